Source: an optimization exercise on an open RTL-to-GDS flow (aim: small area). Production flows keep margins and buffers that such runs may drop. Where RTL was checked, it was by simulation tests only, not by an equivalence proof against the original. Runs are listed by start time; runs that overlapped did not see each other's results, and the first one shown may already differ from the original design. Not every run is shown, and edits may drop behaviour that the tests do not exercise. Function not checked in runs 2 to 6, 22, 23 and 44: the RTL went through the layout flow alone. Power is estimated from default activity; no workload was simulated.

===== constraint.sdc =====
create_clock -name core_clock -period 8.0 [get_ports {clk}]
set_input_delay 1.6000 -clock core_clock [delete_from_list [all_inputs] [get_ports {clk}]]
set_output_delay 1.6000 -clock core_clock [all_outputs]
set_load 0.01 [all_outputs]

===== design.v =====
`timescale 1ns/1ns
module TX(input clk, input rst, input in, input run, input [3:0]rate, input tx_request, output [51:0]out, output valid, output ready, output reg [1:0]cr, output reg [1:0]mod);
reg [3:0]rate_reg;
wire run1, run2, run3, run4;
wire x_scrambled;
wire [1:0]x_encoded, x_matched;
wire [17:0]x0_interleaved, x1_interleaved;
wire [3:0]new_rate_reg;
assign new_rate_reg = (tx_request == 1'b1) ? rate : rate_reg;
scrambler tx_scrambler(.x(in), .initialState(7'd127), .run(run), .clk(clk), .reset(rst), .x_scrambled(x_scrambled), .valid(run1), .rdy(ready));
encoder tx_encoder(.clk(clk), .rst(rst), .x(x_scrambled), .run(run1), .x_encoded(x_encoded), .valid(run2));
cr_matcher tx_cr_matcher(.rst(rst), .clk(clk), .cr(cr), .x(x_encoded), .run(run2), .valid(run3), .x_matched(x_matched));
interleaver tx_interleaver(.clk(clk), .rst(rst), .run(run3), .x(x_matched), .mod(mod), .valid(run4), .x0_interleaved(x0_interleaved), .x1_interleaved(x1_interleaved));
mapper_pi tx_mapper_pi(.clk(clk), .rst(rst), .mod(mod), .x0(x0_interleaved), .x1(x1_interleaved), .run(run4), .valid_tx(valid), .x_out_tx(out));
always @ (*) begin
	if(rate_reg == 4'b1101) begin  
		cr = 2'b00 ;
		mod = 2'b00 ;
	end
	else if(rate_reg == 4'b1111) begin  
		cr = 2'b10 ;
		mod = 2'b00 ;
	end
	else if(rate_reg == 4'b0101) begin  
		cr = 2'b00 ;
		mod = 2'b01 ;
	end
	else if(rate_reg == 4'b0111) begin  
		cr = 2'b10 ;
		mod = 2'b01 ;
	end
	else if(rate_reg == 4'b1001) begin  
		cr = 2'b00 ;
		mod = 2'b10 ;
	end
	else if(rate_reg == 4'b1011) begin  
		cr = 2'b10 ;
		mod = 2'b10 ;
	end
	else if(rate_reg == 4'b0001) begin  
		cr = 2'b01 ;
		mod = 2'b11 ;
	end
	else begin  
		cr = 2'b10 ;
		mod = 2'b11 ;
	end
end
always @ (posedge clk, negedge rst) begin
	if(~rst) begin
		rate_reg <= 4'd0;
	end
	else begin
		rate_reg <= new_rate_reg;
	end
end
endmodule
`timescale 1ns/1ns
module scrambler(input x, input [6:0] initialState, input run, 
		input clk, input reset, output reg x_scrambled
		, output reg valid, output rdy);
	parameter seed_init = 1'b0, ready = 1'b1;
	wire valid_run, internal_xor;
	reg [6:0] scramblerInitBits;
	reg State;
	assign rdy = State;  
	assign valid_run = run & rdy;  
	assign internal_xor = scramblerInitBits[6] ^ scramblerInitBits[3];
	always @(posedge clk, negedge reset) begin
		if(~reset) begin
			State <= 1'b0;  
			scramblerInitBits[6:0] <= 7'd0;
			x_scrambled <= 1'b0;
			valid <= 1'b0;
		end
		else begin
			valid <= valid_run;  
			if(State == seed_init) begin
				State <= ready;
				scramblerInitBits[6:0] <= initialState[6:0];
				x_scrambled <= x_scrambled;
			end
			else begin   
				State <= State;
				if(valid_run) begin
					scramblerInitBits[6:1] <= scramblerInitBits[5:0]; 
					scramblerInitBits[0] <= internal_xor;
					x_scrambled <= x ^ internal_xor;
				end
				else begin  
					scramblerInitBits[6:0] <= scramblerInitBits[6:0];
					x_scrambled <= x_scrambled;
				end
			end
		end
	end
endmodule
`timescale 1ns/1ns
module encoder(input clk, input rst, input x, input run, output [1:0]x_encoded, output valid);
reg [5:0]state;
assign valid = run;
assign x_encoded[1] = x ^ state[4] ^ state[3] ^ state[1] ^ state[0];
assign x_encoded[0] = x ^ state[5] ^ state[4] ^ state[3] ^ state[0];
always @ (posedge clk, negedge rst) begin
	if(~rst) begin
		state <= 6'd0;
	end
	else begin
		if(valid) begin
			state[4:0] <= state[5:1];
			state[5] <= x;
			end
		else begin  
			state[5:0] <= state[5:0]; 
		end
	end
end
endmodule
`timescale 1ns/1ns
module cr_matcher(input rst, input clk, input [1:0]cr, input [1:0]x, input run, output valid, output [1:0]x_matched);
parameter s0 = 2'b00, s1 = 2'b01, s2 = 2'b10, s3 = 2'b11;
reg [1:0]s;
reg r1, r2;
wire [1:0]c1;
wire c2;
wire [1:0]new_s;
assign c1 = (cr == 2'b00) ? 2'b00 : (s == s0) ? 2'b00 : (s == s1) ? 2'b00 : (s == s2) ? 2'b01 : 2'b10;
assign c2 = (cr != 2'b01) ? 1'b0 : ((s == s0) || (s == s1)) ? 1'b0 : 1'b1;
assign valid = ((cr == 2'b00) || (s != s1)) ? run : 1'b0;
assign x_matched[1] = (c1 == 2'b00) ? x[1] : (c1 == 2'b01) ? r1 : r2;
assign x_matched[0] = (c2 == 1'b0) ? x[0] : x[1];
assign new_s = (s == s3) ? s0 : (s == s0) ? s1 : (s == s1) ? s2 : ((s == s2) && ((cr == 2'b00)||(cr == 2'b01))) ? s3 : s0;
always @ (posedge clk, negedge rst) begin
	if(~rst) begin
		s <= 2'b00;
		r1 <= 1'b0;
		r2 <= 1'b0;
	end
	else begin
		if(run) begin
			s <= new_s;
			r1 <= x[1];
			r2 <= x[0];
		end
		else begin
			s <= s;
			r1 <= r1;
			r2 <= r2;
		end
	end
end
endmodule
`timescale 1ns/1ns
module interleaver(input clk, input rst, input run, input [1:0]x, input [1:0]mod, output valid, output [17:0]x0_interleaved, output [17:0]x1_interleaved);
parameter s0 = 4'd0,s1 = 4'd1,s2 = 4'd2,s3 = 4'd3,s4 = 4'd4,s5 = 4'd5,s6 = 4'd6,s7 = 4'd7,s8 = 4'd8;
reg [135:0]evens, odds;
reg [3:0]s;
wire [17:0]inter1_evens, inter1_odds, pre_x_even, pre_x_odd;
wire gozero, count_run;
reg [1:0]inter_mod_even, inter_mod_odd;
reg [3:0]new_s;
assign inter1_evens[17:0] = {evens[0], evens[8], evens[16], evens[24], evens[32], evens[40], evens[48], evens[56], evens[64], evens[72], evens[80], evens[88], evens[96], evens[104], evens[112], evens[120], evens[128], x[1]};
assign inter1_odds[17:0] = {odds[0], odds[8], odds[16], odds[24], odds[32], odds[40], odds[48], odds[56], odds[64], odds[72], odds[80], odds[88], odds[96], odds[104], odds[112], odds[120], odds[128], x[0]};
assign count_run = (s == s0) ? run : 1'b0;
assign valid = (s != s0) ? run : 1'b0;
always @ (*) begin
	if(s == s0) begin
		new_s = ((run == 1'b1) && (gozero == 1'b1)) ? s1 : s;
	end
	else if(s == s1) begin
		new_s = (run == 1'b1) ? s2 : s;
	end
	else if(s == s2) begin
		new_s = (run == 1'b1) ? s3 : s;
	end
	else if(s == s3) begin
		new_s = (run == 1'b1) ? s4 : s;
	end
	else if(s == s4) begin
		new_s = (run == 1'b1) ? s5 : s;
	end
	else if(s == s5) begin
		new_s = (run == 1'b1) ? s6 : s;
	end
	else if(s == s6) begin
		new_s = (run == 1'b1) ? s7 : s;
	end
	else if(s == s7) begin
		new_s = (run == 1'b1) ? s8 : s;
	end
	else begin
		new_s = (run == 1'b1) ? s0 : s;
	end
end
always @ (*) begin
	if((mod == 2'd0) || (mod == 2'd1)) begin
		inter_mod_even = 2'd0;
		inter_mod_odd = 2'd0;
	end
	else if(mod == 2'd2) begin
		inter_mod_even = 2'd0;
		inter_mod_odd = 2'd1;
	end
	else begin
		if((s == s0) || (s == s1)) begin
			inter_mod_even = 2'd0;
			inter_mod_odd = 2'd2;
		end
		else if(s == s2) begin
			inter_mod_even = 2'd3;
			inter_mod_odd = 2'd0;
		end
		else if(s == s3) begin
			inter_mod_even = 2'd2;
			inter_mod_odd = 2'd3;
		end
		else if(s == s4) begin
			inter_mod_even = 2'd0;
			inter_mod_odd = 2'd2;
		end
		else if(s == s5) begin
			inter_mod_even = 2'd3;
			inter_mod_odd = 2'd0;
		end
		else if(s == s6) begin
			inter_mod_even = 2'd2;
			inter_mod_odd = 2'd3;
		end
		else if(s == s7) begin
			inter_mod_even = 2'd0;
			inter_mod_odd = 2'd2;
		end
		else begin
			inter_mod_even = 2'd3;
			inter_mod_odd = 2'd0;
		end
	end
end
interleave2_even inter2_even(.inter_mod(inter_mod_even), .in(inter1_evens), .out(pre_x_even));
interleave2_odd inter2_odd(.inter_mod(inter_mod_odd), .in(inter1_odds), .out(pre_x_odd));
counter8 counter(.clk(clk), .rst(rst), .run(count_run), .mod(mod), .gozero(gozero));
regulator regulator_even(.x(pre_x_even), .mod(mod), .x_regulated(x0_interleaved));
regulator regulator_odd(.x(pre_x_odd), .mod(mod), .x_regulated(x1_interleaved));
always @ (posedge clk, negedge rst) begin
	if(~rst) begin
		s <= 4'd0;
		evens <= 136'd0;
		odds <= 136'd0;
	end
	else begin
		s <= new_s;
		if(run == 1'b1) begin
			evens <= {x[1], evens[135:1]};
			odds <= {x[0], odds[135:1]};
		end
		else begin
			evens <= evens;
			odds <= odds;
		end
	end
end
endmodule
`timescale 1ns/1ns
module interleave2_even(input [1:0]inter_mod, input [17:0]in, output reg [17:0]out);
always @ (*) begin
	if(inter_mod == 2'd3) begin  
		out[5:0] = {in[3], in[5], in[4], in[0], in[2], in[1]};
		out[11:6] = {in[9], in[11], in[10], in[6], in[8], in[7]};
		out[17:12] = {in[15], in[17], in[16], in[12], in[14], in[13]};
	end
	else if(inter_mod == 2'd2) begin  
		out[5:0] = {in[4], in[3], in[5], in[1], in[0], in[2]};
		out[11:6] = {in[10], in[9], in[11], in[7], in[6], in[8]};
		out[17:12] = {in[16], in[15], in[17], in[13], in[12], in[14]};
	end
	else begin  
		out[5:0] = {in[5], in[4], in[3], in[2], in[1], in[0]};
		out[11:6] = {in[11], in[10], in[9], in[8], in[7], in[6]};
		out[17:12] = {in[17], in[16], in[15], in[14], in[13], in[12]};
	end
end
endmodule
`timescale 1ns/1ns
module interleave2_odd(input [1:0]inter_mod, input [17:0]in, output reg [17:0]out);
always @ (*) begin
	if(inter_mod == 2'd3) begin  
		out[5:0] = {in[3], in[5], in[4], in[0], in[2], in[1]};
		out[11:6] = {in[9], in[11], in[10], in[6], in[8], in[7]};
		out[17:12] = {in[15], in[17], in[16], in[12], in[14], in[13]};
	end
	else if(inter_mod == 2'd2) begin  
		out[5:0] = {in[4], in[3], in[5], in[1], in[0], in[2]};
		out[11:6] = {in[10], in[9], in[11], in[7], in[6], in[8]};
		out[17:12] = {in[16], in[15], in[17], in[13], in[12], in[14]};
	end
	else if(inter_mod == 2'd1) begin  
		out[5:0] = {in[4], in[5], in[2], in[3], in[0], in[1]};
		out[11:6] = {in[10], in[11], in[8], in[9], in[6], in[7]};
		out[17:12] = {in[17], in[16], in[15], in[14], in[13], in[12]};  
	end
	else begin  
		out[5:0] = {in[5], in[4], in[3], in[2], in[1], in[0]};
		out[11:6] = {in[11], in[10], in[9], in[8], in[7], in[6]};
		out[17:12] = {in[17], in[16], in[15], in[14], in[13], in[12]};
	end
end
endmodule
`timescale 1ns/1ns
module counter8(input clk, input rst, input run, input [1:0]mod, output gozero);
reg [7:0]count;
wire [7:0]count_end;
assign count_end = (mod == 2'd0) ? 8'd15 : (mod == 2'd1) ? 8'd39 : (mod == 2'd2) ? 8'd87 : 8'd135;
assign gozero = (count == count_end)? 1'b1 : 1'b0;
always @(posedge clk, negedge rst) begin
	if(~rst) begin
		count <= 8'd0;
	end
	else if((run == 1'b1) && (gozero == 1'b1)) begin
		count <= 8'd0;
	end
	else if((run == 1'b1) && (gozero == 1'b0)) begin
		count <= count + 1'b1;
	end
	else begin
		count <= count;
	end
end
endmodule
`timescale 1ns/1ns
module regulator(input [17:0]x, input [1:0]mod, output [17:0]x_regulated);
assign x_regulated = (mod == 2'd0) ? {x[17:3],x[0],x[1],x[2]} : (mod == 2'd1) ? {x[17:6],x[0],x[1],x[2],x[3],x[4],x[5]} : (mod == 2'd2)? {x[17:12],x[0],x[1],x[2],x[3],x[4],x[5],x[6],x[7],x[8],x[9],x[10],x[11]} : {x[0],x[1],x[2],x[3],x[4],x[5],x[6],x[7],x[8],x[9],x[10],x[11],x[12],x[13],x[14],x[15],x[16],x[17]};
endmodule
`timescale 1ns/1ns
module mapper_pi(input clk, input rst, input [1:0]mod, input [17:0]x0, input [17:0]x1, input run, output reg valid_tx, output[51:0]x_out_tx);  
reg [47:0]out_flop;
reg [2:0]s;
wire [47:0]x_out;
wire scram_run, pilot_type;
wire [1:0]useless;
reg [5:0]subc0, subc1, subc2, subc3, subc4, subc5;
assign scram_run = (s == 3'd0) ? run : 1'b0;
assign x_out_tx[51:48] = (s == 3'd0)?{pilot_type, 3'b001}:(s == 3'd1)? 4'd0:(s == 3'd2)?{pilot_type, 3'b001}:(s == 3'd3)? 4'd0:(s == 3'd4)?{pilot_type, 3'b001}:(s == 3'd5)? 4'd0:(s == 3'd6)?{(~pilot_type), 3'b001} : 4'd0;
assign x_out_tx[47:0] = out_flop;
always @ (*) begin
	if(mod == 2'd0) begin  
		subc0 = {5'd0, x0[0]};
		subc1 = {5'd0, x0[1]};
		subc2 = {5'd0, x0[2]};
		subc3 = {5'd0, x1[0]};
		subc4 = {5'd0, x1[1]};
		subc5 = {5'd0, x1[2]};
	end
	else if(mod == 2'd1) begin  
		subc0 = {4'd0, x0[1:0]};
		subc1 = {4'd0, x0[3:2]};
		subc2 = {4'd0, x0[5:4]};
		subc3 = {4'd0, x1[1:0]};
		subc4 = {4'd0, x1[3:2]};
		subc5 = {4'd0, x1[5:4]};
	end
	else if(mod == 2'd2) begin  
		subc0 = {2'd0, x0[3:0]};
		subc1 = {2'd0, x0[7:4]};
		subc2 = {2'd0, x0[11:8]};
		subc3 = {2'd0, x1[3:0]};
		subc4 = {2'd0, x1[7:4]};
		subc5 = {2'd0, x1[11:8]};
	end
	else begin  
		subc0 = x0[5:0];
		subc1 = x0[11:6];
		subc2 = x0[17:12];
		subc3 = x1[5:0];
		subc4 = x1[11:6];
		subc5 = x1[17:12];
	end
end
mapper map0(.x(subc0), .mod(mod), .x_mapped(x_out[7:0]));
mapper map1(.x(subc1), .mod(mod), .x_mapped(x_out[15:8]));
mapper map2(.x(subc2), .mod(mod), .x_mapped(x_out[23:16]));
mapper map3(.x(subc3), .mod(mod), .x_mapped(x_out[31:24]));
mapper map4(.x(subc4), .mod(mod), .x_mapped(x_out[39:32]));
mapper map5(.x(subc5), .mod(mod), .x_mapped(x_out[47:40]));
scrambler scram_pilot(.x(1'b0), .initialState(7'd127), .run(scram_run), .clk(clk), .reset(rst), .x_scrambled(pilot_type), .valid(useless[1]), .rdy(useless[0]));
always @ (posedge clk, negedge rst) begin
	if(~rst) begin
		s <= 3'd0;
		out_flop <= 48'd0;
		valid_tx <= 1'b0;
	end
	else begin
		valid_tx <= run;
		if(run) begin
			s <= s + 1'b1;
			out_flop <= x_out;
		end
		else begin
			s <= s;
			out_flop <= out_flop;
		end
	end
end
endmodule
`timescale 1ns/1ns
module mapper(input [5:0]x, input [1:0]mod, output reg [7:0]x_mapped);
always @ (*) begin
	if(mod == 2'd0) begin  
		x_mapped = (x[0] == 1'b1) ? 8'h10 : 8'h90;
	end
	else if(mod == 2'd1) begin  
		x_mapped[7:4] = (x[0] == 1'b1) ? 4'h1 : 4'h9;
		x_mapped[3:0] = (x[1] == 1'b1) ? 4'h1 : 4'h9;
	end
	else if(mod == 2'd2) begin  
		x_mapped[7:4] = (x[1:0] == 2'd0) ? 4'hb:(x[1:0] == 2'd1) ? 4'h3:(x[1:0] == 2'd2) ? 4'h9: 4'h1;
		x_mapped[3:0] = (x[3:2] == 2'd0) ? 4'hb:(x[3:2] == 2'd1) ? 4'h3:(x[3:2] == 2'd2) ? 4'h9: 4'h1;
	end
	else begin  
		x_mapped[7:4] = (x[2:0] == 3'd0) ? 4'hf:(x[2:0] == 3'd1) ? 4'h7:(x[2:0] == 3'd2) ? 4'h9:(x[2:0] == 3'd3) ? 4'h1:(x[2:0] == 3'd4) ? 4'hd:(x[2:0] == 3'd5) ? 4'h5:(x[2:0] == 3'd6) ? 4'hb:4'h3;
		x_mapped[3:0] = (x[5:3] == 3'd0) ? 4'hf:(x[5:3] == 3'd1) ? 4'h7:(x[5:3] == 3'd2) ? 4'h9:(x[5:3] == 3'd3) ? 4'h1:(x[5:3] == 3'd4) ? 4'hd:(x[5:3] == 3'd5) ? 4'h5:(x[5:3] == 3'd6) ? 4'hb:4'h3;
	end
end
endmodule

===== run.sh =====
#!/bin/bash
# synth_recipe.tcl (not shown) runs the flow's synth.tcl, then flattens the netlist and writes it again
# the make line also repeats each setting of config.mk as NAME=value (left out here)
make -C /OpenROAD-flow-scripts/flow DESIGN_CONFIG=/design/flow/config.mk WORK_HOME=/design/flow/orfs CLKGATE_MAP_FILE= SYNTH_SCRIPT=/design/flow/synth_recipe.tcl finish

===== config.mk =====
export PLATFORM = sky130hd
export DESIGN_NAME = TX
export DESIGN_NICKNAME = TX
export VERILOG_FILES = /design/flow/design.v
export SDC_FILE = /design/flow/constraint.sdc
export NUM_CORES = 8
export LEC_CHECK = 0
export CAP_MARGIN = 20
export CORE_MARGIN = 2
export CORE_UTILIZATION = 40
export SLEW_MARGIN = 20

==> results.yml, run 1 <==
synth:
  seq_area_frac_synth_pct: 56.4
  avgSynthCellArea_um2: 12.7
  ys_ff_latch: 358
  netlist_area_um2: 15900
  yosysWarnings: 10
  ys_types: 93
  synth-async-reset-ratio_pct: 100
  synth_ff_type: "dfrtp_1"
  syn_inst: 1252
  synth_edf_count: 0
clock_network:
  cts_resized: 0
  clk-insertion-delay-late_ns: 0.53
  cts-buffers-inserted: 37
  cts_setup_buffers: 0
  holdBufCountCts: 0
  cts.clk_slew.worst_paths_ns: 0.07
  root_buffer: "clkbuf_16"
  cts.sinks: 358
  cts_tree: "built"
  clockBufferDepth: 3
  htree_num_levels: 2
critical_path:
  r2r-start: "rate_reg[2]"
  critPathLaunchType: "flop"
  critPathBufInv: 2
  critical_path_required_ns: 6.40
  slowest_delay_ns: 0.88
  r2r_end: "tx_mapper_pi.out_flop[21]"
  cp_cell_sequence: "inv_1 -> nand2_1 -> nor2_1 -> clkdlybuf4s50_1"
  end_kind: "primary output"
  rrSetupSlack_ns: 4.29
  arrival_ns: 2.65
  path_max_fanout: 22
  rr_worst_depth: 9
  cp_top_family: "flip-flops"
  crit_slowest_cell: "dfrtp_1"
  critPathKind: "flop to primary output"
finish:
  num_antenna_cells: 0
  nNetsFinal: 1293
  multi_input_comb_area_um2: 6390
  final_area_um2: 18100
  seqCellArea_um2: 8960
  fillers: 3588
  reg.largest.list: "tx_interleaver.evens x136, tx_interleaver.odds x136, tx_mapper_pi.out_flop x38"
  layout-drive-gt1-share_pct: 27.0
  syn_to_final_growth_pct: 13.7
die:
  fp.dieW_um: 203
  fp-row-count: 73
  die-area_um2: 41300
  start_util_pct: 40.3
  die-height_um: 203
  io_pins: 67
  core_region_area_um2: 39500
sta:
  fin_crit_sh_pct: 53.2
  min_period_ns: 4.25
  slew_violations: 0
  hold_viol_final: 0
  worst_pin_slew_ns: 1.05
  rsz0062_at_grt: "false"
  final.setup.tns_ns: 0
  skew_ns: 0.0203
  fmax_mhz: 235
  holdWs_ns: 0.477
  max-slew-margin-rel_pct: 30.0
  finalSetupViolations: 0
  setup_slack_ns: 3.75
routing:
  drtIter0Drc: 793
  vias: 9901
  final_antenna_net_count: 0
  routedWlPerCell_um: 17.6
  via_per_inst: 5.41
  routed_wl_mm: 32.3
  drtPass1Iterations: 5
  drc_errors: 0
power_and_ir_drop:
  p_leak_nw: 8.63
  power_density_nw_per_um2: 281
  ir_drop_mv: 0.135
placed_design:
  port_buffers: 64
  dp_worst_setup_slack_ns: 4.34
  dpl_cell_area_um2: 16800
  gp_congestion: 0.900
  dpl.hpwl_mm: 21.0
global_route:
  grt_pass1_wl_mm: 53.7
  grt_pass1_vias: 9767
  grt_use_total_pct: 16.0
  gr-total-overflow: 0
  grt_antenna_before_repair: 0
  grt_max_degree: 190
worst_hold_path:
  hold_path.class: "flop to flop"
  worstHoldEndpoint: "tx_mapper_pi.out_flop[31]"
  hp-start: "tx_mapper_pi.out_flop[31]"
  min_path_cells: 1
outcome:
  outcome: "no timing/DRC/antenna violations"
job:
  cap_violations: 0
-- synth_stat cells, drive strengths merged (6+ instances only) --
cell type  instances  share of area [%]
dfrtp            358                 56
mux2             278                 20
nand2             96                2.3
o21ai             61                2.0
buf               60                2.4
nor2              59                1.5
a21oi             30               0.99
clkbuf            27               0.64
nand3             21               0.72
o22ai             21               0.83
mux2i             17                1.1
inv               16               0.38
nor3              16               0.60
o31ai             16               0.84
xnor2             14               0.82
a31oi             10               0.39
nand2b            10               0.39
nand4              8               0.32
o211ai             8               0.38
o221ai             8               0.48
ha                 7               0.55
a21o               6               0.28
a221oi             6               0.48
a22o               6               0.33
and3               6               0.24
nor4               6               0.43
-- worst max path at each step --
stage                            startpoint       to  slack [ns]  cells after the start
final                           rate_reg[2]    cr[0]        3.75                      4
after floorplan           tx_mapper_pi.s[0]  out[51]        5.17                      4
after detailed placement        rate_reg[2]    cr[0]        4.34                      4
after global placement          rate_reg[0]   mod[1]        4.37                      3
after CTS                       rate_reg[2]    cr[0]        3.75                      4
after global routing            rate_reg[2]    cr[0]        3.67                      4
-- worst reg2reg max path, cell delays in order, from the launching register on --
cell	delay, ns
dfrtp_1	0.68
o21ai_4	0.67
nand3_2	0.65
o22ai_1	0.37
a21o_1	0.20
nor2_1	0.09
a211oi_1	0.39
ha_1	0.29
o21ai_0	0.16
o31ai_1	0.08
-- through the flow --
stage               instances  util, %  total power (W)
floorplan                1253        -          0.00291
global placement         1763     42.6          0.00334
detailed placement       1763     42.6          0.00335
CTS                      1829     45.8          0.00513
global route             1829     45.8          0.00534
finish                   1829     45.8          0.00507
-- layer usage --
| metal | part of all wire, % | wire length (um) | vias up | track usage [%] |
|---|---|---|---|---|
| met5 | 0 | 0 | - | 0 |
| met1 | 47 | 15300 | 4998 | 23.2 |
| met3 | 6.2 | 1990 | 65 | 3.36 |
| met2 | 43 | 14000 | 280 | 23.6 |
| li1 | - | - | 4558 | - |
| met4 | 3.1 | 994 | 0 | 6.18 |
-- power breakdown --
group / switching, W / internal, W / total, W
combinational: 0.000621 / 0.000540 / 0.00116
sequential: 0.000165 / 0.00199 / 0.00215
clock: 0.000692 / 0.00107 / 0.00176
-- cell families (layout without fill, tap and decap cells) --
kind of cell               Yosys count  count (layout)  share of synthesized area, %
adders and majority gates            8               8                         0.614
other                                2               3                        0.0473
xor gates and xnor gates            20              20                          1.28
muxes                              295             295                          20.8
DFF                                358             358                          56.4
buffers and inverters              104             155                          3.43
and+or+nand+nor                    244             244                          7.52
AOI/OAI and AO/OA                  221             221                          9.93
-- final cells by class --
| cell class | count | share of cell area (%) |
|---|---|---|
| Timing Repair Buffer | 72 | 4.05 |
| Sequential cell | 358 | 49.6 |
| Clock inverter | 11 | 0.790 |
| Inverter | 17 | 0.353 |
| Clock buffer | 55 | 6.18 |
| Tap cell | 525 | 3.64 |
| Multi-Input combinational cell | 791 | 35.4 |
-- cell usage in the layout (no fill, tap or decap), types with 13 or more instances in the layout --
master             n
clkbuf_16         39
xnor2_1           13
nand2_1           95
nor3_1            13
mux2_1            26
mux2_2           252
clkdlybuf4s50_1   63
nand3_1           19
o21ai_1           20
o21ai_0           39
o22ai_1           21
inv_1             13
dfrtp_1          358
mux2i_1           17
o31ai_1           15
a21oi_1           28
nor2_1            57
==> run 2, diff against run 1 <==
==> design.v (replaced) <==
`timescale 1ns/1ns
module TX(input clk, input rst, input in, input run, input [3:0]rate, input tx_request, output [51:0]out, output valid, output ready, output [1:0]cr, output [1:0]mod);
reg m1, m0, c1;
assign mod = {m1, m0};
assign cr = {c1, ~c1 & m1 & m0};
always @(posedge clk, negedge rst) begin
	if(~rst) begin
		m1 <= 1'b1; m0 <= 1'b1; c1 <= 1'b1;
	end
	else if(tx_request) begin
		m1 <= ~(rate[2] & rate[0]);
		m0 <= ~(rate[3] & rate[0]);
		c1 <= rate[1] | ~rate[0];
	end
end
reg st;               
reg [6:0] sc;         
reg [6:0] d;          
reg v1;
wire vr = run & st;
wire fb = sc[6] ^ sc[3];
assign ready = st;
always @(posedge clk, negedge rst) begin
	if(~rst) begin
		st <= 1'b0;
		sc <= 7'h7f;
		d <= 7'd0;
		v1 <= 1'b0;
	end
	else begin
		st <= 1'b1;
		v1 <= vr;
		if(vr) begin
			sc <= {sc[5:0], fb};
			d <= {d[5:0], in ^ fb};
		end
	end
end
wire ea = d[0] ^ d[2] ^ d[3] ^ d[5] ^ d[6];
wire eb = d[0] ^ d[1] ^ d[2] ^ d[3] ^ d[6];
reg [1:0] ps;
reg r1, r2;
wire cr_half = ~c1 & ~cr[0];
wire v3 = v1 & (cr_half | ps != 2'd1);
wire xa = (cr_half | ps[1] == 1'b0) ? ea : (ps == 2'd2) ? r1 : r2;
wire xb = (cr[0] & ps[1]) ? ea : eb;
always @(posedge clk, negedge rst) begin
	if(~rst) begin
		ps <= 2'd0;
	end
	else if(v1) begin
		ps <= (ps == 2'd3) ? 2'd0 : (ps == 2'd2) ? ((~c1) ? 2'd3 : 2'd0) : ps + 2'd1;
	end
end
always @(posedge clk) begin
	if(v1) begin
		r1 <= ea;
		r2 <= eb;
	end
end
reg [136:0] ev, od;
always @(posedge clk) begin
	if(v3) begin
		ev <= {xa, ev[136:90], (mod == 2'd2) ? xa : ev[89], ev[88:42], (mod == 2'd1) ? xa : ev[41], ev[40:18], (mod == 2'd0) ? xa : ev[17], ev[16:1]};
		od <= {xb, od[136:90], (mod == 2'd2) ? xb : od[89], od[88:42], (mod == 2'd1) ? xb : od[41], od[40:18], (mod == 2'd0) ? xb : od[17], od[16:1]};
	end
end
reg [4:0] g;
reg [2:0] w;
reg vt;
wire [4:0] glast = (mod == 2'd0) ? 5'd2 : (mod == 2'd1) ? 5'd5 : (mod == 2'd2) ? 5'd11 : 5'd17;
wire oph = (g == glast);
always @(posedge clk, negedge rst) begin
	if(~rst) begin
		g <= 5'd0;
		w <= 3'd0;
		vt <= 1'b0;
	end
	else begin
		vt <= v3 & oph;
		if(v3) begin
			w <= w + 3'd1;
			if(w == 3'd7) g <= oph ? 5'd0 : g + 5'd1;
		end
	end
end
assign valid = vt;
reg [6:0] pl;
always @(posedge clk, negedge rst) begin
	if(~rst) pl <= 7'h7f;
	else if(v3 & oph & (w == 3'd0)) pl <= {pl[5:0], pl[6] ^ pl[3]};
end
wire [17:0] E, F;
genvar k;
generate for(k = 0; k < 18; k = k + 1) begin : taps
	assign E[k] = ev[8*k];
	assign F[k] = od[8*k];
end endgenerate
wire [2:0] j = w - 3'd1;
wire [1:0] j3 = (j == 3'd0 || j == 3'd3 || j == 3'd6) ? 2'd0 : (j == 3'd1 || j == 3'd4 || j == 3'd7) ? 2'd1 : 2'd2;
reg [17:0] x0, x1;
integer b;
always @(*) begin
	x0 = E;
	x1 = F;
	if(mod == 2'd3) begin
		for(b = 0; b < 6; b = b + 1) begin
			case(j3)
				2'd0: begin x0[3*b+2 -: 3] = E[3*b+2 -: 3]; x1[3*b+2 -: 3] = {F[3*b], F[3*b+2], F[3*b+1]}; end
				2'd1: begin x0[3*b+2 -: 3] = {E[3*b+1], E[3*b], E[3*b+2]}; x1[3*b+2 -: 3] = F[3*b+2 -: 3]; end
				default: begin x0[3*b+2 -: 3] = {E[3*b], E[3*b+2], E[3*b+1]}; x1[3*b+2 -: 3] = {F[3*b+1], F[3*b], F[3*b+2]}; end
			endcase
		end
	end
	else if(mod == 2'd2) begin
		for(b = 0; b < 6; b = b + 1)
			x1[2*b+1 -: 2] = {F[2*b], F[2*b+1]};
	end
end
function [7:0] map(input [5:0] x, input [1:0] m);
	case(m)
		2'd0: map = {~x[0], 3'b001, 4'b0000};
		2'd1: map = {~x[0], 3'b001, ~x[1], 3'b001};
		2'd2: map = {~x[0], 1'b0, ~x[1], 1'b1, ~x[2], 1'b0, ~x[3], 1'b1};
		default: map = {~x[0], ~x[1], ~(x[1] ^ x[2]), 1'b1, ~x[3], ~x[4], ~(x[4] ^ x[5]), 1'b1};
	endcase
endfunction
wire [5:0] s0 = (mod == 2'd0) ? {5'd0, x0[0]} : (mod == 2'd1) ? {4'd0, x0[1:0]} : (mod == 2'd2) ? {2'd0, x0[3:0]} : x0[5:0];
wire [5:0] s1 = (mod == 2'd0) ? {5'd0, x0[1]} : (mod == 2'd1) ? {4'd0, x0[3:2]} : (mod == 2'd2) ? {2'd0, x0[7:4]} : x0[11:6];
wire [5:0] s2 = (mod == 2'd0) ? {5'd0, x0[2]} : (mod == 2'd1) ? {4'd0, x0[5:4]} : (mod == 2'd2) ? {2'd0, x0[11:8]} : x0[17:12];
wire [5:0] s3 = (mod == 2'd0) ? {5'd0, x1[0]} : (mod == 2'd1) ? {4'd0, x1[1:0]} : (mod == 2'd2) ? {2'd0, x1[3:0]} : x1[5:0];
wire [5:0] s4 = (mod == 2'd0) ? {5'd0, x1[1]} : (mod == 2'd1) ? {4'd0, x1[3:2]} : (mod == 2'd2) ? {2'd0, x1[7:4]} : x1[11:6];
wire [5:0] s5 = (mod == 2'd0) ? {5'd0, x1[2]} : (mod == 2'd1) ? {4'd0, x1[5:4]} : (mod == 2'd2) ? {2'd0, x1[11:8]} : x1[17:12];
assign out[47:0] = {map(s5, mod), map(s4, mod), map(s3, mod), map(s2, mod), map(s1, mod), map(s0, mod)};
wire pt = pl[0] ^ (w[2] & w[1]);
assign out[51:48] = {~w[0] & pt, 2'b00, ~w[0]};
endmodule
==> run 2 against run 1 <==
  * Still clean on timing, DRC and antenna
  * Clock-buffer cell count decreased by 23
  * Global-route usage is 2.2 points lower
  * Via count decreased by 38%
  * Area after synthesis is 26% lower
  * Die area decreased by 25%
  * Clock power decreased by about 20%
  * Sequential share of layout area grew 18 points
  * Sequential power shrank 2%
  * Hold slack lost 0.065 ns
  * Maximum frequency is 30% lower
  * Critical endpoint is now out[29]
  * Largest power group unchanged
  * Highest routed layer unchanged
==> results.yml, run 2 <==
global_route:
  grt_pass1_vias: 5664
  grt_antenna_before_repair: 0
  grt_max_degree: 118
  gr-total-overflow: 0
  grt_use_total_pct: 13.8
  grt_pass1_wl_mm: 33.2
critical_path:
  path_max_fanout: 54
  end_kind: "primary output"
  critPathBufInv: 3
  crit_top_cell: "o22ai_1"
  critical_path_required_ns: 6.40
  critPathKind: "flop to primary output"
  critPathLaunchType: "flop"
  cp_cell_sequence: "inv_1 -> ha_1 -> xnor2_2 -> mux2i_4 -> buf_4 -> o22ai_1 -> or3_1 -> xnor2_1 -> o22ai_1 -> clkdlybuf4s50_1"
  crit_slowest_cell: "xnor2_2"
  slowest_delay_ns: 0.84
  arrival_ns: 4.49
  cp_top_family: "buffers and inverters"
placed_design:
  placed_cells: 1126
  gp_congestion: 0.804
  dpl.hpwl_mm: 13.1
  port_buffers: 58
  dpl_cell_area_um2: 12700
finish:
  multi_input_comb_area_um2: 2300
  stdcell_count: 1182
  seqCellArea_um2: 9240
  layout-drive-gt1-share_pct: 14.0
  reg.largest.list: "ev x137, od x137"
  fillers: 2476
  mostFrequentLayoutCells: "276 x edfxtp_1, 60 x nand2_1, 58 x clkdlybuf4s50_1"
  final_common_cell: "edfxtp_1"
  syn_to_final_growth_pct: 16.0
  num_antenna_cells: 0
  nNetsFinal: 792
  final_area_um2: 13700
power_and_ir_drop:
  ir_drop_mv: 0.216
  pwr-share-clk_pct: 26.7
  p_seq_share_pct: 40.2
  totalPowerFinal_w: 0.00526
  p_sw_share_pct: 32.3
  p_leak_nw: 4.73
  power.internal_w: 0.00356
  p_comb_share_pct: 33.1
  switching_power_w: 0.00170
  power_density_nw_per_um2: 383
synth:
  yosysWarnings: 1
  seq_area_frac_synth_pct: 78.0
  synth_edf_count: 276
  synth_ff_type: "edfxtp_1"
  yosysMostFrequentCell: "edfxtp_1"
  syn_inst: 712
  synth_top_area_cell: "edfxtp_1"
  synth_top_cells_by_count: "276 x edfxtp_1, 60 x nand2_1, 39 x nor2_1, 38 x o21ai_0, 22 x inv_1"
  ys_ff_latch: 313
  synth_top_area_share_pct: 70.0
  netlist_area_um2: 11800
  synth-async-reset-ratio_pct: 11.8
  ys_types: 64
  avgSynthCellArea_um2: 16.6
  synth_area_leaders: "edfxtp_1 70%, dfrtp_1 4.2%, dfstp_2 3.8%, nand2_1 1.9%, mux2_2 1.8%"
sta:
  rsz0062_at_grt: "false"
  finalSetupViolations: 0
  skew_ns: 0.0101
  worst_pin_slew_ns: 1.06
  max-slew-margin-rel_pct: 29.0
  fmax_mhz: 164
  fin_crit_sh_pct: 76.1
  min_period_ns: 6.09
  holdWs_ns: 0.412
  final.setup.tns_ns: 0
  slew_violations: 0
  hold_viol_final: 0
die:
  die-height_um: 176
  start_util_pct: 40.9
  core_region_area_um2: 28900
  fp.dieW_um: 176
  io_pins: 67
  fp-row-count: 62
  die-area_um2: 31000
routing:
  via_per_inst: 5.16
  final_antenna_net_count: 0
  routed_wl_mm: 21.8
  routedWlPerCell_um: 18.5
  drtPass1Iterations: 5
  drtIter0Drc: 661
  vias: 6095
  drc_errors: 0
clock_network:
  clk-insertion-delay-late_ns: 0.54
  cts_resized: 0
  root_buffer: "clkbuf_16"
  cts.clk_slew.worst_paths_ns: 0.06
  clockBufferDepth: 3
  cts-buffers-inserted: 31
  cts_tree: "built"
  cts_setup_buffers: 0
  holdBufCountCts: 0
  cts.sinks: 313
  htree_num_levels: 1
outcome:
  outcome: "no timing/DRC/antenna violations"
worst_hold_path:
  hold_path.class: "flop to flop"
job:
  cap_violations: 0
## run 2: cell count changes after synthesis, moves of 11 or more
| cell | delta |
|---|---|
| dfrtp_1 | -338 |
| edfxtp_1 | +276 |
| mux2_2 | -233 |
| nand2_1 | -36 |
| mux2_1 | -26 |
| buf_2 | -23 |
| o21ai_1 | -19 |
| nor2_1 | -18 |
| dfstp_2 | +17 |
| clkbuf_1 | -15 |
| o31ai_1 | -14 |
| nand3_1 | -11 |
## run 2: layout make-up
| cell class | instances | share of cell area (%) |
|---|---|---|
| clock buffer | 32 | 5.68 |
| clock inverter | 24 | 1.57 |
| inverter | 23 | 0.684 |
| multi-input combinational | 344 | 16.8 |
| sequential | 313 | 67.3 |
| tap | 384 | 3.50 |
| timing repair buffer | 62 | 4.48 |
## run 2: worst paths after layout
kind,start,end,slack (ns),depth (start not counted)
max,w[0],out[29],1.91,10
min,ev[2],ev[1],0.41,0
max reg2reg,m0,ev[48],4.31,5
min reg2reg,ev[2],ev[1],0.41,0
max in group asynchronous,rst,pl[0],6.17,2
min in group asynchronous,rst,d[0],1.48,2
## run 2: per-layer routing
| layer | up-vias | share of wire (%) | GRT usage, % |
|---|---|---|---|
| li1 | 2805 | - | - |
| met1 | 3058 | 48 | 22.1 |
| met2 | 197 | 43 | 19.3 |
| met3 | 35 | 6.4 | 2.86 |
| met4 | 0 | 2.1 | 3.27 |
| met5 | - | 0 | 0 |
## run 2: cells by family after synthesis
| group | count (synthesis) | share of synthesized area, % |
|---|---|---|
| XOR/XNOR | 23 | 1.77 |
| other | 2 | 0.0635 |
| multiplexers | 36 | 4.07 |
| AO/OA/AOI/OAI | 136 | 7.44 |
| flip-flops | 313 | 78.0 |
| adder cells (fa/ha/maj) | 8 | 0.846 |
| buffers and inverters | 62 | 2.72 |
| AND/OR/NAND/NOR | 132 | 5.04 |
## run 2: metrics by stage
step                setup WS (ns)  util [%]
detailed placement           2.56      44.0
global route                 1.69      47.4
finish                       1.91      47.4
global placement             2.66      44.0
floorplan                   0.755         -
CTS                          1.94      47.4
## run 2: worst reg2reg max path, cell delays in order, from the launching register on
cell and delay (ns):
dfstp_2 0.85, and2_1 0.56, nor2_1 0.13, o21ai_1 0.68, inv_8 0.46, buf_4 0.58
## run 2: power by group through the flow
stage                     clock network (W)  logic, W  registers, W
after floorplan                           0   0.00115       0.00213
after global placement                    0   0.00170       0.00214
after detailed placement                  0   0.00173       0.00214
after CTS                           0.00144   0.00174       0.00211
after global routing                0.00151   0.00189       0.00213
final                               0.00140   0.00174       0.00211
==> run 3, diff against run 2 <==
--- a/config.mk
+++ b/config.mk
@@ -8,4 +8,6 @@
 export CAP_MARGIN = 20
 export CORE_MARGIN = 2
-export CORE_UTILIZATION = 40
+export CORE_UTILIZATION = 70
+export CTS_BUF_LIST = sky130_fd_sc_hd__clkbuf_8
+export PLACE_DENSITY = 0.8
 export SLEW_MARGIN = 20
==> run 3 against run 2 <==
  * Via count grew 4.8%
  * Clock power shrank 19%
  * Sequential share of layout area grew 2.0 points
  * Largest cell class unchanged
  * Largest power group unchanged
  * Critical endpoint is now out[17]
  * Critical path depth shrank 1
==> results.yml, run 3 <==
outcome:
  outcome: "no timing/DRC/antenna violations"
global_route:
  grt_use_total_pct: 24.3
  grt_pass1_wl_mm: 32.7
  grt_pass1_vias: 6151
  grt_antenna_before_repair: 0
  gr-total-overflow: 0
  grt_max_degree: 110
routing:
  drtPass1Iterations: 11
  routedWlPerCell_um: 20.6
  highest_layer: "met4"
  drc_errors: 0
  met1_length_mm: 8.86
  wl_met3_mm: 2.17
  wl_met2_mm: 9.47
  routed_wl_mm: 21.4
  drtIter0Drc: 700
  via_per_inst: 6.14
  final_antenna_net_count: 0
  vias: 6386
placed_design:
  gp_congestion: 0.859
  dp_worst_setup_slack_ns: 2.54
  placed_cells: 963
  dpl.hpwl_mm: 12.7
  port_buffers: 58
finish:
  num_antenna_cells: 0
  multi_input_comb_area_um2: 2300
  layout-drive-gt1-share_pct: 14.3
  syn_to_final_growth_pct: 12.7
  mostFrequentLayoutCells: "276 x edfxtp_1, 60 x nand2_1, 58 x clkdlybuf4s50_1"
  seqCellArea_um2: 9240
  final_core_util_pct: 80.7
  stdcell_count: 1040
  reg.largest.list: "ev x137, od x137"
  fillers: 818
  final_common_cell: "edfxtp_1"
  nNetsFinal: 808
clock_network:
  cts.clk_slew.worst_paths_ns: 0.06
  cts_setup_buffers: 0
  root_buffer: "clkbuf_8"
  holdBufCountCts: 0
  clockBufferDepth: 3
  clk-insertion-delay-late_ns: 0.55
  cts.sinks: 313
  cts_tree: "built"
  cts-buffers-inserted: 46
  htree_num_levels: 2
  cts_resized: 0
sta:
  fmax_mhz: 164
  worst_pin_slew_ns: 1.06
  rsz0062_at_grt: "false"
  setup_slack_ns: 1.89
  slew_violations: 0
  skew_ns: 0.0174
  final.setup.tns_ns: 0
  min_period_ns: 6.11
  hold_viol_final: 0
  finalSetupViolations: 0
  max-slew-margin-rel_pct: 29.3
  fin_crit_sh_pct: 76.4
synth:
  avgSynthCellArea_um2: 16.6
  synth-async-reset-ratio_pct: 11.8
  synth_ff_type: "edfxtp_1"
  syn_inst: 712
  synth_top_area_share_pct: 70.0
  synth_top_area_cell: "edfxtp_1"
  ys_ff_latch: 313
  synth_edf_count: 276
  yosysMostFrequentCell: "edfxtp_1"
  synth_area_leaders: "edfxtp_1 70%, dfrtp_1 4.2%, dfstp_2 3.8%, nand2_1 1.9%, mux2_2 1.8%"
  seq_area_frac_synth_pct: 78.0
  netlist_area_um2: 11800
  synth_top_cells_by_count: "276 x edfxtp_1, 60 x nand2_1, 39 x nor2_1, 38 x o21ai_0, 22 x inv_1"
  yosysWarnings: 1
  ys_types: 64
worst_hold_path:
  min_path_cells: 0
  hp-start: "ev[84]"
  hold_path.class: "flop to flop"
  worstHoldEndpoint: "ev[83]"
critical_path:
  critPathLaunchType: "flop"
  r2r_end: "od[126]"
  cp_top_family: "XOR/XNOR gates"
  r2r-start: "m0"
  rr_worst_depth: 6
  path_max_fanout: 17
  critPathKind: "flop to primary output"
  crit_slowest_cell: "xnor2_2"
  slowest_delay_ns: 0.84
  cp_cell_sequence: "inv_1 -> ha_1 -> xnor2_2 -> mux2i_4 -> mux2i_1 -> xor2_1 -> a21oi_1 -> a211oi_1 -> clkdlybuf4s50_1"
  rrSetupSlack_ns: 3.51
  critPathBufInv: 2
  arrival_ns: 4.51
  critical_path_required_ns: 6.40
  end_kind: "primary output"
die:
  die-area_um2: 18000
  start_util_pct: 71.6
  io_pins: 67
  core_region_area_um2: 16500
  fp.dieW_um: 134
  fp-row-count: 47
  die-height_um: 134
power_and_ir_drop:
  pwr-share-clk_pct: 22.8
  p_comb_share_pct: 35.0
  p_sw_share_pct: 33.4
  ir_drop_mv: 0.261
  power.internal_w: 0.00334
  p_leak_nw: 4.74
  p_seq_share_pct: 42.2
  switching_power_w: 0.00167
  power_density_nw_per_um2: 376
job:
  cap_violations: 0
run 3: cell types whose count changed in the layout (fill, tap and decap cells not counted), sizes merged:
cell,previous run,this run
buf,4,5
inv,24,43
clkinv,16,7
clkbuf,32,48
bufinv,3,1
clkinvlp,4,1
run 3: worst max path at each step:
| stage | startpoint | end | slack [ns] | cells past startpoint |
|---|---|---|---|---|
| final | w[0] | out[17] | 1.89 | 9 |
| after global routing | w[0] | out[17] | 1.71 | 9 |
| after CTS | w[0] | out[17] | 1.88 | 9 |
| after detailed placement | w[0] | out[17] | 2.54 | 9 |
| after global placement | w[0] | out[17] | 2.80 | 9 |
| after floorplan | m0 | g[0] | 0.75 | 8 |
run 3: per-stage QoR:
stage / power (W) / cell area [um2] / hold slack (ns)
final: 0.00501 / 13300 / 0.411
after global routing: 0.00524 / 13300 / 0.414
after CTS: 0.00501 / 13300 / 0.413
after detailed placement: 0.00385 / 12500 / 0.405
after global placement: 0.00377 / 12500 / 0.400
after floorplan: 0.00328 / 11900 / 0.400
run 3: power by group through the flow:
stage / clock [W] / sequential (W) / combinational (W)
finish: 0.00114 / 0.00212 / 0.00175
global route: 0.00124 / 0.00213 / 0.00186
CTS: 0.00117 / 0.00212 / 0.00172
detailed placement: 0 / 0.00214 / 0.00171
global placement: 0 / 0.00213 / 0.00164
floorplan: 0 / 0.00213 / 0.00115
run 3: layout make-up:
type	count	share of cell area (%)
Clock buffer	48	4.95
Clock inverter	29	1.12
Inverter	23	0.704
Multi-Input combinational cell	344	17.3
Sequential cell	313	69.3
Tap cell	220	2.06
Timing Repair Buffer	63	4.64
run 3: kinds of logic (layout without fill, tap and decap cells):
family	count (synthesis)	after routing	share of synthesized area, %
flip-flops	313	313	78.0
AO/OA/AOI/OAI	136	136	7.44
AND/OR/NAND/NOR	132	132	5.04
buffers and inverters	62	163	2.72
multiplexers	36	36	4.07
XOR/XNOR	23	23	1.77
adder cells (fa/ha/maj)	8	8	0.846
other	2	9	0.0635
run 3: routing by layer:
layer	vias up	track usage [%]
met5	-	0
met1	3058	35.3
met2	402	35.3
met4	0	11.3
li1	2836	-
met3	90	6.39
==> run 4, diff against run 3 <==
--- a/config.mk
+++ b/config.mk
@@ -8,6 +8,5 @@
 export CAP_MARGIN = 20
 export CORE_MARGIN = 2
-export CORE_UTILIZATION = 70
-export CTS_BUF_LIST = sky130_fd_sc_hd__clkbuf_8
-export PLACE_DENSITY = 0.8
+export CORE_UTILIZATION = 40
+export CTS_BUF_LIST = sky130_fd_sc_hd__clkbuf_4
 export SLEW_MARGIN = 20
==> run 4 against run 3 <==
  * Final area up 3.0%
  * Still clean
  * Flip-flop and latch count unchanged
  * First-iteration DRC count up 1.3%
  * Clock power up 19%
  * Power up 3.9%
  * Critical path type unchanged
  * Register-to-register slack better by 0.80 ns
  * Clock-buffer cell count up 67
  * Sequential share of layout area down 2.0 points
  * Routed wire length up 4.8%
  * Largest power group unchanged
  * Largest cell class unchanged
==> results.yml, run 4 <==
routing:
  drtIter0Drc: 709
  drtPass1Iterations: 5
  drc_errors: 0
  final_antenna_net_count: 0
  routedWlPerCell_um: 17.8
  via_per_inst: 5.10
  vias: 6406
  routed_wl_mm: 22.4
die:
  core_region_area_um2: 28900
  die-height_um: 176
  fp-row-count: 62
  start_util_pct: 40.9
  fp.dieW_um: 176
  die-area_um2: 31000
  io_pins: 67
placed_design:
  dpl_cell_area_um2: 12700
  dpl.hpwl_mm: 13.1
  port_buffers: 58
  placed_cells: 1126
  gp_congestion: 0.804
sta:
  max-slew-margin-rel_pct: 29.1
  slew_violations: 0
  min_period_ns: 6.15
  rsz0062_at_grt: "false"
  final.setup.tns_ns: 0
  finalSetupViolations: 0
  fin_crit_sh_pct: 76.9
  fmax_mhz: 163
  worst_pin_slew_ns: 1.06
  hold_viol_final: 0
  skew_ns: 0.0349
synth:
  avgSynthCellArea_um2: 16.6
  synth_edf_count: 276
  yosysMostFrequentCell: "edfxtp_1"
  synth_ff_type: "edfxtp_1"
  ys_types: 64
  syn_inst: 712
  synth_top_area_cell: "edfxtp_1"
  synth_top_area_share_pct: 70.0
  synth_area_leaders: "edfxtp_1 70%, dfrtp_1 4.2%, dfstp_2 3.8%, nand2_1 1.9%, mux2_2 1.8%"
  synth_top_cells_by_count: "276 x edfxtp_1, 60 x nand2_1, 39 x nor2_1, 38 x o21ai_0, 22 x inv_1"
  ys_ff_latch: 313
  seq_area_frac_synth_pct: 78.0
  netlist_area_um2: 11800
  yosysWarnings: 1
  synth-async-reset-ratio_pct: 11.8
finish:
  reg.largest.list: "ev x137, od x137"
  nNetsFinal: 838
  layout-drive-gt1-share_pct: 21.1
  mostFrequentLayoutCells: "276 x edfxtp_1, 115 x clkbuf_4, 60 x nand2_1"
  multi_input_comb_area_um2: 2300
  syn_to_final_growth_pct: 16.0
  final_area_um2: 13700
  seqCellArea_um2: 9240
  stdcell_count: 1257
  fillers: 2520
  final_common_cell: "edfxtp_1"
  num_antenna_cells: 0
clock_network:
  cts_setup_buffers: 0
  clockBufferDepth: 3
  holdBufCountCts: 0
  cts-buffers-inserted: 77
  clk-insertion-delay-late_ns: 0.66
  cts_resized: 0
  cts.sinks: 313
  cts_tree: "built"
  root_buffer: "clkbuf_4"
  htree_num_levels: 3
  cts.clk_slew.worst_paths_ns: 0.08
critical_path:
  crit_top_cell: "o22ai_1"
  path_max_fanout: 54
  arrival_ns: 4.55
  crit_slowest_cell: "xnor2_2"
  critPathLaunchType: "flop"
  critPathKind: "flop to primary output"
  cp_cell_sequence: "inv_1 -> ha_1 -> xnor2_2 -> mux2i_4 -> buf_4 -> o22ai_1 -> or3_1 -> xnor2_1 -> o22ai_1 -> clkdlybuf4s50_1"
  rr_worst_depth: 5
  critical_path_required_ns: 6.40
  end_kind: "primary output"
  slowest_delay_ns: 0.84
worst_hold_path:
  min_path_cells: 0
  hold_path.class: "flop to flop"
global_route:
  gr-total-overflow: 0
  grt_max_degree: 118
  grt_pass1_wl_mm: 34.3
  grt_use_total_pct: 14.5
  grt_antenna_before_repair: 0
  grt_pass1_vias: 6149
job:
  cap_violations: 0
power_and_ir_drop:
  p_leak_nw: 4.85
  ir_drop_mv: 0.230
  totalPowerFinal_w: 0.00521
  power_density_nw_per_um2: 379
outcome:
  outcome: "no timing/DRC/antenna violations"
==> run 4: changes by cell type in the layout (fill, tap and decap cells not counted), sizes merged <==
cell / change
bufinv: +2
buf: -1
clkbuf: +67
clkinv: +5
inv: -19
clkinvlp: -1
==> run 4: final timing paths <==
kind,start,endpoint,slack [ns]
min in group asynchronous,rst,d[6],1.36
setup / recovery,w[0],out[29],1.85
setup reg to reg,m1,ev[11],4.31
max in group asynchronous,rst,pl[2],6.26
hold reg to reg,ev[91],ev[90],0.39
hold / removal,ev[91],ev[90],0.39
==> run 4: worst max-delay path, delay by kind of cell, from the launching register on <==
kind / cells / cell delay (ns)
adders and majority gates: 1 / 0.25
buffers and inverters: 3 / 1.20
muxes: 1 / 0.35
AOI/OAI and AO/OA: 2 / 0.31
DFF: 1 / 0.46
and+or+nand+nor: 1 / 0.35
xor gates and xnor gates: 2 / 0.98
==> run 4: layout make-up <==
class / instances / share of cell area (%)
Timing Repair Buffer: 62 / 4.47
Clock inverter: 16 / 1.03
Sequential cell: 313 / 67.3
Multi-Input combinational cell: 344 / 16.8
Inverter: 23 / 0.683
Clock buffer: 115 / 6.29
Tap cell: 384 / 3.50
==> run 4: cell families (layout without fill, tap and decap cells) <==
logic type	Yosys count	count (layout)	synth area share, %
mux	36	36	4.07
buf+inv	62	216	2.72
flops	313	313	78.0
xor+xnor	23	23	1.77
compound gates	136	136	7.44
simple gates	132	132	5.04
fa+ha+maj	8	8	0.846
other cells	2	9	0.0635
==> run 4: through the flow <==
stage	util, %	setup slack (ns)	hold slack, ns
detailed placement	44.0	2.56	0.405
finish	47.5	1.85	0.388
floorplan	-	0.755	0.400
CTS	47.4	1.80	0.391
global route	47.5	1.55	0.374
global placement	44.0	2.66	0.401
==> run 4: routing by layer <==
metal | global-route usage [%] | routed length [um]
met5 | 0 | 0
met4 | 5.89 | 497
met3 | 4.26 | 1580
met2 | 19.6 | 9660
met1 | 21.9 | 10700
==> run 4: power breakdown <==
group / internal (W) / switching [W]
Sequential: 0.00200 / 0.000110
Clock: 0.000751 / 0.000604
Combinational: 0.000750 / 0.000994
==> run 5, diff against run 4 <==
--- a/config.mk
+++ b/config.mk
@@ -8,5 +8,8 @@
 export CAP_MARGIN = 20
 export CORE_MARGIN = 2
-export CORE_UTILIZATION = 40
-export CTS_BUF_LIST = sky130_fd_sc_hd__clkbuf_4
+export CORE_UTILIZATION = 70
+export CTS_BUF_LIST = sky130_fd_sc_hd__clkbuf_8
+export CTS_CLUSTER_DIAMETER = 60
+export CTS_CLUSTER_SIZE = 20
+export PLACE_DENSITY = 0.8
 export SLEW_MARGIN = 20
==> run 5 against run 4 <==
  * Power down 12%
  * Maximum frequency about the same
  * Critical endpoint is now out[17]
  * Synthesized cell count unchanged
  * Sequential share of layout area up 4.4 points
  * Sequential power about the same
  * Largest power group unchanged
==> results.yml, run 5 <==
die:
  start_util_pct: 71.6
  die-height_um: 134
  core_region_area_um2: 16500
  die-area_um2: 18000
  fp-row-count: 47
  io_pins: 67
  fp.dieW_um: 134
clock_network:
  clk-insertion-delay-late_ns: 0.54
  holdBufCountCts: 0
  cts.sinks: 313
  htree_num_levels: 1
  clockBufferDepth: 3
  cts_resized: 0
  cts-buffers-inserted: 20
  cts_tree: "built"
  cts.clk_slew.worst_paths_ns: 0.12
  root_buffer: "clkbuf_8"
  cts_setup_buffers: 0
synth:
  yosysWarnings: 1
  ys_ff_latch: 313
  synth_area_leaders: "edfxtp_1 70%, dfrtp_1 4.2%, dfstp_2 3.8%, nand2_1 1.9%, mux2_2 1.8%"
  synth_edf_count: 276
  netlist_area_um2: 11800
  synth_top_cells_by_count: "276 x edfxtp_1, 60 x nand2_1, 39 x nor2_1, 38 x o21ai_0, 22 x inv_1"
  seq_area_frac_synth_pct: 78.0
  synth_ff_type: "edfxtp_1"
  synth-async-reset-ratio_pct: 11.8
  syn_inst: 712
  ys_types: 64
  synth_top_area_cell: "edfxtp_1"
  synth_top_area_share_pct: 70.0
  avgSynthCellArea_um2: 16.6
  yosysMostFrequentCell: "edfxtp_1"
critical_path:
  slowest_delay_ns: 0.83
  critPathKind: "flop to primary output"
  critical_path_required_ns: 6.40
  critPathLaunchType: "flop"
  end_kind: "primary output"
  cp_cell_sequence: "inv_1 -> ha_1 -> xnor2_2 -> mux2i_4 -> mux2i_1 -> xor2_1 -> a21oi_1 -> a211oi_1 -> clkdlybuf4s50_1"
  path_max_fanout: 17
  arrival_ns: 4.55
  crit_slowest_cell: "xnor2_2"
finish:
  nNetsFinal: 782
  syn_to_final_growth_pct: 8.94
  final_common_cell: "edfxtp_1"
  mostFrequentLayoutCells: "276 x edfxtp_1, 60 x nand2_1, 58 x clkdlybuf4s50_1"
  reg.largest.list: "ev x137, od x137"
  stdcell_count: 999
  layout-drive-gt1-share_pct: 11.3
  num_antenna_cells: 0
  fillers: 891
global_route:
  grt_use_total_pct: 23.2
  grt-busiest-layer: "met2"
  grt_max_degree: 110
  grt_antenna_before_repair: 0
  grt_pass1_wl_mm: 31.6
  gr-total-overflow: 0
  grt_pass1_vias: 5937
  use_met1_pct: 34.5
  use_met2_pct: 35.4
  met3_usage_pct: 4.46
power_and_ir_drop:
  ir_drop_mv: 0.256
  power_density_nw_per_um2: 356
  power.internal_w: 0.00300
  p_sw_share_pct: 34.5
  switching_power_w: 0.00158
  p_leak_nw: 4.49
  pwr-share-clk_pct: 15.7
  p_seq_share_pct: 46.0
  p_comb_share_pct: 38.2
sta:
  min_period_ns: 6.15
  fin_crit_sh_pct: 76.8
  worst_pin_slew_ns: 1.04
  rsz0062_at_grt: "false"
  fmax_mhz: 163
  finalSetupViolations: 0
  hold_viol_final: 0
  max-slew-margin-rel_pct: 30.1
  final.setup.tns_ns: 0
  slew_violations: 0
  skew_ns: 0.0174
outcome:
  outcome: "no timing/DRC/antenna violations"
routing:
  drtPass1Iterations: 6
  drtIter0Drc: 762
  final_antenna_net_count: 0
  routed_wl_mm: 20.8
  drc_errors: 0
  routedWlPerCell_um: 20.8
  via_per_inst: 6.22
  vias: 6212
placed_design:
  gp_congestion: 0.859
  port_buffers: 58
  dpl.hpwl_mm: 12.7
  placed_cells: 963
worst_hold_path:
  hold_path.class: "flop to flop"
job:
  cap_violations: 0
==> run 5: cell counts after synthesis <==
Identical to the previous run, type by type.
==> run 5: final timing paths <==
kind,start,to,slack [ns],cells past startpoint
setup / recovery,w[0],out[17],1.85,9
hold / removal,od[14],od[13],0.42,0
setup reg to reg,m0,od[133],3.52,6
hold reg to reg,od[14],od[13],0.42,0
max in group asynchronous,rst,pl[0],6.18,2
min in group asynchronous,rst,st,1.47,2
==> run 5: cell type report <==
type | count | area [um2] | share of cell area [%]
Clock buffer | 21 | 289 | 2.24
Sequential cell | 313 | 9240 | 71.6
Tap cell | 220 | 275 | 2.14
Inverter | 23 | 93.8 | 0.728
Multi-Input combinational cell | 344 | 2300 | 17.9
Clock inverter | 15 | 76.3 | 0.592
Timing Repair Buffer | 63 | 618 | 4.80
==> run 5: metal layers <==
metal  wire [um]  vias up
met5           0        -
met4         699        0
met3        2050       77
met2        9380      382
met1        8700     2989
li1            -     2764
==> run 5: worst max-delay path, delay by kind of cell (launching register included) <==
| family | cells | cell delay, ns |
|---|---|---|
| compound gates | 2 | 0.53 |
| flops | 1 | 0.49 |
| mux | 2 | 0.97 |
| fa+ha+maj | 1 | 0.25 |
| xor+xnor | 2 | 1.01 |
| buf+inv | 2 | 0.77 |
==> run 5: cells by family (layout without fill, tap and decap cells) <==
family | Yosys count | in the layout | synth area share [%]
muxes | 36 | 36 | 4.07
and+or+nand+nor | 132 | 132 | 5.04
other | 2 | 9 | 0.0635
DFF | 313 | 313 | 78.0
adders and majority gates | 8 | 8 | 0.846
AOI/OAI and AO/OA | 136 | 136 | 7.44
buffers and inverters | 62 | 122 | 2.72
xor gates and xnor gates | 23 | 23 | 1.77
==> run 5: power groups by stage <==
stage | clock network, W | registers [W] | logic (W)
4_1_cts | 0.000744 | 0.00211 | 0.00172
2_1_floorplan | 0 | 0.00213 | 0.00115
3_5_place_dp | 0 | 0.00214 | 0.00171
3_3_place_gp | 0 | 0.00213 | 0.00164
6_report | 0.000722 | 0.00211 | 0.00175
5_1_grt | 0.000795 | 0.00213 | 0.00187
==> run 5: metrics by stage <==
stage / hold slack, ns / utilization [%] / setup WS (ns) / instance area [um2] / total power (W)
5_1_grt: 0.415 / 78.0 / 1.71 / 12900 / 0.00479
3_5_place_dp: 0.405 / 75.8 / 2.54 / 12500 / 0.00385
6_report: 0.420 / 78.0 / 1.85 / 12900 / 0.00459
2_1_floorplan: 0.400 / - / 0.755 / 11900 / 0.00328
3_3_place_gp: 0.400 / 75.8 / 2.80 / 12500 / 0.00377
4_1_cts: 0.415 / 78.0 / 1.90 / 12900 / 0.00458
==> run 6, diff against run 5 <==
--- a/config.mk
+++ b/config.mk
@@ -9,7 +9,7 @@
 export CORE_MARGIN = 2
 export CORE_UTILIZATION = 70
-export CTS_BUF_LIST = sky130_fd_sc_hd__clkbuf_8
-export CTS_CLUSTER_DIAMETER = 60
-export CTS_CLUSTER_SIZE = 20
+export CTS_BUF_LIST = sky130_fd_sc_hd__clkbuf_16
+export CTS_CLUSTER_DIAMETER = 80
+export CTS_CLUSTER_SIZE = 30
 export PLACE_DENSITY = 0.8
 export SLEW_MARGIN = 20
==> run 6 against run 5 <==
  * Still clean on timing, DRC and antenna
  * Area after synthesis unchanged
  * Non-clock buffer count is the same
  * Clock power grew 11%
  * Routed wire length is 4.0% higher
  * First-iteration DRC count down 0.39%
  * Cell count shrank 1.7%
  * Clock skew is 0.0018 ns lower
  * Die area unchanged
  * Combinational power barely moved
  * Maximum frequency rose by 1.1%
  * Register-to-register slack about the same
  * Critical path type unchanged
  * Critical endpoint unchanged
  * Largest power group unchanged
  * Highest routed layer unchanged
==> results.yml, run 6 <==
placed_design:
  placed_cells: 963
  port_buffers: 58
  dpl.hpwl_mm: 12.7
  dpl_cell_area_um2: 12500
  gp_congestion: 0.859
clock_network:
  cts_tree: "built"
  cts.sinks: 313
  holdBufCountCts: 0
  clockBufferDepth: 3
  root_buffer: "clkbuf_16"
  cts_setup_buffers: 0
  cts_resized: 0
  htree_num_levels: 1
  cts-buffers-inserted: 14
  cts.clk_slew.worst_paths_ns: 0.10
  clk-insertion-delay-late_ns: 0.50
synth:
  synth_top_area_cell: "edfxtp_1"
  synth_edf_count: 276
  ys_ff_latch: 313
  ys_types: 64
  seq_area_frac_synth_pct: 78.0
  yosysWarnings: 1
  yosysMostFrequentCell: "edfxtp_1"
  synth_ff_type: "edfxtp_1"
  syn_inst: 712
  netlist_area_um2: 11800
  synth_top_cells_by_count: "276 x edfxtp_1, 60 x nand2_1, 39 x nor2_1, 38 x o21ai_0, 22 x inv_1"
  synth_area_leaders: "edfxtp_1 70%, dfrtp_1 4.2%, dfstp_2 3.8%, nand2_1 1.9%, mux2_2 1.8%"
  synth_top_area_share_pct: 70.0
  synth-async-reset-ratio_pct: 11.8
  avgSynthCellArea_um2: 16.6
sta:
  fin_crit_sh_pct: 76.0
  min_period_ns: 6.08
  max-slew-margin-rel_pct: 31.7
  final.setup.tns_ns: 0
  fmax_mhz: 164
  rsz0062_at_grt: "false"
  worst_pin_slew_ns: 1.02
  skew_ns: 0.0156
  finalSetupViolations: 0
  hold_viol_final: 0
  slew_violations: 0
routing:
  routed_wl_mm: 21.7
  final_antenna_net_count: 0
  via_per_inst: 6.41
  vias: 6290
  drtIter0Drc: 759
  drc_errors: 0
  routedWlPerCell_um: 22.0
  drtPass1Iterations: 6
global_route:
  gr-total-overflow: 0
  grt_use_total_pct: 24.2
  grt_pass1_wl_mm: 32.6
  grt_pass1_vias: 5947
  grt_max_degree: 110
  grt_antenna_before_repair: 0
critical_path:
  crit_slowest_cell: "xnor2_2"
  critical_path_required_ns: 6.40
  cp_top_family: "XOR/XNOR gates"
  slowest_delay_ns: 0.80
  critPathBufInv: 2
  critPathLaunchType: "flop"
  arrival_ns: 4.48
  cp_cell_sequence: "inv_1 -> ha_1 -> xnor2_2 -> mux2i_4 -> mux2i_1 -> xor2_1 -> a21oi_1 -> a211oi_1 -> clkdlybuf4s50_1"
  critPathKind: "flop to primary output"
  end_kind: "primary output"
  path_max_fanout: 17
die:
  die-area_um2: 18000
  core_region_area_um2: 16500
  fp.dieW_um: 134
  io_pins: 67
  fp-row-count: 47
  start_util_pct: 71.6
  die-height_um: 134
finish:
  num_antenna_cells: 0
  mostFrequentLayoutCells: "276 x edfxtp_1, 60 x nand2_1, 58 x clkdlybuf4s50_1"
  reg.largest.list: "ev x137, od x137"
  stdcell_count: 982
  layout-drive-gt1-share_pct: 10.6
  syn_to_final_growth_pct: 9.26
  nNetsFinal: 776
  final_area_um2: 12900
  final_common_cell: "edfxtp_1"
power_and_ir_drop:
  ir_drop_mv: 0.260
  p_leak_nw: 4.46
  power_density_nw_per_um2: 363
outcome:
  outcome: "no timing/DRC/antenna violations"
job:
  cap_violations: 0
worst_hold_path:
  hold_path.class: "flop to flop"
-- run 6: cell counts after synthesis --
Identical to the previous run, type by type.
-- run 6: cell families after synthesis --
logic type	Yosys count	synth area share, %
AND/OR/NAND/NOR	132	5.04
AO/OA/AOI/OAI	136	7.44
flip-flops	313	78.0
buffers and inverters	62	2.72
other	2	0.0635
multiplexers	36	4.07
XOR/XNOR	23	1.77
adder cells (fa/ha/maj)	8	0.846
-- run 6: routing by layer --
layer | vias to the layer above | GRT usage, % | wire length [um]
met3 | 63 | 4.54 | 2220
met1 | 3042 | 34.8 | 8500
met4 | 0 | 8.30 | 670
met5 | - | 0 | 0
li1 | 2745 | - | -
met2 | 440 | 38.3 | 10300
-- run 6: worst paths after layout --
kind | startpoint | to | slack (ns) | depth (start not counted)
min | ev[39] | ev[38] | 0.42 | 0
max reg2reg | m0 | od[130] | 3.51 | 6
max in group asynchronous | rst | pl[0] | 6.14 | 2
max | w[0] | out[17] | 1.92 | 9
min reg2reg | ev[39] | ev[38] | 0.42 | 0
min in group asynchronous | rst | d[3] | 1.51 | 2
-- run 6: layout make-up --
| class | count | area (um2) |
|---|---|---|
| Clock inverter | 4 | 28.8 |
| Timing Repair Buffer | 63 | 618 |
| Multi-Input combinational cell | 344 | 2300 |
| Fill cell | 859 | 3600 |
| Clock buffer | 15 | 375 |
| Inverter | 23 | 93.8 |
| Sequential cell | 313 | 9240 |
| Tap cell | 220 | 275 |
-- run 6: where the power goes --
group | leakage, nW | internal (W) | switching, W
combinational | 1.26 | 0.000752 | 0.00103
clock | 0.207 | 0.000346 | 0.000458
sequential | 2.99 | 0.00200 | 0.000116
-- run 6: metrics by stage --
stage	total power, W	worst slack (ns)	util [%]	hold slack [ns]
finish	0.00470	1.92	78.2	0.419
global route	0.00488	1.76	78.2	0.427
CTS	0.00467	1.94	78.2	0.420
detailed placement	0.00385	2.54	75.8	0.405
global placement	0.00377	2.80	75.8	0.400
floorplan	0.00328	0.755	-	0.400
==> run 7, diff against run 6 <==
==> design.v (replaced) <==
`timescale 1ns/1ns
module TX(input clk, input rst, input in, input run, input [3:0]rate, input tx_request, output [51:0]out, output valid, output ready, output [1:0]cr, output [1:0]mod);
reg m1, m0, c1;
assign mod = {m1, m0};
assign cr = {c1, ~c1 & m1 & m0};
wire m3 = m1 & m0;
wire m2 = m1 & ~m0;
wire nz = m1 | m0;
wire cr_half = ~c1 & ~cr[0];
always @(posedge clk, negedge rst) begin
	if(~rst) begin
		m1 <= 1'b1; m0 <= 1'b1; c1 <= 1'b1;
	end
	else if(tx_request) begin
		m1 <= ~(rate[2] & rate[0]);
		m0 <= ~(rate[3] & rate[0]);
		c1 <= rate[1] | ~rate[0];
	end
end
reg st;               
reg [6:0] sc;         
reg [6:0] d;          
reg [1:0] q;          
reg v1;               
reg en, enb;          
wire vr = run & st;
wire fb = sc[6] ^ sc[3];
wire en_n = vr & (cr_half | q != 2'd1);
assign ready = st;
always @(posedge clk, negedge rst) begin
	if(~rst) begin
		st <= 1'b0;
		sc <= 7'h7f;
		d <= 7'd0;
		q <= 2'd0;
		v1 <= 1'b0;
		en <= 1'b0;
		enb <= 1'b1;
	end
	else begin
		st <= 1'b1;
		v1 <= vr;
		en <= en_n;
		enb <= ~en_n;
		if(vr) begin
			sc <= {sc[5:0], fb};
			d <= {d[5:0], in ^ fb};
			q <= (q == 2'd3 || (q == 2'd2 && c1)) ? 2'd0 : q + 2'd1;
		end
	end
end
wire ea = d[0] ^ d[2] ^ d[3] ^ d[5] ^ d[6];
wire eb = d[0] ^ d[1] ^ d[2] ^ d[3] ^ d[6];
reg r1, r2;
wire qa = q[0] ^ q[1];
wire xa = (cr_half | qa) ? ea : (q[0] | c1) ? r1 : r2;
wire xb = (cr[0] & ~qa) ? ea : eb;
always @(posedge clk) begin
	if(v1) begin
		r1 <= ea;
		r2 <= eb;
	end
end
reg [136:0] ev, od;
wire [136:0] evn, odn;
genvar p;
generate for(p = 0; p < 137; p = p + 1) begin : chain
	if(p == 136) begin
		assign evn[p] = xa;
		assign odn[p] = xb;
	end
	else if(p == 0) begin
		assign evn[p] = m1 ? ev[1] : m0 ? ev[17] : ev[41];
		assign odn[p] = m1 ? od[1] : m0 ? od[17] : od[41];
	end
	else if(p == 48) begin
		assign evn[p] = m1 ? ev[49] : m0 ? ev[65] : ev[89];
		assign odn[p] = m1 ? od[49] : m0 ? od[65] : od[89];
	end
	else if(p == 96) begin
		assign evn[p] = m1 ? ev[97] : m0 ? ev[113] : xa;
		assign odn[p] = m1 ? od[97] : m0 ? od[113] : xb;
	end
	else if(p == 24 || p == 72) begin
		assign evn[p] = m1 ? ev[p+1] : ev[p+17];
		assign odn[p] = m1 ? od[p+1] : od[p+17];
	end
	else if(p == 120) begin
		assign evn[p] = m1 ? ev[p+1] : xa;
		assign odn[p] = m1 ? od[p+1] : xb;
	end
	else if(p == 128) begin
		assign evn[p] = m0 ? ev[p+1] : xa;
		assign odn[p] = m0 ? od[p+1] : xb;
	end
	else if(p == 8 || p == 32 || p == 56 || p == 80 || p == 104) begin
		assign evn[p] = m0 ? ev[p+1] : ev[p+9];
		assign odn[p] = m0 ? od[p+1] : od[p+9];
	end
	else begin
		assign evn[p] = ev[p+1];
		assign odn[p] = od[p+1];
	end
end endgenerate
always @(posedge clk) begin
	ev <= ({137{en}} & evn) | ({137{enb}} & ev);
	od <= ({137{en}} & odn) | ({137{enb}} & od);
end
reg [4:0] g;
reg [2:0] w;
reg vt;
wire [4:0] glast = (mod == 2'd0) ? 5'd2 : (mod == 2'd1) ? 5'd5 : (mod == 2'd2) ? 5'd11 : 5'd17;
wire oph = (g == glast);
always @(posedge clk, negedge rst) begin
	if(~rst) begin
		g <= 5'd0;
		w <= 3'd0;
		vt <= 1'b0;
	end
	else begin
		vt <= en & oph;
		if(en) begin
			w <= w + 3'd1;
			if(w == 3'd7) g <= oph ? 5'd0 : g + 5'd1;
		end
	end
end
assign valid = vt;
reg [6:0] pl;
always @(posedge clk, negedge rst) begin
	if(~rst) pl <= 7'h7f;
	else if(en & oph & (w == 3'd0)) pl <= {pl[5:0], pl[6] ^ pl[3]};
end
wire J0 = (w == 3'd1) | (w == 3'd4) | (w == 3'd7);
wire J1 = (w == 3'd2) | (w == 3'd5) | (w == 3'd0);
wire J2 = (w == 3'd3) | (w == 3'd6);
wire [2:0] se0 = {m3 & J1, m3 & J2, ~m3 | J0};
wire [2:0] se2 = {m3 & J1, m3 & J2, m3 & J0};
wire [2:0] so0 = {m3 & J2, m3 ? J0 : m2, m3 ? J1 : ~m2};
wire [2:0] so1 = {m3 ? J2 : m2, m3 & J0, m3 & J1};
wire [2:0] so2 = {m3 & J2, m3 & J0, m3 & J1};
function [7:0] sub(input [5:0] t, input [2:0] s0, input [2:0] s1, input [2:0] s2, input m3, input m1, input nz);
	reg n0, n1, n2, n3, n4, n5;
	begin
		n0 = ~(s0[0] & t[0] | s0[1] & t[1] | s0[2] & t[2]);
		n1 = ~(s1[0] & t[1] | s1[1] & t[2] | s1[2] & t[0]);
		n2 = ~(s2[0] & t[2] | s2[1] & t[0] | s2[2] & t[1]);
		n3 = ~(s0[0] & t[3] | s0[1] & t[4] | s0[2] & t[5]);
		n4 = ~(s1[0] & t[4] | s1[1] & t[5] | s1[2] & t[3]);
		n5 = ~(s2[0] & t[5] | s2[1] & t[3] | s2[2] & t[4]);
		sub = {n0, m3 & n1, m1 & ~(n1 ^ n2), 1'b1, nz & n3, m3 & n4, m1 & ~(n4 ^ n5), nz};
	end
endfunction
genvar k;
generate for(k = 0; k < 3; k = k + 1) begin : subc
	wire [5:0] te = {ev[48*k+40], ev[48*k+32], ev[48*k+24], ev[48*k+16], ev[48*k+8], ev[48*k]};
	wire [5:0] to = {od[48*k+40], od[48*k+32], od[48*k+24], od[48*k+16], od[48*k+8], od[48*k]};
	assign out[8*k+7 -: 8] = sub(te, se0, se0, se2, m3, m1, nz);
	assign out[8*k+31 -: 8] = sub(to, so0, so1, so2, m3, m1, nz);
end endgenerate
wire pt = pl[0] ^ (w[2] & w[1]);
assign out[51:48] = {~w[0] & pt, 2'b00, ~w[0]};
endmodule
--- a/config.mk
+++ b/config.mk
@@ -9,7 +9,7 @@
 export CORE_MARGIN = 2
 export CORE_UTILIZATION = 70
-export CTS_BUF_LIST = sky130_fd_sc_hd__clkbuf_16
-export CTS_CLUSTER_DIAMETER = 80
-export CTS_CLUSTER_SIZE = 30
+export CTS_BUF_LIST = sky130_fd_sc_hd__clkbuf_8
+export CTS_CLUSTER_DIAMETER = 50
+export CTS_CLUSTER_SIZE = 16
 export PLACE_DENSITY = 0.8
 export SLEW_MARGIN = 20
==> run 7 against run 6 <==
  * Hold slack improved by 0.058 ns
  * Critical path depth down 2
  * Power is 20% lower
  * Combinational power is 52% lower
  * Sequential share of layout area shrank 18 points
  * Flip-flop and latch count increased by 2
  * Clock power grew 7.8%
  * Via count rose by 22%
  * Critical path type unchanged
  * Cell count up 21%
  * Sequential power shrank 4%
  * First-iteration DRC count up 16%
  * Register-to-register slack better by 1.3 ns
==> results.yml, run 7 <==
synth:
  synth_edf_count: 2
  synth_top_family_by_area: "compound AO/OA/AOI/OAI gates"
  muxShareOfSynthArea_pct: 3.97
  synthSimpleGateAreaFrac_pct: 4.60
  netlist_area_um2: 11400
  yosysMostFrequentCell: "dfxtp_1"
  ys_types: 49
  ys_ff_latch: 315
  synth_top_area_share_pct: 48.1
  synth_ff_type: "dfxtp_1"
  synth_compound_gate_area_share_pct: 26.6
  avgSynthCellArea_um2: 11.9
  synth-async-reset-ratio_pct: 12.4
  synth_area_leaders: "dfxtp_1 48%, a22o_1 21%, dfrtp_1 4.6%, dfstp_2 4.1%, mux2_2 3.2%"
  yosysWarnings: 1
  seq_area_frac_synth_pct: 57.4
  synth_top_cells_by_count: "274 x dfxtp_1, 270 x a22o_1, 60 x clkbuf_1, 32 x mux2_2, 28 x nand2_1"
  synthAdderAreaFrac_pct: 1.10
  synth-xor-area-share_pct: 1.89
  syn_inst: 960
  synth_top_area_cell: "dfxtp_1"
die:
  fp.dieW_um: 132
  die-height_um: 132
  fp-row-count: 46
  start_util_pct: 71.8
  die-area_um2: 17300
  io_pins: 67
  core_region_area_um2: 15900
clock_network:
  holdBufCountCts: 0
  cts_setup_buffers: 0
  cts_tree: "built"
  htree_num_levels: 1
  clk-insertion-delay-late_ns: 0.55
  cts.sinks: 315
  cts_resized: 0
  cts-buffers-inserted: 25
  clockBufferDepth: 3
  cts.clk_slew.worst_paths_ns: 0.10
  root_buffer: "clkbuf_8"
sta:
  fin_crit_sh_pct: 76.9
  max-slew-margin-rel_pct: 30.5
  hold_viol_final: 0
  fmax_mhz: 163
  slew_violations: 0
  worst_pin_slew_ns: 1.03
  rsz0062_at_grt: "false"
  final.setup.tns_ns: 0
  finalSetupViolations: 0
  min_period_ns: 6.15
  skew_ns: 0.0206
routing:
  routed_wl_mm: 22.1
  drc_errors: 0
  vias: 7685
  drtIter0Drc: 881
  via_per_inst: 6.49
  routedWlPerCell_um: 18.7
  final_antenna_net_count: 0
  drtPass1Iterations: 8
job:
  cap_violations: 0
global_route:
  grt_antenna_before_repair: 0
  grt_use_total_pct: 25.3
  gr-total-overflow: 0
  grt_pass1_vias: 7385
  grt_max_degree: 118
  grt_pass1_wl_mm: 37.2
finish:
  nNetsFinal: 979
  layout-drive-gt1-share_pct: 9.92
  reg.largest.list: "ev x137, od x137"
  syn_to_final_growth_pct: 8.35
  final_area_um2: 12400
  final_common_cell: "dfxtp_1"
  mostFrequentLayoutCells: "274 x dfxtp_1, 270 x a22o_1, 57 x clkdlybuf4s50_1"
  num_antenna_cells: 0
outcome:
  outcome: "no timing/DRC/antenna violations"
power_and_ir_drop:
  pwr-share-clk_pct: 23.2
  p_sw_share_pct: 31.6
  switching_power_w: 0.00118
  power.internal_w: 0.00256
  power_density_nw_per_um2: 303
  p_seq_share_pct: 54.2
  ir_drop_mv: 0.187
  p_comb_share_pct: 22.7
  p_leak_nw: 4.92
critical_path:
  critPathLaunchType: "flop"
  critPathBufInv: 2
  arrival_ns: 4.55
  cp_cell_sequence: "nand2_1 -> a21oi_1 -> buf_4 -> a21o_1 -> a221o_1 -> a21oi_1 -> clkdlybuf4s50_1"
  crit_top_cell: "a21oi_1"
  slowest_delay_ns: 1.22
  critPathKind: "flop to primary output"
  r2r-start: "m1"
  cp_top_family: "flip-flops"
  end_kind: "primary output"
  critical_path.startpoint: "m1"
  path_max_fanout: 51
  crit_slowest_cell: "dfstp_2"
  critical_path_required_ns: 6.40
placed_design:
  dpl.hpwl_mm: 13.5
  port_buffers: 58
  dpl_cell_area_um2: 11900
  gp_congestion: 0.808
worst_hold_path:
  hold_path.class: "flop to flop"
  hp-start: "ev[57]"
run 7: changes by cell type after synthesis, moves of 13 or more:
| cell | previous run | this run |
|---|---|---|
| dfxtp_1 | 0 | 274 |
| edfxtp_1 | 276 | 2 |
| a22o_1 | 2 | 270 |
| clkbuf_1 | 12 | 60 |
| nand2_1 | 60 | 28 |
| a222oi_1 | 0 | 24 |
| nor2_1 | 39 | 19 |
| o22ai_1 | 18 | 0 |
| o21ai_0 | 38 | 21 |
| a31oi_1 | 18 | 3 |
| mux2_2 | 19 | 32 |
run 7: power groups by stage:
stage | Sequential, W | Combinational (W) | Clock [W]
finish | 0.00203 | 0.000849 | 0.000867
global route | 0.00206 | 0.000924 | 0.000940
CTS | 0.00202 | 0.000844 | 0.000884
detailed placement | 0.00205 | 0.000840 | 0
global placement | 0.00204 | 0.000809 | 0
floorplan | 0.00195 | 0.000657 | 0
run 7: worst paths after layout:
kind / endpoint / slack (ns) / cells after the start
max: out[35] / 1.85 / 7
min: ev[57] / 0.48 / 1
max reg2reg: ev[96] / 4.78 / 5
min reg2reg: ev[57] / 0.48 / 1
max in group asynchronous: en / 6.31 / 1
min in group asynchronous: d[6] / 1.12 / 1
run 7: layout make-up:
cell class | instances | area, um2
fillers | 1037 | 3530
multi-input cells | 542 | 4390
well taps | 216 | 270
flip-flops and latches | 315 | 6550
inverters | 12 | 45.0
clock buffers | 26 | 358
clock inverters | 9 | 109
repair buffers | 64 | 628
run 7: kinds of logic after synthesis:
| family | Yosys count |
|---|---|
| simple gates | 101 |
| xor+xnor | 23 |
| buf+inv | 110 |
| flops | 315 |
| other cells | 2 |
| fa+ha+maj | 10 |
| mux | 40 |
| compound gates | 359 |
run 7: stage by stage:
stage	instances	total power (W)	worst slack [ns]	hold WS, ns	util (%)
3_3_place_gp	1149	0.00285	2.26	0.446	74.8
2_1_floorplan	967	0.00261	4.39	0.433	-
5_1_grt	1184	0.00392	1.57	0.492	77.8
4_1_cts	1184	0.00375	1.49	0.472	77.7
6_report	1184	0.00374	1.85	0.477	77.8
3_5_place_dp	1149	0.00289	2.07	0.451	74.8
run 7: layer usage:
| metal | share of wire (%) | wire length (um) | track usage (%) | vias to the layer above |
|---|---|---|---|---|
| met5 | 0 | 0 | 0 | - |
| met4 | 2.6 | 573 | 8.15 | 0 |
| met3 | 4.9 | 1090 | 3.20 | 43 |
| met2 | 47 | 10300 | 40.6 | 236 |
| met1 | 46 | 10100 | 36.0 | 3783 |
| li1 | - | - | - | 3623 |
==> run 8, diff against run 7 <==
--- a/config.mk
+++ b/config.mk
@@ -9,7 +9,7 @@
 export CORE_MARGIN = 2
 export CORE_UTILIZATION = 70
-export CTS_BUF_LIST = sky130_fd_sc_hd__clkbuf_8
-export CTS_CLUSTER_DIAMETER = 50
-export CTS_CLUSTER_SIZE = 16
+export CTS_BUF_LIST = sky130_fd_sc_hd__clkbuf_16
+export CTS_CLUSTER_DIAMETER = 80
+export CTS_CLUSTER_SIZE = 30
 export PLACE_DENSITY = 0.8
 export SLEW_MARGIN = 20
==> run 8 against run 7 <==
  * Maximum frequency grew 0.40%
  * Clock power decreased by 4.8%
  * Worst setup slack improved by 0.025 ns
  * Non-clock buffer count did not move
  * Final area down 0.35%
  * Routed wire length increased by 0.79%
  * Power fell by 0.85%
  * Cell count fell by 1.3%
  * Die area unchanged
  * Combinational power increased by 0.7%
  * Critical path depth shrank 1
==> results.yml, run 8 <==
routing:
  drc_errors: 0
  routed_wl_mm: 22.3
  via_per_inst: 6.54
  drtPass1Iterations: 6
  final_antenna_net_count: 0
  vias: 7641
  drtIter0Drc: 823
  routedWlPerCell_um: 19.0
synth:
  netlist_area_um2: 11400
  synth-async-reset-ratio_pct: 12.4
  synth_top_area_share_pct: 48.1
  yosysWarnings: 1
  synth_area_leaders: "dfxtp_1 48%, a22o_1 21%, dfrtp_1 4.6%, dfstp_2 4.1%, mux2_2 3.2%"
  synth_edf_count: 2
  synth_top_area_cell: "dfxtp_1"
  yosysMostFrequentCell: "dfxtp_1"
  synth_ff_type: "dfxtp_1"
  synth_top_cells_by_count: "274 x dfxtp_1, 270 x a22o_1, 60 x clkbuf_1, 32 x mux2_2, 28 x nand2_1"
  avgSynthCellArea_um2: 11.9
  seq_area_frac_synth_pct: 57.4
  ys_types: 49
  ys_ff_latch: 315
  syn_inst: 960
sta:
  final.setup.tns_ns: 0
  finalSetupViolations: 0
  worst_pin_slew_ns: 1.04
  setup_slack_ns: 1.87
  hold_viol_final: 0
  max-slew-margin-rel_pct: 30.8
  skew_ns: 0.0116
  slew_violations: 0
  fin_crit_sh_pct: 76.6
  fmax_mhz: 163
  rsz0062_at_grt: "false"
  min_period_ns: 6.13
power_and_ir_drop:
  power.internal_w: 0.00255
  pwr-share-clk_pct: 22.2
  switching_power_w: 0.00116
  ir_drop_mv: 0.213
  p_seq_share_pct: 54.7
  p_sw_share_pct: 31.2
  p_comb_share_pct: 23.0
  p_leak_nw: 4.88
  power_density_nw_per_um2: 301
clock_network:
  cts_resized: 0
  cts.sinks: 315
  cts.clk_slew.worst_paths_ns: 0.10
  root_buffer: "clkbuf_16"
  cts_tree: "built"
  clockBufferDepth: 3
  clk-insertion-delay-late_ns: 0.49
  htree_num_levels: 1
  cts_setup_buffers: 0
  cts-buffers-inserted: 14
  holdBufCountCts: 0
die:
  fp.dieW_um: 132
  die-height_um: 132
  core_region_area_um2: 15900
  die-area_um2: 17300
  fp-row-count: 46
  io_pins: 67
  start_util_pct: 71.8
finish:
  layout-drive-gt1-share_pct: 8.71
  num_antenna_cells: 0
  final_common_cell: "dfxtp_1"
  mostFrequentLayoutCells: "274 x dfxtp_1, 270 x a22o_1, 57 x clkdlybuf4s50_1"
  final_core_util_pct: 77.5
  nNetsFinal: 968
  syn_to_final_growth_pct: 7.97
  reg.largest.list: "ev x137, od x137"
global_route:
  grt_pass1_wl_mm: 37.5
  grt_use_total_pct: 25.6
  gr-total-overflow: 0
  grt_pass1_vias: 7409
  grt_max_degree: 118
  grt_antenna_before_repair: 0
placed_design:
  gp_congestion: 0.808
  dpl.hpwl_mm: 13.5
  port_buffers: 58
  dp_worst_setup_slack_ns: 2.07
worst_hold_path:
  min_path_cells: 1
  hold_path.class: "flop to flop"
critical_path:
  critPathLaunchType: "flop"
  rr_worst_depth: 5
  path_max_fanout: 51
  critical_path_required_ns: 6.40
  end_kind: "primary output"
  arrival_ns: 4.53
  critPathKind: "flop to primary output"
outcome:
  outcome: "no timing/DRC/antenna violations"
job:
  cap_violations: 0
-- run 8: cell type report --
cell class / instances / area [um2]
clock buffer: 16 / 400
clock inverter: 4 / 22.5
fill: 1026 / 3570
inverter: 12 / 45.0
multi-input combinational: 542 / 4390
sequential: 315 / 6550
tap: 216 / 270
timing repair buffer: 64 / 628
-- run 8: stage by stage --
step | std cells | instance area (um2) | hold WS [ns] | total power [W]
after floorplan | 967 | 11400 | 0.433 | 0.00261
after global placement | 1149 | 11900 | 0.446 | 0.00285
after detailed placement | 1149 | 11900 | 0.451 | 0.00289
after CTS | 1169 | 12300 | 0.479 | 0.00372
after global routing | 1169 | 12300 | 0.495 | 0.00389
final | 1169 | 12300 | 0.476 | 0.00371
-- run 8: worst paths after layout --
kind	slack, ns	from	endpoint
max	1.87	m1	out[9]
min	0.48	ev[57]	ev[57]
max reg2reg	4.78	m1	ev[96]
min reg2reg	0.48	ev[57]	ev[57]
max in group asynchronous	6.25	rst	en
min in group asynchronous	1.17	rst	st
-- run 8: layer usage --
metal	up-vias	wire length, um	global-route usage (%)
met3	41	953	2.74
met5	-	0	0
met1	3788	10100	36.2
met4	0	532	8.57
met2	209	10700	41.4
li1	3603	-	-
-- run 8: critical path, stage by stage, from the launching register on --
cell             delay [ns]
dfstp_2                1.23
nand2_1                0.77
nor2_4                 0.80
a222oi_1               0.32
xnor2_1                0.20
and2_1                 0.14
clkdlybuf4s50_1        0.53
-- run 8: cells by family after synthesis --
| family | Yosys count | synth area share, % |
|---|---|---|
| buffers and inverters | 110 | 4.42 |
| flip-flops | 315 | 57.4 |
| other | 2 | 0.0659 |
| AND/OR/NAND/NOR | 101 | 4.60 |
| multiplexers | 40 | 3.97 |
| adder cells (fa/ha/maj) | 10 | 1.10 |
| XOR/XNOR | 23 | 1.89 |
| AO/OA/AOI/OAI | 359 | 26.6 |
-- run 8: power groups by stage --
stage	combinational (W)	clock, W	sequential (W)
global placement	0.000809	0	0.00204
global route	0.000929	0.000899	0.00206
floorplan	0.000657	0	0.00195
detailed placement	0.000840	0	0.00205
CTS	0.000849	0.000848	0.00202
finish	0.000855	0.000825	0.00203
==> run 9, diff against run 8 <==
==> flow/run.sh (new file) <==
#!/bin/bash
# Standard ORFS layout with smaller port buffers and a leaner clock tree.
set -euo pipefail
export BUFFER_PORTS_ARGS="-buffer_cell sky130_fd_sc_hd__buf_1"
export CTS_ARGS="-sink_clustering_enable -repair_clock_nets -dont_use_dummy_load -buf_list sky130_fd_sc_hd__clkbuf_16 -sink_clustering_size 30 -sink_clustering_max_diameter 80"
bash standard.sh > standard.log 2>&1
==> standard.sh (new file) <==
#!/bin/bash
# synth_recipe.tcl (not shown) runs the flow's synth.tcl, then flattens the netlist and writes it again
# the make line also repeats each setting of config.mk as NAME=value (left out here)
make -C /OpenROAD-flow-scripts/flow DESIGN_CONFIG=/design/flow/config.mk WORK_HOME=/design/flow/orfs CLKGATE_MAP_FILE= SYNTH_SCRIPT=/design/flow/synth_recipe.tcl "${@:-finish}"
removed: run.sh
==> run 9 against run 8 <==
  * Area after synthesis unchanged
  * Clock skew increased by 0.012 ns
  * Maximum frequency increased by 27%
  * Utilization decreased by 2.6 points
  * Hold slack improved by 0.0018 ns
  * Critical path depth increased by 3
  * Flip-flop and latch count unchanged
  * Critical path type unchanged
  * Highest routed layer unchanged
==> results.yml, run 9 <==
finish:
  layout-drive-gt1-share_pct: 8.54
  reg.largest.list: "ev x137, od x137"
  final_core_util_pct: 74.9
  syn_to_final_growth_pct: 4.33
  final_common_cell: "dfxtp_1"
  stdcell_count: 1165
  mostFrequentLayoutCells: "274 x dfxtp_1, 270 x a22o_1, 57 x buf_1"
  num_antenna_cells: 0
  nNetsFinal: 970
synth:
  synth_edf_count: 2
  synth_area_leaders: "dfxtp_1 48%, a22o_1 21%, dfrtp_1 4.6%, dfstp_2 4.1%, mux2_2 3.2%"
  ys_ff_latch: 315
  synth_top_area_cell: "dfxtp_1"
  yosysMostFrequentCell: "dfxtp_1"
  synth_top_cells_by_count: "274 x dfxtp_1, 270 x a22o_1, 60 x clkbuf_1, 32 x mux2_2, 28 x nand2_1"
  yosysWarnings: 1
  netlist_area_um2: 11400
  ys_types: 49
  synth_ff_type: "dfxtp_1"
  seq_area_frac_synth_pct: 57.4
  syn_inst: 960
  avgSynthCellArea_um2: 11.9
  synth_top_area_share_pct: 48.1
  synth-async-reset-ratio_pct: 12.4
clock_network:
  root_buffer: "clkbuf_16"
  clockBufferDepth: 3
  htree_num_levels: 1
  cts.clk_slew.worst_paths_ns: 0.11
  cts_tree: "built"
  cts-buffers-inserted: 14
  clk-insertion-delay-late_ns: 0.49
  holdBufCountCts: 0
  cts_setup_buffers: 0
  cts_resized: 0
  cts.sinks: 315
critical_path:
  critical_path_required_ns: 6.40
  end_kind: "primary output"
  arrival_ns: 3.21
  cp_top_family: "compound AO/OA/AOI/OAI gates"
  slowest_delay_ns: 0.46
  cp_cell_sequence: "ha_1 -> ha_1 -> inv_1 -> a21oi_1 -> buf_4 -> a21o_1 -> a221o_1 -> a21oi_1 -> buf_1"
  critPathKind: "flop to primary output"
  crit_slowest_cell: "dfrtp_1"
  path_max_fanout: 9
  critPathLaunchType: "flop"
  critPathBufInv: 3
die:
  fp.dieW_um: 132
  die-area_um2: 17300
  fp-row-count: 46
  die-height_um: 132
  core_region_area_um2: 15900
  io_pins: 67
  start_util_pct: 71.8
worst_hold_path:
  hold_path.class: "flop to flop"
routing:
  met1_length_mm: 10.0
  wl_met2_mm: 10.2
  routedWlPerCell_um: 18.7
  drtIter0Drc: 645
  vias: 7635
  via_per_inst: 6.55
  wl_met3_um: 976
  final_antenna_net_count: 0
  routed_wl_mm: 21.8
  drc_errors: 0
  drtPass1Iterations: 7
  highest_layer: "met4"
placed_design:
  gp_congestion: 0.815
  placed_cells: 1151
  port_buffers: 58
  dpl.hpwl_mm: 13.5
global_route:
  grt_max_degree: 120
  grt_pass1_wl_mm: 35.8
  grt_antenna_before_repair: 0
  grt_pass1_vias: 7132
  grt_use_total_pct: 24.4
  gr-total-overflow: 0
power_and_ir_drop:
  pwr-share-clk_pct: 21.3
  ir_drop_mv: 0.188
  switching_power_w: 0.00113
  p_seq_share_pct: 56.5
  p_leak_nw: 4.68
  power.internal_w: 0.00244
  p_sw_share_pct: 31.6
  power_density_nw_per_um2: 300
  p_comb_share_pct: 22.2
sta:
  finalSetupViolations: 0
  max-slew-margin-rel_pct: 34.9
  skew_ns: 0.0231
  slew_violations: 0
  hold_viol_final: 0
  final.setup.tns_ns: 0
  min_period_ns: 4.81
  worst_pin_slew_ns: 0.969
  fmax_mhz: 208
  rsz0062_at_grt: "false"
  fin_crit_sh_pct: 60.1
outcome:
  outcome: "no timing/DRC/antenna violations"
job:
  cap_violations: 0
==> run 9: layer usage <==
metal  track usage [%]  up-vias
met5                 0        -
met4              7.13        0
met3              2.97       42
met2              39.0      221
met1              35.0     3774
li1                  -     3598
==> run 9: worst register-to-register path: cells and delay by family (launching register included) <==
kind            cells  cell delay (ns)
flops               1             1.12
buf+inv             2             1.65
compound gates      1             0.30
==> run 9: area by class of cell <==
| cell class | count | area, um2 |
|---|---|---|
| clock buffer | 14 | 350 |
| fill | 1079 | 3990 |
| inverter | 12 | 45.0 |
| multi-input combinational | 542 | 4390 |
| sequential | 315 | 6550 |
| tap | 216 | 270 |
| timing repair buffer | 66 | 287 |
==> run 9: path summary, 6_finish.rpt <==
check,start,end,slack (ns),cells after the start
worst min-delay path,ev[9],ev[9],0.48,1
worst min register to register,ev[9],ev[9],0.48,1
worst max-delay path,w[0],out[35],3.19,9
min in group asynchronous,rst,st,1.22,1
max in group asynchronous,rst,en,6.08,1
worst max register to register,enb,od[92],4.88,3
==> run 9: cell families (layout without fill, tap and decap cells) <==
group / count (synthesis) / in the layout / synth area share [%]
DFF: 315 / 315 / 57.4
adders and majority gates: 10 / 10 / 1.10
muxes: 40 / 40 / 3.97
other: 2 / 9 / 0.0659
xor gates and xnor gates: 23 / 23 / 1.89
buffers and inverters: 110 / 92 / 4.42
AOI/OAI and AO/OA: 359 / 359 / 26.6
and+or+nand+nor: 101 / 101 / 4.60
==> run 9: power groups by stage <==
stage	Sequential (W)	Clock [W]	Combinational, W
3_3_place_gp	0.00203	0	0.000748
4_1_cts	0.00201	0.000774	0.000787
2_1_floorplan	0.00195	0	0.000657
5_1_grt	0.00204	0.000826	0.000868
3_5_place_dp	0.00204	0	0.000780
6_report	0.00202	0.000759	0.000793
==> run 9: stage by stage <==
step	hold slack, ns	area, um2	worst slack (ns)	total power, W
floorplan	0.433	11400	4.39	0.00261
global placement	0.445	11500	3.66	0.00278
detailed placement	0.452	11500	3.52	0.00282
CTS	0.479	11900	2.97	0.00357
global route	0.492	11900	3.06	0.00374
finish	0.478	11900	3.19	0.00357
==> run 10, diff against run 9 <==
==> flow/run.sh (replaced) <==
#!/bin/bash
# Standard ORFS layout with smaller port buffers and a leaner clock tree.
set -euo pipefail
export BUFFER_PORTS_ARGS="-buffer_cell sky130_fd_sc_hd__buf_1"
export CTS_ARGS="-sink_clustering_enable -repair_clock_nets -dont_use_dummy_load -buf_list {sky130_fd_sc_hd__clkbuf_8 sky130_fd_sc_hd__clkbuf_16} -sink_clustering_size 30 -sink_clustering_max_diameter 80"
bash standard.sh > standard.log 2>&1
--- a/config.mk
+++ b/config.mk
@@ -9,7 +9,4 @@
 export CORE_MARGIN = 2
 export CORE_UTILIZATION = 70
-export CTS_BUF_LIST = sky130_fd_sc_hd__clkbuf_16
-export CTS_CLUSTER_DIAMETER = 80
-export CTS_CLUSTER_SIZE = 30
 export PLACE_DENSITY = 0.8
 export SLEW_MARGIN = 20
==> run 10 against run 9 <==
  * Sequential power barely moved
  * Synthesized cell count did not move
  * Clock skew is the same
  * First-iteration DRC count did not move
  * Clock-buffer cell count unchanged
  * Critical path type unchanged
  * Critical endpoint unchanged
  * Highest routed layer unchanged
==> results.yml, run 10 <==
sta:
  hold_viol_final: 0
  setup_slack_ns: 3.19
  slew_violations: 0
  rsz0062_at_grt: "false"
  fmax_mhz: 208
  worst_pin_slew_ns: 0.969
  skew_ns: 0.0231
  finalSetupViolations: 0
  min_period_ns: 4.81
  fin_crit_sh_pct: 60.1
  max-slew-margin-rel_pct: 34.9
  final.setup.tns_ns: 0
  holdWs_ns: 0.478
synth:
  synth_top_area_share_pct: 48.1
  synth_edf_count: 2
  netlist_area_um2: 11400
  synth-async-reset-ratio_pct: 12.4
  synth_area_leaders: "dfxtp_1 48%, a22o_1 21%, dfrtp_1 4.6%, dfstp_2 4.1%, mux2_2 3.2%"
  synth_ff_type: "dfxtp_1"
  yosysWarnings: 1
  ys_ff_latch: 315
  synth_top_area_cell: "dfxtp_1"
  avgSynthCellArea_um2: 11.9
  yosysMostFrequentCell: "dfxtp_1"
  seq_area_frac_synth_pct: 57.4
  synth_top_cells_by_count: "274 x dfxtp_1, 270 x a22o_1, 60 x clkbuf_1, 32 x mux2_2, 28 x nand2_1"
  ys_types: 49
  syn_inst: 960
critical_path:
  r2r-start: "enb"
  arrival_ns: 3.21
  r2r_end: "od[92]"
  path_max_fanout: 9
  critical_path_required_ns: 6.40
  end_kind: "primary output"
  rr_worst_depth: 3
  critPathLaunchType: "flop"
  critPathKind: "flop to primary output"
  rrSetupSlack_ns: 4.88
clock_network:
  htree_num_levels: 1
  cts_resized: 0
  clk-insertion-delay-late_ns: 0.49
  cts.clk_slew.worst_paths_ns: 0.11
  cts_tree: "built"
  root_buffer: "clkbuf_16"
  holdBufCountCts: 0
  cts-buffers-inserted: 14
  cts_setup_buffers: 0
  cts.sinks: 315
  clockBufferDepth: 3
routing:
  drtPass1Iterations: 7
  drc_errors: 0
  routed_wl_mm: 21.8
  vias: 7635
  via_per_inst: 6.55
  routedWlPerCell_um: 18.7
  final_antenna_net_count: 0
  drtIter0Drc: 645
power_and_ir_drop:
  p_comb_share_pct: 22.2
  power_density_nw_per_um2: 300
  ir_drop_mv: 0.188
  p_leak_nw: 4.68
  p_seq_share_pct: 56.5
  pwr-share-clk_pct: 21.3
  p_sw_share_pct: 31.6
  power.internal_w: 0.00244
  switching_power_w: 0.00113
outcome:
  outcome: "no timing/DRC/antenna violations"
global_route:
  grt_antenna_before_repair: 0
  gr-total-overflow: 0
  grt_pass1_vias: 7132
  grt_max_degree: 120
  grt_pass1_wl_mm: 35.8
  grt_use_total_pct: 24.4
worst_hold_path:
  hp-start: "ev[9]"
  worstHoldEndpoint: "ev[9]"
  hold_path.class: "flop to flop"
  min_path_cells: 1
die:
  fp.dieW_um: 132
  die-area_um2: 17300
  start_util_pct: 71.8
  fp-row-count: 46
  io_pins: 67
  die-height_um: 132
  core_region_area_um2: 15900
finish:
  num_antenna_cells: 0
  reg.largest.list: "ev x137, od x137"
  layout-drive-gt1-share_pct: 8.54
  mostFrequentLayoutCells: "274 x dfxtp_1, 270 x a22o_1, 57 x buf_1"
  nNetsFinal: 970
  stdcell_count: 1165
  final_common_cell: "dfxtp_1"
  syn_to_final_growth_pct: 4.33
placed_design:
  placed_cells: 1151
  port_buffers: 58
  dp_worst_setup_slack_ns: 3.52
  gp_congestion: 0.815
  dpl.hpwl_mm: 13.5
job:
  cap_violations: 0
run 10: cell counts in the layout (fill, tap and decap cells not counted):
Identical to the previous run, type by type.
run 10: cells by family (layout without fill, tap and decap cells):
family,after synthesis,count (layout),share of synthesized area [%]
AO/OA/AOI/OAI,359,359,26.6
flip-flops,315,315,57.4
buffers and inverters,110,92,4.42
AND/OR/NAND/NOR,101,101,4.60
multiplexers,40,40,3.97
XOR/XNOR,23,23,1.89
adder cells (fa/ha/maj),10,10,1.10
other,2,9,0.0659
run 10: critical path, cell delays in order (launching register included):
cell,delay (ns)
dfrtp_1,0.46
ha_1,0.25
ha_1,0.22
inv_1,0.29
a21oi_1,0.23
buf_4,0.26
a21o_1,0.26
a221o_1,0.33
a21oi_1,0.25
buf_1,0.19
run 10: per-layer routing:
| layer | part of all wire [%] | vias to the layer above | track usage, % |
|---|---|---|---|
| met2 | 47 | 221 | 39.0 |
| li1 | - | 3598 | - |
| met1 | 46 | 3774 | 35.0 |
| met3 | 4.5 | 42 | 2.97 |
| met5 | 0 | - | 0 |
| met4 | 2.5 | 0 | 7.13 |
run 10: power by group through the flow:
stage | clock network, W | logic (W) | registers [W]
3_3_place_gp | 0 | 0.000748 | 0.00203
6_report | 0.000759 | 0.000793 | 0.00202
2_1_floorplan | 0 | 0.000657 | 0.00195
3_5_place_dp | 0 | 0.000780 | 0.00204
5_1_grt | 0.000826 | 0.000868 | 0.00204
4_1_cts | 0.000774 | 0.000787 | 0.00201
run 10: how the worst max path moves through the flow:
stage                     startpoint       to  slack, ns  depth (start not counted)
after floorplan                 w[0]  out[25]       4.39                          8
after global placement            m0  out[41]       3.66                          6
after detailed placement          m0   out[1]       3.52                          6
after CTS                         m0  out[17]       2.97                          6
after global routing            w[0]  out[35]       3.06                          9
final                           w[0]  out[35]       3.19                          9
run 10: area by class of cell:
cell class	count	area, um2
well taps	216	270
flip-flops and latches	315	6550
multi-input cells	542	4390
clock buffers	14	350
fillers	1079	3990
inverters	12	45.0
repair buffers	66	287
run 10: per-stage QoR:
stage               instance area, um2  total power (W)  util [%]
detailed placement               11500          0.00282      72.6
global route                     11900          0.00374      74.9
global placement                 11500          0.00278      72.6
finish                           11900          0.00357      74.9
CTS                              11900          0.00357      74.8
floorplan                        11400          0.00261         -
==> run 11, diff against run 10 <==
==> flow/run.sh (replaced) <==
#!/bin/bash
# Standard ORFS layout with smaller port buffers and a leaner clock tree.
set -euo pipefail
export BUFFER_PORTS_ARGS="-buffer_cell sky130_fd_sc_hd__buf_1"
export CTS_ARGS="-sink_clustering_enable -repair_clock_nets -dont_use_dummy_load -buf_list sky130_fd_sc_hd__clkbuf_16 -sink_clustering_size 35 -sink_clustering_max_diameter 70"
bash standard.sh > standard.log 2>&1
==> run 11 against run 10 <==
  * Via count fell by 0.58%
  * Die area did not move
  * Clock power rose by 3.6%
  * Final area rose by 0.21%
  * Power rose by 0.85%
  * Routed wire length rose by 0.76%
  * Worst setup slack got worse by 0.025 ns
  * Sequential power barely moved
  * Synthesized cell count did not move
  * Still clean
  * First-iteration DRC count rose by 13%
==> results.yml, run 11 <==
synth:
  yosysWarnings: 1
  synth-xor-area-share_pct: 1.89
  synthAdderAreaFrac_pct: 1.10
  synthSimpleGateAreaFrac_pct: 4.60
  synth_top_area_cell: "dfxtp_1"
  ys_ff_latch: 315
  synth_top_cells_by_count: "274 x dfxtp_1, 270 x a22o_1, 60 x clkbuf_1, 32 x mux2_2, 28 x nand2_1"
  avgSynthCellArea_um2: 11.9
  synth_top_family_by_area: "compound AO/OA/AOI/OAI gates"
  muxShareOfSynthArea_pct: 3.97
  synth_edf_count: 2
  synth_area_leaders: "dfxtp_1 48%, a22o_1 21%, dfrtp_1 4.6%, dfstp_2 4.1%, mux2_2 3.2%"
  synth_top_area_share_pct: 48.1
  synth_compound_gate_area_share_pct: 26.6
  syn_inst: 960
  seq_area_frac_synth_pct: 57.4
  ys_types: 49
  synth_ff_type: "dfxtp_1"
  netlist_area_um2: 11400
  yosysMostFrequentCell: "dfxtp_1"
  synth-async-reset-ratio_pct: 12.4
routing:
  routed_wl_mm: 22.0
  via_per_inst: 6.51
  vias: 7591
  drtIter0Drc: 726
  final_antenna_net_count: 0
  drtPass1Iterations: 10
  routedWlPerCell_um: 18.8
  drc_errors: 0
job:
  cap_violations: 0
clock_network:
  cts_resized: 0
  root_buffer: "clkbuf_16"
  cts_tree: "built"
  cts-buffers-inserted: 15
  clk-insertion-delay-late_ns: 0.50
  holdBufCountCts: 0
  htree_num_levels: 1
  clockBufferDepth: 3
  cts.sinks: 315
  cts.clk_slew.worst_paths_ns: 0.12
  cts_setup_buffers: 0
finish:
  syn_to_final_growth_pct: 4.55
  nNetsFinal: 971
  final_core_util_pct: 75.0
  final_area_um2: 11900
  reg.largest.list: "ev x137, od x137"
  final_common_cell: "dfxtp_1"
  layout-drive-gt1-share_pct: 8.63
  stdcell_count: 1166
  num_antenna_cells: 0
  mostFrequentLayoutCells: "274 x dfxtp_1, 270 x a22o_1, 57 x buf_1"
die:
  die-area_um2: 17300
  io_pins: 67
  core_region_area_um2: 15900
  fp.dieW_um: 132
  die-height_um: 132
  fp-row-count: 46
  start_util_pct: 71.8
power_and_ir_drop:
  power_density_nw_per_um2: 302
  ir_drop_mv: 0.186
  p_leak_nw: 4.69
sta:
  hold_viol_final: 0
  fmax_mhz: 207
  max-slew-margin-rel_pct: 33.3
  min_period_ns: 4.83
  finalSetupViolations: 0
  worst_pin_slew_ns: 0.992
  skew_ns: 0.0442
  slew_violations: 0
  rsz0062_at_grt: "false"
  fin_crit_sh_pct: 60.4
  final.setup.tns_ns: 0
outcome:
  outcome: "no timing/DRC/antenna violations"
global_route:
  grt_pass1_wl_mm: 36.0
  grt_antenna_before_repair: 0
  grt_pass1_vias: 7128
  grt_use_total_pct: 24.6
  grt_max_degree: 120
  gr-total-overflow: 0
critical_path:
  cp_cell_sequence: "buf_4 -> inv_1 -> o31ai_1 -> a222oi_1 -> buf_1"
  cp_top_family: "compound AO/OA/AOI/OAI gates"
  critPathKind: "flop to primary output"
  critPathLaunchType: "flop"
  crit_slowest_cell: "o31ai_1"
  critPathBufInv: 3
  path_max_fanout: 34
  arrival_ns: 3.23
  end_kind: "primary output"
  slowest_delay_ns: 0.90
  critical_path_required_ns: 6.40
placed_design:
  port_buffers: 58
  gp_congestion: 0.815
  dpl.hpwl_mm: 13.5
  placed_cells: 1151
  dpl_cell_area_um2: 11500
worst_hold_path:
  hold_path.class: "flop to flop"
[run 11: cell counts after synthesis]
Identical to the previous run, type by type.
[run 11: cell type report]
| class | count | area [um2] |
|---|---|---|
| Timing Repair Buffer | 66 | 287 |
| Multi-Input combinational cell | 542 | 4390 |
| Clock buffer | 15 | 375 |
| Inverter | 12 | 45.0 |
| Fill cell | 1075 | 3960 |
| Sequential cell | 315 | 6550 |
| Tap cell | 216 | 270 |
[run 11: cell families (layout without fill, tap and decap cells)]
family,Yosys count,count (layout)
AOI/OAI and AO/OA,359,359
DFF,315,315
buffers and inverters,110,93
and+or+nand+nor,101,101
muxes,40,40
xor gates and xnor gates,23,23
adders and majority gates,10,10
other,2,9
[run 11: stage by stage]
| step | worst slack, ns | hold WS, ns | total power [W] |
|---|---|---|---|
| after global placement | 3.66 | 0.445 | 0.00278 |
| after CTS | 2.95 | 0.457 | 0.00360 |
| after detailed placement | 3.52 | 0.452 | 0.00282 |
| after global routing | 3.06 | 0.469 | 0.00377 |
| after floorplan | 4.39 | 0.433 | 0.00261 |
| final | 3.17 | 0.450 | 0.00360 |
[run 11: final timing paths]
path / start / end / slack [ns] / cells past startpoint
worst max-delay path: m0 / out[47] / 3.17 / 5
worst min-delay path: ev[46] / ev[45] / 0.45 / 1
worst max register to register: enb / od[92] / 4.88 / 3
worst min register to register: ev[46] / ev[45] / 0.45 / 1
max in group asynchronous: rst / en / 6.08 / 1
min in group asynchronous: rst / st / 1.21 / 1
[run 11: layer usage]
| metal | track usage (%) | wire [um] | share of wire [%] |
|---|---|---|---|
| met4 | 6.88 | 505 | 2.3 |
| met5 | 0 | 0 | 0 |
| met2 | 39.2 | 10300 | 47 |
| met1 | 35.4 | 10100 | 46 |
| met3 | 3.16 | 1090 | 5.0 |
[run 11: report_power, final]
part           switching [W]  internal, W  total, W
Clock               0.000447     0.000339  0.000786
Combinational       0.000472     0.000323  0.000795
Sequential          0.000217      0.00180   0.00202
==> run 12, diff against run 11 <==
==> flow/run.sh (replaced) <==
#!/bin/bash
# Standard ORFS layout with smaller port buffers and a leaner clock tree.
set -euo pipefail
export BUFFER_PORTS_ARGS="-buffer_cell sky130_fd_sc_hd__buf_1"
export CTS_ARGS="-sink_clustering_enable -repair_clock_nets -dont_use_dummy_load -buf_list sky130_fd_sc_hd__clkbuf_8 -sink_clustering_size 20 -sink_clustering_max_diameter 60"
bash standard.sh > standard.log 2>&1
==> run 12 against run 11 <==
  * Still clean on timing, DRC and antenna
  * Combinational power shrank 0.6%
  * Register-to-register slack worse by 0.04 ns
  * Synthesized cell count unchanged
  * Clock-buffer cell count increased by 5
  * Utilization decreased by 0.63 points
  * Clock power down 15%
  * Critical path depth is 4 higher
  * Highest routed layer unchanged
==> results.yml, run 12 <==
outcome:
  outcome: "no timing/DRC/antenna violations"
sta:
  rsz0062_at_grt: "false"
  finalSetupViolations: 0
  max-slew-margin-rel_pct: 36.8
  min_period_ns: 4.88
  hold_viol_final: 0
  slew_violations: 0
  final.setup.tns_ns: 0
  fin_crit_sh_pct: 60.9
  fmax_mhz: 205
  worst_pin_slew_ns: 0.940
  skew_ns: 0.0522
die:
  die-height_um: 132
  fp.dieW_um: 132
  die-area_um2: 17300
  core_region_area_um2: 15900
  io_pins: 67
  start_util_pct: 71.8
  fp-row-count: 46
clock_network:
  holdBufCountCts: 0
  cts_resized: 0
  htree_num_levels: 1
  cts_tree: "built"
  cts.clk_slew.worst_paths_ns: 0.11
  clk-insertion-delay-late_ns: 0.54
  clockBufferDepth: 3
  cts-buffers-inserted: 20
  cts.sinks: 315
  cts_setup_buffers: 0
  root_buffer: "clkbuf_8"
synth:
  synth_top_cells_by_count: "274 x dfxtp_1, 270 x a22o_1, 60 x clkbuf_1, 32 x mux2_2, 28 x nand2_1"
  ys_types: 49
  ys_ff_latch: 315
  synth_area_leaders: "dfxtp_1 48%, a22o_1 21%, dfrtp_1 4.6%, dfstp_2 4.1%, mux2_2 3.2%"
  netlist_area_um2: 11400
  synth_edf_count: 2
  synth_top_area_cell: "dfxtp_1"
  seq_area_frac_synth_pct: 57.4
  synth_top_area_share_pct: 48.1
  synth_ff_type: "dfxtp_1"
  synth-async-reset-ratio_pct: 12.4
  syn_inst: 960
  yosysMostFrequentCell: "dfxtp_1"
  avgSynthCellArea_um2: 11.9
  yosysWarnings: 1
routing:
  drc_errors: 0
  vias: 7592
  drtPass1Iterations: 8
  drtIter0Drc: 637
  final_antenna_net_count: 0
  routed_wl_mm: 21.8
  routedWlPerCell_um: 18.7
  via_per_inst: 6.48
critical_path:
  critical_path_required_ns: 6.40
  crit_slowest_cell: "dfrtp_1"
  arrival_ns: 3.28
  critPathKind: "flop to primary output"
  cp_cell_sequence: "ha_1 -> ha_1 -> inv_1 -> a21oi_1 -> buf_4 -> a21o_1 -> a221o_1 -> a21oi_1 -> buf_1"
  slowest_delay_ns: 0.47
  critPathLaunchType: "flop"
  path_max_fanout: 9
  end_kind: "primary output"
  rrSetupSlack_ns: 4.84
finish:
  syn_to_final_growth_pct: 3.68
  mostFrequentLayoutCells: "274 x dfxtp_1, 270 x a22o_1, 57 x buf_1"
  nNetsFinal: 976
  fillers: 1104
  final_area_um2: 11800
  layout-drive-gt1-share_pct: 9.11
  num_antenna_cells: 0
  reg.largest.list: "ev x137, od x137"
  final_common_cell: "dfxtp_1"
global_route:
  gr-total-overflow: 0
  grt_pass1_wl_mm: 35.9
  grt_antenna_before_repair: 0
  grt_use_total_pct: 24.5
  grt_pass1_vias: 7195
  grt_max_degree: 120
placed_design:
  port_buffers: 58
  dpl.hpwl_mm: 13.5
  dpl_cell_area_um2: 11500
  gp_congestion: 0.815
power_and_ir_drop:
  power_density_nw_per_um2: 294
  p_leak_nw: 4.65
  switching_power_w: 0.00113
  power.internal_w: 0.00235
  p_seq_share_pct: 58.0
  p_comb_share_pct: 22.7
  p_sw_share_pct: 32.4
  ir_drop_mv: 0.186
  pwr-share-clk_pct: 19.2
job:
  cap_violations: 0
worst_hold_path:
  hold_path.class: "flop to flop"
## run 12: per-stage QoR
stage               util, %  hold WS (ns)  std cells  setup WS [ns]  total power [W]
floorplan                 -         0.433        967           4.39          0.00261
global placement       72.6         0.445       1151           3.66          0.00278
detailed placement     72.6         0.452       1151           3.52          0.00282
CTS                    74.3         0.433       1171           2.94          0.00348
global route           74.4         0.453       1171           3.00          0.00365
finish                 74.4         0.430       1171           3.12          0.00348
## run 12: final cells by class
type                    count  area, um2  share of cell area, %
flip-flops and latches    315       6550                   55.4
multi-input cells         542       4390                   37.2
repair buffers             66        287                   2.42
inverters                  12       45.0                  0.381
clock buffers              20        275                   2.33
well taps                 216        270                   2.29
## run 12: final timing paths
path,start,endpoint,depth (start not counted)
max,w[0],out[35],9
min,ev[124],ev[123],1
max reg2reg,enb,od[80],3
min reg2reg,ev[124],ev[123],1
max in group asynchronous,rst,en,1
min in group asynchronous,rst,st,1
## run 12: power groups by stage
stage	registers (W)	clock network, W	logic, W
after floorplan	0.00195	0	0.000657
after global placement	0.00203	0	0.000748
after detailed placement	0.00204	0	0.000780
after CTS	0.00201	0.000684	0.000784
after global routing	0.00204	0.000739	0.000864
final	0.00202	0.000669	0.000790
## run 12: routing by layer
layer	track usage, %	part of all wire [%]
met2	38.7	46
met4	8.39	2.6
met1	34.6	46
met3	3.90	5.2
met5	0	0
## run 12: cell families after synthesis
logic type | synth area share (%)
flops | 57.4
fa+ha+maj | 1.10
simple gates | 4.60
compound gates | 26.6
xor+xnor | 1.89
other cells | 0.0659
buf+inv | 4.42
mux | 3.97
## run 12: critical path, delay by kind of cell (launching register included)
| kind | cells | cell delay [ns] |
|---|---|---|
| compound gates | 4 | 1.07 |
| fa+ha+maj | 2 | 0.47 |
| buf+inv | 3 | 0.74 |
| flops | 1 | 0.47 |
==> run 13, diff against run 12 <==
==> flow/run.sh (replaced) <==
#!/bin/bash
# Standard ORFS layout with smaller port buffers and a leaner clock tree.
set -euo pipefail
export BUFFER_PORTS_ARGS="-buffer_cell sky130_fd_sc_hd__buf_1"
export CTS_ARGS="-sink_clustering_enable -repair_clock_nets -dont_use_dummy_load -buf_list sky130_fd_sc_hd__clkbuf_4 -sink_clustering_size 12 -sink_clustering_max_diameter 40"
bash standard.sh > standard.log 2>&1
==> run 13 against run 12 <==
  * Still clean
  * Synthesized cell count unchanged
  * Register-to-register slack about the same
  * Flip-flop and latch count did not move
  * Cell count grew 1.3%
  * Non-clock buffer count unchanged
  * Worst setup slack got worse by 0.085 ns
  * Clock-buffer cell count rose by 14
  * Routed wire length is 0.53% higher
  * Final area is 0.15% lower
  * Power shrank 0.48%
  * Largest power group unchanged
==> results.yml, run 13 <==
die:
  start_util_pct: 71.8
  fp-row-count: 46
  die-area_um2: 17300
  die-height_um: 132
  io_pins: 67
  core_region_area_um2: 15900
  fp.dieW_um: 132
critical_path:
  critPathKind: "flop to primary output"
  end_kind: "primary output"
  critPathLaunchType: "flop"
  path_max_fanout: 9
  arrival_ns: 3.36
  critical_path_required_ns: 6.40
synth:
  syn_inst: 960
  synth_top_area_share_pct: 48.1
  synth_top_area_cell: "dfxtp_1"
  yosysMostFrequentCell: "dfxtp_1"
  synth_edf_count: 2
  ys_ff_latch: 315
  seq_area_frac_synth_pct: 57.4
  yosysWarnings: 1
  avgSynthCellArea_um2: 11.9
  synth-async-reset-ratio_pct: 12.4
  synth_area_leaders: "dfxtp_1 48%, a22o_1 21%, dfrtp_1 4.6%, dfstp_2 4.1%, mux2_2 3.2%"
  ys_types: 49
  synth_ff_type: "dfxtp_1"
  synth_top_cells_by_count: "274 x dfxtp_1, 270 x a22o_1, 60 x clkbuf_1, 32 x mux2_2, 28 x nand2_1"
  netlist_area_um2: 11400
placed_design:
  port_buffers: 58
  dpl.hpwl_mm: 13.5
  dpl_cell_area_um2: 11500
  gp_congestion: 0.815
outcome:
  outcome: "no timing/DRC/antenna violations"
finish:
  multi_input_comb_area_um2: 4390
  mostFrequentLayoutCells: "274 x dfxtp_1, 270 x a22o_1, 57 x buf_1"
  reg.largest.list: "ev x137, od x137"
  fillers: 1107
  nNetsFinal: 990
  final_area_um2: 11800
  layout-drive-gt1-share_pct: 10.4
  final_common_cell: "dfxtp_1"
  seqCellArea_um2: 6550
  syn_to_final_growth_pct: 3.52
  final_core_util_pct: 74.3
routing:
  drtPass1Iterations: 7
  routed_wl_mm: 22.0
  final_antenna_net_count: 0
  via_per_inst: 6.51
  drtIter0Drc: 672
  routedWlPerCell_um: 18.5
  vias: 7715
  drc_errors: 0
global_route:
  grt_use_total_pct: 24.9
  grt_antenna_before_repair: 1
  grt_pass1_vias: 7287
  grt_max_degree: 120
  gr-total-overflow: 0
  grt_pass1_wl_mm: 36.1
clock_network:
  cts.clk_slew.worst_paths_ns: 0.11
  cts-buffers-inserted: 34
  clk-insertion-delay-late_ns: 0.62
  htree_num_levels: 2
  holdBufCountCts: 0
  clockBufferDepth: 3
  cts_setup_buffers: 0
  cts_tree: "built"
  root_buffer: "clkbuf_4"
  cts.sinks: 315
  cts_resized: 0
sta:
  finalSetupViolations: 0
  min_period_ns: 4.96
  slew_violations: 0
  skew_ns: 0.0353
  final.setup.tns_ns: 0
  fmax_mhz: 202
  rsz0062_at_grt: "false"
  hold_viol_final: 0
  max-slew-margin-rel_pct: 36.3
  fin_crit_sh_pct: 62.0
  worst_pin_slew_ns: 0.947
job:
  cap_violations: 0
power_and_ir_drop:
  p_leak_nw: 4.67
  totalPowerFinal_w: 0.00346
  power_density_nw_per_um2: 293
  ir_drop_mv: 0.189
worst_hold_path:
  hold_path.class: "flop to flop"
run 13: worst paths after layout:
path / start / endpoint / slack (ns) / cells past startpoint
worst min register to register: od[59] / od[58] / 0.46 / 1
worst min-delay path: od[59] / od[58] / 0.46 / 1
worst max-delay path: w[0] / out[35] / 3.04 / 9
min in group asynchronous: rst / vt / 1.09 / 1
max in group asynchronous: rst / en / 6.25 / 1
worst max register to register: enb / od[32] / 4.85 / 3
run 13: metal layers:
metal  part of all wire [%]  wire length (um)  vias to the layer above  global-route usage, %
met5                      0                 0                        -                      0
met4                    2.7               593                        0                   9.96
met3                    6.0              1310                       61                   4.21
met2                     46             10200                      262                   39.0
met1                     45              9880                     3758                   34.8
li1                       -                 -                     3634                      -
run 13: layout make-up:
cell class              instances  area share [%]
multi-input cells             542            37.2
diodes                          1          0.0212
flip-flops and latches        315            55.5
clock buffers                  34            2.16
inverters                      12           0.382
repair buffers                 66            2.43
well taps                     216            2.29
run 13: worst max-delay path, stage by stage (launching register included):
cell,delay [ns]
dfrtp_1,0.47
ha_1,0.25
ha_1,0.22
inv_1,0.29
a21oi_1,0.23
buf_4,0.26
a21o_1,0.26
a221o_1,0.33
a21oi_1,0.23
buf_1,0.19
run 13: stage by stage:
| stage | setup WS (ns) | cells | hold WS (ns) |
|---|---|---|---|
| global placement | 3.66 | 1151 | 0.445 |
| detailed placement | 3.52 | 1151 | 0.452 |
| CTS | 2.83 | 1185 | 0.458 |
| global route | 2.89 | 1186 | 0.488 |
| finish | 3.04 | 1186 | 0.460 |
| floorplan | 4.39 | 967 | 0.433 |
run 13: power breakdown:
| part | internal, W | switching [W] | leakage [nW] |
|---|---|---|---|
| logic | 0.000322 | 0.000467 | 1.83 |
| clock network | 0.000198 | 0.000457 | 0.156 |
| registers | 0.00180 | 0.000215 | 2.68 |
| total | 0.00232 | 0.00114 | 4.67 |
run 13: logic make-up (layout without fill, tap and decap cells):
family	after synthesis	in the layout	share of synthesized area (%)
xor+xnor	23	23	1.89
fa+ha+maj	10	10	1.10
other cells	2	10	0.0659
simple gates	101	101	4.60
buf+inv	110	112	4.42
mux	40	40	3.97
compound gates	359	359	26.6
flops	315	315	57.4
==> run 14, diff against run 13 <==
--- a/design.v
+++ b/design.v
@@ -19,11 +19,10 @@
 end
 reg st;               
-reg [6:0] sc;         
+reg [6:0] scn;        
 reg [6:0] d;          
 reg [1:0] q;          
-reg v1;               
 reg en, enb;          
 wire vr = run & st;
-wire fb = sc[6] ^ sc[3];
+wire fb = scn[6] ^ scn[3];
 wire en_n = vr & (cr_half | q != 2'd1);
 assign ready = st;
@@ -31,18 +30,14 @@
 	if(~rst) begin
 		st <= 1'b0;
-		sc <= 7'h7f;
+		scn <= 7'h00;
 		d <= 7'd0;
 		q <= 2'd0;
-		v1 <= 1'b0;
 		en <= 1'b0;
-		enb <= 1'b1;
 	end
 	else begin
 		st <= 1'b1;
-		v1 <= vr;
 		en <= en_n;
-		enb <= ~en_n;
 		if(vr) begin
-			sc <= {sc[5:0], fb};
+			scn <= {scn[5:0], ~fb};
 			d <= {d[5:0], in ^ fb};
 			q <= (q == 2'd3 || (q == 2'd2 && c1)) ? 2'd0 : q + 2'd1;
@@ -50,4 +45,5 @@
 	end
 end
+always @(posedge clk) enb <= ~en_n;
 wire ea = d[0] ^ d[2] ^ d[3] ^ d[5] ^ d[6];
 wire eb = d[0] ^ d[1] ^ d[2] ^ d[3] ^ d[6];
@@ -57,8 +53,6 @@
 wire xb = (cr[0] & ~qa) ? ea : eb;
 always @(posedge clk) begin
-	if(v1) begin
-		r1 <= ea;
-		r2 <= eb;
-	end
+	r1 <= ea;
+	r2 <= eb;
 end
 reg [136:0] ev, od;
@@ -110,6 +104,5 @@
 reg [2:0] w;
 reg vt;
-wire [4:0] glast = (mod == 2'd0) ? 5'd2 : (mod == 2'd1) ? 5'd5 : (mod == 2'd2) ? 5'd11 : 5'd17;
-wire oph = (g == glast);
+wire oph = m1 ? (m0 ? g[4] & g[0] : g[3] & g[1] & g[0]) : (m0 ? g[2] & g[0] : g[1]);
 always @(posedge clk, negedge rst) begin
 	if(~rst) begin
@@ -127,8 +120,8 @@
 end
 assign valid = vt;
-reg [6:0] pl;
+reg [6:0] pln;        
 always @(posedge clk, negedge rst) begin
-	if(~rst) pl <= 7'h7f;
-	else if(en & oph & (w == 3'd0)) pl <= {pl[5:0], pl[6] ^ pl[3]};
+	if(~rst) pln <= 7'h00;
+	else if(en & oph & (w == 3'd0)) pln <= {pln[5:0], ~(pln[6] ^ pln[3])};
 end
 wire J0 = (w == 3'd1) | (w == 3'd4) | (w == 3'd7);
@@ -159,5 +152,5 @@
 	assign out[8*k+31 -: 8] = sub(to, so0, so1, so2, m3, m1, nz);
 end endgenerate
-wire pt = pl[0] ^ (w[2] & w[1]);
+wire pt = ~pln[0] ^ (w[2] & w[1]);
 assign out[51:48] = {~w[0] & pt, 2'b00, ~w[0]};
 endmodule
==> flow/run.sh (replaced) <==
#!/bin/bash
# Standard ORFS layout with smaller port buffers and a leaner clock tree.
set -euo pipefail
export BUFFER_PORTS_ARGS="-buffer_cell sky130_fd_sc_hd__buf_1"
export CTS_ARGS="-sink_clustering_enable -repair_clock_nets -dont_use_dummy_load -buf_list sky130_fd_sc_hd__clkbuf_8 -sink_clustering_size 20 -sink_clustering_max_diameter 60"
bash standard.sh > standard.log 2>&1
--- a/config.mk
+++ b/config.mk
@@ -8,5 +8,5 @@
 export CAP_MARGIN = 20
 export CORE_MARGIN = 2
-export CORE_UTILIZATION = 70
-export PLACE_DENSITY = 0.8
+export CORE_UTILIZATION = 80
+export PLACE_DENSITY = 0.9
 export SLEW_MARGIN = 20
==> run 14 against run 13 <==
  * Still clean on timing, DRC and antenna
  * Power increased by 2.7%
  * Area after synthesis decreased by 0.94%
  * Critical path depth is 3 lower
  * Synthesized cell count shrank 0.94%
  * Final area shrank 1.5%
  * Critical endpoint is now out[37]
  * Highest routed layer unchanged
==> results.yml, run 14 <==
sta:
  hold_viol_final: 0
  finalSetupViolations: 0
  min_period_ns: 5.45
  max-slew-margin-rel_pct: 23.6
  fmax_mhz: 184
  worst_pin_slew_ns: 1.15
  fin_crit_sh_pct: 68.1
  skew_ns: 0.0359
  final.setup.tns_ns: 0
  rsz0062_at_grt: "false"
  holdWs_ns: 0.472
  slew_violations: 0
power_and_ir_drop:
  power_density_nw_per_um2: 306
  p_leak_nw: 4.59
  ir_drop_mv: 0.294
global_route:
  grt_antenna_before_repair: 0
  grt_pass1_vias: 7360
  grt_use_total_pct: 29.5
  grt_max_degree: 283
  grt_pass1_wl_mm: 36.2
  gr-total-overflow: 0
critical_path:
  arrival_ns: 3.85
  path_max_fanout: 33
  critPathKind: "flop to primary output"
  critPathLaunchType: "flop"
  critical_path_required_ns: 6.40
  end_kind: "primary output"
synth:
  avgSynthCellArea_um2: 11.9
  seq_area_frac_synth_pct: 57.3
  synth_area_leaders: "dfxtp_1 49%, a22o_1 21%, dfrtp_1 7.5%, mux2_2 3.7%, clkbuf_1 2.1%"
  synth_ff_type: "dfxtp_1"
  yosysWarnings: 1
  synth_top_area_share_pct: 49.1
  syn_inst: 951
  netlist_area_um2: 11300
  yosysMostFrequentCell: "dfxtp_1"
  synth_edf_count: 0
  ys_ff_latch: 314
  synth_top_area_cell: "dfxtp_1"
  ys_types: 49
  synth-async-reset-ratio_pct: 11.8
  synth_top_cells_by_count: "277 x dfxtp_1, 271 x a22o_1, 64 x clkbuf_1, 37 x mux2_2, 34 x dfrtp_1"
clock_network:
  holdBufCountCts: 0
  cts.sinks: 314
  htree_num_levels: 1
  clk-insertion-delay-late_ns: 0.54
  cts_setup_buffers: 0
  root_buffer: "clkbuf_8"
  cts-buffers-inserted: 19
  cts_resized: 0
  cts_tree: "built"
  clockBufferDepth: 3
  cts.clk_slew.worst_paths_ns: 0.11
die:
  start_util_pct: 81.7
  core_region_area_um2: 13800
  io_pins: 67
  die-height_um: 123
  fp.dieW_um: 123
  fp-row-count: 43
  die-area_um2: 15100
placed_design:
  port_buffers: 58
  gp_congestion: 0.868
  placed_cells: 1103
  dpl.hpwl_mm: 13.6
  dpl_cell_area_um2: 11400
routing:
  routedWlPerCell_um: 19.8
  via_per_inst: 6.86
  drtPass1Iterations: 5
  drc_errors: 0
  routed_wl_mm: 22.3
  vias: 7692
  drtIter0Drc: 815
  final_antenna_net_count: 0
finish:
  syn_to_final_growth_pct: 2.97
  reg.largest.list: "ev x137, od x137"
  num_antenna_cells: 0
  nNetsFinal: 963
  final_common_cell: "dfxtp_1"
  layout-drive-gt1-share_pct: 8.07
  mostFrequentLayoutCells: "276 x dfxtp_1, 271 x a22o_1, 57 x buf_1"
  final_area_um2: 11600
  stdcell_count: 1122
  fillers: 759
worst_hold_path:
  hold_path.class: "flop to flop"
outcome:
  outcome: "no timing/DRC/antenna violations"
job:
  cap_violations: 0
## run 14: cell types whose count changed after synthesis, moves of 4 or more
cell / change
clkbuf_1: +4
xnor2_1: +11
inv_1: -4
a222oi_1: -9
a221o_1: +6
mux2_2: +5
nor2_1: +13
dfstp_2: -15
nor2b_1: -9
nand2_1: -6
xor2_1: -9
and2_1: -11
nor3b_1: +6
dfrtp_1: +13
## run 14: final cells by class
cell class | instances | area, um2 | area share [%]
multi-input cells | 536 | 4350 | 37.4
inverters | 10 | 37.5 | 0.323
well taps | 180 | 225 | 1.94
repair buffers | 63 | 273 | 2.35
flip-flops and latches | 314 | 6480 | 55.7
clock buffers | 19 | 262 | 2.25
## run 14: through the flow
step                      worst slack, ns  power [W]  utilization [%]
after global routing                 2.39    0.00373             84.1
final                                2.55    0.00356             84.1
after floorplan                      4.43    0.00268                -
after global placement               3.37    0.00284             82.2
after CTS                            2.68    0.00355             84.1
after detailed placement             3.24    0.00291             82.2
## run 14: where the power goes
part           total (W)  internal (W)  switching (W)
Combinational   0.000861      0.000354       0.000507
Clock           0.000660      0.000216       0.000444
Sequential       0.00203       0.00181       0.000221
Total            0.00356       0.00238        0.00117
## run 14: cells by family (layout without fill, tap and decap cells)
group / Yosys count / in the layout / synth area share, %
AO/OA/AOI/OAI: 362 / 362 / 27.0
XOR/XNOR: 24 / 24 / 1.86
adder cells (fa/ha/maj): 10 / 10 / 1.11
buffers and inverters: 108 / 92 / 4.43
flip-flops: 314 / 314 / 57.3
multiplexers: 44 / 44 / 4.53
other: 2 / 9 / 0.0665
AND/OR/NAND/NOR: 87 / 87 / 3.66
## run 14: final timing paths
kind / startpoint / end / slack [ns] / cells past startpoint
max in group asynchronous: rst / en / 6.15 / 1
max reg2reg: m1 / pln[3] / 5.40 / 5
min: ev[125] / ev[124] / 0.47 / 1
min in group asynchronous: rst / g[0] / 1.17 / 1
min reg2reg: ev[125] / ev[124] / 0.47 / 1
max: m1 / out[37] / 2.55 / 6
## run 14: worst max-delay path, stage by stage (launching register included)
cell      delay (ns)
dfstp_2         1.00
nand2_1         0.74
a21oi_2         0.82
a222oi_1        0.24
xnor2_1         0.18
nor2_1          0.16
buf_1           0.17
## run 14: routing by layer
metal / vias to the layer above / global-route usage [%] / share of wire (%)
li1: 3567 / - / -
met1: 3795 / 41.0 / 45
met2: 280 / 46.8 / 47
met3: 50 / 4.46 / 5.4
met4: 0 / 11.3 / 2.8
met5: - / 0 / 0
==> run 15, diff against run 14 <==
--- a/config.mk
+++ b/config.mk
@@ -8,5 +8,5 @@
 export CAP_MARGIN = 20
 export CORE_MARGIN = 2
-export CORE_UTILIZATION = 80
-export PLACE_DENSITY = 0.9
+export CORE_UTILIZATION = 70
+export PLACE_DENSITY = 0.8
 export SLEW_MARGIN = 20
==> run 15 against run 14 <==
  * Still clean on timing, DRC and antenna
  * Maximum frequency increased by 4.6%
  * Critical path depth increased by 1
  * Power decreased by 0.49%
  * Cell count increased by 3.5%
  * First-iteration DRC count decreased by 12%
  * Non-clock buffer count increased by 3
  * Synthesized cell count unchanged
  * Flip-flop and latch count unchanged
  * Routed wire length decreased by 2.3%
  * Critical path type unchanged
  * Critical endpoint unchanged
  * Largest cell class unchanged
  * Largest power group unchanged
==> results.yml, run 15 <==
routing:
  via_per_inst: 6.54
  routed_wl_mm: 21.7
  drtIter0Drc: 720
  drc_errors: 0
  vias: 7592
  drtPass1Iterations: 7
  routedWlPerCell_um: 18.7
  final_antenna_net_count: 0
critical_path:
  crit_end: "out[37]"
  r2r-start: "en"
  critPathLaunchType: "flop"
  rr_worst_depth: 4
  rrSetupSlack_ns: 5.29
  path_max_fanout: 33
  arrival_ns: 3.61
  critical_path.startpoint: "m1"
  r2r_end: "od[128]"
  end_kind: "primary output"
  critPathKind: "flop to primary output"
  critical_path_required_ns: 6.40
synth:
  synth_top_cells_by_count: "277 x dfxtp_1, 271 x a22o_1, 64 x clkbuf_1, 37 x mux2_2, 34 x dfrtp_1"
  avgSynthCellArea_um2: 11.9
  synthSimpleGateAreaFrac_pct: 3.66
  yosysMostFrequentCell: "dfxtp_1"
  yosysWarnings: 1
  synth_top_area_share_pct: 49.1
  synthAdderAreaFrac_pct: 1.11
  synth-xor-area-share_pct: 1.86
  ys_types: 49
  synth-async-reset-ratio_pct: 11.8
  synth_top_area_cell: "dfxtp_1"
  netlist_area_um2: 11300
  synth_edf_count: 0
  syn_inst: 951
  synth_compound_gate_area_share_pct: 27.0
  synth_area_leaders: "dfxtp_1 49%, a22o_1 21%, dfrtp_1 7.5%, mux2_2 3.7%, clkbuf_1 2.1%"
  synth_top_family_by_area: "compound AO/OA/AOI/OAI gates"
  muxShareOfSynthArea_pct: 4.53
  ys_ff_latch: 314
  seq_area_frac_synth_pct: 57.3
  synth_ff_type: "dfxtp_1"
finish:
  mostFrequentLayoutCells: "276 x dfxtp_1, 271 x a22o_1, 57 x buf_1"
  layout-drive-gt1-share_pct: 8.36
  final_area_um2: 11700
  syn_to_final_growth_pct: 3.46
  fillers: 1115
  final_common_cell: "dfxtp_1"
  num_antenna_cells: 0
  nNetsFinal: 966
  reg.largest.list: "ev x137, od x137"
die:
  fp-row-count: 46
  die-height_um: 131
  die-area_um2: 17200
  start_util_pct: 71.4
  io_pins: 67
  fp.dieW_um: 131
  core_region_area_um2: 15800
power_and_ir_drop:
  ir_drop_mv: 0.215
  p_leak_nw: 4.61
  power_density_nw_per_um2: 303
  totalPowerFinal_w: 0.00354
sta:
  rsz0062_at_grt: "false"
  hold_viol_final: 0
  min_period_ns: 5.21
  skew_ns: 0.0198
  final.setup.tns_ns: 0
  worst_pin_slew_ns: 0.976
  slew_violations: 0
  fin_crit_sh_pct: 65.1
  max-slew-margin-rel_pct: 34.8
  setup_slack_ns: 2.79
  finalSetupViolations: 0
  fmax_mhz: 192
clock_network:
  cts_tree: "built"
  cts-buffers-inserted: 19
  cts_setup_buffers: 0
  root_buffer: "clkbuf_8"
  cts_resized: 0
  cts.sinks: 314
  clk-insertion-delay-late_ns: 0.53
  holdBufCountCts: 0
  htree_num_levels: 1
  cts.clk_slew.worst_paths_ns: 0.10
  clockBufferDepth: 3
job:
  cap_violations: 0
placed_design:
  gp_congestion: 0.795
  port_buffers: 58
  dpl.hpwl_mm: 13.7
  dpl_cell_area_um2: 11400
  dp_worst_setup_slack_ns: 3.43
global_route:
  grt_antenna_before_repair: 0
  grt_pass1_vias: 7056
  grt_use_total_pct: 25.0
  gr-total-overflow: 0
  grt_max_degree: 120
  grt_pass1_wl_mm: 35.1
worst_hold_path:
  hold_path.class: "flop to flop"
outcome:
  outcome: "no timing/DRC/antenna violations"
==> run 15: worst min path at each step <==
stage,from,to,slack (ns),depth (start not counted)
6_report,od[52],od[52],0.48,1
3_3_place_gp,ev[25],ev[25],0.45,1
4_1_cts,od[97],od[97],0.48,1
2_1_floorplan,ev[105],ev[105],0.43,1
3_5_place_dp,od[21],od[21],0.45,1
5_1_grt,od[114],od[114],0.50,1
==> run 15: stage by stage <==
stage          cells  util (%)  hold slack, ns
2_1_floorplan    958         -           0.433
3_3_place_gp    1142      72.2           0.448
3_5_place_dp    1142      72.2           0.454
4_1_cts         1161      73.8           0.482
5_1_grt         1161      73.8           0.497
6_report        1161      73.8           0.480
==> run 15: cell type report <==
cell class,count,area [um2],share of cell area [%]
clock buffers,19,262,2.24
flip-flops and latches,314,6480,55.5
multi-input cells,536,4350,37.2
repair buffers,66,283,2.42
inverters,10,37.5,0.321
well taps,216,270,2.31
==> run 15: power by group <==
part           switching (W)  internal (W)  total, W
clock network       0.000436      0.000216  0.000652
registers           0.000228       0.00181   0.00204
logic               0.000492      0.000354  0.000846
==> run 15: logic make-up after synthesis <==
kind of cell | after synthesis
compound gates | 362
flops | 314
buf+inv | 108
simple gates | 87
mux | 44
xor+xnor | 24
fa+ha+maj | 10
other cells | 2
==> run 15: critical path, stage by stage (launching register included) <==
cell and delay [ns]:
dfstp_2 0.53, buf_4 0.34, nand2_1 0.66, a21oi_2 0.82, a222oi_1 0.24, xnor2_1 0.18, nor2_1 0.14, buf_1 0.18
==> run 15: routing by layer <==
metal	up-vias	share of wire, %	GRT usage, %
met5	-	0	0
met4	0	2.4	7.26
met2	225	46	39.6
met1	3751	46	35.8
met3	43	5.1	3.91
li1	3573	-	-
==> run 16, diff against run 15 <==
--- a/flow/run.sh
+++ b/flow/run.sh
@@ -4,3 +4,4 @@
 export BUFFER_PORTS_ARGS="-buffer_cell sky130_fd_sc_hd__buf_1"
 export CTS_ARGS="-sink_clustering_enable -repair_clock_nets -dont_use_dummy_load -buf_list sky130_fd_sc_hd__clkbuf_8 -sink_clustering_size 20 -sink_clustering_max_diameter 60"
+
 bash standard.sh > standard.log 2>&1
--- a/config.mk
+++ b/config.mk
@@ -6,7 +6,7 @@
 export NUM_CORES = 8
 export LEC_CHECK = 0
-export CAP_MARGIN = 20
+export CAP_MARGIN = 0
 export CORE_MARGIN = 2
 export CORE_UTILIZATION = 70
 export PLACE_DENSITY = 0.8
-export SLEW_MARGIN = 20
+export SLEW_MARGIN = 0
==> run 16 against run 15 <==
  * Still clean
  * Clock-buffer cell count unchanged
  * Maximum frequency rose by 0.80%
  * Worst setup slack improved by 0.042 ns
  * Hold slack about the same
  * Routed wire length rose by 0.27%
  * Global-route usage did not move
  * First-iteration DRC count grew 0.56%
  * Critical path depth stayed put
  * Critical endpoint unchanged
==> results.yml, run 16 <==
global_route:
  grt_max_degree: 120
  grt_antenna_before_repair: 0
  use_met2_pct: 39.6
  met3_usage_pct: 3.91
  grt_use_total_pct: 25.0
  grt-busiest-layer: "met2"
  grt_pass1_vias: 7056
  use_met1_pct: 35.8
  grt_pass1_wl_mm: 35.1
  gr-total-overflow: 0
die:
  start_util_pct: 71.4
  fp.dieW_um: 131
  core_region_area_um2: 15800
  die-height_um: 131
  io_pins: 67
  fp-row-count: 46
  die-area_um2: 17200
critical_path:
  end_kind: "primary output"
  r2r_end: "od[56]"
  r2r-start: "enb"
  arrival_ns: 3.56
  path_max_fanout: 33
  rrSetupSlack_ns: 5.03
  critPathKind: "flop to primary output"
  rr_worst_depth: 3
  critical_path_required_ns: 6.40
  critPathLaunchType: "flop"
synth:
  synth_edf_count: 0
  synth_area_leaders: "dfxtp_1 49%, a22o_1 21%, dfrtp_1 7.5%, mux2_2 3.7%, clkbuf_1 2.1%"
  synth_top_cells_by_count: "277 x dfxtp_1, 271 x a22o_1, 64 x clkbuf_1, 37 x mux2_2, 34 x dfrtp_1"
  yosysMostFrequentCell: "dfxtp_1"
  synth_top_area_share_pct: 49.1
  ys_types: 49
  synth_ff_type: "dfxtp_1"
  seq_area_frac_synth_pct: 57.3
  synth_top_area_cell: "dfxtp_1"
  ys_ff_latch: 314
  netlist_area_um2: 11300
  avgSynthCellArea_um2: 11.9
  synth-async-reset-ratio_pct: 11.8
  yosysWarnings: 1
  syn_inst: 951
routing:
  via_per_inst: 6.50
  vias: 7545
  drtIter0Drc: 724
  routedWlPerCell_um: 18.8
  routed_wl_mm: 21.8
  final_antenna_net_count: 0
  drtPass1Iterations: 5
  drc_errors: 0
sta:
  fin_crit_sh_pct: 64.6
  setup_slack_ns: 2.84
  skew_ns: 0.0192
  worst_pin_slew_ns: 1.13
  final.setup.tns_ns: 0
  fmax_mhz: 194
  finalSetupViolations: 0
  rsz0062_at_grt: "false"
  min_period_ns: 5.16
  hold_viol_final: 0
  max-slew-margin-rel_pct: 24.9
  slew_violations: 0
clock_network:
  cts_resized: 0
  cts.sinks: 314
  root_buffer: "clkbuf_8"
  cts_setup_buffers: 0
  cts-buffers-inserted: 19
  clockBufferDepth: 3
  holdBufCountCts: 0
  htree_num_levels: 1
  clk-insertion-delay-late_ns: 0.53
  cts.clk_slew.worst_paths_ns: 0.10
  cts_tree: "built"
finish:
  nNetsFinal: 966
  mostFrequentLayoutCells: "276 x dfxtp_1, 271 x a22o_1, 57 x buf_1"
  layout-drive-gt1-share_pct: 8.36
  fillers: 1113
  num_antenna_cells: 0
  reg.largest.list: "ev x137, od x137"
  final_common_cell: "dfxtp_1"
  final_area_um2: 11700
  syn_to_final_growth_pct: 3.42
worst_hold_path:
  min_path_cells: 1
  worstHoldEndpoint: "od[52]"
  hold_path.class: "flop to flop"
  hp-start: "od[52]"
placed_design:
  gp_congestion: 0.795
  dpl_cell_area_um2: 11400
  port_buffers: 58
  dp_worst_setup_slack_ns: 3.43
  dpl.hpwl_mm: 13.7
power_and_ir_drop:
  power_density_nw_per_um2: 303
  ir_drop_mv: 0.215
  totalPowerFinal_w: 0.00354
  p_leak_nw: 4.60
job:
  cap_violations: 0
outcome:
  outcome: "no timing/DRC/antenna violations"
-- run 16: cell counts after synthesis --
No cell type changed its count.
-- run 16: worst max path at each step --
stage	startpoint	to	slack, ns	cells past startpoint
floorplan	w[0]	out[13]	4.43	8
global placement	m1	out[37]	3.56	7
detailed placement	m1	out[37]	3.43	7
CTS	m1	out[37]	2.85	7
global route	m1	out[37]	2.62	7
finish	m1	out[37]	2.84	7
-- run 16: cells by family after synthesis --
logic type | Yosys count | synth area share [%]
muxes | 44 | 4.53
other | 2 | 0.0665
AOI/OAI and AO/OA | 362 | 27.0
and+or+nand+nor | 87 | 3.66
adders and majority gates | 10 | 1.11
xor gates and xnor gates | 24 | 1.86
DFF | 314 | 57.3
buffers and inverters | 108 | 4.43
-- run 16: metrics by stage --
stage	hold WS [ns]	utilization, %	instances
6_report	0.480	73.8	1161
5_1_grt	0.497	73.8	1161
4_1_cts	0.482	73.8	1161
3_5_place_dp	0.454	72.2	1142
3_3_place_gp	0.448	72.2	1142
2_1_floorplan	0.433	-	958
-- run 16: power breakdown --
group	switching [W]	internal (W)	leakage, nW	total (W)
combinational	0.000495	0.000353	1.76	0.000848
sequential	0.000228	0.00181	2.70	0.00204
clock	0.000436	0.000216	0.137	0.000652
total	0.00116	0.00238	4.60	0.00354
-- run 16: per-layer routing --
layer	routed length (um)	part of all wire, %
met1	10000	46
met2	10200	47
met3	1100	5.0
met4	507	2.3
met5	0	0
-- run 16: final cells by class --
| class | count | area (um2) | share of cell area [%] |
|---|---|---|---|
| Tap cell | 216 | 270 | 2.31 |
| Inverter | 10 | 37.5 | 0.321 |
| Timing Repair Buffer | 66 | 279 | 2.39 |
| Multi-Input combinational cell | 536 | 4350 | 37.2 |
| Clock buffer | 19 | 262 | 2.24 |
| Sequential cell | 314 | 6480 | 55.5 |
-- run 16: worst max-delay path: stages (launching register included) --
cell and delay [ns]:
dfstp_2 0.53, buf_4 0.33, nand2_1 0.64, a21oi_2 0.81, a222oi_1 0.24, xnor2_1 0.18
nor2_1 0.14, buf_1 0.18
==> run 17, diff against run 16 <==
--- a/flow/run.sh
+++ b/flow/run.sh
@@ -4,4 +4,4 @@
 export BUFFER_PORTS_ARGS="-buffer_cell sky130_fd_sc_hd__buf_1"
 export CTS_ARGS="-sink_clustering_enable -repair_clock_nets -dont_use_dummy_load -buf_list sky130_fd_sc_hd__clkbuf_8 -sink_clustering_size 20 -sink_clustering_max_diameter 60"
-
+export RECOVER_POWER=100
 bash standard.sh > standard.log 2>&1
--- a/config.mk
+++ b/config.mk
@@ -6,7 +6,7 @@
 export NUM_CORES = 8
 export LEC_CHECK = 0
-export CAP_MARGIN = 0
+export CAP_MARGIN = 20
 export CORE_MARGIN = 2
 export CORE_UTILIZATION = 70
 export PLACE_DENSITY = 0.8
-export SLEW_MARGIN = 0
+export SLEW_MARGIN = 20
==> run 17 against run 16 <==
  * Now fails the layout checks on max-capacitance violations, max-slew violations
  * First-iteration DRC count decreased by 3.0%
  * Sequential share of layout area about the same
  * Cell count did not move
  * Power is essentially flat
  * Global-route usage is the same
  * Largest power group unchanged
  * Highest routed layer unchanged
==> results.yml, run 17 <==
sta:
  finalSetupViolations: 0
  fin_crit_sh_pct: 72.9
  max-slew-margin-rel_pct: -104
  skew_ns: 0.0209
  rsz0062_at_grt: "false"
  min_period_ns: 5.84
  setup_slack_ns: 2.16
  hold_viol_final: 0
  fmax_mhz: 171
  worst_pin_slew_ns: 3.06
  final.setup.tns_ns: 0
  slew_violations: 377
die:
  fp.dieW_um: 131
  die-height_um: 131
  fp-row-count: 46
  io_pins: 67
  core_region_area_um2: 15800
  start_util_pct: 71.4
  die-area_um2: 17200
power_and_ir_drop:
  power.internal_w: 0.00238
  p_comb_share_pct: 24.0
  power_density_nw_per_um2: 304
  p_seq_share_pct: 57.5
  ir_drop_mv: 0.216
  p_sw_share_pct: 32.8
  pwr-share-clk_pct: 18.4
  switching_power_w: 0.00116
  p_leak_nw: 4.59
finish:
  fillers: 1122
  final_common_cell: "dfxtp_1"
  nNetsFinal: 966
  layout-drive-gt1-share_pct: 7.41
  stdcell_count: 1161
  syn_to_final_growth_pct: 3.26
  final_core_util_pct: 73.7
  mostFrequentLayoutCells: "277 x dfxtp_1, 271 x a22o_1, 56 x buf_1"
  num_antenna_cells: 0
  seqCellArea_um2: 6470
  multi_input_comb_area_um2: 4350
  reg.largest.list: "ev x137, od x137"
placed_design:
  gp_congestion: 0.795
  placed_cells: 1142
  dpl.hpwl_mm: 13.7
  port_buffers: 58
  dp_worst_setup_slack_ns: 3.43
synth:
  yosysMostFrequentCell: "dfxtp_1"
  netlist_area_um2: 11300
  synth_top_area_cell: "dfxtp_1"
  seq_area_frac_synth_pct: 57.3
  synth-async-reset-ratio_pct: 11.8
  synth_edf_count: 0
  syn_inst: 951
  ys_types: 49
  synth_ff_type: "dfxtp_1"
  yosysWarnings: 1
  ys_ff_latch: 314
  synth_top_area_share_pct: 49.1
  synth_area_leaders: "dfxtp_1 49%, a22o_1 21%, dfrtp_1 7.5%, mux2_2 3.7%, clkbuf_1 2.1%"
  avgSynthCellArea_um2: 11.9
  synth_top_cells_by_count: "277 x dfxtp_1, 271 x a22o_1, 64 x clkbuf_1, 37 x mux2_2, 34 x dfrtp_1"
critical_path:
  end_kind: "primary output"
  crit_slowest_cell: "clkbuf_1"
  arrival_ns: 4.24
  cp_cell_sequence: "clkbuf_1 -> and2_0 -> nand3_1 -> a221o_1 -> xnor2_1 -> nor2_1 -> buf_1"
  r2r-start: "enb"
  critical_path.startpoint: "m0"
  slowest_delay_ns: 1.44
  path_max_fanout: 34
  critPathKind: "flop to primary output"
  critical_path_required_ns: 6.40
  critPathLaunchType: "flop"
global_route:
  gr-total-overflow: 0
  grt_pass1_wl_mm: 35.1
  grt_use_total_pct: 25.0
  grt_max_degree: 120
  grt_pass1_vias: 7056
  grt_antenna_before_repair: 0
clock_network:
  cts.clk_slew.worst_paths_ns: 0.11
  cts_setup_buffers: 0
  root_buffer: "clkbuf_8"
  cts.sinks: 314
  clockBufferDepth: 3
  cts_resized: 0
  holdBufCountCts: 0
  clk-insertion-delay-late_ns: 0.53
  htree_num_levels: 1
  cts_tree: "built"
  cts-buffers-inserted: 19
worst_hold_path:
  hold_path.class: "flop to flop"
  hp-start: "od[52]"
routing:
  drtPass1Iterations: 5
  drc_errors: 0
  via_per_inst: 6.48
  drtIter0Drc: 702
  final_antenna_net_count: 0
  vias: 7525
  routedWlPerCell_um: 18.8
  routed_wl_mm: 21.8
outcome:
  failed_checks: "max-capacitance violations, max-slew violations"
  outcome: "finished with violations"
job:
  cap_violations: 6
[run 17: layout make-up]
type                            instances  share of cell area [%]
Sequential cell                       314                    55.5
Timing Repair Buffer                   66                    2.32
Clock buffer                           19                    2.24
Inverter                               10                   0.322
Multi-Input combinational cell        536                    37.3
Tap cell                              216                    2.32
[run 17: per-layer routing]
layer	global-route usage (%)	up-vias	wire, um
met2	39.6	226	10100
li1	-	3569	-
met4	7.26	0	457
met5	0	-	0
met3	3.91	43	1070
met1	35.8	3687	10200
[run 17: critical path, delay by kind of cell (launching register included)]
kind	cells	cell delay [ns]
AOI/OAI and AO/OA	1	0.48
buffers and inverters	2	1.60
DFF	1	0.59
and+or+nand+nor	3	0.91
xor gates and xnor gates	1	0.14
[run 17: worst paths after layout]
path / depth (start not counted) / slack (ns) / to
worst max-delay path: 7 / 2.16 / out[1]
worst min-delay path: 1 / 0.48 / od[52]
worst max register to register: 3 / 2.44 / ev[56]
worst min register to register: 1 / 0.48 / od[52]
max in group asynchronous: 1 / 5.30 / w[2]
min in group asynchronous: 1 / 1.60 / d[5]
[run 17: cells by family after synthesis]
| family | synth area share (%) |
|---|---|
| AND/OR/NAND/NOR | 3.66 |
| multiplexers | 4.53 |
| AO/OA/AOI/OAI | 27.0 |
| adder cells (fa/ha/maj) | 1.11 |
| flip-flops | 57.3 |
| XOR/XNOR | 1.86 |
| buffers and inverters | 4.43 |
| other | 0.0665 |
[run 17: power by group through the flow]
stage / Combinational (W) / Clock, W / Sequential [W]
floorplan: 0.000714 / 0 / 0.00197
global placement: 0.000802 / 0 / 0.00205
detailed placement: 0.000838 / 0 / 0.00207
CTS: 0.000844 / 0.000667 / 0.00204
global route: 0.000927 / 0.000729 / 0.00207
finish: 0.000851 / 0.000653 / 0.00204
[run 17: stage by stage]
| stage | cell area (um2) | hold WS, ns | power [W] |
|---|---|---|---|
| 6_report | 11700 | 0.482 | 0.00354 |
| 5_1_grt | 11700 | 0.497 | 0.00373 |
| 4_1_cts | 11700 | 0.482 | 0.00355 |
| 3_5_place_dp | 11400 | 0.454 | 0.00291 |
| 3_3_place_gp | 11400 | 0.448 | 0.00285 |
| 2_1_floorplan | 11300 | 0.433 | 0.00268 |
==> run 18, diff against run 17 <==
==> flow/run.sh (replaced) <==
#!/bin/bash
# ORFS layout as in standard.sh, with three changes:
#  - synthesis maps logic with an area-recovering ABC script (flow/abc_area.script)
#    instead of ORFS's speed script; registers are mapped exactly as before
#  - port buffers use buf_1
#  - the clock tree uses clkbuf_8 with clusters of 20 sinks and no dummy loads
set -euo pipefail
W=$(pwd)
F=$W/flow
# synthesis script: ORFS synth.tcl with the ABC script replaced
python3 - "$FLOW_HOME/scripts/synth.tcl" "$W/synth_area.tcl" "$F/abc_area.script" <<'PY'
import sys
src, dst, script = sys.argv[1:]
s = open(src).read()
a = "  log_cmd abc {*}$abc_args\n"
assert s.count(a) == 1
s = s.replace(a, "  set abc_args [lreplace $abc_args 1 1 %s]\n%s" % (script, a))
open(dst, "w").write(s)
PY
sed "s#source \$::env(SCRIPTS_DIR)/synth.tcl#source $W/synth_area.tcl#" synth_recipe.tcl > synth_top.tcl
grep -q "synth_area.tcl" synth_top.tcl
sed "s#SYNTH_SCRIPT=[^ ]*#SYNTH_SCRIPT=$W/synth_top.tcl#" standard.sh > flow_run.sh
grep -q "synth_top.tcl" flow_run.sh
export BUFFER_PORTS_ARGS="-buffer_cell sky130_fd_sc_hd__buf_1"
export CTS_ARGS="-sink_clustering_enable -repair_clock_nets -dont_use_dummy_load -buf_list sky130_fd_sc_hd__clkbuf_8 -sink_clustering_size 20 -sink_clustering_max_diameter 60"
bash flow_run.sh > flow_run.log 2>&1
==> flow/abc_area.script (new file) <==
&get -n
&st
&syn2
&dch
&nf -R 1000
&put
==> run 18 against run 17 <==
  * The run now finishes clean
  * Worst setup slack gained 0.71 ns
  * Global-route usage is 2.3 points higher
  * Die area shrank 4.6%
  * Hold slack lost 0.0054 ns
  * Non-clock buffer count increased by 3
  * Flip-flop and latch count stayed put
  * Area after synthesis down 4.7%
  * First-iteration DRC count increased by 0.43%
  * Clock-buffer cell count is the same
  * Routed wire length grew 2.5%
  * Final area decreased by 1.4%
  * Synthesized cell count down 5.7%
  * Critical path type unchanged
  * Critical endpoint is now out[5]
==> results.yml, run 18 <==
clock_network:
  root_buffer: "clkbuf_8"
  cts_setup_buffers: 0
  holdBufCountCts: 0
  cts_tree: "built"
  cts-buffers-inserted: 19
  cts.sinks: 314
  clk-insertion-delay-late_ns: 0.55
  htree_num_levels: 1
  cts.clk_slew.worst_paths_ns: 0.10
  cts_resized: 0
  clockBufferDepth: 3
finish:
  final_area_um2: 11500
  mostFrequentLayoutCells: "276 x dfxtp_1, 260 x a22o_1, 58 x nand2_1"
  layout-drive-gt1-share_pct: 4.10
  final_common_cell: "dfxtp_1"
  nNetsFinal: 996
  syn_to_final_growth_pct: 6.84
  stdcell_count: 1163
  reg.largest.list: "ev x137, od x137"
  num_antenna_cells: 0
synth:
  synth_top_area_cell: "dfxtp_1"
  netlist_area_um2: 10800
  ys_types: 33
  synth_ff_type: "dfxtp_1"
  synth_top_area_share_pct: 51.5
  synth-async-reset-ratio_pct: 11.8
  synth_top_cells_by_count: "277 x dfxtp_1, 260 x a22o_1, 58 x nand2_1, 57 x o21ai_0, 38 x nor2_1"
  seq_area_frac_synth_pct: 60.2
  ys_ff_latch: 314
  synth_area_leaders: "dfxtp_1 52%, a22o_1 21%, dfrtp_1 7.9%, mux2_1 2.7%, o21ai_0 2.7%"
  avgSynthCellArea_um2: 12.0
  yosysMostFrequentCell: "dfxtp_1"
  yosysWarnings: 1
  synth_edf_count: 0
  syn_inst: 897
critical_path:
  crit_top_cell: "nand2_1"
  rrSetupSlack_ns: 5.01
  critical_path.startpoint: "m1"
  rr_worst_depth: 8
  path_max_fanout: 38
  crit_slowest_cell: "dfstp_2"
  critPathLaunchType: "flop"
  r2r_end: "ev[96]"
  slowest_delay_ns: 0.55
  cp_cell_sequence: "buf_4 -> clkinv_1 -> nor2_1 -> nand2_1 -> a22oi_1 -> nand2_1 -> o21ai_0 -> a21oi_1 -> buf_1"
  crit_end: "out[5]"
  critical_path_required_ns: 6.40
  end_kind: "primary output"
  critPathKind: "flop to primary output"
  r2r-start: "m1"
  arrival_ns: 3.53
global_route:
  grt_pass1_wl_mm: 36.6
  grt_max_degree: 126
  grt_use_total_pct: 27.2
  grt_antenna_before_repair: 0
  gr-total-overflow: 0
  grt_pass1_vias: 7193
routing:
  via_per_inst: 6.62
  drtPass1Iterations: 7
  final_antenna_net_count: 0
  drtIter0Drc: 705
  vias: 7697
  routed_wl_mm: 22.3
  routedWlPerCell_um: 19.2
  drc_errors: 0
sta:
  fmax_mhz: 195
  slew_violations: 0
  skew_ns: 0.0496
  finalSetupViolations: 0
  setup_slack_ns: 2.87
  min_period_ns: 5.13
  max-slew-margin-rel_pct: 31.5
  final.setup.tns_ns: 0
  worst_pin_slew_ns: 1.02
  rsz0062_at_grt: "false"
  hold_viol_final: 0
  fin_crit_sh_pct: 64.1
power_and_ir_drop:
  ir_drop_mv: 0.262
  totalPowerFinal_w: 0.00440
  power_density_nw_per_um2: 383
  p_leak_nw: 4.68
placed_design:
  placed_cells: 1143
  dpl.hpwl_mm: 13.4
  dpl_cell_area_um2: 11200
  dp_worst_setup_slack_ns: 3.44
  port_buffers: 58
  gp_congestion: 0.794
die:
  core_region_area_um2: 15100
  io_pins: 67
  fp.dieW_um: 128
  die-height_um: 128
  fp-row-count: 45
  start_util_pct: 71.3
  die-area_um2: 16400
worst_hold_path:
  min_path_cells: 1
  hold_path.class: "flop to flop"
outcome:
  outcome: "no timing/DRC/antenna violations"
job:
  cap_violations: 0
## run 18: changes by cell type after synthesis, sizes merged, moves of 8 or more
cell,before,now
buf,34,17
mux2,37,26
a22oi,1,13
a221o,18,6
xnor2,21,5
a22o,271,260
o21ai,20,57
inv,9,0
clkbuf,64,0
clkinv,1,9
nand2,22,58
nand3,11,1
## run 18: area by class of cell
| cell class | count | area (um2) |
|---|---|---|
| Sequential cell | 314 | 6480 |
| Multi-Input combinational cell | 564 | 4160 |
| Timing Repair Buffer | 69 | 318 |
| Tap cell | 188 | 235 |
| Fill cell | 1025 | 3590 |
| Clock buffer | 19 | 262 |
| Inverter | 9 | 33.8 |
## run 18: where the power goes
part | total, W | internal, W | switching [W]
Clock | 0.000656 | 0.000216 | 0.000439
Combinational | 0.00123 | 0.000565 | 0.000661
Sequential | 0.00252 | 0.00210 | 0.000424
Total | 0.00440 | 0.00288 | 0.00152
## run 18: routing by layer
metal,wire (um),global-route usage [%]
met1,9990,38.3
met3,1020,3.51
met5,0,0
met4,559,8.53
met2,10800,44.5
## run 18: through the flow
step / util (%) / hold WS (ns)
CTS: 76.0 / 0.478
finish: 76.2 / 0.477
global placement: 74.2 / 0.446
detailed placement: 74.3 / 0.451
floorplan: - / 0.434
global route: 76.2 / 0.499
## run 18: worst min-delay path by stage
| stage | from | endpoint | slack (ns) |
|---|---|---|---|
| detailed placement | od[129] | od[129] | 0.45 |
| global route | od[129] | od[129] | 0.50 |
| floorplan | ev[121] | ev[121] | 0.43 |
| CTS | od[132] | od[131] | 0.48 |
| finish | od[121] | od[121] | 0.48 |
| global placement | od[129] | od[129] | 0.45 |
## run 18: worst max-delay path, delay by kind of cell (launching register included)
family / cells / cell delay [ns]
buffers and inverters: 3 / 1.02
and+or+nand+nor: 3 / 0.91
DFF: 1 / 0.55
AOI/OAI and AO/OA: 3 / 0.53
## run 18: kinds of logic (layout without fill, tap and decap cells)
group	count (synthesis)	after routing	share of synthesized area, %
compound gates	391	391	28.8
xor+xnor	12	12	0.977
fa+ha+maj	10	10	1.16
buf+inv	26	97	1.50
flops	314	314	60.2
mux	28	28	2.91
other cells	2	9	0.0698
simple gates	114	114	4.36
==> run 19, diff against run 18 <==
--- a/flow/run.sh
+++ b/flow/run.sh
@@ -23,4 +23,4 @@
 grep -q "synth_top.tcl" flow_run.sh
 export BUFFER_PORTS_ARGS="-buffer_cell sky130_fd_sc_hd__buf_1"
-export CTS_ARGS="-sink_clustering_enable -repair_clock_nets -dont_use_dummy_load -buf_list sky130_fd_sc_hd__clkbuf_8 -sink_clustering_size 20 -sink_clustering_max_diameter 60"
+export CTS_ARGS="-sink_clustering_enable -repair_clock_nets -dont_use_dummy_load -buf_list sky130_fd_sc_hd__clkbuf_8 -sink_clustering_size 20 -sink_clustering_max_diameter 40"
 bash flow_run.sh > flow_run.log 2>&1
==> flow/abc_area.script (replaced) <==
&get -n
&st
&syn2
&dch
&nf -R 1000 -p -F 16 -C 32 -E 100
&put
==> run 19 against run 18 <==
  * Via count hardly changed
  * Clock-buffer cell count is 18 higher
  * Still clean
  * Critical endpoint unchanged
  * Critical path type unchanged
  * Synthesized cell count is 2.7% lower
  * First-iteration DRC count is 20% higher
  * Highest routed layer unchanged
  * Non-clock buffer count is 2 lower
==> results.yml, run 19 <==
routing:
  via_per_inst: 6.67
  vias: 7700
  routed_wl_mm: 22.1
  drtPass1Iterations: 6
  routedWlPerCell_um: 19.1
  final_antenna_net_count: 0
  drc_errors: 0
  drtIter0Drc: 848
synth:
  synth_top_cells_by_count: "277 x dfxtp_1, 257 x a22o_1, 49 x o21ai_0, 40 x nor2_1, 37 x nand2_1"
  synth_ff_type: "dfxtp_1"
  synth-async-reset-ratio_pct: 11.8
  ys_ff_latch: 314
  yosysMostFrequentCell: "dfxtp_1"
  synth_edf_count: 0
  ys_types: 29
  avgSynthCellArea_um2: 12.3
  seq_area_frac_synth_pct: 60.4
  yosysWarnings: 1
  syn_inst: 873
  netlist_area_um2: 10700
  synth_top_area_share_pct: 51.7
  synth_top_area_cell: "dfxtp_1"
  synth_area_leaders: "dfxtp_1 52%, a22o_1 21%, dfrtp_1 7.9%, a222oi_1 2.8%, mux2_1 2.4%"
clock_network:
  cts.sinks: 314
  cts.clk_slew.worst_paths_ns: 0.08
  cts-buffers-inserted: 37
  root_buffer: "clkbuf_8"
  clockBufferDepth: 3
  clk-insertion-delay-late_ns: 0.53
  cts_setup_buffers: 0
  htree_num_levels: 2
  holdBufCountCts: 0
  cts_resized: 0
  cts_tree: "built"
critical_path:
  critPathKind: "flop to primary output"
  arrival_ns: 3.96
  end_kind: "primary output"
  path_max_fanout: 32
  critical_path_required_ns: 6.40
  critPathLaunchType: "flop"
die:
  start_util_pct: 71.1
  die-height_um: 128
  die-area_um2: 16300
  fp-row-count: 45
  fp.dieW_um: 128
  io_pins: 67
  core_region_area_um2: 15100
placed_design:
  port_buffers: 58
  dp_worst_setup_slack_ns: 3.14
  dpl.hpwl_mm: 12.8
  gp_congestion: 0.801
  placed_cells: 1118
power_and_ir_drop:
  ir_drop_mv: 0.245
  power_density_nw_per_um2: 399
  p_leak_nw: 4.74
  totalPowerFinal_w: 0.00466
finish:
  final_common_cell: "dfxtp_1"
  mostFrequentLayoutCells: "276 x dfxtp_1, 257 x a22o_1, 57 x buf_1"
  layout-drive-gt1-share_pct: 5.58
  reg.largest.list: "ev x137, od x137"
  nNetsFinal: 988
  stdcell_count: 1155
  syn_to_final_growth_pct: 8.85
  fillers: 993
  num_antenna_cells: 0
global_route:
  grt_pass1_vias: 7338
  grt_pass1_wl_mm: 36.6
  grt_max_degree: 120
  grt_use_total_pct: 27.2
  grt_antenna_before_repair: 0
  gr-total-overflow: 0
sta:
  fin_crit_sh_pct: 69.5
  fmax_mhz: 180
  rsz0062_at_grt: "false"
  hold_viol_final: 0
  holdWs_ns: 0.463
  final.setup.tns_ns: 0
  setup_slack_ns: 2.44
  max-slew-margin-rel_pct: 26.9
  worst_pin_slew_ns: 1.08
  finalSetupViolations: 0
  slew_violations: 0
  skew_ns: 0.0238
  min_period_ns: 5.56
worst_hold_path:
  hold_path.class: "flop to flop"
job:
  cap_violations: 0
outcome:
  outcome: "no timing/DRC/antenna violations"
## run 19: final cells by class
class                      instances  area (um2)  share of cell area [%]
clock buffer                      37         509                    4.36
inverter                          10        37.5                   0.322
multi-input combinational        539        4120                    35.3
sequential                       314        6480                    55.5
tap                              188         235                    2.02
timing repair buffer              67         290                    2.49
## run 19: cell families after synthesis
logic type / count (synthesis) / share of synthesized area, %
adder cells (fa/ha/maj): 10 / 1.17
other: 2 / 0.0700
buffers and inverters: 27 / 1.54
flip-flops: 314 / 60.4
AND/OR/NAND/NOR: 99 / 3.93
multiplexers: 25 / 2.60
XOR/XNOR: 25 / 2.04
AO/OA/AOI/OAI: 371 / 28.3
## run 19: stage by stage
step | instance area, um2 | util, %
floorplan | 10700 | -
global placement | 11200 | 73.9
detailed placement | 11200 | 73.9
CTS | 11700 | 77.3
global route | 11700 | 77.3
finish | 11700 | 77.3
## run 19: path summary, 6_finish.rpt
path	slack (ns)	cells after the start	end	start
setup / recovery	2.44	8	out[5]	m1
hold / removal	0.46	1	ev[126]	ev[127]
setup reg to reg	4.89	8	ev[96]	m1
hold reg to reg	0.46	1	ev[126]	ev[127]
max in group asynchronous	6.15	1	en	rst
min in group asynchronous	1.19	1	g[0]	rst
## run 19: layer usage
metal | vias to the layer above | part of all wire, % | track usage, %
li1 | 3599 | - | -
met1 | 3771 | 44 | 38.4
met2 | 273 | 47 | 42.1
met3 | 57 | 6.0 | 4.55
met4 | 0 | 2.6 | 11.1
met5 | - | 0 | 0
## run 19: power breakdown
part / internal (W) / switching, W
clock network: 0.000412 / 0.000495
registers: 0.00210 / 0.000434
logic: 0.000571 / 0.000646
total: 0.00309 / 0.00157
## run 19: critical path, stage by stage (launching register included)
cell and delay (ns):
dfstp_2 1.01, clkinv_1 0.46, buf_4 0.36, nor2_1 0.19, nand2_1 0.40, a222oi_1 0.61, xor2_1 0.12, nor2_1 0.10
buf_1 0.16
==> run 20, diff against run 19 <==
--- a/flow/run.sh
+++ b/flow/run.sh
@@ -23,4 +23,4 @@
 grep -q "synth_top.tcl" flow_run.sh
 export BUFFER_PORTS_ARGS="-buffer_cell sky130_fd_sc_hd__buf_1"
-export CTS_ARGS="-sink_clustering_enable -repair_clock_nets -dont_use_dummy_load -buf_list sky130_fd_sc_hd__clkbuf_8 -sink_clustering_size 20 -sink_clustering_max_diameter 40"
+export CTS_ARGS="-sink_clustering_enable -repair_clock_nets -dont_use_dummy_load -buf_list sky130_fd_sc_hd__clkbuf_8 -sink_clustering_size 18 -sink_clustering_max_diameter 60"
 bash flow_run.sh > flow_run.log 2>&1
==> run 20 against run 19 <==
  * Still clean
  * Clock power down 24%
  * Global-route usage decreased by 0.85 points
  * Maximum frequency grew 0.13%
  * Routed wire length down 2.8%
  * Clock skew is 0.018 ns higher
  * Area after synthesis did not move
  * Hold slack worse by 0.013 ns
  * Clock-buffer cell count shrank 16
  * Die area is the same
  * Synthesized cell count is the same
  * Power down 5.0%
  * Sequential share of layout area rose by 1.1 points
  * Critical path type unchanged
  * Critical endpoint unchanged
==> results.yml, run 20 <==
global_route:
  grt_antenna_before_repair: 0
  grt_pass1_vias: 7123
  gr-total-overflow: 0
  grt_max_degree: 120
  grt_use_total_pct: 26.3
  grt_pass1_wl_mm: 35.6
synth:
  yosysWarnings: 1
  synth_ff_type: "dfxtp_1"
  synth_area_leaders: "dfxtp_1 52%, a22o_1 21%, dfrtp_1 7.9%, a222oi_1 2.8%, mux2_1 2.4%"
  avgSynthCellArea_um2: 12.3
  syn_inst: 873
  synth_top_area_share_pct: 51.7
  synth_top_area_cell: "dfxtp_1"
  yosysMostFrequentCell: "dfxtp_1"
  ys_ff_latch: 314
  synth_top_cells_by_count: "277 x dfxtp_1, 257 x a22o_1, 49 x o21ai_0, 40 x nor2_1, 37 x nand2_1"
  synth-async-reset-ratio_pct: 11.8
  netlist_area_um2: 10700
  seq_area_frac_synth_pct: 60.4
  ys_types: 29
  synth_edf_count: 0
sta:
  max-slew-margin-rel_pct: 28.0
  fmax_mhz: 180
  min_period_ns: 5.55
  fin_crit_sh_pct: 69.4
  finalSetupViolations: 0
  skew_ns: 0.0417
  rsz0062_at_grt: "false"
  final.setup.tns_ns: 0
  slew_violations: 0
  hold_viol_final: 0
  worst_pin_slew_ns: 1.07
critical_path:
  end_kind: "primary output"
  r2r-start: "m1"
  arrival_ns: 3.95
  critical_path_required_ns: 6.40
  rr_worst_depth: 8
  crit_top_cell: "nor2_1"
  critPathLaunchType: "flop"
  crit_slowest_cell: "dfstp_2"
  critPathBufInv: 3
  slowest_delay_ns: 1.01
  cp_top_family: "flip-flops"
  critical_path.startpoint: "m1"
  path_max_fanout: 32
  r2r_end: "ev[96]"
  cp_cell_sequence: "clkinv_1 -> buf_4 -> nor2_1 -> nand2_1 -> a222oi_1 -> xor2_1 -> nor2_1 -> buf_1"
  rrSetupSlack_ns: 4.88
  critPathKind: "flop to primary output"
routing:
  routedWlPerCell_um: 18.8
  drtPass1Iterations: 6
  final_antenna_net_count: 0
  via_per_inst: 6.62
  drtIter0Drc: 785
  routed_wl_mm: 21.5
  drc_errors: 0
  vias: 7542
power_and_ir_drop:
  totalPowerFinal_w: 0.00443
  power_density_nw_per_um2: 387
  ir_drop_mv: 0.252
  p_leak_nw: 4.63
die:
  core_region_area_um2: 15100
  fp-row-count: 45
  io_pins: 67
  start_util_pct: 71.1
  die-height_um: 128
  fp.dieW_um: 128
  die-area_um2: 16300
placed_design:
  placed_cells: 1118
  gp_congestion: 0.801
  dpl.hpwl_mm: 12.8
  port_buffers: 58
worst_hold_path:
  hp-start: "st"
  hold_path.class: "flop to flop"
  worstHoldEndpoint: "enb"
  min_path_cells: 1
finish:
  final_common_cell: "dfxtp_1"
  reg.largest.list: "ev x137, od x137"
  mostFrequentLayoutCells: "276 x dfxtp_1, 257 x a22o_1, 57 x buf_1"
  layout-drive-gt1-share_pct: 4.00
  nNetsFinal: 972
  final_core_util_pct: 75.9
  num_antenna_cells: 0
  stdcell_count: 1139
  fillers: 1029
  syn_to_final_growth_pct: 6.79
clock_network:
  cts.sinks: 314
  cts_setup_buffers: 0
  cts.clk_slew.worst_paths_ns: 0.11
  clk-insertion-delay-late_ns: 0.55
  cts_resized: 0
  cts_tree: "built"
  root_buffer: "clkbuf_8"
  htree_num_levels: 1
  holdBufCountCts: 0
  clockBufferDepth: 3
  cts-buffers-inserted: 21
outcome:
  outcome: "no timing/DRC/antenna violations"
job:
  cap_violations: 0
==> run 20: cell count changes in the layout (fill, tap and decap cells not counted) <==
cell      delta
clkbuf_8    -16
==> run 20: worst max path at each step <==
stage / to / slack [ns] / cells after the start
2_1_floorplan: pln[1] / 2.52 / 3
3_3_place_gp: out[17] / 3.25 / 8
3_5_place_dp: out[5] / 3.14 / 8
4_1_cts: out[5] / 2.47 / 8
5_1_grt: out[9] / 2.19 / 8
6_report: out[5] / 2.45 / 8
==> run 20: layout make-up <==
type | instances | area (um2) | share of cell area (%)
inverters | 10 | 37.5 | 0.328
clock buffers | 21 | 289 | 2.52
multi-input cells | 539 | 4120 | 35.9
repair buffers | 67 | 290 | 2.54
well taps | 188 | 235 | 2.05
flip-flops and latches | 314 | 6480 | 56.6
==> run 20: cells by family (layout without fill, tap and decap cells) <==
family	after synthesis	in the layout	share of synthesized area, %
buf+inv	27	98	1.54
simple gates	99	99	3.93
other cells	2	9	0.0700
fa+ha+maj	10	10	1.17
compound gates	371	371	28.3
flops	314	314	60.4
xor+xnor	25	25	2.04
mux	25	25	2.60
==> run 20: through the flow <==
stage,instance area [um2],worst slack [ns],hold slack [ns]
after floorplan,10700,2.52,0.434
final,11400,2.45,0.450
after global placement,11200,3.25,0.446
after detailed placement,11200,3.14,0.451
after CTS,11400,2.47,0.466
after global routing,11400,2.19,0.484
==> run 20: layer usage <==
layer	global-route usage, %	wire, um	vias up
met2	41.3	10100	233
met1	37.7	9590	3705
met3	4.17	1320	44
li1	-	-	3560
met4	8.99	473	0
met5	0	0	-
==> run 20: power breakdown <==
group / leakage [nW] / switching, W / internal [W] / total, W
Combinational: 1.75 / 0.000643 / 0.000571 / 0.00121
Clock: 0.151 / 0.000449 / 0.000238 / 0.000686
Sequential: 2.73 / 0.000428 / 0.00210 / 0.00253
Total: 4.63 / 0.00152 / 0.00291 / 0.00443
==> run 21, diff against run 20 <==
--- a/flow/run.sh
+++ b/flow/run.sh
@@ -23,4 +23,4 @@
 grep -q "synth_top.tcl" flow_run.sh
 export BUFFER_PORTS_ARGS="-buffer_cell sky130_fd_sc_hd__buf_1"
-export CTS_ARGS="-sink_clustering_enable -repair_clock_nets -dont_use_dummy_load -buf_list sky130_fd_sc_hd__clkbuf_8 -sink_clustering_size 18 -sink_clustering_max_diameter 60"
+export CTS_ARGS="-sink_clustering_enable -repair_clock_nets -dont_use_dummy_load -buf_list {sky130_fd_sc_hd__clkbuf_4 sky130_fd_sc_hd__clkbuf_8} -sink_clustering_size 18 -sink_clustering_max_diameter 60"
 bash flow_run.sh > flow_run.log 2>&1
==> run 21 against run 20 <==
  * Final area stayed put
  * Global-route usage stayed put
  * Utilization unchanged
  * First-iteration DRC count stayed put
  * Maximum frequency unchanged
  * Combinational power about the same
  * Critical path type unchanged
  * Largest power group unchanged
==> results.yml, run 21 <==
outcome:
  outcome: "no timing/DRC/antenna violations"
sta:
  slew_violations: 0
  worst_pin_slew_ns: 1.07
  max-slew-margin-rel_pct: 28.0
  rsz0062_at_grt: "false"
  finalSetupViolations: 0
  hold_viol_final: 0
  min_period_ns: 5.55
  final.setup.tns_ns: 0
  skew_ns: 0.0417
  fmax_mhz: 180
  fin_crit_sh_pct: 69.4
clock_network:
  cts-buffers-inserted: 21
  cts.sinks: 314
  holdBufCountCts: 0
  cts_setup_buffers: 0
  clk-insertion-delay-late_ns: 0.55
  clockBufferDepth: 3
  root_buffer: "clkbuf_8"
  cts.clk_slew.worst_paths_ns: 0.11
  cts_resized: 0
  cts_tree: "built"
  htree_num_levels: 1
power_and_ir_drop:
  switching_power_w: 0.00152
  power_density_nw_per_um2: 387
  p_leak_nw: 4.63
  p_comb_share_pct: 27.4
  power.internal_w: 0.00291
  p_seq_share_pct: 57.1
  pwr-share-clk_pct: 15.5
  p_sw_share_pct: 34.3
  ir_drop_mv: 0.252
die:
  fp-row-count: 45
  fp.dieW_um: 128
  die-height_um: 128
  core_region_area_um2: 15100
  start_util_pct: 71.1
  io_pins: 67
  die-area_um2: 16300
worst_hold_path:
  min_path_cells: 1
  worstHoldEndpoint: "enb"
  hold_path.class: "flop to flop"
  hp-start: "st"
finish:
  nNetsFinal: 972
  reg.largest.list: "ev x137, od x137"
  mostFrequentLayoutCells: "276 x dfxtp_1, 257 x a22o_1, 57 x buf_1"
  num_antenna_cells: 0
  stdcell_count: 1139
  final_common_cell: "dfxtp_1"
  fillers: 1029
  syn_to_final_growth_pct: 6.79
  layout-drive-gt1-share_pct: 4.00
synth:
  yosysWarnings: 1
  syn_inst: 873
  yosysMostFrequentCell: "dfxtp_1"
  synth_ff_type: "dfxtp_1"
  netlist_area_um2: 10700
  synth_top_cells_by_count: "277 x dfxtp_1, 257 x a22o_1, 49 x o21ai_0, 40 x nor2_1, 37 x nand2_1"
  synth_area_leaders: "dfxtp_1 52%, a22o_1 21%, dfrtp_1 7.9%, a222oi_1 2.8%, mux2_1 2.4%"
  synth_top_area_share_pct: 51.7
  seq_area_frac_synth_pct: 60.4
  synth_edf_count: 0
  ys_types: 29
  synth-async-reset-ratio_pct: 11.8
  avgSynthCellArea_um2: 12.3
  synth_top_area_cell: "dfxtp_1"
  ys_ff_latch: 314
routing:
  drtIter0Drc: 785
  final_antenna_net_count: 0
  routed_wl_mm: 21.5
  drc_errors: 0
  vias: 7542
  via_per_inst: 6.62
  drtPass1Iterations: 6
  routedWlPerCell_um: 18.8
critical_path:
  rr_worst_depth: 8
  critPathLaunchType: "flop"
  arrival_ns: 3.95
  cp_cell_sequence: "clkinv_1 -> buf_4 -> nor2_1 -> nand2_1 -> a222oi_1 -> xor2_1 -> nor2_1 -> buf_1"
  crit_slowest_cell: "dfstp_2"
  crit_top_cell: "nor2_1"
  slowest_delay_ns: 1.01
  cp_top_family: "flip-flops"
  critical_path.startpoint: "m1"
  critPathBufInv: 3
  critical_path_required_ns: 6.40
  r2r_end: "ev[96]"
  r2r-start: "m1"
  critPathKind: "flop to primary output"
  rrSetupSlack_ns: 4.88
  path_max_fanout: 32
  end_kind: "primary output"
global_route:
  grt_pass1_vias: 7123
  gr-total-overflow: 0
  grt_antenna_before_repair: 0
  grt_pass1_wl_mm: 35.6
  grt_max_degree: 120
  grt_use_total_pct: 26.3
placed_design:
  placed_cells: 1118
  port_buffers: 58
  gp_congestion: 0.801
  dpl.hpwl_mm: 12.8
job:
  cap_violations: 0
-- run 21: final cells by class --
cell class              instances  area [um2]  share of cell area [%]
flip-flops and latches        314        6480                    56.6
multi-input cells             539        4120                    35.9
repair buffers                 67         290                    2.54
clock buffers                  21         289                    2.52
well taps                     188         235                    2.05
inverters                      10        37.5                   0.328
-- run 21: cell families (layout without fill, tap and decap cells) --
| family | Yosys count | count (layout) | share of synthesized area, % |
|---|---|---|---|
| AND/OR/NAND/NOR | 99 | 99 | 3.93 |
| flip-flops | 314 | 314 | 60.4 |
| adder cells (fa/ha/maj) | 10 | 10 | 1.17 |
| AO/OA/AOI/OAI | 371 | 371 | 28.3 |
| multiplexers | 25 | 25 | 2.60 |
| buffers and inverters | 27 | 98 | 1.54 |
| other | 2 | 9 | 0.0700 |
| XOR/XNOR | 25 | 25 | 2.04 |
-- run 21: worst max path at each step --
stage / end / slack (ns) / depth (start not counted)
finish: out[5] / 2.45 / 8
global route: out[9] / 2.19 / 8
CTS: out[5] / 2.47 / 8
detailed placement: out[5] / 3.14 / 8
global placement: out[17] / 3.25 / 8
floorplan: pln[1] / 2.52 / 3
-- run 21: metal layers --
metal | global-route usage, % | vias to the layer above | wire length (um)
met5 | 0 | - | 0
met4 | 8.99 | 0 | 473
met3 | 4.17 | 44 | 1320
met2 | 41.3 | 233 | 10100
met1 | 37.7 | 3705 | 9590
li1 | - | 3560 | -
-- run 21: metrics by stage --
stage	utilization (%)	power (W)	setup slack [ns]	hold WS [ns]	cell area [um2]
3_3_place_gp	73.9	0.00367	3.25	0.446	11200
2_1_floorplan	-	0.00333	2.52	0.434	10700
3_5_place_dp	73.9	0.00375	3.14	0.451	11200
5_1_grt	75.9	0.00470	2.19	0.484	11400
6_report	75.9	0.00443	2.45	0.450	11400
4_1_cts	75.9	0.00443	2.47	0.466	11400
-- run 21: power by group through the flow --
| stage | clock, W | sequential, W | combinational [W] |
|---|---|---|---|
| final | 0.000686 | 0.00253 | 0.00121 |
| after global routing | 0.000757 | 0.00260 | 0.00134 |
| after CTS | 0.000703 | 0.00252 | 0.00121 |
| after detailed placement | 0 | 0.00255 | 0.00120 |
| after global placement | 0 | 0.00251 | 0.00115 |
| after floorplan | 0 | 0.00248 | 0.000852 |
==> run 22, diff against run 21 <==
--- a/design.v
+++ b/design.v
@@ -56,45 +56,21 @@
 	r2 <= eb;
 end
+wire mq0 = ~m1 & ~m0;    
+wire mq1 = ~m1 & m0;     
 reg [136:0] ev, od;
-wire [136:0] evn, odn;
-genvar p;
-generate for(p = 0; p < 137; p = p + 1) begin : chain
-	if(p == 136) begin
-		assign evn[p] = xa;
-		assign odn[p] = xb;
+reg [136:0] evn, odn;
+integer p;
+always @(*) begin
+	evn = {xa, ev[136:1]};
+	odn = {xb, od[136:1]};
+	if(m2) begin evn[128] = xa; odn[128] = xb; end
+	if(mq1) begin evn[120] = xa; odn[120] = xb; end
+	if(mq0) begin evn[112] = xa; odn[112] = xb; end
+	for(p = 0; p < 2; p = p + 1) begin
+		if(m2) begin evn[48*p+32] = ev[48*p+49]; odn[48*p+32] = od[48*p+49]; end
+		if(mq1) begin evn[48*p+24] = ev[48*p+57]; odn[48*p+24] = od[48*p+57]; end
+		if(mq0) begin evn[48*p+16] = ev[48*p+57]; odn[48*p+16] = od[48*p+57]; end
 	end
-	else if(p == 0) begin
-		assign evn[p] = m1 ? ev[1] : m0 ? ev[17] : ev[41];
-		assign odn[p] = m1 ? od[1] : m0 ? od[17] : od[41];
-	end
-	else if(p == 48) begin
-		assign evn[p] = m1 ? ev[49] : m0 ? ev[65] : ev[89];
-		assign odn[p] = m1 ? od[49] : m0 ? od[65] : od[89];
-	end
-	else if(p == 96) begin
-		assign evn[p] = m1 ? ev[97] : m0 ? ev[113] : xa;
-		assign odn[p] = m1 ? od[97] : m0 ? od[113] : xb;
-	end
-	else if(p == 24 || p == 72) begin
-		assign evn[p] = m1 ? ev[p+1] : ev[p+17];
-		assign odn[p] = m1 ? od[p+1] : od[p+17];
-	end
-	else if(p == 120) begin
-		assign evn[p] = m1 ? ev[p+1] : xa;
-		assign odn[p] = m1 ? od[p+1] : xb;
-	end
-	else if(p == 128) begin
-		assign evn[p] = m0 ? ev[p+1] : xa;
-		assign odn[p] = m0 ? od[p+1] : xb;
-	end
-	else if(p == 8 || p == 32 || p == 56 || p == 80 || p == 104) begin
-		assign evn[p] = m0 ? ev[p+1] : ev[p+9];
-		assign odn[p] = m0 ? od[p+1] : od[p+9];
-	end
-	else begin
-		assign evn[p] = ev[p+1];
-		assign odn[p] = od[p+1];
-	end
-end endgenerate
+end
 always @(posedge clk) begin
 	ev <= ({137{en}} & evn) | ({137{enb}} & ev);
@@ -128,10 +104,15 @@
 wire J1 = (w == 3'd2) | (w == 3'd5) | (w == 3'd0);
 wire J2 = (w == 3'd3) | (w == 3'd6);
-wire [2:0] se0 = {m3 & J1, m3 & J2, ~m3 | J0};
-wire [2:0] se2 = {m3 & J1, m3 & J2, m3 & J0};
-wire [2:0] so0 = {m3 & J2, m3 ? J0 : m2, m3 ? J1 : ~m2};
-wire [2:0] so1 = {m3 ? J2 : m2, m3 & J0, m3 & J1};
-wire [2:0] so2 = {m3 & J2, m3 & J0, m3 & J1};
-function [7:0] sub(input [5:0] t, input [2:0] s0, input [2:0] s1, input [2:0] s2, input m3, input m1, input nz);
+wire A0 = m3 & J0, A1 = m3 & J2, A2 = m3 & J1;
+wire B0 = m3 & J1, B1 = m3 & J0, B2 = m3 & J2;
+wire [2:0] le0 = {A2 | ~m1, A1 | m2, A0};
+wire [2:0] le3 = {A2, A1, A0 | ~m3};
+wire [2:0] le2 = {A2, A1, A0};
+wire [2:0] lo0 = {B2 | ~m3, B1, B0};
+wire [2:0] lo1 = {B2, B1, B0 | m2};
+wire [2:0] lo2 = {B2, B1, B0};
+wire [2:0] lo3 = {B2, B1 | m2, B0 | ~m1};
+wire [2:0] lo4 = {B2 | m2, B1, B0};
+function [7:0] sub(input [5:0] t, input [2:0] s0, input [2:0] s1, input [2:0] s2, input [2:0] s3, input [2:0] s4, input [2:0] s5, input m3, input m1, input nz);
 	reg n0, n1, n2, n3, n4, n5;
 	begin
@@ -139,7 +120,7 @@
 		n1 = ~(s1[0] & t[1] | s1[1] & t[2] | s1[2] & t[0]);
 		n2 = ~(s2[0] & t[2] | s2[1] & t[0] | s2[2] & t[1]);
-		n3 = ~(s0[0] & t[3] | s0[1] & t[4] | s0[2] & t[5]);
-		n4 = ~(s1[0] & t[4] | s1[1] & t[5] | s1[2] & t[3]);
-		n5 = ~(s2[0] & t[5] | s2[1] & t[3] | s2[2] & t[4]);
+		n3 = ~(s3[0] & t[3] | s3[1] & t[4] | s3[2] & t[5]);
+		n4 = ~(s4[0] & t[4] | s4[1] & t[5] | s4[2] & t[3]);
+		n5 = ~(s5[0] & t[5] | s5[1] & t[3] | s5[2] & t[4]);
 		sub = {n0, m3 & n1, m1 & ~(n1 ^ n2), 1'b1, nz & n3, m3 & n4, m1 & ~(n4 ^ n5), nz};
 	end
@@ -149,6 +130,6 @@
 	wire [5:0] te = {ev[48*k+40], ev[48*k+32], ev[48*k+24], ev[48*k+16], ev[48*k+8], ev[48*k]};
 	wire [5:0] to = {od[48*k+40], od[48*k+32], od[48*k+24], od[48*k+16], od[48*k+8], od[48*k]};
-	assign out[8*k+7 -: 8] = sub(te, se0, se0, se2, m3, m1, nz);
-	assign out[8*k+31 -: 8] = sub(to, so0, so1, so2, m3, m1, nz);
+	assign out[8*k+7 -: 8] = sub(te, le0, le0, le2, le3, le3, le2, m3, m1, nz);
+	assign out[8*k+31 -: 8] = sub(to, lo0, lo1, lo2, lo3, lo4, lo2, m3, m1, nz);
 end endgenerate
 wire pt = ~pln[0] ^ (w[2] & w[1]);
--- a/flow/run.sh
+++ b/flow/run.sh
@@ -23,4 +23,4 @@
 grep -q "synth_top.tcl" flow_run.sh
 export BUFFER_PORTS_ARGS="-buffer_cell sky130_fd_sc_hd__buf_1"
-export CTS_ARGS="-sink_clustering_enable -repair_clock_nets -dont_use_dummy_load -buf_list {sky130_fd_sc_hd__clkbuf_4 sky130_fd_sc_hd__clkbuf_8} -sink_clustering_size 18 -sink_clustering_max_diameter 60"
+export CTS_ARGS="-sink_clustering_enable -repair_clock_nets -dont_use_dummy_load -buf_list sky130_fd_sc_hd__clkbuf_8 -sink_clustering_size 18 -sink_clustering_max_diameter 60"
 bash flow_run.sh > flow_run.log 2>&1
==> run 22 against run 21 <==
  * Largest power group unchanged
  * Via count decreased by 0.50%
  * Area after synthesis decreased by 0.23%
  * Critical path type unchanged
  * Non-clock buffer count decreased by 1
  * Maximum frequency increased by 6.0%
  * Die area decreased by 0.23%
  * Critical path depth decreased by 1
  * Cell count decreased by 0.70%
  * Largest cell class unchanged
  * Clock-buffer cell count unchanged
  * Register-to-register slack improved by 0.32 ns
  * Worst setup slack improved by 0.31 ns
  * Utilization decreased by 0.083 points
==> results.yml, run 22 <==
critical_path:
  arrival_ns: 3.64
  critPathLaunchType: "flop"
  rrSetupSlack_ns: 5.20
  end_kind: "primary output"
  slowest_delay_ns: 0.99
  cp.depth: 7
  r2r-start: "m0"
  crit_end: "out[17]"
  critical_path_required_ns: 6.40
  r2r_end: "pln[1]"
  crit_slowest_cell: "dfstp_2"
  cp_cell_sequence: "nand2_1 -> nor2_1 -> buf_4 -> a222oi_1 -> xnor2_1 -> and2_0 -> buf_1"
  cp_top_family: "simple AND/OR/NAND/NOR gates"
  critical_path.startpoint: "m1"
  path_max_fanout: 38
  critPathKind: "flop to primary output"
  critPathBufInv: 2
  rr_worst_depth: 6
synth:
  ys_types: 31
  synth_top_area_share_pct: 51.8
  avgSynthCellArea_um2: 12.4
  synth_area_leaders: "dfxtp_1 52%, a22o_1 21%, dfrtp_1 8.0%, a222oi_1 2.8%, o21ai_0 2.2%"
  synth_top_cells_by_count: "277 x dfxtp_1, 257 x a22o_1, 47 x o21ai_0, 40 x nand2_1, 34 x dfrtp_1"
  synth-async-reset-ratio_pct: 11.8
  ys_ff_latch: 314
  yosysWarnings: 1
  synth_edf_count: 0
  seq_area_frac_synth_pct: 60.5
  yosysMostFrequentCell: "dfxtp_1"
  synth_top_area_cell: "dfxtp_1"
  synth_ff_type: "dfxtp_1"
  syn_inst: 866
  netlist_area_um2: 10700
global_route:
  gr-total-overflow: 0
  grt_max_degree: 125
  grt_pass1_wl_mm: 34.7
  grt_antenna_before_repair: 0
  grt_use_total_pct: 25.9
  grt_pass1_vias: 6996
sta:
  final.setup.tns_ns: 0
  fmax_mhz: 191
  max-slew-margin-rel_pct: 29.8
  fin_crit_sh_pct: 65.5
  hold_viol_final: 0
  skew_ns: 0.0360
  min_period_ns: 5.24
  slew_violations: 0
  finalSetupViolations: 0
  holdWs_ns: 0.455
  rsz0062_at_grt: "false"
  worst_pin_slew_ns: 1.05
finish:
  layout-drive-gt1-share_pct: 3.82
  nNetsFinal: 965
  syn_to_final_growth_pct: 6.92
  final_common_cell: "dfxtp_1"
  fillers: 1040
  seqCellArea_um2: 6480
  multi_input_comb_area_um2: 4100
  reg.largest.list: "ev x137, od x137"
  num_antenna_cells: 0
  mostFrequentLayoutCells: "276 x dfxtp_1, 257 x a22o_1, 57 x buf_1"
placed_design:
  port_buffers: 58
  gp_congestion: 0.782
  dpl.hpwl_mm: 13.2
clock_network:
  cts-buffers-inserted: 21
  clockBufferDepth: 3
  htree_num_levels: 1
  cts_tree: "built"
  cts_setup_buffers: 0
  cts.sinks: 314
  clk-insertion-delay-late_ns: 0.53
  cts_resized: 0
  cts.clk_slew.worst_paths_ns: 0.10
  holdBufCountCts: 0
  root_buffer: "clkbuf_8"
routing:
  final_antenna_net_count: 0
  drtPass1Iterations: 8
  routedWlPerCell_um: 19.0
  drc_errors: 0
  routed_wl_mm: 21.5
  drtIter0Drc: 857
  via_per_inst: 6.63
  vias: 7504
power_and_ir_drop:
  power_density_nw_per_um2: 361
  ir_drop_mv: 0.223
  p_leak_nw: 4.55
worst_hold_path:
  hold_path.class: "flop to flop"
die:
  core_region_area_um2: 15100
  die-height_um: 128
  fp-row-count: 45
  die-area_um2: 16300
  start_util_pct: 70.9
  io_pins: 67
  fp.dieW_um: 128
job:
  cap_violations: 0
outcome:
  outcome: "no timing/DRC/antenna violations"
## run 22: cell count changes in the layout (fill, tap and decap cells not counted), moves of 6 or more
cell / before / now
xor2_1: 20 / 6
a21oi_1: 16 / 7
nor2_1: 39 / 31
and2_0: 2 / 14
a21o_1: 6 / 0
xnor2_1: 5 / 18
## run 22: through the flow
| step | setup WS, ns | util, % | power (W) | area (um2) | instances |
|---|---|---|---|---|---|
| floorplan | 2.49 | - | 0.00308 | 10700 | 873 |
| global placement | 3.47 | 73.6 | 0.00337 | 11100 | 1109 |
| detailed placement | 3.35 | 73.6 | 0.00346 | 11100 | 1109 |
| CTS | 2.74 | 75.6 | 0.00413 | 11400 | 1130 |
| global route | 2.58 | 75.8 | 0.00436 | 11400 | 1131 |
| finish | 2.76 | 75.8 | 0.00413 | 11400 | 1131 |
## run 22: how the worst min path moves through the flow
stage	from	endpoint	slack, ns	depth (start not counted)
after floorplan	ev[113]	ev[113]	0.43	1
after global placement	ev[113]	ev[113]	0.45	1
after detailed placement	od[121]	od[121]	0.45	1
after CTS	d[4]	d[5]	0.46	1
after global routing	d[4]	d[5]	0.47	1
final	d[4]	d[5]	0.46	1
## run 22: worst reg2reg max path: stages, from the launching register on
cell      delay (ns)
dfstp_2         0.91
nor2b_1         0.61
a32oi_1         0.19
nand2_1         0.14
and2_0          0.16
nand3b_1        0.27
mux2_1          0.41
## run 22: final cells by class
type	instances	share of cell area (%)
multi-input combinational	534	35.8
sequential	314	56.7
tap	188	2.06
inverter	8	0.263
clock buffer	21	2.53
timing repair buffer	66	2.65
## run 22: power by group
group          switching, W  leakage [nW]  internal [W]
clock network      0.000441         0.151      0.000238
logic              0.000605          1.68      0.000499
registers          0.000351          2.72       0.00200
total               0.00140          4.55       0.00273
## run 22: metal layers
layer / vias to the layer above / GRT usage [%] / wire length, um
met5: - / 0 / 0
met4: 0 / 7.43 / 427
met3: 39 / 4.06 / 1080
met2: 221 / 42.9 / 10400
met1: 3720 / 35.5 / 9650
li1: 3524 / - / -
## run 22: cells by family (layout without fill, tap and decap cells)
| logic type | count (synthesis) | in the layout | share of synthesized area (%) |
|---|---|---|---|
| AO/OA/AOI/OAI | 356 | 356 | 27.5 |
| XOR/XNOR | 24 | 24 | 1.97 |
| multiplexers | 22 | 22 | 2.29 |
| buffers and inverters | 25 | 95 | 1.47 |
| other | 2 | 9 | 0.0702 |
| adder cells (fa/ha/maj) | 11 | 11 | 1.29 |
| flip-flops | 314 | 314 | 60.5 |
| AND/OR/NAND/NOR | 112 | 112 | 4.84 |
==> run 23, diff against run 22 <==
--- a/flow/run.sh
+++ b/flow/run.sh
@@ -23,4 +23,4 @@
 grep -q "synth_top.tcl" flow_run.sh
 export BUFFER_PORTS_ARGS="-buffer_cell sky130_fd_sc_hd__buf_1"
-export CTS_ARGS="-sink_clustering_enable -repair_clock_nets -dont_use_dummy_load -buf_list sky130_fd_sc_hd__clkbuf_8 -sink_clustering_size 18 -sink_clustering_max_diameter 60"
+export CTS_ARGS="-sink_clustering_enable -repair_clock_nets -dont_use_dummy_load -buf_list sky130_fd_sc_hd__clkbuf_8 -sink_clustering_buffer sky130_fd_sc_hd__clkbuf_4 -sink_clustering_size 10 -sink_clustering_max_diameter 50"
 bash flow_run.sh > flow_run.log 2>&1
==> run 23 against run 22 <==
  * Still clean
  * Synthesized cell count unchanged
  * Sequential share of layout area down 0.099 points
  * Combinational power about the same
  * Global-route usage up 0.80 points
  * First-iteration DRC count down 14%
  * Clock-buffer cell count up 16
  * Power up 0.83%
  * Flip-flop and latch count unchanged
  * Highest routed layer unchanged
==> results.yml, run 23 <==
clock_network:
  htree_num_levels: 2
  cts-buffers-inserted: 37
  cts_tree: "built"
  root_buffer: "clkbuf_8"
  cts_resized: 0
  cts.clk_slew.worst_paths_ns: 0.11
  cts.sinks: 314
  clk-insertion-delay-late_ns: 0.54
  clockBufferDepth: 3
  cts_setup_buffers: 0
  holdBufCountCts: 0
power_and_ir_drop:
  totalPowerFinal_w: 0.00417
  p_leak_nw: 4.59
  power_density_nw_per_um2: 364
  ir_drop_mv: 0.238
sta:
  rsz0062_at_grt: "false"
  skew_ns: 0.0345
  worst_pin_slew_ns: 1.08
  hold_viol_final: 0
  max-slew-margin-rel_pct: 28.1
  fin_crit_sh_pct: 65.6
  finalSetupViolations: 0
  slew_violations: 0
  fmax_mhz: 191
  min_period_ns: 5.25
  final.setup.tns_ns: 0
synth:
  yosysWarnings: 1
  synth_edf_count: 0
  ys_ff_latch: 314
  synth_top_area_cell: "dfxtp_1"
  synth_top_family_by_area: "compound AO/OA/AOI/OAI gates"
  avgSynthCellArea_um2: 12.4
  seq_area_frac_synth_pct: 60.5
  netlist_area_um2: 10700
  syn_inst: 866
  ys_types: 31
  synth_area_leaders: "dfxtp_1 52%, a22o_1 21%, dfrtp_1 8.0%, a222oi_1 2.8%, o21ai_0 2.2%"
  synthSimpleGateAreaFrac_pct: 4.84
  synth_top_cells_by_count: "277 x dfxtp_1, 257 x a22o_1, 47 x o21ai_0, 40 x nand2_1, 34 x dfrtp_1"
  synth_compound_gate_area_share_pct: 27.5
  synthAdderAreaFrac_pct: 1.29
  synth-async-reset-ratio_pct: 11.8
  muxShareOfSynthArea_pct: 2.29
  yosysMostFrequentCell: "dfxtp_1"
  synth-xor-area-share_pct: 1.97
  synth_ff_type: "dfxtp_1"
  synth_top_area_share_pct: 51.8
die:
  fp.dieW_um: 128
  start_util_pct: 70.9
  core_region_area_um2: 15100
  io_pins: 67
  fp-row-count: 45
  die-area_um2: 16300
  die-height_um: 128
critical_path:
  critPathLaunchType: "flop"
  rr_worst_depth: 6
  path_max_fanout: 38
  r2r-start: "m0"
  r2r_end: "pln[1]"
  critical_path_required_ns: 6.40
  end_kind: "primary output"
  arrival_ns: 3.65
  critPathKind: "flop to primary output"
  rrSetupSlack_ns: 5.23
global_route:
  gr-total-overflow: 0
  grt_use_total_pct: 26.7
  grt_antenna_before_repair: 0
  grt_max_degree: 125
  grt_pass1_vias: 7209
  grt_pass1_wl_mm: 35.3
finish:
  final_core_util_pct: 75.9
  nNetsFinal: 981
  num_antenna_cells: 0
  layout-drive-gt1-share_pct: 5.42
  reg.largest.list: "ev x137, od x137"
  final_area_um2: 11500
  syn_to_final_growth_pct: 7.11
  mostFrequentLayoutCells: "276 x dfxtp_1, 257 x a22o_1, 57 x buf_1"
  final_common_cell: "dfxtp_1"
routing:
  drc_errors: 0
  vias: 7558
  routed_wl_mm: 22.0
  drtIter0Drc: 736
  highest_layer: "met4"
  met1_length_mm: 9.93
  final_antenna_net_count: 0
  wl_met2_mm: 10.3
  via_per_inst: 6.59
  wl_met3_mm: 1.15
  routedWlPerCell_um: 19.1
  drtPass1Iterations: 8
job:
  cap_violations: 0
worst_hold_path:
  min_path_cells: 1
  worstHoldEndpoint: "od[121]"
  hp-start: "od[122]"
  hold_path.class: "flop to flop"
placed_design:
  dpl_cell_area_um2: 11100
  port_buffers: 58
  gp_congestion: 0.782
  dpl.hpwl_mm: 13.2
outcome:
  outcome: "no timing/DRC/antenna violations"
## run 23: changes by cell type in the layout (fill, tap and decap cells not counted), sizes merged
| cell | before | now |
|---|---|---|
| clkbuf | 22 | 38 |
## run 23: final cells by class
type	instances	area, um2
Fill cell	1040	3630
Sequential cell	314	6480
Tap cell	188	235
Clock buffer	37	309
Inverter	8	30.0
Multi-Input combinational cell	534	4100
Timing Repair Buffer	66	303
## run 23: cells by family (layout without fill, tap and decap cells)
family | count (synthesis) | after routing
compound gates | 356 | 356
flops | 314 | 314
simple gates | 112 | 112
buf+inv | 25 | 111
xor+xnor | 24 | 24
mux | 22 | 22
fa+ha+maj | 11 | 11
other cells | 2 | 9
## run 23: worst max path at each step
stage | startpoint | endpoint | slack, ns
after floorplan | en | pln[1] | 2.49
after global placement | m1 | out[17] | 3.47
after detailed placement | m1 | out[17] | 3.35
after CTS | m1 | out[17] | 2.76
after global routing | m1 | out[17] | 2.57
final | m1 | out[17] | 2.75
## run 23: per-layer routing
| layer | track usage, % | up-vias |
|---|---|---|
| li1 | - | 3563 |
| met1 | 35.8 | 3718 |
| met2 | 43.2 | 231 |
| met3 | 4.69 | 46 |
| met4 | 11.0 | 0 |
| met5 | 0 | - |
## run 23: critical path, stage by stage, from the launching register on
cell and delay [ns]:
dfstp_2 1.00, nand2_1 0.29, nor2_1 0.74, buf_4 0.36
a222oi_1 0.17, xnor2_1 0.20, and2_0 0.18, buf_1 0.16
## run 23: where the power goes
group | total, W | internal [W] | switching, W | leakage [nW]
registers | 0.00235 | 0.00200 | 0.000351 | 2.72
logic | 0.00110 | 0.000499 | 0.000606 | 1.68
clock network | 0.000712 | 0.000244 | 0.000468 | 0.183
total | 0.00417 | 0.00274 | 0.00143 | 4.59
## run 23: per-stage QoR
step	hold WS (ns)	setup slack, ns	std cells
after floorplan	0.434	2.49	873
after global placement	0.448	3.47	1109
after detailed placement	0.451	3.35	1109
after CTS	0.471	2.76	1146
after global routing	0.469	2.57	1147
final	0.477	2.75	1147
==> run 24, diff against run 23 <==
--- a/design.v
+++ b/design.v
@@ -74,6 +74,6 @@
 end
 always @(posedge clk) begin
-	ev <= ({137{en}} & evn) | ({137{enb}} & ev);
-	od <= ({137{en}} & odn) | ({137{enb}} & od);
+	ev <= {({136{en}} & evn[136:1]) | ({136{enb}} & ev[136:1]), ev[1]};
+	od <= {({136{en}} & odn[136:1]) | ({136{enb}} & od[136:1]), od[1]};
 end
 reg [4:0] g;
--- a/flow/run.sh
+++ b/flow/run.sh
@@ -23,4 +23,4 @@
 grep -q "synth_top.tcl" flow_run.sh
 export BUFFER_PORTS_ARGS="-buffer_cell sky130_fd_sc_hd__buf_1"
-export CTS_ARGS="-sink_clustering_enable -repair_clock_nets -dont_use_dummy_load -buf_list sky130_fd_sc_hd__clkbuf_8 -sink_clustering_buffer sky130_fd_sc_hd__clkbuf_4 -sink_clustering_size 10 -sink_clustering_max_diameter 50"
+export CTS_ARGS="-sink_clustering_enable -repair_clock_nets -dont_use_dummy_load -buf_list sky130_fd_sc_hd__clkbuf_8 -sink_clustering_size 18 -sink_clustering_max_diameter 60"
 bash flow_run.sh > flow_run.log 2>&1
==> run 24 against run 23 <==
  * Cell count fell by 1.7%
  * Area after synthesis fell by 0.16%
  * Register-to-register slack got worse by 0.19 ns
  * Die area fell by 0.16%
  * Global-route usage fell by 0.30 points
  * Clock skew rose by 0.022 ns
  * Critical endpoint is now out[9]
  * Largest power group unchanged
==> results.yml, run 24 <==
outcome:
  outcome: "no timing/DRC/antenna violations"
sta:
  slew_violations: 0
  finalSetupViolations: 0
  hold_viol_final: 0
  min_period_ns: 5.26
  fin_crit_sh_pct: 65.7
  max-slew-margin-rel_pct: 25.7
  rsz0062_at_grt: "false"
  skew_ns: 0.0565
  worst_pin_slew_ns: 1.12
  final.setup.tns_ns: 0
  fmax_mhz: 190
synth:
  synth_area_leaders: "dfxtp_1 52%, a22o_1 21%, dfrtp_1 8.0%, a222oi_1 2.8%, o21ai_0 2.2%"
  synth_top_area_share_pct: 51.9
  ys_types: 31
  synth_edf_count: 0
  netlist_area_um2: 10700
  yosysWarnings: 1
  synth-async-reset-ratio_pct: 11.8
  yosysMostFrequentCell: "dfxtp_1"
  synth_top_cells_by_count: "277 x dfxtp_1, 255 x a22o_1, 47 x o21ai_0, 40 x nand2_1, 34 x dfrtp_1"
  avgSynthCellArea_um2: 12.4
  seq_area_frac_synth_pct: 60.6
  synth_top_area_cell: "dfxtp_1"
  syn_inst: 864
  synth_ff_type: "dfxtp_1"
  ys_ff_latch: 314
finish:
  nNetsFinal: 961
  final_area_um2: 11400
  num_antenna_cells: 0
  layout-drive-gt1-share_pct: 3.62
  mostFrequentLayoutCells: "276 x dfxtp_1, 255 x a22o_1, 57 x buf_1"
  final_common_cell: "dfxtp_1"
  reg.largest.list: "ev x137, od x137"
  syn_to_final_growth_pct: 6.57
  fillers: 1038
critical_path:
  arrival_ns: 3.66
  path_max_fanout: 38
  end_kind: "primary output"
  crit_slowest_cell: "dfstp_2"
  critPathLaunchType: "flop"
  critPathKind: "flop to primary output"
  cp_cell_sequence: "nand2_1 -> nor2_1 -> buf_4 -> a222oi_1 -> xnor2_1 -> and2_0 -> buf_1"
  critical_path_required_ns: 6.40
  slowest_delay_ns: 0.97
placed_design:
  dpl.hpwl_mm: 13.2
  gp_congestion: 0.816
  port_buffers: 58
  dpl_cell_area_um2: 11100
routing:
  via_per_inst: 6.57
  drc_errors: 0
  vias: 7410
  routedWlPerCell_um: 19.4
  wl_met2_mm: 10.0
  final_antenna_net_count: 0
  met1_length_mm: 10.0
  drtIter0Drc: 767
  wl_met3_mm: 1.25
  routed_wl_mm: 21.8
  drtPass1Iterations: 8
  highest_layer: "met4"
die:
  io_pins: 67
  start_util_pct: 71.0
  fp.dieW_um: 128
  die-area_um2: 16300
  die-height_um: 128
  core_region_area_um2: 15000
  fp-row-count: 45
job:
  cap_violations: 0
clock_network:
  root_buffer: "clkbuf_8"
  clockBufferDepth: 3
  cts_tree: "built"
  htree_num_levels: 1
  clk-insertion-delay-late_ns: 0.54
  cts.sinks: 314
  cts_setup_buffers: 0
  cts.clk_slew.worst_paths_ns: 0.11
  cts_resized: 0
  cts-buffers-inserted: 21
  holdBufCountCts: 0
power_and_ir_drop:
  power_density_nw_per_um2: 364
  p_leak_nw: 4.53
  ir_drop_mv: 0.277
global_route:
  grt_pass1_vias: 6979
  grt_pass1_wl_mm: 35.3
  gr-total-overflow: 0
  grt_max_degree: 109
  grt_use_total_pct: 26.4
  grt_antenna_before_repair: 0
worst_hold_path:
  hold_path.class: "flop to flop"
-- run 24: changes by cell type after synthesis --
cell / delta
a22o_1: -2
-- run 24: area by class of cell --
type / count / area (um2) / area share (%)
Clock buffer: 21 / 289 / 2.54
Timing Repair Buffer: 64 / 264 / 2.32
Tap cell: 188 / 235 / 2.07
Multi-Input combinational cell: 532 / 4080 / 35.9
Inverter: 8 / 30.0 / 0.264
Sequential cell: 314 / 6480 / 57.0
-- run 24: kinds of logic (layout without fill, tap and decap cells) --
group           after synthesis  count (layout)  synth area share, %
other cells                   2               9               0.0703
fa+ha+maj                    11              11                 1.29
mux                          22              22                 2.30
flops                       314             314                 60.6
buf+inv                      25              93                 1.48
compound gates              354             354                 27.4
simple gates                112             112                 4.85
xor+xnor                     24              24                 1.97
-- run 24: path summary, 6_finish.rpt --
check	startpoint	end	slack, ns	cells after the start
max reg2reg	m0	pln[1]	5.04	6
max in group asynchronous	rst	en	6.18	1
max	m1	out[9]	2.74	7
min reg2reg	od[1]	od[0]	0.36	0
min	od[1]	od[0]	0.36	0
min in group asynchronous	rst	pln[4]	1.17	1
-- run 24: through the flow --
step / std cells / setup slack (ns) / power, W / hold WS, ns / util, %
after global placement: 1106 / 3.56 / 0.00338 / 0.343 / 73.7
after floorplan: 871 / 2.53 / 0.00308 / 0.332 / -
final: 1127 / 2.74 / 0.00414 / 0.357 / 75.7
after global routing: 1127 / 2.56 / 0.00438 / 0.368 / 75.7
after CTS: 1127 / 2.78 / 0.00414 / 0.364 / 75.7
after detailed placement: 1106 / 3.39 / 0.00346 / 0.346 / 73.7
-- run 24: critical path: cells and delay by family, from the launching register on --
family | cells | cell delay, ns
xor gates and xnor gates | 1 | 0.21
buffers and inverters | 2 | 0.55
DFF | 1 | 0.97
AOI/OAI and AO/OA | 1 | 0.17
and+or+nand+nor | 3 | 1.23
-- run 24: layer usage --
layer / up-vias / track usage, %
met5: - / 0
met4: 0 / 8.73
met3: 46 / 4.02
met2: 239 / 41.6
met1: 3626 / 37.6
li1: 3499 / -
-- run 24: where the power goes --
| group | leakage (nW) | internal [W] | switching (W) |
|---|---|---|---|
| logic | 1.66 | 0.000490 | 0.000594 |
| registers | 2.72 | 0.00200 | 0.000372 |
| clock network | 0.151 | 0.000238 | 0.000448 |
==> run 25, diff against run 24 <==
--- a/config.mk
+++ b/config.mk
@@ -8,5 +8,5 @@
 export CAP_MARGIN = 20
 export CORE_MARGIN = 2
-export CORE_UTILIZATION = 70
-export PLACE_DENSITY = 0.8
+export CORE_UTILIZATION = 60
+export PLACE_DENSITY = 0.7
 export SLEW_MARGIN = 20
==> run 25 against run 24 <==
  * Cell count grew 3.3%
  * Combinational power hardly changed
  * Hold slack better by 0.0025 ns
  * Non-clock buffer count unchanged
  * Synthesized cell count unchanged
  * Clock skew down 0.030 ns
  * Critical path depth is 1 lower
  * Worst setup slack worse by 0.0052 ns
  * Utilization decreased by 9.7 points
  * Flip-flop and latch count did not move
  * Final area increased by 0.60%
  * Clock-buffer cell count unchanged
==> results.yml, run 25 <==
outcome:
  outcome: "no timing/DRC/antenna violations"
global_route:
  grt_max_degree: 125
  grt_antenna_before_repair: 0
  grt_pass1_vias: 6869
  gr-total-overflow: 0
  grt_pass1_wl_mm: 35.4
  grt_use_total_pct: 23.3
power_and_ir_drop:
  p_comb_share_pct: 26.4
  power.internal_w: 0.00273
  p_sw_share_pct: 34.0
  p_seq_share_pct: 57.1
  switching_power_w: 0.00140
  p_leak_nw: 4.54
  pwr-share-clk_pct: 16.5
  power_density_nw_per_um2: 361
  ir_drop_mv: 0.231
critical_path:
  rr_worst_depth: 5
  cp_cell_sequence: "nand2_1 -> nor2_2 -> a222oi_1 -> xnor2_1 -> and2_0 -> buf_1"
  r2r-start: "en"
  rrSetupSlack_ns: 4.78
  arrival_ns: 3.66
  path_max_fanout: 38
  end_kind: "primary output"
  critPathKind: "flop to primary output"
  critPathBufInv: 1
  critPathLaunchType: "flop"
  cp.depth: 6
  slowest_delay_ns: 1.00
  crit_slowest_cell: "nor2_2"
  critical_path.startpoint: "m1"
  r2r_end: "od[80]"
  cp_top_family: "simple AND/OR/NAND/NOR gates"
  critical_path_required_ns: 6.40
synth:
  synth_top_cells_by_count: "277 x dfxtp_1, 255 x a22o_1, 47 x o21ai_0, 40 x nand2_1, 34 x dfrtp_1"
  syn_inst: 864
  netlist_area_um2: 10700
  seq_area_frac_synth_pct: 60.6
  synth_ff_type: "dfxtp_1"
  synth_edf_count: 0
  synth-async-reset-ratio_pct: 11.8
  avgSynthCellArea_um2: 12.4
  ys_types: 31
  yosysMostFrequentCell: "dfxtp_1"
  synth_top_area_share_pct: 51.9
  synth_top_area_cell: "dfxtp_1"
  synth_area_leaders: "dfxtp_1 52%, a22o_1 21%, dfrtp_1 8.0%, a222oi_1 2.8%, o21ai_0 2.2%"
  yosysWarnings: 1
  ys_ff_latch: 314
routing:
  drtIter0Drc: 690
  drc_errors: 0
  routedWlPerCell_um: 19.0
  drtPass1Iterations: 6
  via_per_inst: 6.33
  final_antenna_net_count: 0
  routed_wl_mm: 22.1
  vias: 7364
die:
  core_region_area_um2: 17400
  die-height_um: 137
  start_util_pct: 61.5
  io_pins: 67
  fp.dieW_um: 137
  fp-row-count: 48
  die-area_um2: 18900
finish:
  final_area_um2: 11400
  nNetsFinal: 961
  layout-drive-gt1-share_pct: 3.73
  reg.largest.list: "ev x137, od x137"
  seqCellArea_um2: 6480
  mostFrequentLayoutCells: "276 x dfxtp_1, 255 x a22o_1, 57 x buf_1"
  final_core_util_pct: 66.0
  final_common_cell: "dfxtp_1"
  fillers: 1331
  multi_input_comb_area_um2: 4080
  syn_to_final_growth_pct: 7.22
  num_antenna_cells: 0
placed_design:
  dpl_cell_area_um2: 11100
  gp_congestion: 0.755
  port_buffers: 58
  dpl.hpwl_mm: 13.6
  dp_worst_setup_slack_ns: 3.39
sta:
  rsz0062_at_grt: "false"
  worst_pin_slew_ns: 1.21
  hold_viol_final: 0
  finalSetupViolations: 0
  min_period_ns: 5.26
  slew_violations: 0
  skew_ns: 0.0265
  fin_crit_sh_pct: 65.8
  fmax_mhz: 190
  final.setup.tns_ns: 0
  setup_slack_ns: 2.74
  max-slew-margin-rel_pct: 19.4
  holdWs_ns: 0.360
worst_hold_path:
  worstHoldEndpoint: "ev[0]"
  min_path_cells: 0
  hold_path.class: "flop to flop"
  hp-start: "ev[1]"
job:
  cap_violations: 0
clock_network:
  cts_resized: 0
  htree_num_levels: 1
  cts.clk_slew.worst_paths_ns: 0.11
  cts_setup_buffers: 0
  holdBufCountCts: 0
  cts_tree: "built"
  root_buffer: "clkbuf_8"
  cts.sinks: 314
  clk-insertion-delay-late_ns: 0.54
  cts-buffers-inserted: 21
  clockBufferDepth: 3
==> run 25: changes by cell type in the layout (fill, tap and decap cells not counted) <==
cell / previous run / this run
buf_16: 0 / 1
buf_4: 6 / 5
nor2_1: 31 / 30
nor2_2: 0 / 1
==> run 25: metal layers <==
metal / track usage, % / part of all wire [%]
met5: 0 / 0
met2: 36.9 / 47
met3: 3.27 / 4.8
met4: 6.87 / 2.2
met1: 33.2 / 46
==> run 25: worst register-to-register path, delay by kind of cell, from the launching register on <==
kind,cells,cell delay [ns]
AO/OA/AOI/OAI,2,0.65
buffers and inverters,3,1.77
flip-flops,1,0.72
==> run 25: how the worst max path moves through the flow <==
stage	slack, ns	to
2_1_floorplan	2.53	pln[1]
4_1_cts	2.76	out[45]
3_5_place_dp	3.39	out[45]
5_1_grt	2.57	out[9]
6_report	2.74	out[9]
3_3_place_gp	3.48	out[45]
==> run 25: final cells by class <==
class                      count  area share (%)
clock buffer                  21            2.52
inverter                       8           0.262
multi-input combinational    532            35.7
sequential                   314            56.6
tap                          225            2.46
timing repair buffer          64            2.48
==> run 25: logic make-up after synthesis <==
logic type                 after synthesis  synth area share, %
buffers and inverters                   25                 1.48
DFF                                    314                 60.6
xor gates and xnor gates                24                 1.97
AOI/OAI and AO/OA                      354                 27.4
and+or+nand+nor                        112                 4.85
adders and majority gates               11                 1.29
muxes                                   22                 2.30
other                                    2               0.0703
==> run 25: power by group through the flow <==
| stage | Clock, W | Combinational, W | Sequential, W |
|---|---|---|---|
| floorplan | 0 | 0.000750 | 0.00233 |
| global placement | 0 | 0.00102 | 0.00237 |
| detailed placement | 0 | 0.00106 | 0.00240 |
| CTS | 0.000705 | 0.00107 | 0.00237 |
| global route | 0.000764 | 0.00121 | 0.00241 |
| finish | 0.000682 | 0.00109 | 0.00236 |
==> run 25: per-stage QoR <==
stage               power, W  instances
CTS                  0.00414       1163
floorplan            0.00308        871
finish               0.00413       1164
detailed placement   0.00346       1142
global placement     0.00339       1142
global route         0.00439       1164
==> run 26, diff against run 25 <==
--- a/config.mk
+++ b/config.mk
@@ -8,5 +8,5 @@
 export CAP_MARGIN = 20
 export CORE_MARGIN = 2
-export CORE_UTILIZATION = 60
-export PLACE_DENSITY = 0.7
+export CORE_UTILIZATION = 76
+export PLACE_DENSITY = 0.86
 export SLEW_MARGIN = 20
==> run 26 against run 25 <==
  * Still clean
  * Sequential share of layout area up 0.15 points
  * Clock skew down 0.0030 ns
  * Maximum frequency up 3.1%
  * Global-route usage up 5.8 points
  * First-iteration DRC count up 30%
  * Non-clock buffer count up 2
  * Hold slack better by 0.0014 ns
  * Flip-flop and latch count unchanged
  * Register-to-register slack better by 0.59 ns
  * Power up 0.75%
  * Critical path depth up 2
  * Synthesized cell count unchanged
  * Largest power group unchanged
==> results.yml, run 26 <==
outcome:
  outcome: "no timing/DRC/antenna violations"
clock_network:
  cts.sinks: 314
  cts.clk_slew.worst_paths_ns: 0.11
  clk-insertion-delay-late_ns: 0.54
  cts_resized: 0
  cts_setup_buffers: 0
  holdBufCountCts: 0
  cts-buffers-inserted: 21
  root_buffer: "clkbuf_8"
  cts_tree: "built"
  clockBufferDepth: 3
  htree_num_levels: 1
synth:
  synth_top_area_cell: "dfxtp_1"
  netlist_area_um2: 10700
  synth_top_area_share_pct: 51.9
  syn_inst: 864
  synth_area_leaders: "dfxtp_1 52%, a22o_1 21%, dfrtp_1 8.0%, a222oi_1 2.8%, o21ai_0 2.2%"
  synth_top_cells_by_count: "277 x dfxtp_1, 255 x a22o_1, 47 x o21ai_0, 40 x nand2_1, 34 x dfrtp_1"
  yosysWarnings: 1
  avgSynthCellArea_um2: 12.4
  yosysMostFrequentCell: "dfxtp_1"
  synth_ff_type: "dfxtp_1"
  ys_types: 31
  ys_ff_latch: 314
  synth-async-reset-ratio_pct: 11.8
  seq_area_frac_synth_pct: 60.6
  synth_edf_count: 0
global_route:
  grt_max_degree: 282
  grt_pass1_wl_mm: 34.9
  grt_antenna_before_repair: 0
  gr-total-overflow: 0
  grt_pass1_vias: 6862
  grt_use_total_pct: 29.0
routing:
  via_per_inst: 6.76
  vias: 7582
  drtPass1Iterations: 9
  drc_errors: 0
  routedWlPerCell_um: 19.9
  final_antenna_net_count: 0
  drtIter0Drc: 898
  routed_wl_mm: 22.3
finish:
  nNetsFinal: 963
  syn_to_final_growth_pct: 6.92
  num_antenna_cells: 0
  layout-drive-gt1-share_pct: 3.83
  final_area_um2: 11400
  final_common_cell: "dfxtp_1"
  mostFrequentLayoutCells: "276 x dfxtp_1, 255 x a22o_1, 57 x buf_1"
  reg.largest.list: "ev x137, od x137"
sta:
  skew_ns: 0.0235
  slew_violations: 0
  final.setup.tns_ns: 0
  max-slew-margin-rel_pct: 25.8
  rsz0062_at_grt: "false"
  min_period_ns: 5.11
  fin_crit_sh_pct: 63.8
  finalSetupViolations: 0
  hold_viol_final: 0
  fmax_mhz: 196
  worst_pin_slew_ns: 1.11
critical_path:
  critPathLaunchType: "flop"
  crit_slowest_cell: "a211oi_1"
  arrival_ns: 3.51
  critPathKind: "flop to primary output"
  critical_path_required_ns: 6.40
  critPathBufInv: 1
  path_max_fanout: 6
  end_kind: "primary output"
  crit_top_cell: "ha_1"
  cp_cell_sequence: "ha_1 -> ha_1 -> a211oi_1 -> nand2_1 -> a222oi_1 -> xnor2_1 -> and2_0 -> buf_1"
  slowest_delay_ns: 0.55
  cp_top_family: "compound AO/OA/AOI/OAI gates"
worst_hold_path:
  hold_path.class: "flop to flop"
placed_design:
  dpl.hpwl_mm: 13.2
  dpl_cell_area_um2: 11100
  port_buffers: 58
  gp_congestion: 0.804
power_and_ir_drop:
  power_density_nw_per_um2: 365
  ir_drop_mv: 0.257
  p_leak_nw: 4.55
die:
  die-height_um: 123
  fp.dieW_um: 123
  io_pins: 67
  start_util_pct: 77.2
  die-area_um2: 15000
  core_region_area_um2: 13800
  fp-row-count: 43
job:
  cap_violations: 0
==> run 26: path summary, 6_finish.rpt <==
kind / startpoint / endpoint / slack, ns / cells after the start
max: w[0] / out[9] / 2.89 / 8
min: ev[1] / ev[0] / 0.36 / 0
max reg2reg: m1 / pln[6] / 5.37 / 7
min reg2reg: ev[1] / ev[0] / 0.36 / 0
max in group asynchronous: rst / en / 6.15 / 1
min in group asynchronous: rst / d[0] / 1.16 / 1
==> run 26: power by group <==
part | internal (W) | switching, W | leakage [nW]
Sequential | 0.00200 | 0.000345 | 2.72
Clock | 0.000238 | 0.000452 | 0.151
Combinational | 0.000500 | 0.000630 | 1.68
==> run 26: layout make-up <==
type                            count  area, um2
Tap cell                          180        225
Clock buffer                       21        289
Fill cell                         816       2410
Timing Repair Buffer               66        312
Multi-Input combinational cell    532       4080
Inverter                            8       30.0
Sequential cell                   314       6480
==> run 26: logic make-up after synthesis <==
family / after synthesis / synth area share, %
xor+xnor: 24 / 1.97
fa+ha+maj: 11 / 1.29
mux: 22 / 2.30
other cells: 2 / 0.0703
flops: 314 / 60.6
buf+inv: 25 / 1.48
compound gates: 354 / 27.4
simple gates: 112 / 4.85
==> run 26: metal layers <==
layer	vias up	global-route usage, %	part of all wire [%]
met2	301	44.5	46
met3	59	5.16	6.5
met4	0	10.9	3.4
met1	3719	41.4	44
met5	-	0	0
li1	3503	-	-
==> run 26: worst reg2reg max path, cell delays in order, from the launching register on <==
cell and delay, ns:
dfstp_2 0.99, nor2_1 0.15, buf_4 0.25, a32oi_1 0.17, nand2_1 0.12, and2_0 0.19, nand3b_1 0.29, mux2_1 0.36
==> run 26: stage by stage <==
stage / power [W] / util, % / std cells / setup slack [ns] / hold slack [ns]
after global routing: 0.00437 / 82.6 / 1121 / 2.68 / 0.374
after CTS: 0.00415 / 82.3 / 1120 / 2.80 / 0.364
after global placement: 0.00337 / 80.3 / 1099 / 3.52 / 0.344
final: 0.00416 / 82.6 / 1121 / 2.89 / 0.361
after detailed placement: 0.00346 / 80.3 / 1099 / 3.39 / 0.349
after floorplan: 0.00308 / - / 871 / 2.53 / 0.332
==> run 27, diff against run 26 <==
--- a/flow/run.sh
+++ b/flow/run.sh
@@ -22,4 +22,5 @@
 sed "s#SYNTH_SCRIPT=[^ ]*#SYNTH_SCRIPT=$W/synth_top.tcl#" standard.sh > flow_run.sh
 grep -q "synth_top.tcl" flow_run.sh
+export SKIP_REPAIR_TIE_FANOUT=1
 export BUFFER_PORTS_ARGS="-buffer_cell sky130_fd_sc_hd__buf_1"
 export CTS_ARGS="-sink_clustering_enable -repair_clock_nets -dont_use_dummy_load -buf_list sky130_fd_sc_hd__clkbuf_8 -sink_clustering_size 18 -sink_clustering_max_diameter 60"
--- a/config.mk
+++ b/config.mk
@@ -8,5 +8,5 @@
 export CAP_MARGIN = 20
 export CORE_MARGIN = 2
-export CORE_UTILIZATION = 76
-export PLACE_DENSITY = 0.86
+export CORE_UTILIZATION = 70
+export PLACE_DENSITY = 0.8
 export SLEW_MARGIN = 20
==> run 27 against run 26 <==
  * Area after synthesis unchanged
  * Global-route usage decreased by 2.3 points
  * Clock-buffer cell count unchanged
  * Combinational power about the same
  * Largest cell class unchanged
  * Flip-flop and latch count unchanged
  * Critical endpoint unchanged
==> results.yml, run 27 <==
clock_network:
  root_buffer: "clkbuf_8"
  cts.clk_slew.worst_paths_ns: 0.10
  htree_num_levels: 1
  cts_tree: "built"
  clockBufferDepth: 3
  cts_setup_buffers: 0
  cts.sinks: 314
  holdBufCountCts: 0
  cts-buffers-inserted: 21
  clk-insertion-delay-late_ns: 0.54
  cts_resized: 0
die:
  fp.dieW_um: 128
  io_pins: 67
  core_region_area_um2: 15000
  die-area_um2: 16300
  start_util_pct: 71.0
  fp-row-count: 45
  die-height_um: 128
routing:
  routedWlPerCell_um: 19.7
  via_per_inst: 6.63
  drtIter0Drc: 793
  drtPass1Iterations: 8
  drc_errors: 0
  vias: 7427
  final_antenna_net_count: 0
  routed_wl_mm: 22.1
power_and_ir_drop:
  ir_drop_mv: 0.256
  p_leak_nw: 4.51
  power_density_nw_per_um2: 364
  totalPowerFinal_w: 0.00414
synth:
  synth_ff_type: "dfxtp_1"
  yosysMostFrequentCell: "dfxtp_1"
  ys_types: 31
  synth_edf_count: 0
  muxShareOfSynthArea_pct: 2.30
  synth_top_area_share_pct: 51.9
  synthSimpleGateAreaFrac_pct: 4.85
  synthAdderAreaFrac_pct: 1.29
  synth_area_leaders: "dfxtp_1 52%, a22o_1 21%, dfrtp_1 8.0%, a222oi_1 2.8%, o21ai_0 2.2%"
  yosysWarnings: 1
  ys_ff_latch: 314
  synth-async-reset-ratio_pct: 11.8
  synth_top_area_cell: "dfxtp_1"
  seq_area_frac_synth_pct: 60.6
  netlist_area_um2: 10700
  synth-xor-area-share_pct: 1.97
  synth_top_family_by_area: "compound AO/OA/AOI/OAI gates"
  syn_inst: 864
  avgSynthCellArea_um2: 12.4
  synth_top_cells_by_count: "277 x dfxtp_1, 255 x a22o_1, 47 x o21ai_0, 40 x nand2_1, 34 x dfrtp_1"
  synth_compound_gate_area_share_pct: 27.4
critical_path:
  crit_slowest_cell: "dfstp_2"
  critPathKind: "flop to primary output"
  path_max_fanout: 38
  slowest_delay_ns: 0.99
  cp_cell_sequence: "nand2_1 -> nor2_1 -> buf_4 -> a222oi_1 -> xnor2_1 -> and2_0 -> buf_1"
  arrival_ns: 3.63
  end_kind: "primary output"
  critical_path_required_ns: 6.40
  critPathLaunchType: "flop"
placed_design:
  port_buffers: 58
  dpl_cell_area_um2: 11100
  dpl.hpwl_mm: 13.5
  placed_cells: 1100
  gp_congestion: 0.800
sta:
  hold_viol_final: 0
  skew_ns: 0.0290
  min_period_ns: 5.23
  rsz0062_at_grt: "false"
  slew_violations: 0
  final.setup.tns_ns: 0
  fmax_mhz: 191
  holdWs_ns: 0.360
  max-slew-margin-rel_pct: 28.7
  worst_pin_slew_ns: 1.07
  finalSetupViolations: 0
  fin_crit_sh_pct: 65.4
job:
  cap_violations: 0
global_route:
  grt_pass1_vias: 7100
  gr-total-overflow: 0
  grt_use_total_pct: 26.7
  grt_antenna_before_repair: 0
  grt_max_degree: 122
  grt_pass1_wl_mm: 35.8
finish:
  reg.largest.list: "ev x137, od x137"
  layout-drive-gt1-share_pct: 3.75
  nNetsFinal: 955
  stdcell_count: 1121
  mostFrequentLayoutCells: "276 x dfxtp_1, 255 x a22o_1, 57 x buf_1"
  fillers: 1011
  final_common_cell: "dfxtp_1"
  num_antenna_cells: 0
  final_area_um2: 11400
  syn_to_final_growth_pct: 6.43
outcome:
  outcome: "no timing/DRC/antenna violations"
worst_hold_path:
  hold_path.class: "flop to flop"
==> run 27: report_power, final <==
| part | leakage (nW) | switching [W] | internal [W] |
|---|---|---|---|
| combinational | 1.64 | 0.000610 | 0.000494 |
| sequential | 2.72 | 0.000359 | 0.00200 |
| clock | 0.151 | 0.000437 | 0.000238 |
| total | 4.51 | 0.00141 | 0.00273 |
==> run 27: critical path, delay by kind of cell (launching register included) <==
kind,cells,cell delay [ns]
compound gates,1,0.17
xor+xnor,1,0.19
buf+inv,2,0.55
flops,1,0.99
simple gates,3,1.20
==> run 27: cell type report <==
| type | instances | area [um2] | share of cell area (%) |
|---|---|---|---|
| clock buffers | 21 | 289 | 2.54 |
| well taps | 188 | 235 | 2.07 |
| repair buffers | 65 | 275 | 2.42 |
| flip-flops and latches | 314 | 6480 | 57.0 |
| multi-input cells | 525 | 4050 | 35.7 |
| inverters | 8 | 30.0 | 0.264 |
==> run 27: worst paths after layout <==
kind / startpoint / end / slack (ns) / cells past startpoint
setup reg to reg: m0 / pln[3] / 5.12 / 6
hold / removal: ev[1] / ev[0] / 0.36 / 0
max in group asynchronous: rst / en / 6.14 / 1
min in group asynchronous: rst / g[4] / 1.19 / 1
hold reg to reg: ev[1] / ev[0] / 0.36 / 0
setup / recovery: m1 / out[9] / 2.77 / 7
==> run 27: stage by stage <==
step                util [%]  worst slack (ns)
floorplan                  -              2.53
global placement        73.6              3.48
detailed placement      73.6              3.36
CTS                     75.5              2.76
finish                  75.6              2.77
global route            75.6              2.58
==> run 27: logic make-up (layout without fill, tap and decap cells) <==
logic type | after synthesis | count (layout)
buffers and inverters | 25 | 94
multiplexers | 22 | 22
AO/OA/AOI/OAI | 354 | 354
other | 2 | 2
flip-flops | 314 | 314
AND/OR/NAND/NOR | 112 | 112
adder cells (fa/ha/maj) | 11 | 11
XOR/XNOR | 24 | 24
==> run 27: layer usage <==
| metal | track usage, % | vias up | part of all wire (%) |
|---|---|---|---|
| li1 | - | 3506 | - |
| met1 | 39.0 | 3653 | 46 |
| met2 | 41.1 | 218 | 46 |
| met3 | 3.73 | 50 | 5.0 |
| met4 | 9.63 | 0 | 3.0 |
| met5 | 0 | - | 0 |
==> run 28, diff against run 27 <==
--- a/flow/run.sh
+++ b/flow/run.sh
@@ -24,4 +24,4 @@
 export SKIP_REPAIR_TIE_FANOUT=1
 export BUFFER_PORTS_ARGS="-buffer_cell sky130_fd_sc_hd__buf_1"
-export CTS_ARGS="-sink_clustering_enable -repair_clock_nets -dont_use_dummy_load -buf_list sky130_fd_sc_hd__clkbuf_8 -sink_clustering_size 18 -sink_clustering_max_diameter 60"
+export CTS_ARGS="-sink_clustering_enable -repair_clock_nets -dont_use_dummy_load -buf_list sky130_fd_sc_hd__clkbuf_8 -sink_clustering_size 18 -sink_clustering_max_diameter 60 -root_buf sky130_fd_sc_hd__clkbuf_16"
 bash flow_run.sh > flow_run.log 2>&1
==> run 28 against run 27 <==
  * Combinational power about the same
  * Area after synthesis unchanged
  * Sequential power about the same
==> results.yml, run 28 <==
outcome:
  outcome: "no timing/DRC/antenna violations"
synth:
  synth_top_area_share_pct: 51.9
  yosysMostFrequentCell: "dfxtp_1"
  synth_top_area_cell: "dfxtp_1"
  syn_inst: 864
  avgSynthCellArea_um2: 12.4
  synth_top_cells_by_count: "277 x dfxtp_1, 255 x a22o_1, 47 x o21ai_0, 40 x nand2_1, 34 x dfrtp_1"
  ys_ff_latch: 314
  synth-async-reset-ratio_pct: 11.8
  yosysWarnings: 1
  synth_edf_count: 0
  synth_area_leaders: "dfxtp_1 52%, a22o_1 21%, dfrtp_1 8.0%, a222oi_1 2.8%, o21ai_0 2.2%"
  ys_types: 31
  seq_area_frac_synth_pct: 60.6
  netlist_area_um2: 10700
  synth_ff_type: "dfxtp_1"
clock_network:
  cts_resized: 0
  cts.sinks: 314
  root_buffer: "clkbuf_16"
  cts.clk_slew.worst_paths_ns: 0.10
  cts_setup_buffers: 0
  cts-buffers-inserted: 21
  htree_num_levels: 1
  cts_tree: "built"
  holdBufCountCts: 0
  clk-insertion-delay-late_ns: 0.49
  clockBufferDepth: 3
sta:
  hold_viol_final: 0
  max-slew-margin-rel_pct: 28.4
  fin_crit_sh_pct: 65.0
  final.setup.tns_ns: 0
  rsz0062_at_grt: "false"
  slew_violations: 0
  holdWs_ns: 0.362
  skew_ns: 0.0242
  finalSetupViolations: 0
  worst_pin_slew_ns: 1.07
  fmax_mhz: 192
  min_period_ns: 5.20
global_route:
  grt_pass1_vias: 7094
  grt_use_total_pct: 26.8
  gr-total-overflow: 0
  grt_antenna_before_repair: 0
  grt_max_degree: 122
  grt_pass1_wl_mm: 35.9
critical_path:
  crit_slowest_cell: "dfstp_2"
  critPathKind: "flop to primary output"
  arrival_ns: 3.60
  slowest_delay_ns: 0.99
  cp_cell_sequence: "nand2_1 -> nor2_1 -> buf_4 -> a222oi_1 -> xnor2_1 -> and2_0 -> buf_1"
  critical_path_required_ns: 6.40
  path_max_fanout: 38
  critPathLaunchType: "flop"
  end_kind: "primary output"
power_and_ir_drop:
  switching_power_w: 0.00141
  p_seq_share_pct: 56.5
  p_sw_share_pct: 33.7
  p_leak_nw: 4.53
  power.internal_w: 0.00277
  ir_drop_mv: 0.263
  pwr-share-clk_pct: 17.1
  totalPowerFinal_w: 0.00417
  power_density_nw_per_um2: 366
  p_comb_share_pct: 26.4
routing:
  drtIter0Drc: 820
  routedWlPerCell_um: 19.6
  drtPass1Iterations: 6
  via_per_inst: 6.60
  final_antenna_net_count: 0
  vias: 7399
  drc_errors: 0
  routed_wl_mm: 22.0
worst_hold_path:
  hold_path.class: "flop to flop"
die:
  io_pins: 67
  die-area_um2: 16300
  fp-row-count: 45
  core_region_area_um2: 15000
  start_util_pct: 71.0
  fp.dieW_um: 128
  die-height_um: 128
placed_design:
  gp_congestion: 0.800
  dpl.hpwl_mm: 13.5
  port_buffers: 58
finish:
  num_antenna_cells: 0
  layout-drive-gt1-share_pct: 3.75
  syn_to_final_growth_pct: 6.75
  nNetsFinal: 955
  mostFrequentLayoutCells: "276 x dfxtp_1, 255 x a22o_1, 57 x buf_1"
  final_common_cell: "dfxtp_1"
  reg.largest.list: "ev x137, od x137"
job:
  cap_violations: 0
[run 28: critical path, delay by kind of cell (launching register included)]
family,cells,cell delay [ns]
AND/OR/NAND/NOR,3,1.21
buffers and inverters,2,0.55
AO/OA/AOI/OAI,1,0.17
XOR/XNOR,1,0.19
flip-flops,1,0.99
[run 28: area by class of cell]
cell class / count / area [um2]
Sequential cell: 314 / 6480
Multi-Input combinational cell: 525 / 4050
Timing Repair Buffer: 65 / 275
Inverter: 8 / 30.0
Tap cell: 188 / 235
Clock buffer: 21 / 323
Fill cell: 1013 / 3630
[run 28: final timing paths]
check	from	endpoint	slack [ns]	depth (start not counted)
setup / recovery	m1	out[9]	2.80	7
hold / removal	od[1]	od[0]	0.36	0
setup reg to reg	m0	pln[3]	5.13	6
hold reg to reg	od[1]	od[0]	0.36	0
max in group asynchronous	rst	en	6.11	1
min in group asynchronous	rst	q[0]	1.23	1
[run 28: metrics by stage]
| step | util (%) | area, um2 | worst slack [ns] | cells |
|---|---|---|---|---|
| after floorplan | - | 10700 | 2.53 | 864 |
| after global placement | 73.6 | 11100 | 3.48 | 1100 |
| after detailed placement | 73.6 | 11100 | 3.36 | 1100 |
| after CTS | 75.8 | 11400 | 2.81 | 1121 |
| after global routing | 75.8 | 11400 | 2.64 | 1121 |
| final | 75.8 | 11400 | 2.80 | 1121 |
[run 28: layer usage]
metal | global-route usage (%) | wire (um) | vias to the layer above | part of all wire [%]
li1 | - | - | 3513 | -
met1 | 39.2 | 9940 | 3644 | 45
met2 | 41.4 | 10200 | 196 | 47
met3 | 3.60 | 1210 | 46 | 5.5
met4 | 9.18 | 586 | 0 | 2.7
met5 | 0 | 0 | - | 0
[run 28: kinds of logic after synthesis]
group | count (synthesis) | share of synthesized area [%]
and+or+nand+nor | 112 | 4.85
xor gates and xnor gates | 24 | 1.97
adders and majority gates | 11 | 1.29
buffers and inverters | 25 | 1.48
DFF | 314 | 60.6
muxes | 22 | 2.30
other | 2 | 0.0703
AOI/OAI and AO/OA | 354 | 27.4
[run 28: power groups by stage]
stage	Clock, W	Sequential [W]	Combinational, W
final	0.000714	0.00235	0.00110
after global routing	0.000791	0.00241	0.00121
after CTS	0.000734	0.00235	0.00110
after detailed placement	0	0.00238	0.00109
after global placement	0	0.00234	0.00104
after floorplan	0	0.00233	0.000750
==> run 29, diff against run 28 <==
--- a/flow/run.sh
+++ b/flow/run.sh
@@ -24,4 +24,4 @@
 export SKIP_REPAIR_TIE_FANOUT=1
 export BUFFER_PORTS_ARGS="-buffer_cell sky130_fd_sc_hd__buf_1"
-export CTS_ARGS="-sink_clustering_enable -repair_clock_nets -dont_use_dummy_load -buf_list sky130_fd_sc_hd__clkbuf_8 -sink_clustering_size 18 -sink_clustering_max_diameter 60 -root_buf sky130_fd_sc_hd__clkbuf_16"
+export CTS_ARGS="-sink_clustering_enable -repair_clock_nets -dont_use_dummy_load -buf_list sky130_fd_sc_hd__clkbuf_8 -sink_clustering_size 21 -sink_clustering_max_diameter 60"
 bash flow_run.sh > flow_run.log 2>&1
==> run 29 against run 28 <==
  * Clock-buffer cell count fell by 2
  * Sequential power barely moved
  * Die area did not move
  * Still clean
  * Flip-flop and latch count did not move
  * Cell count fell by 0.18%
  * Critical path depth did not move
  * Non-clock buffer count did not move
  * Power fell by 1.4%
  * Global-route usage barely moved
  * Clock power fell by 8.8%
  * Utilization fell by 0.41 points
==> results.yml, run 29 <==
sta:
  final.setup.tns_ns: 0
  worst_pin_slew_ns: 1.07
  fmax_mhz: 192
  rsz0062_at_grt: "false"
  max-slew-margin-rel_pct: 28.6
  skew_ns: 0.0655
  fin_crit_sh_pct: 65.1
  finalSetupViolations: 0
  setup_slack_ns: 2.79
  hold_viol_final: 0
  slew_violations: 0
  min_period_ns: 5.21
synth:
  ys_ff_latch: 314
  synth_area_leaders: "dfxtp_1 52%, a22o_1 21%, dfrtp_1 8.0%, a222oi_1 2.8%, o21ai_0 2.2%"
  synth_top_area_share_pct: 51.9
  avgSynthCellArea_um2: 12.4
  yosysWarnings: 1
  synth_top_cells_by_count: "277 x dfxtp_1, 255 x a22o_1, 47 x o21ai_0, 40 x nand2_1, 34 x dfrtp_1"
  seq_area_frac_synth_pct: 60.6
  netlist_area_um2: 10700
  synth_ff_type: "dfxtp_1"
  synth-async-reset-ratio_pct: 11.8
  synth_top_area_cell: "dfxtp_1"
  yosysMostFrequentCell: "dfxtp_1"
  synth_edf_count: 0
  ys_types: 31
  syn_inst: 864
global_route:
  grt_antenna_before_repair: 0
  grt_pass1_wl_mm: 35.9
  gr-total-overflow: 0
  grt_pass1_vias: 7096
  grt_use_total_pct: 26.8
  grt_max_degree: 122
routing:
  highest_layer: "met4"
  routed_wl_mm: 22.0
  wl_met3_mm: 1.20
  drtPass1Iterations: 8
  via_per_inst: 6.66
  drc_errors: 0
  final_antenna_net_count: 0
  routedWlPerCell_um: 19.6
  wl_met2_mm: 10.1
  vias: 7447
  met1_length_mm: 10.0
  drtIter0Drc: 738
finish:
  nNetsFinal: 953
  num_antenna_cells: 0
  syn_to_final_growth_pct: 6.17
  fillers: 1020
  mostFrequentLayoutCells: "276 x dfxtp_1, 255 x a22o_1, 57 x buf_1"
  final_area_um2: 11300
  stdcell_count: 1119
  layout-drive-gt1-share_pct: 3.54
  final_common_cell: "dfxtp_1"
  reg.largest.list: "ev x137, od x137"
critical_path:
  slowest_delay_ns: 0.99
  critical_path_required_ns: 6.40
  end_kind: "primary output"
  critPathKind: "flop to primary output"
  arrival_ns: 3.61
  critPathLaunchType: "flop"
  path_max_fanout: 38
  cp_cell_sequence: "nand2_1 -> nor2_1 -> buf_4 -> a222oi_1 -> xnor2_1 -> and2_0 -> buf_1"
  crit_slowest_cell: "dfstp_2"
placed_design:
  gp_congestion: 0.800
  dp_worst_setup_slack_ns: 3.36
  dpl_cell_area_um2: 11100
  dpl.hpwl_mm: 13.5
  placed_cells: 1100
  port_buffers: 58
clock_network:
  cts-buffers-inserted: 19
  cts_setup_buffers: 0
  holdBufCountCts: 0
  cts.clk_slew.worst_paths_ns: 0.12
  clk-insertion-delay-late_ns: 0.55
  htree_num_levels: 1
  cts_resized: 0
  root_buffer: "clkbuf_8"
  clockBufferDepth: 3
  cts.sinks: 314
  cts_tree: "built"
die:
  die-area_um2: 16300
  core_region_area_um2: 15000
  start_util_pct: 71.0
  io_pins: 67
  fp.dieW_um: 128
  fp-row-count: 45
  die-height_um: 128
power_and_ir_drop:
  ir_drop_mv: 0.257
  p_leak_nw: 4.50
  power_density_nw_per_um2: 362
outcome:
  outcome: "no timing/DRC/antenna violations"
worst_hold_path:
  hold_path.class: "flop to flop"
job:
  cap_violations: 0
-- run 29: per-layer routing --
metal,global-route usage [%],vias up
met5,0,-
met4,9.11,0
met3,4.02,48
met2,41.3,236
met1,39.2,3655
li1,-,3508
-- run 29: final timing paths --
check / cells past startpoint / to / slack, ns / startpoint
worst max register to register: 6 / pln[6] / 5.11 / m0
min in group asynchronous: 1 / g[4] / 1.16 / rst
worst min register to register: 0 / ev[0] / 0.36 / ev[1]
max in group asynchronous: 1 / en / 6.14 / rst
worst max-delay path: 7 / out[9] / 2.79 / m1
worst min-delay path: 0 / ev[0] / 0.36 / ev[1]
-- run 29: kinds of logic after synthesis --
family,count (synthesis),share of synthesized area [%]
buffers and inverters,25,1.48
other,2,0.0703
AO/OA/AOI/OAI,354,27.4
flip-flops,314,60.6
multiplexers,22,2.30
AND/OR/NAND/NOR,112,4.85
adder cells (fa/ha/maj),11,1.29
XOR/XNOR,24,1.97
-- run 29: power breakdown --
part	switching [W]	internal [W]
Sequential	0.000357	0.00200
Combinational	0.000609	0.000494
Clock	0.000435	0.000216
Total	0.00140	0.00271
-- run 29: final cells by class --
cell class              count  area, um2  area share (%)
repair buffers             65        275            2.43
flip-flops and latches    314       6480            57.2
well taps                 188        235            2.07
multi-input cells         525       4050            35.8
inverters                   8       30.0           0.265
clock buffers              19        262            2.31
-- run 29: worst max-delay path, delay by kind of cell, from the launching register on --
family                 cells  cell delay [ns]
AO/OA/AOI/OAI              1             0.17
XOR/XNOR                   1             0.19
buffers and inverters      2             0.55
flip-flops                 1             0.99
AND/OR/NAND/NOR            3             1.20
-- run 29: metrics by stage --
step	hold slack [ns]	total power [W]	utilization (%)
after global placement	0.341	0.00338	73.6
after floorplan	0.332	0.00308	-
after CTS	0.365	0.00411	75.4
after global routing	0.372	0.00435	75.4
final	0.363	0.00411	75.4
after detailed placement	0.347	0.00346	73.6
==> run 30, diff against run 29 <==
--- a/design.v
+++ b/design.v
@@ -80,4 +80,5 @@
 reg [2:0] w;
 reg vt;
+wire w7 = (w == 3'd7);
 wire oph = m1 ? (m0 ? g[4] & g[0] : g[3] & g[1] & g[0]) : (m0 ? g[2] & g[0] : g[1]);
 always @(posedge clk, negedge rst) begin
@@ -89,15 +90,14 @@
 	else begin
 		vt <= en & oph;
-		if(en) begin
-			w <= w + 3'd1;
-			if(w == 3'd7) g <= oph ? 5'd0 : g + 5'd1;
-		end
+		w <= ({3{en}} & (w + 3'd1)) | ({3{enb}} & w);
+		g <= ({5{en & w7}} & (oph ? 5'd0 : g + 5'd1)) | ({5{enb | ~w7}} & g);
 	end
 end
 assign valid = vt;
-reg [6:0] pln;        
+reg [6:0] pln;
+wire pw = oph & (w == 3'd0);        
 always @(posedge clk, negedge rst) begin
 	if(~rst) pln <= 7'h00;
-	else if(en & oph & (w == 3'd0)) pln <= {pln[5:0], ~(pln[6] ^ pln[3])};
+	else pln <= ({7{en & pw}} & {pln[5:0], ~(pln[6] ^ pln[3])}) | ({7{enb | ~pw}} & pln);
 end
 wire J0 = (w == 3'd1) | (w == 3'd4) | (w == 3'd7);
--- a/flow/run.sh
+++ b/flow/run.sh
@@ -24,4 +24,4 @@
 export SKIP_REPAIR_TIE_FANOUT=1
 export BUFFER_PORTS_ARGS="-buffer_cell sky130_fd_sc_hd__buf_1"
-export CTS_ARGS="-sink_clustering_enable -repair_clock_nets -dont_use_dummy_load -buf_list sky130_fd_sc_hd__clkbuf_8 -sink_clustering_size 21 -sink_clustering_max_diameter 60"
+export CTS_ARGS="-sink_clustering_enable -repair_clock_nets -dont_use_dummy_load -buf_list sky130_fd_sc_hd__clkbuf_8 -sink_clustering_size 18 -sink_clustering_max_diameter 60"
 bash flow_run.sh > flow_run.log 2>&1
==> run 30 against run 29 <==
  * Still clean on timing, DRC and antenna
  * Via count fell by 1.1%
  * Combinational power is essentially flat
  * Sequential power fell by 2%
  * Sequential share of layout area is 0.14 points lower
  * Hold slack gained 0.0026 ns
  * Clock power grew 4.3%
  * Cell count stayed put
  * Maximum frequency shrank 0.92%
  * Utilization increased by 0.19 points
  * Critical path depth unchanged
  * Final area up 0.25%
  * Global-route usage fell by 0.92 points
  * Largest power group unchanged
==> results.yml, run 30 <==
synth:
  yosysWarnings: 1
  syn_inst: 862
  ys_types: 30
  synth_top_area_share_pct: 52.0
  synth-async-reset-ratio_pct: 11.8
  synth_top_cells_by_count: "277 x dfxtp_1, 263 x a22o_1, 51 x o21ai_0, 38 x nand2_1, 34 x dfrtp_1"
  synth_ff_type: "dfxtp_1"
  synth_top_area_cell: "dfxtp_1"
  netlist_area_um2: 10700
  avgSynthCellArea_um2: 12.4
  synth_edf_count: 0
  yosysMostFrequentCell: "dfxtp_1"
  seq_area_frac_synth_pct: 60.7
  ys_ff_latch: 314
  synth_area_leaders: "dfxtp_1 52%, a22o_1 22%, dfrtp_1 8.0%, a222oi_1 2.8%, o21ai_0 2.4%"
sta:
  finalSetupViolations: 0
  fmax_mhz: 190
  fin_crit_sh_pct: 65.7
  final.setup.tns_ns: 0
  hold_viol_final: 0
  rsz0062_at_grt: "false"
  worst_pin_slew_ns: 1.11
  slew_violations: 0
  min_period_ns: 5.26
  max-slew-margin-rel_pct: 26.0
  skew_ns: 0.0459
finish:
  syn_to_final_growth_pct: 6.64
  layout-drive-gt1-share_pct: 3.76
  num_antenna_cells: 0
  stdcell_count: 1119
  final_area_um2: 11400
  final_common_cell: "dfxtp_1"
  nNetsFinal: 952
  mostFrequentLayoutCells: "276 x dfxtp_1, 263 x a22o_1, 57 x buf_1"
  reg.largest.list: "ev x137, od x137"
routing:
  drtPass1Iterations: 6
  via_per_inst: 6.58
  drtIter0Drc: 783
  final_antenna_net_count: 0
  drc_errors: 0
  routed_wl_mm: 21.3
  routedWlPerCell_um: 19.0
  vias: 7367
clock_network:
  root_buffer: "clkbuf_8"
  cts.clk_slew.worst_paths_ns: 0.10
  cts-buffers-inserted: 21
  clk-insertion-delay-late_ns: 0.54
  cts.sinks: 314
  cts_setup_buffers: 0
  cts_resized: 0
  clockBufferDepth: 3
  cts_tree: "built"
  holdBufCountCts: 0
  htree_num_levels: 1
critical_path:
  critPathLaunchType: "flop"
  end_kind: "primary output"
  critPathKind: "flop to primary output"
  critical_path_required_ns: 6.40
  arrival_ns: 3.66
  path_max_fanout: 37
job:
  cap_violations: 0
global_route:
  grt_use_total_pct: 25.9
  grt_pass1_wl_mm: 34.7
  grt_antenna_before_repair: 0
  grt_pass1_vias: 6873
  grt_max_degree: 278
  gr-total-overflow: 0
power_and_ir_drop:
  pwr-share-clk_pct: 16.5
  p_seq_share_pct: 56.3
  p_sw_share_pct: 33.7
  p_leak_nw: 4.46
  p_comb_share_pct: 27.3
  ir_drop_mv: 0.300
  power.internal_w: 0.00273
  switching_power_w: 0.00139
  power_density_nw_per_um2: 363
die:
  fp-row-count: 45
  core_region_area_um2: 15000
  fp.dieW_um: 127
  die-area_um2: 16200
  start_util_pct: 70.9
  io_pins: 67
  die-height_um: 127
outcome:
  outcome: "no timing/DRC/antenna violations"
worst_hold_path:
  hold_path.class: "flop to flop"
placed_design:
  placed_cells: 1098
  dpl_cell_area_um2: 11100
  dpl.hpwl_mm: 12.6
  port_buffers: 58
  gp_congestion: 0.787
run 30: changes by cell type after synthesis, sizes merged, moves of 3 or more:
| cell | delta |
|---|---|
| o21ai | +4 |
| mux2 | -6 |
| nor2 | -3 |
| a22o | +8 |
run 30: cell families after synthesis:
logic type | Yosys count | share of synthesized area (%)
fa+ha+maj | 10 | 1.17
flops | 314 | 60.7
buf+inv | 26 | 1.51
xor+xnor | 24 | 1.97
compound gates | 365 | 28.3
simple gates | 105 | 4.59
mux | 16 | 1.67
other cells | 2 | 0.0705
run 30: critical path, stage by stage, from the launching register on:
cell      delay (ns)
dfstp_2         0.93
nand2_1         0.32
nor2_1          0.85
buf_4           0.35
a222oi_1        0.12
xnor2_1         0.19
and2_0          0.20
buf_1           0.17
run 30: metal layers:
| metal | GRT usage (%) | vias up | wire, um |
|---|---|---|---|
| met3 | 3.39 | 38 | 1040 |
| met2 | 40.6 | 203 | 9810 |
| met4 | 6.79 | 0 | 477 |
| met1 | 38.4 | 3624 | 9940 |
| li1 | - | 3502 | - |
| met5 | 0 | - | 0 |
run 30: final cells by class:
type / count / area (um2)
flip-flops and latches: 314 / 6480
fillers: 1026 / 3670
clock buffers: 21 / 289
inverters: 9 / 33.8
well taps: 188 / 235
multi-input cells: 522 / 4030
repair buffers: 65 / 297
run 30: stage by stage:
stage / utilization (%) / hold slack (ns) / setup slack, ns / power, W
final: 75.6 / 0.366 / 2.74 / 0.00412
after floorplan: - / 0.332 / 2.50 / 0.00307
after global routing: 75.6 / 0.366 / 2.56 / 0.00436
after detailed placement: 73.7 / 0.350 / 3.31 / 0.00345
after CTS: 75.6 / 0.362 / 2.71 / 0.00413
after global placement: 73.7 / 0.342 / 3.45 / 0.00337
run 30: power groups by stage:
stage | Sequential (W) | Clock, W | Combinational [W]
2_1_floorplan | 0.00232 | 0 | 0.000742
3_3_place_gp | 0.00231 | 0 | 0.00106
3_5_place_dp | 0.00234 | 0 | 0.00111
4_1_cts | 0.00231 | 0.000697 | 0.00112
5_1_grt | 0.00237 | 0.000759 | 0.00123
6_report | 0.00232 | 0.000679 | 0.00113
run 30: worst paths after layout:
check,from,to,cells past startpoint,slack (ns)
max in group asynchronous,rst,en,1,6.19
worst max register to register,m0,pln[0],7,4.92
worst min register to register,od[1],od[0],0,0.37
worst min-delay path,od[1],od[0],0,0.37
min in group asynchronous,rst,d[6],1,1.17
worst max-delay path,m1,out[41],7,2.74
==> run 31, diff against run 30 <==
--- a/config.mk
+++ b/config.mk
@@ -9,4 +9,6 @@
 export CORE_MARGIN = 2
 export CORE_UTILIZATION = 70
+export GPL_ROUTABILITY_DRIVEN = 0
+export GPL_TIMING_DRIVEN = 0
 export PLACE_DENSITY = 0.8
 export SLEW_MARGIN = 20
==> run 31 against run 30 <==
  * Sequential share of layout area down 1.4 points
  * Power rose by 1.2%
  * First-iteration DRC count down 1.4%
  * Critical path depth unchanged
  * Routed wire length grew 2.5%
  * Synthesized cell count is the same
  * Final area rose by 2.5%
==> results.yml, run 31 <==
finish:
  syn_to_final_growth_pct: 9.30
  layout-drive-gt1-share_pct: 6.30
  final_common_cell: "dfxtp_1"
  reg.largest.list: "ev x137, od x137"
  num_antenna_cells: 0
  nNetsFinal: 973
  mostFrequentLayoutCells: "276 x dfxtp_1, 263 x a22o_1, 57 x buf_1"
power_and_ir_drop:
  ir_drop_mv: 0.236
  power.internal_w: 0.00277
  p_sw_share_pct: 33.7
  p_leak_nw: 4.60
  power_density_nw_per_um2: 358
  pwr-share-clk_pct: 16.4
  p_comb_share_pct: 27.3
  switching_power_w: 0.00140
  p_seq_share_pct: 56.2
global_route:
  grt_max_degree: 82
  grt_use_total_pct: 26.4
  use_met2_pct: 40.6
  gr-total-overflow: 0
  grt-busiest-layer: "met2"
  use_met1_pct: 38.5
  grt_pass1_vias: 7047
  met3_usage_pct: 3.98
  grt_antenna_before_repair: 0
  grt_pass1_wl_mm: 35.2
routing:
  via_per_inst: 6.58
  routed_wl_mm: 21.8
  drtPass1Iterations: 9
  final_antenna_net_count: 0
  routedWlPerCell_um: 19.1
  vias: 7506
  drtIter0Drc: 772
  drc_errors: 0
clock_network:
  cts.clk_slew.worst_paths_ns: 0.10
  holdBufCountCts: 0
  cts_setup_buffers: 0
  cts_tree: "built"
  root_buffer: "clkbuf_8"
  cts_resized: 0
  htree_num_levels: 1
  cts-buffers-inserted: 21
  cts.sinks: 314
  clk-insertion-delay-late_ns: 0.53
  clockBufferDepth: 3
synth:
  syn_inst: 862
  synth_top_cells_by_count: "277 x dfxtp_1, 263 x a22o_1, 51 x o21ai_0, 38 x nand2_1, 34 x dfrtp_1"
  synth_edf_count: 0
  ys_ff_latch: 314
  yosysMostFrequentCell: "dfxtp_1"
  synth_top_area_share_pct: 52.0
  synthAdderAreaFrac_pct: 1.17
  avgSynthCellArea_um2: 12.4
  seq_area_frac_synth_pct: 60.7
  muxShareOfSynthArea_pct: 1.67
  synth_area_leaders: "dfxtp_1 52%, a22o_1 22%, dfrtp_1 8.0%, a222oi_1 2.8%, o21ai_0 2.4%"
  netlist_area_um2: 10700
  ys_types: 30
  synth_compound_gate_area_share_pct: 28.3
  synth-async-reset-ratio_pct: 11.8
  synth-xor-area-share_pct: 1.97
  synth_ff_type: "dfxtp_1"
  synth_top_area_cell: "dfxtp_1"
  yosysWarnings: 1
  synthSimpleGateAreaFrac_pct: 4.59
  synth_top_family_by_area: "compound AO/OA/AOI/OAI gates"
critical_path:
  rr_worst_depth: 7
  rrSetupSlack_ns: 4.81
  cp_cell_sequence: "nand2_1 -> nor2_2 -> buf_8 -> a222oi_1 -> xnor2_1 -> and2_0 -> buf_1"
  slowest_delay_ns: 1.00
  cp_top_family: "simple AND/OR/NAND/NOR gates"
  r2r_end: "pln[0]"
  crit_slowest_cell: "dfstp_2"
  critical_path_required_ns: 6.40
  critPathBufInv: 2
  critPathLaunchType: "flop"
  r2r-start: "m0"
  end_kind: "primary output"
  critPathKind: "flop to primary output"
  arrival_ns: 3.48
  cp.depth: 7
  path_max_fanout: 37
die:
  die-area_um2: 16200
  core_region_area_um2: 15000
  io_pins: 67
  fp.dieW_um: 127
  die-height_um: 127
  start_util_pct: 70.9
  fp-row-count: 45
sta:
  fin_crit_sh_pct: 63.6
  slew_violations: 0
  finalSetupViolations: 0
  max-slew-margin-rel_pct: 41.6
  skew_ns: 0.0224
  worst_pin_slew_ns: 0.867
  rsz0062_at_grt: "false"
  fmax_mhz: 197
  setup_slack_ns: 2.92
  final.setup.tns_ns: 0
  hold_viol_final: 0
  min_period_ns: 5.09
job:
  cap_violations: 0
worst_hold_path:
  worstHoldEndpoint: "od[0]"
  min_path_cells: 0
  hold_path.class: "flop to flop"
  hp-start: "od[1]"
placed_design:
  dp_worst_setup_slack_ns: 3.53
  dpl.hpwl_mm: 13.6
  port_buffers: 58
outcome:
  outcome: "no timing/DRC/antenna violations"
==> run 31: cell counts after synthesis <==
Identical to the previous run, type by type.
==> run 31: worst max-delay path by stage <==
| stage | startpoint | endpoint | slack [ns] |
|---|---|---|---|
| 3_5_place_dp | m1 | out[41] | 3.53 |
| 3_3_place_gp | enb | pln[0] | 0.82 |
| 2_1_floorplan | enb | pln[0] | 2.50 |
| 4_1_cts | m1 | out[41] | 2.95 |
| 6_report | m1 | out[33] | 2.92 |
| 5_1_grt | m1 | out[45] | 2.70 |
==> run 31: power by group through the flow <==
stage | clock [W] | combinational, W | sequential [W]
after detailed placement | 0 | 0.00113 | 0.00237
final | 0.000686 | 0.00114 | 0.00235
after floorplan | 0 | 0.000742 | 0.00232
after CTS | 0.000702 | 0.00114 | 0.00234
after global placement | 0 | 0.000950 | 0.00242
after global routing | 0.000755 | 0.00125 | 0.00240
==> run 31: area by class of cell <==
| class | instances | area [um2] |
|---|---|---|
| tap | 188 | 235 |
| buffer | 17 | 128 |
| clock buffer | 21 | 289 |
| inverter | 9 | 33.8 |
| sequential | 314 | 6480 |
| multi-input combinational | 522 | 4040 |
| timing repair buffer | 69 | 445 |
| fill | 961 | 3380 |
==> run 31: stage by stage <==
step	utilization, %	power [W]	hold slack, ns	cells	area, um2
finish	77.5	0.00417	0.363	1140	11600
global route	77.5	0.00441	0.370	1140	11600
CTS	77.5	0.00418	0.366	1140	11600
detailed placement	75.6	0.00350	0.350	1119	11400
global placement	73.9	0.00337	0.340	1108	11100
floorplan	-	0.00307	0.332	862	10700
==> run 31: logic make-up (layout without fill, tap and decap cells) <==
family                   count (synthesis)  in the layout
XOR/XNOR                                24             24
adder cells (fa/ha/maj)                 10             10
other                                    2              2
buffers and inverters                   26            116
AND/OR/NAND/NOR                        105            105
multiplexers                            16             16
flip-flops                             314            314
AO/OA/AOI/OAI                          365            365
==> run 31: per-layer routing <==
metal / share of wire (%) / routed length [um]
met3: 6.0 / 1300
met4: 2.5 / 538
met2: 45 / 9830
met1: 46 / 10100
met5: 0 / 0
==> run 32, diff against run 31 <==
--- a/config.mk
+++ b/config.mk
@@ -9,5 +9,4 @@
 export CORE_MARGIN = 2
 export CORE_UTILIZATION = 70
-export GPL_ROUTABILITY_DRIVEN = 0
 export GPL_TIMING_DRIVEN = 0
 export PLACE_DENSITY = 0.8
==> run 32 against run 31 <==
  * First-iteration DRC count unchanged
  * Worst setup slack unchanged
  * Largest power group unchanged
  * Die area unchanged
  * Sequential power about the same
  * Cell count unchanged
  * Routed wire length unchanged
  * Maximum frequency unchanged
  * Synthesized cell count unchanged
  * Clock skew unchanged
  * Hold slack unchanged
==> results.yml, run 32 <==
sta:
  slew_violations: 0
  skew_ns: 0.0224
  min_period_ns: 5.09
  hold_viol_final: 0
  fmax_mhz: 197
  final.setup.tns_ns: 0
  fin_crit_sh_pct: 63.6
  finalSetupViolations: 0
  worst_pin_slew_ns: 0.867
  max-slew-margin-rel_pct: 41.6
  rsz0062_at_grt: "false"
global_route:
  grt_pass1_wl_mm: 35.2
  use_met1_pct: 38.5
  gr-total-overflow: 0
  grt_use_total_pct: 26.4
  grt_antenna_before_repair: 0
  use_met2_pct: 40.6
  met3_usage_pct: 3.98
  grt-busiest-layer: "met2"
  grt_max_degree: 82
  grt_pass1_vias: 7047
critical_path:
  slowest_delay_ns: 1.00
  arrival_ns: 3.48
  critPathKind: "flop to primary output"
  cp_top_family: "simple AND/OR/NAND/NOR gates"
  cp_cell_sequence: "nand2_1 -> nor2_2 -> buf_8 -> a222oi_1 -> xnor2_1 -> and2_0 -> buf_1"
  path_max_fanout: 37
  critPathBufInv: 2
  end_kind: "primary output"
  crit_slowest_cell: "dfstp_2"
  critPathLaunchType: "flop"
  critical_path_required_ns: 6.40
placed_design:
  dpl_cell_area_um2: 11400
  gp_congestion: 0.776
  dpl.hpwl_mm: 13.6
  port_buffers: 58
synth:
  seq_area_frac_synth_pct: 60.7
  ys_types: 30
  synth_top_cells_by_count: "277 x dfxtp_1, 263 x a22o_1, 51 x o21ai_0, 38 x nand2_1, 34 x dfrtp_1"
  synth_top_family_by_area: "compound AO/OA/AOI/OAI gates"
  yosysWarnings: 1
  syn_inst: 862
  synth-xor-area-share_pct: 1.97
  synth_area_leaders: "dfxtp_1 52%, a22o_1 22%, dfrtp_1 8.0%, a222oi_1 2.8%, o21ai_0 2.4%"
  avgSynthCellArea_um2: 12.4
  ys_ff_latch: 314
  synthAdderAreaFrac_pct: 1.17
  synth_top_area_cell: "dfxtp_1"
  synth_ff_type: "dfxtp_1"
  synth-async-reset-ratio_pct: 11.8
  synth_edf_count: 0
  synth_compound_gate_area_share_pct: 28.3
  synthSimpleGateAreaFrac_pct: 4.59
  yosysMostFrequentCell: "dfxtp_1"
  synth_top_area_share_pct: 52.0
  muxShareOfSynthArea_pct: 1.67
  netlist_area_um2: 10700
routing:
  via_per_inst: 6.58
  drtIter0Drc: 772
  vias: 7506
  final_antenna_net_count: 0
  routed_wl_mm: 21.8
  drtPass1Iterations: 9
  routedWlPerCell_um: 19.1
  drc_errors: 0
worst_hold_path:
  hold_path.class: "flop to flop"
clock_network:
  cts.clk_slew.worst_paths_ns: 0.10
  cts_resized: 0
  htree_num_levels: 1
  clk-insertion-delay-late_ns: 0.53
  holdBufCountCts: 0
  root_buffer: "clkbuf_8"
  cts-buffers-inserted: 21
  cts_tree: "built"
  cts_setup_buffers: 0
  clockBufferDepth: 3
  cts.sinks: 314
finish:
  nNetsFinal: 973
  num_antenna_cells: 0
  final_area_um2: 11600
  final_core_util_pct: 77.5
  reg.largest.list: "ev x137, od x137"
  mostFrequentLayoutCells: "276 x dfxtp_1, 263 x a22o_1, 57 x buf_1"
  final_common_cell: "dfxtp_1"
  layout-drive-gt1-share_pct: 6.30
  syn_to_final_growth_pct: 9.30
  fillers: 961
die:
  start_util_pct: 70.9
  die-area_um2: 16200
  fp-row-count: 45
  io_pins: 67
  fp.dieW_um: 127
  core_region_area_um2: 15000
  die-height_um: 127
job:
  cap_violations: 0
power_and_ir_drop:
  p_leak_nw: 4.60
  totalPowerFinal_w: 0.00417
  ir_drop_mv: 0.236
  power_density_nw_per_um2: 358
outcome:
  outcome: "no timing/DRC/antenna violations"
==> run 32: cell counts in the layout (fill, tap and decap cells not counted) <==
No cell type changed its count.
==> run 32: power breakdown <==
part	total, W	internal (W)	switching, W
Sequential	0.00235	0.00200	0.000351
Clock	0.000686	0.000238	0.000448
Combinational	0.00114	0.000534	0.000606
==> run 32: cells by family (layout without fill, tap and decap cells) <==
logic type / after synthesis / count (layout)
AOI/OAI and AO/OA: 365 / 365
xor gates and xnor gates: 24 / 24
adders and majority gates: 10 / 10
buffers and inverters: 26 / 116
DFF: 314 / 314
muxes: 16 / 16
other: 2 / 2
and+or+nand+nor: 105 / 105
==> run 32: routing by layer <==
layer,routed length [um],part of all wire [%],vias to the layer above
li1,-,-,3547
met1,10100,46,3634
met2,9830,45,276
met3,1300,6.0,49
met4,538,2.5,0
met5,0,0,-
==> run 32: stage by stage <==
step	hold slack (ns)	std cells	setup WS, ns
finish	0.363	1140	2.92
global placement	0.340	1108	0.824
CTS	0.366	1140	2.95
floorplan	0.332	862	2.50
global route	0.370	1140	2.70
detailed placement	0.350	1119	3.53
==> run 32: final timing paths <==
| kind | slack, ns | from | depth (start not counted) | to |
|---|---|---|---|---|
| max | 2.92 | m1 | 7 | out[33] |
| min reg2reg | 0.36 | od[1] | 0 | od[0] |
| max reg2reg | 4.81 | m0 | 7 | pln[0] |
| min in group asynchronous | 0.88 | rst | 1 | st |
| min | 0.36 | od[1] | 0 | od[0] |
| max in group asynchronous | 6.73 | rst | 2 | g[1] |
==> run 32: final cells by class <==
type | instances | area, um2 | share of cell area [%]
sequential | 314 | 6480 | 55.6
timing repair buffer | 69 | 445 | 3.82
tap | 188 | 235 | 2.02
clock buffer | 21 | 289 | 2.48
inverter | 9 | 33.8 | 0.290
buffer | 17 | 128 | 1.10
multi-input combinational | 522 | 4040 | 34.6
==> run 33, diff against run 32 <==
--- a/design.v
+++ b/design.v
@@ -80,5 +80,4 @@
 reg [2:0] w;
 reg vt;
-wire w7 = (w == 3'd7);
 wire oph = m1 ? (m0 ? g[4] & g[0] : g[3] & g[1] & g[0]) : (m0 ? g[2] & g[0] : g[1]);
 always @(posedge clk, negedge rst) begin
@@ -90,14 +89,15 @@
 	else begin
 		vt <= en & oph;
-		w <= ({3{en}} & (w + 3'd1)) | ({3{enb}} & w);
-		g <= ({5{en & w7}} & (oph ? 5'd0 : g + 5'd1)) | ({5{enb | ~w7}} & g);
+		if(en) begin
+			w <= w + 3'd1;
+			if(w == 3'd7) g <= oph ? 5'd0 : g + 5'd1;
+		end
 	end
 end
 assign valid = vt;
-reg [6:0] pln;
-wire pw = oph & (w == 3'd0);        
+reg [6:0] pln;        
 always @(posedge clk, negedge rst) begin
 	if(~rst) pln <= 7'h00;
-	else pln <= ({7{en & pw}} & {pln[5:0], ~(pln[6] ^ pln[3])}) | ({7{enb | ~pw}} & pln);
+	else if(en & oph & (w == 3'd0)) pln <= {pln[5:0], ~(pln[6] ^ pln[3])};
 end
 wire J0 = (w == 3'd1) | (w == 3'd4) | (w == 3'd7);
--- a/config.mk
+++ b/config.mk
@@ -9,5 +9,4 @@
 export CORE_MARGIN = 2
 export CORE_UTILIZATION = 70
-export GPL_TIMING_DRIVEN = 0
-export PLACE_DENSITY = 0.8
+export PLACE_DENSITY = 0.92
 export SLEW_MARGIN = 20
==> run 33 against run 32 <==
  * Still clean
  * Non-clock buffer count shrank 23
  * Area after synthesis grew 0.19%
  * Clock power shrank 0.7%
  * Largest power group unchanged
==> results.yml, run 33 <==
synth:
  synth_top_area_share_pct: 51.9
  synth_top_area_cell: "dfxtp_1"
  syn_inst: 864
  synth_ff_type: "dfxtp_1"
  synth_area_leaders: "dfxtp_1 52%, a22o_1 21%, dfrtp_1 8.0%, a222oi_1 2.8%, o21ai_0 2.2%"
  synth_top_cells_by_count: "277 x dfxtp_1, 255 x a22o_1, 47 x o21ai_0, 40 x nand2_1, 34 x dfrtp_1"
  netlist_area_um2: 10700
  avgSynthCellArea_um2: 12.4
  synth_edf_count: 0
  yosysMostFrequentCell: "dfxtp_1"
  ys_ff_latch: 314
  seq_area_frac_synth_pct: 60.6
  synth-async-reset-ratio_pct: 11.8
  yosysWarnings: 1
  ys_types: 31
sta:
  rsz0062_at_grt: "false"
  skew_ns: 0.0328
  slew_violations: 0
  min_period_ns: 5.08
  finalSetupViolations: 0
  hold_viol_final: 0
  max-slew-margin-rel_pct: 29.2
  fmax_mhz: 197
  fin_crit_sh_pct: 63.4
  worst_pin_slew_ns: 1.06
  final.setup.tns_ns: 0
  holdWs_ns: 0.362
power_and_ir_drop:
  p_comb_share_pct: 26.5
  p_seq_share_pct: 57.0
  p_sw_share_pct: 34.1
  pwr-share-clk_pct: 16.5
  switching_power_w: 0.00141
  power.internal_w: 0.00273
  ir_drop_mv: 0.275
  p_leak_nw: 4.51
  power_density_nw_per_um2: 364
  totalPowerFinal_w: 0.00414
die:
  die-area_um2: 16300
  start_util_pct: 71.0
  fp-row-count: 45
  io_pins: 67
  fp.dieW_um: 128
  die-height_um: 128
  core_region_area_um2: 15000
routing:
  final_antenna_net_count: 0
  drc_errors: 0
  via_per_inst: 6.69
  routedWlPerCell_um: 19.3
  drtIter0Drc: 796
  drtPass1Iterations: 8
  routed_wl_mm: 21.6
  vias: 7486
finish:
  num_antenna_cells: 0
  final_common_cell: "dfxtp_1"
  final_core_util_pct: 75.6
  syn_to_final_growth_pct: 6.41
  nNetsFinal: 953
  mostFrequentLayoutCells: "276 x dfxtp_1, 255 x a22o_1, 57 x buf_1"
  layout-drive-gt1-share_pct: 3.65
  stdcell_count: 1119
  fillers: 979
  reg.largest.list: "ev x137, od x137"
job:
  cap_violations: 0
clock_network:
  cts_tree: "built"
  htree_num_levels: 1
  cts_resized: 0
  holdBufCountCts: 0
  clk-insertion-delay-late_ns: 0.54
  cts.sinks: 314
  cts.clk_slew.worst_paths_ns: 0.11
  cts-buffers-inserted: 21
  clockBufferDepth: 3
  cts_setup_buffers: 0
  root_buffer: "clkbuf_8"
critical_path:
  end_kind: "primary output"
  critPathKind: "flop to primary output"
  arrival_ns: 3.48
  rrSetupSlack_ns: 5.06
  path_max_fanout: 24
  critical_path_required_ns: 6.40
  critPathLaunchType: "flop"
placed_design:
  dpl.hpwl_mm: 12.6
  placed_cells: 1098
  gp_congestion: 0.776
  port_buffers: 58
global_route:
  gr-total-overflow: 0
  grt_pass1_wl_mm: 35.3
  grt_max_degree: 234
  grt_antenna_before_repair: 0
  grt_pass1_vias: 7062
  grt_use_total_pct: 26.2
outcome:
  outcome: "no timing/DRC/antenna violations"
worst_hold_path:
  hold_path.class: "flop to flop"
==> run 33: cell types whose count changed after synthesis, moves of 2 or more <==
cell / delta
and3_1: +2
nand3_1: -2
o21ai_0: -4
mux2_1: +6
nor2_1: +3
a22o_1: -8
nand2_1: +2
nor3_1: +2
==> run 33: final timing paths <==
kind / from / end / cells past startpoint
setup / recovery: w[0] / out[25] / 9
hold / removal: od[1] / od[0] / 0
setup reg to reg: m0 / pln[1] / 6
hold reg to reg: od[1] / od[0] / 0
max in group asynchronous: rst / en / 1
min in group asynchronous: rst / g[0] / 1
==> run 33: cell type report <==
type | count | area [um2] | area share (%)
sequential | 314 | 6480 | 57.0
multi-input combinational | 525 | 4060 | 35.7
clock buffer | 21 | 289 | 2.54
timing repair buffer | 63 | 269 | 2.37
tap | 188 | 235 | 2.07
inverter | 8 | 30.0 | 0.264
==> run 33: through the flow <==
| step | worst slack (ns) | cell area, um2 |
|---|---|---|
| 3_5_place_dp | 3.32 | 11100 |
| 5_1_grt | 2.70 | 11400 |
| 6_report | 2.92 | 11400 |
| 3_3_place_gp | 3.47 | 11100 |
| 4_1_cts | 2.70 | 11400 |
| 2_1_floorplan | 2.53 | 10700 |
==> run 33: cells by family after synthesis <==
| group | share of synthesized area, % |
|---|---|
| DFF | 60.6 |
| buffers and inverters | 1.48 |
| xor gates and xnor gates | 1.97 |
| AOI/OAI and AO/OA | 27.4 |
| muxes | 2.30 |
| adders and majority gates | 1.29 |
| other | 0.0703 |
| and+or+nand+nor | 4.85 |
==> run 33: power groups by stage <==
stage / Sequential, W / Combinational [W] / Clock, W
2_1_floorplan: 0.00233 / 0.000750 / 0
3_3_place_gp: 0.00235 / 0.00104 / 0
3_5_place_dp: 0.00237 / 0.00108 / 0
4_1_cts: 0.00234 / 0.00109 / 0.000694
5_1_grt: 0.00241 / 0.00121 / 0.000757
6_report: 0.00236 / 0.00110 / 0.000681
==> run 33: routing by layer <==
metal	vias to the layer above	global-route usage, %	wire length (um)
met5	-	0	0
met4	0	7.56	522
met3	38	5.03	1520
met2	273	41.3	9970
met1	3684	37.4	9580
li1	3491	-	-
==> run 33: worst max-delay path, cell delays in order (launching register included) <==
cell and delay, ns:
dfrtp_1 0.47, clkinv_1 0.18, ha_1 0.26, nor3_1 0.21
a21oi_1 0.10, and3_1 0.57, a222oi_1 0.62, xnor2_1 0.18
and2_0 0.19, buf_1 0.16
==> run 34, diff against run 33 <==
--- a/config.mk
+++ b/config.mk
@@ -9,4 +9,4 @@
 export CORE_MARGIN = 2
 export CORE_UTILIZATION = 70
-export PLACE_DENSITY = 0.92
+export PLACE_DENSITY = 0.65
 export SLEW_MARGIN = 20
==> run 34 against run 33 <==
  * Die area stayed put
  * Power hardly changed
  * Clock-buffer cell count stayed put
  * Sequential share of layout area is 0.050 points higher
  * Register-to-register slack better by 0.15 ns
  * Critical path type unchanged
  * Clock power hardly changed
  * Critical path depth is 3 lower
  * Cell count stayed put
==> results.yml, run 34 <==
sta:
  final.setup.tns_ns: 0
  max-slew-margin-rel_pct: 20.3
  slew_violations: 0
  worst_pin_slew_ns: 1.19
  fmax_mhz: 189
  hold_viol_final: 0
  finalSetupViolations: 0
  fin_crit_sh_pct: 66.0
  min_period_ns: 5.28
  rsz0062_at_grt: "false"
  skew_ns: 0.0452
global_route:
  grt_pass1_wl_mm: 35.2
  gr-total-overflow: 0
  grt_antenna_before_repair: 0
  grt_pass1_vias: 6978
  grt_max_degree: 121
  grt_use_total_pct: 26.2
critical_path:
  end_kind: "primary output"
  critPathKind: "flop to primary output"
  critPathLaunchType: "flop"
  arrival_ns: 3.68
  critical_path_required_ns: 6.40
  path_max_fanout: 38
placed_design:
  port_buffers: 58
  dpl.hpwl_mm: 13.3
  placed_cells: 1098
  gp_congestion: 0.800
clock_network:
  root_buffer: "clkbuf_8"
  htree_num_levels: 1
  cts-buffers-inserted: 21
  clockBufferDepth: 3
  clk-insertion-delay-late_ns: 0.54
  holdBufCountCts: 0
  cts_setup_buffers: 0
  cts.sinks: 314
  cts_tree: "built"
  cts.clk_slew.worst_paths_ns: 0.11
  cts_resized: 0
routing:
  via_per_inst: 6.55
  routed_wl_mm: 21.7
  met1_length_mm: 9.95
  wl_met3_mm: 1.13
  drtIter0Drc: 685
  final_antenna_net_count: 0
  vias: 7325
  drc_errors: 0
  highest_layer: "met4"
  routedWlPerCell_um: 19.4
  wl_met2_mm: 9.85
  drtPass1Iterations: 7
synth:
  synth_area_leaders: "dfxtp_1 52%, a22o_1 21%, dfrtp_1 8.0%, a222oi_1 2.8%, o21ai_0 2.2%"
  synth-async-reset-ratio_pct: 11.8
  netlist_area_um2: 10700
  ys_ff_latch: 314
  syn_inst: 864
  synth_top_area_cell: "dfxtp_1"
  yosysMostFrequentCell: "dfxtp_1"
  seq_area_frac_synth_pct: 60.6
  synth_top_cells_by_count: "277 x dfxtp_1, 255 x a22o_1, 47 x o21ai_0, 40 x nand2_1, 34 x dfrtp_1"
  synth_ff_type: "dfxtp_1"
  avgSynthCellArea_um2: 12.4
  ys_types: 31
  synth_edf_count: 0
  yosysWarnings: 1
  synth_top_area_share_pct: 51.9
finish:
  final_core_util_pct: 75.5
  mostFrequentLayoutCells: "276 x dfxtp_1, 255 x a22o_1, 57 x buf_1"
  nNetsFinal: 953
  stdcell_count: 1119
  final_common_cell: "dfxtp_1"
  num_antenna_cells: 0
  layout-drive-gt1-share_pct: 3.65
  syn_to_final_growth_pct: 6.32
  reg.largest.list: "ev x137, od x137"
die:
  die-area_um2: 16300
  die-height_um: 128
  io_pins: 67
  core_region_area_um2: 15000
  start_util_pct: 71.0
  fp-row-count: 45
  fp.dieW_um: 128
power_and_ir_drop:
  ir_drop_mv: 0.278
  totalPowerFinal_w: 0.00414
  p_leak_nw: 4.50
  power_density_nw_per_um2: 365
worst_hold_path:
  hold_path.class: "flop to flop"
job:
  cap_violations: 0
outcome:
  outcome: "no timing/DRC/antenna violations"
[run 34: cell counts after synthesis]
Identical to the previous run, type by type.
[run 34: routing by layer]
layer / GRT usage [%] / vias to the layer above
met1: 37.1 / 3579
li1: - / 3498
met5: 0 / -
met4: 9.24 / 0
met3: 5.11 / 49
met2: 40.7 / 199
[run 34: final timing paths]
path / depth (start not counted) / end / from / slack (ns)
hold reg to reg: 0 / ev[0] / ev[1] / 0.36
max in group asynchronous: 1 / en / rst / 6.14
min in group asynchronous: 1 / g[1] / rst / 1.16
hold / removal: 0 / ev[0] / ev[1] / 0.36
setup / recovery: 6 / out[37] / m1 / 2.72
setup reg to reg: 6 / pln[4] / m0 / 5.21
[run 34: cell type report]
class                   count  area, um2
flip-flops and latches    314       6480
multi-input cells         525       4060
fillers                  1036       3680
clock buffers              21        289
repair buffers             63        260
well taps                 188        235
inverters                   8       30.0
[run 34: worst max-delay path, stage by stage (launching register included)]
cell and delay, ns:
dfstp_2 0.97, nand2_1 0.30, nor2_2 0.99, a222oi_1 0.30
xnor2_1 0.24, and2_0 0.18, buf_1 0.17
[run 34: where the power goes]
group | total (W) | leakage, nW | switching, W | internal [W]
sequential | 0.00236 | 2.72 | 0.000362 | 0.00200
combinational | 0.00110 | 1.63 | 0.000608 | 0.000490
clock | 0.000681 | 0.151 | 0.000443 | 0.000238
[run 34: cell families after synthesis]
| group | after synthesis | synth area share, % |
|---|---|---|
| buffers and inverters | 25 | 1.48 |
| other | 2 | 0.0703 |
| flip-flops | 314 | 60.6 |
| AND/OR/NAND/NOR | 112 | 4.85 |
| XOR/XNOR | 24 | 1.97 |
| multiplexers | 22 | 2.30 |
| AO/OA/AOI/OAI | 354 | 27.4 |
| adder cells (fa/ha/maj) | 11 | 1.29 |
[run 34: metrics by stage]
step                cell area, um2  setup slack [ns]  hold slack, ns
floorplan                    10700              2.53           0.332
global placement             11100              3.51           0.344
detailed placement           11100              3.38           0.352
CTS                          11300              2.75           0.359
global route                 11400              2.51           0.365
finish                       11400              2.72           0.362
==> run 35, diff against run 34 <==
--- a/design.v
+++ b/design.v
@@ -80,5 +80,7 @@
 reg [2:0] w;
 reg vt;
-wire oph = m1 ? (m0 ? g[4] & g[0] : g[3] & g[1] & g[0]) : (m0 ? g[2] & g[0] : g[1]);
+wire w7 = (w == 3'd7);
+wire oph = m1 ? (m0 ? g[4] & ~g[3] & ~g[1] : g[4] & g[1] & g[0]) : (m0 ? g[4] : g[1]);
+wire [4:0] gn = {g[3:0], ~(g[4] ^ g[1])};
 always @(posedge clk, negedge rst) begin
 	if(~rst) begin
@@ -89,15 +91,14 @@
 	else begin
 		vt <= en & oph;
-		if(en) begin
-			w <= w + 3'd1;
-			if(w == 3'd7) g <= oph ? 5'd0 : g + 5'd1;
-		end
+		w <= ({3{en}} & (w + 3'd1)) | ({3{enb}} & w);
+		g <= ({5{en & w7}} & (oph ? 5'd0 : gn)) | ({5{enb | ~w7}} & g);
 	end
 end
 assign valid = vt;
-reg [6:0] pln;        
+reg [6:0] pln;
+wire pw = oph & (w == 3'd0);        
 always @(posedge clk, negedge rst) begin
 	if(~rst) pln <= 7'h00;
-	else if(en & oph & (w == 3'd0)) pln <= {pln[5:0], ~(pln[6] ^ pln[3])};
+	else pln <= ({7{en & pw}} & {pln[5:0], ~(pln[6] ^ pln[3])}) | ({7{enb | ~pw}} & pln);
 end
 wire J0 = (w == 3'd1) | (w == 3'd4) | (w == 3'd7);
--- a/flow/run.sh
+++ b/flow/run.sh
@@ -1,8 +1,10 @@
 #!/bin/bash
-# ORFS layout as in standard.sh, with three changes:
+# ORFS layout as in standard.sh, with these changes:
 #  - synthesis maps logic with an area-recovering ABC script (flow/abc_area.script)
 #    instead of ORFS's speed script; registers are mapped exactly as before
 #  - port buffers use buf_1
-#  - the clock tree uses clkbuf_8 with clusters of 20 sinks and no dummy loads
+#  - the clock tree uses clkbuf_8 with clusters of up to 18 sinks and no dummy loads
+#  - the constant outputs share the tie cells (no tie fanout repair)
+# make's output goes to flow_run.log; ORFS keeps each step's log under orfs/logs.
 set -euo pipefail
 W=$(pwd)
--- a/config.mk
+++ b/config.mk
@@ -9,4 +9,4 @@
 export CORE_MARGIN = 2
 export CORE_UTILIZATION = 70
-export PLACE_DENSITY = 0.65
+export PLACE_DENSITY = 0.8
 export SLEW_MARGIN = 20
==> run 35 against run 34 <==
  * Routed wire length fell by 1.9%
  * Final area barely moved
  * Cell count fell by 0.80%
  * Utilization barely moved
  * Sequential power barely moved
  * Largest cell class unchanged
  * Power fell by 0.43%
  * Highest routed layer unchanged
  * Critical path type unchanged
  * Critical path depth rose by 1
  * Sequential share of layout area barely moved
  * Still clean on timing, DRC and antenna
  * Clock skew fell by 0.0042 ns
  * Flip-flop and latch count did not move
  * Critical endpoint is now out[33]
  * First-iteration DRC count rose by 3.1%
==> results.yml, run 35 <==
sta:
  skew_ns: 0.0410
  worst_pin_slew_ns: 0.958
  final.setup.tns_ns: 0
  slew_violations: 0
  min_period_ns: 5.25
  holdWs_ns: 0.358
  hold_viol_final: 0
  setup_slack_ns: 2.75
  fin_crit_sh_pct: 65.6
  max-slew-margin-rel_pct: 36.1
  fmax_mhz: 190
  finalSetupViolations: 0
  rsz0062_at_grt: "false"
finish:
  num_antenna_cells: 0
  layout-drive-gt1-share_pct: 4.23
  final_core_util_pct: 75.5
  fillers: 1027
  mostFrequentLayoutCells: "276 x dfxtp_1, 267 x a22o_1, 57 x buf_1"
  syn_to_final_growth_pct: 6.83
  reg.largest.list: "ev x137, od x137"
  nNetsFinal: 943
  final_common_cell: "dfxtp_1"
critical_path:
  critical_path_required_ns: 6.40
  end_kind: "primary output"
  cp_top_family: "simple AND/OR/NAND/NOR gates"
  path_max_fanout: 37
  critPathKind: "flop to primary output"
  critPathLaunchType: "flop"
  critPathBufInv: 2
  crit_slowest_cell: "dfstp_2"
  cp_cell_sequence: "nand2_1 -> nor2_1 -> buf_4 -> a222oi_1 -> xnor2_1 -> and2_0 -> buf_1"
  rrSetupSlack_ns: 5.47
  slowest_delay_ns: 0.95
  arrival_ns: 3.65
clock_network:
  root_buffer: "clkbuf_8"
  clk-insertion-delay-late_ns: 0.54
  cts_setup_buffers: 0
  cts_resized: 0
  cts.clk_slew.worst_paths_ns: 0.10
  htree_num_levels: 1
  clockBufferDepth: 3
  holdBufCountCts: 0
  cts-buffers-inserted: 21
  cts.sinks: 314
  cts_tree: "built"
synth:
  synth-async-reset-ratio_pct: 11.8
  syn_inst: 850
  yosysMostFrequentCell: "dfxtp_1"
  synth_top_area_cell: "dfxtp_1"
  yosysWarnings: 1
  seq_area_frac_synth_pct: 60.9
  synth_top_cells_by_count: "277 x dfxtp_1, 267 x a22o_1, 46 x o21ai_0, 34 x dfrtp_1, 32 x nand2_1"
  synth_area_leaders: "dfxtp_1 52%, a22o_1 22%, dfrtp_1 8.0%, a222oi_1 2.8%, o21ai_0 2.2%"
  netlist_area_um2: 10600
  synth_edf_count: 0
  synth_ff_type: "dfxtp_1"
  synth_top_area_share_pct: 52.2
  ys_ff_latch: 314
  ys_types: 31
  avgSynthCellArea_um2: 12.5
power_and_ir_drop:
  totalPowerFinal_w: 0.00412
  p_leak_nw: 4.48
  power_density_nw_per_um2: 363
  ir_drop_mv: 0.230
global_route:
  grt_pass1_vias: 6883
  grt_use_total_pct: 25.7
  grt_antenna_before_repair: 0
  grt_pass1_wl_mm: 34.5
  grt_max_degree: 119
  gr-total-overflow: 0
routing:
  routedWlPerCell_um: 19.2
  via_per_inst: 6.58
  drtIter0Drc: 706
  routed_wl_mm: 21.3
  drtPass1Iterations: 6
  vias: 7307
  drc_errors: 0
  final_antenna_net_count: 0
die:
  die-area_um2: 16200
  io_pins: 67
  core_region_area_um2: 15000
  fp.dieW_um: 127
  start_util_pct: 70.7
  fp-row-count: 45
  die-height_um: 127
placed_design:
  dp_worst_setup_slack_ns: 3.31
  gp_congestion: 0.803
  port_buffers: 58
  dpl.hpwl_mm: 12.8
worst_hold_path:
  hold_path.class: "flop to flop"
outcome:
  outcome: "no timing/DRC/antenna violations"
job:
  cap_violations: 0
run 35: worst register-to-register path, delay by kind of cell, from the launching register on:
kind	cells	cell delay, ns
compound gates	1	0.21
buf+inv	1	0.92
simple gates	1	0.43
flops	1	0.92
run 35: power breakdown:
group | leakage, nW | internal, W | switching (W)
logic | 1.60 | 0.000499 | 0.000599
clock network | 0.151 | 0.000238 | 0.000444
registers | 2.72 | 0.00200 | 0.000344
run 35: stage by stage:
stage	cells	instance area, um2
finish	1110	11300
global route	1110	11300
CTS	1109	11300
detailed placement	1088	11000
global placement	1088	11000
floorplan	850	10600
run 35: cell families after synthesis:
kind of cell,after synthesis,share of synthesized area [%]
simple gates,96,4.25
xor+xnor,21,1.73
mux,17,1.78
buf+inv,25,1.48
fa+ha+maj,10,1.18
flops,314,60.9
other cells,2,0.0707
compound gates,365,28.6
run 35: path summary, 6_finish.rpt:
check / from / to / cells past startpoint
min reg2reg: ev[1] / ev[0] / 0
max: m1 / out[33] / 7
max in group asynchronous: rst / en / 1
min: ev[1] / ev[0] / 0
max reg2reg: enb / pln[0] / 3
min in group asynchronous: rst / pln[3] / 1
run 35: area by class of cell:
class | instances | area [um2] | area share (%)
clock buffer | 21 | 289 | 2.55
multi-input combinational | 511 | 4010 | 35.3
timing repair buffer | 68 | 307 | 2.70
inverter | 8 | 30.0 | 0.265
sequential | 314 | 6480 | 57.1
tap | 188 | 235 | 2.07
run 35: layer usage:
layer	track usage (%)	share of wire, %	vias up
li1	-	-	3477
met1	38.2	47	3588
met2	38.5	44	194
met3	4.56	5.7	48
met4	8.47	2.8	0
met5	0	0	-
==> run 36, diff against run 35 <==
--- a/design.v
+++ b/design.v
@@ -59,21 +59,30 @@
 wire mq1 = ~m1 & m0;     
 reg [136:0] ev, od;
-reg [136:0] evn, odn;
+wire g2 = en & m2, g2n = en & ~m2;
+wire g1 = en & mq1, g1n = en & ~mq1;
+wire g0 = en & mq0, g0n = en & ~mq0;
+reg [136:0] evs, ods;    
 integer p;
 always @(*) begin
-	evn = {xa, ev[136:1]};
-	odn = {xb, od[136:1]};
-	if(m2) begin evn[128] = xa; odn[128] = xb; end
-	if(mq1) begin evn[120] = xa; odn[120] = xb; end
-	if(mq0) begin evn[112] = xa; odn[112] = xb; end
+	evs = {137{en}} & {xa, ev[136:1]};
+	ods = {137{en}} & {xb, od[136:1]};
+	evs[128] = g2 & xa | g2n & ev[129];
+	ods[128] = g2 & xb | g2n & od[129];
+	evs[120] = g1 & xa | g1n & ev[121];
+	ods[120] = g1 & xb | g1n & od[121];
+	evs[112] = g0 & xa | g0n & ev[113];
+	ods[112] = g0 & xb | g0n & od[113];
 	for(p = 0; p < 2; p = p + 1) begin
-		if(m2) begin evn[48*p+32] = ev[48*p+49]; odn[48*p+32] = od[48*p+49]; end
-		if(mq1) begin evn[48*p+24] = ev[48*p+57]; odn[48*p+24] = od[48*p+57]; end
-		if(mq0) begin evn[48*p+16] = ev[48*p+57]; odn[48*p+16] = od[48*p+57]; end
+		evs[48*p+32] = g2 & ev[48*p+49] | g2n & ev[48*p+33];
+		ods[48*p+32] = g2 & od[48*p+49] | g2n & od[48*p+33];
+		evs[48*p+24] = g1 & ev[48*p+57] | g1n & ev[48*p+25];
+		ods[48*p+24] = g1 & od[48*p+57] | g1n & od[48*p+25];
+		evs[48*p+16] = g0 & ev[48*p+57] | g0n & ev[48*p+17];
+		ods[48*p+16] = g0 & od[48*p+57] | g0n & od[48*p+17];
 	end
 end
 always @(posedge clk) begin
-	ev <= {({136{en}} & evn[136:1]) | ({136{enb}} & ev[136:1]), ev[1]};
-	od <= {({136{en}} & odn[136:1]) | ({136{enb}} & od[136:1]), od[1]};
+	ev <= {evs[136:1] | ({136{enb}} & ev[136:1]), ev[1]};
+	od <= {ods[136:1] | ({136{enb}} & od[136:1]), od[1]};
 end
 reg [4:0] g;
==> run 36 against run 35 <==
  * Global-route usage increased by 0.92 points
  * Area after synthesis down 0.52%
  * Critical path depth did not move
  * Non-clock buffer count down 1
  * Largest power group unchanged
  * Routed wire length increased by 2.7%
  * First-iteration DRC count up 24%
  * Utilization increased by 1.4 points
  * Die area down 0.50%
  * Power shrank 4.7%
==> results.yml, run 36 <==
finish:
  seqCellArea_um2: 6480
  final_common_cell: "dfxtp_1"
  num_antenna_cells: 0
  multi_input_comb_area_um2: 3920
  mostFrequentLayoutCells: "276 x dfxtp_1, 267 x a22o_1, 57 x buf_1"
  fillers: 982
  reg.largest.list: "ev x137, od x137"
  layout-drive-gt1-share_pct: 4.07
  nNetsFinal: 931
  syn_to_final_growth_pct: 6.56
  stdcell_count: 1094
critical_path:
  critPathKind: "flop to primary output"
  path_max_fanout: 24
  critPathLaunchType: "flop"
  critical_path_required_ns: 6.40
  arrival_ns: 3.54
  end_kind: "primary output"
synth:
  synth_area_leaders: "dfxtp_1 52%, a22o_1 22%, dfrtp_1 8.1%, a222oi_1 3.4%, mux2_1 1.6%"
  synth_top_area_share_pct: 52.5
  yosysWarnings: 1
  yosysMostFrequentCell: "dfxtp_1"
  synth-async-reset-ratio_pct: 11.8
  netlist_area_um2: 10600
  synth_ff_type: "dfxtp_1"
  seq_area_frac_synth_pct: 61.3
  ys_ff_latch: 314
  synth_edf_count: 0
  syn_inst: 839
  synth_top_cells_by_count: "277 x dfxtp_1, 267 x a22o_1, 37 x nor2_1, 36 x a222oi_1, 34 x dfrtp_1"
  synth_top_area_cell: "dfxtp_1"
  ys_types: 31
  avgSynthCellArea_um2: 12.6
global_route:
  grt_pass1_vias: 6973
  grt_max_degree: 109
  gr-total-overflow: 0
  grt_pass1_wl_mm: 35.3
  grt_use_total_pct: 26.6
  grt_antenna_before_repair: 0
sta:
  hold_viol_final: 0
  skew_ns: 0.0411
  rsz0062_at_grt: "false"
  holdWs_ns: 0.365
  fmax_mhz: 194
  final.setup.tns_ns: 0
  fin_crit_sh_pct: 64.3
  finalSetupViolations: 0
  setup_slack_ns: 2.86
  slew_violations: 0
  max-slew-margin-rel_pct: 25.9
  min_period_ns: 5.14
  worst_pin_slew_ns: 1.11
clock_network:
  root_buffer: "clkbuf_8"
  holdBufCountCts: 0
  clockBufferDepth: 3
  cts-buffers-inserted: 21
  cts.clk_slew.worst_paths_ns: 0.11
  clk-insertion-delay-late_ns: 0.54
  cts_setup_buffers: 0
  cts_resized: 0
  htree_num_levels: 1
  cts_tree: "built"
  cts.sinks: 314
placed_design:
  dp_worst_setup_slack_ns: 3.50
  gp_congestion: 0.808
  dpl.hpwl_mm: 13.2
  port_buffers: 58
  placed_cells: 1073
routing:
  drc_errors: 0
  final_antenna_net_count: 0
  drtIter0Drc: 877
  routed_wl_mm: 21.8
  drtPass1Iterations: 11
  vias: 7307
  via_per_inst: 6.68
  routedWlPerCell_um: 20.0
power_and_ir_drop:
  power_density_nw_per_um2: 349
  totalPowerFinal_w: 0.00393
  p_leak_nw: 4.43
  p_sw_share_pct: 33.4
  p_comb_share_pct: 25.0
  ir_drop_mv: 0.294
  p_seq_share_pct: 57.6
  switching_power_w: 0.00131
  pwr-share-clk_pct: 17.4
  power.internal_w: 0.00261
die:
  fp.dieW_um: 127
  die-area_um2: 16100
  fp-row-count: 44
  io_pins: 67
  die-height_um: 127
  core_region_area_um2: 14600
  start_util_pct: 72.2
outcome:
  outcome: "no timing/DRC/antenna violations"
job:
  cap_violations: 0
worst_hold_path:
  hold_path.class: "flop to flop"
-- run 36: cell type report --
| cell class | count | area share (%) |
|---|---|---|
| Clock buffer | 21 | 2.57 |
| Sequential cell | 314 | 57.6 |
| Tap cell | 184 | 2.04 |
| Timing Repair Buffer | 67 | 2.54 |
| Multi-Input combinational cell | 493 | 34.8 |
| Inverter | 15 | 0.500 |
-- run 36: final timing paths --
kind                        from       to  depth (start not counted)  slack (ns)
min in group asynchronous    rst   scn[3]                          1        1.17
max                           m0  out[45]                          7        2.86
min reg2reg                ev[1]    ev[0]                          0        0.36
min                        ev[1]    ev[0]                          0        0.36
max in group asynchronous    rst       en                          1        6.16
max reg2reg                   en   ev[24]                          5        4.51
-- run 36: critical path: stages, from the launching register on --
cell and delay (ns):
dfstp_2 0.88, nand2_1 0.26, nor2_1 0.78, buf_4 0.35
a222oi_1 0.14, xor2_1 0.22, nor2_1 0.19, buf_1 0.17
-- run 36: power groups by stage --
stage,registers (W),clock network (W),logic [W]
3_5_place_dp,0.00229,0,0.000967
4_1_cts,0.00226,0.000701,0.000975
5_1_grt,0.00231,0.000756,0.00108
3_3_place_gp,0.00226,0,0.000928
6_report,0.00226,0.000682,0.000982
2_1_floorplan,0.00225,0,0.000663
-- run 36: per-layer routing --
layer / track usage, % / share of wire [%] / vias to the layer above
li1: - / - / 3447
met1: 37.8 / 45 / 3559
met2: 43.1 / 47 / 259
met3: 4.22 / 5.7 / 42
met4: 7.11 / 1.9 / 0
met5: 0 / 0 / -
-- run 36: metrics by stage --
step / util (%) / cell area [um2]
after floorplan: - / 10600
after global placement: 74.9 / 11000
after detailed placement: 74.9 / 11000
after CTS: 76.9 / 11300
after global routing: 76.9 / 11300
final: 76.9 / 11300
-- run 36: cell families (layout without fill, tap and decap cells) --
kind of cell / after synthesis / count (layout) / share of synthesized area (%)
AOI/OAI and AO/OA: 360 / 360 / 28.7
xor gates and xnor gates: 21 / 21 / 1.74
adders and majority gates: 10 / 10 / 1.18
buffers and inverters: 32 / 103 / 1.74
DFF: 314 / 314 / 61.3
muxes: 17 / 17 / 1.79
other: 2 / 2 / 0.0711
and+or+nand+nor: 83 / 83 / 3.48
==> run 37, diff against run 36 <==
--- a/flow/run.sh
+++ b/flow/run.sh
@@ -6,4 +6,5 @@
 #  - the clock tree uses clkbuf_8 with clusters of up to 18 sinks and no dummy loads
 #  - the constant outputs share the tie cells (no tie fanout repair)
+#  - no adder extraction before ABC (ADDER_MAP_FILE empty), so ABC maps all logic
 # make's output goes to flow_run.log; ORFS keeps each step's log under orfs/logs.
 set -euo pipefail
@@ -22,6 +23,6 @@
 sed "s#source \$::env(SCRIPTS_DIR)/synth.tcl#source $W/synth_area.tcl#" synth_recipe.tcl > synth_top.tcl
 grep -q "synth_area.tcl" synth_top.tcl
-sed "s#SYNTH_SCRIPT=[^ ]*#SYNTH_SCRIPT=$W/synth_top.tcl#" standard.sh > flow_run.sh
-grep -q "synth_top.tcl" flow_run.sh
+sed -e "s#SYNTH_SCRIPT=[^ ]*#SYNTH_SCRIPT=$W/synth_top.tcl ADDER_MAP_FILE=#" standard.sh > flow_run.sh
+grep -q "synth_top.tcl ADDER_MAP_FILE=" flow_run.sh
 export SKIP_REPAIR_TIE_FANOUT=1
 export BUFFER_PORTS_ARGS="-buffer_cell sky130_fd_sc_hd__buf_1"
==> run 37 against run 36 <==
  * Critical path depth unchanged
  * Utilization fell by 0.30 points
  * Flip-flop and latch count did not move
  * Combinational power down 7.5%
  * Critical path type unchanged
==> results.yml, run 37 <==
routing:
  routedWlPerCell_um: 20.0
  drc_errors: 0
  drtIter0Drc: 1024
  routed_wl_mm: 21.9
  vias: 7486
  drtPass1Iterations: 9
  via_per_inst: 6.83
  final_antenna_net_count: 0
die:
  start_util_pct: 71.7
  die-height_um: 126
  fp-row-count: 44
  die-area_um2: 15900
  io_pins: 67
  core_region_area_um2: 14600
  fp.dieW_um: 126
finish:
  nNetsFinal: 923
  seqCellArea_um2: 6480
  final_common_cell: "dfxtp_1"
  multi_input_comb_area_um2: 3820
  final_core_util_pct: 76.6
  mostFrequentLayoutCells: "276 x dfxtp_1, 266 x a22o_1, 57 x buf_1"
  syn_to_final_growth_pct: 6.78
  fillers: 983
  layout-drive-gt1-share_pct: 3.95
  reg.largest.list: "ev x137, od x137"
  num_antenna_cells: 0
sta:
  slew_violations: 0
  skew_ns: 0.0356
  fin_crit_sh_pct: 69.3
  rsz0062_at_grt: "false"
  hold_viol_final: 0
  min_period_ns: 5.54
  worst_pin_slew_ns: 1.07
  final.setup.tns_ns: 0
  finalSetupViolations: 0
  setup_slack_ns: 2.46
  holdWs_ns: 0.366
  max-slew-margin-rel_pct: 27.9
  fmax_mhz: 180
synth:
  syn_inst: 842
  synth_edf_count: 0
  yosysWarnings: 1
  synth_ff_type: "dfxtp_1"
  synth_top_area_cell: "dfxtp_1"
  seq_area_frac_synth_pct: 61.9
  netlist_area_um2: 10500
  synth-async-reset-ratio_pct: 11.8
  avgSynthCellArea_um2: 12.4
  ys_types: 32
  synth_area_leaders: "dfxtp_1 53%, a22o_1 22%, dfrtp_1 8.1%, a222oi_1 3.2%, o21ai_0 1.5%"
  synth_top_cells_by_count: "277 x dfxtp_1, 266 x a22o_1, 39 x nor2_1, 34 x dfrtp_1, 33 x a222oi_1"
  synth_top_area_share_pct: 53.0
  yosysMostFrequentCell: "dfxtp_1"
  ys_ff_latch: 314
global_route:
  grt_pass1_wl_mm: 35.7
  gr-total-overflow: 0
  grt_use_total_pct: 27.0
  grt_antenna_before_repair: 0
  grt_pass1_vias: 6967
  grt_max_degree: 119
placed_design:
  dp_worst_setup_slack_ns: 3.13
  gp_congestion: 0.830
  port_buffers: 58
  dpl.hpwl_mm: 13.3
clock_network:
  clk-insertion-delay-late_ns: 0.54
  clockBufferDepth: 3
  root_buffer: "clkbuf_8"
  cts_tree: "built"
  cts.clk_slew.worst_paths_ns: 0.10
  cts_resized: 0
  htree_num_levels: 1
  cts.sinks: 314
  cts-buffers-inserted: 21
  cts_setup_buffers: 0
  holdBufCountCts: 0
power_and_ir_drop:
  totalPowerFinal_w: 0.00383
  ir_drop_mv: 0.268
  p_leak_nw: 4.36
  power_density_nw_per_um2: 343
critical_path:
  end_kind: "primary output"
  arrival_ns: 3.94
  critPathKind: "flop to primary output"
  critPathLaunchType: "flop"
  critical_path_required_ns: 6.40
  path_max_fanout: 25
outcome:
  outcome: "no timing/DRC/antenna violations"
worst_hold_path:
  hold_path.class: "flop to flop"
job:
  cap_violations: 0
[run 37: final cells by class]
class                           count  share of cell area (%)
Sequential cell                   314                    58.0
Timing Repair Buffer               66                    2.71
Tap cell                          184                    2.06
Multi-Input combinational cell    498                    34.2
Clock buffer                       21                    2.59
Inverter                           13                   0.437
[run 37: kinds of logic (layout without fill, tap and decap cells)]
kind of cell    Yosys count  count (layout)  synth area share, %
compound gates          368             368                 29.3
xor+xnor                 20              20                 1.67
buf+inv                  30             100                 1.69
flops                   314             314                 61.9
mux                      15              15                 1.60
other cells               2               2               0.0718
simple gates             93              93                 3.79
[run 37: final timing paths]
check / startpoint / endpoint / slack [ns] / cells past startpoint
hold / removal: od[1] / od[0] / 0.37 / 0
setup reg to reg: m1 / od[24] / 5.14 / 4
min in group asynchronous: rst / pln[6] / 1.16 / 1
setup / recovery: m1 / out[33] / 2.46 / 7
max in group asynchronous: rst / en / 6.19 / 1
hold reg to reg: od[1] / od[0] / 0.37 / 0
[run 37: through the flow]
stage          area (um2)  instances
6_report            11200       1096
5_1_grt             11200       1096
4_1_cts             11100       1095
3_5_place_dp        10900       1074
3_3_place_gp        10900       1074
2_1_floorplan       10500        842
[run 37: critical path, cell delays in order (launching register included)]
cell	delay (ns)
dfstp_2	0.88
clkinv_1	0.62
nor2_1	0.85
buf_4	0.36
a222oi_1	0.15
xor2_1	0.21
nor2_1	0.16
buf_1	0.18
[run 37: per-layer routing]
layer | vias to the layer above | share of wire (%) | track usage, %
li1 | 3449 | - | -
met1 | 3719 | 45 | 40.2
met2 | 260 | 46 | 41.2
met3 | 58 | 6.8 | 3.87
met4 | 0 | 2.6 | 8.73
met5 | - | 0 | 0
[run 37: power by group]
group | leakage (nW) | internal (W) | total [W] | switching, W
logic | 1.50 | 0.000398 | 0.000908 | 0.000509
registers | 2.72 | 0.00194 | 0.00224 | 0.000299
clock network | 0.151 | 0.000238 | 0.000687 | 0.000449
==> run 38, diff against run 37 <==
--- a/flow/run.sh
+++ b/flow/run.sh
@@ -27,4 +27,4 @@
 export SKIP_REPAIR_TIE_FANOUT=1
 export BUFFER_PORTS_ARGS="-buffer_cell sky130_fd_sc_hd__buf_1"
-export CTS_ARGS="-sink_clustering_enable -repair_clock_nets -dont_use_dummy_load -buf_list sky130_fd_sc_hd__clkbuf_8 -sink_clustering_size 18 -sink_clustering_max_diameter 60"
+export CTS_ARGS="-sink_clustering_enable -repair_clock_nets -dont_use_dummy_load -buf_list sky130_fd_sc_hd__clkbuf_8 -sink_clustering_size 19 -sink_clustering_max_diameter 60"
 bash flow_run.sh > flow_run.log 2>&1
==> run 38 against run 37 <==
  * Final area fell by 0.12%
  * Clock-buffer cell count shrank 1
  * Critical path depth is the same
  * Cell count is essentially flat
  * Sequential share of layout area grew 0.071 points
  * Die area did not move
  * Maximum frequency up 0.44%
  * Non-clock buffer count stayed put
  * Area after synthesis stayed put
  * Largest power group unchanged
==> results.yml, run 38 <==
outcome:
  outcome: "no timing/DRC/antenna violations"
die:
  core_region_area_um2: 14600
  fp-row-count: 44
  io_pins: 67
  fp.dieW_um: 126
  start_util_pct: 71.7
  die-height_um: 126
  die-area_um2: 15900
clock_network:
  cts_setup_buffers: 0
  root_buffer: "clkbuf_8"
  cts-buffers-inserted: 20
  holdBufCountCts: 0
  cts_tree: "built"
  clockBufferDepth: 3
  cts_resized: 0
  htree_num_levels: 1
  clk-insertion-delay-late_ns: 0.54
  cts.clk_slew.worst_paths_ns: 0.11
  cts.sinks: 314
finish:
  reg.largest.list: "ev x137, od x137"
  final_common_cell: "dfxtp_1"
  layout-drive-gt1-share_pct: 3.84
  nNetsFinal: 922
  num_antenna_cells: 0
  syn_to_final_growth_pct: 6.65
  mostFrequentLayoutCells: "276 x dfxtp_1, 266 x a22o_1, 57 x buf_1"
sta:
  max-slew-margin-rel_pct: 28.7
  rsz0062_at_grt: "false"
  setup_slack_ns: 2.48
  min_period_ns: 5.52
  skew_ns: 0.0441
  finalSetupViolations: 0
  fin_crit_sh_pct: 69.0
  fmax_mhz: 181
  final.setup.tns_ns: 0
  slew_violations: 0
  hold_viol_final: 0
  worst_pin_slew_ns: 1.06
synth:
  syn_inst: 842
  netlist_area_um2: 10500
  yosysMostFrequentCell: "dfxtp_1"
  synth_edf_count: 0
  ys_types: 32
  synth_top_area_cell: "dfxtp_1"
  seq_area_frac_synth_pct: 61.9
  yosysWarnings: 1
  synth_top_cells_by_count: "277 x dfxtp_1, 266 x a22o_1, 39 x nor2_1, 34 x dfrtp_1, 33 x a222oi_1"
  synth_top_area_share_pct: 53.0
  avgSynthCellArea_um2: 12.4
  synth_area_leaders: "dfxtp_1 53%, a22o_1 22%, dfrtp_1 8.1%, a222oi_1 3.2%, o21ai_0 1.5%"
  synth-async-reset-ratio_pct: 11.8
  synth_ff_type: "dfxtp_1"
  ys_ff_latch: 314
routing:
  routed_wl_mm: 22.1
  drtIter0Drc: 1032
  final_antenna_net_count: 0
  routedWlPerCell_um: 20.2
  drtPass1Iterations: 10
  via_per_inst: 6.81
  drc_errors: 0
  vias: 7460
global_route:
  grt-busiest-layer: "met2"
  met3_usage_pct: 3.78
  grt_pass1_vias: 6949
  use_met2_pct: 41.5
  grt_pass1_wl_mm: 35.7
  grt_antenna_before_repair: 0
  use_met1_pct: 40.0
  gr-total-overflow: 0
  grt_use_total_pct: 27.1
  grt_max_degree: 119
power_and_ir_drop:
  ir_drop_mv: 0.268
  totalPowerFinal_w: 0.00382
  p_leak_nw: 4.36
  power_density_nw_per_um2: 342
critical_path:
  arrival_ns: 3.92
  critical_path_required_ns: 6.40
  critPathLaunchType: "flop"
  path_max_fanout: 25
  end_kind: "primary output"
  critPathKind: "flop to primary output"
worst_hold_path:
  hold_path.class: "flop to flop"
job:
  cap_violations: 0
placed_design:
  dp_worst_setup_slack_ns: 3.13
  gp_congestion: 0.830
  port_buffers: 58
  dpl.hpwl_mm: 13.3
-- run 38: cell counts after synthesis --
Identical to the previous run, type by type.
-- run 38: final timing paths --
path / startpoint / end / slack [ns] / depth (start not counted)
hold reg to reg: od[1] / od[0] / 0.35 / 0
min in group asynchronous: rst / pln[6] / 1.17 / 1
setup / recovery: m1 / out[33] / 2.48 / 7
setup reg to reg: m1 / od[24] / 5.17 / 4
max in group asynchronous: rst / en / 6.19 / 1
hold / removal: od[1] / od[0] / 0.35 / 0
-- run 38: layout make-up --
class,instances,area [um2]
clock buffer,20,275
inverter,13,48.8
sequential,314,6480
multi-input combinational,498,3820
tap,184,230
timing repair buffer,66,303
fill,973,3430
-- run 38: kinds of logic after synthesis --
family,Yosys count,share of synthesized area [%]
xor gates and xnor gates,20,1.67
other,2,0.0718
and+or+nand+nor,93,3.79
DFF,314,61.9
buffers and inverters,30,1.69
muxes,15,1.60
AOI/OAI and AO/OA,368,29.3
-- run 38: metal layers --
metal / part of all wire (%) / vias up
met3: 6.4 / 60
met4: 3.0 / 0
met5: 0 / -
met1: 45 / 3693
li1: - / 3446
met2: 45 / 261
-- run 38: critical path, stage by stage (launching register included) --
cell and delay (ns):
dfstp_2 0.87, clkinv_1 0.61, nor2_1 0.83, buf_4 0.35, a222oi_1 0.14, xor2_1 0.22, nor2_1 0.18, buf_1 0.18
-- run 38: through the flow --
step	hold slack, ns	utilization (%)	area (um2)	cells
6_report	0.354	76.5	11200	1095
5_1_grt	0.365	76.5	11200	1095
4_1_cts	0.367	76.3	11100	1094
3_5_place_dp	0.355	74.4	10900	1074
3_3_place_gp	0.343	74.4	10900	1074
2_1_floorplan	0.332	-	10500	842
-- run 38: report_power, final --
group | leakage (nW) | switching, W | total [W] | internal, W
Combinational | 1.50 | 0.000508 | 0.000906 | 0.000398
Sequential | 2.72 | 0.000304 | 0.00224 | 0.00194
Clock | 0.144 | 0.000442 | 0.000669 | 0.000227
Total | 4.36 | 0.00125 | 0.00382 | 0.00256
==> run 39, diff against run 38 <==
--- a/flow/run.sh
+++ b/flow/run.sh
@@ -27,4 +27,4 @@
 export SKIP_REPAIR_TIE_FANOUT=1
 export BUFFER_PORTS_ARGS="-buffer_cell sky130_fd_sc_hd__buf_1"
-export CTS_ARGS="-sink_clustering_enable -repair_clock_nets -dont_use_dummy_load -buf_list sky130_fd_sc_hd__clkbuf_8 -sink_clustering_size 19 -sink_clustering_max_diameter 60"
+export CTS_ARGS="-sink_clustering_enable -repair_clock_nets -dont_use_dummy_load -buf_list sky130_fd_sc_hd__clkbuf_8 -sink_clustering_size 20 -sink_clustering_max_diameter 45"
 bash flow_run.sh > flow_run.log 2>&1
==> run 39 against run 38 <==
  * Sequential share of layout area is 0.71 points lower
  * Clock skew is 0.0091 ns lower
  * Utilization is 0.94 points higher
  * Sequential power hardly changed
  * Via count is 0.38% higher
  * Clock power is about 20% higher
  * Hold slack better by 0.015 ns
  * Critical path type unchanged
  * Largest power group unchanged
  * Highest routed layer unchanged
==> results.yml, run 39 <==
outcome:
  outcome: "no timing/DRC/antenna violations"
power_and_ir_drop:
  ir_drop_mv: 0.247
  p_comb_share_pct: 23.0
  pwr-share-clk_pct: 20.3
  switching_power_w: 0.00128
  p_leak_nw: 4.43
  power_density_nw_per_um2: 350
  p_seq_share_pct: 56.7
  power.internal_w: 0.00267
  p_sw_share_pct: 32.4
clock_network:
  clockBufferDepth: 3
  root_buffer: "clkbuf_8"
  cts.clk_slew.worst_paths_ns: 0.09
  cts.sinks: 314
  cts_setup_buffers: 0
  cts_tree: "built"
  clk-insertion-delay-late_ns: 0.57
  htree_num_levels: 1
  holdBufCountCts: 0
  cts_resized: 0
  cts-buffers-inserted: 30
die:
  core_region_area_um2: 14600
  fp-row-count: 44
  fp.dieW_um: 126
  die-height_um: 126
  die-area_um2: 15900
  start_util_pct: 71.7
  io_pins: 67
finish:
  multi_input_comb_area_um2: 3820
  fillers: 956
  layout-drive-gt1-share_pct: 4.89
  seqCellArea_um2: 6480
  nNetsFinal: 932
  reg.largest.list: "ev x137, od x137"
  num_antenna_cells: 0
  final_area_um2: 11300
  syn_to_final_growth_pct: 7.96
  mostFrequentLayoutCells: "276 x dfxtp_1, 266 x a22o_1, 57 x buf_1"
  final_common_cell: "dfxtp_1"
  stdcell_count: 1105
sta:
  min_period_ns: 5.57
  hold_viol_final: 0
  fmax_mhz: 180
  worst_pin_slew_ns: 1.07
  fin_crit_sh_pct: 69.6
  final.setup.tns_ns: 0
  skew_ns: 0.0350
  holdWs_ns: 0.369
  setup_slack_ns: 2.43
  rsz0062_at_grt: "false"
  max-slew-margin-rel_pct: 27.8
  slew_violations: 0
  finalSetupViolations: 0
critical_path:
  rrSetupSlack_ns: 5.13
  critPathKind: "flop to primary output"
  critical_path_required_ns: 6.40
  critical_path.startpoint: "m1"
  arrival_ns: 3.97
  r2r_end: "od[72]"
  critPathLaunchType: "flop"
  end_kind: "primary output"
  path_max_fanout: 25
  rr_worst_depth: 4
  r2r-start: "m1"
routing:
  drtPass1Iterations: 8
  final_antenna_net_count: 0
  via_per_inst: 6.78
  vias: 7488
  drc_errors: 0
  routed_wl_mm: 22.3
  drtIter0Drc: 1016
  routedWlPerCell_um: 20.2
global_route:
  grt_pass1_wl_mm: 36.2
  grt_antenna_before_repair: 0
  gr-total-overflow: 0
  grt_max_degree: 119
  grt_pass1_vias: 7003
  grt_use_total_pct: 27.5
placed_design:
  dpl_cell_area_um2: 10900
  dpl.hpwl_mm: 13.3
  gp_congestion: 0.830
  port_buffers: 58
  dp_worst_setup_slack_ns: 3.13
  placed_cells: 1074
job:
  cap_violations: 0
synth:
  yosysWarnings: 1
  synth_area_leaders: "dfxtp_1 53%, a22o_1 22%, dfrtp_1 8.1%, a222oi_1 3.2%, o21ai_0 1.5%"
  synth_top_area_cell: "dfxtp_1"
  ys_types: 32
  syn_inst: 842
  avgSynthCellArea_um2: 12.4
  synth_edf_count: 0
  ys_ff_latch: 314
  seq_area_frac_synth_pct: 61.9
  synth_top_cells_by_count: "277 x dfxtp_1, 266 x a22o_1, 39 x nor2_1, 34 x dfrtp_1, 33 x a222oi_1"
  synth_top_area_share_pct: 53.0
  synth_ff_type: "dfxtp_1"
  yosysMostFrequentCell: "dfxtp_1"
  netlist_area_um2: 10500
  synth-async-reset-ratio_pct: 11.8
worst_hold_path:
  min_path_cells: 0
  hp-start: "ev[1]"
  hold_path.class: "flop to flop"
  worstHoldEndpoint: "ev[0]"
run 39: changes by cell type in the layout (fill, tap and decap cells not counted), sizes merged:
cell    delta
clkbuf    +10
run 39: worst max-delay path by stage:
stage	slack, ns	cells after the start	endpoint
3_5_place_dp	3.13	7	out[33]
4_1_cts	2.53	7	out[33]
6_report	2.43	7	out[33]
2_1_floorplan	2.51	2	ev[120]
5_1_grt	2.28	7	out[33]
3_3_place_gp	3.24	7	out[33]
run 39: cell families after synthesis:
group | count (synthesis) | share of synthesized area, %
DFF | 314 | 61.9
buffers and inverters | 30 | 1.69
muxes | 15 | 1.60
xor gates and xnor gates | 20 | 1.67
other | 2 | 0.0718
and+or+nand+nor | 93 | 3.79
AOI/OAI and AO/OA | 368 | 29.3
run 39: per-layer routing:
layer | global-route usage [%] | wire [um] | vias to the layer above
li1 | - | - | 3470
met1 | 40.8 | 9910 | 3653
met2 | 42.0 | 10200 | 299
met3 | 3.91 | 1560 | 66
met4 | 8.92 | 659 | 0
met5 | 0 | 0 | -
run 39: power groups by stage:
stage | combinational, W | sequential [W] | clock (W)
2_1_floorplan | 0.000614 | 0.00222 | 0
4_1_cts | 0.000885 | 0.00224 | 0.000815
6_report | 0.000909 | 0.00224 | 0.000803
5_1_grt | 0.000996 | 0.00228 | 0.000872
3_3_place_gp | 0.000842 | 0.00224 | 0
3_5_place_dp | 0.000874 | 0.00227 | 0
run 39: area by class of cell:
cell class | count | area share (%)
sequential | 314 | 57.4
multi-input combinational | 498 | 33.8
clock buffer | 30 | 3.65
timing repair buffer | 66 | 2.68
tap | 184 | 2.04
inverter | 13 | 0.432
run 39: through the flow:
| stage | util [%] | power, W |
|---|---|---|
| floorplan | - | 0.00283 |
| global placement | 74.4 | 0.00308 |
| detailed placement | 74.4 | 0.00315 |
| CTS | 77.2 | 0.00394 |
| global route | 77.5 | 0.00415 |
| finish | 77.5 | 0.00395 |
run 39: critical path, stage by stage, from the launching register on:
cell and delay [ns]:
dfstp_2 0.87, clkinv_1 0.61, nor2_1 0.82, buf_4 0.35, a222oi_1 0.16, xor2_1 0.22
nor2_1 0.18, buf_1 0.18
==> run 40, diff against run 39 <==
--- a/flow/run.sh
+++ b/flow/run.sh
@@ -27,4 +27,4 @@
 export SKIP_REPAIR_TIE_FANOUT=1
 export BUFFER_PORTS_ARGS="-buffer_cell sky130_fd_sc_hd__buf_1"
-export CTS_ARGS="-sink_clustering_enable -repair_clock_nets -dont_use_dummy_load -buf_list sky130_fd_sc_hd__clkbuf_8 -sink_clustering_size 20 -sink_clustering_max_diameter 45"
+export CTS_ARGS="-sink_clustering_enable -repair_clock_nets -dont_use_dummy_load -buf_list sky130_fd_sc_hd__clkbuf_8 -sink_clustering_size 19 -sink_clustering_max_diameter 70"
 bash flow_run.sh > flow_run.log 2>&1
==> run 40 against run 39 <==
  * Still clean
  * Area after synthesis unchanged
  * Synthesized cell count unchanged
  * Global-route usage shrank 0.42 points
  * Cell count down 0.90%
  * Hold slack lost 0.015 ns
  * Power is 3.4% lower
  * Routed wire length is 0.85% lower
  * Sequential share of layout area rose by 0.71 points
  * Via count is 0.37% lower
  * Maximum frequency grew 0.89%
  * Critical path depth stayed put
  * First-iteration DRC count grew 1.6%
  * Critical endpoint unchanged
  * Largest cell class unchanged
==> results.yml, run 40 <==
sta:
  max-slew-margin-rel_pct: 28.7
  final.setup.tns_ns: 0
  min_period_ns: 5.52
  rsz0062_at_grt: "false"
  fin_crit_sh_pct: 69.0
  hold_viol_final: 0
  skew_ns: 0.0441
  slew_violations: 0
  finalSetupViolations: 0
  worst_pin_slew_ns: 1.06
  fmax_mhz: 181
clock_network:
  cts-buffers-inserted: 20
  htree_num_levels: 1
  holdBufCountCts: 0
  cts.clk_slew.worst_paths_ns: 0.11
  clockBufferDepth: 3
  cts_resized: 0
  root_buffer: "clkbuf_8"
  clk-insertion-delay-late_ns: 0.54
  cts.sinks: 314
  cts_setup_buffers: 0
  cts_tree: "built"
synth:
  seq_area_frac_synth_pct: 61.9
  yosysMostFrequentCell: "dfxtp_1"
  syn_inst: 842
  netlist_area_um2: 10500
  avgSynthCellArea_um2: 12.4
  ys_ff_latch: 314
  synth_edf_count: 0
  yosysWarnings: 1
  synth_top_cells_by_count: "277 x dfxtp_1, 266 x a22o_1, 39 x nor2_1, 34 x dfrtp_1, 33 x a222oi_1"
  synth_top_area_share_pct: 53.0
  synth_ff_type: "dfxtp_1"
  synth_area_leaders: "dfxtp_1 53%, a22o_1 22%, dfrtp_1 8.1%, a222oi_1 3.2%, o21ai_0 1.5%"
  ys_types: 32
  synth-async-reset-ratio_pct: 11.8
  synth_top_area_cell: "dfxtp_1"
critical_path:
  path_max_fanout: 25
  critical_path_required_ns: 6.40
  cp_cell_sequence: "clkinv_1 -> nor2_1 -> buf_4 -> a222oi_1 -> xor2_1 -> nor2_1 -> buf_1"
  rr_worst_depth: 4
  arrival_ns: 3.92
  crit_top_cell: "nor2_1"
  slowest_delay_ns: 0.87
  critPathKind: "flop to primary output"
  crit_slowest_cell: "dfstp_2"
  end_kind: "primary output"
  critPathLaunchType: "flop"
outcome:
  outcome: "no timing/DRC/antenna violations"
global_route:
  grt_pass1_wl_mm: 35.7
  grt_antenna_before_repair: 0
  grt_pass1_vias: 6949
  grt_max_degree: 119
  gr-total-overflow: 0
  grt_use_total_pct: 27.1
power_and_ir_drop:
  p_comb_share_pct: 23.8
  power_density_nw_per_um2: 342
  p_leak_nw: 4.36
  p_seq_share_pct: 58.7
  power.internal_w: 0.00256
  p_sw_share_pct: 32.9
  switching_power_w: 0.00125
  pwr-share-clk_pct: 17.5
  totalPowerFinal_w: 0.00382
  ir_drop_mv: 0.268
job:
  cap_violations: 0
routing:
  drtPass1Iterations: 10
  routed_wl_mm: 22.1
  via_per_inst: 6.81
  drc_errors: 0
  routedWlPerCell_um: 20.2
  drtIter0Drc: 1032
  final_antenna_net_count: 0
  vias: 7460
die:
  start_util_pct: 71.7
  io_pins: 67
  die-height_um: 126
  core_region_area_um2: 14600
  fp-row-count: 44
  die-area_um2: 15900
  fp.dieW_um: 126
finish:
  syn_to_final_growth_pct: 6.65
  nNetsFinal: 922
  fillers: 973
  mostFrequentLayoutCells: "276 x dfxtp_1, 266 x a22o_1, 57 x buf_1"
  layout-drive-gt1-share_pct: 3.84
  num_antenna_cells: 0
  final_common_cell: "dfxtp_1"
  multi_input_comb_area_um2: 3820
  reg.largest.list: "ev x137, od x137"
  seqCellArea_um2: 6480
worst_hold_path:
  hold_path.class: "flop to flop"
  min_path_cells: 0
placed_design:
  port_buffers: 58
  gp_congestion: 0.830
  dpl.hpwl_mm: 13.3
==> run 40: cell counts after synthesis <==
No cell type changed its count.
==> run 40: power groups by stage <==
stage | combinational (W) | sequential (W) | clock (W)
3_5_place_dp | 0.000874 | 0.00227 | 0
3_3_place_gp | 0.000842 | 0.00224 | 0
4_1_cts | 0.000885 | 0.00224 | 0.000684
6_report | 0.000906 | 0.00224 | 0.000669
5_1_grt | 0.000993 | 0.00228 | 0.000735
2_1_floorplan | 0.000614 | 0.00222 | 0
==> run 40: final timing paths <==
kind	startpoint	slack, ns	endpoint
min in group asynchronous	rst	1.17	pln[6]
max reg2reg	m1	5.17	od[24]
max in group asynchronous	rst	6.19	en
max	m1	2.48	out[33]
min	od[1]	0.35	od[0]
min reg2reg	od[1]	0.35	od[0]
==> run 40: area by class of cell <==
| type | instances | share of cell area [%] |
|---|---|---|
| Clock buffer | 20 | 2.47 |
| Inverter | 13 | 0.437 |
| Multi-Input combinational cell | 498 | 34.2 |
| Sequential cell | 314 | 58.1 |
| Tap cell | 184 | 2.06 |
| Timing Repair Buffer | 66 | 2.71 |
==> run 40: cells by family (layout without fill, tap and decap cells) <==
group           after synthesis  count (layout)  synth area share (%)
buf+inv                      30              99                  1.69
flops                       314             314                  61.9
other cells                   2               2                0.0718
simple gates                 93              93                  3.79
mux                          15              15                  1.60
compound gates              368             368                  29.3
xor+xnor                     20              20                  1.67
==> run 40: routing by layer <==
metal,up-vias,global-route usage [%],share of wire [%]
met3,60,3.78,6.4
met5,-,0,0
li1,3446,-,-
met2,261,41.5,45
met1,3693,40.0,45
met4,0,9.05,3.0
==> run 40: metrics by stage <==
| step | instances | hold slack [ns] | instance area [um2] | worst slack, ns | utilization, % |
|---|---|---|---|---|---|
| after floorplan | 842 | 0.332 | 10500 | 2.51 | - |
| after global placement | 1074 | 0.343 | 10900 | 3.24 | 74.4 |
| after detailed placement | 1074 | 0.355 | 10900 | 3.13 | 74.4 |
| after CTS | 1094 | 0.367 | 11100 | 2.55 | 76.3 |
| after global routing | 1095 | 0.365 | 11200 | 2.31 | 76.5 |
| final | 1095 | 0.354 | 11200 | 2.48 | 76.5 |
==> run 40: critical path, delay by kind of cell, from the launching register on <==
kind	cells	cell delay, ns
DFF	1	0.87
and+or+nand+nor	2	1.01
AOI/OAI and AO/OA	1	0.14
xor gates and xnor gates	1	0.22
buffers and inverters	3	1.14
==> run 41, diff against run 40 <==
--- a/flow/run.sh
+++ b/flow/run.sh
@@ -27,4 +27,4 @@
 export SKIP_REPAIR_TIE_FANOUT=1
 export BUFFER_PORTS_ARGS="-buffer_cell sky130_fd_sc_hd__buf_1"
-export CTS_ARGS="-sink_clustering_enable -repair_clock_nets -dont_use_dummy_load -buf_list sky130_fd_sc_hd__clkbuf_8 -sink_clustering_size 19 -sink_clustering_max_diameter 70"
+export CTS_ARGS="-sink_clustering_enable -repair_clock_nets -dont_use_dummy_load -buf_list sky130_fd_sc_hd__clkbuf_4 -sink_clustering_buffer sky130_fd_sc_hd__clkbuf_8 -sink_clustering_size 19 -sink_clustering_max_diameter 60"
 bash flow_run.sh > flow_run.log 2>&1
==> run 41 against run 40 <==
  * Register-to-register slack hardly changed
  * Global-route usage hardly changed
  * Via count hardly changed
  * Routed wire length is 0.69% lower
  * Largest cell class unchanged
==> results.yml, run 41 <==
outcome:
  outcome: "no timing/DRC/antenna violations"
power_and_ir_drop:
  p_comb_share_pct: 23.9
  ir_drop_mv: 0.251
  p_leak_nw: 4.35
  totalPowerFinal_w: 0.00380
  p_seq_share_pct: 58.9
  switching_power_w: 0.00125
  power_density_nw_per_um2: 341
  pwr-share-clk_pct: 17.2
  power.internal_w: 0.00254
  p_sw_share_pct: 33.0
global_route:
  grt_antenna_before_repair: 0
  gr-total-overflow: 0
  grt_use_total_pct: 27.0
  grt_max_degree: 119
  grt_pass1_vias: 6965
  grt_pass1_wl_mm: 35.7
finish:
  seqCellArea_um2: 6480
  mostFrequentLayoutCells: "276 x dfxtp_1, 266 x a22o_1, 57 x buf_1"
  final_common_cell: "dfxtp_1"
  syn_to_final_growth_pct: 6.47
  nNetsFinal: 922
  reg.largest.list: "ev x137, od x137"
  final_core_util_pct: 76.4
  num_antenna_cells: 0
  layout-drive-gt1-share_pct: 3.84
  stdcell_count: 1095
  multi_input_comb_area_um2: 3820
  final_area_um2: 11100
  fillers: 980
critical_path:
  critical_path_required_ns: 6.40
  rr_worst_depth: 4
  path_max_fanout: 25
  rrSetupSlack_ns: 5.17
  slowest_delay_ns: 0.87
  r2r_end: "od[24]"
  critPathKind: "flop to primary output"
  crit_slowest_cell: "dfstp_2"
  r2r-start: "m1"
  crit_top_cell: "nor2_1"
  cp_cell_sequence: "clkinv_1 -> nor2_1 -> buf_4 -> a222oi_1 -> xor2_1 -> nor2_1 -> buf_1"
  end_kind: "primary output"
  critical_path.startpoint: "m1"
  critPathLaunchType: "flop"
  crit_end: "out[33]"
  arrival_ns: 4.08
placed_design:
  port_buffers: 58
  gp_congestion: 0.830
  dpl.hpwl_mm: 13.3
  placed_cells: 1074
  dpl_cell_area_um2: 10900
clock_network:
  cts.clk_slew.worst_paths_ns: 0.12
  clk-insertion-delay-late_ns: 0.67
  cts_resized: 0
  clockBufferDepth: 3
  holdBufCountCts: 0
  cts-buffers-inserted: 20
  cts_tree: "built"
  htree_num_levels: 1
  cts_setup_buffers: 0
  cts.sinks: 314
  root_buffer: "clkbuf_4"
sta:
  hold_viol_final: 0
  skew_ns: 0.0596
  max-slew-margin-rel_pct: 28.5
  min_period_ns: 5.68
  slew_violations: 0
  fmax_mhz: 176
  fin_crit_sh_pct: 71.0
  worst_pin_slew_ns: 1.06
  rsz0062_at_grt: "false"
  final.setup.tns_ns: 0
  finalSetupViolations: 0
routing:
  drc_errors: 0
  routedWlPerCell_um: 20.0
  via_per_inst: 6.81
  final_antenna_net_count: 0
  routed_wl_mm: 21.9
  drtPass1Iterations: 10
  drtIter0Drc: 1077
  vias: 7458
die:
  fp-row-count: 44
  die-height_um: 126
  io_pins: 67
  start_util_pct: 71.7
  die-area_um2: 15900
  core_region_area_um2: 14600
  fp.dieW_um: 126
synth:
  muxShareOfSynthArea_pct: 1.60
  ys_types: 32
  synth_top_area_share_pct: 53.0
  seq_area_frac_synth_pct: 61.9
  synth_top_family_by_area: "compound AO/OA/AOI/OAI gates"
  synth_compound_gate_area_share_pct: 29.3
  synth_ff_type: "dfxtp_1"
  synth-async-reset-ratio_pct: 11.8
  synthSimpleGateAreaFrac_pct: 3.79
  syn_inst: 842
  yosysWarnings: 1
  synth_edf_count: 0
  netlist_area_um2: 10500
  synth_top_cells_by_count: "277 x dfxtp_1, 266 x a22o_1, 39 x nor2_1, 34 x dfrtp_1, 33 x a222oi_1"
  avgSynthCellArea_um2: 12.4
  synth-xor-area-share_pct: 1.67
  synth_area_leaders: "dfxtp_1 53%, a22o_1 22%, dfrtp_1 8.1%, a222oi_1 3.2%, o21ai_0 1.5%"
  yosysMostFrequentCell: "dfxtp_1"
  synth_top_area_cell: "dfxtp_1"
  ys_ff_latch: 314
  synthAdderAreaFrac_pct: 0
job:
  cap_violations: 0
worst_hold_path:
  hold_path.class: "flop to flop"
  min_path_cells: 0
==> run 41: cell count changes in the layout (fill, tap and decap cells not counted) <==
cell,before,now
clkbuf_4,0,3
clkbuf_8,20,17
==> run 41: cell families after synthesis <==
kind of cell,after synthesis
flip-flops,314
multiplexers,15
XOR/XNOR,20
AND/OR/NAND/NOR,93
other,2
buffers and inverters,30
AO/OA/AOI/OAI,368
==> run 41: power by group through the flow <==
stage	clock network [W]	registers, W	logic, W
2_1_floorplan	0	0.00222	0.000614
3_3_place_gp	0	0.00224	0.000842
3_5_place_dp	0	0.00227	0.000874
4_1_cts	0.000663	0.00224	0.000885
5_1_grt	0.000715	0.00228	0.000993
6_report	0.000653	0.00224	0.000906
==> run 41: final cells by class <==
class                   instances  share of cell area [%]
clock buffers                  20                    2.30
multi-input cells             498                    34.3
well taps                     184                    2.07
inverters                      13                   0.438
flip-flops and latches        314                    58.2
repair buffers                 66                    2.72
==> run 41: worst min path at each step <==
stage | startpoint | to
floorplan | ev[1] | ev[0]
global placement | od[1] | od[0]
detailed placement | od[1] | od[0]
CTS | od[1] | od[0]
global route | od[1] | od[0]
finish | od[1] | od[0]
==> run 41: routing by layer <==
layer / vias up / track usage, % / share of wire, %
met2: 289 / 41.7 / 46
met1: 3659 / 39.8 / 45
met5: - / 0 / 0
li1: 3447 / - / -
met4: 0 / 9.05 / 3.2
met3: 63 / 3.78 / 6.6
==> run 41: worst max-delay path: cells and delay by family (launching register included) <==
kind,cells,cell delay (ns)
buf+inv,3,1.14
simple gates,2,1.05
flops,1,0.87
xor+xnor,1,0.22
compound gates,1,0.14
==> run 41: stage by stage <==
step	hold slack (ns)	worst slack, ns
4_1_cts	0.367	2.43
5_1_grt	0.365	2.18
3_3_place_gp	0.343	3.24
2_1_floorplan	0.332	2.51
3_5_place_dp	0.355	3.13
6_report	0.354	2.32
==> run 42, diff against run 41 <==
--- a/flow/run.sh
+++ b/flow/run.sh
@@ -4,5 +4,6 @@
 #    instead of ORFS's speed script; registers are mapped exactly as before
 #  - port buffers use buf_1
-#  - the clock tree uses clkbuf_8 with clusters of up to 18 sinks and no dummy loads
+#  - the clock tree drives clusters of up to 19 sinks from clkbuf_8 leaf buffers,
+#    with clkbuf_4 above them and no dummy loads
 #  - the constant outputs share the tie cells (no tie fanout repair)
 #  - no adder extraction before ABC (ADDER_MAP_FILE empty), so ABC maps all logic
==> run 42 against run 41 <==
  * Routed wire length unchanged
  * Hold slack unchanged
  * Power unchanged
  * Global-route usage unchanged
  * Sequential power about the same
  * Register-to-register slack about the same
  * Still clean on timing, DRC and antenna
  * Synthesized cell count unchanged
  * Critical path type unchanged
  * Die area unchanged
  * Combinational power about the same
  * Maximum frequency unchanged
==> results.yml, run 42 <==
outcome:
  outcome: "no timing/DRC/antenna violations"
clock_network:
  cts.clk_slew.worst_paths_ns: 0.12
  clockBufferDepth: 3
  cts_tree: "built"
  htree_num_levels: 1
  cts_resized: 0
  cts.sinks: 314
  holdBufCountCts: 0
  cts-buffers-inserted: 20
  cts_setup_buffers: 0
  clk-insertion-delay-late_ns: 0.67
  root_buffer: "clkbuf_4"
synth:
  netlist_area_um2: 10500
  synth_ff_type: "dfxtp_1"
  yosysWarnings: 1
  syn_inst: 842
  yosysMostFrequentCell: "dfxtp_1"
  seq_area_frac_synth_pct: 61.9
  synth_top_area_cell: "dfxtp_1"
  ys_ff_latch: 314
  synth-async-reset-ratio_pct: 11.8
  synth_top_cells_by_count: "277 x dfxtp_1, 266 x a22o_1, 39 x nor2_1, 34 x dfrtp_1, 33 x a222oi_1"
  synth_edf_count: 0
  ys_types: 32
  synth_area_leaders: "dfxtp_1 53%, a22o_1 22%, dfrtp_1 8.1%, a222oi_1 3.2%, o21ai_0 1.5%"
  synth_top_area_share_pct: 53.0
  avgSynthCellArea_um2: 12.4
sta:
  slew_violations: 0
  final.setup.tns_ns: 0
  worst_pin_slew_ns: 1.06
  rsz0062_at_grt: "false"
  finalSetupViolations: 0
  max-slew-margin-rel_pct: 28.5
  skew_ns: 0.0596
  min_period_ns: 5.68
  fin_crit_sh_pct: 71.0
  setup_slack_ns: 2.32
  hold_viol_final: 0
  fmax_mhz: 176
job:
  cap_violations: 0
placed_design:
  dp_worst_setup_slack_ns: 3.13
  dpl.hpwl_mm: 13.3
  gp_congestion: 0.830
  port_buffers: 58
  placed_cells: 1074
power_and_ir_drop:
  p_sw_share_pct: 33.0
  switching_power_w: 0.00125
  p_comb_share_pct: 23.9
  ir_drop_mv: 0.251
  pwr-share-clk_pct: 17.2
  p_leak_nw: 4.35
  power.internal_w: 0.00254
  p_seq_share_pct: 58.9
  power_density_nw_per_um2: 341
finish:
  num_antenna_cells: 0
  layout-drive-gt1-share_pct: 3.84
  stdcell_count: 1095
  nNetsFinal: 922
  final_common_cell: "dfxtp_1"
  syn_to_final_growth_pct: 6.47
  reg.largest.list: "ev x137, od x137"
  mostFrequentLayoutCells: "276 x dfxtp_1, 266 x a22o_1, 57 x buf_1"
  fillers: 980
  final_core_util_pct: 76.4
die:
  core_region_area_um2: 14600
  die-height_um: 126
  fp.dieW_um: 126
  fp-row-count: 44
  die-area_um2: 15900
  start_util_pct: 71.7
  io_pins: 67
worst_hold_path:
  hold_path.class: "flop to flop"
  min_path_cells: 0
critical_path:
  arrival_ns: 4.08
  path_max_fanout: 25
  rr_worst_depth: 4
  critical_path_required_ns: 6.40
  critPathKind: "flop to primary output"
  critPathLaunchType: "flop"
  end_kind: "primary output"
global_route:
  gr-total-overflow: 0
  grt_antenna_before_repair: 0
  grt_max_degree: 119
  grt_use_total_pct: 27.0
  grt_pass1_vias: 6965
  grt_pass1_wl_mm: 35.7
routing:
  drtIter0Drc: 1077
  routed_wl_mm: 21.9
  vias: 7458
  via_per_inst: 6.81
  drtPass1Iterations: 10
  drc_errors: 0
  final_antenna_net_count: 0
  routedWlPerCell_um: 20.0
[run 42: cell counts in the layout (fill, tap and decap cells not counted)]
Identical to the previous run, type by type.
[run 42: power by group through the flow]
stage	Clock (W)	Sequential (W)	Combinational (W)
final	0.000653	0.00224	0.000906
after global routing	0.000715	0.00228	0.000993
after CTS	0.000663	0.00224	0.000885
after detailed placement	0	0.00227	0.000874
after global placement	0	0.00224	0.000842
after floorplan	0	0.00222	0.000614
[run 42: routing by layer]
metal	up-vias	wire (um)	GRT usage, %
met5	-	0	0
li1	3447	-	-
met4	0	712	9.05
met1	3659	9780	39.8
met2	289	9990	41.7
met3	63	1460	3.78
[run 42: final cells by class]
cell class	instances	area, um2	share of cell area (%)
sequential	314	6480	58.2
multi-input combinational	498	3820	34.3
timing repair buffer	66	303	2.72
clock buffer	20	256	2.30
tap	184	230	2.07
inverter	13	48.8	0.438
[run 42: worst max-delay path, cell delays in order (launching register included)]
cell and delay (ns):
dfstp_2 0.87, clkinv_1 0.61, nor2_1 0.87, buf_4 0.35, a222oi_1 0.14, xor2_1 0.22, nor2_1 0.18, buf_1 0.18
[run 42: final timing paths]
check,end,startpoint,slack (ns)
max,out[33],m1,2.32
max in group asynchronous,en,rst,6.30
min,od[0],od[1],0.35
min reg2reg,od[0],od[1],0.35
max reg2reg,od[24],m1,5.17
min in group asynchronous,pln[6],rst,1.05
[run 42: metrics by stage]
stage               power [W]  hold WS [ns]  cell area (um2)
floorplan             0.00283         0.332            10500
global placement      0.00308         0.343            10900
detailed placement    0.00315         0.355            10900
CTS                   0.00379         0.367            11100
global route          0.00399         0.365            11100
finish                0.00380         0.354            11100
[run 42: logic make-up (layout without fill, tap and decap cells)]
logic type	count (synthesis)	count (layout)	share of synthesized area, %
xor+xnor	20	20	1.67
compound gates	368	368	29.3
mux	15	15	1.60
other cells	2	2	0.0718
buf+inv	30	99	1.69
simple gates	93	93	3.79
flops	314	314	61.9
==> run 43, diff against run 42 <==
--- a/config.mk
+++ b/config.mk
@@ -6,7 +6,7 @@
 export NUM_CORES = 8
 export LEC_CHECK = 0
-export CAP_MARGIN = 20
+export CAP_MARGIN = 0
 export CORE_MARGIN = 2
 export CORE_UTILIZATION = 70
 export PLACE_DENSITY = 0.8
-export SLEW_MARGIN = 20
+export SLEW_MARGIN = 0
==> run 43 against run 42 <==
  * Sequential share of layout area rose by 0.19 points
  * Via count barely moved
  * Still clean
  * Largest power group unchanged
  * Cell count barely moved
  * Non-clock buffer count fell by 1
  * Critical path type unchanged
==> results.yml, run 43 <==
power_and_ir_drop:
  totalPowerFinal_w: 0.00379
  power_density_nw_per_um2: 341
  p_leak_nw: 4.33
  ir_drop_mv: 0.260
finish:
  fillers: 984
  syn_to_final_growth_pct: 6.12
  layout-drive-gt1-share_pct: 3.74
  final_common_cell: "dfxtp_1"
  nNetsFinal: 921
  seqCellArea_um2: 6480
  multi_input_comb_area_um2: 3820
  stdcell_count: 1094
  mostFrequentLayoutCells: "276 x dfxtp_1, 266 x a22o_1, 57 x buf_1"
  reg.largest.list: "ev x137, od x137"
  num_antenna_cells: 0
placed_design:
  dpl.hpwl_mm: 13.3
  gp_congestion: 0.830
  dp_worst_setup_slack_ns: 3.13
  port_buffers: 58
  placed_cells: 1074
synth:
  yosysMostFrequentCell: "dfxtp_1"
  synth-async-reset-ratio_pct: 11.8
  synth_top_area_cell: "dfxtp_1"
  synth_top_area_share_pct: 53.0
  seq_area_frac_synth_pct: 61.9
  muxShareOfSynthArea_pct: 1.60
  synth_compound_gate_area_share_pct: 29.3
  synthSimpleGateAreaFrac_pct: 3.79
  ys_types: 32
  netlist_area_um2: 10500
  synthAdderAreaFrac_pct: 0
  ys_ff_latch: 314
  synth_area_leaders: "dfxtp_1 53%, a22o_1 22%, dfrtp_1 8.1%, a222oi_1 3.2%, o21ai_0 1.5%"
  syn_inst: 842
  yosysWarnings: 1
  avgSynthCellArea_um2: 12.4
  synth_top_cells_by_count: "277 x dfxtp_1, 266 x a22o_1, 39 x nor2_1, 34 x dfrtp_1, 33 x a222oi_1"
  synth_ff_type: "dfxtp_1"
  synth_top_family_by_area: "compound AO/OA/AOI/OAI gates"
  synth-xor-area-share_pct: 1.67
  synth_edf_count: 0
clock_network:
  root_buffer: "clkbuf_4"
  cts_tree: "built"
  cts_setup_buffers: 0
  cts.sinks: 314
  htree_num_levels: 1
  clockBufferDepth: 3
  clk-insertion-delay-late_ns: 0.65
  cts.clk_slew.worst_paths_ns: 0.11
  cts-buffers-inserted: 20
  cts_resized: 0
  holdBufCountCts: 0
worst_hold_path:
  min_path_cells: 0
  hp-start: "od[1]"
  worstHoldEndpoint: "od[0]"
  hold_path.class: "flop to flop"
global_route:
  grt_max_degree: 119
  grt_pass1_wl_mm: 35.7
  grt_pass1_vias: 6965
  grt_use_total_pct: 27.0
  grt_antenna_before_repair: 0
  gr-total-overflow: 0
die:
  die-area_um2: 15900
  fp.dieW_um: 126
  fp-row-count: 44
  core_region_area_um2: 14600
  io_pins: 67
  die-height_um: 126
  start_util_pct: 71.7
critical_path:
  rrSetupSlack_ns: 5.17
  critical_path_required_ns: 6.40
  slowest_delay_ns: 0.88
  path_max_fanout: 25
  r2r_end: "od[72]"
  end_kind: "primary output"
  cp_cell_sequence: "clkinv_1 -> nor2_1 -> buf_4 -> a222oi_1 -> xor2_1 -> nor2_1 -> buf_1"
  critPathLaunchType: "flop"
  critPathKind: "flop to primary output"
  r2r-start: "m1"
  rr_worst_depth: 4
  crit_top_cell: "nor2_1"
  crit_slowest_cell: "dfstp_2"
  arrival_ns: 4.11
sta:
  finalSetupViolations: 0
  rsz0062_at_grt: "false"
  skew_ns: 0.0496
  fmax_mhz: 175
  slew_violations: 0
  fin_crit_sh_pct: 71.3
  setup_slack_ns: 2.29
  min_period_ns: 5.71
  hold_viol_final: 0
  worst_pin_slew_ns: 1.20
  max-slew-margin-rel_pct: 19.9
  final.setup.tns_ns: 0
routing:
  wl_met2_mm: 10.1
  final_antenna_net_count: 0
  routedWlPerCell_um: 20.1
  met1_length_mm: 9.73
  drc_errors: 0
  drtIter0Drc: 1123
  via_per_inst: 6.82
  vias: 7456
  wl_met3_mm: 1.57
  drtPass1Iterations: 6
  highest_layer: "met4"
  routed_wl_mm: 22.0
outcome:
  outcome: "no timing/DRC/antenna violations"
job:
  cap_violations: 0
-- run 43: cell counts after synthesis --
Identical to the previous run, type by type.
-- run 43: critical path: cells and delay by family, from the launching register on --
family	cells	cell delay [ns]
AO/OA/AOI/OAI	1	0.15
XOR/XNOR	1	0.22
buffers and inverters	3	1.16
flip-flops	1	0.88
AND/OR/NAND/NOR	2	1.05
-- run 43: kinds of logic (layout without fill, tap and decap cells) --
logic type / count (synthesis) / after routing
AOI/OAI and AO/OA: 368 / 368
DFF: 314 / 314
and+or+nand+nor: 93 / 93
buffers and inverters: 30 / 98
xor gates and xnor gates: 20 / 20
muxes: 15 / 15
other: 2 / 2
-- run 43: through the flow --
step / area, um2 / utilization [%] / hold WS (ns)
after CTS: 11100 / 76.1 / 0.367
after floorplan: 10500 / - / 0.332
final: 11100 / 76.1 / 0.357
after global placement: 10900 / 74.4 / 0.343
after global routing: 11100 / 76.1 / 0.366
after detailed placement: 10900 / 74.4 / 0.355
-- run 43: report_power, final --
group | total [W] | switching (W) | internal, W
Sequential | 0.00225 | 0.000313 | 0.00194
Combinational | 0.000888 | 0.000494 | 0.000394
Clock | 0.000649 | 0.000442 | 0.000208
Total | 0.00379 | 0.00125 | 0.00254
-- run 43: worst max path at each step --
stage / to / slack (ns) / startpoint
global route: out[33] / 2.17 / m1
finish: out[33] / 2.29 / m1
detailed placement: out[33] / 3.13 / m1
CTS: out[33] / 2.43 / m1
global placement: out[33] / 3.24 / m1
floorplan: ev[120] / 2.51 / enb
-- run 43: metal layers --
| metal | global-route usage, % | vias to the layer above |
|---|---|---|
| met5 | 0 | - |
| met4 | 9.05 | 0 |
| met3 | 3.78 | 58 |
| met2 | 41.7 | 285 |
| met1 | 39.8 | 3671 |
| li1 | - | 3442 |
-- run 43: area by class of cell --
cell class | count | share of cell area (%)
clock buffer | 20 | 2.31
inverter | 13 | 0.439
multi-input combinational | 498 | 34.4
sequential | 314 | 58.4
tap | 184 | 2.07
timing repair buffer | 65 | 2.44
==> run 44, diff against run 43 <==
--- a/design.v
+++ b/design.v
@@ -82,7 +82,15 @@
 	end
 end
+reg [136:0] one;
+always @(*) begin
+	one = 137'd0;
+	for(p = 0; p < 3; p = p + 1) begin
+		one[48*p+8] = ~m1;
+		one[48*p+40] = ~m1;
+	end
+end
 always @(posedge clk) begin
-	ev <= {evs[136:1] | ({136{enb}} & ev[136:1]), ev[1]};
-	od <= {ods[136:1] | ({136{enb}} & od[136:1]), od[1]};
+	ev <= {evs[136:1] | ({136{enb}} & ev[136:1]) | one[136:1], ev[1]};
+	od <= {ods[136:1] | ({136{enb}} & od[136:1]) | one[136:1], od[1]};
 end
 reg [4:0] g;
@@ -117,11 +125,13 @@
 wire B0 = m3 & J1, B1 = m3 & J0, B2 = m3 & J2;
 wire [2:0] le0 = {A2 | ~m1, A1 | m2, A0};
-wire [2:0] le3 = {A2, A1, A0 | ~m3};
+wire [2:0] le1 = {A2, A1 | m2, A0 | ~m1};
+wire [2:0] le3 = {A2 | mq0, A1, A0 | m2 | mq1};
+wire [2:0] le4 = {A2, A1 | ~m1, A0 | m2};
 wire [2:0] le2 = {A2, A1, A0};
 wire [2:0] lo0 = {B2 | ~m3, B1, B0};
-wire [2:0] lo1 = {B2, B1, B0 | m2};
+wire [2:0] lo1 = {B2, B1, B0 | ~m3};
 wire [2:0] lo2 = {B2, B1, B0};
-wire [2:0] lo3 = {B2, B1 | m2, B0 | ~m1};
-wire [2:0] lo4 = {B2 | m2, B1, B0};
+wire [2:0] lo3 = {B2 | mq0, B1 | m2, B0 | mq1};
+wire [2:0] lo4 = {B2 | m2, B1 | ~m1, B0};
 function [7:0] sub(input [5:0] t, input [2:0] s0, input [2:0] s1, input [2:0] s2, input [2:0] s3, input [2:0] s4, input [2:0] s5, input m3, input m1, input nz);
 	reg n0, n1, n2, n3, n4, n5;
@@ -133,5 +143,5 @@
 		n4 = ~(s4[0] & t[4] | s4[1] & t[5] | s4[2] & t[3]);
 		n5 = ~(s5[0] & t[5] | s5[1] & t[3] | s5[2] & t[4]);
-		sub = {n0, m3 & n1, m1 & ~(n1 ^ n2), 1'b1, nz & n3, m3 & n4, m1 & ~(n4 ^ n5), nz};
+		sub = {n0, m3 & n1, ~(n1 ^ n2), 1'b1, n3, m3 & n4, ~(n4 ^ n5), nz};
 	end
 endfunction
@@ -140,5 +150,5 @@
 	wire [5:0] te = {ev[48*k+40], ev[48*k+32], ev[48*k+24], ev[48*k+16], ev[48*k+8], ev[48*k]};
 	wire [5:0] to = {od[48*k+40], od[48*k+32], od[48*k+24], od[48*k+16], od[48*k+8], od[48*k]};
-	assign out[8*k+7 -: 8] = sub(te, le0, le0, le2, le3, le3, le2, m3, m1, nz);
+	assign out[8*k+7 -: 8] = sub(te, le0, le1, le2, le3, le4, le2, m3, m1, nz);
 	assign out[8*k+31 -: 8] = sub(to, lo0, lo1, lo2, lo3, lo4, lo2, m3, m1, nz);
 end endgenerate
==> run 44 against run 43 <==
  * Clock skew fell by 0.017 ns
  * Worst setup slack better by 0.62 ns
  * Highest routed layer unchanged
  * Via count fell by 1.0%
  * Area after synthesis down 0.12%
  * Routed wire length down 2.3%
  * Hold slack improved by 0.021 ns
  * Flip-flop and latch count stayed put
  * Die area decreased by 0.11%
  * First-iteration DRC count down 23%
  * Combinational power rose by about 50%
  * Largest power group unchanged
  * Final area is essentially flat
  * Global-route usage decreased by 0.88 points
==> results.yml, run 44 <==
die:
  fp-row-count: 44
  die-area_um2: 15900
  fp.dieW_um: 126
  core_region_area_um2: 14600
  io_pins: 67
  start_util_pct: 71.7
  die-height_um: 126
finish:
  layout-drive-gt1-share_pct: 3.74
  mostFrequentLayoutCells: "276 x dfxtp_1, 254 x a22o_1, 57 x buf_1"
  fillers: 953
  syn_to_final_growth_pct: 6.18
  final_common_cell: "dfxtp_1"
  reg.largest.list: "ev x137, od x137"
  num_antenna_cells: 0
  nNetsFinal: 919
  stdcell_count: 1092
power_and_ir_drop:
  p_comb_share_pct: 28.4
  p_seq_share_pct: 57.9
  switching_power_w: 0.00159
  power_density_nw_per_um2: 422
  p_leak_nw: 4.53
  pwr-share-clk_pct: 13.7
  p_sw_share_pct: 33.9
  totalPowerFinal_w: 0.00469
  power.internal_w: 0.00310
  ir_drop_mv: 0.238
routing:
  drtPass1Iterations: 8
  routed_wl_mm: 21.5
  final_antenna_net_count: 0
  via_per_inst: 6.76
  drtIter0Drc: 869
  routedWlPerCell_um: 19.7
  drc_errors: 0
  vias: 7381
job:
  cap_violations: 0
clock_network:
  holdBufCountCts: 0
  root_buffer: "clkbuf_4"
  cts.clk_slew.worst_paths_ns: 0.11
  cts.sinks: 314
  cts-buffers-inserted: 20
  clk-insertion-delay-late_ns: 0.65
  cts_tree: "built"
  htree_num_levels: 1
  cts_setup_buffers: 0
  cts_resized: 0
  clockBufferDepth: 3
sta:
  slew_violations: 0
  fin_crit_sh_pct: 63.6
  finalSetupViolations: 0
  fmax_mhz: 196
  skew_ns: 0.0327
  hold_viol_final: 0
  rsz0062_at_grt: "false"
  max-slew-margin-rel_pct: 14.2
  holdWs_ns: 0.378
  worst_pin_slew_ns: 1.28
  min_period_ns: 5.09
  final.setup.tns_ns: 0
synth:
  netlist_area_um2: 10500
  synth_ff_type: "dfxtp_1"
  synth_top_area_share_pct: 53.0
  ys_types: 36
  synth_edf_count: 0
  synth_area_leaders: "dfxtp_1 53%, a22o_1 21%, dfrtp_1 8.1%, a222oi_1 3.4%, nand2_1 1.9%"
  avgSynthCellArea_um2: 12.5
  ys_ff_latch: 314
  synth-async-reset-ratio_pct: 11.8
  syn_inst: 839
  seq_area_frac_synth_pct: 61.9
  synth_top_cells_by_count: "277 x dfxtp_1, 254 x a22o_1, 53 x nand2_1, 36 x a222oi_1, 34 x dfrtp_1"
  yosysMostFrequentCell: "dfxtp_1"
  synth_top_area_cell: "dfxtp_1"
  yosysWarnings: 1
worst_hold_path:
  worstHoldEndpoint: "od[0]"
  hold_path.class: "flop to flop"
  min_path_cells: 0
  hp-start: "od[1]"
critical_path:
  end_kind: "primary output"
  critPathLaunchType: "flop"
  r2r_end: "g[1]"
  cp_cell_sequence: "nand2_1 -> nor2_1 -> nor2_1 -> nand2_1 -> a21boi_0 -> a222oi_1 -> xnor2_1 -> buf_1"
  arrival_ns: 3.49
  rrSetupSlack_ns: 5.26
  r2r-start: "en"
  critical_path_required_ns: 6.40
  critPathBufInv: 1
  crit_slowest_cell: "a21boi_0"
  cp_top_family: "compound AO/OA/AOI/OAI gates"
  slowest_delay_ns: 1.01
  path_max_fanout: 8
  critPathKind: "flop to primary output"
  rr_worst_depth: 4
global_route:
  grt_max_degree: 115
  grt_use_total_pct: 26.2
  grt_pass1_vias: 6819
  gr-total-overflow: 0
  grt_pass1_wl_mm: 34.8
  grt_antenna_before_repair: 0
placed_design:
  placed_cells: 1072
  port_buffers: 58
  gp_congestion: 0.835
  dpl.hpwl_mm: 13.4
outcome:
  outcome: "no timing/DRC/antenna violations"
run 44: cell types whose count changed in the layout (fill, tap and decap cells not counted), sizes merged, moves of 4 or more:
cell    delta
nand2     +21
nor2      -21
a22o      -12
o21ai     -11
xnor2     +11
a21oi      -8
nand3      +8
o22ai      +8
xor2       -8
a221o      -6
and2       +6
clkinv     -6
nand3b     +4
run 44: cell families after synthesis:
family	after synthesis	synth area share, %
AOI/OAI and AO/OA	345	27.9
DFF	314	61.9
and+or+nand+nor	117	5.21
buffers and inverters	24	1.47
xor gates and xnor gates	23	1.93
muxes	14	1.50
other	2	0.0718
run 44: area by class of cell:
class	instances	area, um2	share of cell area [%]
clock buffers	20	256	2.31
flip-flops and latches	314	6480	58.4
well taps	184	230	2.07
inverters	7	26.3	0.237
repair buffers	66	279	2.51
multi-input cells	501	3820	34.5
run 44: worst max path at each step:
stage,from,cells past startpoint,slack (ns),end
floorplan,enb,2,2.60,pln[0]
global placement,w[0],7,3.61,out[5]
detailed placement,w[0],7,3.42,out[6]
CTS,w[0],7,2.65,out[6]
global route,w[0],8,2.75,out[10]
finish,w[0],8,2.91,out[17]
run 44: routing by layer:
metal  up-vias  wire length [um]  track usage, %
met5         -                 0               0
met4         0               659            9.50
met3        54              1340            3.91
met2       264              9680            39.6
met1      3621              9830            38.6
li1       3442                 -               -
run 44: power groups by stage:
stage / Sequential, W / Clock [W] / Combinational [W]
3_3_place_gp: 0.00270 / 0 / 0.00126
2_1_floorplan: 0.00263 / 0 / 0.000969
4_1_cts: 0.00270 / 0.000658 / 0.00133
5_1_grt: 0.00279 / 0.000706 / 0.00146
3_5_place_dp: 0.00273 / 0 / 0.00132
6_report: 0.00272 / 0.000641 / 0.00133
run 44: per-stage QoR:
stage / cell area, um2 / util, % / setup WS (ns)
after floorplan: 10500 / - / 2.60
after global placement: 10800 / 74.3 / 3.61
after detailed placement: 10800 / 74.3 / 3.42
after CTS: 11100 / 76.1 / 2.65
after global routing: 11100 / 76.1 / 2.75
final: 11100 / 76.1 / 2.91
==> run 45, diff against run 44 <==
--- a/design.v
+++ b/design.v
@@ -82,15 +82,7 @@
 	end
 end
-reg [136:0] one;
-always @(*) begin
-	one = 137'd0;
-	for(p = 0; p < 3; p = p + 1) begin
-		one[48*p+8] = ~m1;
-		one[48*p+40] = ~m1;
-	end
-end
 always @(posedge clk) begin
-	ev <= {evs[136:1] | ({136{enb}} & ev[136:1]) | one[136:1], ev[1]};
-	od <= {ods[136:1] | ({136{enb}} & od[136:1]) | one[136:1], od[1]};
+	ev <= {evs[136:1] | ({136{enb}} & ev[136:1]), ev[1]};
+	od <= {ods[136:1] | ({136{enb}} & od[136:1]), od[1]};
 end
 reg [4:0] g;
@@ -125,13 +117,11 @@
 wire B0 = m3 & J1, B1 = m3 & J0, B2 = m3 & J2;
 wire [2:0] le0 = {A2 | ~m1, A1 | m2, A0};
-wire [2:0] le1 = {A2, A1 | m2, A0 | ~m1};
-wire [2:0] le3 = {A2 | mq0, A1, A0 | m2 | mq1};
-wire [2:0] le4 = {A2, A1 | ~m1, A0 | m2};
+wire [2:0] le3 = {A2, A1, A0 | ~m3};
 wire [2:0] le2 = {A2, A1, A0};
 wire [2:0] lo0 = {B2 | ~m3, B1, B0};
-wire [2:0] lo1 = {B2, B1, B0 | ~m3};
+wire [2:0] lo1 = {B2, B1, B0 | m2};
 wire [2:0] lo2 = {B2, B1, B0};
-wire [2:0] lo3 = {B2 | mq0, B1 | m2, B0 | mq1};
-wire [2:0] lo4 = {B2 | m2, B1 | ~m1, B0};
+wire [2:0] lo3 = {B2, B1 | m2, B0 | ~m1};
+wire [2:0] lo4 = {B2 | m2, B1, B0};
 function [7:0] sub(input [5:0] t, input [2:0] s0, input [2:0] s1, input [2:0] s2, input [2:0] s3, input [2:0] s4, input [2:0] s5, input m3, input m1, input nz);
 	reg n0, n1, n2, n3, n4, n5;
@@ -143,5 +133,5 @@
 		n4 = ~(s4[0] & t[4] | s4[1] & t[5] | s4[2] & t[3]);
 		n5 = ~(s5[0] & t[5] | s5[1] & t[3] | s5[2] & t[4]);
-		sub = {n0, m3 & n1, ~(n1 ^ n2), 1'b1, n3, m3 & n4, ~(n4 ^ n5), nz};
+		sub = {n0, m3 & n1, m1 & ~(n1 ^ n2), 1'b1, nz & n3, m3 & n4, m1 & ~(n4 ^ n5), nz};
 	end
 endfunction
@@ -150,5 +140,5 @@
 	wire [5:0] te = {ev[48*k+40], ev[48*k+32], ev[48*k+24], ev[48*k+16], ev[48*k+8], ev[48*k]};
 	wire [5:0] to = {od[48*k+40], od[48*k+32], od[48*k+24], od[48*k+16], od[48*k+8], od[48*k]};
-	assign out[8*k+7 -: 8] = sub(te, le0, le1, le2, le3, le4, le2, m3, m1, nz);
+	assign out[8*k+7 -: 8] = sub(te, le0, le0, le2, le3, le3, le2, m3, m1, nz);
 	assign out[8*k+31 -: 8] = sub(to, lo0, lo1, lo2, lo3, lo4, lo2, m3, m1, nz);
 end endgenerate
--- a/flow/run.sh
+++ b/flow/run.sh
@@ -28,4 +28,4 @@
 export SKIP_REPAIR_TIE_FANOUT=1
 export BUFFER_PORTS_ARGS="-buffer_cell sky130_fd_sc_hd__buf_1"
-export CTS_ARGS="-sink_clustering_enable -repair_clock_nets -dont_use_dummy_load -buf_list sky130_fd_sc_hd__clkbuf_4 -sink_clustering_buffer sky130_fd_sc_hd__clkbuf_8 -sink_clustering_size 19 -sink_clustering_max_diameter 60"
+export CTS_ARGS="-sink_clustering_enable -repair_clock_nets -dont_use_dummy_load -buf_list sky130_fd_sc_hd__clkbuf_4 -sink_clustering_buffer sky130_fd_sc_hd__clkbuf_8 -sink_clustering_size 20 -sink_clustering_max_diameter 60"
 bash flow_run.sh > flow_run.log 2>&1
==> run 45 against run 44 <==
  * Clock power shrank 2%
  * Register-to-register slack worse by 0.10 ns
  * Non-clock buffer count down 1
  * Cell count about the same
  * Maximum frequency fell by 9.5%
  * Critical endpoint is now out[33]
==> results.yml, run 45 <==
synth:
  synth_top_area_cell: "dfxtp_1"
  yosysWarnings: 1
  syn_inst: 842
  ys_types: 32
  synth_area_leaders: "dfxtp_1 53%, a22o_1 22%, dfrtp_1 8.1%, a222oi_1 3.2%, o21ai_0 1.5%"
  yosysMostFrequentCell: "dfxtp_1"
  ys_ff_latch: 314
  synth_ff_type: "dfxtp_1"
  synth_top_cells_by_count: "277 x dfxtp_1, 266 x a22o_1, 39 x nor2_1, 34 x dfrtp_1, 33 x a222oi_1"
  netlist_area_um2: 10500
  avgSynthCellArea_um2: 12.4
  seq_area_frac_synth_pct: 61.9
  synth_edf_count: 0
  synth_top_area_share_pct: 53.0
  synth-async-reset-ratio_pct: 11.8
sta:
  finalSetupViolations: 0
  holdWs_ns: 0.365
  min_period_ns: 5.63
  max-slew-margin-rel_pct: 20.2
  final.setup.tns_ns: 0
  hold_viol_final: 0
  worst_pin_slew_ns: 1.20
  rsz0062_at_grt: "false"
  fin_crit_sh_pct: 70.3
  slew_violations: 0
  fmax_mhz: 178
  skew_ns: 0.0565
  setup_slack_ns: 2.37
clock_network:
  cts.sinks: 314
  htree_num_levels: 1
  cts_setup_buffers: 0
  cts_tree: "built"
  cts-buffers-inserted: 19
  clk-insertion-delay-late_ns: 0.64
  cts.clk_slew.worst_paths_ns: 0.12
  cts_resized: 0
  clockBufferDepth: 3
  root_buffer: "clkbuf_4"
  holdBufCountCts: 0
worst_hold_path:
  min_path_cells: 0
  hp-start: "ev[1]"
  worstHoldEndpoint: "ev[0]"
  hold_path.class: "flop to flop"
global_route:
  grt_pass1_wl_mm: 35.6
  grt_pass1_vias: 6959
  grt_max_degree: 119
  gr-total-overflow: 0
  grt_antenna_before_repair: 0
  grt_use_total_pct: 26.9
power_and_ir_drop:
  ir_drop_mv: 0.238
  p_sw_share_pct: 32.9
  pwr-share-clk_pct: 16.8
  p_comb_share_pct: 23.6
  p_seq_share_pct: 59.7
  p_leak_nw: 4.33
  power.internal_w: 0.00253
  power_density_nw_per_um2: 340
  switching_power_w: 0.00124
finish:
  num_antenna_cells: 0
  reg.largest.list: "ev x137, od x137"
  layout-drive-gt1-share_pct: 3.63
  final_common_cell: "dfxtp_1"
  fillers: 986
  mostFrequentLayoutCells: "276 x dfxtp_1, 266 x a22o_1, 57 x buf_1"
  nNetsFinal: 920
  syn_to_final_growth_pct: 5.99
critical_path:
  path_max_fanout: 25
  cp_cell_sequence: "clkinv_1 -> nor2_1 -> buf_4 -> a222oi_1 -> xor2_1 -> nor2_1 -> buf_1"
  slowest_delay_ns: 0.89
  critPathLaunchType: "flop"
  rr_worst_depth: 4
  crit_top_cell: "nor2_1"
  arrival_ns: 4.03
  critical_path_required_ns: 6.40
  r2r-start: "m1"
  crit_slowest_cell: "dfstp_2"
  rrSetupSlack_ns: 5.16
  critPathKind: "flop to primary output"
  r2r_end: "od[72]"
  end_kind: "primary output"
routing:
  final_antenna_net_count: 0
  via_per_inst: 6.81
  drtPass1Iterations: 9
  drtIter0Drc: 879
  routed_wl_mm: 21.9
  routedWlPerCell_um: 20.0
  vias: 7445
  drc_errors: 0
outcome:
  outcome: "no timing/DRC/antenna violations"
die:
  core_region_area_um2: 14600
  fp.dieW_um: 126
  start_util_pct: 71.7
  fp-row-count: 44
  io_pins: 67
  die-height_um: 126
  die-area_um2: 15900
job:
  cap_violations: 0
placed_design:
  gp_congestion: 0.830
  port_buffers: 58
  dpl.hpwl_mm: 13.3
  dp_worst_setup_slack_ns: 3.13
run 45: cells by family after synthesis:
| family | synth area share (%) |
|---|---|
| other cells | 0.0718 |
| xor+xnor | 1.67 |
| mux | 1.60 |
| buf+inv | 1.69 |
| flops | 61.9 |
| simple gates | 3.79 |
| compound gates | 29.3 |
run 45: final cells by class:
type | count | area [um2] | share of cell area [%]
tap | 184 | 230 | 2.08
timing repair buffer | 65 | 272 | 2.45
sequential | 314 | 6480 | 58.4
clock buffer | 19 | 243 | 2.19
inverter | 13 | 48.8 | 0.440
multi-input combinational | 498 | 3820 | 34.4
run 45: worst max path at each step:
stage          startpoint      end  slack, ns  cells after the start
3_3_place_gp           m1  out[33]       3.24                      7
6_report               m1  out[33]       2.37                      7
3_5_place_dp           m1  out[33]       3.13                      7
4_1_cts                m1  out[33]       2.45                      7
5_1_grt                m1  out[33]       2.19                      7
2_1_floorplan         enb  ev[120]       2.51                      2
run 45: power by group through the flow:
| stage | logic, W | clock network (W) | registers, W |
|---|---|---|---|
| finish | 0.000888 | 0.000631 | 0.00225 |
| global route | 0.000973 | 0.000699 | 0.00229 |
| CTS | 0.000885 | 0.000648 | 0.00224 |
| detailed placement | 0.000874 | 0 | 0.00227 |
| global placement | 0.000842 | 0 | 0.00224 |
| floorplan | 0.000614 | 0 | 0.00222 |
run 45: routing by layer:
layer / up-vias / global-route usage, % / part of all wire, %
met4: 0 / 8.14 / 2.3
met5: - / 0 / 0
met1: 3695 / 39.8 / 45
met3: 51 / 3.74 / 6.1
met2: 256 / 41.7 / 46
li1: 3443 / - / -
run 45: critical path: cells and delay by family, from the launching register on:
family	cells	cell delay (ns)
AO/OA/AOI/OAI	1	0.15
XOR/XNOR	1	0.22
buffers and inverters	3	1.14
flip-flops	1	0.89
AND/OR/NAND/NOR	2	1.01
run 45: stage by stage:
stage          cell area (um2)  utilization, %  std cells  total power, W
3_3_place_gp             10900            74.4       1074         0.00308
5_1_grt                  11100            76.0       1093         0.00397
2_1_floorplan            10500               -        842         0.00283
4_1_cts                  11100            76.0       1093         0.00377
6_report                 11100            76.0       1093         0.00377
3_5_place_dp             10900            74.4       1074         0.00315
==> run 46, diff against run 45 <==
--- a/flow/run.sh
+++ b/flow/run.sh
@@ -28,4 +28,4 @@
 export SKIP_REPAIR_TIE_FANOUT=1
 export BUFFER_PORTS_ARGS="-buffer_cell sky130_fd_sc_hd__buf_1"
-export CTS_ARGS="-sink_clustering_enable -repair_clock_nets -dont_use_dummy_load -buf_list sky130_fd_sc_hd__clkbuf_4 -sink_clustering_buffer sky130_fd_sc_hd__clkbuf_8 -sink_clustering_size 20 -sink_clustering_max_diameter 60"
+export CTS_ARGS="-sink_clustering_enable -repair_clock_nets -dont_use_dummy_load -buf_list sky130_fd_sc_hd__clkbuf_4 -sink_clustering_buffer sky130_fd_sc_hd__clkbuf_8 -sink_clustering_size 20 -sink_clustering_max_diameter 50"
 bash flow_run.sh > flow_run.log 2>&1
==> run 46 against run 45 <==
  * Final area grew 0.50%
  * Largest cell class unchanged
  * Critical path type unchanged
  * Highest routed layer unchanged
  * Sequential power barely moved
  * Register-to-register slack lost 0.05 ns
  * Still clean
==> results.yml, run 46 <==
global_route:
  grt_antenna_before_repair: 0
  grt_pass1_vias: 6958
  grt_pass1_wl_mm: 36.0
  grt_use_total_pct: 27.3
  grt_max_degree: 119
  gr-total-overflow: 0
synth:
  synth_area_leaders: "dfxtp_1 53%, a22o_1 22%, dfrtp_1 8.1%, a222oi_1 3.2%, o21ai_0 1.5%"
  netlist_area_um2: 10500
  synth_top_area_share_pct: 53.0
  synth-async-reset-ratio_pct: 11.8
  synth_ff_type: "dfxtp_1"
  yosysWarnings: 1
  seq_area_frac_synth_pct: 61.9
  syn_inst: 842
  ys_types: 32
  ys_ff_latch: 314
  synth_edf_count: 0
  avgSynthCellArea_um2: 12.4
  yosysMostFrequentCell: "dfxtp_1"
  synth_top_area_cell: "dfxtp_1"
  synth_top_cells_by_count: "277 x dfxtp_1, 266 x a22o_1, 39 x nor2_1, 34 x dfrtp_1, 33 x a222oi_1"
sta:
  fin_crit_sh_pct: 71.4
  slew_violations: 0
  fmax_mhz: 175
  setup_slack_ns: 2.29
  final.setup.tns_ns: 0
  max-slew-margin-rel_pct: 20.4
  hold_viol_final: 0
  finalSetupViolations: 0
  rsz0062_at_grt: "false"
  worst_pin_slew_ns: 1.19
  skew_ns: 0.0557
  min_period_ns: 5.71
job:
  cap_violations: 0
placed_design:
  dp_worst_setup_slack_ns: 3.13
  gp_congestion: 0.830
  dpl.hpwl_mm: 13.3
  port_buffers: 58
power_and_ir_drop:
  ir_drop_mv: 0.267
  p_leak_nw: 4.35
  power_density_nw_per_um2: 343
finish:
  fillers: 988
  num_antenna_cells: 0
  final_common_cell: "dfxtp_1"
  reg.largest.list: "ev x137, od x137"
  final_core_util_pct: 76.4
  mostFrequentLayoutCells: "276 x dfxtp_1, 266 x a22o_1, 57 x buf_1"
  nNetsFinal: 924
  syn_to_final_growth_pct: 6.52
  layout-drive-gt1-share_pct: 4.05
critical_path:
  crit_top_cell: "nor2_1"
  slowest_delay_ns: 0.88
  critical_path_required_ns: 6.40
  crit_slowest_cell: "dfstp_2"
  critPathLaunchType: "flop"
  arrival_ns: 4.11
  critPathKind: "flop to primary output"
  end_kind: "primary output"
  cp_cell_sequence: "clkinv_1 -> nor2_1 -> buf_4 -> a222oi_1 -> xor2_1 -> nor2_1 -> buf_1"
  path_max_fanout: 25
clock_network:
  root_buffer: "clkbuf_4"
  clockBufferDepth: 3
  cts.clk_slew.worst_paths_ns: 0.12
  cts_tree: "built"
  cts_setup_buffers: 0
  clk-insertion-delay-late_ns: 0.68
  cts.sinks: 314
  htree_num_levels: 1
  cts-buffers-inserted: 23
  holdBufCountCts: 0
  cts_resized: 0
routing:
  routedWlPerCell_um: 20.0
  via_per_inst: 6.79
  routed_wl_mm: 22.0
  drtPass1Iterations: 8
  vias: 7454
  drtIter0Drc: 941
  drc_errors: 0
  final_antenna_net_count: 0
die:
  die-height_um: 126
  start_util_pct: 71.7
  die-area_um2: 15900
  fp-row-count: 44
  fp.dieW_um: 126
  io_pins: 67
  core_region_area_um2: 14600
outcome:
  outcome: "no timing/DRC/antenna violations"
worst_hold_path:
  hold_path.class: "flop to flop"
-- run 46: area by class of cell --
class | instances | area [um2] | area share [%]
timing repair buffer | 65 | 272 | 2.44
multi-input combinational | 498 | 3820 | 34.2
tap | 184 | 230 | 2.07
sequential | 314 | 6480 | 58.1
clock buffer | 23 | 298 | 2.67
inverter | 13 | 48.8 | 0.438
-- run 46: path summary, 6_finish.rpt --
| path | from | end | slack [ns] | depth (start not counted) |
|---|---|---|---|---|
| max in group asynchronous | rst | en | 6.36 | 1 |
| hold reg to reg | od[1] | od[0] | 0.33 | 0 |
| hold / removal | od[1] | od[0] | 0.33 | 0 |
| min in group asynchronous | rst | g[1] | 1.02 | 1 |
| setup reg to reg | m1 | od[24] | 5.11 | 4 |
| setup / recovery | m1 | out[33] | 2.29 | 7 |
-- run 46: layer usage --
metal  share of wire [%]  track usage, %  up-vias
li1                    -               -     3446
met1                  45            40.2     3685
met2                  46            42.5      280
met3                 6.6            3.61       43
met4                 2.3            8.34        0
met5                   0               0        -
-- run 46: power breakdown --
| group | switching [W] | internal [W] | total [W] | leakage [nW] |
|---|---|---|---|---|
| registers | 0.000312 | 0.00194 | 0.00225 | 2.72 |
| clock network | 0.000450 | 0.000239 | 0.000688 | 0.158 |
| logic | 0.000494 | 0.000394 | 0.000888 | 1.48 |
-- run 46: worst max-delay path: cells and delay by family (launching register included) --
| kind | cells | cell delay [ns] |
|---|---|---|
| AOI/OAI and AO/OA | 1 | 0.15 |
| and+or+nand+nor | 2 | 1.01 |
| buffers and inverters | 3 | 1.16 |
| DFF | 1 | 0.88 |
| xor gates and xnor gates | 1 | 0.22 |
-- run 46: cells by family (layout without fill, tap and decap cells) --
family	count (synthesis)	after routing	share of synthesized area [%]
multiplexers	15	15	1.60
flip-flops	314	314	61.9
other	2	2	0.0718
AND/OR/NAND/NOR	93	93	3.79
XOR/XNOR	20	20	1.67
AO/OA/AOI/OAI	368	368	29.3
buffers and inverters	30	101	1.69
-- run 46: metrics by stage --
| stage | hold slack (ns) | instance area, um2 | total power [W] | cells |
|---|---|---|---|---|
| 2_1_floorplan | 0.332 | 10500 | 0.00283 | 842 |
| 3_3_place_gp | 0.343 | 10900 | 0.00308 | 1074 |
| 3_5_place_dp | 0.355 | 10900 | 0.00315 | 1074 |
| 4_1_cts | 0.350 | 11100 | 0.00383 | 1097 |
| 5_1_grt | 0.342 | 11100 | 0.00402 | 1097 |
| 6_report | 0.334 | 11100 | 0.00383 | 1097 |

==> afterwards: timing with drivers on the ports <==
In the flow no input, the clock included, has a driving cell. The finished layouts below were timed again as built, in two steps. Step 1, drivers: a clkbuf_16 drives clk and a buf_2 each remaining input, both assumed. Step 2 adds t to the input delays and takes it off the output delays; t is the mean of the earliest and latest rising clock arrival at the registers after step 1. Input paths then give back, and output paths get back, about the clock's delay inside the block. Three values: ideal, step 1, step 2; two values: the first two.
run | shift t [ns] | setup slack, ns | worst register clock-pin slew, ns
run 1 | 0.573 | 3.747 / 3.694 / 4.267 | 0.07 / 0.07
run 2 | 0.585 | 1.911 / 1.865 / 2.450 | 0.07 / 0.07
run 3 | 0.584 | 1.891 / 1.849 / 2.433 | 0.07 / 0.07
run 4 | 0.685 | 1.850 / 1.812 / 2.497 | 0.08 / 0.08
run 5 | 0.575 | 1.852 / 1.813 / 2.388 | 0.12 / 0.12
run 6 | 0.538 | 1.917 / 1.873 / 2.411 | 0.12 / 0.12
run 7 | 0.581 | 1.850 / 1.811 / 2.391 | 0.10 / 0.10
run 8 | 0.532 | 1.875 / 1.833 / 2.364 | 0.11 / 0.11
run 9 | 0.520 | 3.192 / 3.149 / 3.669 | 0.11 / 0.11
run 10 | 0.520 | 3.192 / 3.149 / 3.669 | 0.11 / 0.11
run 11 | 0.521 | 3.166 / 3.123 / 3.644 | 0.12 / 0.12
run 12 | 0.554 | 3.124 / 3.082 / 3.636 | 0.12 / 0.12
run 13 | 0.645 | 3.040 / 2.998 / 3.643 | 0.12 / 0.12
run 14 | 0.567 | 2.553 / 2.511 / 3.078 | 0.12 / 0.12
run 15 | 0.555 | 2.794 / 2.756 / 3.311 | 0.12 / 0.12
run 16 | 0.556 | 2.836 / 2.797 / 3.353 | 0.12 / 0.12
run 17 | 0.555 | 2.164 / 2.126 / 2.438 | 0.12 / 0.12
run 18 | 0.563 | 2.870 / 2.831 / 3.394 | 0.12 / 0.12
run 19 | 0.557 | 2.442 / 2.404 / 2.961 | 0.08 / 0.08
run 20 | 0.565 | 2.449 / 2.411 / 2.976 | 0.11 / 0.11
run 21 | 0.565 | 2.449 / 2.411 / 2.976 | 0.11 / 0.11
run 22 | 0.554 | 2.761 / 2.721 / 3.275 | 0.11 / 0.11
run 23 | 0.559 | 2.753 / 2.713 / 3.272 | 0.11 / 0.11
run 24 | 0.553 | 2.743 / 2.705 / 3.258 | 0.11 / 0.11
run 25 | 0.570 | 2.738 / 2.697 / 3.266 | 0.11 / 0.11
run 26 | 0.572 | 2.894 / 2.855 / 3.427 | 0.11 / 0.11
run 27 | 0.560 | 2.765 / 2.728 / 3.288 | 0.11 / 0.11
run 28 | 0.516 | 2.803 / 2.762 / 3.277 | 0.11 / 0.11
run 29 | 0.541 | 2.790 / 2.751 / 3.292 | 0.12 / 0.12
run 30 | 0.557 | 2.742 / 2.702 / 3.259 | 0.11 / 0.11
run 31 | 0.561 | 2.915 / 2.876 / 3.437 | 0.11 / 0.11
run 32 | 0.561 | 2.915 / 2.876 / 3.437 | 0.11 / 0.11
run 33 | 0.559 | 2.924 / 2.885 / 3.445 | 0.11 / 0.11
run 34 | 0.557 | 2.720 / 2.679 / 3.236 | 0.11 / 0.11
run 35 | 0.558 | 2.750 / 2.706 / 3.265 | 0.11 / 0.11
run 36 | 0.556 | 2.857 / 2.816 / 3.372 | 0.11 / 0.11
run 37 | 0.561 | 2.459 / 2.421 / 2.983 | 0.11 / 0.11
run 38 | 0.553 | 2.484 / 2.444 / 2.997 | 0.11 / 0.11
run 39 | 0.594 | 2.434 / 2.394 / 2.988 | 0.10 / 0.10
run 40 | 0.553 | 2.484 / 2.444 / 2.997 | 0.11 / 0.11
run 41 | 0.675 | 2.322 / 2.285 / 2.960 | 0.12 / 0.12
run 42 | 0.675 | 2.322 / 2.285 / 2.960 | 0.12 / 0.12
run 43 | 0.665 | 2.293 / 2.256 / 2.921 | 0.12 / 0.12
run 44 | 0.673 | 2.909 / 2.871 / 3.544 | 0.11 / 0.11
run 45 | 0.653 | 2.373 / 2.336 / 2.989 | 0.12 / 0.12
run 46 | 0.692 | 2.287 / 2.250 / 2.942 | 0.12 / 0.12
